This is an optimization exercise on Yosys and OpenROAD, whose aim is small area and a short achievable clock period, not a production implementation. Where RTL was checked, it was by simulation tests only, not by an equivalence proof against the original. Runs are listed by start time; runs that overlapped did not see each other's results, and the first one shown may already differ from the original design. Not every run is shown, and edits may drop behaviour that the tests do not exercise. Only the layout flow was run in runs 2 to 5; the RTL was not checked for function there. Power figures rest on the tool's default switching activity, not on a simulated workload.

File: flow/constraint.sdc
create_clock -name core_clock -period 7.0 [get_ports {clk}]
set_input_delay 1.4000 -clock core_clock [delete_from_list [all_inputs] [get_ports {clk}]]
set_output_delay 1.4000 -clock core_clock [all_outputs]
set_load 0.01 [all_outputs]
File: flow/run.sh
#!/bin/bash
# synth_recipe.tcl (not shown) runs the flow's synth.tcl, then flattens the netlist and writes it again
# the make line also repeats each setting of config.mk as NAME=value (left out here)
make -C /OpenROAD-flow-scripts/flow DESIGN_CONFIG=/design/flow/config.mk WORK_HOME=/design/flow/orfs CLKGATE_MAP_FILE= SYNTH_SCRIPT=/design/flow/synth_recipe.tcl finish
File: flow/config.mk
export PLATFORM = sky130hd
export DESIGN_NAME = counter
export DESIGN_NICKNAME = counter
export VERILOG_FILES = /design/flow/design.v
export SDC_FILE = /design/flow/constraint.sdc
export NUM_CORES = 4
export LEC_CHECK = 0
export CAP_MARGIN = 40
export CORE_AREA = 6 6 674 674
export DIE_AREA = 0 0 680 680
export PLACE_DENSITY = 0.55
export SLEW_MARGIN = 40
File: flow/design.v
module counter(out,data,load,reset,clk);
parameter n=939;
output[n-1:0] out;
input[n-1:0] data;
input load,clk,reset;
reg[n-1:0] out;
always @(posedge clk or negedge reset)            
      begin
        if(!reset)  	out=0;     
        else  if(!load) out=data;	   
        else	 	out=out+1;	   
     end
endmodule
==> results of run 1 <==
==> power by group <==
group	switching [mW]	leakage, nW	internal (mW)
logic	4.47	24.6	2.22
clock network	3.75	2.58	5.04
registers	1.59	10.4	5.89
==> worst max path at each step <==
stage / start / cells after the start / to
floorplan: out[361] / 10 / out[777]
global placement: out[0] / 10 / out[844]
detailed placement: out[346] / 10 / out[912]
CTS: out[400] / 9 / out[675]
global route: out[400] / 9 / out[668]
finish: out[346] / 10 / out[909]
==> critical path, cell delays in order, from the launching register on <==
cell and delay (ps):
dfrtp_1 660, nand3_1 560, nor4_2 1010, nand4_1 620
buf_4 390, nor2_1 320, nand3_1 520, nor4_2 1030
buf_4 380, xnor2_1 150, a21oi_1 80
==> kinds of logic after synthesis <==
| family | count (synthesis) | synth area share |
|---|---|---|
| and+or+nand+nor | 6275 | 0.459 |
| AOI/OAI and AO/OA | 960 | 0.0687 |
| DFF | 939 | 0.329 |
| xor gates and xnor gates | 908 | 0.111 |
| buffers and inverters | 568 | 0.0307 |
| muxes | 3 | 0.000473 |
| adders and majority gates | 1 | 0.000175 |
==> placed cells by master (no fill, tap or decap), types with 18 or more instances in the layout <==
cell             instances
nor3_2                 111
nand2_1                806
inv_1                  139
and2_1                  77
nand3_1                742
a21oi_1                901
clkbuf_8                30
or3_1                   79
a31oi_1                 26
diode_2                149
nor2b_1                 18
clkbuf_16              156
dfrtp_1                924
buf_4                 1260
and3_1                 189
xor2_1                 184
nor4_1                 544
clkbuf_1                22
buf_12                  21
or4_1                   86
clkinv_2                28
nor3_1                 560
xnor2_1                721
nor2_1                1465
and4_1                 103
nor4_2                 250
nand3_2                 18
or2_2                   26
nor4_4                  46
clkdlybuf4s50_1       1874
nand4_1                930
nor2_2                  73
==> layer usage <==
metal / GRT usage / vias up / share of wire
met5: 0 / - / 0.00060
met3: 0.266 / 2252 / 0.16
met4: 0.335 / 100 / 0.086
met2: 0.600 / 11700 / 0.35
met1: 0.631 / 61700 / 0.40
li1: - / 41900 / -
==> Yosys cell counts (all sizes together), types with 6 or more instances <==
cell type  instances
nand2            809
nand4b            17
or4               90
nand3b            14
and2              81
nor2b             18
or3               79
dfrtp            939
xor2             184
nor3             685
and3             191
nor3b             18
a21oi            901
nand2b            10
inv              139
and4             103
o31a               6
nand3            761
o31ai             11
buf               53
nand4            945
or2               26
o21ai             13
nor4             840
xnor2            724
nor4b             28
nor2            1543
nor4bb             7
clkbuf           374
a31oi             26
==> layout make-up <==
cell class,instances,area share
Antenna cell,149,0.00325
Timing Repair Buffer,3181,0.253
Tap cell,5904,0.0644
Clock buffer,208,0.0384
Clock inverter,63,0.00753
Sequential cell,939,0.205
Inverter,141,0.00462
Multi-Input combinational cell,8147,0.424
==> through the flow <==
step / instances / hold WS (ps) / util
finish: 18700 / 396 / 0.259
global route: 18600 / 417 / 0.258
CTS: 18600 / 540 / 0.257
detailed placement: 18300 / 566 / 0.245
global placement: 18300 / 564 / 0.243
floorplan: 9654 / 579 / -
==> impl_metrics.toml, run 1 <==
[run_status]
status = "finished clean"

[sta]
worst_slew_pin_slew_ps = 1090
fin_ws_ps = 1140
skew_ps = 91.0
fin_crit_ps = 5860
fin_crit_sh = 0.838
slew_viol_final = 0
tns_ps = 0
rsz0062_at_grt = "no"
finalSetupViolCount = 0
hold_viol_final = 0
slew_headroom = 0.271
fmax_mhz = 171

[worst_setup_path]
crit_type = "flop to flop"
cp_max_fo = 9
r2r-start = "out[346]"
critPathLaunchType = "flop"
r2r-end = "out[909]"
cp-end-kind = "flop"
cp.arrival_ps = 6640
rrSetupSlack_ps = 1140
cp.required_ps = 7780
reg2regPathDepth = 10

[place]
placed_cell_area_mm2 = 0.109
place_hpwl_mm = 1030
pre_cts_slack_ps = 1690
place_congestion = 1.15
numPortBuffers = 1880

[cts]
cts_setup_buffers = 0
cts-root-buf = "clkbuf_16"
h-tree-depth = 4
ctsResizeCount = 0
worstSkewPairLatency_ps = 970
hold_buffers = 0
cts_made_buffers = 152
clockBufferDepth = 4
cts_tree = "built"
clock-sinks = 939
cts.clk_slew.worst_paths_ps = 60

[pwr]
finalPower_mw = 23.0
pwr_density_cell_mw_per_mm2 = 200
leakagePower_nw = 37.6
peakVddDrop_mv = 0.185

[synthesis]
synth.distinct_cells = 53
synth_ff_type = "dfrtp_1"
ys_top_cells_by_area = "dfrtp_1 (33%), xnor2_1 (8.9%), nand4_1 (8.2%), nor2_1 (8.1%), nor4_1 (7.0%)"
yosysWarningCount = 1
async_flop_share = 1.00
synth_edf_count = 0
synth_cells = 9654
seq_area_frac_synth = 0.329
mappedNetlistNets = 10600
ys_ff_latch = 939
syn_area_mm2 = 0.0713
post_synth.cell_area_avg_um2 = 7.39
synth_top_cell_by_area = "dfrtp_1"
yosysTopAreaCellShare = 0.329

[route]
via_per_inst = 6.27
ant_nets = 0
routed-via-count = 118000
drt_iter0_markers = 23300
wl_per_cell_um = 63.6
wirelength_mm = 1190
firstDrtPassIters = 9
route.detailed.drc = 0

[layout]
syn2layout_area_growth_pct = 60.8
fillers = 49200
seq_area_mm2 = 0.0235
multi_input_area_mm2 = 0.0486
fin_nets = 13500
drive_gt1_frac = 0.171
stdcell_area_mm2 = 0.115
largest_reg_flops = 939

[floorplan]
coreArea_mm2 = 0.443
die_y_um = 680
row_count = 244
die_area_mm2 = 0.462
die_w_um = 680
initial_core_util = 0.161
ioPinCount = 1881

[global_routing]
grt_usage = 0.487
grt-ovfl-total = 0
antenna_found_initial = 341
grt_start_max_net_pins = 200
grt_pass1_wl_mm = 1420
grt_pass1_vias = 104000

[run]
drv_cap = 0

[min_path]
min_path_type = "input pin to async pin"
==> inputs of run 2 (changes only) <==
==> flow/design.v (replaced) <==
module counter(out,data,load,reset,clk);
parameter n=939;
output[n-1:0] out;
input[n-1:0] data;
input load,clk,reset;
reg[n-1:0] out;
wire[n-1:0] t;    
wire w1 = out[0] & out[1] & out[2] & out[3];
wire w2 = out[4] & out[5] & out[6] & out[7];
wire w3 = out[8] & out[9] & out[10] & out[11];
wire w4 = out[12] & out[13] & out[14] & out[15];
wire w5 = out[16] & out[17] & out[18] & out[19];
wire w6 = out[20] & out[21] & out[22] & out[23];
wire w7 = out[24] & out[25] & out[26] & out[27];
wire w8 = out[28] & out[29] & out[30] & out[31];
wire w9 = out[32] & out[33] & out[34] & out[35];
wire w10 = out[36] & out[37] & out[38] & out[39];
wire w11 = out[40] & out[41] & out[42] & out[43];
wire w12 = out[44] & out[45] & out[46] & out[47];
wire w13 = out[48] & out[49] & out[50] & out[51];
wire w14 = out[52] & out[53] & out[54] & out[55];
wire w15 = out[56] & out[57] & out[58] & out[59];
wire w16 = out[60] & out[61] & out[62] & out[63];
wire w17 = out[64] & out[65] & out[66] & out[67];
wire w18 = out[68] & out[69] & out[70] & out[71];
wire w19 = out[72] & out[73] & out[74] & out[75];
wire w20 = out[76] & out[77] & out[78] & out[79];
wire w21 = out[80] & out[81] & out[82] & out[83];
wire w22 = out[84] & out[85] & out[86] & out[87];
wire w23 = out[88] & out[89] & out[90] & out[91];
wire w24 = out[92] & out[93] & out[94] & out[95];
wire w25 = out[96] & out[97] & out[98] & out[99];
wire w26 = out[100] & out[101] & out[102] & out[103];
wire w27 = out[104] & out[105] & out[106] & out[107];
wire w28 = out[108] & out[109] & out[110] & out[111];
wire w29 = out[112] & out[113] & out[114] & out[115];
wire w30 = out[116] & out[117] & out[118] & out[119];
wire w31 = out[120] & out[121] & out[122] & out[123];
wire w32 = out[124] & out[125] & out[126] & out[127];
wire w33 = out[128] & out[129] & out[130] & out[131];
wire w34 = out[132] & out[133] & out[134] & out[135];
wire w35 = out[136] & out[137] & out[138] & out[139];
wire w36 = out[140] & out[141] & out[142] & out[143];
wire w37 = out[144] & out[145] & out[146] & out[147];
wire w38 = out[148] & out[149] & out[150] & out[151];
wire w39 = out[152] & out[153] & out[154] & out[155];
wire w40 = out[156] & out[157] & out[158] & out[159];
wire w41 = out[160] & out[161] & out[162] & out[163];
wire w42 = out[164] & out[165] & out[166] & out[167];
wire w43 = out[168] & out[169] & out[170] & out[171];
wire w44 = out[172] & out[173] & out[174] & out[175];
wire w45 = out[176] & out[177] & out[178] & out[179];
wire w46 = out[180] & out[181] & out[182] & out[183];
wire w47 = out[184] & out[185] & out[186] & out[187];
wire w48 = out[188] & out[189] & out[190] & out[191];
wire w49 = out[192] & out[193] & out[194] & out[195];
wire w50 = out[196] & out[197] & out[198] & out[199];
wire w51 = out[200] & out[201] & out[202] & out[203];
wire w52 = out[204] & out[205] & out[206] & out[207];
wire w53 = out[208] & out[209] & out[210] & out[211];
wire w54 = out[212] & out[213] & out[214] & out[215];
wire w55 = out[216] & out[217] & out[218] & out[219];
wire w56 = out[220] & out[221] & out[222] & out[223];
wire w57 = out[224] & out[225] & out[226] & out[227];
wire w58 = out[228] & out[229] & out[230] & out[231];
wire w59 = out[232] & out[233] & out[234] & out[235];
wire w60 = out[236] & out[237] & out[238] & out[239];
wire w61 = out[240] & out[241] & out[242] & out[243];
wire w62 = out[244] & out[245] & out[246] & out[247];
wire w63 = out[248] & out[249] & out[250] & out[251];
wire w64 = out[252] & out[253] & out[254] & out[255];
wire w65 = out[256] & out[257] & out[258] & out[259];
wire w66 = out[260] & out[261] & out[262] & out[263];
wire w67 = out[264] & out[265] & out[266] & out[267];
wire w68 = out[268] & out[269] & out[270] & out[271];
wire w69 = out[272] & out[273] & out[274] & out[275];
wire w70 = out[276] & out[277] & out[278] & out[279];
wire w71 = out[280] & out[281] & out[282] & out[283];
wire w72 = out[284] & out[285] & out[286] & out[287];
wire w73 = out[288] & out[289] & out[290] & out[291];
wire w74 = out[292] & out[293] & out[294] & out[295];
wire w75 = out[296] & out[297] & out[298] & out[299];
wire w76 = out[300] & out[301] & out[302] & out[303];
wire w77 = out[304] & out[305] & out[306] & out[307];
wire w78 = out[308] & out[309] & out[310] & out[311];
wire w79 = out[312] & out[313] & out[314] & out[315];
wire w80 = out[316] & out[317] & out[318] & out[319];
wire w81 = out[320] & out[321] & out[322] & out[323];
wire w82 = out[324] & out[325] & out[326] & out[327];
wire w83 = out[328] & out[329] & out[330] & out[331];
wire w84 = out[332] & out[333] & out[334] & out[335];
wire w85 = out[336] & out[337] & out[338] & out[339];
wire w86 = out[340] & out[341] & out[342] & out[343];
wire w87 = out[344] & out[345] & out[346] & out[347];
wire w88 = out[348] & out[349] & out[350] & out[351];
wire w89 = out[352] & out[353] & out[354] & out[355];
wire w90 = out[356] & out[357] & out[358] & out[359];
wire w91 = out[360] & out[361] & out[362] & out[363];
wire w92 = out[364] & out[365] & out[366] & out[367];
wire w93 = out[368] & out[369] & out[370] & out[371];
wire w94 = out[372] & out[373] & out[374] & out[375];
wire w95 = out[376] & out[377] & out[378] & out[379];
wire w96 = out[380] & out[381] & out[382] & out[383];
wire w97 = out[384] & out[385] & out[386] & out[387];
wire w98 = out[388] & out[389] & out[390] & out[391];
wire w99 = out[392] & out[393] & out[394] & out[395];
wire w100 = out[396] & out[397] & out[398] & out[399];
wire w101 = out[400] & out[401] & out[402] & out[403];
wire w102 = out[404] & out[405] & out[406] & out[407];
wire w103 = out[408] & out[409] & out[410] & out[411];
wire w104 = out[412] & out[413] & out[414] & out[415];
wire w105 = out[416] & out[417] & out[418] & out[419];
wire w106 = out[420] & out[421] & out[422] & out[423];
wire w107 = out[424] & out[425] & out[426] & out[427];
wire w108 = out[428] & out[429] & out[430] & out[431];
wire w109 = out[432] & out[433] & out[434] & out[435];
wire w110 = out[436] & out[437] & out[438] & out[439];
wire w111 = out[440] & out[441] & out[442] & out[443];
wire w112 = out[444] & out[445] & out[446] & out[447];
wire w113 = out[448] & out[449] & out[450] & out[451];
wire w114 = out[452] & out[453] & out[454] & out[455];
wire w115 = out[456] & out[457] & out[458] & out[459];
wire w116 = out[460] & out[461] & out[462] & out[463];
wire w117 = out[464] & out[465] & out[466] & out[467];
wire w118 = out[468] & out[469] & out[470] & out[471];
wire w119 = out[472] & out[473] & out[474] & out[475];
wire w120 = out[476] & out[477] & out[478] & out[479];
wire w121 = out[480] & out[481] & out[482] & out[483];
wire w122 = out[484] & out[485] & out[486] & out[487];
wire w123 = out[488] & out[489] & out[490] & out[491];
wire w124 = out[492] & out[493] & out[494] & out[495];
wire w125 = out[496] & out[497] & out[498] & out[499];
wire w126 = out[500] & out[501] & out[502] & out[503];
wire w127 = out[504] & out[505] & out[506] & out[507];
wire w128 = out[508] & out[509] & out[510] & out[511];
wire w129 = out[512] & out[513] & out[514] & out[515];
wire w130 = out[516] & out[517] & out[518] & out[519];
wire w131 = out[520] & out[521] & out[522] & out[523];
wire w132 = out[524] & out[525] & out[526] & out[527];
wire w133 = out[528] & out[529] & out[530] & out[531];
wire w134 = out[532] & out[533] & out[534] & out[535];
wire w135 = out[536] & out[537] & out[538] & out[539];
wire w136 = out[540] & out[541] & out[542] & out[543];
wire w137 = out[544] & out[545] & out[546] & out[547];
wire w138 = out[548] & out[549] & out[550] & out[551];
wire w139 = out[552] & out[553] & out[554] & out[555];
wire w140 = out[556] & out[557] & out[558] & out[559];
wire w141 = out[560] & out[561] & out[562] & out[563];
wire w142 = out[564] & out[565] & out[566] & out[567];
wire w143 = out[568] & out[569] & out[570] & out[571];
wire w144 = out[572] & out[573] & out[574] & out[575];
wire w145 = out[576] & out[577] & out[578] & out[579];
wire w146 = out[580] & out[581] & out[582] & out[583];
wire w147 = out[584] & out[585] & out[586] & out[587];
wire w148 = out[588] & out[589] & out[590] & out[591];
wire w149 = out[592] & out[593] & out[594] & out[595];
wire w150 = out[596] & out[597] & out[598] & out[599];
wire w151 = out[600] & out[601] & out[602] & out[603];
wire w152 = out[604] & out[605] & out[606] & out[607];
wire w153 = out[608] & out[609] & out[610] & out[611];
wire w154 = out[612] & out[613] & out[614] & out[615];
wire w155 = out[616] & out[617] & out[618] & out[619];
wire w156 = out[620] & out[621] & out[622] & out[623];
wire w157 = out[624] & out[625] & out[626] & out[627];
wire w158 = out[628] & out[629] & out[630] & out[631];
wire w159 = out[632] & out[633] & out[634] & out[635];
wire w160 = out[636] & out[637] & out[638] & out[639];
wire w161 = out[640] & out[641] & out[642] & out[643];
wire w162 = out[644] & out[645] & out[646] & out[647];
wire w163 = out[648] & out[649] & out[650] & out[651];
wire w164 = out[652] & out[653] & out[654] & out[655];
wire w165 = out[656] & out[657] & out[658] & out[659];
wire w166 = out[660] & out[661] & out[662] & out[663];
wire w167 = out[664] & out[665] & out[666] & out[667];
wire w168 = out[668] & out[669] & out[670] & out[671];
wire w169 = out[672] & out[673] & out[674] & out[675];
wire w170 = out[676] & out[677] & out[678] & out[679];
wire w171 = out[680] & out[681] & out[682] & out[683];
wire w172 = out[684] & out[685] & out[686] & out[687];
wire w173 = out[688] & out[689] & out[690] & out[691];
wire w174 = out[692] & out[693] & out[694] & out[695];
wire w175 = out[696] & out[697] & out[698] & out[699];
wire w176 = out[700] & out[701] & out[702] & out[703];
wire w177 = out[704] & out[705] & out[706] & out[707];
wire w178 = out[708] & out[709] & out[710] & out[711];
wire w179 = out[712] & out[713] & out[714] & out[715];
wire w180 = out[716] & out[717] & out[718] & out[719];
wire w181 = out[720] & out[721] & out[722] & out[723];
wire w182 = out[724] & out[725] & out[726] & out[727];
wire w183 = out[728] & out[729] & out[730] & out[731];
wire w184 = out[732] & out[733] & out[734] & out[735];
wire w185 = out[736] & out[737] & out[738] & out[739];
wire w186 = out[740] & out[741] & out[742] & out[743];
wire w187 = out[744] & out[745] & out[746] & out[747];
wire w188 = out[748] & out[749] & out[750] & out[751];
wire w189 = out[752] & out[753] & out[754] & out[755];
wire w190 = out[756] & out[757] & out[758] & out[759];
wire w191 = out[760] & out[761] & out[762] & out[763];
wire w192 = out[764] & out[765] & out[766] & out[767];
wire w193 = out[768] & out[769] & out[770] & out[771];
wire w194 = out[772] & out[773] & out[774] & out[775];
wire w195 = out[776] & out[777] & out[778] & out[779];
wire w196 = out[780] & out[781] & out[782] & out[783];
wire w197 = out[784] & out[785] & out[786] & out[787];
wire w198 = out[788] & out[789] & out[790] & out[791];
wire w199 = out[792] & out[793] & out[794] & out[795];
wire w200 = out[796] & out[797] & out[798] & out[799];
wire w201 = out[800] & out[801] & out[802] & out[803];
wire w202 = out[804] & out[805] & out[806] & out[807];
wire w203 = out[808] & out[809] & out[810] & out[811];
wire w204 = out[812] & out[813] & out[814] & out[815];
wire w205 = out[816] & out[817] & out[818] & out[819];
wire w206 = out[820] & out[821] & out[822] & out[823];
wire w207 = out[824] & out[825] & out[826] & out[827];
wire w208 = out[828] & out[829] & out[830] & out[831];
wire w209 = out[832] & out[833] & out[834] & out[835];
wire w210 = out[836] & out[837] & out[838] & out[839];
wire w211 = out[840] & out[841] & out[842] & out[843];
wire w212 = out[844] & out[845] & out[846] & out[847];
wire w213 = out[848] & out[849] & out[850] & out[851];
wire w214 = out[852] & out[853] & out[854] & out[855];
wire w215 = out[856] & out[857] & out[858] & out[859];
wire w216 = out[860] & out[861] & out[862] & out[863];
wire w217 = out[864] & out[865] & out[866] & out[867];
wire w218 = out[868] & out[869] & out[870] & out[871];
wire w219 = out[872] & out[873] & out[874] & out[875];
wire w220 = out[876] & out[877] & out[878] & out[879];
wire w221 = out[880] & out[881] & out[882] & out[883];
wire w222 = out[884] & out[885] & out[886] & out[887];
wire w223 = out[888] & out[889] & out[890] & out[891];
wire w224 = out[892] & out[893] & out[894] & out[895];
wire w225 = out[896] & out[897] & out[898] & out[899];
wire w226 = out[900] & out[901] & out[902] & out[903];
wire w227 = out[904] & out[905] & out[906] & out[907];
wire w228 = out[908] & out[909] & out[910] & out[911];
wire w229 = out[912] & out[913] & out[914] & out[915];
wire w230 = out[916] & out[917] & out[918] & out[919];
wire w231 = out[920] & out[921] & out[922] & out[923];
wire w232 = out[924] & out[925] & out[926] & out[927];
wire w233 = out[928] & out[929] & out[930] & out[931];
wire w234 = out[932] & out[933] & out[934] & out[935];
wire w235 = out[936] & out[937] & out[938];
wire w236 = w1 & w2 & w3 & w4;
wire w237 = w5 & w6 & w7 & w8;
wire w238 = w9 & w10 & w11 & w12;
wire w239 = w13 & w14 & w15 & w16;
wire w240 = w17 & w18 & w19 & w20;
wire w241 = w21 & w22 & w23 & w24;
wire w242 = w25 & w26 & w27 & w28;
wire w243 = w29 & w30 & w31 & w32;
wire w244 = w33 & w34 & w35 & w36;
wire w245 = w37 & w38 & w39 & w40;
wire w246 = w41 & w42 & w43 & w44;
wire w247 = w45 & w46 & w47 & w48;
wire w248 = w49 & w50 & w51 & w52;
wire w249 = w53 & w54 & w55 & w56;
wire w250 = w57 & w58 & w59 & w60;
wire w251 = w61 & w62 & w63 & w64;
wire w252 = w65 & w66 & w67 & w68;
wire w253 = w69 & w70 & w71 & w72;
wire w254 = w73 & w74 & w75 & w76;
wire w255 = w77 & w78 & w79 & w80;
wire w256 = w81 & w82 & w83 & w84;
wire w257 = w85 & w86 & w87 & w88;
wire w258 = w89 & w90 & w91 & w92;
wire w259 = w93 & w94 & w95 & w96;
wire w260 = w97 & w98 & w99 & w100;
wire w261 = w101 & w102 & w103 & w104;
wire w262 = w105 & w106 & w107 & w108;
wire w263 = w109 & w110 & w111 & w112;
wire w264 = w113 & w114 & w115 & w116;
wire w265 = w117 & w118 & w119 & w120;
wire w266 = w121 & w122 & w123 & w124;
wire w267 = w125 & w126 & w127 & w128;
wire w268 = w129 & w130 & w131 & w132;
wire w269 = w133 & w134 & w135 & w136;
wire w270 = w137 & w138 & w139 & w140;
wire w271 = w141 & w142 & w143 & w144;
wire w272 = w145 & w146 & w147 & w148;
wire w273 = w149 & w150 & w151 & w152;
wire w274 = w153 & w154 & w155 & w156;
wire w275 = w157 & w158 & w159 & w160;
wire w276 = w161 & w162 & w163 & w164;
wire w277 = w165 & w166 & w167 & w168;
wire w278 = w169 & w170 & w171 & w172;
wire w279 = w173 & w174 & w175 & w176;
wire w280 = w177 & w178 & w179 & w180;
wire w281 = w181 & w182 & w183 & w184;
wire w282 = w185 & w186 & w187 & w188;
wire w283 = w189 & w190 & w191 & w192;
wire w284 = w193 & w194 & w195 & w196;
wire w285 = w197 & w198 & w199 & w200;
wire w286 = w201 & w202 & w203 & w204;
wire w287 = w205 & w206 & w207 & w208;
wire w288 = w209 & w210 & w211 & w212;
wire w289 = w213 & w214 & w215 & w216;
wire w290 = w217 & w218 & w219 & w220;
wire w291 = w221 & w222 & w223 & w224;
wire w292 = w225 & w226 & w227 & w228;
wire w293 = w229 & w230 & w231 & w232;
wire w294 = w233 & w234 & w235;
wire w295 = w236 & w237 & w238 & w239;
wire w296 = w240 & w241 & w242 & w243;
wire w297 = w244 & w245 & w246 & w247;
wire w298 = w248 & w249 & w250 & w251;
wire w299 = w252 & w253 & w254 & w255;
wire w300 = w256 & w257 & w258 & w259;
wire w301 = w260 & w261 & w262 & w263;
wire w302 = w264 & w265 & w266 & w267;
wire w303 = w268 & w269 & w270 & w271;
wire w304 = w272 & w273 & w274 & w275;
wire w305 = w276 & w277 & w278 & w279;
wire w306 = w280 & w281 & w282 & w283;
wire w307 = w284 & w285 & w286 & w287;
wire w308 = w288 & w289 & w290 & w291;
wire w309 = w292 & w293 & w294;
wire w310 = w295 & w296 & w297 & w298;
wire w311 = w299 & w300 & w301 & w302;
wire w312 = w303 & w304 & w305 & w306;
wire w313 = w307 & w308 & w309;
wire w314 = w310 & w311 & w312 & w313;
wire w315 = w310 & w311;
wire w316 = w310 & w311 & w312;
wire w317 = w295 & w296;
wire w318 = w295 & w296 & w297;
wire w319 = w310 & w299;
wire w320 = w310 & w299 & w300;
wire w321 = w310 & w299 & w300 & w301;
wire w322 = w315 & w303;
wire w323 = w315 & w303 & w304;
wire w324 = w315 & w303 & w304 & w305;
wire w325 = w316 & w307;
wire w326 = w316 & w307 & w308;
wire w327 = w236 & w237;
wire w328 = w236 & w237 & w238;
wire w329 = w295 & w240;
wire w330 = w295 & w240 & w241;
wire w331 = w295 & w240 & w241 & w242;
wire w332 = w317 & w244;
wire w333 = w317 & w244 & w245;
wire w334 = w317 & w244 & w245 & w246;
wire w335 = w318 & w248;
wire w336 = w318 & w248 & w249;
wire w337 = w318 & w248 & w249 & w250;
wire w338 = w310 & w252;
wire w339 = w310 & w252 & w253;
wire w340 = w310 & w252 & w253 & w254;
wire w341 = w319 & w256;
wire w342 = w319 & w256 & w257;
wire w343 = w319 & w256 & w257 & w258;
wire w344 = w320 & w260;
wire w345 = w320 & w260 & w261;
wire w346 = w320 & w260 & w261 & w262;
wire w347 = w321 & w264;
wire w348 = w321 & w264 & w265;
wire w349 = w321 & w264 & w265 & w266;
wire w350 = w315 & w268;
wire w351 = w315 & w268 & w269;
wire w352 = w315 & w268 & w269 & w270;
wire w353 = w322 & w272;
wire w354 = w322 & w272 & w273;
wire w355 = w322 & w272 & w273 & w274;
wire w356 = w323 & w276;
wire w357 = w323 & w276 & w277;
wire w358 = w323 & w276 & w277 & w278;
wire w359 = w324 & w280;
wire w360 = w324 & w280 & w281;
wire w361 = w324 & w280 & w281 & w282;
wire w362 = w316 & w284;
wire w363 = w316 & w284 & w285;
wire w364 = w316 & w284 & w285 & w286;
wire w365 = w325 & w288;
wire w366 = w325 & w288 & w289;
wire w367 = w325 & w288 & w289 & w290;
wire w368 = w326 & w292;
wire w369 = w326 & w292 & w293;
wire w370 = w1 & w2;
wire w371 = w1 & w2 & w3;
wire w372 = w236 & w5;
wire w373 = w236 & w5 & w6;
wire w374 = w236 & w5 & w6 & w7;
wire w375 = w327 & w9;
wire w376 = w327 & w9 & w10;
wire w377 = w327 & w9 & w10 & w11;
wire w378 = w328 & w13;
wire w379 = w328 & w13 & w14;
wire w380 = w328 & w13 & w14 & w15;
wire w381 = w295 & w17;
wire w382 = w295 & w17 & w18;
wire w383 = w295 & w17 & w18 & w19;
wire w384 = w329 & w21;
wire w385 = w329 & w21 & w22;
wire w386 = w329 & w21 & w22 & w23;
wire w387 = w330 & w25;
wire w388 = w330 & w25 & w26;
wire w389 = w330 & w25 & w26 & w27;
wire w390 = w331 & w29;
wire w391 = w331 & w29 & w30;
wire w392 = w331 & w29 & w30 & w31;
wire w393 = w317 & w33;
wire w394 = w317 & w33 & w34;
wire w395 = w317 & w33 & w34 & w35;
wire w396 = w332 & w37;
wire w397 = w332 & w37 & w38;
wire w398 = w332 & w37 & w38 & w39;
wire w399 = w333 & w41;
wire w400 = w333 & w41 & w42;
wire w401 = w333 & w41 & w42 & w43;
wire w402 = w334 & w45;
wire w403 = w334 & w45 & w46;
wire w404 = w334 & w45 & w46 & w47;
wire w405 = w318 & w49;
wire w406 = w318 & w49 & w50;
wire w407 = w318 & w49 & w50 & w51;
wire w408 = w335 & w53;
wire w409 = w335 & w53 & w54;
wire w410 = w335 & w53 & w54 & w55;
wire w411 = w336 & w57;
wire w412 = w336 & w57 & w58;
wire w413 = w336 & w57 & w58 & w59;
wire w414 = w337 & w61;
wire w415 = w337 & w61 & w62;
wire w416 = w337 & w61 & w62 & w63;
wire w417 = w310 & w65;
wire w418 = w310 & w65 & w66;
wire w419 = w310 & w65 & w66 & w67;
wire w420 = w338 & w69;
wire w421 = w338 & w69 & w70;
wire w422 = w338 & w69 & w70 & w71;
wire w423 = w339 & w73;
wire w424 = w339 & w73 & w74;
wire w425 = w339 & w73 & w74 & w75;
wire w426 = w340 & w77;
wire w427 = w340 & w77 & w78;
wire w428 = w340 & w77 & w78 & w79;
wire w429 = w319 & w81;
wire w430 = w319 & w81 & w82;
wire w431 = w319 & w81 & w82 & w83;
wire w432 = w341 & w85;
wire w433 = w341 & w85 & w86;
wire w434 = w341 & w85 & w86 & w87;
wire w435 = w342 & w89;
wire w436 = w342 & w89 & w90;
wire w437 = w342 & w89 & w90 & w91;
wire w438 = w343 & w93;
wire w439 = w343 & w93 & w94;
wire w440 = w343 & w93 & w94 & w95;
wire w441 = w320 & w97;
wire w442 = w320 & w97 & w98;
wire w443 = w320 & w97 & w98 & w99;
wire w444 = w344 & w101;
wire w445 = w344 & w101 & w102;
wire w446 = w344 & w101 & w102 & w103;
wire w447 = w345 & w105;
wire w448 = w345 & w105 & w106;
wire w449 = w345 & w105 & w106 & w107;
wire w450 = w346 & w109;
wire w451 = w346 & w109 & w110;
wire w452 = w346 & w109 & w110 & w111;
wire w453 = w321 & w113;
wire w454 = w321 & w113 & w114;
wire w455 = w321 & w113 & w114 & w115;
wire w456 = w347 & w117;
wire w457 = w347 & w117 & w118;
wire w458 = w347 & w117 & w118 & w119;
wire w459 = w348 & w121;
wire w460 = w348 & w121 & w122;
wire w461 = w348 & w121 & w122 & w123;
wire w462 = w349 & w125;
wire w463 = w349 & w125 & w126;
wire w464 = w349 & w125 & w126 & w127;
wire w465 = w315 & w129;
wire w466 = w315 & w129 & w130;
wire w467 = w315 & w129 & w130 & w131;
wire w468 = w350 & w133;
wire w469 = w350 & w133 & w134;
wire w470 = w350 & w133 & w134 & w135;
wire w471 = w351 & w137;
wire w472 = w351 & w137 & w138;
wire w473 = w351 & w137 & w138 & w139;
wire w474 = w352 & w141;
wire w475 = w352 & w141 & w142;
wire w476 = w352 & w141 & w142 & w143;
wire w477 = w322 & w145;
wire w478 = w322 & w145 & w146;
wire w479 = w322 & w145 & w146 & w147;
wire w480 = w353 & w149;
wire w481 = w353 & w149 & w150;
wire w482 = w353 & w149 & w150 & w151;
wire w483 = w354 & w153;
wire w484 = w354 & w153 & w154;
wire w485 = w354 & w153 & w154 & w155;
wire w486 = w355 & w157;
wire w487 = w355 & w157 & w158;
wire w488 = w355 & w157 & w158 & w159;
wire w489 = w323 & w161;
wire w490 = w323 & w161 & w162;
wire w491 = w323 & w161 & w162 & w163;
wire w492 = w356 & w165;
wire w493 = w356 & w165 & w166;
wire w494 = w356 & w165 & w166 & w167;
wire w495 = w357 & w169;
wire w496 = w357 & w169 & w170;
wire w497 = w357 & w169 & w170 & w171;
wire w498 = w358 & w173;
wire w499 = w358 & w173 & w174;
wire w500 = w358 & w173 & w174 & w175;
wire w501 = w324 & w177;
wire w502 = w324 & w177 & w178;
wire w503 = w324 & w177 & w178 & w179;
wire w504 = w359 & w181;
wire w505 = w359 & w181 & w182;
wire w506 = w359 & w181 & w182 & w183;
wire w507 = w360 & w185;
wire w508 = w360 & w185 & w186;
wire w509 = w360 & w185 & w186 & w187;
wire w510 = w361 & w189;
wire w511 = w361 & w189 & w190;
wire w512 = w361 & w189 & w190 & w191;
wire w513 = w316 & w193;
wire w514 = w316 & w193 & w194;
wire w515 = w316 & w193 & w194 & w195;
wire w516 = w362 & w197;
wire w517 = w362 & w197 & w198;
wire w518 = w362 & w197 & w198 & w199;
wire w519 = w363 & w201;
wire w520 = w363 & w201 & w202;
wire w521 = w363 & w201 & w202 & w203;
wire w522 = w364 & w205;
wire w523 = w364 & w205 & w206;
wire w524 = w364 & w205 & w206 & w207;
wire w525 = w325 & w209;
wire w526 = w325 & w209 & w210;
wire w527 = w325 & w209 & w210 & w211;
wire w528 = w365 & w213;
wire w529 = w365 & w213 & w214;
wire w530 = w365 & w213 & w214 & w215;
wire w531 = w366 & w217;
wire w532 = w366 & w217 & w218;
wire w533 = w366 & w217 & w218 & w219;
wire w534 = w367 & w221;
wire w535 = w367 & w221 & w222;
wire w536 = w367 & w221 & w222 & w223;
wire w537 = w326 & w225;
wire w538 = w326 & w225 & w226;
wire w539 = w326 & w225 & w226 & w227;
wire w540 = w368 & w229;
wire w541 = w368 & w229 & w230;
wire w542 = w368 & w229 & w230 & w231;
wire w543 = w369 & w233;
wire w544 = w369 & w233 & w234;
wire w545 = out[0] & out[1];
wire w546 = out[0] & out[1] & out[2];
wire w547 = w1 & out[4];
wire w548 = w1 & out[4] & out[5];
wire w549 = w1 & out[4] & out[5] & out[6];
wire w550 = w370 & out[8];
wire w551 = w370 & out[8] & out[9];
wire w552 = w370 & out[8] & out[9] & out[10];
wire w553 = w371 & out[12];
wire w554 = w371 & out[12] & out[13];
wire w555 = w371 & out[12] & out[13] & out[14];
wire w556 = w236 & out[16];
wire w557 = w236 & out[16] & out[17];
wire w558 = w236 & out[16] & out[17] & out[18];
wire w559 = w372 & out[20];
wire w560 = w372 & out[20] & out[21];
wire w561 = w372 & out[20] & out[21] & out[22];
wire w562 = w373 & out[24];
wire w563 = w373 & out[24] & out[25];
wire w564 = w373 & out[24] & out[25] & out[26];
wire w565 = w374 & out[28];
wire w566 = w374 & out[28] & out[29];
wire w567 = w374 & out[28] & out[29] & out[30];
wire w568 = w327 & out[32];
wire w569 = w327 & out[32] & out[33];
wire w570 = w327 & out[32] & out[33] & out[34];
wire w571 = w375 & out[36];
wire w572 = w375 & out[36] & out[37];
wire w573 = w375 & out[36] & out[37] & out[38];
wire w574 = w376 & out[40];
wire w575 = w376 & out[40] & out[41];
wire w576 = w376 & out[40] & out[41] & out[42];
wire w577 = w377 & out[44];
wire w578 = w377 & out[44] & out[45];
wire w579 = w377 & out[44] & out[45] & out[46];
wire w580 = w328 & out[48];
wire w581 = w328 & out[48] & out[49];
wire w582 = w328 & out[48] & out[49] & out[50];
wire w583 = w378 & out[52];
wire w584 = w378 & out[52] & out[53];
wire w585 = w378 & out[52] & out[53] & out[54];
wire w586 = w379 & out[56];
wire w587 = w379 & out[56] & out[57];
wire w588 = w379 & out[56] & out[57] & out[58];
wire w589 = w380 & out[60];
wire w590 = w380 & out[60] & out[61];
wire w591 = w380 & out[60] & out[61] & out[62];
wire w592 = w295 & out[64];
wire w593 = w295 & out[64] & out[65];
wire w594 = w295 & out[64] & out[65] & out[66];
wire w595 = w381 & out[68];
wire w596 = w381 & out[68] & out[69];
wire w597 = w381 & out[68] & out[69] & out[70];
wire w598 = w382 & out[72];
wire w599 = w382 & out[72] & out[73];
wire w600 = w382 & out[72] & out[73] & out[74];
wire w601 = w383 & out[76];
wire w602 = w383 & out[76] & out[77];
wire w603 = w383 & out[76] & out[77] & out[78];
wire w604 = w329 & out[80];
wire w605 = w329 & out[80] & out[81];
wire w606 = w329 & out[80] & out[81] & out[82];
wire w607 = w384 & out[84];
wire w608 = w384 & out[84] & out[85];
wire w609 = w384 & out[84] & out[85] & out[86];
wire w610 = w385 & out[88];
wire w611 = w385 & out[88] & out[89];
wire w612 = w385 & out[88] & out[89] & out[90];
wire w613 = w386 & out[92];
wire w614 = w386 & out[92] & out[93];
wire w615 = w386 & out[92] & out[93] & out[94];
wire w616 = w330 & out[96];
wire w617 = w330 & out[96] & out[97];
wire w618 = w330 & out[96] & out[97] & out[98];
wire w619 = w387 & out[100];
wire w620 = w387 & out[100] & out[101];
wire w621 = w387 & out[100] & out[101] & out[102];
wire w622 = w388 & out[104];
wire w623 = w388 & out[104] & out[105];
wire w624 = w388 & out[104] & out[105] & out[106];
wire w625 = w389 & out[108];
wire w626 = w389 & out[108] & out[109];
wire w627 = w389 & out[108] & out[109] & out[110];
wire w628 = w331 & out[112];
wire w629 = w331 & out[112] & out[113];
wire w630 = w331 & out[112] & out[113] & out[114];
wire w631 = w390 & out[116];
wire w632 = w390 & out[116] & out[117];
wire w633 = w390 & out[116] & out[117] & out[118];
wire w634 = w391 & out[120];
wire w635 = w391 & out[120] & out[121];
wire w636 = w391 & out[120] & out[121] & out[122];
wire w637 = w392 & out[124];
wire w638 = w392 & out[124] & out[125];
wire w639 = w392 & out[124] & out[125] & out[126];
wire w640 = w317 & out[128];
wire w641 = w317 & out[128] & out[129];
wire w642 = w317 & out[128] & out[129] & out[130];
wire w643 = w393 & out[132];
wire w644 = w393 & out[132] & out[133];
wire w645 = w393 & out[132] & out[133] & out[134];
wire w646 = w394 & out[136];
wire w647 = w394 & out[136] & out[137];
wire w648 = w394 & out[136] & out[137] & out[138];
wire w649 = w395 & out[140];
wire w650 = w395 & out[140] & out[141];
wire w651 = w395 & out[140] & out[141] & out[142];
wire w652 = w332 & out[144];
wire w653 = w332 & out[144] & out[145];
wire w654 = w332 & out[144] & out[145] & out[146];
wire w655 = w396 & out[148];
wire w656 = w396 & out[148] & out[149];
wire w657 = w396 & out[148] & out[149] & out[150];
wire w658 = w397 & out[152];
wire w659 = w397 & out[152] & out[153];
wire w660 = w397 & out[152] & out[153] & out[154];
wire w661 = w398 & out[156];
wire w662 = w398 & out[156] & out[157];
wire w663 = w398 & out[156] & out[157] & out[158];
wire w664 = w333 & out[160];
wire w665 = w333 & out[160] & out[161];
wire w666 = w333 & out[160] & out[161] & out[162];
wire w667 = w399 & out[164];
wire w668 = w399 & out[164] & out[165];
wire w669 = w399 & out[164] & out[165] & out[166];
wire w670 = w400 & out[168];
wire w671 = w400 & out[168] & out[169];
wire w672 = w400 & out[168] & out[169] & out[170];
wire w673 = w401 & out[172];
wire w674 = w401 & out[172] & out[173];
wire w675 = w401 & out[172] & out[173] & out[174];
wire w676 = w334 & out[176];
wire w677 = w334 & out[176] & out[177];
wire w678 = w334 & out[176] & out[177] & out[178];
wire w679 = w402 & out[180];
wire w680 = w402 & out[180] & out[181];
wire w681 = w402 & out[180] & out[181] & out[182];
wire w682 = w403 & out[184];
wire w683 = w403 & out[184] & out[185];
wire w684 = w403 & out[184] & out[185] & out[186];
wire w685 = w404 & out[188];
wire w686 = w404 & out[188] & out[189];
wire w687 = w404 & out[188] & out[189] & out[190];
wire w688 = w318 & out[192];
wire w689 = w318 & out[192] & out[193];
wire w690 = w318 & out[192] & out[193] & out[194];
wire w691 = w405 & out[196];
wire w692 = w405 & out[196] & out[197];
wire w693 = w405 & out[196] & out[197] & out[198];
wire w694 = w406 & out[200];
wire w695 = w406 & out[200] & out[201];
wire w696 = w406 & out[200] & out[201] & out[202];
wire w697 = w407 & out[204];
wire w698 = w407 & out[204] & out[205];
wire w699 = w407 & out[204] & out[205] & out[206];
wire w700 = w335 & out[208];
wire w701 = w335 & out[208] & out[209];
wire w702 = w335 & out[208] & out[209] & out[210];
wire w703 = w408 & out[212];
wire w704 = w408 & out[212] & out[213];
wire w705 = w408 & out[212] & out[213] & out[214];
wire w706 = w409 & out[216];
wire w707 = w409 & out[216] & out[217];
wire w708 = w409 & out[216] & out[217] & out[218];
wire w709 = w410 & out[220];
wire w710 = w410 & out[220] & out[221];
wire w711 = w410 & out[220] & out[221] & out[222];
wire w712 = w336 & out[224];
wire w713 = w336 & out[224] & out[225];
wire w714 = w336 & out[224] & out[225] & out[226];
wire w715 = w411 & out[228];
wire w716 = w411 & out[228] & out[229];
wire w717 = w411 & out[228] & out[229] & out[230];
wire w718 = w412 & out[232];
wire w719 = w412 & out[232] & out[233];
wire w720 = w412 & out[232] & out[233] & out[234];
wire w721 = w413 & out[236];
wire w722 = w413 & out[236] & out[237];
wire w723 = w413 & out[236] & out[237] & out[238];
wire w724 = w337 & out[240];
wire w725 = w337 & out[240] & out[241];
wire w726 = w337 & out[240] & out[241] & out[242];
wire w727 = w414 & out[244];
wire w728 = w414 & out[244] & out[245];
wire w729 = w414 & out[244] & out[245] & out[246];
wire w730 = w415 & out[248];
wire w731 = w415 & out[248] & out[249];
wire w732 = w415 & out[248] & out[249] & out[250];
wire w733 = w416 & out[252];
wire w734 = w416 & out[252] & out[253];
wire w735 = w416 & out[252] & out[253] & out[254];
wire w736 = w310 & out[256];
wire w737 = w310 & out[256] & out[257];
wire w738 = w310 & out[256] & out[257] & out[258];
wire w739 = w417 & out[260];
wire w740 = w417 & out[260] & out[261];
wire w741 = w417 & out[260] & out[261] & out[262];
wire w742 = w418 & out[264];
wire w743 = w418 & out[264] & out[265];
wire w744 = w418 & out[264] & out[265] & out[266];
wire w745 = w419 & out[268];
wire w746 = w419 & out[268] & out[269];
wire w747 = w419 & out[268] & out[269] & out[270];
wire w748 = w338 & out[272];
wire w749 = w338 & out[272] & out[273];
wire w750 = w338 & out[272] & out[273] & out[274];
wire w751 = w420 & out[276];
wire w752 = w420 & out[276] & out[277];
wire w753 = w420 & out[276] & out[277] & out[278];
wire w754 = w421 & out[280];
wire w755 = w421 & out[280] & out[281];
wire w756 = w421 & out[280] & out[281] & out[282];
wire w757 = w422 & out[284];
wire w758 = w422 & out[284] & out[285];
wire w759 = w422 & out[284] & out[285] & out[286];
wire w760 = w339 & out[288];
wire w761 = w339 & out[288] & out[289];
wire w762 = w339 & out[288] & out[289] & out[290];
wire w763 = w423 & out[292];
wire w764 = w423 & out[292] & out[293];
wire w765 = w423 & out[292] & out[293] & out[294];
wire w766 = w424 & out[296];
wire w767 = w424 & out[296] & out[297];
wire w768 = w424 & out[296] & out[297] & out[298];
wire w769 = w425 & out[300];
wire w770 = w425 & out[300] & out[301];
wire w771 = w425 & out[300] & out[301] & out[302];
wire w772 = w340 & out[304];
wire w773 = w340 & out[304] & out[305];
wire w774 = w340 & out[304] & out[305] & out[306];
wire w775 = w426 & out[308];
wire w776 = w426 & out[308] & out[309];
wire w777 = w426 & out[308] & out[309] & out[310];
wire w778 = w427 & out[312];
wire w779 = w427 & out[312] & out[313];
wire w780 = w427 & out[312] & out[313] & out[314];
wire w781 = w428 & out[316];
wire w782 = w428 & out[316] & out[317];
wire w783 = w428 & out[316] & out[317] & out[318];
wire w784 = w319 & out[320];
wire w785 = w319 & out[320] & out[321];
wire w786 = w319 & out[320] & out[321] & out[322];
wire w787 = w429 & out[324];
wire w788 = w429 & out[324] & out[325];
wire w789 = w429 & out[324] & out[325] & out[326];
wire w790 = w430 & out[328];
wire w791 = w430 & out[328] & out[329];
wire w792 = w430 & out[328] & out[329] & out[330];
wire w793 = w431 & out[332];
wire w794 = w431 & out[332] & out[333];
wire w795 = w431 & out[332] & out[333] & out[334];
wire w796 = w341 & out[336];
wire w797 = w341 & out[336] & out[337];
wire w798 = w341 & out[336] & out[337] & out[338];
wire w799 = w432 & out[340];
wire w800 = w432 & out[340] & out[341];
wire w801 = w432 & out[340] & out[341] & out[342];
wire w802 = w433 & out[344];
wire w803 = w433 & out[344] & out[345];
wire w804 = w433 & out[344] & out[345] & out[346];
wire w805 = w434 & out[348];
wire w806 = w434 & out[348] & out[349];
wire w807 = w434 & out[348] & out[349] & out[350];
wire w808 = w342 & out[352];
wire w809 = w342 & out[352] & out[353];
wire w810 = w342 & out[352] & out[353] & out[354];
wire w811 = w435 & out[356];
wire w812 = w435 & out[356] & out[357];
wire w813 = w435 & out[356] & out[357] & out[358];
wire w814 = w436 & out[360];
wire w815 = w436 & out[360] & out[361];
wire w816 = w436 & out[360] & out[361] & out[362];
wire w817 = w437 & out[364];
wire w818 = w437 & out[364] & out[365];
wire w819 = w437 & out[364] & out[365] & out[366];
wire w820 = w343 & out[368];
wire w821 = w343 & out[368] & out[369];
wire w822 = w343 & out[368] & out[369] & out[370];
wire w823 = w438 & out[372];
wire w824 = w438 & out[372] & out[373];
wire w825 = w438 & out[372] & out[373] & out[374];
wire w826 = w439 & out[376];
wire w827 = w439 & out[376] & out[377];
wire w828 = w439 & out[376] & out[377] & out[378];
wire w829 = w440 & out[380];
wire w830 = w440 & out[380] & out[381];
wire w831 = w440 & out[380] & out[381] & out[382];
wire w832 = w320 & out[384];
wire w833 = w320 & out[384] & out[385];
wire w834 = w320 & out[384] & out[385] & out[386];
wire w835 = w441 & out[388];
wire w836 = w441 & out[388] & out[389];
wire w837 = w441 & out[388] & out[389] & out[390];
wire w838 = w442 & out[392];
wire w839 = w442 & out[392] & out[393];
wire w840 = w442 & out[392] & out[393] & out[394];
wire w841 = w443 & out[396];
wire w842 = w443 & out[396] & out[397];
wire w843 = w443 & out[396] & out[397] & out[398];
wire w844 = w344 & out[400];
wire w845 = w344 & out[400] & out[401];
wire w846 = w344 & out[400] & out[401] & out[402];
wire w847 = w444 & out[404];
wire w848 = w444 & out[404] & out[405];
wire w849 = w444 & out[404] & out[405] & out[406];
wire w850 = w445 & out[408];
wire w851 = w445 & out[408] & out[409];
wire w852 = w445 & out[408] & out[409] & out[410];
wire w853 = w446 & out[412];
wire w854 = w446 & out[412] & out[413];
wire w855 = w446 & out[412] & out[413] & out[414];
wire w856 = w345 & out[416];
wire w857 = w345 & out[416] & out[417];
wire w858 = w345 & out[416] & out[417] & out[418];
wire w859 = w447 & out[420];
wire w860 = w447 & out[420] & out[421];
wire w861 = w447 & out[420] & out[421] & out[422];
wire w862 = w448 & out[424];
wire w863 = w448 & out[424] & out[425];
wire w864 = w448 & out[424] & out[425] & out[426];
wire w865 = w449 & out[428];
wire w866 = w449 & out[428] & out[429];
wire w867 = w449 & out[428] & out[429] & out[430];
wire w868 = w346 & out[432];
wire w869 = w346 & out[432] & out[433];
wire w870 = w346 & out[432] & out[433] & out[434];
wire w871 = w450 & out[436];
wire w872 = w450 & out[436] & out[437];
wire w873 = w450 & out[436] & out[437] & out[438];
wire w874 = w451 & out[440];
wire w875 = w451 & out[440] & out[441];
wire w876 = w451 & out[440] & out[441] & out[442];
wire w877 = w452 & out[444];
wire w878 = w452 & out[444] & out[445];
wire w879 = w452 & out[444] & out[445] & out[446];
wire w880 = w321 & out[448];
wire w881 = w321 & out[448] & out[449];
wire w882 = w321 & out[448] & out[449] & out[450];
wire w883 = w453 & out[452];
wire w884 = w453 & out[452] & out[453];
wire w885 = w453 & out[452] & out[453] & out[454];
wire w886 = w454 & out[456];
wire w887 = w454 & out[456] & out[457];
wire w888 = w454 & out[456] & out[457] & out[458];
wire w889 = w455 & out[460];
wire w890 = w455 & out[460] & out[461];
wire w891 = w455 & out[460] & out[461] & out[462];
wire w892 = w347 & out[464];
wire w893 = w347 & out[464] & out[465];
wire w894 = w347 & out[464] & out[465] & out[466];
wire w895 = w456 & out[468];
wire w896 = w456 & out[468] & out[469];
wire w897 = w456 & out[468] & out[469] & out[470];
wire w898 = w457 & out[472];
wire w899 = w457 & out[472] & out[473];
wire w900 = w457 & out[472] & out[473] & out[474];
wire w901 = w458 & out[476];
wire w902 = w458 & out[476] & out[477];
wire w903 = w458 & out[476] & out[477] & out[478];
wire w904 = w348 & out[480];
wire w905 = w348 & out[480] & out[481];
wire w906 = w348 & out[480] & out[481] & out[482];
wire w907 = w459 & out[484];
wire w908 = w459 & out[484] & out[485];
wire w909 = w459 & out[484] & out[485] & out[486];
wire w910 = w460 & out[488];
wire w911 = w460 & out[488] & out[489];
wire w912 = w460 & out[488] & out[489] & out[490];
wire w913 = w461 & out[492];
wire w914 = w461 & out[492] & out[493];
wire w915 = w461 & out[492] & out[493] & out[494];
wire w916 = w349 & out[496];
wire w917 = w349 & out[496] & out[497];
wire w918 = w349 & out[496] & out[497] & out[498];
wire w919 = w462 & out[500];
wire w920 = w462 & out[500] & out[501];
wire w921 = w462 & out[500] & out[501] & out[502];
wire w922 = w463 & out[504];
wire w923 = w463 & out[504] & out[505];
wire w924 = w463 & out[504] & out[505] & out[506];
wire w925 = w464 & out[508];
wire w926 = w464 & out[508] & out[509];
wire w927 = w464 & out[508] & out[509] & out[510];
wire w928 = w315 & out[512];
wire w929 = w315 & out[512] & out[513];
wire w930 = w315 & out[512] & out[513] & out[514];
wire w931 = w465 & out[516];
wire w932 = w465 & out[516] & out[517];
wire w933 = w465 & out[516] & out[517] & out[518];
wire w934 = w466 & out[520];
wire w935 = w466 & out[520] & out[521];
wire w936 = w466 & out[520] & out[521] & out[522];
wire w937 = w467 & out[524];
wire w938 = w467 & out[524] & out[525];
wire w939 = w467 & out[524] & out[525] & out[526];
wire w940 = w350 & out[528];
wire w941 = w350 & out[528] & out[529];
wire w942 = w350 & out[528] & out[529] & out[530];
wire w943 = w468 & out[532];
wire w944 = w468 & out[532] & out[533];
wire w945 = w468 & out[532] & out[533] & out[534];
wire w946 = w469 & out[536];
wire w947 = w469 & out[536] & out[537];
wire w948 = w469 & out[536] & out[537] & out[538];
wire w949 = w470 & out[540];
wire w950 = w470 & out[540] & out[541];
wire w951 = w470 & out[540] & out[541] & out[542];
wire w952 = w351 & out[544];
wire w953 = w351 & out[544] & out[545];
wire w954 = w351 & out[544] & out[545] & out[546];
wire w955 = w471 & out[548];
wire w956 = w471 & out[548] & out[549];
wire w957 = w471 & out[548] & out[549] & out[550];
wire w958 = w472 & out[552];
wire w959 = w472 & out[552] & out[553];
wire w960 = w472 & out[552] & out[553] & out[554];
wire w961 = w473 & out[556];
wire w962 = w473 & out[556] & out[557];
wire w963 = w473 & out[556] & out[557] & out[558];
wire w964 = w352 & out[560];
wire w965 = w352 & out[560] & out[561];
wire w966 = w352 & out[560] & out[561] & out[562];
wire w967 = w474 & out[564];
wire w968 = w474 & out[564] & out[565];
wire w969 = w474 & out[564] & out[565] & out[566];
wire w970 = w475 & out[568];
wire w971 = w475 & out[568] & out[569];
wire w972 = w475 & out[568] & out[569] & out[570];
wire w973 = w476 & out[572];
wire w974 = w476 & out[572] & out[573];
wire w975 = w476 & out[572] & out[573] & out[574];
wire w976 = w322 & out[576];
wire w977 = w322 & out[576] & out[577];
wire w978 = w322 & out[576] & out[577] & out[578];
wire w979 = w477 & out[580];
wire w980 = w477 & out[580] & out[581];
wire w981 = w477 & out[580] & out[581] & out[582];
wire w982 = w478 & out[584];
wire w983 = w478 & out[584] & out[585];
wire w984 = w478 & out[584] & out[585] & out[586];
wire w985 = w479 & out[588];
wire w986 = w479 & out[588] & out[589];
wire w987 = w479 & out[588] & out[589] & out[590];
wire w988 = w353 & out[592];
wire w989 = w353 & out[592] & out[593];
wire w990 = w353 & out[592] & out[593] & out[594];
wire w991 = w480 & out[596];
wire w992 = w480 & out[596] & out[597];
wire w993 = w480 & out[596] & out[597] & out[598];
wire w994 = w481 & out[600];
wire w995 = w481 & out[600] & out[601];
wire w996 = w481 & out[600] & out[601] & out[602];
wire w997 = w482 & out[604];
wire w998 = w482 & out[604] & out[605];
wire w999 = w482 & out[604] & out[605] & out[606];
wire w1000 = w354 & out[608];
wire w1001 = w354 & out[608] & out[609];
wire w1002 = w354 & out[608] & out[609] & out[610];
wire w1003 = w483 & out[612];
wire w1004 = w483 & out[612] & out[613];
wire w1005 = w483 & out[612] & out[613] & out[614];
wire w1006 = w484 & out[616];
wire w1007 = w484 & out[616] & out[617];
wire w1008 = w484 & out[616] & out[617] & out[618];
wire w1009 = w485 & out[620];
wire w1010 = w485 & out[620] & out[621];
wire w1011 = w485 & out[620] & out[621] & out[622];
wire w1012 = w355 & out[624];
wire w1013 = w355 & out[624] & out[625];
wire w1014 = w355 & out[624] & out[625] & out[626];
wire w1015 = w486 & out[628];
wire w1016 = w486 & out[628] & out[629];
wire w1017 = w486 & out[628] & out[629] & out[630];
wire w1018 = w487 & out[632];
wire w1019 = w487 & out[632] & out[633];
wire w1020 = w487 & out[632] & out[633] & out[634];
wire w1021 = w488 & out[636];
wire w1022 = w488 & out[636] & out[637];
wire w1023 = w488 & out[636] & out[637] & out[638];
wire w1024 = w323 & out[640];
wire w1025 = w323 & out[640] & out[641];
wire w1026 = w323 & out[640] & out[641] & out[642];
wire w1027 = w489 & out[644];
wire w1028 = w489 & out[644] & out[645];
wire w1029 = w489 & out[644] & out[645] & out[646];
wire w1030 = w490 & out[648];
wire w1031 = w490 & out[648] & out[649];
wire w1032 = w490 & out[648] & out[649] & out[650];
wire w1033 = w491 & out[652];
wire w1034 = w491 & out[652] & out[653];
wire w1035 = w491 & out[652] & out[653] & out[654];
wire w1036 = w356 & out[656];
wire w1037 = w356 & out[656] & out[657];
wire w1038 = w356 & out[656] & out[657] & out[658];
wire w1039 = w492 & out[660];
wire w1040 = w492 & out[660] & out[661];
wire w1041 = w492 & out[660] & out[661] & out[662];
wire w1042 = w493 & out[664];
wire w1043 = w493 & out[664] & out[665];
wire w1044 = w493 & out[664] & out[665] & out[666];
wire w1045 = w494 & out[668];
wire w1046 = w494 & out[668] & out[669];
wire w1047 = w494 & out[668] & out[669] & out[670];
wire w1048 = w357 & out[672];
wire w1049 = w357 & out[672] & out[673];
wire w1050 = w357 & out[672] & out[673] & out[674];
wire w1051 = w495 & out[676];
wire w1052 = w495 & out[676] & out[677];
wire w1053 = w495 & out[676] & out[677] & out[678];
wire w1054 = w496 & out[680];
wire w1055 = w496 & out[680] & out[681];
wire w1056 = w496 & out[680] & out[681] & out[682];
wire w1057 = w497 & out[684];
wire w1058 = w497 & out[684] & out[685];
wire w1059 = w497 & out[684] & out[685] & out[686];
wire w1060 = w358 & out[688];
wire w1061 = w358 & out[688] & out[689];
wire w1062 = w358 & out[688] & out[689] & out[690];
wire w1063 = w498 & out[692];
wire w1064 = w498 & out[692] & out[693];
wire w1065 = w498 & out[692] & out[693] & out[694];
wire w1066 = w499 & out[696];
wire w1067 = w499 & out[696] & out[697];
wire w1068 = w499 & out[696] & out[697] & out[698];
wire w1069 = w500 & out[700];
wire w1070 = w500 & out[700] & out[701];
wire w1071 = w500 & out[700] & out[701] & out[702];
wire w1072 = w324 & out[704];
wire w1073 = w324 & out[704] & out[705];
wire w1074 = w324 & out[704] & out[705] & out[706];
wire w1075 = w501 & out[708];
wire w1076 = w501 & out[708] & out[709];
wire w1077 = w501 & out[708] & out[709] & out[710];
wire w1078 = w502 & out[712];
wire w1079 = w502 & out[712] & out[713];
wire w1080 = w502 & out[712] & out[713] & out[714];
wire w1081 = w503 & out[716];
wire w1082 = w503 & out[716] & out[717];
wire w1083 = w503 & out[716] & out[717] & out[718];
wire w1084 = w359 & out[720];
wire w1085 = w359 & out[720] & out[721];
wire w1086 = w359 & out[720] & out[721] & out[722];
wire w1087 = w504 & out[724];
wire w1088 = w504 & out[724] & out[725];
wire w1089 = w504 & out[724] & out[725] & out[726];
wire w1090 = w505 & out[728];
wire w1091 = w505 & out[728] & out[729];
wire w1092 = w505 & out[728] & out[729] & out[730];
wire w1093 = w506 & out[732];
wire w1094 = w506 & out[732] & out[733];
wire w1095 = w506 & out[732] & out[733] & out[734];
wire w1096 = w360 & out[736];
wire w1097 = w360 & out[736] & out[737];
wire w1098 = w360 & out[736] & out[737] & out[738];
wire w1099 = w507 & out[740];
wire w1100 = w507 & out[740] & out[741];
wire w1101 = w507 & out[740] & out[741] & out[742];
wire w1102 = w508 & out[744];
wire w1103 = w508 & out[744] & out[745];
wire w1104 = w508 & out[744] & out[745] & out[746];
wire w1105 = w509 & out[748];
wire w1106 = w509 & out[748] & out[749];
wire w1107 = w509 & out[748] & out[749] & out[750];
wire w1108 = w361 & out[752];
wire w1109 = w361 & out[752] & out[753];
wire w1110 = w361 & out[752] & out[753] & out[754];
wire w1111 = w510 & out[756];
wire w1112 = w510 & out[756] & out[757];
wire w1113 = w510 & out[756] & out[757] & out[758];
wire w1114 = w511 & out[760];
wire w1115 = w511 & out[760] & out[761];
wire w1116 = w511 & out[760] & out[761] & out[762];
wire w1117 = w512 & out[764];
wire w1118 = w512 & out[764] & out[765];
wire w1119 = w512 & out[764] & out[765] & out[766];
wire w1120 = w316 & out[768];
wire w1121 = w316 & out[768] & out[769];
wire w1122 = w316 & out[768] & out[769] & out[770];
wire w1123 = w513 & out[772];
wire w1124 = w513 & out[772] & out[773];
wire w1125 = w513 & out[772] & out[773] & out[774];
wire w1126 = w514 & out[776];
wire w1127 = w514 & out[776] & out[777];
wire w1128 = w514 & out[776] & out[777] & out[778];
wire w1129 = w515 & out[780];
wire w1130 = w515 & out[780] & out[781];
wire w1131 = w515 & out[780] & out[781] & out[782];
wire w1132 = w362 & out[784];
wire w1133 = w362 & out[784] & out[785];
wire w1134 = w362 & out[784] & out[785] & out[786];
wire w1135 = w516 & out[788];
wire w1136 = w516 & out[788] & out[789];
wire w1137 = w516 & out[788] & out[789] & out[790];
wire w1138 = w517 & out[792];
wire w1139 = w517 & out[792] & out[793];
wire w1140 = w517 & out[792] & out[793] & out[794];
wire w1141 = w518 & out[796];
wire w1142 = w518 & out[796] & out[797];
wire w1143 = w518 & out[796] & out[797] & out[798];
wire w1144 = w363 & out[800];
wire w1145 = w363 & out[800] & out[801];
wire w1146 = w363 & out[800] & out[801] & out[802];
wire w1147 = w519 & out[804];
wire w1148 = w519 & out[804] & out[805];
wire w1149 = w519 & out[804] & out[805] & out[806];
wire w1150 = w520 & out[808];
wire w1151 = w520 & out[808] & out[809];
wire w1152 = w520 & out[808] & out[809] & out[810];
wire w1153 = w521 & out[812];
wire w1154 = w521 & out[812] & out[813];
wire w1155 = w521 & out[812] & out[813] & out[814];
wire w1156 = w364 & out[816];
wire w1157 = w364 & out[816] & out[817];
wire w1158 = w364 & out[816] & out[817] & out[818];
wire w1159 = w522 & out[820];
wire w1160 = w522 & out[820] & out[821];
wire w1161 = w522 & out[820] & out[821] & out[822];
wire w1162 = w523 & out[824];
wire w1163 = w523 & out[824] & out[825];
wire w1164 = w523 & out[824] & out[825] & out[826];
wire w1165 = w524 & out[828];
wire w1166 = w524 & out[828] & out[829];
wire w1167 = w524 & out[828] & out[829] & out[830];
wire w1168 = w325 & out[832];
wire w1169 = w325 & out[832] & out[833];
wire w1170 = w325 & out[832] & out[833] & out[834];
wire w1171 = w525 & out[836];
wire w1172 = w525 & out[836] & out[837];
wire w1173 = w525 & out[836] & out[837] & out[838];
wire w1174 = w526 & out[840];
wire w1175 = w526 & out[840] & out[841];
wire w1176 = w526 & out[840] & out[841] & out[842];
wire w1177 = w527 & out[844];
wire w1178 = w527 & out[844] & out[845];
wire w1179 = w527 & out[844] & out[845] & out[846];
wire w1180 = w365 & out[848];
wire w1181 = w365 & out[848] & out[849];
wire w1182 = w365 & out[848] & out[849] & out[850];
wire w1183 = w528 & out[852];
wire w1184 = w528 & out[852] & out[853];
wire w1185 = w528 & out[852] & out[853] & out[854];
wire w1186 = w529 & out[856];
wire w1187 = w529 & out[856] & out[857];
wire w1188 = w529 & out[856] & out[857] & out[858];
wire w1189 = w530 & out[860];
wire w1190 = w530 & out[860] & out[861];
wire w1191 = w530 & out[860] & out[861] & out[862];
wire w1192 = w366 & out[864];
wire w1193 = w366 & out[864] & out[865];
wire w1194 = w366 & out[864] & out[865] & out[866];
wire w1195 = w531 & out[868];
wire w1196 = w531 & out[868] & out[869];
wire w1197 = w531 & out[868] & out[869] & out[870];
wire w1198 = w532 & out[872];
wire w1199 = w532 & out[872] & out[873];
wire w1200 = w532 & out[872] & out[873] & out[874];
wire w1201 = w533 & out[876];
wire w1202 = w533 & out[876] & out[877];
wire w1203 = w533 & out[876] & out[877] & out[878];
wire w1204 = w367 & out[880];
wire w1205 = w367 & out[880] & out[881];
wire w1206 = w367 & out[880] & out[881] & out[882];
wire w1207 = w534 & out[884];
wire w1208 = w534 & out[884] & out[885];
wire w1209 = w534 & out[884] & out[885] & out[886];
wire w1210 = w535 & out[888];
wire w1211 = w535 & out[888] & out[889];
wire w1212 = w535 & out[888] & out[889] & out[890];
wire w1213 = w536 & out[892];
wire w1214 = w536 & out[892] & out[893];
wire w1215 = w536 & out[892] & out[893] & out[894];
wire w1216 = w326 & out[896];
wire w1217 = w326 & out[896] & out[897];
wire w1218 = w326 & out[896] & out[897] & out[898];
wire w1219 = w537 & out[900];
wire w1220 = w537 & out[900] & out[901];
wire w1221 = w537 & out[900] & out[901] & out[902];
wire w1222 = w538 & out[904];
wire w1223 = w538 & out[904] & out[905];
wire w1224 = w538 & out[904] & out[905] & out[906];
wire w1225 = w539 & out[908];
wire w1226 = w539 & out[908] & out[909];
wire w1227 = w539 & out[908] & out[909] & out[910];
wire w1228 = w368 & out[912];
wire w1229 = w368 & out[912] & out[913];
wire w1230 = w368 & out[912] & out[913] & out[914];
wire w1231 = w540 & out[916];
wire w1232 = w540 & out[916] & out[917];
wire w1233 = w540 & out[916] & out[917] & out[918];
wire w1234 = w541 & out[920];
wire w1235 = w541 & out[920] & out[921];
wire w1236 = w541 & out[920] & out[921] & out[922];
wire w1237 = w542 & out[924];
wire w1238 = w542 & out[924] & out[925];
wire w1239 = w542 & out[924] & out[925] & out[926];
wire w1240 = w369 & out[928];
wire w1241 = w369 & out[928] & out[929];
wire w1242 = w369 & out[928] & out[929] & out[930];
wire w1243 = w543 & out[932];
wire w1244 = w543 & out[932] & out[933];
wire w1245 = w543 & out[932] & out[933] & out[934];
wire w1246 = w544 & out[936];
wire w1247 = w544 & out[936] & out[937];
assign t[0] = 1'b1;
assign t[1] = out[0];
assign t[2] = w545;
assign t[3] = w546;
assign t[4] = w1;
assign t[5] = w547;
assign t[6] = w548;
assign t[7] = w549;
assign t[8] = w370;
assign t[9] = w550;
assign t[10] = w551;
assign t[11] = w552;
assign t[12] = w371;
assign t[13] = w553;
assign t[14] = w554;
assign t[15] = w555;
assign t[16] = w236;
assign t[17] = w556;
assign t[18] = w557;
assign t[19] = w558;
assign t[20] = w372;
assign t[21] = w559;
assign t[22] = w560;
assign t[23] = w561;
assign t[24] = w373;
assign t[25] = w562;
assign t[26] = w563;
assign t[27] = w564;
assign t[28] = w374;
assign t[29] = w565;
assign t[30] = w566;
assign t[31] = w567;
assign t[32] = w327;
assign t[33] = w568;
assign t[34] = w569;
assign t[35] = w570;
assign t[36] = w375;
assign t[37] = w571;
assign t[38] = w572;
assign t[39] = w573;
assign t[40] = w376;
assign t[41] = w574;
assign t[42] = w575;
assign t[43] = w576;
assign t[44] = w377;
assign t[45] = w577;
assign t[46] = w578;
assign t[47] = w579;
assign t[48] = w328;
assign t[49] = w580;
assign t[50] = w581;
assign t[51] = w582;
assign t[52] = w378;
assign t[53] = w583;
assign t[54] = w584;
assign t[55] = w585;
assign t[56] = w379;
assign t[57] = w586;
assign t[58] = w587;
assign t[59] = w588;
assign t[60] = w380;
assign t[61] = w589;
assign t[62] = w590;
assign t[63] = w591;
assign t[64] = w295;
assign t[65] = w592;
assign t[66] = w593;
assign t[67] = w594;
assign t[68] = w381;
assign t[69] = w595;
assign t[70] = w596;
assign t[71] = w597;
assign t[72] = w382;
assign t[73] = w598;
assign t[74] = w599;
assign t[75] = w600;
assign t[76] = w383;
assign t[77] = w601;
assign t[78] = w602;
assign t[79] = w603;
assign t[80] = w329;
assign t[81] = w604;
assign t[82] = w605;
assign t[83] = w606;
assign t[84] = w384;
assign t[85] = w607;
assign t[86] = w608;
assign t[87] = w609;
assign t[88] = w385;
assign t[89] = w610;
assign t[90] = w611;
assign t[91] = w612;
assign t[92] = w386;
assign t[93] = w613;
assign t[94] = w614;
assign t[95] = w615;
assign t[96] = w330;
assign t[97] = w616;
assign t[98] = w617;
assign t[99] = w618;
assign t[100] = w387;
assign t[101] = w619;
assign t[102] = w620;
assign t[103] = w621;
assign t[104] = w388;
assign t[105] = w622;
assign t[106] = w623;
assign t[107] = w624;
assign t[108] = w389;
assign t[109] = w625;
assign t[110] = w626;
assign t[111] = w627;
assign t[112] = w331;
assign t[113] = w628;
assign t[114] = w629;
assign t[115] = w630;
assign t[116] = w390;
assign t[117] = w631;
assign t[118] = w632;
assign t[119] = w633;
assign t[120] = w391;
assign t[121] = w634;
assign t[122] = w635;
assign t[123] = w636;
assign t[124] = w392;
assign t[125] = w637;
assign t[126] = w638;
assign t[127] = w639;
assign t[128] = w317;
assign t[129] = w640;
assign t[130] = w641;
assign t[131] = w642;
assign t[132] = w393;
assign t[133] = w643;
assign t[134] = w644;
assign t[135] = w645;
assign t[136] = w394;
assign t[137] = w646;
assign t[138] = w647;
assign t[139] = w648;
assign t[140] = w395;
assign t[141] = w649;
assign t[142] = w650;
assign t[143] = w651;
assign t[144] = w332;
assign t[145] = w652;
assign t[146] = w653;
assign t[147] = w654;
assign t[148] = w396;
assign t[149] = w655;
assign t[150] = w656;
assign t[151] = w657;
assign t[152] = w397;
assign t[153] = w658;
assign t[154] = w659;
assign t[155] = w660;
assign t[156] = w398;
assign t[157] = w661;
assign t[158] = w662;
assign t[159] = w663;
assign t[160] = w333;
assign t[161] = w664;
assign t[162] = w665;
assign t[163] = w666;
assign t[164] = w399;
assign t[165] = w667;
assign t[166] = w668;
assign t[167] = w669;
assign t[168] = w400;
assign t[169] = w670;
assign t[170] = w671;
assign t[171] = w672;
assign t[172] = w401;
assign t[173] = w673;
assign t[174] = w674;
assign t[175] = w675;
assign t[176] = w334;
assign t[177] = w676;
assign t[178] = w677;
assign t[179] = w678;
assign t[180] = w402;
assign t[181] = w679;
assign t[182] = w680;
assign t[183] = w681;
assign t[184] = w403;
assign t[185] = w682;
assign t[186] = w683;
assign t[187] = w684;
assign t[188] = w404;
assign t[189] = w685;
assign t[190] = w686;
assign t[191] = w687;
assign t[192] = w318;
assign t[193] = w688;
assign t[194] = w689;
assign t[195] = w690;
assign t[196] = w405;
assign t[197] = w691;
assign t[198] = w692;
assign t[199] = w693;
assign t[200] = w406;
assign t[201] = w694;
assign t[202] = w695;
assign t[203] = w696;
assign t[204] = w407;
assign t[205] = w697;
assign t[206] = w698;
assign t[207] = w699;
assign t[208] = w335;
assign t[209] = w700;
assign t[210] = w701;
assign t[211] = w702;
assign t[212] = w408;
assign t[213] = w703;
assign t[214] = w704;
assign t[215] = w705;
assign t[216] = w409;
assign t[217] = w706;
assign t[218] = w707;
assign t[219] = w708;
assign t[220] = w410;
assign t[221] = w709;
assign t[222] = w710;
assign t[223] = w711;
assign t[224] = w336;
assign t[225] = w712;
assign t[226] = w713;
assign t[227] = w714;
assign t[228] = w411;
assign t[229] = w715;
assign t[230] = w716;
assign t[231] = w717;
assign t[232] = w412;
assign t[233] = w718;
assign t[234] = w719;
assign t[235] = w720;
assign t[236] = w413;
assign t[237] = w721;
assign t[238] = w722;
assign t[239] = w723;
assign t[240] = w337;
assign t[241] = w724;
assign t[242] = w725;
assign t[243] = w726;
assign t[244] = w414;
assign t[245] = w727;
assign t[246] = w728;
assign t[247] = w729;
assign t[248] = w415;
assign t[249] = w730;
assign t[250] = w731;
assign t[251] = w732;
assign t[252] = w416;
assign t[253] = w733;
assign t[254] = w734;
assign t[255] = w735;
assign t[256] = w310;
assign t[257] = w736;
assign t[258] = w737;
assign t[259] = w738;
assign t[260] = w417;
assign t[261] = w739;
assign t[262] = w740;
assign t[263] = w741;
assign t[264] = w418;
assign t[265] = w742;
assign t[266] = w743;
assign t[267] = w744;
assign t[268] = w419;
assign t[269] = w745;
assign t[270] = w746;
assign t[271] = w747;
assign t[272] = w338;
assign t[273] = w748;
assign t[274] = w749;
assign t[275] = w750;
assign t[276] = w420;
assign t[277] = w751;
assign t[278] = w752;
assign t[279] = w753;
assign t[280] = w421;
assign t[281] = w754;
assign t[282] = w755;
assign t[283] = w756;
assign t[284] = w422;
assign t[285] = w757;
assign t[286] = w758;
assign t[287] = w759;
assign t[288] = w339;
assign t[289] = w760;
assign t[290] = w761;
assign t[291] = w762;
assign t[292] = w423;
assign t[293] = w763;
assign t[294] = w764;
assign t[295] = w765;
assign t[296] = w424;
assign t[297] = w766;
assign t[298] = w767;
assign t[299] = w768;
assign t[300] = w425;
assign t[301] = w769;
assign t[302] = w770;
assign t[303] = w771;
assign t[304] = w340;
assign t[305] = w772;
assign t[306] = w773;
assign t[307] = w774;
assign t[308] = w426;
assign t[309] = w775;
assign t[310] = w776;
assign t[311] = w777;
assign t[312] = w427;
assign t[313] = w778;
assign t[314] = w779;
assign t[315] = w780;
assign t[316] = w428;
assign t[317] = w781;
assign t[318] = w782;
assign t[319] = w783;
assign t[320] = w319;
assign t[321] = w784;
assign t[322] = w785;
assign t[323] = w786;
assign t[324] = w429;
assign t[325] = w787;
assign t[326] = w788;
assign t[327] = w789;
assign t[328] = w430;
assign t[329] = w790;
assign t[330] = w791;
assign t[331] = w792;
assign t[332] = w431;
assign t[333] = w793;
assign t[334] = w794;
assign t[335] = w795;
assign t[336] = w341;
assign t[337] = w796;
assign t[338] = w797;
assign t[339] = w798;
assign t[340] = w432;
assign t[341] = w799;
assign t[342] = w800;
assign t[343] = w801;
assign t[344] = w433;
assign t[345] = w802;
assign t[346] = w803;
assign t[347] = w804;
assign t[348] = w434;
assign t[349] = w805;
assign t[350] = w806;
assign t[351] = w807;
assign t[352] = w342;
assign t[353] = w808;
assign t[354] = w809;
assign t[355] = w810;
assign t[356] = w435;
assign t[357] = w811;
assign t[358] = w812;
assign t[359] = w813;
assign t[360] = w436;
assign t[361] = w814;
assign t[362] = w815;
assign t[363] = w816;
assign t[364] = w437;
assign t[365] = w817;
assign t[366] = w818;
assign t[367] = w819;
assign t[368] = w343;
assign t[369] = w820;
assign t[370] = w821;
assign t[371] = w822;
assign t[372] = w438;
assign t[373] = w823;
assign t[374] = w824;
assign t[375] = w825;
assign t[376] = w439;
assign t[377] = w826;
assign t[378] = w827;
assign t[379] = w828;
assign t[380] = w440;
assign t[381] = w829;
assign t[382] = w830;
assign t[383] = w831;
assign t[384] = w320;
assign t[385] = w832;
assign t[386] = w833;
assign t[387] = w834;
assign t[388] = w441;
assign t[389] = w835;
assign t[390] = w836;
assign t[391] = w837;
assign t[392] = w442;
assign t[393] = w838;
assign t[394] = w839;
assign t[395] = w840;
assign t[396] = w443;
assign t[397] = w841;
assign t[398] = w842;
assign t[399] = w843;
assign t[400] = w344;
assign t[401] = w844;
assign t[402] = w845;
assign t[403] = w846;
assign t[404] = w444;
assign t[405] = w847;
assign t[406] = w848;
assign t[407] = w849;
assign t[408] = w445;
assign t[409] = w850;
assign t[410] = w851;
assign t[411] = w852;
assign t[412] = w446;
assign t[413] = w853;
assign t[414] = w854;
assign t[415] = w855;
assign t[416] = w345;
assign t[417] = w856;
assign t[418] = w857;
assign t[419] = w858;
assign t[420] = w447;
assign t[421] = w859;
assign t[422] = w860;
assign t[423] = w861;
assign t[424] = w448;
assign t[425] = w862;
assign t[426] = w863;
assign t[427] = w864;
assign t[428] = w449;
assign t[429] = w865;
assign t[430] = w866;
assign t[431] = w867;
assign t[432] = w346;
assign t[433] = w868;
assign t[434] = w869;
assign t[435] = w870;
assign t[436] = w450;
assign t[437] = w871;
assign t[438] = w872;
assign t[439] = w873;
assign t[440] = w451;
assign t[441] = w874;
assign t[442] = w875;
assign t[443] = w876;
assign t[444] = w452;
assign t[445] = w877;
assign t[446] = w878;
assign t[447] = w879;
assign t[448] = w321;
assign t[449] = w880;
assign t[450] = w881;
assign t[451] = w882;
assign t[452] = w453;
assign t[453] = w883;
assign t[454] = w884;
assign t[455] = w885;
assign t[456] = w454;
assign t[457] = w886;
assign t[458] = w887;
assign t[459] = w888;
assign t[460] = w455;
assign t[461] = w889;
assign t[462] = w890;
assign t[463] = w891;
assign t[464] = w347;
assign t[465] = w892;
assign t[466] = w893;
assign t[467] = w894;
assign t[468] = w456;
assign t[469] = w895;
assign t[470] = w896;
assign t[471] = w897;
assign t[472] = w457;
assign t[473] = w898;
assign t[474] = w899;
assign t[475] = w900;
assign t[476] = w458;
assign t[477] = w901;
assign t[478] = w902;
assign t[479] = w903;
assign t[480] = w348;
assign t[481] = w904;
assign t[482] = w905;
assign t[483] = w906;
assign t[484] = w459;
assign t[485] = w907;
assign t[486] = w908;
assign t[487] = w909;
assign t[488] = w460;
assign t[489] = w910;
assign t[490] = w911;
assign t[491] = w912;
assign t[492] = w461;
assign t[493] = w913;
assign t[494] = w914;
assign t[495] = w915;
assign t[496] = w349;
assign t[497] = w916;
assign t[498] = w917;
assign t[499] = w918;
assign t[500] = w462;
assign t[501] = w919;
assign t[502] = w920;
assign t[503] = w921;
assign t[504] = w463;
assign t[505] = w922;
assign t[506] = w923;
assign t[507] = w924;
assign t[508] = w464;
assign t[509] = w925;
assign t[510] = w926;
assign t[511] = w927;
assign t[512] = w315;
assign t[513] = w928;
assign t[514] = w929;
assign t[515] = w930;
assign t[516] = w465;
assign t[517] = w931;
assign t[518] = w932;
assign t[519] = w933;
assign t[520] = w466;
assign t[521] = w934;
assign t[522] = w935;
assign t[523] = w936;
assign t[524] = w467;
assign t[525] = w937;
assign t[526] = w938;
assign t[527] = w939;
assign t[528] = w350;
assign t[529] = w940;
assign t[530] = w941;
assign t[531] = w942;
assign t[532] = w468;
assign t[533] = w943;
assign t[534] = w944;
assign t[535] = w945;
assign t[536] = w469;
assign t[537] = w946;
assign t[538] = w947;
assign t[539] = w948;
assign t[540] = w470;
assign t[541] = w949;
assign t[542] = w950;
assign t[543] = w951;
assign t[544] = w351;
assign t[545] = w952;
assign t[546] = w953;
assign t[547] = w954;
assign t[548] = w471;
assign t[549] = w955;
assign t[550] = w956;
assign t[551] = w957;
assign t[552] = w472;
assign t[553] = w958;
assign t[554] = w959;
assign t[555] = w960;
assign t[556] = w473;
assign t[557] = w961;
assign t[558] = w962;
assign t[559] = w963;
assign t[560] = w352;
assign t[561] = w964;
assign t[562] = w965;
assign t[563] = w966;
assign t[564] = w474;
assign t[565] = w967;
assign t[566] = w968;
assign t[567] = w969;
assign t[568] = w475;
assign t[569] = w970;
assign t[570] = w971;
assign t[571] = w972;
assign t[572] = w476;
assign t[573] = w973;
assign t[574] = w974;
assign t[575] = w975;
assign t[576] = w322;
assign t[577] = w976;
assign t[578] = w977;
assign t[579] = w978;
assign t[580] = w477;
assign t[581] = w979;
assign t[582] = w980;
assign t[583] = w981;
assign t[584] = w478;
assign t[585] = w982;
assign t[586] = w983;
assign t[587] = w984;
assign t[588] = w479;
assign t[589] = w985;
assign t[590] = w986;
assign t[591] = w987;
assign t[592] = w353;
assign t[593] = w988;
assign t[594] = w989;
assign t[595] = w990;
assign t[596] = w480;
assign t[597] = w991;
assign t[598] = w992;
assign t[599] = w993;
assign t[600] = w481;
assign t[601] = w994;
assign t[602] = w995;
assign t[603] = w996;
assign t[604] = w482;
assign t[605] = w997;
assign t[606] = w998;
assign t[607] = w999;
assign t[608] = w354;
assign t[609] = w1000;
assign t[610] = w1001;
assign t[611] = w1002;
assign t[612] = w483;
assign t[613] = w1003;
assign t[614] = w1004;
assign t[615] = w1005;
assign t[616] = w484;
assign t[617] = w1006;
assign t[618] = w1007;
assign t[619] = w1008;
assign t[620] = w485;
assign t[621] = w1009;
assign t[622] = w1010;
assign t[623] = w1011;
assign t[624] = w355;
assign t[625] = w1012;
assign t[626] = w1013;
assign t[627] = w1014;
assign t[628] = w486;
assign t[629] = w1015;
assign t[630] = w1016;
assign t[631] = w1017;
assign t[632] = w487;
assign t[633] = w1018;
assign t[634] = w1019;
assign t[635] = w1020;
assign t[636] = w488;
assign t[637] = w1021;
assign t[638] = w1022;
assign t[639] = w1023;
assign t[640] = w323;
assign t[641] = w1024;
assign t[642] = w1025;
assign t[643] = w1026;
assign t[644] = w489;
assign t[645] = w1027;
assign t[646] = w1028;
assign t[647] = w1029;
assign t[648] = w490;
assign t[649] = w1030;
assign t[650] = w1031;
assign t[651] = w1032;
assign t[652] = w491;
assign t[653] = w1033;
assign t[654] = w1034;
assign t[655] = w1035;
assign t[656] = w356;
assign t[657] = w1036;
assign t[658] = w1037;
assign t[659] = w1038;
assign t[660] = w492;
assign t[661] = w1039;
assign t[662] = w1040;
assign t[663] = w1041;
assign t[664] = w493;
assign t[665] = w1042;
assign t[666] = w1043;
assign t[667] = w1044;
assign t[668] = w494;
assign t[669] = w1045;
assign t[670] = w1046;
assign t[671] = w1047;
assign t[672] = w357;
assign t[673] = w1048;
assign t[674] = w1049;
assign t[675] = w1050;
assign t[676] = w495;
assign t[677] = w1051;
assign t[678] = w1052;
assign t[679] = w1053;
assign t[680] = w496;
assign t[681] = w1054;
assign t[682] = w1055;
assign t[683] = w1056;
assign t[684] = w497;
assign t[685] = w1057;
assign t[686] = w1058;
assign t[687] = w1059;
assign t[688] = w358;
assign t[689] = w1060;
assign t[690] = w1061;
assign t[691] = w1062;
assign t[692] = w498;
assign t[693] = w1063;
assign t[694] = w1064;
assign t[695] = w1065;
assign t[696] = w499;
assign t[697] = w1066;
assign t[698] = w1067;
assign t[699] = w1068;
assign t[700] = w500;
assign t[701] = w1069;
assign t[702] = w1070;
assign t[703] = w1071;
assign t[704] = w324;
assign t[705] = w1072;
assign t[706] = w1073;
assign t[707] = w1074;
assign t[708] = w501;
assign t[709] = w1075;
assign t[710] = w1076;
assign t[711] = w1077;
assign t[712] = w502;
assign t[713] = w1078;
assign t[714] = w1079;
assign t[715] = w1080;
assign t[716] = w503;
assign t[717] = w1081;
assign t[718] = w1082;
assign t[719] = w1083;
assign t[720] = w359;
assign t[721] = w1084;
assign t[722] = w1085;
assign t[723] = w1086;
assign t[724] = w504;
assign t[725] = w1087;
assign t[726] = w1088;
assign t[727] = w1089;
assign t[728] = w505;
assign t[729] = w1090;
assign t[730] = w1091;
assign t[731] = w1092;
assign t[732] = w506;
assign t[733] = w1093;
assign t[734] = w1094;
assign t[735] = w1095;
assign t[736] = w360;
assign t[737] = w1096;
assign t[738] = w1097;
assign t[739] = w1098;
assign t[740] = w507;
assign t[741] = w1099;
assign t[742] = w1100;
assign t[743] = w1101;
assign t[744] = w508;
assign t[745] = w1102;
assign t[746] = w1103;
assign t[747] = w1104;
assign t[748] = w509;
assign t[749] = w1105;
assign t[750] = w1106;
assign t[751] = w1107;
assign t[752] = w361;
assign t[753] = w1108;
assign t[754] = w1109;
assign t[755] = w1110;
assign t[756] = w510;
assign t[757] = w1111;
assign t[758] = w1112;
assign t[759] = w1113;
assign t[760] = w511;
assign t[761] = w1114;
assign t[762] = w1115;
assign t[763] = w1116;
assign t[764] = w512;
assign t[765] = w1117;
assign t[766] = w1118;
assign t[767] = w1119;
assign t[768] = w316;
assign t[769] = w1120;
assign t[770] = w1121;
assign t[771] = w1122;
assign t[772] = w513;
assign t[773] = w1123;
assign t[774] = w1124;
assign t[775] = w1125;
assign t[776] = w514;
assign t[777] = w1126;
assign t[778] = w1127;
assign t[779] = w1128;
assign t[780] = w515;
assign t[781] = w1129;
assign t[782] = w1130;
assign t[783] = w1131;
assign t[784] = w362;
assign t[785] = w1132;
assign t[786] = w1133;
assign t[787] = w1134;
assign t[788] = w516;
assign t[789] = w1135;
assign t[790] = w1136;
assign t[791] = w1137;
assign t[792] = w517;
assign t[793] = w1138;
assign t[794] = w1139;
assign t[795] = w1140;
assign t[796] = w518;
assign t[797] = w1141;
assign t[798] = w1142;
assign t[799] = w1143;
assign t[800] = w363;
assign t[801] = w1144;
assign t[802] = w1145;
assign t[803] = w1146;
assign t[804] = w519;
assign t[805] = w1147;
assign t[806] = w1148;
assign t[807] = w1149;
assign t[808] = w520;
assign t[809] = w1150;
assign t[810] = w1151;
assign t[811] = w1152;
assign t[812] = w521;
assign t[813] = w1153;
assign t[814] = w1154;
assign t[815] = w1155;
assign t[816] = w364;
assign t[817] = w1156;
assign t[818] = w1157;
assign t[819] = w1158;
assign t[820] = w522;
assign t[821] = w1159;
assign t[822] = w1160;
assign t[823] = w1161;
assign t[824] = w523;
assign t[825] = w1162;
assign t[826] = w1163;
assign t[827] = w1164;
assign t[828] = w524;
assign t[829] = w1165;
assign t[830] = w1166;
assign t[831] = w1167;
assign t[832] = w325;
assign t[833] = w1168;
assign t[834] = w1169;
assign t[835] = w1170;
assign t[836] = w525;
assign t[837] = w1171;
assign t[838] = w1172;
assign t[839] = w1173;
assign t[840] = w526;
assign t[841] = w1174;
assign t[842] = w1175;
assign t[843] = w1176;
assign t[844] = w527;
assign t[845] = w1177;
assign t[846] = w1178;
assign t[847] = w1179;
assign t[848] = w365;
assign t[849] = w1180;
assign t[850] = w1181;
assign t[851] = w1182;
assign t[852] = w528;
assign t[853] = w1183;
assign t[854] = w1184;
assign t[855] = w1185;
assign t[856] = w529;
assign t[857] = w1186;
assign t[858] = w1187;
assign t[859] = w1188;
assign t[860] = w530;
assign t[861] = w1189;
assign t[862] = w1190;
assign t[863] = w1191;
assign t[864] = w366;
assign t[865] = w1192;
assign t[866] = w1193;
assign t[867] = w1194;
assign t[868] = w531;
assign t[869] = w1195;
assign t[870] = w1196;
assign t[871] = w1197;
assign t[872] = w532;
assign t[873] = w1198;
assign t[874] = w1199;
assign t[875] = w1200;
assign t[876] = w533;
assign t[877] = w1201;
assign t[878] = w1202;
assign t[879] = w1203;
assign t[880] = w367;
assign t[881] = w1204;
assign t[882] = w1205;
assign t[883] = w1206;
assign t[884] = w534;
assign t[885] = w1207;
assign t[886] = w1208;
assign t[887] = w1209;
assign t[888] = w535;
assign t[889] = w1210;
assign t[890] = w1211;
assign t[891] = w1212;
assign t[892] = w536;
assign t[893] = w1213;
assign t[894] = w1214;
assign t[895] = w1215;
assign t[896] = w326;
assign t[897] = w1216;
assign t[898] = w1217;
assign t[899] = w1218;
assign t[900] = w537;
assign t[901] = w1219;
assign t[902] = w1220;
assign t[903] = w1221;
assign t[904] = w538;
assign t[905] = w1222;
assign t[906] = w1223;
assign t[907] = w1224;
assign t[908] = w539;
assign t[909] = w1225;
assign t[910] = w1226;
assign t[911] = w1227;
assign t[912] = w368;
assign t[913] = w1228;
assign t[914] = w1229;
assign t[915] = w1230;
assign t[916] = w540;
assign t[917] = w1231;
assign t[918] = w1232;
assign t[919] = w1233;
assign t[920] = w541;
assign t[921] = w1234;
assign t[922] = w1235;
assign t[923] = w1236;
assign t[924] = w542;
assign t[925] = w1237;
assign t[926] = w1238;
assign t[927] = w1239;
assign t[928] = w369;
assign t[929] = w1240;
assign t[930] = w1241;
assign t[931] = w1242;
assign t[932] = w543;
assign t[933] = w1243;
assign t[934] = w1244;
assign t[935] = w1245;
assign t[936] = w544;
assign t[937] = w1246;
assign t[938] = w1247;
always @(posedge clk or negedge reset)
  if(!reset)     out <= {n{1'b0}};
  else if(!load) out <= data;
  else           out <= out ^ t;
endmodule
==> flow/flow/run.sh (new file) <==
#!/bin/bash
export BUFFER_PORTS_ARGS="-buffer_cell sky130_fd_sc_hd__buf_1"
export PLACE_PINS_ARGS="-min_distance 1 -min_distance_in_tracks"
cp standard.sh standard.sh.txt
bash standard.sh > standard.log 2>&1
==> flow/standard.sh (new file) <==
#!/bin/bash
# synth_recipe.tcl (not shown) runs the flow's synth.tcl, then flattens the netlist and writes it again
# the make line also repeats each setting of config.mk as NAME=value (left out here)
make -C /OpenROAD-flow-scripts/flow DESIGN_CONFIG=/design/flow/config.mk WORK_HOME=/design/flow/orfs CLKGATE_MAP_FILE= SYNTH_SCRIPT=/design/flow/synth_recipe.tcl "${@:-finish}"
--- a/flow/config.mk
+++ b/flow/config.mk
@@ -8,5 +8,5 @@
 export CAP_MARGIN = 40
-export CORE_AREA = 6 6 674 674
-export DIE_AREA = 0 0 680 680
-export PLACE_DENSITY = 0.55
+export CORE_AREA = 4 4 356 356
+export DIE_AREA = 0 0 360 360
+export PLACE_DENSITY = 0.6
 export SLEW_MARGIN = 40
removed: flow/run.sh
==> impl_metrics.toml, run 2 <==
[worst_setup_path]
cp-end-kind = "flop"
critPathLaunchType = "flop"
cp.arrival_ps = 5980
reg2regPathDepth = 12
cp-startpoint = "out[47]"
cp_max_fo = 45
r2r-start = "out[47]"
r2r-end = "out[750]"
cp.required_ps = 7600
rrSetupSlack_ps = 1630
crit_type = "flop to flop"

[sta]
fin_crit_sh = 0.767
tns_ps = 0
worst_slew_pin_slew_ps = 901
slew_headroom = 0.394
skew_ps = 26.7
fmax_mhz = 186
fin_crit_ps = 5370
holdWs_ps = 490
hold_viol_final = 0
finalSetupViolCount = 0
rsz0062_at_grt = "no"
slew_viol_final = 0

[cts]
worstSkewPairLatency_ps = 730
ctsResizeCount = 0
cts_tree = "built"
h-tree-depth = 3
cts-root-buf = "clkbuf_16"
clock-sinks = 939
clockBufferDepth = 3
cts.clk_slew.worst_paths_ps = 60
cts_setup_buffers = 0
hold_buffers = 0
cts_made_buffers = 110

[route]
drt_iter0_markers = 3447
wl_per_cell_um = 30.9
ant_nets = 0
routed-via-count = 42600
via_per_inst = 5.55
route.detailed.drc = 0
firstDrtPassIters = 9
wirelength_mm = 238

[synthesis]
yosysMostFrequentCell = "dfrtp_1"
synth_cells = 3912
yosysWarningCount = 1
synth_edf_count = 0
ys_top_cells_by_area = "dfrtp_1 (48%), ha_1 (18%), mux2_2 (16%), xnor2_1 (4.2%), nand4_1 (2.9%)"
seq_area_frac_synth = 0.478
syn_area_mm2 = 0.0492
synth_ff_type = "dfrtp_1"
ys_ff_latch = 939
async_flop_share = 1.00
post_synth.cell_area_avg_um2 = 12.6
synthTopCellsByCount = "dfrtp_1 (939), ha_1 (704), mux2_2 (704)"
synth_top_cell_by_area = "dfrtp_1"
synth.distinct_cells = 40
mappedNetlistNets = 5558
yosysTopAreaCellShare = 0.478

[floorplan]
ioPinCount = 1881
coreArea_mm2 = 0.122
initial_core_util = 0.402
die_area_mm2 = 0.130
die_w_um = 360
die_y_um = 360
row_count = 128

[global_routing]
grt-ovfl-total = 0
antenna_found_initial = 189
grt_start_max_net_pins = 143
grt_usage = 0.355
grt_pass1_vias = 42500
grt_pass1_wl_mm = 326

[layout]
seq_area_mm2 = 0.0235
drive_gt1_frac = 0.169
multi_input_area_mm2 = 0.0250
fin_util = 0.512
layout.cells.most_common = "buf_1"
final_cell_mix = "buf_1 (1878), dfrtp_1 (939), mux2_2 (704), ha_1 (704), nor2_1 (327)"
syn2layout_area_growth_pct = 27.3
fillers = 11500
fin_nets = 7447
largest_reg_flops = 939

[place]
place_hpwl_mm = 195
place_congestion = 1.09
numPortBuffers = 1880

[pwr]
leakagePower_nw = 26.4
finalPower_mw = 15.1
peakVddDrop_mv = 0.213
pwr_density_cell_mw_per_mm2 = 242

[min_path]
hold_end = "out[0]"
min_path_type = "flop to flop"
worstHoldStart = "out[0]"
whs_path_depth = 1

[run]
drv_cap = 0

[run_status]
status = "finished clean"
-- run 2: through the flow --
| step | cell area, µm² | setup slack (ps) | std cells |
|---|---|---|---|
| floorplan | 49200 | 3210 | 3912 |
| global placement | 58200 | 1870 | 7308 |
| detailed placement | 58300 | 1760 | 7309 |
| CTS | 62100 | 1730 | 7517 |
| global route | 62500 | 1450 | 7635 |
| finish | 62600 | 1630 | 7683 |
-- run 2: how the worst max path moves through the flow --
stage,endpoint
after floorplan,out[906]
after global placement,out[346]
after detailed placement,out[346]
after CTS,out[750]
after global routing,out[750]
final,out[750]
-- run 2: kinds of logic (layout without fill, tap and decap cells) --
logic type	after synthesis	in the layout	synth area share
AO/OA/AOI/OAI	234	234	0.0238
XOR/XNOR	234	234	0.0417
adder cells (fa/ha/maj)	704	704	0.179
buffers and inverters	186	2171	0.0150
flip-flops	939	939	0.478
multiplexers	705	705	0.161
other	0	161	0
AND/OR/NAND/NOR	910	910	0.101
-- run 2: routing by layer --
| metal | part of all wire | up-vias | global-route usage |
|---|---|---|---|
| li1 | - | 18400 | - |
| met1 | 0.34 | 20600 | 0.369 |
| met2 | 0.42 | 2482 | 0.503 |
| met3 | 0.12 | 1110 | 0.193 |
| met4 | 0.11 | 68 | 0.338 |
| met5 | 0.0021 | - | 0.0113 |
-- run 2: where the power goes --
| part | switching (mW) | leakage, nW | total, mW | internal (mW) |
|---|---|---|---|---|
| Clock | 2.45 | 1.89 | 6.03 | 3.58 |
| Combinational | 1.63 | 13.6 | 2.60 | 0.964 |
| Sequential | 0.534 | 10.8 | 6.50 | 5.97 |
-- run 2: layout make-up --
class / instances / share of cell area
multi-input combinational: 2787 / 0.399
tap: 1625 / 0.0325
sequential: 939 / 0.375
timing repair buffer: 1932 / 0.124
inverter: 31 / 0.00186
clock inverter: 32 / 0.00514
antenna: 161 / 0.00643
clock buffer: 176 / 0.0557
-- run 2: worst max-delay path, cell delays in order, from the launching register on --
cell     delay [ps]
dfrtp_1         390
nand4_1         280
nor4_1          870
nand4_1         580
nor4_4          870
nand4_1         220
buf_4           300
buf_4           390
nor4_1          450
ha_1            220
ha_1            150
ha_1            220
mux2_2          260
==> inputs of run 3 (changes only) <==
==> flow/design.v (replaced) <==
module counter(out,data,load,reset,clk);
parameter n=939;
output[n-1:0] out;
input[n-1:0] data;
input load,clk,reset;
reg[n-1:0] out;
wire[n-1:0] nxt;
wire[117:0] gn;    
wire p0_1;
wire p0_2;
wire p0_3;
wire p0_4;
wire p0_5;
wire p0_6;
wire p0_7;
wire p0_8;
wire p0_9;
wire p0_10;
wire p0_11;
wire p0_12;
wire p0_13;
wire p0_14;
wire p0_15;
wire p0_16;
wire p0_17;
wire p0_18;
wire p0_19;
wire p0_20;
wire p0_21;
wire p0_22;
wire p0_23;
wire p0_24;
wire p0_25;
wire p0_26;
wire p0_27;
wire p0_28;
wire p0_29;
wire p0_30;
wire p0_31;
wire p0_32;
wire p0_33;
wire p0_34;
wire p0_35;
wire p0_36;
wire p0_37;
wire p0_38;
wire p0_39;
wire p0_40;
wire p0_41;
wire p0_42;
wire p0_43;
wire p0_44;
wire p0_45;
wire p0_46;
wire p0_47;
wire p0_48;
wire p0_49;
wire p0_50;
wire p0_51;
wire p0_52;
wire p0_53;
wire p0_54;
wire p0_55;
wire p0_56;
wire p0_57;
wire p0_58;
wire p0_59;
wire p0_60;
wire p0_61;
wire p0_62;
wire p0_63;
wire p0_64;
wire p0_65;
wire p0_66;
wire p0_67;
wire p0_68;
wire p0_69;
wire p0_70;
wire p0_71;
wire p0_72;
wire p0_73;
wire p0_74;
wire p0_75;
wire p0_76;
wire p0_77;
wire p0_78;
wire p0_79;
wire p0_80;
wire p0_81;
wire p0_82;
wire p0_83;
wire p0_84;
wire p0_85;
wire p0_86;
wire p0_87;
wire p0_88;
wire p0_89;
wire p0_90;
wire p0_91;
wire p0_92;
wire p0_93;
wire p0_94;
wire p0_95;
wire p0_96;
wire p0_97;
wire p0_98;
wire p0_99;
wire p0_100;
wire p0_101;
wire p0_102;
wire p0_103;
wire p0_104;
wire p0_105;
wire p0_106;
wire p0_107;
wire p0_108;
wire p0_109;
wire p0_110;
wire p0_111;
wire p0_112;
wire p0_113;
wire p0_114;
wire p0_115;
wire p0_116;
wire p0_117;
wire gn_0_n;
wire p1_2;
wire p1_3;
wire p1_4;
wire p1_5;
wire p1_6;
wire p1_7;
wire p1_8;
wire p1_9;
wire p1_10;
wire p1_11;
wire p1_12;
wire p1_13;
wire p1_14;
wire p1_15;
wire p1_16;
wire p1_17;
wire p1_18;
wire p1_19;
wire p1_20;
wire p1_21;
wire p1_22;
wire p1_23;
wire p1_24;
wire p1_25;
wire p1_26;
wire p1_27;
wire p1_28;
wire p1_29;
wire p1_30;
wire p1_31;
wire p1_32;
wire p1_33;
wire p1_34;
wire p1_35;
wire p1_36;
wire p1_37;
wire p1_38;
wire p1_39;
wire p1_40;
wire p1_41;
wire p1_42;
wire p1_43;
wire p1_44;
wire p1_45;
wire p1_46;
wire p1_47;
wire p1_48;
wire p1_49;
wire p1_50;
wire p1_51;
wire p1_52;
wire p1_53;
wire p1_54;
wire p1_55;
wire p1_56;
wire p1_57;
wire p1_58;
wire p1_59;
wire p1_60;
wire p1_61;
wire p1_62;
wire p1_63;
wire p1_64;
wire p1_65;
wire p1_66;
wire p1_67;
wire p1_68;
wire p1_69;
wire p1_70;
wire p1_71;
wire p1_72;
wire p1_73;
wire p1_74;
wire p1_75;
wire p1_76;
wire p1_77;
wire p1_78;
wire p1_79;
wire p1_80;
wire p1_81;
wire p1_82;
wire p1_83;
wire p1_84;
wire p1_85;
wire p1_86;
wire p1_87;
wire p1_88;
wire p1_89;
wire p1_90;
wire p1_91;
wire p1_92;
wire p1_93;
wire p1_94;
wire p1_95;
wire p1_96;
wire p1_97;
wire p1_98;
wire p1_99;
wire p1_100;
wire p1_101;
wire p1_102;
wire p1_103;
wire p1_104;
wire p1_105;
wire p1_106;
wire p1_107;
wire p1_108;
wire p1_109;
wire p1_110;
wire p1_111;
wire p1_112;
wire p1_113;
wire p1_114;
wire p1_115;
wire p1_116;
wire p1_117;
wire p2_4;
wire p0_1_n;
wire p2_5;
wire p2_6;
wire p2_7;
wire p2_8;
wire p2_9;
wire p2_10;
wire p2_11;
wire p2_12;
wire p2_13;
wire p2_14;
wire p2_15;
wire p2_16;
wire p2_17;
wire p2_18;
wire p2_19;
wire p2_20;
wire p2_21;
wire p2_22;
wire p2_23;
wire p2_24;
wire p2_25;
wire p2_26;
wire p2_27;
wire p2_28;
wire p2_29;
wire p2_30;
wire p2_31;
wire p2_32;
wire p2_33;
wire p2_34;
wire p2_35;
wire p2_36;
wire p2_37;
wire p2_38;
wire p2_39;
wire p2_40;
wire p2_41;
wire p2_42;
wire p2_43;
wire p2_44;
wire p2_45;
wire p2_46;
wire p2_47;
wire p2_48;
wire p2_49;
wire p2_50;
wire p2_51;
wire p2_52;
wire p2_53;
wire p2_54;
wire p2_55;
wire p2_56;
wire p2_57;
wire p2_58;
wire p2_59;
wire p2_60;
wire p2_61;
wire p2_62;
wire p2_63;
wire p2_64;
wire p2_65;
wire p2_66;
wire p2_67;
wire p2_68;
wire p2_69;
wire p2_70;
wire p2_71;
wire p2_72;
wire p2_73;
wire p2_74;
wire p2_75;
wire p2_76;
wire p2_77;
wire p2_78;
wire p2_79;
wire p2_80;
wire p2_81;
wire p2_82;
wire p2_83;
wire p2_84;
wire p2_85;
wire p2_86;
wire p2_87;
wire p2_88;
wire p2_89;
wire p2_90;
wire p2_91;
wire p2_92;
wire p2_93;
wire p2_94;
wire p2_95;
wire p2_96;
wire p2_97;
wire p2_98;
wire p2_99;
wire p2_100;
wire p2_101;
wire p2_102;
wire p2_103;
wire p2_104;
wire p2_105;
wire p2_106;
wire p2_107;
wire p2_108;
wire p2_109;
wire p2_110;
wire p2_111;
wire p2_112;
wire p2_113;
wire p2_114;
wire p2_115;
wire p2_116;
wire p2_117;
wire p3_8;
wire p3_9;
wire p1_2_n;
wire p3_10;
wire p1_3_n;
wire p3_11;
wire p3_12;
wire p3_13;
wire p3_14;
wire p3_15;
wire p3_16;
wire p3_17;
wire p3_18;
wire p3_19;
wire p3_20;
wire p3_21;
wire p3_22;
wire p3_23;
wire p3_24;
wire p3_25;
wire p3_26;
wire p3_27;
wire p3_28;
wire p3_29;
wire p3_30;
wire p3_31;
wire p3_32;
wire p3_33;
wire p3_34;
wire p3_35;
wire p3_36;
wire p3_37;
wire p3_38;
wire p3_39;
wire p3_40;
wire p3_41;
wire p3_42;
wire p3_43;
wire p3_44;
wire p3_45;
wire p3_46;
wire p3_47;
wire p3_48;
wire p3_49;
wire p3_50;
wire p3_51;
wire p3_52;
wire p3_53;
wire p3_54;
wire p3_55;
wire p3_56;
wire p3_57;
wire p3_58;
wire p3_59;
wire p3_60;
wire p3_61;
wire p3_62;
wire p3_63;
wire p3_64;
wire p3_65;
wire p3_66;
wire p3_67;
wire p3_68;
wire p3_69;
wire p3_70;
wire p3_71;
wire p3_72;
wire p3_73;
wire p3_74;
wire p3_75;
wire p3_76;
wire p3_77;
wire p3_78;
wire p3_79;
wire p3_80;
wire p3_81;
wire p3_82;
wire p3_83;
wire p3_84;
wire p3_85;
wire p3_86;
wire p3_87;
wire p3_88;
wire p3_89;
wire p3_90;
wire p3_91;
wire p3_92;
wire p3_93;
wire p3_94;
wire p3_95;
wire p3_96;
wire p3_97;
wire p3_98;
wire p3_99;
wire p3_100;
wire p3_101;
wire p3_102;
wire p3_103;
wire p3_104;
wire p3_105;
wire p3_106;
wire p3_107;
wire p3_108;
wire p3_109;
wire p3_110;
wire p3_111;
wire p3_112;
wire p3_113;
wire p3_114;
wire p3_115;
wire p3_116;
wire p3_117;
wire p4_16;
wire p4_17;
wire p4_18;
wire p4_19;
wire p2_4_n;
wire p4_20;
wire p2_5_n;
wire p4_21;
wire p2_6_n;
wire p4_22;
wire p2_7_n;
wire p4_23;
wire p4_24;
wire p4_25;
wire p4_26;
wire p4_27;
wire p4_28;
wire p4_29;
wire p4_30;
wire p4_31;
wire p4_32;
wire p4_33;
wire p4_34;
wire p4_35;
wire p4_36;
wire p4_37;
wire p4_38;
wire p4_39;
wire p4_40;
wire p4_41;
wire p4_42;
wire p4_43;
wire p4_44;
wire p4_45;
wire p4_46;
wire p4_47;
wire p4_48;
wire p4_49;
wire p4_50;
wire p4_51;
wire p4_52;
wire p4_53;
wire p4_54;
wire p4_55;
wire p4_56;
wire p4_57;
wire p4_58;
wire p4_59;
wire p4_60;
wire p4_61;
wire p4_62;
wire p4_63;
wire p4_64;
wire p4_65;
wire p4_66;
wire p4_67;
wire p4_68;
wire p4_69;
wire p4_70;
wire p4_71;
wire p4_72;
wire p4_73;
wire p4_74;
wire p4_75;
wire p4_76;
wire p4_77;
wire p4_78;
wire p4_79;
wire p4_80;
wire p4_81;
wire p4_82;
wire p4_83;
wire p4_84;
wire p4_85;
wire p4_86;
wire p4_87;
wire p4_88;
wire p4_89;
wire p4_90;
wire p4_91;
wire p4_92;
wire p4_93;
wire p4_94;
wire p4_95;
wire p4_96;
wire p4_97;
wire p4_98;
wire p4_99;
wire p4_100;
wire p4_101;
wire p4_102;
wire p4_103;
wire p4_104;
wire p4_105;
wire p4_106;
wire p4_107;
wire p4_108;
wire p4_109;
wire p4_110;
wire p4_111;
wire p4_112;
wire p4_113;
wire p4_114;
wire p4_115;
wire p4_116;
wire p4_117;
wire p5_32;
wire p5_33;
wire p5_34;
wire p5_35;
wire p5_36;
wire p5_37;
wire p5_38;
wire p5_39;
wire p3_8_n;
wire p5_40;
wire p3_9_n;
wire p5_41;
wire p3_10_n;
wire p5_42;
wire p3_11_n;
wire p5_43;
wire p3_12_n;
wire p5_44;
wire p3_13_n;
wire p5_45;
wire p3_14_n;
wire p5_46;
wire p3_15_n;
wire p5_47;
wire p5_48;
wire p5_49;
wire p5_50;
wire p5_51;
wire p5_52;
wire p5_53;
wire p5_54;
wire p5_55;
wire p5_56;
wire p5_57;
wire p5_58;
wire p5_59;
wire p5_60;
wire p5_61;
wire p5_62;
wire p5_63;
wire p5_64;
wire p5_65;
wire p5_66;
wire p5_67;
wire p5_68;
wire p5_69;
wire p5_70;
wire p5_71;
wire p5_72;
wire p5_73;
wire p5_74;
wire p5_75;
wire p5_76;
wire p5_77;
wire p5_78;
wire p5_79;
wire p5_80;
wire p5_81;
wire p5_82;
wire p5_83;
wire p5_84;
wire p5_85;
wire p5_86;
wire p5_87;
wire p5_88;
wire p5_89;
wire p5_90;
wire p5_91;
wire p5_92;
wire p5_93;
wire p5_94;
wire p5_95;
wire p5_96;
wire p5_97;
wire p5_98;
wire p5_99;
wire p5_100;
wire p5_101;
wire p5_102;
wire p5_103;
wire p5_104;
wire p5_105;
wire p5_106;
wire p5_107;
wire p5_108;
wire p5_109;
wire p5_110;
wire p5_111;
wire p5_112;
wire p5_113;
wire p5_114;
wire p5_115;
wire p5_116;
wire p5_117;
wire p6_64;
wire p6_65;
wire p6_66;
wire p6_67;
wire p6_68;
wire p6_69;
wire p6_70;
wire p6_71;
wire p6_72;
wire p6_73;
wire p6_74;
wire p6_75;
wire p6_76;
wire p6_77;
wire p6_78;
wire p6_79;
wire p4_16_n;
wire p6_80;
wire p4_17_n;
wire p6_81;
wire p4_18_n;
wire p6_82;
wire p4_19_n;
wire p6_83;
wire p4_20_n;
wire p6_84;
wire p4_21_n;
wire p6_85;
wire p4_22_n;
wire p6_86;
wire p4_23_n;
wire p6_87;
wire p4_24_n;
wire p6_88;
wire p4_25_n;
wire p6_89;
wire p4_26_n;
wire p6_90;
wire p4_27_n;
wire p6_91;
wire p4_28_n;
wire p6_92;
wire p4_29_n;
wire p6_93;
wire p4_30_n;
wire p6_94;
wire p4_31_n;
wire p6_95;
wire p6_96;
wire p6_97;
wire p6_98;
wire p6_99;
wire p6_100;
wire p6_101;
wire p6_102;
wire p6_103;
wire p6_104;
wire p6_105;
wire p6_106;
wire p6_107;
wire p6_108;
wire p6_109;
wire p6_110;
wire p6_111;
wire p6_112;
wire p6_113;
wire p6_114;
wire p6_115;
wire p6_116;
wire p6_117;
cnt_nor2 up0_1(.a(gn[1]), .b(gn[0]), .y(p0_1));
cnt_nor2 up0_2(.a(gn[2]), .b(gn[1]), .y(p0_2));
cnt_nor2 up0_3(.a(gn[3]), .b(gn[2]), .y(p0_3));
cnt_nor2 up0_4(.a(gn[4]), .b(gn[3]), .y(p0_4));
cnt_nor2 up0_5(.a(gn[5]), .b(gn[4]), .y(p0_5));
cnt_nor2 up0_6(.a(gn[6]), .b(gn[5]), .y(p0_6));
cnt_nor2 up0_7(.a(gn[7]), .b(gn[6]), .y(p0_7));
cnt_nor2 up0_8(.a(gn[8]), .b(gn[7]), .y(p0_8));
cnt_nor2 up0_9(.a(gn[9]), .b(gn[8]), .y(p0_9));
cnt_nor2 up0_10(.a(gn[10]), .b(gn[9]), .y(p0_10));
cnt_nor2 up0_11(.a(gn[11]), .b(gn[10]), .y(p0_11));
cnt_nor2 up0_12(.a(gn[12]), .b(gn[11]), .y(p0_12));
cnt_nor2 up0_13(.a(gn[13]), .b(gn[12]), .y(p0_13));
cnt_nor2 up0_14(.a(gn[14]), .b(gn[13]), .y(p0_14));
cnt_nor2 up0_15(.a(gn[15]), .b(gn[14]), .y(p0_15));
cnt_nor2 up0_16(.a(gn[16]), .b(gn[15]), .y(p0_16));
cnt_nor2 up0_17(.a(gn[17]), .b(gn[16]), .y(p0_17));
cnt_nor2 up0_18(.a(gn[18]), .b(gn[17]), .y(p0_18));
cnt_nor2 up0_19(.a(gn[19]), .b(gn[18]), .y(p0_19));
cnt_nor2 up0_20(.a(gn[20]), .b(gn[19]), .y(p0_20));
cnt_nor2 up0_21(.a(gn[21]), .b(gn[20]), .y(p0_21));
cnt_nor2 up0_22(.a(gn[22]), .b(gn[21]), .y(p0_22));
cnt_nor2 up0_23(.a(gn[23]), .b(gn[22]), .y(p0_23));
cnt_nor2 up0_24(.a(gn[24]), .b(gn[23]), .y(p0_24));
cnt_nor2 up0_25(.a(gn[25]), .b(gn[24]), .y(p0_25));
cnt_nor2 up0_26(.a(gn[26]), .b(gn[25]), .y(p0_26));
cnt_nor2 up0_27(.a(gn[27]), .b(gn[26]), .y(p0_27));
cnt_nor2 up0_28(.a(gn[28]), .b(gn[27]), .y(p0_28));
cnt_nor2 up0_29(.a(gn[29]), .b(gn[28]), .y(p0_29));
cnt_nor2 up0_30(.a(gn[30]), .b(gn[29]), .y(p0_30));
cnt_nor2 up0_31(.a(gn[31]), .b(gn[30]), .y(p0_31));
cnt_nor2 up0_32(.a(gn[32]), .b(gn[31]), .y(p0_32));
cnt_nor2 up0_33(.a(gn[33]), .b(gn[32]), .y(p0_33));
cnt_nor2 up0_34(.a(gn[34]), .b(gn[33]), .y(p0_34));
cnt_nor2 up0_35(.a(gn[35]), .b(gn[34]), .y(p0_35));
cnt_nor2 up0_36(.a(gn[36]), .b(gn[35]), .y(p0_36));
cnt_nor2 up0_37(.a(gn[37]), .b(gn[36]), .y(p0_37));
cnt_nor2 up0_38(.a(gn[38]), .b(gn[37]), .y(p0_38));
cnt_nor2 up0_39(.a(gn[39]), .b(gn[38]), .y(p0_39));
cnt_nor2 up0_40(.a(gn[40]), .b(gn[39]), .y(p0_40));
cnt_nor2 up0_41(.a(gn[41]), .b(gn[40]), .y(p0_41));
cnt_nor2 up0_42(.a(gn[42]), .b(gn[41]), .y(p0_42));
cnt_nor2 up0_43(.a(gn[43]), .b(gn[42]), .y(p0_43));
cnt_nor2 up0_44(.a(gn[44]), .b(gn[43]), .y(p0_44));
cnt_nor2 up0_45(.a(gn[45]), .b(gn[44]), .y(p0_45));
cnt_nor2 up0_46(.a(gn[46]), .b(gn[45]), .y(p0_46));
cnt_nor2 up0_47(.a(gn[47]), .b(gn[46]), .y(p0_47));
cnt_nor2 up0_48(.a(gn[48]), .b(gn[47]), .y(p0_48));
cnt_nor2 up0_49(.a(gn[49]), .b(gn[48]), .y(p0_49));
cnt_nor2 up0_50(.a(gn[50]), .b(gn[49]), .y(p0_50));
cnt_nor2 up0_51(.a(gn[51]), .b(gn[50]), .y(p0_51));
cnt_nor2 up0_52(.a(gn[52]), .b(gn[51]), .y(p0_52));
cnt_nor2 up0_53(.a(gn[53]), .b(gn[52]), .y(p0_53));
cnt_nor2 up0_54(.a(gn[54]), .b(gn[53]), .y(p0_54));
cnt_nor2 up0_55(.a(gn[55]), .b(gn[54]), .y(p0_55));
cnt_nor2 up0_56(.a(gn[56]), .b(gn[55]), .y(p0_56));
cnt_nor2 up0_57(.a(gn[57]), .b(gn[56]), .y(p0_57));
cnt_nor2 up0_58(.a(gn[58]), .b(gn[57]), .y(p0_58));
cnt_nor2 up0_59(.a(gn[59]), .b(gn[58]), .y(p0_59));
cnt_nor2 up0_60(.a(gn[60]), .b(gn[59]), .y(p0_60));
cnt_nor2 up0_61(.a(gn[61]), .b(gn[60]), .y(p0_61));
cnt_nor2 up0_62(.a(gn[62]), .b(gn[61]), .y(p0_62));
cnt_nor2 up0_63(.a(gn[63]), .b(gn[62]), .y(p0_63));
cnt_nor2 up0_64(.a(gn[64]), .b(gn[63]), .y(p0_64));
cnt_nor2 up0_65(.a(gn[65]), .b(gn[64]), .y(p0_65));
cnt_nor2 up0_66(.a(gn[66]), .b(gn[65]), .y(p0_66));
cnt_nor2 up0_67(.a(gn[67]), .b(gn[66]), .y(p0_67));
cnt_nor2 up0_68(.a(gn[68]), .b(gn[67]), .y(p0_68));
cnt_nor2 up0_69(.a(gn[69]), .b(gn[68]), .y(p0_69));
cnt_nor2 up0_70(.a(gn[70]), .b(gn[69]), .y(p0_70));
cnt_nor2 up0_71(.a(gn[71]), .b(gn[70]), .y(p0_71));
cnt_nor2 up0_72(.a(gn[72]), .b(gn[71]), .y(p0_72));
cnt_nor2 up0_73(.a(gn[73]), .b(gn[72]), .y(p0_73));
cnt_nor2 up0_74(.a(gn[74]), .b(gn[73]), .y(p0_74));
cnt_nor2 up0_75(.a(gn[75]), .b(gn[74]), .y(p0_75));
cnt_nor2 up0_76(.a(gn[76]), .b(gn[75]), .y(p0_76));
cnt_nor2 up0_77(.a(gn[77]), .b(gn[76]), .y(p0_77));
cnt_nor2 up0_78(.a(gn[78]), .b(gn[77]), .y(p0_78));
cnt_nor2 up0_79(.a(gn[79]), .b(gn[78]), .y(p0_79));
cnt_nor2 up0_80(.a(gn[80]), .b(gn[79]), .y(p0_80));
cnt_nor2 up0_81(.a(gn[81]), .b(gn[80]), .y(p0_81));
cnt_nor2 up0_82(.a(gn[82]), .b(gn[81]), .y(p0_82));
cnt_nor2 up0_83(.a(gn[83]), .b(gn[82]), .y(p0_83));
cnt_nor2 up0_84(.a(gn[84]), .b(gn[83]), .y(p0_84));
cnt_nor2 up0_85(.a(gn[85]), .b(gn[84]), .y(p0_85));
cnt_nor2 up0_86(.a(gn[86]), .b(gn[85]), .y(p0_86));
cnt_nor2 up0_87(.a(gn[87]), .b(gn[86]), .y(p0_87));
cnt_nor2 up0_88(.a(gn[88]), .b(gn[87]), .y(p0_88));
cnt_nor2 up0_89(.a(gn[89]), .b(gn[88]), .y(p0_89));
cnt_nor2 up0_90(.a(gn[90]), .b(gn[89]), .y(p0_90));
cnt_nor2 up0_91(.a(gn[91]), .b(gn[90]), .y(p0_91));
cnt_nor2 up0_92(.a(gn[92]), .b(gn[91]), .y(p0_92));
cnt_nor2 up0_93(.a(gn[93]), .b(gn[92]), .y(p0_93));
cnt_nor2 up0_94(.a(gn[94]), .b(gn[93]), .y(p0_94));
cnt_nor2 up0_95(.a(gn[95]), .b(gn[94]), .y(p0_95));
cnt_nor2 up0_96(.a(gn[96]), .b(gn[95]), .y(p0_96));
cnt_nor2 up0_97(.a(gn[97]), .b(gn[96]), .y(p0_97));
cnt_nor2 up0_98(.a(gn[98]), .b(gn[97]), .y(p0_98));
cnt_nor2 up0_99(.a(gn[99]), .b(gn[98]), .y(p0_99));
cnt_nor2 up0_100(.a(gn[100]), .b(gn[99]), .y(p0_100));
cnt_nor2 up0_101(.a(gn[101]), .b(gn[100]), .y(p0_101));
cnt_nor2 up0_102(.a(gn[102]), .b(gn[101]), .y(p0_102));
cnt_nor2 up0_103(.a(gn[103]), .b(gn[102]), .y(p0_103));
cnt_nor2 up0_104(.a(gn[104]), .b(gn[103]), .y(p0_104));
cnt_nor2 up0_105(.a(gn[105]), .b(gn[104]), .y(p0_105));
cnt_nor2 up0_106(.a(gn[106]), .b(gn[105]), .y(p0_106));
cnt_nor2 up0_107(.a(gn[107]), .b(gn[106]), .y(p0_107));
cnt_nor2 up0_108(.a(gn[108]), .b(gn[107]), .y(p0_108));
cnt_nor2 up0_109(.a(gn[109]), .b(gn[108]), .y(p0_109));
cnt_nor2 up0_110(.a(gn[110]), .b(gn[109]), .y(p0_110));
cnt_nor2 up0_111(.a(gn[111]), .b(gn[110]), .y(p0_111));
cnt_nor2 up0_112(.a(gn[112]), .b(gn[111]), .y(p0_112));
cnt_nor2 up0_113(.a(gn[113]), .b(gn[112]), .y(p0_113));
cnt_nor2 up0_114(.a(gn[114]), .b(gn[113]), .y(p0_114));
cnt_nor2 up0_115(.a(gn[115]), .b(gn[114]), .y(p0_115));
cnt_nor2 up0_116(.a(gn[116]), .b(gn[115]), .y(p0_116));
cnt_nor2 up0_117(.a(gn[117]), .b(gn[116]), .y(p0_117));
cnt_inv ugn_0_n(.a(gn[0]), .y(gn_0_n));
cnt_nand2 up1_2(.a(p0_2), .b(gn_0_n), .y(p1_2));
cnt_nand2 up1_3(.a(p0_3), .b(p0_1), .y(p1_3));
cnt_nand2 up1_4(.a(p0_4), .b(p0_2), .y(p1_4));
cnt_nand2 up1_5(.a(p0_5), .b(p0_3), .y(p1_5));
cnt_nand2 up1_6(.a(p0_6), .b(p0_4), .y(p1_6));
cnt_nand2 up1_7(.a(p0_7), .b(p0_5), .y(p1_7));
cnt_nand2 up1_8(.a(p0_8), .b(p0_6), .y(p1_8));
cnt_nand2 up1_9(.a(p0_9), .b(p0_7), .y(p1_9));
cnt_nand2 up1_10(.a(p0_10), .b(p0_8), .y(p1_10));
cnt_nand2 up1_11(.a(p0_11), .b(p0_9), .y(p1_11));
cnt_nand2 up1_12(.a(p0_12), .b(p0_10), .y(p1_12));
cnt_nand2 up1_13(.a(p0_13), .b(p0_11), .y(p1_13));
cnt_nand2 up1_14(.a(p0_14), .b(p0_12), .y(p1_14));
cnt_nand2 up1_15(.a(p0_15), .b(p0_13), .y(p1_15));
cnt_nand2 up1_16(.a(p0_16), .b(p0_14), .y(p1_16));
cnt_nand2 up1_17(.a(p0_17), .b(p0_15), .y(p1_17));
cnt_nand2 up1_18(.a(p0_18), .b(p0_16), .y(p1_18));
cnt_nand2 up1_19(.a(p0_19), .b(p0_17), .y(p1_19));
cnt_nand2 up1_20(.a(p0_20), .b(p0_18), .y(p1_20));
cnt_nand2 up1_21(.a(p0_21), .b(p0_19), .y(p1_21));
cnt_nand2 up1_22(.a(p0_22), .b(p0_20), .y(p1_22));
cnt_nand2 up1_23(.a(p0_23), .b(p0_21), .y(p1_23));
cnt_nand2 up1_24(.a(p0_24), .b(p0_22), .y(p1_24));
cnt_nand2 up1_25(.a(p0_25), .b(p0_23), .y(p1_25));
cnt_nand2 up1_26(.a(p0_26), .b(p0_24), .y(p1_26));
cnt_nand2 up1_27(.a(p0_27), .b(p0_25), .y(p1_27));
cnt_nand2 up1_28(.a(p0_28), .b(p0_26), .y(p1_28));
cnt_nand2 up1_29(.a(p0_29), .b(p0_27), .y(p1_29));
cnt_nand2 up1_30(.a(p0_30), .b(p0_28), .y(p1_30));
cnt_nand2 up1_31(.a(p0_31), .b(p0_29), .y(p1_31));
cnt_nand2 up1_32(.a(p0_32), .b(p0_30), .y(p1_32));
cnt_nand2 up1_33(.a(p0_33), .b(p0_31), .y(p1_33));
cnt_nand2 up1_34(.a(p0_34), .b(p0_32), .y(p1_34));
cnt_nand2 up1_35(.a(p0_35), .b(p0_33), .y(p1_35));
cnt_nand2 up1_36(.a(p0_36), .b(p0_34), .y(p1_36));
cnt_nand2 up1_37(.a(p0_37), .b(p0_35), .y(p1_37));
cnt_nand2 up1_38(.a(p0_38), .b(p0_36), .y(p1_38));
cnt_nand2 up1_39(.a(p0_39), .b(p0_37), .y(p1_39));
cnt_nand2 up1_40(.a(p0_40), .b(p0_38), .y(p1_40));
cnt_nand2 up1_41(.a(p0_41), .b(p0_39), .y(p1_41));
cnt_nand2 up1_42(.a(p0_42), .b(p0_40), .y(p1_42));
cnt_nand2 up1_43(.a(p0_43), .b(p0_41), .y(p1_43));
cnt_nand2 up1_44(.a(p0_44), .b(p0_42), .y(p1_44));
cnt_nand2 up1_45(.a(p0_45), .b(p0_43), .y(p1_45));
cnt_nand2 up1_46(.a(p0_46), .b(p0_44), .y(p1_46));
cnt_nand2 up1_47(.a(p0_47), .b(p0_45), .y(p1_47));
cnt_nand2 up1_48(.a(p0_48), .b(p0_46), .y(p1_48));
cnt_nand2 up1_49(.a(p0_49), .b(p0_47), .y(p1_49));
cnt_nand2 up1_50(.a(p0_50), .b(p0_48), .y(p1_50));
cnt_nand2 up1_51(.a(p0_51), .b(p0_49), .y(p1_51));
cnt_nand2 up1_52(.a(p0_52), .b(p0_50), .y(p1_52));
cnt_nand2 up1_53(.a(p0_53), .b(p0_51), .y(p1_53));
cnt_nand2 up1_54(.a(p0_54), .b(p0_52), .y(p1_54));
cnt_nand2 up1_55(.a(p0_55), .b(p0_53), .y(p1_55));
cnt_nand2 up1_56(.a(p0_56), .b(p0_54), .y(p1_56));
cnt_nand2 up1_57(.a(p0_57), .b(p0_55), .y(p1_57));
cnt_nand2 up1_58(.a(p0_58), .b(p0_56), .y(p1_58));
cnt_nand2 up1_59(.a(p0_59), .b(p0_57), .y(p1_59));
cnt_nand2 up1_60(.a(p0_60), .b(p0_58), .y(p1_60));
cnt_nand2 up1_61(.a(p0_61), .b(p0_59), .y(p1_61));
cnt_nand2 up1_62(.a(p0_62), .b(p0_60), .y(p1_62));
cnt_nand2 up1_63(.a(p0_63), .b(p0_61), .y(p1_63));
cnt_nand2 up1_64(.a(p0_64), .b(p0_62), .y(p1_64));
cnt_nand2 up1_65(.a(p0_65), .b(p0_63), .y(p1_65));
cnt_nand2 up1_66(.a(p0_66), .b(p0_64), .y(p1_66));
cnt_nand2 up1_67(.a(p0_67), .b(p0_65), .y(p1_67));
cnt_nand2 up1_68(.a(p0_68), .b(p0_66), .y(p1_68));
cnt_nand2 up1_69(.a(p0_69), .b(p0_67), .y(p1_69));
cnt_nand2 up1_70(.a(p0_70), .b(p0_68), .y(p1_70));
cnt_nand2 up1_71(.a(p0_71), .b(p0_69), .y(p1_71));
cnt_nand2 up1_72(.a(p0_72), .b(p0_70), .y(p1_72));
cnt_nand2 up1_73(.a(p0_73), .b(p0_71), .y(p1_73));
cnt_nand2 up1_74(.a(p0_74), .b(p0_72), .y(p1_74));
cnt_nand2 up1_75(.a(p0_75), .b(p0_73), .y(p1_75));
cnt_nand2 up1_76(.a(p0_76), .b(p0_74), .y(p1_76));
cnt_nand2 up1_77(.a(p0_77), .b(p0_75), .y(p1_77));
cnt_nand2 up1_78(.a(p0_78), .b(p0_76), .y(p1_78));
cnt_nand2 up1_79(.a(p0_79), .b(p0_77), .y(p1_79));
cnt_nand2 up1_80(.a(p0_80), .b(p0_78), .y(p1_80));
cnt_nand2 up1_81(.a(p0_81), .b(p0_79), .y(p1_81));
cnt_nand2 up1_82(.a(p0_82), .b(p0_80), .y(p1_82));
cnt_nand2 up1_83(.a(p0_83), .b(p0_81), .y(p1_83));
cnt_nand2 up1_84(.a(p0_84), .b(p0_82), .y(p1_84));
cnt_nand2 up1_85(.a(p0_85), .b(p0_83), .y(p1_85));
cnt_nand2 up1_86(.a(p0_86), .b(p0_84), .y(p1_86));
cnt_nand2 up1_87(.a(p0_87), .b(p0_85), .y(p1_87));
cnt_nand2 up1_88(.a(p0_88), .b(p0_86), .y(p1_88));
cnt_nand2 up1_89(.a(p0_89), .b(p0_87), .y(p1_89));
cnt_nand2 up1_90(.a(p0_90), .b(p0_88), .y(p1_90));
cnt_nand2 up1_91(.a(p0_91), .b(p0_89), .y(p1_91));
cnt_nand2 up1_92(.a(p0_92), .b(p0_90), .y(p1_92));
cnt_nand2 up1_93(.a(p0_93), .b(p0_91), .y(p1_93));
cnt_nand2 up1_94(.a(p0_94), .b(p0_92), .y(p1_94));
cnt_nand2 up1_95(.a(p0_95), .b(p0_93), .y(p1_95));
cnt_nand2 up1_96(.a(p0_96), .b(p0_94), .y(p1_96));
cnt_nand2 up1_97(.a(p0_97), .b(p0_95), .y(p1_97));
cnt_nand2 up1_98(.a(p0_98), .b(p0_96), .y(p1_98));
cnt_nand2 up1_99(.a(p0_99), .b(p0_97), .y(p1_99));
cnt_nand2 up1_100(.a(p0_100), .b(p0_98), .y(p1_100));
cnt_nand2 up1_101(.a(p0_101), .b(p0_99), .y(p1_101));
cnt_nand2 up1_102(.a(p0_102), .b(p0_100), .y(p1_102));
cnt_nand2 up1_103(.a(p0_103), .b(p0_101), .y(p1_103));
cnt_nand2 up1_104(.a(p0_104), .b(p0_102), .y(p1_104));
cnt_nand2 up1_105(.a(p0_105), .b(p0_103), .y(p1_105));
cnt_nand2 up1_106(.a(p0_106), .b(p0_104), .y(p1_106));
cnt_nand2 up1_107(.a(p0_107), .b(p0_105), .y(p1_107));
cnt_nand2 up1_108(.a(p0_108), .b(p0_106), .y(p1_108));
cnt_nand2 up1_109(.a(p0_109), .b(p0_107), .y(p1_109));
cnt_nand2 up1_110(.a(p0_110), .b(p0_108), .y(p1_110));
cnt_nand2 up1_111(.a(p0_111), .b(p0_109), .y(p1_111));
cnt_nand2 up1_112(.a(p0_112), .b(p0_110), .y(p1_112));
cnt_nand2 up1_113(.a(p0_113), .b(p0_111), .y(p1_113));
cnt_nand2 up1_114(.a(p0_114), .b(p0_112), .y(p1_114));
cnt_nand2 up1_115(.a(p0_115), .b(p0_113), .y(p1_115));
cnt_nand2 up1_116(.a(p0_116), .b(p0_114), .y(p1_116));
cnt_nand2 up1_117(.a(p0_117), .b(p0_115), .y(p1_117));
cnt_nor2 up2_4(.a(p1_4), .b(gn[0]), .y(p2_4));
cnt_inv up0_1_n(.a(p0_1), .y(p0_1_n));
cnt_nor2 up2_5(.a(p1_5), .b(p0_1_n), .y(p2_5));
cnt_nor2 up2_6(.a(p1_6), .b(p1_2), .y(p2_6));
cnt_nor2 up2_7(.a(p1_7), .b(p1_3), .y(p2_7));
cnt_nor2 up2_8(.a(p1_8), .b(p1_4), .y(p2_8));
cnt_nor2 up2_9(.a(p1_9), .b(p1_5), .y(p2_9));
cnt_nor2 up2_10(.a(p1_10), .b(p1_6), .y(p2_10));
cnt_nor2 up2_11(.a(p1_11), .b(p1_7), .y(p2_11));
cnt_nor2 up2_12(.a(p1_12), .b(p1_8), .y(p2_12));
cnt_nor2 up2_13(.a(p1_13), .b(p1_9), .y(p2_13));
cnt_nor2 up2_14(.a(p1_14), .b(p1_10), .y(p2_14));
cnt_nor2 up2_15(.a(p1_15), .b(p1_11), .y(p2_15));
cnt_nor2 up2_16(.a(p1_16), .b(p1_12), .y(p2_16));
cnt_nor2 up2_17(.a(p1_17), .b(p1_13), .y(p2_17));
cnt_nor2 up2_18(.a(p1_18), .b(p1_14), .y(p2_18));
cnt_nor2 up2_19(.a(p1_19), .b(p1_15), .y(p2_19));
cnt_nor2 up2_20(.a(p1_20), .b(p1_16), .y(p2_20));
cnt_nor2 up2_21(.a(p1_21), .b(p1_17), .y(p2_21));
cnt_nor2 up2_22(.a(p1_22), .b(p1_18), .y(p2_22));
cnt_nor2 up2_23(.a(p1_23), .b(p1_19), .y(p2_23));
cnt_nor2 up2_24(.a(p1_24), .b(p1_20), .y(p2_24));
cnt_nor2 up2_25(.a(p1_25), .b(p1_21), .y(p2_25));
cnt_nor2 up2_26(.a(p1_26), .b(p1_22), .y(p2_26));
cnt_nor2 up2_27(.a(p1_27), .b(p1_23), .y(p2_27));
cnt_nor2 up2_28(.a(p1_28), .b(p1_24), .y(p2_28));
cnt_nor2 up2_29(.a(p1_29), .b(p1_25), .y(p2_29));
cnt_nor2 up2_30(.a(p1_30), .b(p1_26), .y(p2_30));
cnt_nor2 up2_31(.a(p1_31), .b(p1_27), .y(p2_31));
cnt_nor2 up2_32(.a(p1_32), .b(p1_28), .y(p2_32));
cnt_nor2 up2_33(.a(p1_33), .b(p1_29), .y(p2_33));
cnt_nor2 up2_34(.a(p1_34), .b(p1_30), .y(p2_34));
cnt_nor2 up2_35(.a(p1_35), .b(p1_31), .y(p2_35));
cnt_nor2 up2_36(.a(p1_36), .b(p1_32), .y(p2_36));
cnt_nor2 up2_37(.a(p1_37), .b(p1_33), .y(p2_37));
cnt_nor2 up2_38(.a(p1_38), .b(p1_34), .y(p2_38));
cnt_nor2 up2_39(.a(p1_39), .b(p1_35), .y(p2_39));
cnt_nor2 up2_40(.a(p1_40), .b(p1_36), .y(p2_40));
cnt_nor2 up2_41(.a(p1_41), .b(p1_37), .y(p2_41));
cnt_nor2 up2_42(.a(p1_42), .b(p1_38), .y(p2_42));
cnt_nor2 up2_43(.a(p1_43), .b(p1_39), .y(p2_43));
cnt_nor2 up2_44(.a(p1_44), .b(p1_40), .y(p2_44));
cnt_nor2 up2_45(.a(p1_45), .b(p1_41), .y(p2_45));
cnt_nor2 up2_46(.a(p1_46), .b(p1_42), .y(p2_46));
cnt_nor2 up2_47(.a(p1_47), .b(p1_43), .y(p2_47));
cnt_nor2 up2_48(.a(p1_48), .b(p1_44), .y(p2_48));
cnt_nor2 up2_49(.a(p1_49), .b(p1_45), .y(p2_49));
cnt_nor2 up2_50(.a(p1_50), .b(p1_46), .y(p2_50));
cnt_nor2 up2_51(.a(p1_51), .b(p1_47), .y(p2_51));
cnt_nor2 up2_52(.a(p1_52), .b(p1_48), .y(p2_52));
cnt_nor2 up2_53(.a(p1_53), .b(p1_49), .y(p2_53));
cnt_nor2 up2_54(.a(p1_54), .b(p1_50), .y(p2_54));
cnt_nor2 up2_55(.a(p1_55), .b(p1_51), .y(p2_55));
cnt_nor2 up2_56(.a(p1_56), .b(p1_52), .y(p2_56));
cnt_nor2 up2_57(.a(p1_57), .b(p1_53), .y(p2_57));
cnt_nor2 up2_58(.a(p1_58), .b(p1_54), .y(p2_58));
cnt_nor2 up2_59(.a(p1_59), .b(p1_55), .y(p2_59));
cnt_nor2 up2_60(.a(p1_60), .b(p1_56), .y(p2_60));
cnt_nor2 up2_61(.a(p1_61), .b(p1_57), .y(p2_61));
cnt_nor2 up2_62(.a(p1_62), .b(p1_58), .y(p2_62));
cnt_nor2 up2_63(.a(p1_63), .b(p1_59), .y(p2_63));
cnt_nor2 up2_64(.a(p1_64), .b(p1_60), .y(p2_64));
cnt_nor2 up2_65(.a(p1_65), .b(p1_61), .y(p2_65));
cnt_nor2 up2_66(.a(p1_66), .b(p1_62), .y(p2_66));
cnt_nor2 up2_67(.a(p1_67), .b(p1_63), .y(p2_67));
cnt_nor2 up2_68(.a(p1_68), .b(p1_64), .y(p2_68));
cnt_nor2 up2_69(.a(p1_69), .b(p1_65), .y(p2_69));
cnt_nor2 up2_70(.a(p1_70), .b(p1_66), .y(p2_70));
cnt_nor2 up2_71(.a(p1_71), .b(p1_67), .y(p2_71));
cnt_nor2 up2_72(.a(p1_72), .b(p1_68), .y(p2_72));
cnt_nor2 up2_73(.a(p1_73), .b(p1_69), .y(p2_73));
cnt_nor2 up2_74(.a(p1_74), .b(p1_70), .y(p2_74));
cnt_nor2 up2_75(.a(p1_75), .b(p1_71), .y(p2_75));
cnt_nor2 up2_76(.a(p1_76), .b(p1_72), .y(p2_76));
cnt_nor2 up2_77(.a(p1_77), .b(p1_73), .y(p2_77));
cnt_nor2 up2_78(.a(p1_78), .b(p1_74), .y(p2_78));
cnt_nor2 up2_79(.a(p1_79), .b(p1_75), .y(p2_79));
cnt_nor2 up2_80(.a(p1_80), .b(p1_76), .y(p2_80));
cnt_nor2 up2_81(.a(p1_81), .b(p1_77), .y(p2_81));
cnt_nor2 up2_82(.a(p1_82), .b(p1_78), .y(p2_82));
cnt_nor2 up2_83(.a(p1_83), .b(p1_79), .y(p2_83));
cnt_nor2 up2_84(.a(p1_84), .b(p1_80), .y(p2_84));
cnt_nor2 up2_85(.a(p1_85), .b(p1_81), .y(p2_85));
cnt_nor2 up2_86(.a(p1_86), .b(p1_82), .y(p2_86));
cnt_nor2 up2_87(.a(p1_87), .b(p1_83), .y(p2_87));
cnt_nor2 up2_88(.a(p1_88), .b(p1_84), .y(p2_88));
cnt_nor2 up2_89(.a(p1_89), .b(p1_85), .y(p2_89));
cnt_nor2 up2_90(.a(p1_90), .b(p1_86), .y(p2_90));
cnt_nor2 up2_91(.a(p1_91), .b(p1_87), .y(p2_91));
cnt_nor2 up2_92(.a(p1_92), .b(p1_88), .y(p2_92));
cnt_nor2 up2_93(.a(p1_93), .b(p1_89), .y(p2_93));
cnt_nor2 up2_94(.a(p1_94), .b(p1_90), .y(p2_94));
cnt_nor2 up2_95(.a(p1_95), .b(p1_91), .y(p2_95));
cnt_nor2 up2_96(.a(p1_96), .b(p1_92), .y(p2_96));
cnt_nor2 up2_97(.a(p1_97), .b(p1_93), .y(p2_97));
cnt_nor2 up2_98(.a(p1_98), .b(p1_94), .y(p2_98));
cnt_nor2 up2_99(.a(p1_99), .b(p1_95), .y(p2_99));
cnt_nor2 up2_100(.a(p1_100), .b(p1_96), .y(p2_100));
cnt_nor2 up2_101(.a(p1_101), .b(p1_97), .y(p2_101));
cnt_nor2 up2_102(.a(p1_102), .b(p1_98), .y(p2_102));
cnt_nor2 up2_103(.a(p1_103), .b(p1_99), .y(p2_103));
cnt_nor2 up2_104(.a(p1_104), .b(p1_100), .y(p2_104));
cnt_nor2 up2_105(.a(p1_105), .b(p1_101), .y(p2_105));
cnt_nor2 up2_106(.a(p1_106), .b(p1_102), .y(p2_106));
cnt_nor2 up2_107(.a(p1_107), .b(p1_103), .y(p2_107));
cnt_nor2 up2_108(.a(p1_108), .b(p1_104), .y(p2_108));
cnt_nor2 up2_109(.a(p1_109), .b(p1_105), .y(p2_109));
cnt_nor2 up2_110(.a(p1_110), .b(p1_106), .y(p2_110));
cnt_nor2 up2_111(.a(p1_111), .b(p1_107), .y(p2_111));
cnt_nor2 up2_112(.a(p1_112), .b(p1_108), .y(p2_112));
cnt_nor2 up2_113(.a(p1_113), .b(p1_109), .y(p2_113));
cnt_nor2 up2_114(.a(p1_114), .b(p1_110), .y(p2_114));
cnt_nor2 up2_115(.a(p1_115), .b(p1_111), .y(p2_115));
cnt_nor2 up2_116(.a(p1_116), .b(p1_112), .y(p2_116));
cnt_nor2 up2_117(.a(p1_117), .b(p1_113), .y(p2_117));
cnt_nand2 up3_8(.a(p2_8), .b(gn_0_n), .y(p3_8));
cnt_nand2 up3_9(.a(p2_9), .b(p0_1), .y(p3_9));
cnt_inv up1_2_n(.a(p1_2), .y(p1_2_n));
cnt_nand2 up3_10(.a(p2_10), .b(p1_2_n), .y(p3_10));
cnt_inv up1_3_n(.a(p1_3), .y(p1_3_n));
cnt_nand2 up3_11(.a(p2_11), .b(p1_3_n), .y(p3_11));
cnt_nand2 up3_12(.a(p2_12), .b(p2_4), .y(p3_12));
cnt_nand2 up3_13(.a(p2_13), .b(p2_5), .y(p3_13));
cnt_nand2 up3_14(.a(p2_14), .b(p2_6), .y(p3_14));
cnt_nand2 up3_15(.a(p2_15), .b(p2_7), .y(p3_15));
cnt_nand2 up3_16(.a(p2_16), .b(p2_8), .y(p3_16));
cnt_nand2 up3_17(.a(p2_17), .b(p2_9), .y(p3_17));
cnt_nand2 up3_18(.a(p2_18), .b(p2_10), .y(p3_18));
cnt_nand2 up3_19(.a(p2_19), .b(p2_11), .y(p3_19));
cnt_nand2 up3_20(.a(p2_20), .b(p2_12), .y(p3_20));
cnt_nand2 up3_21(.a(p2_21), .b(p2_13), .y(p3_21));
cnt_nand2 up3_22(.a(p2_22), .b(p2_14), .y(p3_22));
cnt_nand2 up3_23(.a(p2_23), .b(p2_15), .y(p3_23));
cnt_nand2 up3_24(.a(p2_24), .b(p2_16), .y(p3_24));
cnt_nand2 up3_25(.a(p2_25), .b(p2_17), .y(p3_25));
cnt_nand2 up3_26(.a(p2_26), .b(p2_18), .y(p3_26));
cnt_nand2 up3_27(.a(p2_27), .b(p2_19), .y(p3_27));
cnt_nand2 up3_28(.a(p2_28), .b(p2_20), .y(p3_28));
cnt_nand2 up3_29(.a(p2_29), .b(p2_21), .y(p3_29));
cnt_nand2 up3_30(.a(p2_30), .b(p2_22), .y(p3_30));
cnt_nand2 up3_31(.a(p2_31), .b(p2_23), .y(p3_31));
cnt_nand2 up3_32(.a(p2_32), .b(p2_24), .y(p3_32));
cnt_nand2 up3_33(.a(p2_33), .b(p2_25), .y(p3_33));
cnt_nand2 up3_34(.a(p2_34), .b(p2_26), .y(p3_34));
cnt_nand2 up3_35(.a(p2_35), .b(p2_27), .y(p3_35));
cnt_nand2 up3_36(.a(p2_36), .b(p2_28), .y(p3_36));
cnt_nand2 up3_37(.a(p2_37), .b(p2_29), .y(p3_37));
cnt_nand2 up3_38(.a(p2_38), .b(p2_30), .y(p3_38));
cnt_nand2 up3_39(.a(p2_39), .b(p2_31), .y(p3_39));
cnt_nand2 up3_40(.a(p2_40), .b(p2_32), .y(p3_40));
cnt_nand2 up3_41(.a(p2_41), .b(p2_33), .y(p3_41));
cnt_nand2 up3_42(.a(p2_42), .b(p2_34), .y(p3_42));
cnt_nand2 up3_43(.a(p2_43), .b(p2_35), .y(p3_43));
cnt_nand2 up3_44(.a(p2_44), .b(p2_36), .y(p3_44));
cnt_nand2 up3_45(.a(p2_45), .b(p2_37), .y(p3_45));
cnt_nand2 up3_46(.a(p2_46), .b(p2_38), .y(p3_46));
cnt_nand2 up3_47(.a(p2_47), .b(p2_39), .y(p3_47));
cnt_nand2 up3_48(.a(p2_48), .b(p2_40), .y(p3_48));
cnt_nand2 up3_49(.a(p2_49), .b(p2_41), .y(p3_49));
cnt_nand2 up3_50(.a(p2_50), .b(p2_42), .y(p3_50));
cnt_nand2 up3_51(.a(p2_51), .b(p2_43), .y(p3_51));
cnt_nand2 up3_52(.a(p2_52), .b(p2_44), .y(p3_52));
cnt_nand2 up3_53(.a(p2_53), .b(p2_45), .y(p3_53));
cnt_nand2 up3_54(.a(p2_54), .b(p2_46), .y(p3_54));
cnt_nand2 up3_55(.a(p2_55), .b(p2_47), .y(p3_55));
cnt_nand2 up3_56(.a(p2_56), .b(p2_48), .y(p3_56));
cnt_nand2 up3_57(.a(p2_57), .b(p2_49), .y(p3_57));
cnt_nand2 up3_58(.a(p2_58), .b(p2_50), .y(p3_58));
cnt_nand2 up3_59(.a(p2_59), .b(p2_51), .y(p3_59));
cnt_nand2 up3_60(.a(p2_60), .b(p2_52), .y(p3_60));
cnt_nand2 up3_61(.a(p2_61), .b(p2_53), .y(p3_61));
cnt_nand2 up3_62(.a(p2_62), .b(p2_54), .y(p3_62));
cnt_nand2 up3_63(.a(p2_63), .b(p2_55), .y(p3_63));
cnt_nand2 up3_64(.a(p2_64), .b(p2_56), .y(p3_64));
cnt_nand2 up3_65(.a(p2_65), .b(p2_57), .y(p3_65));
cnt_nand2 up3_66(.a(p2_66), .b(p2_58), .y(p3_66));
cnt_nand2 up3_67(.a(p2_67), .b(p2_59), .y(p3_67));
cnt_nand2 up3_68(.a(p2_68), .b(p2_60), .y(p3_68));
cnt_nand2 up3_69(.a(p2_69), .b(p2_61), .y(p3_69));
cnt_nand2 up3_70(.a(p2_70), .b(p2_62), .y(p3_70));
cnt_nand2 up3_71(.a(p2_71), .b(p2_63), .y(p3_71));
cnt_nand2 up3_72(.a(p2_72), .b(p2_64), .y(p3_72));
cnt_nand2 up3_73(.a(p2_73), .b(p2_65), .y(p3_73));
cnt_nand2 up3_74(.a(p2_74), .b(p2_66), .y(p3_74));
cnt_nand2 up3_75(.a(p2_75), .b(p2_67), .y(p3_75));
cnt_nand2 up3_76(.a(p2_76), .b(p2_68), .y(p3_76));
cnt_nand2 up3_77(.a(p2_77), .b(p2_69), .y(p3_77));
cnt_nand2 up3_78(.a(p2_78), .b(p2_70), .y(p3_78));
cnt_nand2 up3_79(.a(p2_79), .b(p2_71), .y(p3_79));
cnt_nand2 up3_80(.a(p2_80), .b(p2_72), .y(p3_80));
cnt_nand2 up3_81(.a(p2_81), .b(p2_73), .y(p3_81));
cnt_nand2 up3_82(.a(p2_82), .b(p2_74), .y(p3_82));
cnt_nand2 up3_83(.a(p2_83), .b(p2_75), .y(p3_83));
cnt_nand2 up3_84(.a(p2_84), .b(p2_76), .y(p3_84));
cnt_nand2 up3_85(.a(p2_85), .b(p2_77), .y(p3_85));
cnt_nand2 up3_86(.a(p2_86), .b(p2_78), .y(p3_86));
cnt_nand2 up3_87(.a(p2_87), .b(p2_79), .y(p3_87));
cnt_nand2 up3_88(.a(p2_88), .b(p2_80), .y(p3_88));
cnt_nand2 up3_89(.a(p2_89), .b(p2_81), .y(p3_89));
cnt_nand2 up3_90(.a(p2_90), .b(p2_82), .y(p3_90));
cnt_nand2 up3_91(.a(p2_91), .b(p2_83), .y(p3_91));
cnt_nand2 up3_92(.a(p2_92), .b(p2_84), .y(p3_92));
cnt_nand2 up3_93(.a(p2_93), .b(p2_85), .y(p3_93));
cnt_nand2 up3_94(.a(p2_94), .b(p2_86), .y(p3_94));
cnt_nand2 up3_95(.a(p2_95), .b(p2_87), .y(p3_95));
cnt_nand2 up3_96(.a(p2_96), .b(p2_88), .y(p3_96));
cnt_nand2 up3_97(.a(p2_97), .b(p2_89), .y(p3_97));
cnt_nand2 up3_98(.a(p2_98), .b(p2_90), .y(p3_98));
cnt_nand2 up3_99(.a(p2_99), .b(p2_91), .y(p3_99));
cnt_nand2 up3_100(.a(p2_100), .b(p2_92), .y(p3_100));
cnt_nand2 up3_101(.a(p2_101), .b(p2_93), .y(p3_101));
cnt_nand2 up3_102(.a(p2_102), .b(p2_94), .y(p3_102));
cnt_nand2 up3_103(.a(p2_103), .b(p2_95), .y(p3_103));
cnt_nand2 up3_104(.a(p2_104), .b(p2_96), .y(p3_104));
cnt_nand2 up3_105(.a(p2_105), .b(p2_97), .y(p3_105));
cnt_nand2 up3_106(.a(p2_106), .b(p2_98), .y(p3_106));
cnt_nand2 up3_107(.a(p2_107), .b(p2_99), .y(p3_107));
cnt_nand2 up3_108(.a(p2_108), .b(p2_100), .y(p3_108));
cnt_nand2 up3_109(.a(p2_109), .b(p2_101), .y(p3_109));
cnt_nand2 up3_110(.a(p2_110), .b(p2_102), .y(p3_110));
cnt_nand2 up3_111(.a(p2_111), .b(p2_103), .y(p3_111));
cnt_nand2 up3_112(.a(p2_112), .b(p2_104), .y(p3_112));
cnt_nand2 up3_113(.a(p2_113), .b(p2_105), .y(p3_113));
cnt_nand2 up3_114(.a(p2_114), .b(p2_106), .y(p3_114));
cnt_nand2 up3_115(.a(p2_115), .b(p2_107), .y(p3_115));
cnt_nand2 up3_116(.a(p2_116), .b(p2_108), .y(p3_116));
cnt_nand2 up3_117(.a(p2_117), .b(p2_109), .y(p3_117));
cnt_nor2 up4_16(.a(p3_16), .b(gn[0]), .y(p4_16));
cnt_nor2 up4_17(.a(p3_17), .b(p0_1_n), .y(p4_17));
cnt_nor2 up4_18(.a(p3_18), .b(p1_2), .y(p4_18));
cnt_nor2 up4_19(.a(p3_19), .b(p1_3), .y(p4_19));
cnt_inv up2_4_n(.a(p2_4), .y(p2_4_n));
cnt_nor2 up4_20(.a(p3_20), .b(p2_4_n), .y(p4_20));
cnt_inv up2_5_n(.a(p2_5), .y(p2_5_n));
cnt_nor2 up4_21(.a(p3_21), .b(p2_5_n), .y(p4_21));
cnt_inv up2_6_n(.a(p2_6), .y(p2_6_n));
cnt_nor2 up4_22(.a(p3_22), .b(p2_6_n), .y(p4_22));
cnt_inv up2_7_n(.a(p2_7), .y(p2_7_n));
cnt_nor2 up4_23(.a(p3_23), .b(p2_7_n), .y(p4_23));
cnt_nor2 up4_24(.a(p3_24), .b(p3_8), .y(p4_24));
cnt_nor2 up4_25(.a(p3_25), .b(p3_9), .y(p4_25));
cnt_nor2 up4_26(.a(p3_26), .b(p3_10), .y(p4_26));
cnt_nor2 up4_27(.a(p3_27), .b(p3_11), .y(p4_27));
cnt_nor2 up4_28(.a(p3_28), .b(p3_12), .y(p4_28));
cnt_nor2 up4_29(.a(p3_29), .b(p3_13), .y(p4_29));
cnt_nor2 up4_30(.a(p3_30), .b(p3_14), .y(p4_30));
cnt_nor2 up4_31(.a(p3_31), .b(p3_15), .y(p4_31));
cnt_nor2 up4_32(.a(p3_32), .b(p3_16), .y(p4_32));
cnt_nor2 up4_33(.a(p3_33), .b(p3_17), .y(p4_33));
cnt_nor2 up4_34(.a(p3_34), .b(p3_18), .y(p4_34));
cnt_nor2 up4_35(.a(p3_35), .b(p3_19), .y(p4_35));
cnt_nor2 up4_36(.a(p3_36), .b(p3_20), .y(p4_36));
cnt_nor2 up4_37(.a(p3_37), .b(p3_21), .y(p4_37));
cnt_nor2 up4_38(.a(p3_38), .b(p3_22), .y(p4_38));
cnt_nor2 up4_39(.a(p3_39), .b(p3_23), .y(p4_39));
cnt_nor2 up4_40(.a(p3_40), .b(p3_24), .y(p4_40));
cnt_nor2 up4_41(.a(p3_41), .b(p3_25), .y(p4_41));
cnt_nor2 up4_42(.a(p3_42), .b(p3_26), .y(p4_42));
cnt_nor2 up4_43(.a(p3_43), .b(p3_27), .y(p4_43));
cnt_nor2 up4_44(.a(p3_44), .b(p3_28), .y(p4_44));
cnt_nor2 up4_45(.a(p3_45), .b(p3_29), .y(p4_45));
cnt_nor2 up4_46(.a(p3_46), .b(p3_30), .y(p4_46));
cnt_nor2 up4_47(.a(p3_47), .b(p3_31), .y(p4_47));
cnt_nor2 up4_48(.a(p3_48), .b(p3_32), .y(p4_48));
cnt_nor2 up4_49(.a(p3_49), .b(p3_33), .y(p4_49));
cnt_nor2 up4_50(.a(p3_50), .b(p3_34), .y(p4_50));
cnt_nor2 up4_51(.a(p3_51), .b(p3_35), .y(p4_51));
cnt_nor2 up4_52(.a(p3_52), .b(p3_36), .y(p4_52));
cnt_nor2 up4_53(.a(p3_53), .b(p3_37), .y(p4_53));
cnt_nor2 up4_54(.a(p3_54), .b(p3_38), .y(p4_54));
cnt_nor2 up4_55(.a(p3_55), .b(p3_39), .y(p4_55));
cnt_nor2 up4_56(.a(p3_56), .b(p3_40), .y(p4_56));
cnt_nor2 up4_57(.a(p3_57), .b(p3_41), .y(p4_57));
cnt_nor2 up4_58(.a(p3_58), .b(p3_42), .y(p4_58));
cnt_nor2 up4_59(.a(p3_59), .b(p3_43), .y(p4_59));
cnt_nor2 up4_60(.a(p3_60), .b(p3_44), .y(p4_60));
cnt_nor2 up4_61(.a(p3_61), .b(p3_45), .y(p4_61));
cnt_nor2 up4_62(.a(p3_62), .b(p3_46), .y(p4_62));
cnt_nor2 up4_63(.a(p3_63), .b(p3_47), .y(p4_63));
cnt_nor2 up4_64(.a(p3_64), .b(p3_48), .y(p4_64));
cnt_nor2 up4_65(.a(p3_65), .b(p3_49), .y(p4_65));
cnt_nor2 up4_66(.a(p3_66), .b(p3_50), .y(p4_66));
cnt_nor2 up4_67(.a(p3_67), .b(p3_51), .y(p4_67));
cnt_nor2 up4_68(.a(p3_68), .b(p3_52), .y(p4_68));
cnt_nor2 up4_69(.a(p3_69), .b(p3_53), .y(p4_69));
cnt_nor2 up4_70(.a(p3_70), .b(p3_54), .y(p4_70));
cnt_nor2 up4_71(.a(p3_71), .b(p3_55), .y(p4_71));
cnt_nor2 up4_72(.a(p3_72), .b(p3_56), .y(p4_72));
cnt_nor2 up4_73(.a(p3_73), .b(p3_57), .y(p4_73));
cnt_nor2 up4_74(.a(p3_74), .b(p3_58), .y(p4_74));
cnt_nor2 up4_75(.a(p3_75), .b(p3_59), .y(p4_75));
cnt_nor2 up4_76(.a(p3_76), .b(p3_60), .y(p4_76));
cnt_nor2 up4_77(.a(p3_77), .b(p3_61), .y(p4_77));
cnt_nor2 up4_78(.a(p3_78), .b(p3_62), .y(p4_78));
cnt_nor2 up4_79(.a(p3_79), .b(p3_63), .y(p4_79));
cnt_nor2 up4_80(.a(p3_80), .b(p3_64), .y(p4_80));
cnt_nor2 up4_81(.a(p3_81), .b(p3_65), .y(p4_81));
cnt_nor2 up4_82(.a(p3_82), .b(p3_66), .y(p4_82));
cnt_nor2 up4_83(.a(p3_83), .b(p3_67), .y(p4_83));
cnt_nor2 up4_84(.a(p3_84), .b(p3_68), .y(p4_84));
cnt_nor2 up4_85(.a(p3_85), .b(p3_69), .y(p4_85));
cnt_nor2 up4_86(.a(p3_86), .b(p3_70), .y(p4_86));
cnt_nor2 up4_87(.a(p3_87), .b(p3_71), .y(p4_87));
cnt_nor2 up4_88(.a(p3_88), .b(p3_72), .y(p4_88));
cnt_nor2 up4_89(.a(p3_89), .b(p3_73), .y(p4_89));
cnt_nor2 up4_90(.a(p3_90), .b(p3_74), .y(p4_90));
cnt_nor2 up4_91(.a(p3_91), .b(p3_75), .y(p4_91));
cnt_nor2 up4_92(.a(p3_92), .b(p3_76), .y(p4_92));
cnt_nor2 up4_93(.a(p3_93), .b(p3_77), .y(p4_93));
cnt_nor2 up4_94(.a(p3_94), .b(p3_78), .y(p4_94));
cnt_nor2 up4_95(.a(p3_95), .b(p3_79), .y(p4_95));
cnt_nor2 up4_96(.a(p3_96), .b(p3_80), .y(p4_96));
cnt_nor2 up4_97(.a(p3_97), .b(p3_81), .y(p4_97));
cnt_nor2 up4_98(.a(p3_98), .b(p3_82), .y(p4_98));
cnt_nor2 up4_99(.a(p3_99), .b(p3_83), .y(p4_99));
cnt_nor2 up4_100(.a(p3_100), .b(p3_84), .y(p4_100));
cnt_nor2 up4_101(.a(p3_101), .b(p3_85), .y(p4_101));
cnt_nor2 up4_102(.a(p3_102), .b(p3_86), .y(p4_102));
cnt_nor2 up4_103(.a(p3_103), .b(p3_87), .y(p4_103));
cnt_nor2 up4_104(.a(p3_104), .b(p3_88), .y(p4_104));
cnt_nor2 up4_105(.a(p3_105), .b(p3_89), .y(p4_105));
cnt_nor2 up4_106(.a(p3_106), .b(p3_90), .y(p4_106));
cnt_nor2 up4_107(.a(p3_107), .b(p3_91), .y(p4_107));
cnt_nor2 up4_108(.a(p3_108), .b(p3_92), .y(p4_108));
cnt_nor2 up4_109(.a(p3_109), .b(p3_93), .y(p4_109));
cnt_nor2 up4_110(.a(p3_110), .b(p3_94), .y(p4_110));
cnt_nor2 up4_111(.a(p3_111), .b(p3_95), .y(p4_111));
cnt_nor2 up4_112(.a(p3_112), .b(p3_96), .y(p4_112));
cnt_nor2 up4_113(.a(p3_113), .b(p3_97), .y(p4_113));
cnt_nor2 up4_114(.a(p3_114), .b(p3_98), .y(p4_114));
cnt_nor2 up4_115(.a(p3_115), .b(p3_99), .y(p4_115));
cnt_nor2 up4_116(.a(p3_116), .b(p3_100), .y(p4_116));
cnt_nor2 up4_117(.a(p3_117), .b(p3_101), .y(p4_117));
cnt_nand2 up5_32(.a(p4_32), .b(gn_0_n), .y(p5_32));
cnt_nand2 up5_33(.a(p4_33), .b(p0_1), .y(p5_33));
cnt_nand2 up5_34(.a(p4_34), .b(p1_2_n), .y(p5_34));
cnt_nand2 up5_35(.a(p4_35), .b(p1_3_n), .y(p5_35));
cnt_nand2 up5_36(.a(p4_36), .b(p2_4), .y(p5_36));
cnt_nand2 up5_37(.a(p4_37), .b(p2_5), .y(p5_37));
cnt_nand2 up5_38(.a(p4_38), .b(p2_6), .y(p5_38));
cnt_nand2 up5_39(.a(p4_39), .b(p2_7), .y(p5_39));
cnt_inv up3_8_n(.a(p3_8), .y(p3_8_n));
cnt_nand2 up5_40(.a(p4_40), .b(p3_8_n), .y(p5_40));
cnt_inv up3_9_n(.a(p3_9), .y(p3_9_n));
cnt_nand2 up5_41(.a(p4_41), .b(p3_9_n), .y(p5_41));
cnt_inv up3_10_n(.a(p3_10), .y(p3_10_n));
cnt_nand2 up5_42(.a(p4_42), .b(p3_10_n), .y(p5_42));
cnt_inv up3_11_n(.a(p3_11), .y(p3_11_n));
cnt_nand2 up5_43(.a(p4_43), .b(p3_11_n), .y(p5_43));
cnt_inv up3_12_n(.a(p3_12), .y(p3_12_n));
cnt_nand2 up5_44(.a(p4_44), .b(p3_12_n), .y(p5_44));
cnt_inv up3_13_n(.a(p3_13), .y(p3_13_n));
cnt_nand2 up5_45(.a(p4_45), .b(p3_13_n), .y(p5_45));
cnt_inv up3_14_n(.a(p3_14), .y(p3_14_n));
cnt_nand2 up5_46(.a(p4_46), .b(p3_14_n), .y(p5_46));
cnt_inv up3_15_n(.a(p3_15), .y(p3_15_n));
cnt_nand2 up5_47(.a(p4_47), .b(p3_15_n), .y(p5_47));
cnt_nand2 up5_48(.a(p4_48), .b(p4_16), .y(p5_48));
cnt_nand2 up5_49(.a(p4_49), .b(p4_17), .y(p5_49));
cnt_nand2 up5_50(.a(p4_50), .b(p4_18), .y(p5_50));
cnt_nand2 up5_51(.a(p4_51), .b(p4_19), .y(p5_51));
cnt_nand2 up5_52(.a(p4_52), .b(p4_20), .y(p5_52));
cnt_nand2 up5_53(.a(p4_53), .b(p4_21), .y(p5_53));
cnt_nand2 up5_54(.a(p4_54), .b(p4_22), .y(p5_54));
cnt_nand2 up5_55(.a(p4_55), .b(p4_23), .y(p5_55));
cnt_nand2 up5_56(.a(p4_56), .b(p4_24), .y(p5_56));
cnt_nand2 up5_57(.a(p4_57), .b(p4_25), .y(p5_57));
cnt_nand2 up5_58(.a(p4_58), .b(p4_26), .y(p5_58));
cnt_nand2 up5_59(.a(p4_59), .b(p4_27), .y(p5_59));
cnt_nand2 up5_60(.a(p4_60), .b(p4_28), .y(p5_60));
cnt_nand2 up5_61(.a(p4_61), .b(p4_29), .y(p5_61));
cnt_nand2 up5_62(.a(p4_62), .b(p4_30), .y(p5_62));
cnt_nand2 up5_63(.a(p4_63), .b(p4_31), .y(p5_63));
cnt_nand2 up5_64(.a(p4_64), .b(p4_32), .y(p5_64));
cnt_nand2 up5_65(.a(p4_65), .b(p4_33), .y(p5_65));
cnt_nand2 up5_66(.a(p4_66), .b(p4_34), .y(p5_66));
cnt_nand2 up5_67(.a(p4_67), .b(p4_35), .y(p5_67));
cnt_nand2 up5_68(.a(p4_68), .b(p4_36), .y(p5_68));
cnt_nand2 up5_69(.a(p4_69), .b(p4_37), .y(p5_69));
cnt_nand2 up5_70(.a(p4_70), .b(p4_38), .y(p5_70));
cnt_nand2 up5_71(.a(p4_71), .b(p4_39), .y(p5_71));
cnt_nand2 up5_72(.a(p4_72), .b(p4_40), .y(p5_72));
cnt_nand2 up5_73(.a(p4_73), .b(p4_41), .y(p5_73));
cnt_nand2 up5_74(.a(p4_74), .b(p4_42), .y(p5_74));
cnt_nand2 up5_75(.a(p4_75), .b(p4_43), .y(p5_75));
cnt_nand2 up5_76(.a(p4_76), .b(p4_44), .y(p5_76));
cnt_nand2 up5_77(.a(p4_77), .b(p4_45), .y(p5_77));
cnt_nand2 up5_78(.a(p4_78), .b(p4_46), .y(p5_78));
cnt_nand2 up5_79(.a(p4_79), .b(p4_47), .y(p5_79));
cnt_nand2 up5_80(.a(p4_80), .b(p4_48), .y(p5_80));
cnt_nand2 up5_81(.a(p4_81), .b(p4_49), .y(p5_81));
cnt_nand2 up5_82(.a(p4_82), .b(p4_50), .y(p5_82));
cnt_nand2 up5_83(.a(p4_83), .b(p4_51), .y(p5_83));
cnt_nand2 up5_84(.a(p4_84), .b(p4_52), .y(p5_84));
cnt_nand2 up5_85(.a(p4_85), .b(p4_53), .y(p5_85));
cnt_nand2 up5_86(.a(p4_86), .b(p4_54), .y(p5_86));
cnt_nand2 up5_87(.a(p4_87), .b(p4_55), .y(p5_87));
cnt_nand2 up5_88(.a(p4_88), .b(p4_56), .y(p5_88));
cnt_nand2 up5_89(.a(p4_89), .b(p4_57), .y(p5_89));
cnt_nand2 up5_90(.a(p4_90), .b(p4_58), .y(p5_90));
cnt_nand2 up5_91(.a(p4_91), .b(p4_59), .y(p5_91));
cnt_nand2 up5_92(.a(p4_92), .b(p4_60), .y(p5_92));
cnt_nand2 up5_93(.a(p4_93), .b(p4_61), .y(p5_93));
cnt_nand2 up5_94(.a(p4_94), .b(p4_62), .y(p5_94));
cnt_nand2 up5_95(.a(p4_95), .b(p4_63), .y(p5_95));
cnt_nand2 up5_96(.a(p4_96), .b(p4_64), .y(p5_96));
cnt_nand2 up5_97(.a(p4_97), .b(p4_65), .y(p5_97));
cnt_nand2 up5_98(.a(p4_98), .b(p4_66), .y(p5_98));
cnt_nand2 up5_99(.a(p4_99), .b(p4_67), .y(p5_99));
cnt_nand2 up5_100(.a(p4_100), .b(p4_68), .y(p5_100));
cnt_nand2 up5_101(.a(p4_101), .b(p4_69), .y(p5_101));
cnt_nand2 up5_102(.a(p4_102), .b(p4_70), .y(p5_102));
cnt_nand2 up5_103(.a(p4_103), .b(p4_71), .y(p5_103));
cnt_nand2 up5_104(.a(p4_104), .b(p4_72), .y(p5_104));
cnt_nand2 up5_105(.a(p4_105), .b(p4_73), .y(p5_105));
cnt_nand2 up5_106(.a(p4_106), .b(p4_74), .y(p5_106));
cnt_nand2 up5_107(.a(p4_107), .b(p4_75), .y(p5_107));
cnt_nand2 up5_108(.a(p4_108), .b(p4_76), .y(p5_108));
cnt_nand2 up5_109(.a(p4_109), .b(p4_77), .y(p5_109));
cnt_nand2 up5_110(.a(p4_110), .b(p4_78), .y(p5_110));
cnt_nand2 up5_111(.a(p4_111), .b(p4_79), .y(p5_111));
cnt_nand2 up5_112(.a(p4_112), .b(p4_80), .y(p5_112));
cnt_nand2 up5_113(.a(p4_113), .b(p4_81), .y(p5_113));
cnt_nand2 up5_114(.a(p4_114), .b(p4_82), .y(p5_114));
cnt_nand2 up5_115(.a(p4_115), .b(p4_83), .y(p5_115));
cnt_nand2 up5_116(.a(p4_116), .b(p4_84), .y(p5_116));
cnt_nand2 up5_117(.a(p4_117), .b(p4_85), .y(p5_117));
cnt_nor2 up6_64(.a(p5_64), .b(gn[0]), .y(p6_64));
cnt_nor2 up6_65(.a(p5_65), .b(p0_1_n), .y(p6_65));
cnt_nor2 up6_66(.a(p5_66), .b(p1_2), .y(p6_66));
cnt_nor2 up6_67(.a(p5_67), .b(p1_3), .y(p6_67));
cnt_nor2 up6_68(.a(p5_68), .b(p2_4_n), .y(p6_68));
cnt_nor2 up6_69(.a(p5_69), .b(p2_5_n), .y(p6_69));
cnt_nor2 up6_70(.a(p5_70), .b(p2_6_n), .y(p6_70));
cnt_nor2 up6_71(.a(p5_71), .b(p2_7_n), .y(p6_71));
cnt_nor2 up6_72(.a(p5_72), .b(p3_8), .y(p6_72));
cnt_nor2 up6_73(.a(p5_73), .b(p3_9), .y(p6_73));
cnt_nor2 up6_74(.a(p5_74), .b(p3_10), .y(p6_74));
cnt_nor2 up6_75(.a(p5_75), .b(p3_11), .y(p6_75));
cnt_nor2 up6_76(.a(p5_76), .b(p3_12), .y(p6_76));
cnt_nor2 up6_77(.a(p5_77), .b(p3_13), .y(p6_77));
cnt_nor2 up6_78(.a(p5_78), .b(p3_14), .y(p6_78));
cnt_nor2 up6_79(.a(p5_79), .b(p3_15), .y(p6_79));
cnt_inv up4_16_n(.a(p4_16), .y(p4_16_n));
cnt_nor2 up6_80(.a(p5_80), .b(p4_16_n), .y(p6_80));
cnt_inv up4_17_n(.a(p4_17), .y(p4_17_n));
cnt_nor2 up6_81(.a(p5_81), .b(p4_17_n), .y(p6_81));
cnt_inv up4_18_n(.a(p4_18), .y(p4_18_n));
cnt_nor2 up6_82(.a(p5_82), .b(p4_18_n), .y(p6_82));
cnt_inv up4_19_n(.a(p4_19), .y(p4_19_n));
cnt_nor2 up6_83(.a(p5_83), .b(p4_19_n), .y(p6_83));
cnt_inv up4_20_n(.a(p4_20), .y(p4_20_n));
cnt_nor2 up6_84(.a(p5_84), .b(p4_20_n), .y(p6_84));
cnt_inv up4_21_n(.a(p4_21), .y(p4_21_n));
cnt_nor2 up6_85(.a(p5_85), .b(p4_21_n), .y(p6_85));
cnt_inv up4_22_n(.a(p4_22), .y(p4_22_n));
cnt_nor2 up6_86(.a(p5_86), .b(p4_22_n), .y(p6_86));
cnt_inv up4_23_n(.a(p4_23), .y(p4_23_n));
cnt_nor2 up6_87(.a(p5_87), .b(p4_23_n), .y(p6_87));
cnt_inv up4_24_n(.a(p4_24), .y(p4_24_n));
cnt_nor2 up6_88(.a(p5_88), .b(p4_24_n), .y(p6_88));
cnt_inv up4_25_n(.a(p4_25), .y(p4_25_n));
cnt_nor2 up6_89(.a(p5_89), .b(p4_25_n), .y(p6_89));
cnt_inv up4_26_n(.a(p4_26), .y(p4_26_n));
cnt_nor2 up6_90(.a(p5_90), .b(p4_26_n), .y(p6_90));
cnt_inv up4_27_n(.a(p4_27), .y(p4_27_n));
cnt_nor2 up6_91(.a(p5_91), .b(p4_27_n), .y(p6_91));
cnt_inv up4_28_n(.a(p4_28), .y(p4_28_n));
cnt_nor2 up6_92(.a(p5_92), .b(p4_28_n), .y(p6_92));
cnt_inv up4_29_n(.a(p4_29), .y(p4_29_n));
cnt_nor2 up6_93(.a(p5_93), .b(p4_29_n), .y(p6_93));
cnt_inv up4_30_n(.a(p4_30), .y(p4_30_n));
cnt_nor2 up6_94(.a(p5_94), .b(p4_30_n), .y(p6_94));
cnt_inv up4_31_n(.a(p4_31), .y(p4_31_n));
cnt_nor2 up6_95(.a(p5_95), .b(p4_31_n), .y(p6_95));
cnt_nor2 up6_96(.a(p5_96), .b(p5_32), .y(p6_96));
cnt_nor2 up6_97(.a(p5_97), .b(p5_33), .y(p6_97));
cnt_nor2 up6_98(.a(p5_98), .b(p5_34), .y(p6_98));
cnt_nor2 up6_99(.a(p5_99), .b(p5_35), .y(p6_99));
cnt_nor2 up6_100(.a(p5_100), .b(p5_36), .y(p6_100));
cnt_nor2 up6_101(.a(p5_101), .b(p5_37), .y(p6_101));
cnt_nor2 up6_102(.a(p5_102), .b(p5_38), .y(p6_102));
cnt_nor2 up6_103(.a(p5_103), .b(p5_39), .y(p6_103));
cnt_nor2 up6_104(.a(p5_104), .b(p5_40), .y(p6_104));
cnt_nor2 up6_105(.a(p5_105), .b(p5_41), .y(p6_105));
cnt_nor2 up6_106(.a(p5_106), .b(p5_42), .y(p6_106));
cnt_nor2 up6_107(.a(p5_107), .b(p5_43), .y(p6_107));
cnt_nor2 up6_108(.a(p5_108), .b(p5_44), .y(p6_108));
cnt_nor2 up6_109(.a(p5_109), .b(p5_45), .y(p6_109));
cnt_nor2 up6_110(.a(p5_110), .b(p5_46), .y(p6_110));
cnt_nor2 up6_111(.a(p5_111), .b(p5_47), .y(p6_111));
cnt_nor2 up6_112(.a(p5_112), .b(p5_48), .y(p6_112));
cnt_nor2 up6_113(.a(p5_113), .b(p5_49), .y(p6_113));
cnt_nor2 up6_114(.a(p5_114), .b(p5_50), .y(p6_114));
cnt_nor2 up6_115(.a(p5_115), .b(p5_51), .y(p6_115));
cnt_nor2 up6_116(.a(p5_116), .b(p5_52), .y(p6_116));
cnt_nor2 up6_117(.a(p5_117), .b(p5_53), .y(p6_117));
cnt_grp #(.K(8), .CP(2)) g0(.q(out[7:0]), .d(data[7:0]), .cx(1'b1), .load(load), .nxt(nxt[7:0]), .gn(gn[0]));
cnt_grp #(.K(8), .CP(0)) g1(.q(out[15:8]), .d(data[15:8]), .cx(gn[0]), .load(load), .nxt(nxt[15:8]), .gn(gn[1]));
cnt_grp #(.K(8), .CP(1)) g2(.q(out[23:16]), .d(data[23:16]), .cx(p0_1), .load(load), .nxt(nxt[23:16]), .gn(gn[2]));
cnt_grp #(.K(8), .CP(0)) g3(.q(out[31:24]), .d(data[31:24]), .cx(p1_2), .load(load), .nxt(nxt[31:24]), .gn(gn[3]));
cnt_grp #(.K(8), .CP(0)) g4(.q(out[39:32]), .d(data[39:32]), .cx(p1_3), .load(load), .nxt(nxt[39:32]), .gn(gn[4]));
cnt_grp #(.K(8), .CP(1)) g5(.q(out[47:40]), .d(data[47:40]), .cx(p2_4), .load(load), .nxt(nxt[47:40]), .gn(gn[5]));
cnt_grp #(.K(8), .CP(1)) g6(.q(out[55:48]), .d(data[55:48]), .cx(p2_5), .load(load), .nxt(nxt[55:48]), .gn(gn[6]));
cnt_grp #(.K(8), .CP(1)) g7(.q(out[63:56]), .d(data[63:56]), .cx(p2_6), .load(load), .nxt(nxt[63:56]), .gn(gn[7]));
cnt_grp #(.K(8), .CP(1)) g8(.q(out[71:64]), .d(data[71:64]), .cx(p2_7), .load(load), .nxt(nxt[71:64]), .gn(gn[8]));
cnt_grp #(.K(8), .CP(0)) g9(.q(out[79:72]), .d(data[79:72]), .cx(p3_8), .load(load), .nxt(nxt[79:72]), .gn(gn[9]));
cnt_grp #(.K(8), .CP(0)) g10(.q(out[87:80]), .d(data[87:80]), .cx(p3_9), .load(load), .nxt(nxt[87:80]), .gn(gn[10]));
cnt_grp #(.K(8), .CP(0)) g11(.q(out[95:88]), .d(data[95:88]), .cx(p3_10), .load(load), .nxt(nxt[95:88]), .gn(gn[11]));
cnt_grp #(.K(8), .CP(0)) g12(.q(out[103:96]), .d(data[103:96]), .cx(p3_11), .load(load), .nxt(nxt[103:96]), .gn(gn[12]));
cnt_grp #(.K(8), .CP(0)) g13(.q(out[111:104]), .d(data[111:104]), .cx(p3_12), .load(load), .nxt(nxt[111:104]), .gn(gn[13]));
cnt_grp #(.K(8), .CP(0)) g14(.q(out[119:112]), .d(data[119:112]), .cx(p3_13), .load(load), .nxt(nxt[119:112]), .gn(gn[14]));
cnt_grp #(.K(8), .CP(0)) g15(.q(out[127:120]), .d(data[127:120]), .cx(p3_14), .load(load), .nxt(nxt[127:120]), .gn(gn[15]));
cnt_grp #(.K(8), .CP(0)) g16(.q(out[135:128]), .d(data[135:128]), .cx(p3_15), .load(load), .nxt(nxt[135:128]), .gn(gn[16]));
cnt_grp #(.K(8), .CP(1)) g17(.q(out[143:136]), .d(data[143:136]), .cx(p4_16), .load(load), .nxt(nxt[143:136]), .gn(gn[17]));
cnt_grp #(.K(8), .CP(1)) g18(.q(out[151:144]), .d(data[151:144]), .cx(p4_17), .load(load), .nxt(nxt[151:144]), .gn(gn[18]));
cnt_grp #(.K(8), .CP(1)) g19(.q(out[159:152]), .d(data[159:152]), .cx(p4_18), .load(load), .nxt(nxt[159:152]), .gn(gn[19]));
cnt_grp #(.K(8), .CP(1)) g20(.q(out[167:160]), .d(data[167:160]), .cx(p4_19), .load(load), .nxt(nxt[167:160]), .gn(gn[20]));
cnt_grp #(.K(8), .CP(1)) g21(.q(out[175:168]), .d(data[175:168]), .cx(p4_20), .load(load), .nxt(nxt[175:168]), .gn(gn[21]));
cnt_grp #(.K(8), .CP(1)) g22(.q(out[183:176]), .d(data[183:176]), .cx(p4_21), .load(load), .nxt(nxt[183:176]), .gn(gn[22]));
cnt_grp #(.K(8), .CP(1)) g23(.q(out[191:184]), .d(data[191:184]), .cx(p4_22), .load(load), .nxt(nxt[191:184]), .gn(gn[23]));
cnt_grp #(.K(8), .CP(1)) g24(.q(out[199:192]), .d(data[199:192]), .cx(p4_23), .load(load), .nxt(nxt[199:192]), .gn(gn[24]));
cnt_grp #(.K(8), .CP(1)) g25(.q(out[207:200]), .d(data[207:200]), .cx(p4_24), .load(load), .nxt(nxt[207:200]), .gn(gn[25]));
cnt_grp #(.K(8), .CP(1)) g26(.q(out[215:208]), .d(data[215:208]), .cx(p4_25), .load(load), .nxt(nxt[215:208]), .gn(gn[26]));
cnt_grp #(.K(8), .CP(1)) g27(.q(out[223:216]), .d(data[223:216]), .cx(p4_26), .load(load), .nxt(nxt[223:216]), .gn(gn[27]));
cnt_grp #(.K(8), .CP(1)) g28(.q(out[231:224]), .d(data[231:224]), .cx(p4_27), .load(load), .nxt(nxt[231:224]), .gn(gn[28]));
cnt_grp #(.K(8), .CP(1)) g29(.q(out[239:232]), .d(data[239:232]), .cx(p4_28), .load(load), .nxt(nxt[239:232]), .gn(gn[29]));
cnt_grp #(.K(8), .CP(1)) g30(.q(out[247:240]), .d(data[247:240]), .cx(p4_29), .load(load), .nxt(nxt[247:240]), .gn(gn[30]));
cnt_grp #(.K(8), .CP(1)) g31(.q(out[255:248]), .d(data[255:248]), .cx(p4_30), .load(load), .nxt(nxt[255:248]), .gn(gn[31]));
cnt_grp #(.K(8), .CP(1)) g32(.q(out[263:256]), .d(data[263:256]), .cx(p4_31), .load(load), .nxt(nxt[263:256]), .gn(gn[32]));
cnt_grp #(.K(8), .CP(0)) g33(.q(out[271:264]), .d(data[271:264]), .cx(p5_32), .load(load), .nxt(nxt[271:264]), .gn(gn[33]));
cnt_grp #(.K(8), .CP(0)) g34(.q(out[279:272]), .d(data[279:272]), .cx(p5_33), .load(load), .nxt(nxt[279:272]), .gn(gn[34]));
cnt_grp #(.K(8), .CP(0)) g35(.q(out[287:280]), .d(data[287:280]), .cx(p5_34), .load(load), .nxt(nxt[287:280]), .gn(gn[35]));
cnt_grp #(.K(8), .CP(0)) g36(.q(out[295:288]), .d(data[295:288]), .cx(p5_35), .load(load), .nxt(nxt[295:288]), .gn(gn[36]));
cnt_grp #(.K(8), .CP(0)) g37(.q(out[303:296]), .d(data[303:296]), .cx(p5_36), .load(load), .nxt(nxt[303:296]), .gn(gn[37]));
cnt_grp #(.K(8), .CP(0)) g38(.q(out[311:304]), .d(data[311:304]), .cx(p5_37), .load(load), .nxt(nxt[311:304]), .gn(gn[38]));
cnt_grp #(.K(8), .CP(0)) g39(.q(out[319:312]), .d(data[319:312]), .cx(p5_38), .load(load), .nxt(nxt[319:312]), .gn(gn[39]));
cnt_grp #(.K(8), .CP(0)) g40(.q(out[327:320]), .d(data[327:320]), .cx(p5_39), .load(load), .nxt(nxt[327:320]), .gn(gn[40]));
cnt_grp #(.K(8), .CP(0)) g41(.q(out[335:328]), .d(data[335:328]), .cx(p5_40), .load(load), .nxt(nxt[335:328]), .gn(gn[41]));
cnt_grp #(.K(8), .CP(0)) g42(.q(out[343:336]), .d(data[343:336]), .cx(p5_41), .load(load), .nxt(nxt[343:336]), .gn(gn[42]));
cnt_grp #(.K(8), .CP(0)) g43(.q(out[351:344]), .d(data[351:344]), .cx(p5_42), .load(load), .nxt(nxt[351:344]), .gn(gn[43]));
cnt_grp #(.K(8), .CP(0)) g44(.q(out[359:352]), .d(data[359:352]), .cx(p5_43), .load(load), .nxt(nxt[359:352]), .gn(gn[44]));
cnt_grp #(.K(8), .CP(0)) g45(.q(out[367:360]), .d(data[367:360]), .cx(p5_44), .load(load), .nxt(nxt[367:360]), .gn(gn[45]));
cnt_grp #(.K(8), .CP(0)) g46(.q(out[375:368]), .d(data[375:368]), .cx(p5_45), .load(load), .nxt(nxt[375:368]), .gn(gn[46]));
cnt_grp #(.K(8), .CP(0)) g47(.q(out[383:376]), .d(data[383:376]), .cx(p5_46), .load(load), .nxt(nxt[383:376]), .gn(gn[47]));
cnt_grp #(.K(8), .CP(0)) g48(.q(out[391:384]), .d(data[391:384]), .cx(p5_47), .load(load), .nxt(nxt[391:384]), .gn(gn[48]));
cnt_grp #(.K(8), .CP(0)) g49(.q(out[399:392]), .d(data[399:392]), .cx(p5_48), .load(load), .nxt(nxt[399:392]), .gn(gn[49]));
cnt_grp #(.K(8), .CP(0)) g50(.q(out[407:400]), .d(data[407:400]), .cx(p5_49), .load(load), .nxt(nxt[407:400]), .gn(gn[50]));
cnt_grp #(.K(8), .CP(0)) g51(.q(out[415:408]), .d(data[415:408]), .cx(p5_50), .load(load), .nxt(nxt[415:408]), .gn(gn[51]));
cnt_grp #(.K(8), .CP(0)) g52(.q(out[423:416]), .d(data[423:416]), .cx(p5_51), .load(load), .nxt(nxt[423:416]), .gn(gn[52]));
cnt_grp #(.K(8), .CP(0)) g53(.q(out[431:424]), .d(data[431:424]), .cx(p5_52), .load(load), .nxt(nxt[431:424]), .gn(gn[53]));
cnt_grp #(.K(8), .CP(0)) g54(.q(out[439:432]), .d(data[439:432]), .cx(p5_53), .load(load), .nxt(nxt[439:432]), .gn(gn[54]));
cnt_grp #(.K(8), .CP(0)) g55(.q(out[447:440]), .d(data[447:440]), .cx(p5_54), .load(load), .nxt(nxt[447:440]), .gn(gn[55]));
cnt_grp #(.K(8), .CP(0)) g56(.q(out[455:448]), .d(data[455:448]), .cx(p5_55), .load(load), .nxt(nxt[455:448]), .gn(gn[56]));
cnt_grp #(.K(8), .CP(0)) g57(.q(out[463:456]), .d(data[463:456]), .cx(p5_56), .load(load), .nxt(nxt[463:456]), .gn(gn[57]));
cnt_grp #(.K(8), .CP(0)) g58(.q(out[471:464]), .d(data[471:464]), .cx(p5_57), .load(load), .nxt(nxt[471:464]), .gn(gn[58]));
cnt_grp #(.K(8), .CP(0)) g59(.q(out[479:472]), .d(data[479:472]), .cx(p5_58), .load(load), .nxt(nxt[479:472]), .gn(gn[59]));
cnt_grp #(.K(8), .CP(0)) g60(.q(out[487:480]), .d(data[487:480]), .cx(p5_59), .load(load), .nxt(nxt[487:480]), .gn(gn[60]));
cnt_grp #(.K(8), .CP(0)) g61(.q(out[495:488]), .d(data[495:488]), .cx(p5_60), .load(load), .nxt(nxt[495:488]), .gn(gn[61]));
cnt_grp #(.K(8), .CP(0)) g62(.q(out[503:496]), .d(data[503:496]), .cx(p5_61), .load(load), .nxt(nxt[503:496]), .gn(gn[62]));
cnt_grp #(.K(8), .CP(0)) g63(.q(out[511:504]), .d(data[511:504]), .cx(p5_62), .load(load), .nxt(nxt[511:504]), .gn(gn[63]));
cnt_grp #(.K(8), .CP(0)) g64(.q(out[519:512]), .d(data[519:512]), .cx(p5_63), .load(load), .nxt(nxt[519:512]), .gn(gn[64]));
cnt_grp #(.K(8), .CP(1)) g65(.q(out[527:520]), .d(data[527:520]), .cx(p6_64), .load(load), .nxt(nxt[527:520]), .gn(gn[65]));
cnt_grp #(.K(8), .CP(1)) g66(.q(out[535:528]), .d(data[535:528]), .cx(p6_65), .load(load), .nxt(nxt[535:528]), .gn(gn[66]));
cnt_grp #(.K(8), .CP(1)) g67(.q(out[543:536]), .d(data[543:536]), .cx(p6_66), .load(load), .nxt(nxt[543:536]), .gn(gn[67]));
cnt_grp #(.K(8), .CP(1)) g68(.q(out[551:544]), .d(data[551:544]), .cx(p6_67), .load(load), .nxt(nxt[551:544]), .gn(gn[68]));
cnt_grp #(.K(8), .CP(1)) g69(.q(out[559:552]), .d(data[559:552]), .cx(p6_68), .load(load), .nxt(nxt[559:552]), .gn(gn[69]));
cnt_grp #(.K(8), .CP(1)) g70(.q(out[567:560]), .d(data[567:560]), .cx(p6_69), .load(load), .nxt(nxt[567:560]), .gn(gn[70]));
cnt_grp #(.K(8), .CP(1)) g71(.q(out[575:568]), .d(data[575:568]), .cx(p6_70), .load(load), .nxt(nxt[575:568]), .gn(gn[71]));
cnt_grp #(.K(8), .CP(1)) g72(.q(out[583:576]), .d(data[583:576]), .cx(p6_71), .load(load), .nxt(nxt[583:576]), .gn(gn[72]));
cnt_grp #(.K(8), .CP(1)) g73(.q(out[591:584]), .d(data[591:584]), .cx(p6_72), .load(load), .nxt(nxt[591:584]), .gn(gn[73]));
cnt_grp #(.K(8), .CP(1)) g74(.q(out[599:592]), .d(data[599:592]), .cx(p6_73), .load(load), .nxt(nxt[599:592]), .gn(gn[74]));
cnt_grp #(.K(8), .CP(1)) g75(.q(out[607:600]), .d(data[607:600]), .cx(p6_74), .load(load), .nxt(nxt[607:600]), .gn(gn[75]));
cnt_grp #(.K(8), .CP(1)) g76(.q(out[615:608]), .d(data[615:608]), .cx(p6_75), .load(load), .nxt(nxt[615:608]), .gn(gn[76]));
cnt_grp #(.K(8), .CP(1)) g77(.q(out[623:616]), .d(data[623:616]), .cx(p6_76), .load(load), .nxt(nxt[623:616]), .gn(gn[77]));
cnt_grp #(.K(8), .CP(1)) g78(.q(out[631:624]), .d(data[631:624]), .cx(p6_77), .load(load), .nxt(nxt[631:624]), .gn(gn[78]));
cnt_grp #(.K(8), .CP(1)) g79(.q(out[639:632]), .d(data[639:632]), .cx(p6_78), .load(load), .nxt(nxt[639:632]), .gn(gn[79]));
cnt_grp #(.K(8), .CP(1)) g80(.q(out[647:640]), .d(data[647:640]), .cx(p6_79), .load(load), .nxt(nxt[647:640]), .gn(gn[80]));
cnt_grp #(.K(8), .CP(1)) g81(.q(out[655:648]), .d(data[655:648]), .cx(p6_80), .load(load), .nxt(nxt[655:648]), .gn(gn[81]));
cnt_grp #(.K(8), .CP(1)) g82(.q(out[663:656]), .d(data[663:656]), .cx(p6_81), .load(load), .nxt(nxt[663:656]), .gn(gn[82]));
cnt_grp #(.K(8), .CP(1)) g83(.q(out[671:664]), .d(data[671:664]), .cx(p6_82), .load(load), .nxt(nxt[671:664]), .gn(gn[83]));
cnt_grp #(.K(8), .CP(1)) g84(.q(out[679:672]), .d(data[679:672]), .cx(p6_83), .load(load), .nxt(nxt[679:672]), .gn(gn[84]));
cnt_grp #(.K(8), .CP(1)) g85(.q(out[687:680]), .d(data[687:680]), .cx(p6_84), .load(load), .nxt(nxt[687:680]), .gn(gn[85]));
cnt_grp #(.K(8), .CP(1)) g86(.q(out[695:688]), .d(data[695:688]), .cx(p6_85), .load(load), .nxt(nxt[695:688]), .gn(gn[86]));
cnt_grp #(.K(8), .CP(1)) g87(.q(out[703:696]), .d(data[703:696]), .cx(p6_86), .load(load), .nxt(nxt[703:696]), .gn(gn[87]));
cnt_grp #(.K(8), .CP(1)) g88(.q(out[711:704]), .d(data[711:704]), .cx(p6_87), .load(load), .nxt(nxt[711:704]), .gn(gn[88]));
cnt_grp #(.K(8), .CP(1)) g89(.q(out[719:712]), .d(data[719:712]), .cx(p6_88), .load(load), .nxt(nxt[719:712]), .gn(gn[89]));
cnt_grp #(.K(8), .CP(1)) g90(.q(out[727:720]), .d(data[727:720]), .cx(p6_89), .load(load), .nxt(nxt[727:720]), .gn(gn[90]));
cnt_grp #(.K(8), .CP(1)) g91(.q(out[735:728]), .d(data[735:728]), .cx(p6_90), .load(load), .nxt(nxt[735:728]), .gn(gn[91]));
cnt_grp #(.K(8), .CP(1)) g92(.q(out[743:736]), .d(data[743:736]), .cx(p6_91), .load(load), .nxt(nxt[743:736]), .gn(gn[92]));
cnt_grp #(.K(8), .CP(1)) g93(.q(out[751:744]), .d(data[751:744]), .cx(p6_92), .load(load), .nxt(nxt[751:744]), .gn(gn[93]));
cnt_grp #(.K(8), .CP(1)) g94(.q(out[759:752]), .d(data[759:752]), .cx(p6_93), .load(load), .nxt(nxt[759:752]), .gn(gn[94]));
cnt_grp #(.K(8), .CP(1)) g95(.q(out[767:760]), .d(data[767:760]), .cx(p6_94), .load(load), .nxt(nxt[767:760]), .gn(gn[95]));
cnt_grp #(.K(8), .CP(1)) g96(.q(out[775:768]), .d(data[775:768]), .cx(p6_95), .load(load), .nxt(nxt[775:768]), .gn(gn[96]));
cnt_grp #(.K(8), .CP(1)) g97(.q(out[783:776]), .d(data[783:776]), .cx(p6_96), .load(load), .nxt(nxt[783:776]), .gn(gn[97]));
cnt_grp #(.K(8), .CP(1)) g98(.q(out[791:784]), .d(data[791:784]), .cx(p6_97), .load(load), .nxt(nxt[791:784]), .gn(gn[98]));
cnt_grp #(.K(8), .CP(1)) g99(.q(out[799:792]), .d(data[799:792]), .cx(p6_98), .load(load), .nxt(nxt[799:792]), .gn(gn[99]));
cnt_grp #(.K(8), .CP(1)) g100(.q(out[807:800]), .d(data[807:800]), .cx(p6_99), .load(load), .nxt(nxt[807:800]), .gn(gn[100]));
cnt_grp #(.K(8), .CP(1)) g101(.q(out[815:808]), .d(data[815:808]), .cx(p6_100), .load(load), .nxt(nxt[815:808]), .gn(gn[101]));
cnt_grp #(.K(8), .CP(1)) g102(.q(out[823:816]), .d(data[823:816]), .cx(p6_101), .load(load), .nxt(nxt[823:816]), .gn(gn[102]));
cnt_grp #(.K(8), .CP(1)) g103(.q(out[831:824]), .d(data[831:824]), .cx(p6_102), .load(load), .nxt(nxt[831:824]), .gn(gn[103]));
cnt_grp #(.K(8), .CP(1)) g104(.q(out[839:832]), .d(data[839:832]), .cx(p6_103), .load(load), .nxt(nxt[839:832]), .gn(gn[104]));
cnt_grp #(.K(8), .CP(1)) g105(.q(out[847:840]), .d(data[847:840]), .cx(p6_104), .load(load), .nxt(nxt[847:840]), .gn(gn[105]));
cnt_grp #(.K(8), .CP(1)) g106(.q(out[855:848]), .d(data[855:848]), .cx(p6_105), .load(load), .nxt(nxt[855:848]), .gn(gn[106]));
cnt_grp #(.K(8), .CP(1)) g107(.q(out[863:856]), .d(data[863:856]), .cx(p6_106), .load(load), .nxt(nxt[863:856]), .gn(gn[107]));
cnt_grp #(.K(8), .CP(1)) g108(.q(out[871:864]), .d(data[871:864]), .cx(p6_107), .load(load), .nxt(nxt[871:864]), .gn(gn[108]));
cnt_grp #(.K(8), .CP(1)) g109(.q(out[879:872]), .d(data[879:872]), .cx(p6_108), .load(load), .nxt(nxt[879:872]), .gn(gn[109]));
cnt_grp #(.K(8), .CP(1)) g110(.q(out[887:880]), .d(data[887:880]), .cx(p6_109), .load(load), .nxt(nxt[887:880]), .gn(gn[110]));
cnt_grp #(.K(8), .CP(1)) g111(.q(out[895:888]), .d(data[895:888]), .cx(p6_110), .load(load), .nxt(nxt[895:888]), .gn(gn[111]));
cnt_grp #(.K(8), .CP(1)) g112(.q(out[903:896]), .d(data[903:896]), .cx(p6_111), .load(load), .nxt(nxt[903:896]), .gn(gn[112]));
cnt_grp #(.K(8), .CP(1)) g113(.q(out[911:904]), .d(data[911:904]), .cx(p6_112), .load(load), .nxt(nxt[911:904]), .gn(gn[113]));
cnt_grp #(.K(8), .CP(1)) g114(.q(out[919:912]), .d(data[919:912]), .cx(p6_113), .load(load), .nxt(nxt[919:912]), .gn(gn[114]));
cnt_grp #(.K(8), .CP(1)) g115(.q(out[927:920]), .d(data[927:920]), .cx(p6_114), .load(load), .nxt(nxt[927:920]), .gn(gn[115]));
cnt_grp #(.K(8), .CP(1)) g116(.q(out[935:928]), .d(data[935:928]), .cx(p6_115), .load(load), .nxt(nxt[935:928]), .gn(gn[116]));
cnt_grp #(.K(3), .CP(1)) g117(.q(out[938:936]), .d(data[938:936]), .cx(p6_116), .load(load), .nxt(nxt[938:936]), .gn(gn[117]));
always @(posedge clk or negedge reset)
  if(!reset) out <= {n{1'b0}};
  else       out <= nxt;
endmodule
module cnt_grp #(parameter K=4, parameter CP=1) (input [K-1:0] q, input [K-1:0] d, input cx, input load, output [K-1:0] nxt, output gn);
wire c = (CP == 2) ? 1'b1 : (CP == 1) ? cx : ~cx;
wire [K-1:0] t;
assign t[0] = c;
genvar i;
generate for (i=1; i<K; i=i+1) begin: b
  assign t[i] = c & (&q[i-1:0]);
end endgenerate
assign nxt = load ? (q ^ t) : d;
assign gn = ~&q;
endmodule
module cnt_nor2(input a, input b, output y);
assign y = ~(a | b);
endmodule
module cnt_nand2(input a, input b, output y);
assign y = ~(a & b);
endmodule
module cnt_inv(input a, output y);
assign y = ~a;
endmodule
module cnt_andn(input a, input bn, output y);
assign y = a & ~bn;
endmodule
--- a/flow/config.mk
+++ b/flow/config.mk
@@ -8,5 +8,8 @@
 export CAP_MARGIN = 40
-export CORE_AREA = 4 4 356 356
-export DIE_AREA = 0 0 360 360
+export CORE_AREA = 4 4 336 336
+export DIE_AREA = 0 0 340 340
 export PLACE_DENSITY = 0.6
+export SETUP_SLACK_MARGIN = 4.5
 export SLEW_MARGIN = 40
+export SYNTH_HIERARCHICAL = 1
+export SYNTH_MINIMUM_KEEP_SIZE = 0
==> impl_metrics.toml, run 3 <==
[run_status]
failing_step = "5_1_grt"
status = "did not finish"
stop_error = "[ERROR GRT-0116] Global routing finished with congestion. Check the congestion regions in the DRC Viewer."

[global_routing]
grt-ovfl-total = 78
grt_usage = 0.594
grt_start_max_net_pins = 217
grt_pass1_wl_mm = 503
grt_pass1_vias = 71400

[cts]
cts_made_buffers = 109
clockBufferDepth = 3
clock-sinks = 939
hold_buffers = 0
h-tree-depth = 3
cts-root-buf = "clkbuf_16"

[synthesis]
mappedNetlistNets = 6913
post_synth.cell_area_avg_um2 = 9.08
yosysWarningCount = 7
synth_cells = 5852
syn_area_mm2 = 0.0531

[place]
place_congestion = 1.06
place_hpwl_mm = 210
place_inst = 9132
placed_cell_area_mm2 = 0.0628
numPortBuffers = 1880

[floorplan]
row_count = 121
die_y_um = 340
die_w_um = 340
ioPinCount = 1881
initial_core_util = 0.487
run 3: how the worst max path moves through the flow:
stage	startpoint	to	slack (ps)	cells past startpoint
floorplan	out[0]	out[502]	4190	12
global placement	out[11]	out[910]	3310	14
detailed placement	out[0]	out[647]	3300	11
CTS	out[0]	out[711]	4010	15
run 3: metrics by stage:
| step | setup WS (ps) | util |
|---|---|---|
| 2_1_floorplan | 4190 | - |
| 3_3_place_gp | 3310 | 0.575 |
| 3_5_place_dp | 3300 | 0.575 |
| 4_1_cts | 4010 | 0.830 |
run 3: repair_timing:
action                                  in CTS
endpoints found under the setup margin    1829
endpoints found under the hold margin        0
setup buffers                             1452
gates cloned                                49
pin swaps                                  814
resized for setup                         4024
run 3: power groups by stage:
stage / Sequential (mW) / Clock (mW) / Combinational, mW
4_1_cts: 6.54 / 6.01 / 4.50
3_5_place_dp: 6.77 / 0 / 2.50
3_3_place_gp: 6.73 / 0 / 2.47
2_1_floorplan: 6.87 / 0 / 0.939
run 3: metal layers:
layer / track usage / overflow
met5: 0.105 / 0
met4: 0.506 / 36
met3: 0.377 / 2
met2: 0.805 / 38
met1: 0.633 / 2
==> inputs of run 4 (changes only) <==
==> flow/design.v (replaced) <==
module counter(out,data,load,reset,clk);
parameter n=939;
output[n-1:0] out;
input[n-1:0] data;
input load,clk,reset;
reg[n-1:0] out;
wire[n-1:0] nxt;
wire[234:0] gn;    
wire[234:0] c;     
cnt_pre pre(.gn(gn), .c(c));
genvar g;
generate for (g=0; g<235; g=g+1) begin: grp
  if (g*4+4 <= n)
    cnt_grp #(.K(4)) u(.q(out[g*4+4-1:g*4]), .d(data[g*4+4-1:g*4]), .c(c[g]), .load(load), .nxt(nxt[g*4+4-1:g*4]), .gn(gn[g]));
  else
    cnt_grp #(.K(n-g*4)) u(.q(out[n-1:g*4]), .d(data[n-1:g*4]), .c(c[g]), .load(load), .nxt(nxt[n-1:g*4]), .gn(gn[g]));
end endgenerate
always @(posedge clk or negedge reset)
  if(!reset) out <= {n{1'b0}};
  else       out <= nxt;
endmodule
module cnt_grp #(parameter K=4) (input [K-1:0] q, input [K-1:0] d, input c, input load, output [K-1:0] nxt, output gn);
wire [K-1:0] t;
assign t[0] = c;
genvar i;
generate for (i=1; i<K; i=i+1) begin: b
  assign t[i] = c & (&q[i-1:0]);
end endgenerate
assign nxt = load ? (q ^ t) : d;
assign gn = ~&q;
endmodule
module cnt_pre(input [234:0] gn, output [234:0] c);
assign c[0] = 1'b1;
genvar g;
generate for (g=1; g<235; g=g+1) begin: p
  assign c[g] = ~|gn[g-1:0];
end endgenerate
endmodule
==> impl_metrics.toml, run 4 <==
[run_status]
status = "did not finish"
failing_step = "5_1_grt"
stop_error = "[ERROR GRT-0116] Global routing finished with congestion. Check the congestion regions in the DRC Viewer."

[cts]
cts-root-buf = "clkbuf_16"
clock-sinks = 939
clockBufferDepth = 3
cts_made_buffers = 112
hold_buffers = 0
h-tree-depth = 3

[place]
numPortBuffers = 1880
place_hpwl_mm = 185
place_congestion = 1.07
pre_cts_slack_ps = 1870

[global_routing]
grt-ovfl-total = 4
grt_usage = 0.442
grt_pass1_wl_mm = 369
grt_pass1_vias = 52700
grt_start_max_net_pins = 213

[synthesis]
synth_cells = 4623
yosysWarningCount = 7
post_synth.cell_area_avg_um2 = 10.3
mappedNetlistNets = 5800
syn_area_mm2 = 0.0477

[floorplan]
row_count = 121
die_w_um = 340
ioPinCount = 1881
die_y_um = 340
initial_core_util = 0.437
run 4: worst max-delay path by stage:
stage                          end  slack (ps)  cells past startpoint
after floorplan           out[924]        3140                     11
after CTS                 out[936]        3090                     12
after global placement    out[828]        1860                     12
after detailed placement  out[932]        1870                     10
run 4: repair_timing:
| action | in CTS |
|---|---|
| buffers inserted | 449 |
| hold endpoints to repair | 0 |
| resized for setup | 2017 |
| pin swaps | 512 |
| gates cloned | 4 |
| setup endpoints to repair | 1840 |
run 4: through the flow:
step | cells | hold slack [ps] | cell area (µm²)
floorplan | 4623 | 615 | 49900
global placement | 8004 | 583 | 59100
detailed placement | 8005 | 589 | 59100
CTS | 8658 | 600 | 71800
run 4: per-layer routing:
layer,overflow,GRT usage
met5,0,0.0321
met4,1,0.386
met3,0,0.255
met2,3,0.630
met1,0,0.460
run 4: power groups by stage:
stage | clock network [mW] | registers [mW] | logic (mW)
after floorplan | 0 | 6.81 | 0.820
after global placement | 0 | 6.67 | 2.43
after detailed placement | 0 | 6.70 | 2.45
after CTS | 5.79 | 6.62 | 3.01
==> inputs of run 5 (changes only) <==
==> flow/design.v: back to that of run 3 <==
--- a/flow/config.mk
+++ b/flow/config.mk
@@ -7,3 +7,3 @@
 export LEC_CHECK = 0
-export CAP_MARGIN = 40
+export CAP_MARGIN = 20
 export CORE_AREA = 4 4 336 336
@@ -11,4 +11,4 @@
 export PLACE_DENSITY = 0.6
-export SETUP_SLACK_MARGIN = 4.5
-export SLEW_MARGIN = 40
+export SETUP_SLACK_MARGIN = 4.0
+export SLEW_MARGIN = 20
 export SYNTH_HIERARCHICAL = 1
==> impl_metrics.toml, run 5 <==
[cts]
clockBufferDepth = 3
cts_made_buffers = 109
cts_tree = "built"
h-tree-depth = 3
clock-sinks = 939
worstSkewPairLatency_ps = 720
cts-root-buf = "clkbuf_16"
hold_buffers = 0
cts.clk_slew.worst_paths_ps = 60

[sta]
slew_headroom = 0.305
fmax_mhz = 316
finalSetupViolCount = 0
slew_viol_final = 0
tns_ps = 0
fin_crit_ps = 3170
hold_viol_final = 0
worst_slew_pin_slew_ps = 1040
rsz0062_at_grt = "yes"
skew_ps = 23.7
fin_crit_sh = 0.453

[place]
numPortBuffers = 1880
place_inst = 9135
place_hpwl_mm = 210
place_congestion = 1.03

[floorplan]
die_y_um = 340
initial_core_util = 0.487
row_count = 121
die_w_um = 340
die_area_mm2 = 0.116
coreArea_mm2 = 0.109
ioPinCount = 1881

[route]
route.detailed.drc = 0
firstDrtPassIters = 9
drt_iter0_markers = 6244
ant_nets = 0
via_per_inst = 6.10
wirelength_mm = 282
wl_per_cell_um = 28.5
routed-via-count = 60500

[synthesis]
syn_area_mm2 = 0.0531
post_synth.cell_area_avg_um2 = 9.08
mappedNetlistNets = 6913
yosysWarningCount = 7
synth_cells = 5852

[layout]
final_cell_mix = "buf_1 (1843), nor2_1 (829), dfrtp_1 (696)"
seq_area_mm2 = 0.0238
instances_no_fill = 9908
multi_input_area_mm2 = 0.0318
syn2layout_area_growth_pct = 38.0
drive_gt1_frac = 0.220
largest_reg_flops = 939
fillers = 9434
layout.cells.most_common = "buf_1"
fin_nets = 9255

[worst_setup_path]
cp.required_ps = 7630
cp-end-kind = "flop"
critPathLaunchType = "flop"
crit_type = "flop to flop"
rrSetupSlack_ps = 3830
cp.arrival_ps = 3800
cp_max_fo = 5

[global_routing]
grt_usage = 0.463
grt-ovfl-total = 0
grt_pass1_vias = 53800
antenna_found_initial = 191
grt_start_max_net_pins = 207
grt_pass1_wl_mm = 388

[pwr]
leakagePower_nw = 26.2
pwr_density_cell_mw_per_mm2 = 216
peakVddDrop_mv = 0.196

[run]
drv_cap = 0

[min_path]
min_path_type = "flop to flop"

[run_status]
status = "finished clean"
## run 5: worst max-delay path: stages, from the launching register on
cell and delay [ps]:
dfrtp_1 360, ha_2 200, nand2_2 60, or3_4 450
nor2_4 220, buf_6 140, inv_4 30, nor2_4 170
buf_6 150, buf_6 90, buf_6 100, nand2_8 60
buf_12 140, nand3b_1 220, buf_6 170, or3_1 320
a31oi_1 180
## run 5: power breakdown
group	switching, mW	leakage, nW	internal (mW)
logic	1.80	13.9	1.01
clock network	2.50	1.90	3.75
registers	0.797	10.4	5.95
total	5.10	26.2	10.7
## run 5: per-layer routing
metal / wire length (µm) / GRT usage / vias up
li1: - / - / 26200
met1: 93900 / 0.507 / 29000
met2: 119000 / 0.648 / 3709
met3: 37000 / 0.246 / 1424
met4: 31900 / 0.406 / 114
met5: 983 / 0.0238 / -
## run 5: area by class of cell
class,count,area share
multi-input cells,4675,0.433
well taps,1476,0.0252
diodes,146,0.00498
clock buffers,159,0.0436
clock inverters,44,0.00903
inverters,150,0.00862
flip-flops and latches,939,0.325
repair buffers,2319,0.151
## run 5: timing repair
item	CTS	global route
setup endpoints to repair	767	590
setup buffers	165	230
cloned	7	22
pin swaps	90	275
gates resized for setup	374	782
## run 5: path summary, 6_finish.rpt
path	from	depth (start not counted)	end
hold / removal	out[38]	2	out[38]
max in group asynchronous	reset	3	out[579]
min in group asynchronous	reset	1	out[13]
setup reg to reg	out[0]	16	out[308]
setup / recovery	out[0]	16	out[308]
hold reg to reg	out[38]	2	out[38]
## run 5: stage by stage
step                hold WS (ps)  cell area (µm²)   util  setup slack, ps  total power, mW
floorplan                    543            53200      -             4030             7.80
global placement             499            62200  0.570             2660             9.19
detailed placement           520            62200  0.570             2560             9.25
CTS                          580            68600  0.628             3940             15.5
global route                 616            73100  0.670             3770             16.3
finish                       592            73300  0.672             3830             15.8
## Run 6: large edit since run 5, in outline
flow/design.v: 1615 -> 2274 lines; modules unchanged: 5
  counter: edited, 1592 -> 2251 lines, shown in part
==> module counter, changes in run 6, first 141 of 2356 lines <==
@@ -7,3 +7,120 @@
 wire[n-1:0] nxt;
-wire[117:0] gn;    
+wire[234:0] gn;    
+wire bf0;
+wire bf1;
+wire bf2;
+wire bf3;
+wire bf4;
+wire bf5;
+wire bf6;
+wire bf7;
+wire bf8;
+wire bf9;
+wire bf10;
+wire bf11;
+wire bf12;
+wire bf13;
+wire bf14;
+wire bf15;
+wire bf16;
+wire bf17;
+wire bf18;
+wire bf19;
+wire bf20;
+wire bf21;
+wire bf22;
+wire bf23;
+wire bf24;
+wire bf25;
+wire bf26;
+wire bf27;
+wire bf28;
+wire bf29;
+wire bf30;
+wire bf31;
+wire bf32;
+wire bf33;
+wire bf34;
+wire bf35;
+wire bf36;
+wire bf37;
+wire bf38;
+wire bf39;
+wire bf40;
+wire bf41;
+wire bf42;
+wire bf43;
+wire bf44;
+wire bf45;
+wire bf46;
+wire bf47;
+wire bf48;
+wire bf49;
+wire bf50;
+wire bf51;
+wire bf52;
+wire bf53;
+wire bf54;
+wire bf55;
+wire bf56;
+wire bf57;
+wire bf58;
+wire bf59;
+wire bf60;
+wire bf61;
+wire bf62;
+wire bf63;
+wire bf64;
+wire bf65;
+wire bf66;
+wire bf67;
+wire bf68;
+wire bf69;
+wire bf70;
+wire bf71;
+wire bf72;
+wire bf73;
+wire bf74;
+wire bf75;
+wire bf76;
+wire bf77;
+wire bf78;
+wire bf79;
+wire bf80;
+wire bf81;
+wire bf82;
+wire bf83;
+wire bf84;
+wire bf85;
+wire bf86;
+wire bf87;
+wire bf88;
+wire bf89;
+wire bf90;
+wire bf91;
+wire bf92;
+wire bf93;
+wire bf94;
+wire bf95;
+wire bf96;
+wire bf97;
+wire bf98;
+wire bf99;
+wire bf100;
+wire bf101;
+wire bf102;
+wire bf103;
+wire bf104;
+wire bf105;
+wire bf106;
+wire bf107;
+wire bf108;
+wire bf109;
+wire bf110;
+wire bf111;
+wire bf112;
+wire bf113;
+wire bf114;
+wire bf115;
+wire bf116;
 wire p0_1;
@@ -124,4 +241,5 @@
 wire p0_116;
+wire bf116_n;
 wire p0_117;
-wire gn_0_n;
+wire bf0_n;
 wire p1_2;
@@ -241,2 +359,3 @@
 wire p1_116;
+wire p0_115_n;
 wire p1_117;
@@ -356,2 +475,3 @@
 wire p2_116;
+wire p1_113_n;
 wire p2_117;
@@ -468,2 +588,3 @@
 wire p3_116;
+wire p2_109_n;
 wire p3_117;
--- a/flow/config.mk
+++ b/flow/config.mk
@@ -9,5 +9,7 @@
 export CORE_AREA = 4 4 336 336
+export CTS_BUF_LIST = sky130_fd_sc_hd__clkbuf_4 sky130_fd_sc_hd__clkbuf_8
+export CTS_CLUSTER_SIZE = 20
 export DIE_AREA = 0 0 340 340
 export PLACE_DENSITY = 0.6
-export SETUP_SLACK_MARGIN = 4.0
+export SETUP_SLACK_MARGIN = 4.3
 export SLEW_MARGIN = 20
==> impl_metrics.toml, run 6 <==
[run_status]
status = "did not finish"
failing_step = "5_1_grt"
stop_error = "[ERROR GRT-0116] Global routing finished with congestion. Check the congestion regions in the DRC Viewer."

[place]
placed_cell_area_mm2 = 0.0593
place_hpwl_mm = 217
place_inst = 8674
numPortBuffers = 1880
place_congestion = 1.07

[cts]
cts-root-buf = "clkbuf_8"
cts_made_buffers = 173
clock-sinks = 939
hold_buffers = 0
clockBufferDepth = 3
h-tree-depth = 4

[global_routing]
grt_pass1_vias = 61100
grt_start_max_net_pins = 199
grt-ovfl-total = 9
grt_pass1_wl_mm = 429
grt_usage = 0.520

[synthesis]
yosysWarningCount = 7
syn_area_mm2 = 0.0499
post_synth.cell_area_avg_um2 = 9.44
mappedNetlistNets = 6462
synth_cells = 5284

[floorplan]
die_w_um = 340
ioPinCount = 1881
die_y_um = 340
row_count = 121
initial_core_util = 0.457
==> run 6: how the worst min path moves through the flow <==
stage                       from      to  depth (start not counted)
after global placement    out[0]  out[0]                          1
after floorplan           out[0]  out[0]                          1
after CTS                 out[0]  out[0]                          1
after detailed placement  out[0]  out[0]                          1
==> run 6: power groups by stage <==
stage                     logic [mW]  clock network [mW]  registers (mW)
after floorplan                0.764                   0            6.80
after global placement          2.42                   0            6.64
after detailed placement        2.42                   0            6.67
after CTS                       4.22                5.65            6.35
==> run 6: metrics by stage <==
| step | util | worst slack, ps |
|---|---|---|
| 4_1_cts | 0.731 | 4050 |
| 3_5_place_dp | 0.543 | 3070 |
| 3_3_place_gp | 0.543 | 3130 |
| 2_1_floorplan | - | 4250 |
==> run 6: what timing repair did <==
item | CTS
setup buffers | 1127
gates cloned | 0
gates resized for setup | 3009
pin swaps | 158
setup endpoints to repair | 1770
==> run 6: metal layers <==
| layer | GRT overflow | global-route usage |
|---|---|---|
| met2 | 3 | 0.733 |
| met5 | 0 | 0.0813 |
| met1 | 0 | 0.545 |
| met4 | 6 | 0.453 |
| met3 | 0 | 0.304 |
==> inputs of run 7 (changes only) <==
==> flow/config.mk (replaced) <==
export PLATFORM = sky130hd
export DESIGN_NAME = counter
export DESIGN_NICKNAME = counter
export VERILOG_FILES = /design/flow/design.v
export SDC_FILE = /design/flow/constraint.sdc
export NUM_CORES = 4
export LEC_CHECK = 0
export CAP_MARGIN = 20
export CORE_AREA = 4 4 296 296
export DIE_AREA = 0 0 300 300
export PLACE_DENSITY = 0.75
export SETUP_SLACK_MARGIN = 4.0
export SLEW_MARGIN = 20
export SYNTH_HIERARCHICAL = 1
export SYNTH_MINIMUM_KEEP_SIZE = 0
==> impl_metrics.toml, run 7 <==
[run_status]
status = "did not finish"
failing_step = "5_1_grt"
stop_error = "[ERROR GRT-0116] Global routing finished with congestion. Check the congestion regions in the DRC Viewer."

[floorplan]
row_count = 106
die_y_um = 300
initial_core_util = 0.593
ioPinCount = 1881
die_w_um = 300

[place]
place_inst = 8323
numPortBuffers = 1880
place_hpwl_mm = 210
place_congestion = 1.19
pre_cts_slack_ps = 2600

[synthesis]
syn_area_mm2 = 0.0499
post_synth.cell_area_avg_um2 = 9.44
synth_cells = 5284
yosysWarningCount = 7
mappedNetlistNets = 6462

[cts]
cts-root-buf = "clkbuf_16"
clock-sinks = 939
cts_made_buffers = 101
clockBufferDepth = 3
h-tree-depth = 3

[global_routing]
grt_pass1_vias = 53500
grt_usage = 0.599
grt_start_max_net_pins = 230
grt-ovfl-total = 4
grt_pass1_wl_mm = 384
## run 7: worst max path at each step
stage | endpoint | slack (ps) | startpoint | cells after the start
floorplan | out[892] | 4020 | out[0] | 13
CTS | out[884] | 3940 | out[0] | 13
detailed placement | out[892] | 2600 | out[0] | 13
global placement | out[892] | 2770 | out[0] | 13
## run 7: what timing repair did
action                                  in CTS
endpoints found under the setup margin     751
hold buffers                                 0
hold endpoints to repair                     0
resized for setup                          254
setup buffers                               30
pin swaps                                   30
## run 7: power by group through the flow
stage                     Combinational, mW  Sequential [mW]  Clock (mW)
after floorplan                       0.763             6.80           0
after global placement                 2.41             6.63           0
after detailed placement               2.44             6.67           0
after CTS                              2.48             6.58        5.53
## run 7: metal layers
| metal | global-route usage | overflow |
|---|---|---|
| met1 | 0.620 | 0 |
| met2 | 0.816 | 3 |
| met4 | 0.576 | 1 |
| met3 | 0.370 | 0 |
| met5 | 0.0536 | 0 |
## run 7: per-stage QoR
step | util | area (µm²)
after CTS | 0.751 | 63200
after global placement | 0.699 | 58700
after detailed placement | 0.699 | 58700
after floorplan | - | 49900
==> inputs of run 8 (changes only) <==
--- a/flow/config.mk
+++ b/flow/config.mk
@@ -8,5 +8,5 @@
 export CAP_MARGIN = 20
-export CORE_AREA = 4 4 296 296
-export DIE_AREA = 0 0 300 300
-export PLACE_DENSITY = 0.75
+export CORE_AREA = 4 4 556 176
+export DIE_AREA = 0 0 560 180
+export PLACE_DENSITY = 0.7
 export SETUP_SLACK_MARGIN = 4.0
==> impl_metrics.toml, run 8 <==
[pwr]
leakagePower_nw = 25.1
p_int_mw = 9.37
power.net_switching_mw = 4.52
pwr-share-seq = 0.477
power.share.clock = 0.345
peakVddDrop_mv = 0.167
pwr_density_cell_mw_per_mm2 = 209
switching_share = 0.325
p_comb_frac = 0.178

[global_routing]
grt_pass1_vias = 50800
grt_start_max_net_pins = 212
grt_usage = 0.460
antenna_found_initial = 113
grt-ovfl-total = 0
grt_pass1_wl_mm = 343

[layout]
syn2layout_area_growth_pct = 33.2
fin_nets = 8647
drive_gt1_frac = 0.159
instances_no_fill = 8883
final_cell_mix = "buf_1 (1878), nor2_1 (873), dfrtp_1 (872)"
layout.cells.most_common = "buf_1"
largest_reg_flops = 939

[route]
firstDrtPassIters = 10
wirelength_mm = 245
drt_iter0_markers = 6420
routed-via-count = 54600
route.detailed.drc = 0
via_per_inst = 6.15
ant_nets = 0
wl_per_cell_um = 27.5

[cts]
h-tree-depth = 3
cts_made_buffers = 78
cts.clk_slew.worst_paths_ps = 80
cts-root-buf = "clkbuf_16"
clock-sinks = 939
clockBufferDepth = 3
cts_tree = "built"
worstSkewPairLatency_ps = 680
hold_buffers = 0

[run_status]
status = "finished clean"

[synthesis]
post_synth.cell_area_avg_um2 = 9.44
synth_cells = 5284
yosysWarningCount = 7
mappedNetlistNets = 6462
syn_area_mm2 = 0.0499

[min_path]
hold_end = "out[0]"
min_path_type = "flop to flop"
worstHoldStart = "out[0]"
whs_path_depth = 2

[floorplan]
ioPinCount = 1881
die_w_um = 560
row_count = 62
coreArea_mm2 = 0.0930
die_area_mm2 = 0.101
die_y_um = 180
initial_core_util = 0.536

[worst_setup_path]
cp.arrival_ps = 3710
r2r-start = "out[432]"
path_cells = "nand4_1, nor2_4, buf_12, buf_12, nand2_2, nor2_4, nand2_2, nor2_4, nand2_4, nor2_4, nand2_4, nor2_4, ha_1, mux2_2"
path_common_cell = "nor2_4"
crit_type = "flop to flop"
critPathLaunchType = "flop"
cp_max_fo = 5
max_stage_delay_ps = 410
crit_path_top_delay_cell = "dfrtp_1"
rrSetupSlack_ps = 3840
reg2regPathDepth = 14
cp.required_ps = 7550
r2r-end = "out[676]"
cp-end-kind = "flop"

[sta]
fin_crit_ps = 3160
fmax_mhz = 317
tns_ps = 0
finalSetupViolCount = 0
skew_ps = 35.6
slew_headroom = 0.241
hold_viol_final = 0
slew_viol_final = 0
worst_slew_pin_slew_ps = 1140
holdWs_ps = 573
fin_crit_sh = 0.451
rsz0062_at_grt = "yes"

[place]
place_inst = 8456
place_hpwl_mm = 194
place_congestion = 1.20
numPortBuffers = 1880

[run]
drv_cap = 0
-- run 8: per-layer routing --
| metal | track usage | share of wire | vias to the layer above |
|---|---|---|---|
| met2 | 0.614 | 0.41 | 3783 |
| met5 | 0.0352 | 0.0030 | - |
| met3 | 0.240 | 0.14 | 1357 |
| li1 | - | - | 22900 |
| met1 | 0.553 | 0.36 | 26600 |
| met4 | 0.355 | 0.093 | 40 |
-- run 8: repair_timing --
action / CTS / global route
resized for setup: 439 / 437
buffers inserted: 61 / 120
pin swaps: 62 / 150
setup endpoints to repair: 825 / 530
cloned: 0 / 0
-- run 8: through the flow --
step / worst slack (ps) / total power, mW / area, µm² / utilization
3_5_place_dp: 2270 / 8.96 / 59000 / 0.634
5_1_grt: 3880 / 14.4 / 66400 / 0.714
3_3_place_gp: 2490 / 8.87 / 59000 / 0.634
4_1_cts: 3930 / 13.7 / 63800 / 0.686
2_1_floorplan: 4020 / 7.57 / 49900 / -
6_report: 3840 / 13.9 / 66400 / 0.714
-- run 8: power by group through the flow --
stage                     registers [mW]  logic, mW  clock network (mW)
after global placement              6.63       2.25                   0
after floorplan                     6.80      0.763                   0
final                               6.62       2.48                4.79
after detailed placement            6.68       2.28                   0
after global routing                6.69       2.62                5.05
after CTS                           6.58       2.33                4.78
-- run 8: how the worst max path moves through the flow --
stage	cells past startpoint	from	to	slack, ps
floorplan	13	out[0]	out[892]	4020
global placement	13	out[0]	out[500]	2490
detailed placement	13	out[0]	out[508]	2270
CTS	12	out[496]	out[540]	3930
global route	13	out[0]	out[860]	3880
finish	14	out[432]	out[676]	3840
-- run 8: cell type report --
| class | instances | area, µm² |
|---|---|---|
| multi-input cells | 4205 | 28500 |
| inverters | 140 | 536 |
| diodes | 104 | 260 |
| well taps | 1248 | 1560 |
| fillers | 7573 | 26600 |
| flip-flops and latches | 939 | 23600 |
| clock buffers | 107 | 2200 |
| clock inverters | 35 | 419 |
| repair buffers | 2105 | 9370 |
-- run 8: critical path, delay by kind of cell (launching register included) --
family,cells,cell delay (ps)
simple gates,10,1820
flops,1,410
buf+inv,2,270
mux,1,260
fa+ha+maj,1,230
==> inputs of run 9 (changes only) <==
--- a/flow/config.mk
+++ b/flow/config.mk
@@ -11,3 +11,3 @@
 export PLACE_DENSITY = 0.7
-export SETUP_SLACK_MARGIN = 4.0
+export SETUP_SLACK_MARGIN = 4.2
 export SLEW_MARGIN = 20
==> impl_metrics.toml, run 9 <==
[run_status]
status = "finished clean"

[layout]
fillers = 6755
largest_reg_flops = 939
multi_input_area_mm2 = 0.0297
final_cell_mix = "buf_1 (1733), dfrtp_1 (863), nor2_1 (814)"
drive_gt1_frac = 0.235
layout.cells.most_common = "buf_1"
fin_nets = 8971
seq_area_mm2 = 0.0236
syn2layout_area_growth_pct = 41.7

[cts]
cts-root-buf = "clkbuf_16"
cts.clk_slew.worst_paths_ps = 80
clockBufferDepth = 3
h-tree-depth = 3
cts_made_buffers = 79
worstSkewPairLatency_ps = 680
hold_buffers = 0
clock-sinks = 939
cts_tree = "built"

[sta]
rsz0062_at_grt = "yes"
fin_crit_ps = 3080
slew_headroom = 0.193
fmax_mhz = 324
finalSetupViolCount = 0
slew_viol_final = 0
fin_crit_sh = 0.441
skew_ps = 32.6
tns_ps = 0
hold_viol_final = 0
worst_slew_pin_slew_ps = 1210

[synthesis]
mappedNetlistNets = 6462
syn_area_mm2 = 0.0499
synth_cells = 5284
yosysWarningCount = 7
post_synth.cell_area_avg_um2 = 9.44

[route]
via_per_inst = 6.18
ant_nets = 0
routed-via-count = 56800
wirelength_mm = 257
firstDrtPassIters = 7
wl_per_cell_um = 27.9
route.detailed.drc = 0
drt_iter0_markers = 7137

[worst_setup_path]
cp.arrival_ps = 3640
critPathLaunchType = "flop"
cp-end-kind = "flop"
max_stage_delay_ps = 420
cp_max_fo = 6
crit_type = "flop to flop"
r2r-end = "out[772]"
crit_buf_inv = 3
r2r-start = "out[10]"
crit_path_top_delay_cell = "dfrtp_1"
path_cells = "nand4_1, nor2_4, buf_4, nand2_8, nor2_4, nand2_4, nor2_4, buf_4, nand2_4, inv_1, nand2_2, nor2_2, ha_1, mux2_2"
cp.required_ps = 7560
path_common_cell = "nor2_4"
reg2regPathDepth = 14
cpLargestDelayFamily = "simple AND/OR/NAND/NOR gates"
rrSetupSlack_ps = 3920

[global_routing]
grt_usage = 0.480
grt_pass1_vias = 53200
grt_pass1_wl_mm = 359
grt_start_max_net_pins = 210
antenna_found_initial = 108
grt-ovfl-total = 0

[pwr]
switching_share = 0.325
power.net_switching_mw = 4.70
p_int_mw = 9.77
pwr_density_cell_mw_per_mm2 = 205
peakVddDrop_mv = 0.175
power.share.clock = 0.349
pwr-share-seq = 0.454
p_comb_frac = 0.197
finalPower_mw = 14.5
leakagePower_nw = 27.8

[run]
drv_cap = 0

[floorplan]
coreArea_mm2 = 0.0930
die_w_um = 560
ioPinCount = 1881
initial_core_util = 0.536
die_area_mm2 = 0.101
row_count = 62
die_y_um = 180

[min_path]
worstHoldStart = "out[937]"
min_path_type = "flop to flop"
whs_path_depth = 2
hold_end = "out[937]"

[place]
numPortBuffers = 1880
place_hpwl_mm = 196
place_congestion = 1.16
-- run 9: how the worst max path moves through the flow --
stage                          end  startpoint  slack (ps)  cells past startpoint
after CTS                 out[932]     out[51]        4120                     14
after global placement    out[676]    out[433]        2430                     12
final                     out[772]     out[10]        3920                     14
after detailed placement  out[492]      out[0]        2490                     11
after global routing      out[107]     out[16]        3870                     19
after floorplan           out[900]      out[0]        4190                     13
-- run 9: final cells by class --
| cell class | count | share of cell area |
|---|---|---|
| timing repair buffer | 2428 | 0.173 |
| multi-input combinational | 4205 | 0.420 |
| antenna | 95 | 0.00336 |
| clock buffer | 101 | 0.0314 |
| inverter | 140 | 0.00772 |
| sequential | 939 | 0.334 |
| clock inverter | 44 | 0.00818 |
| tap | 1248 | 0.0221 |
-- run 9: routing by layer --
| layer | share of wire | up-vias | GRT usage |
|---|---|---|---|
| li1 | - | 23500 | - |
| met1 | 0.36 | 27500 | 0.567 |
| met2 | 0.40 | 4198 | 0.643 |
| met3 | 0.15 | 1514 | 0.272 |
| met4 | 0.091 | 62 | 0.351 |
| met5 | 0.0031 | - | 0.0523 |
-- run 9: worst register-to-register path, cell delays in order, from the launching register on --
cell     delay (ps)
dfrtp_1         420
nand4_1         240
nor2_4          180
buf_4           160
nand2_8          80
nor2_4          250
nand2_4         170
nor2_4          340
buf_4           190
nand2_4          80
inv_1            70
nand2_2         130
nor2_2          170
ha_1            240
mux2_2          260
-- run 9: timing repair --
item	in CTS	in global routing
buffers inserted	267	238
resized for setup	780	603
pin swaps	168	239
endpoints found under the setup margin	932	816
-- run 9: power groups by stage --
| stage | combinational [mW] | sequential, mW | clock [mW] |
|---|---|---|---|
| 6_report | 2.85 | 6.57 | 5.06 |
| 5_1_grt | 3.00 | 6.63 | 5.30 |
| 4_1_cts | 2.53 | 6.54 | 5.03 |
| 3_5_place_dp | 2.29 | 6.68 | 0 |
| 3_3_place_gp | 2.25 | 6.62 | 0 |
| 2_1_floorplan | 0.764 | 6.80 | 0 |
-- run 9: per-stage QoR --
stage / setup slack (ps) / instances / hold WS (ps) / util / cell area (µm²)
after detailed placement: 2490 / 8455 / 497 / 0.634 / 59000
after global placement: 2430 / 8455 / 480 / 0.634 / 59000
final: 3920 / 9200 / 624 / 0.760 / 70700
after CTS: 4120 / 8867 / 616 / 0.716 / 66600
after floorplan: 4190 / 5284 / 519 / - / 49900
after global routing: 3870 / 9178 / 639 / 0.759 / 70600
==> inputs of run 10 (changes only) <==
--- a/flow/config.mk
+++ b/flow/config.mk
@@ -11,3 +11,3 @@
 export PLACE_DENSITY = 0.7
-export SETUP_SLACK_MARGIN = 4.2
+export SETUP_SLACK_MARGIN = 3.8
 export SLEW_MARGIN = 20
==> impl_metrics.toml, run 10 <==
[run_status]
status = "finished clean"

[worst_setup_path]
cpLargestDelayFamily = "simple AND/OR/NAND/NOR gates"
path_common_cell = "nor2_4"
crit_path_top_delay_cell = "dfrtp_1"
critPathLaunchType = "flop"
cp.required_ps = 7540
cp.arrival_ps = 3880
path_cells = "nand4_1, nor2_4, nand2_1, nor2_1, nand2_1, nor2_4, nand2_4, nor2_4, buf_4, inv_1, nor2_1, ha_1, mux2_2"
cp_max_fo = 6
cp-end-kind = "flop"
crit_buf_inv = 2
crit_type = "flop to flop"
max_stage_delay_ps = 430

[route]
route.detailed.drc = 0
wirelength_mm = 241
routed-via-count = 53800
ant_nets = 0
firstDrtPassIters = 9
wl_per_cell_um = 27.6
via_per_inst = 6.15
drt_iter0_markers = 6174

[sta]
rsz0062_at_grt = "yes"
fin_crit_ps = 3340
slew_viol_final = 0
finalSetupViolCount = 0
slew_headroom = 0.239
tns_ps = 0
hold_viol_final = 0
skew_ps = 26.0
worst_slew_pin_slew_ps = 1140
holdWs_ps = 507
fin_crit_sh = 0.477
fmax_mhz = 299

[pwr]
power.net_switching_mw = 4.45
leakagePower_nw = 23.9
peakVddDrop_mv = 0.158
pwr_density_cell_mw_per_mm2 = 212
pwr-share-seq = 0.486
power.share.clock = 0.338
p_int_mw = 9.16
switching_share = 0.327
p_comb_frac = 0.176

[global_routing]
grt_pass1_wl_mm = 341
grt_pass1_vias = 50300
grt_util_met1 = 0.559
met3_usage = 0.230
antenna_found_initial = 100
busiest_layer = "met2"
grt_start_max_net_pins = 212
grt-ovfl-total = 0
grt_usage = 0.455
use_met2 = 0.612

[synthesis]
syn_area_mm2 = 0.0499
post_synth.cell_area_avg_um2 = 9.44
synth_cells = 5284
mappedNetlistNets = 6462
yosysWarningCount = 7

[cts]
worstSkewPairLatency_ps = 670
h-tree-depth = 3
cts_made_buffers = 76
cts_tree = "built"
cts.clk_slew.worst_paths_ps = 80
clock-sinks = 939
cts-root-buf = "clkbuf_16"
clockBufferDepth = 3
hold_buffers = 0

[floorplan]
die_y_um = 180
row_count = 62
initial_core_util = 0.536
die_w_um = 560
ioPinCount = 1881
coreArea_mm2 = 0.0930
die_area_mm2 = 0.101

[layout]
largest_reg_flops = 939
drive_gt1_frac = 0.110
fillers = 7730
fin_util = 0.690
seq_area_mm2 = 0.0235
syn2layout_area_growth_pct = 28.6
instances_no_fill = 8751
final_cell_mix = "buf_1 (1878), nor2_1 (995), dfrtp_1 (933)"
multi_input_area_mm2 = 0.0274
fin_nets = 8532
layout.cells.most_common = "buf_1"

[place]
place_hpwl_mm = 194
place_inst = 8452
numPortBuffers = 1880
place_congestion = 1.16

[min_path]
min_path_type = "flop to flop"

[run]
drv_cap = 0
-- run 10: cell count changes in the layout (fill, tap and decap cells not counted), moves of 34 or more --
cell | previous run | this run
dfrtp_1 | 863 | 933
buf_2 | 49 | 0
buf_6 | 35 | 1
buf_4 | 467 | 70
nand2_2 | 146 | 68
nor2_1 | 814 | 995
nand2_4 | 85 | 19
clkbuf_2 | 83 | 0
buf_1 | 1733 | 1878
nand2_1 | 145 | 296
dfrtp_2 | 76 | 6
nor2_4 | 288 | 128
-- run 10: what timing repair did --
item | 4_1_cts | 5_1_grt
setup endpoints to repair | 828 | 443
setup buffers | 32 | 40
pin swaps | 23 | 56
gates resized for setup | 261 | 231
hold endpoints to repair | 0 | 0
-- run 10: worst paths after layout --
kind                            endpoint  depth (start not counted)     start  slack, ps
worst max-delay path            out[396]                         13  out[128]       3660
worst min-delay path              out[0]                          1    out[0]        510
worst max register to register  out[396]                         13  out[128]       3660
worst min register to register    out[0]                          1    out[0]        510
max in group asynchronous       out[891]                          3     reset       4690
min in group asynchronous       out[542]                          1     reset        780
-- run 10: power by group through the flow --
stage	registers, mW	clock network, mW	logic, mW
after global placement	6.63	0	2.24
after detailed placement	6.68	0	2.28
final	6.61	4.61	2.39
after CTS	6.58	4.60	2.31
after floorplan	6.80	0	0.763
after global routing	6.69	4.84	2.54
-- run 10: routing by layer --
| metal | part of all wire | vias up |
|---|---|---|
| met5 | 0.0041 | - |
| met4 | 0.088 | 44 |
| met3 | 0.13 | 1254 |
| met2 | 0.40 | 3687 |
| met1 | 0.37 | 26200 |
| li1 | - | 22600 |
-- run 10: per-stage QoR --
stage               cell area (µm²)  worst slack, ps  power, mW
finish                        64200             3660       13.6
global route                  64100             3680       14.1
CTS                           62700             3740       13.5
detailed placement            59000             2130       8.96
global placement              59000             2380       8.87
floorplan                     49900             3820       7.57
-- run 10: area by class of cell --
type / count / share of cell area
multi-input cells: 4205 / 0.428
flip-flops and latches: 939 / 0.366
repair buffers: 1992 / 0.131
clock buffers: 103 / 0.0336
well taps: 1248 / 0.0243
inverters: 140 / 0.00825
clock inverters: 31 / 0.00503
diodes: 93 / 0.00363
==> inputs of run 11 (changes only) <==
--- a/flow/config.mk
+++ b/flow/config.mk
@@ -9,5 +9,7 @@
 export CORE_AREA = 4 4 556 176
+export CTS_CLUSTER_DIAMETER = 60
+export CTS_CLUSTER_SIZE = 20
 export DIE_AREA = 0 0 560 180
 export PLACE_DENSITY = 0.7
-export SETUP_SLACK_MARGIN = 3.8
+export SETUP_SLACK_MARGIN = 4.0
 export SLEW_MARGIN = 20
@@ -15 +17,2 @@
 export SYNTH_MINIMUM_KEEP_SIZE = 0
+export TNS_END_PERCENT = 10
==> impl_metrics.toml, run 11 <==
[run_status]
status = "finished clean"

[global_routing]
grt_start_max_net_pins = 212
grt_usage = 0.454
grt_pass1_vias = 50400
grt_pass1_wl_mm = 340
antenna_found_initial = 112
grt-ovfl-total = 0

[place]
place_hpwl_mm = 194
place_congestion = 1.20
numPortBuffers = 1880

[cts]
cts-root-buf = "clkbuf_16"
clock-sinks = 939
worstSkewPairLatency_ps = 690
cts_made_buffers = 52
h-tree-depth = 2
clockBufferDepth = 3
cts_tree = "built"
cts.clk_slew.worst_paths_ps = 90

[sta]
fin_crit_sh = 0.446
skew_ps = 35.3
worst_slew_pin_slew_ps = 1200
finalSetupViolCount = 0
hold_viol_final = 0
tns_ps = 0
slew_viol_final = 0
slew_headroom = 0.198
fmax_mhz = 320
rsz0062_at_grt = "yes"
fin_crit_ps = 3120

[floorplan]
die_w_um = 560
coreArea_mm2 = 0.0930
die_y_um = 180
initial_core_util = 0.536
die_area_mm2 = 0.101
ioPinCount = 1881
row_count = 62

[synthesis]
synth_cells = 5284
post_synth.cell_area_avg_um2 = 9.44
mappedNetlistNets = 6462
yosysWarningCount = 7
syn_area_mm2 = 0.0499

[route]
wirelength_mm = 241
route.detailed.drc = 0
ant_nets = 0
wl_per_cell_um = 27.4
via_per_inst = 6.12
firstDrtPassIters = 10
drt_iter0_markers = 5800
routed-via-count = 53900

[layout]
final_cell_mix = "buf_1 (1878), nor2_1 (907), dfrtp_1 (865)"
syn2layout_area_growth_pct = 29.7
drive_gt1_frac = 0.144
layout.cells.most_common = "buf_1"
largest_reg_flops = 939
fin_util = 0.696
fin_nets = 8616
fillers = 7851

[worst_setup_path]
cp.required_ps = 7570
cp-startpoint = "out[745]"
r2r-end = "out[780]"
crit_end = "out[780]"
cp.arrival_ps = 3690
rrSetupSlack_ps = 3880
critPathLaunchType = "flop"
cp_max_fo = 5
r2r-start = "out[745]"
cp-end-kind = "flop"
reg2regPathDepth = 12
crit_type = "flop to flop"

[pwr]
peakVddDrop_mv = 0.180
leakagePower_nw = 24.2
pwr_density_cell_mw_per_mm2 = 192

[min_path]
min_path_type = "flop to flop"

[run]
drv_cap = 0
-- run 11: how the worst min path moves through the flow --
stage,to,start,slack [ps],depth (start not counted)
after global routing,out[0],out[0],580,2
after floorplan,out[0],out[0],520,1
after detailed placement,out[0],out[0],490,1
after CTS,out[0],out[0],500,1
final,out[0],out[0],570,2
after global placement,out[0],out[0],470,1
-- run 11: power by group --
group          switching (mW)  total, mW  internal, mW
clock network            1.96       3.31          1.35
logic                    1.56       2.49         0.928
registers               0.682       6.61          5.93
-- run 11: area by class of cell --
| class | instances | area, µm² | share of cell area |
|---|---|---|---|
| Inverter | 140 | 533 | 0.00824 |
| Sequential cell | 939 | 23600 | 0.365 |
| Timing Repair Buffer | 2100 | 9290 | 0.143 |
| Clock buffer | 54 | 1330 | 0.0206 |
| Multi-Input combinational cell | 4205 | 28100 | 0.435 |
| Tap cell | 1248 | 1560 | 0.0241 |
| Antenna cell | 108 | 270 | 0.00418 |
-- run 11: per-stage QoR --
stage / setup slack [ps] / total power [mW] / hold slack (ps) / area, µm² / instances
6_report: 3880 / 12.4 / 574 / 64700 / 8794
5_1_grt: 3850 / 12.8 / 584 / 64700 / 8784
4_1_cts: 3930 / 12.2 / 502 / 62200 / 8564
3_5_place_dp: 2270 / 8.96 / 488 / 59000 / 8456
3_3_place_gp: 2490 / 8.87 / 468 / 59000 / 8456
2_1_floorplan: 4020 / 7.57 / 519 / 49900 / 5284
-- run 11: layer usage --
metal / global-route usage / vias up / share of wire
met5: 0.0583 / - / 0.0045
met3: 0.234 / 1257 / 0.14
met4: 0.355 / 38 / 0.092
li1: - / 22700 / -
met1: 0.547 / 26300 / 0.36
met2: 0.604 / 3571 / 0.40
-- run 11: critical path, stage by stage (launching register included) --
cell     delay [ps]
dfrtp_1         450
nand4_1         190
nor2_2          250
nand2_1         270
nor2_2          270
nand2_1         120
nor2_2          260
nand2_1         180
nor2_2          200
nand2_4         150
nor2_2          160
ha_1            240
mux2_2          250
-- run 11: repair_timing --
| item | in CTS | in global routing |
|---|---|---|
| endpoints found under the setup margin | 822 | 555 |
| resized for setup | 388 | 389 |
| pin swaps | 47 | 125 |
| setup buffers | 54 | 122 |
| hold buffers | 0 | 0 |
==> inputs of run 12 (changes only) <==
--- a/flow/config.mk
+++ b/flow/config.mk
@@ -7,3 +7,3 @@
 export LEC_CHECK = 0
-export CAP_MARGIN = 20
+export CAP_MARGIN = 10
 export CORE_AREA = 4 4 556 176
@@ -14,5 +14,4 @@
 export SETUP_SLACK_MARGIN = 4.0
-export SLEW_MARGIN = 20
+export SLEW_MARGIN = 10
 export SYNTH_HIERARCHICAL = 1
 export SYNTH_MINIMUM_KEEP_SIZE = 0
-export TNS_END_PERCENT = 10
==> impl_metrics.toml, run 12 <==
[run_status]
status = "finished clean"

[pwr]
pwr_density_cell_mw_per_mm2 = 191
leakagePower_nw = 24.3
peakVddDrop_mv = 0.180

[place]
place_congestion = 1.20
numPortBuffers = 1880
pre_cts_slack_ps = 2270
place_hpwl_mm = 194

[global_routing]
grt_usage = 0.454
grt_start_max_net_pins = 212
grt_pass1_vias = 50400
grt_pass1_wl_mm = 340
antenna_found_initial = 111
grt-ovfl-total = 0

[cts]
cts_made_buffers = 52
h-tree-depth = 2
cts-root-buf = "clkbuf_16"
cts.clk_slew.worst_paths_ps = 100
clockBufferDepth = 3
clock-sinks = 939
cts_tree = "built"
hold_buffers = 0
worstSkewPairLatency_ps = 700

[route]
route.detailed.drc = 0
wl_per_cell_um = 27.5
routed-via-count = 53900
wirelength_mm = 242
drt_iter0_markers = 6071
firstDrtPassIters = 7
ant_nets = 0
via_per_inst = 6.13

[run]
drv_cap = 0

[floorplan]
die_area_mm2 = 0.101
ioPinCount = 1881
coreArea_mm2 = 0.0930
initial_core_util = 0.536
die_y_um = 180
die_w_um = 560
row_count = 62

[synthesis]
post_synth.cell_area_avg_um2 = 9.44
yosysWarningCount = 7
mappedNetlistNets = 6462
synth_cells = 5284
syn_area_mm2 = 0.0499

[sta]
rsz0062_at_grt = "yes"
worst_slew_pin_slew_ps = 1220
fmax_mhz = 324
hold_viol_final = 0
tns_ps = 0
slew_headroom = 0.185
fin_crit_ps = 3090
skew_ps = 39.8
fin_ws_ps = 3910
finalSetupViolCount = 0
slew_viol_final = 0
fin_crit_sh = 0.441

[min_path]
min_path_type = "flop to flop"

[worst_setup_path]
cp.required_ps = 7560
cp.arrival_ps = 3650
cp-end-kind = "flop"
cp_max_fo = 5
crit_type = "flop to flop"
critPathLaunchType = "flop"

[layout]
fin_nets = 8623
layout.cells.most_common = "buf_1"
final_cell_mix = "buf_1 (1878), nor2_1 (890), dfrtp_1 (870)"
drive_gt1_frac = 0.148
largest_reg_flops = 939
syn2layout_area_growth_pct = 30.3
-- run 12: timing repair --
item                                    in CTS  in global routing
pin swaps                                   56                138
endpoints found under the setup margin     822                498
resized for setup                          440                390
buffers inserted                            66                117
-- run 12: cell type report --
| cell class | count | area [µm²] |
|---|---|---|
| inverters | 140 | 533 |
| multi-input cells | 4205 | 28400 |
| diodes | 101 | 253 |
| well taps | 1248 | 1560 |
| repair buffers | 2107 | 9370 |
| clock buffers | 54 | 1330 |
| fillers | 7811 | 28000 |
| flip-flops and latches | 939 | 23600 |
-- run 12: power by group --
part           internal [mW]  switching [mW]
registers               5.93           0.684
clock network           1.35            1.97
logic                  0.930            1.56
total                   8.21            4.21
-- run 12: per-layer routing --
layer | global-route usage | share of wire | up-vias
met5 | 0.0606 | 0.0056 | -
met4 | 0.350 | 0.092 | 56
met3 | 0.228 | 0.13 | 1281
met2 | 0.606 | 0.41 | 3559
met1 | 0.550 | 0.37 | 26300
li1 | - | - | 22700
-- run 12: stage by stage --
stage / hold WS (ps) / util / instances / area, µm² / total power [mW]
6_report: 624 / 0.699 / 8794 / 65000 / 12.4
3_5_place_dp: 488 / 0.634 / 8456 / 59000 / 8.96
3_3_place_gp: 468 / 0.634 / 8456 / 59000 / 8.87
5_1_grt: 636 / 0.698 / 8781 / 65000 / 12.9
2_1_floorplan: 519 / - / 5284 / 49900 / 7.57
4_1_cts: 502 / 0.672 / 8576 / 62500 / 12.2
-- run 12: path summary, 6_finish.rpt --
path	from	cells past startpoint	end	slack, ps
worst max-delay path	out[717]	12	out[788]	3910
worst min-delay path	out[249]	2	out[249]	620
worst max register to register	out[717]	12	out[788]	3910
worst min register to register	out[249]	2	out[249]	620
max in group asynchronous	reset	3	out[84]	4340
min in group asynchronous	reset	1	out[0]	820
-- run 12: critical path, stage by stage (launching register included) --
cell	delay, ps
dfrtp_1	440
nand4_1	130
nor2_1	330
nand2_1	290
nor2_1	220
nand2_1	100
nor2_1	200
nand2_2	190
nor2_1	210
nand2_4	150
nor2_2	190
ha_1	250
mux2_2	260
==> inputs of run 13 (changes only) <==
--- a/flow/config.mk
+++ b/flow/config.mk
@@ -7,3 +7,3 @@
 export LEC_CHECK = 0
-export CAP_MARGIN = 10
+export CAP_MARGIN = 20
 export CORE_AREA = 4 4 556 176
@@ -12,5 +12,5 @@
 export DIE_AREA = 0 0 560 180
-export PLACE_DENSITY = 0.7
+export PLACE_DENSITY = 0.6
 export SETUP_SLACK_MARGIN = 4.0
-export SLEW_MARGIN = 10
+export SLEW_MARGIN = 20
 export SYNTH_HIERARCHICAL = 1
==> impl_metrics.toml, run 13 <==
[layout]
largest_reg_flops = 939
final_cell_mix = "buf_1 (1875), nor2_1 (899), dfrtp_1 (886)"
multi_input_area_mm2 = 0.0283
layout.cells.most_common = "buf_1"
seq_area_mm2 = 0.0236
fin_nets = 8608
drive_gt1_frac = 0.142
fillers = 7854
syn2layout_area_growth_pct = 30.0

[global_routing]
grt_pass1_vias = 49000
met3_usage = 0.172
grt_pass1_wl_mm = 311
grt_start_max_net_pins = 178
antenna_found_initial = 123
use_met2 = 0.593
busiest_layer = "met2"
grt_util_met1 = 0.482
grt-ovfl-total = 0
grt_usage = 0.413

[floorplan]
die_y_um = 180
die_w_um = 560
row_count = 62
ioPinCount = 1881
coreArea_mm2 = 0.0930
initial_core_util = 0.536
die_area_mm2 = 0.101

[sta]
rsz0062_at_grt = "yes"
finalSetupViolCount = 0
tns_ps = 0
fmax_mhz = 323
fin_crit_sh = 0.443
hold_viol_final = 0
slew_headroom = 0.286
skew_ps = 23.0
worst_slew_pin_slew_ps = 1070
fin_crit_ps = 3100
slew_viol_final = 0

[worst_setup_path]
cp.arrival_ps = 3660
cp.required_ps = 7560
rrSetupSlack_ps = 3900
reg2regPathDepth = 13
crit_type = "flop to flop"
cp_max_fo = 4
crit_end = "out[660]"
cp-end-kind = "flop"
r2r-start = "out[425]"
critPathLaunchType = "flop"
cp-startpoint = "out[425]"
r2r-end = "out[660]"

[route]
ant_nets = 0
drt_iter0_markers = 4939
firstDrtPassIters = 6
route.detailed.drc = 0
wirelength_mm = 221
routed-via-count = 52000
via_per_inst = 5.92
wl_per_cell_um = 25.1

[cts]
cts.clk_slew.worst_paths_ps = 100
h-tree-depth = 2
cts-root-buf = "clkbuf_16"
clockBufferDepth = 3
hold_buffers = 0
worstSkewPairLatency_ps = 670
clock-sinks = 939
cts_tree = "built"
cts_made_buffers = 52

[place]
place_congestion = 1.05
numPortBuffers = 1880
place_hpwl_mm = 173

[pwr]
pwr_density_cell_mw_per_mm2 = 189
finalPower_mw = 12.2
leakagePower_nw = 24.2
peakVddDrop_mv = 0.183

[synthesis]
syn_area_mm2 = 0.0499
synth_cells = 5284
yosysWarningCount = 7
mappedNetlistNets = 6462
post_synth.cell_area_avg_um2 = 9.44

[min_path]
min_path_type = "flop to flop"

[run]
drv_cap = 0

[run_status]
status = "finished clean"
run 13: power by group:
part	internal [mW]	total [mW]	leakage, nW	switching (mW)
combinational	0.911	2.39	13.0	1.48
clock	1.35	3.25	0.655	1.91
sequential	5.93	6.59	10.5	0.662
run 13: worst min-delay path by stage:
stage | from | endpoint | cells after the start
finish | out[0] | out[0] | 1
global route | out[0] | out[0] | 1
CTS | out[0] | out[0] | 1
detailed placement | out[0] | out[0] | 1
global placement | out[0] | out[0] | 1
floorplan | out[0] | out[0] | 1
run 13: area by class of cell:
class,count,area share
diodes,112,0.00432
clock buffers,54,0.0205
inverters,140,0.00816
multi-input cells,4205,0.437
flip-flops and latches,939,0.363
well taps,1248,0.0241
repair buffers,2092,0.143
run 13: worst max-delay path: stages (launching register included):
cell,delay (ps)
dfrtp_1,410
nand4_1,230
nor2_4,180
buf_12,150
nand2_1,140
nor2_4,170
nand2_2,160
nor2_4,270
nand2_4,160
nor2_4,220
nand2_1,180
nor2_2,180
ha_1,240
mux2_2,260
run 13: metrics by stage:
step,instance area (µm²),hold WS (ps),setup slack [ps],util,std cells
finish,64900,539,3900,0.697,8790
global route,64800,578,3880,0.697,8779
CTS,62300,504,3960,0.670,8572
detailed placement,58900,481,2210,0.633,8451
global placement,58900,472,2360,0.633,8451
floorplan,49900,519,4020,-,5284
run 13: repair_timing:
item | CTS | global route
buffers inserted | 67 | 106
endpoints found under the setup margin | 832 | 570
resized for setup | 394 | 404
hold endpoints to repair | 0 | 0
pin swaps | 53 | 129
run 13: per-layer routing:
layer,vias to the layer above,part of all wire
met4,44,0.097
met2,2933,0.43
met5,-,0.0022
met3,1085,0.11
li1,22800,-
met1,25200,0.36
==> inputs of run 14 (changes only) <==
--- a/flow/config.mk
+++ b/flow/config.mk
@@ -12,3 +12,3 @@
 export DIE_AREA = 0 0 560 180
-export PLACE_DENSITY = 0.6
+export PLACE_DENSITY = 0.7
 export SETUP_SLACK_MARGIN = 4.0
==> impl_metrics.toml, run 14 <==
[worst_setup_path]
cp-end-kind = "flop"
crit_path_top_delay_cell = "dfrtp_1"
crit_type = "flop to flop"
rrSetupSlack_ps = 3910
cp.arrival_ps = 3650
cp_max_fo = 5
path_cells = "nand4_1, nor2_1, nand2_1, nor2_1, nand2_1, nor2_1, nand2_2, nor2_1, nand2_4, nor2_2, ha_1, mux2_2"
cp-startpoint = "out[717]"
path_common_cell = "nor2_1"
r2r-start = "out[717]"
r2r-end = "out[788]"
reg2regPathDepth = 12
max_stage_delay_ps = 440
critPathLaunchType = "flop"
cp.required_ps = 7560

[route]
wirelength_mm = 242
ant_nets = 0
routed-via-count = 53900
via_per_inst = 6.13
drt_iter0_markers = 6071
route.detailed.drc = 0
wl_per_cell_um = 27.5
firstDrtPassIters = 7

[floorplan]
coreArea_mm2 = 0.0930
initial_core_util = 0.536
ioPinCount = 1881
die_y_um = 180
row_count = 62
die_w_um = 560
die_area_mm2 = 0.101

[global_routing]
grt-ovfl-total = 0
grt_pass1_vias = 50400
grt_pass1_wl_mm = 340
grt_usage = 0.454
antenna_found_initial = 111
grt_start_max_net_pins = 212

[run_status]
status = "finished clean"

[layout]
largest_reg_flops = 939
fillers = 7811
fin_util = 0.699
fin_nets = 8623
drive_gt1_frac = 0.148
final_cell_mix = "buf_1 (1878), nor2_1 (890), dfrtp_1 (870)"
syn2layout_area_growth_pct = 30.3
layout.cells.most_common = "buf_1"

[sta]
tns_ps = 0
finalSetupViolCount = 0
rsz0062_at_grt = "yes"
slew_headroom = 0.185
hold_viol_final = 0
fmax_mhz = 324
slew_viol_final = 0
skew_ps = 39.8
fin_crit_sh = 0.441
worst_slew_pin_slew_ps = 1220
fin_crit_ps = 3090

[pwr]
finalPower_mw = 12.4
pwr-share-seq = 0.532
leakagePower_nw = 24.3
pwr_density_cell_mw_per_mm2 = 191
peakVddDrop_mv = 0.180
power.share.clock = 0.267
p_int_mw = 8.21
switching_share = 0.339
power.net_switching_mw = 4.21
p_comb_frac = 0.201

[min_path]
whs_path_depth = 2
min_path_type = "flop to flop"
hold_end = "out[249]"
worstHoldStart = "out[249]"

[synthesis]
post_synth.cell_area_avg_um2 = 9.44
syn_area_mm2 = 0.0499
synth_cells = 5284
yosysWarningCount = 7
mappedNetlistNets = 6462

[run]
drv_cap = 0

[cts]
cts_tree = "built"
clock-sinks = 939
clockBufferDepth = 3
hold_buffers = 0
h-tree-depth = 2
cts_made_buffers = 52
cts-root-buf = "clkbuf_16"
cts.clk_slew.worst_paths_ps = 100
worstSkewPairLatency_ps = 700

[place]
place_hpwl_mm = 194
place_congestion = 1.20
numPortBuffers = 1880
[run 14: cell types whose count changed in the layout (fill, tap and decap cells not counted), sizes merged]
cell,change
diode,-11
buf,+17
clkinvlp,+1
clkbuf,-2
inv,-1
[run 14: worst max-delay path by stage]
stage | endpoint | cells after the start
after floorplan | out[892] | 13
after global placement | out[500] | 13
final | out[788] | 12
after detailed placement | out[508] | 13
after global routing | out[820] | 12
after CTS | out[676] | 13
[run 14: layer usage]
metal	vias to the layer above	track usage	part of all wire
li1	22700	-	-
met1	26300	0.550	0.37
met2	3559	0.606	0.41
met3	1281	0.228	0.13
met4	56	0.350	0.092
met5	-	0.0606	0.0056
[run 14: repair_timing]
item,CTS,global route
hold endpoints to repair,0,0
setup buffers,66,117
setup endpoints to repair,822,498
pin swaps,56,138
gates cloned,0,0
gates resized for setup,440,390
[run 14: stage by stage]
| stage | setup WS (ps) | area, µm² | instances | hold WS (ps) |
|---|---|---|---|---|
| 6_report | 3910 | 65000 | 8794 | 624 |
| 5_1_grt | 3880 | 65000 | 8781 | 636 |
| 4_1_cts | 3940 | 62500 | 8576 | 502 |
| 3_5_place_dp | 2270 | 59000 | 8456 | 488 |
| 3_3_place_gp | 2490 | 59000 | 8456 | 468 |
| 2_1_floorplan | 4020 | 49900 | 5284 | 519 |
[run 14: power by group through the flow]
stage	Clock, mW	Combinational (mW)	Sequential [mW]
after CTS	3.30	2.34	6.58
after global placement	0	2.25	6.63
after global routing	3.54	2.63	6.69
final	3.31	2.49	6.61
after detailed placement	0	2.28	6.68
after floorplan	0	0.763	6.80
[run 14: worst max-delay path: cells and delay by family (launching register included)]
| family | cells | cell delay [ps] |
|---|---|---|
| mux | 1 | 260 |
| flops | 1 | 440 |
| fa+ha+maj | 1 | 250 |
| simple gates | 10 | 2010 |
[run 14: cell type report]
type / instances / area (µm²) / share of cell area
diodes: 101 / 253 / 0.00389
repair buffers: 2107 / 9370 / 0.144
well taps: 1248 / 1560 / 0.0240
clock buffers: 54 / 1330 / 0.0205
inverters: 140 / 533 / 0.00820
multi-input cells: 4205 / 28400 / 0.436
flip-flops and latches: 939 / 23600 / 0.363
==> inputs of run 15 (changes only) <==
--- a/flow/config.mk
+++ b/flow/config.mk
@@ -10,5 +10,5 @@
 export CTS_CLUSTER_DIAMETER = 60
-export CTS_CLUSTER_SIZE = 20
+export CTS_CLUSTER_SIZE = 24
 export DIE_AREA = 0 0 560 180
-export PLACE_DENSITY = 0.7
+export PLACE_DENSITY = 0.6
 export SETUP_SLACK_MARGIN = 4.0
==> impl_metrics.toml, run 15 <==
[route]
ant_nets = 0
via_per_inst = 5.91
drt_iter0_markers = 5058
route.detailed.drc = 0
wirelength_mm = 221
wl_per_cell_um = 25.1
firstDrtPassIters = 6
routed-via-count = 52100

[synthesis]
synth_cells = 5284
post_synth.cell_area_avg_um2 = 9.44
yosysWarningCount = 7
mappedNetlistNets = 6462
syn_area_mm2 = 0.0499

[cts]
cts-root-buf = "clkbuf_16"
cts_tree = "built"
clockBufferDepth = 3
cts.clk_slew.worst_paths_ps = 100
cts_made_buffers = 45
h-tree-depth = 2
clock-sinks = 939
worstSkewPairLatency_ps = 660

[sta]
fmax_mhz = 322
skew_ps = 22.6
rsz0062_at_grt = "yes"
slew_headroom = 0.283
tns_ps = 0
worst_slew_pin_slew_ps = 1070
fin_ws_ps = 3900
fin_crit_ps = 3100
finalSetupViolCount = 0
slew_viol_final = 0
fin_crit_sh = 0.443
holdWs_ps = 617
hold_viol_final = 0

[layout]
largest_reg_flops = 939
fin_nets = 8625
final_cell_mix = "buf_1 (1875), nor2_1 (896), dfrtp_1 (886)"
fillers = 7849
drive_gt1_frac = 0.143
syn2layout_area_growth_pct = 30.0
seq_area_mm2 = 0.0236
layout.cells.most_common = "buf_1"
multi_input_area_mm2 = 0.0283

[worst_setup_path]
cp.required_ps = 7550
cp-end-kind = "flop"
crit_path_top_delay_cell = "dfrtp_1"
cp.arrival_ps = 3650
critPathLaunchType = "flop"
path_cells = "nand4_1, nor2_4, buf_4, nand2_1, nor2_1, nand2_1, nor2_2, nand2_1, nor2_4, nand2_2, nor2_2, ha_1, mux2_2"
crit_buf_inv = 1
path_common_cell = "nand2_1"
cp_max_fo = 4
rrSetupSlack_ps = 3900
max_stage_delay_ps = 400
cpLargestDelayFamily = "simple AND/OR/NAND/NOR gates"
crit_type = "flop to flop"

[place]
numPortBuffers = 1880
pre_cts_slack_ps = 2210
place_congestion = 1.05
place_hpwl_mm = 173

[global_routing]
grt_pass1_wl_mm = 312
grt-ovfl-total = 0
antenna_found_initial = 127
grt_start_max_net_pins = 178
grt_usage = 0.413
grt_pass1_vias = 49000

[pwr]
leakagePower_nw = 24.2
power.net_switching_mw = 4.02
peakVddDrop_mv = 0.142
switching_share = 0.333
p_comb_frac = 0.199
p_int_mw = 8.05
pwr-share-seq = 0.545
pwr_density_cell_mw_per_mm2 = 186
power.share.clock = 0.255

[run]
drv_cap = 0

[run_status]
status = "finished clean"

[floorplan]
die_area_mm2 = 0.101
die_y_um = 180
die_w_um = 560
coreArea_mm2 = 0.0930
initial_core_util = 0.536
row_count = 62
ioPinCount = 1881

[min_path]
min_path_type = "flop to flop"
## run 15: changes by cell type in the layout (fill, tap and decap cells not counted), sizes merged
cell / previous run / this run
bufinv: 0 / 1
clkinvlp: 2 / 3
buf: 2105 / 2112
clkbuf: 56 / 49
diode: 101 / 117
inv: 138 / 140
## run 15: path summary, 6_finish.rpt
check	from	end	depth (start not counted)
max	out[147]	out[908]	13
max in group asynchronous	reset	out[113]	3
min	out[249]	out[249]	2
min in group asynchronous	reset	out[581]	1
max reg2reg	out[147]	out[908]	13
min reg2reg	out[249]	out[249]	2
## run 15: tightest hold or removal path: cells and delay by family (launching register included)
| family | cells | cell delay, ps |
|---|---|---|
| flops | 1 | 410 |
| xor+xnor | 1 | 120 |
| compound gates | 1 | 60 |
## run 15: final cells by class
class                   instances  share of cell area
well taps                    1248              0.0241
clock inverters                 4            0.000830
multi-input cells            4205               0.436
flip-flops and latches        939               0.364
inverters                     140             0.00816
clock buffers                  45              0.0174
diodes                        117             0.00452
repair buffers               2116               0.145
## run 15: power by group through the flow
| stage | registers, mW | clock network, mW | logic (mW) |
|---|---|---|---|
| floorplan | 6.80 | 0 | 0.763 |
| global placement | 6.62 | 0 | 2.17 |
| detailed placement | 6.66 | 0 | 2.21 |
| CTS | 6.56 | 3.11 | 2.27 |
| global route | 6.67 | 3.33 | 2.57 |
| finish | 6.59 | 3.08 | 2.41 |
## run 15: per-stage QoR
step                      power (mW)  utilization  instances  area, µm²
final                           12.1        0.697       8814      64800
after detailed placement        8.88        0.633       8451      58900
after global routing            12.6        0.697       8801      64800
after global placement          8.79        0.633       8451      58900
after floorplan                 7.57            -       5284      49900
after CTS                       11.9        0.670       8582      62300
## run 15: repair_timing
action,4_1_cts,5_1_grt
endpoints found under the setup margin,833,557
pin swaps,62,127
buffers inserted,82,115
gates resized for setup,401,387
hold buffers,0,0
## run 15: metal layers
layer | vias up | share of wire | GRT usage
met4 | 38 | 0.093 | 0.345
li1 | 22700 | - | -
met1 | 25300 | 0.36 | 0.482
met5 | - | 0.0022 | 0
met3 | 1048 | 0.11 | 0.171
met2 | 2901 | 0.43 | 0.594
==> inputs of run 16 (changes only) <==
--- a/flow/config.mk
+++ b/flow/config.mk
@@ -10,5 +10,5 @@
 export CTS_CLUSTER_DIAMETER = 60
-export CTS_CLUSTER_SIZE = 24
+export CTS_CLUSTER_SIZE = 20
 export DIE_AREA = 0 0 560 180
-export PLACE_DENSITY = 0.6
+export PLACE_DENSITY = 0.45
 export SETUP_SLACK_MARGIN = 4.0
==> impl_metrics.toml, run 16 <==
[layout]
largest_reg_flops = 939
syn2layout_area_growth_pct = 29.5
seq_area_mm2 = 0.0236
drive_gt1_frac = 0.135
layout.cells.most_common = "buf_1"
multi_input_area_mm2 = 0.0281
fillers = 7769
final_cell_mix = "buf_1 (1877), nor2_1 (926), dfrtp_1 (878)"
fin_nets = 8595

[place]
place_congestion = 1.03
numPortBuffers = 1880
pre_cts_slack_ps = 2230
place_hpwl_mm = 172

[worst_setup_path]
cp-end-kind = "flop"
r2r-end = "out[936]"
rrSetupSlack_ps = 3950
cp_max_fo = 5
cp.required_ps = 7560
critPathLaunchType = "flop"
cp.arrival_ps = 3610
r2r-start = "out[777]"
reg2regPathDepth = 12
crit_type = "flop to flop"

[cts]
clock-sinks = 939
worstSkewPairLatency_ps = 680
hold_buffers = 0
cts_tree = "built"
h-tree-depth = 2
cts-root-buf = "clkbuf_16"
cts.clk_slew.worst_paths_ps = 90
clockBufferDepth = 3
cts_made_buffers = 52

[floorplan]
row_count = 62
die_w_um = 560
die_area_mm2 = 0.101
die_y_um = 180
ioPinCount = 1881
coreArea_mm2 = 0.0930
initial_core_util = 0.536

[route]
wirelength_mm = 216
firstDrtPassIters = 6
via_per_inst = 5.84
route.detailed.drc = 0
drt_iter0_markers = 4680
routed-via-count = 51300
wl_per_cell_um = 24.6
ant_nets = 0

[synthesis]
yosysWarningCount = 7
syn_area_mm2 = 0.0499
post_synth.cell_area_avg_um2 = 9.44
synth_cells = 5284
mappedNetlistNets = 6462

[sta]
fin_ws_ps = 3950
skew_ps = 39.5
rsz0062_at_grt = "yes"
tns_ps = 0
slew_viol_final = 0
holdWs_ps = 616
worst_slew_pin_slew_ps = 1190
finalSetupViolCount = 0
slew_headroom = 0.206
fin_crit_ps = 3050
hold_viol_final = 0
fmax_mhz = 327
fin_crit_sh = 0.436

[pwr]
peakVddDrop_mv = 0.170
pwr-share-seq = 0.539
p_comb_frac = 0.194
power.share.clock = 0.266
leakagePower_nw = 23.9
pwr_density_cell_mw_per_mm2 = 189
power.net_switching_mw = 4.03
finalPower_mw = 12.2
p_int_mw = 8.19
switching_share = 0.330

[min_path]
hold_end = "out[938]"
min_path_type = "flop to flop"
whs_path_depth = 2
worstHoldStart = "out[938]"

[global_routing]
grt_usage = 0.405
antenna_found_initial = 136
grt_pass1_vias = 48900
grt_pass1_wl_mm = 307
grt_start_max_net_pins = 224
grt-ovfl-total = 0

[run]
drv_cap = 0

[run_status]
status = "finished clean"
[run 16: worst max-delay path by stage]
stage	slack, ps	end	cells past startpoint	startpoint
floorplan	4020	out[892]	13	out[0]
global placement	2320	out[508]	13	out[0]
detailed placement	2230	out[508]	13	out[0]
CTS	3960	out[492]	12	out[129]
global route	3890	out[308]	13	out[176]
finish	3950	out[936]	12	out[777]
[run 16: power by group through the flow]
stage                     Combinational [mW]  Sequential [mW]  Clock (mW)
after floorplan                        0.763             6.80           0
after global routing                    2.54             6.67        3.51
after global placement                  2.17             6.62           0
after CTS                               2.26             6.56        3.28
after detailed placement                2.21             6.66           0
final                                   2.37             6.59        3.26
[run 16: layout make-up]
class                           instances  share of cell area
Antenna cell                          130             0.00504
Clock buffer                           54              0.0206
Inverter                              140             0.00829
Multi-Input combinational cell       4205               0.435
Sequential cell                       939               0.365
Tap cell                             1248              0.0242
Timing Repair Buffer                 2079               0.142
[run 16: worst max-delay path, stage by stage (launching register included)]
cell,delay (ps)
dfrtp_1,440
nand4_1,260
nor2_4,300
nand2_1,140
nor2_1,270
nand2_1,130
nor2_2,210
nand2_1,210
nor2_4,260
nand2_1,160
inv_1,90
ha_1,220
mux2_2,260
[run 16: routing by layer]
layer,global-route usage,wire (µm)
met4,0.342,20900
met5,0,353
met2,0.594,94500
met3,0.156,23600
met1,0.471,76900
[run 16: repair_timing]
item / in CTS / in global routing
setup buffers: 56 / 101
resized for setup: 394 / 342
endpoints found under the setup margin: 833 / 509
pin swaps: 55 / 139
gates cloned: 0 / 0
hold endpoints to repair: 0 / 0
[run 16: stage by stage]
stage	cell area, µm²	instances	utilization
2_1_floorplan	49900	5284	-
3_3_place_gp	59000	8453	0.634
3_5_place_dp	59000	8453	0.634
4_1_cts	62300	8563	0.669
5_1_grt	64600	8786	0.694
6_report	64600	8795	0.694
==> inputs of run 17 (changes only) <==
--- a/flow/config.mk
+++ b/flow/config.mk
@@ -12,3 +12,3 @@
 export DIE_AREA = 0 0 560 180
-export PLACE_DENSITY = 0.45
+export PLACE_DENSITY = 0.4
 export SETUP_SLACK_MARGIN = 4.0
==> impl_metrics.toml, run 17 <==
[run_status]
status = "finished clean"

[pwr]
peakVddDrop_mv = 0.170
leakagePower_nw = 23.9
finalPower_mw = 12.2
pwr_density_cell_mw_per_mm2 = 189

[route]
routed-via-count = 51300
wl_per_cell_um = 24.6
route.detailed.drc = 0
ant_nets = 0
wirelength_mm = 216
firstDrtPassIters = 6
via_per_inst = 5.84
drt_iter0_markers = 4680

[sta]
worst_slew_pin_slew_ps = 1190
skew_ps = 39.5
tns_ps = 0
holdWs_ps = 616
slew_headroom = 0.206
fin_ws_ps = 3950
fmax_mhz = 327
hold_viol_final = 0
fin_crit_ps = 3050
rsz0062_at_grt = "yes"
fin_crit_sh = 0.436
finalSetupViolCount = 0
slew_viol_final = 0

[cts]
hold_buffers = 0
h-tree-depth = 2
cts.clk_slew.worst_paths_ps = 90
cts_tree = "built"
clock-sinks = 939
worstSkewPairLatency_ps = 680
cts_made_buffers = 52
cts-root-buf = "clkbuf_16"
clockBufferDepth = 3

[layout]
final_cell_mix = "buf_1 (1877), nor2_1 (926), dfrtp_1 (878)"
syn2layout_area_growth_pct = 29.5
layout.cells.most_common = "buf_1"
drive_gt1_frac = 0.135
largest_reg_flops = 939
fin_nets = 8595
instances_no_fill = 8795
fillers = 7769

[floorplan]
die_area_mm2 = 0.101
ioPinCount = 1881
initial_core_util = 0.536
coreArea_mm2 = 0.0930
die_w_um = 560
die_y_um = 180
row_count = 62

[worst_setup_path]
reg2regPathDepth = 12
cp-startpoint = "out[777]"
cp_max_fo = 5
max_stage_delay_ps = 440
cpLargestDelayFamily = "simple AND/OR/NAND/NOR gates"
critPathLaunchType = "flop"
crit_type = "flop to flop"
path_common_cell = "nand2_1"
crit_buf_inv = 1
critical_path_depth = 12
r2r-end = "out[936]"
path_cells = "nand4_1, nor2_4, nand2_1, nor2_1, nand2_1, nor2_2, nand2_1, nor2_4, nand2_1, inv_1, ha_1, mux2_2"
cp-end-kind = "flop"
crit_path_top_delay_cell = "dfrtp_1"
cp.arrival_ps = 3610
cp.required_ps = 7560
r2r-start = "out[777]"
rrSetupSlack_ps = 3950
crit_end = "out[936]"

[min_path]
min_path_type = "flop to flop"

[synthesis]
mappedNetlistNets = 6462
yosysWarningCount = 7
post_synth.cell_area_avg_um2 = 9.44
synth_cells = 5284
syn_area_mm2 = 0.0499

[place]
place_inst = 8453
numPortBuffers = 1880
pre_cts_slack_ps = 2230
place_congestion = 1.03
place_hpwl_mm = 172

[global_routing]
grt_pass1_vias = 48900
grt_pass1_wl_mm = 307
grt_start_max_net_pins = 224
antenna_found_initial = 136
grt-ovfl-total = 0
grt_usage = 0.405

[run]
drv_cap = 0
## run 17: final cells by class
type                       instances  area (µm²)  share of cell area
inverter                         140         536             0.00829
sequential                       939       23600               0.365
timing repair buffer            2079        9150               0.142
tap                             1248        1560              0.0242
antenna                          130         325             0.00504
clock buffer                      54        1330              0.0206
multi-input combinational       4205       28100               0.435
## run 17: worst min-delay path by stage
stage	start	depth (start not counted)	end
6_report	out[938]	2	out[938]
5_1_grt	out[545]	2	out[545]
4_1_cts	out[0]	1	out[0]
3_5_place_dp	out[0]	1	out[0]
3_3_place_gp	out[0]	1	out[0]
2_1_floorplan	out[0]	1	out[0]
## run 17: routing by layer
metal / up-vias / routed length [µm] / global-route usage / share of wire
met5: - / 353 / 0 / 0.0016
met4: 26 / 20900 / 0.342 / 0.097
met2: 2741 / 94500 / 0.594 / 0.44
met1: 24900 / 76900 / 0.471 / 0.36
met3: 1032 / 23600 / 0.156 / 0.11
li1: 22700 / - / - / -
## run 17: timing repair
action	4_1_cts	5_1_grt
gates resized for setup	394	342
buffers inserted	56	101
setup endpoints to repair	833	509
pin swaps	55	139
## run 17: where the power goes
part           switching, mW  total (mW)  internal (mW)
logic                   1.46        2.37          0.911
clock network           1.91        3.26           1.35
registers              0.663        6.59           5.93
## run 17: stage by stage
stage          area, µm²  utilization
3_3_place_gp       59000        0.634
3_5_place_dp       59000        0.634
2_1_floorplan      49900            -
6_report           64600        0.694
4_1_cts            62300        0.669
5_1_grt            64600        0.694
## run 17: worst register-to-register path: cells and delay by family (launching register included)
kind	cells	cell delay, ps
adder cells (fa/ha/maj)	1	220
buffers and inverters	1	90
flip-flops	1	440
multiplexers	1	260
AND/OR/NAND/NOR	9	1950
==> inputs of run 18 (changes only) <==
--- a/flow/config.mk
+++ b/flow/config.mk
@@ -12,3 +12,3 @@
 export DIE_AREA = 0 0 560 180
-export PLACE_DENSITY = 0.4
+export PLACE_DENSITY = 0.5
 export SETUP_SLACK_MARGIN = 4.0
==> impl_metrics.toml, run 18 <==
[run_status]
status = "finished clean"

[worst_setup_path]
critPathLaunchType = "flop"
max_stage_delay_ps = 440
crit_path_top_delay_cell = "dfrtp_1"
cp-end-kind = "flop"
reg2regPathDepth = 12
r2r-start = "out[777]"
cp.arrival_ps = 3610
rrSetupSlack_ps = 3950
path_cells = "nand4_1, nor2_4, nand2_1, nor2_1, nand2_1, nor2_2, nand2_1, nor2_4, nand2_1, inv_1, ha_1, mux2_2"
cp_max_fo = 5
cp.required_ps = 7560
path_common_cell = "nand2_1"
r2r-end = "out[936]"
crit_type = "flop to flop"

[global_routing]
grt-ovfl-total = 0
grt_pass1_wl_mm = 307
busiest_layer = "met2"
grt_usage = 0.405
grt_pass1_vias = 48900
antenna_found_initial = 136
grt_start_max_net_pins = 224
use_met2 = 0.594
met3_usage = 0.156
grt_util_met1 = 0.471

[synthesis]
post_synth.cell_area_avg_um2 = 9.44
synth_cells = 5284
yosysWarningCount = 7
mappedNetlistNets = 6462
syn_area_mm2 = 0.0499

[pwr]
pwr_density_cell_mw_per_mm2 = 189
leakagePower_nw = 23.9
peakVddDrop_mv = 0.170

[cts]
clock-sinks = 939
clockBufferDepth = 3
cts.clk_slew.worst_paths_ps = 90
cts_made_buffers = 52
hold_buffers = 0
h-tree-depth = 2
worstSkewPairLatency_ps = 680
cts-root-buf = "clkbuf_16"
cts_tree = "built"

[sta]
hold_viol_final = 0
tns_ps = 0
fin_crit_sh = 0.436
skew_ps = 39.5
slew_viol_final = 0
fin_crit_ps = 3050
worst_slew_pin_slew_ps = 1190
rsz0062_at_grt = "yes"
finalSetupViolCount = 0
fmax_mhz = 327
slew_headroom = 0.206

[run]
drv_cap = 0

[floorplan]
die_area_mm2 = 0.101
coreArea_mm2 = 0.0930
ioPinCount = 1881
die_w_um = 560
row_count = 62
initial_core_util = 0.536
die_y_um = 180

[layout]
fin_nets = 8595
fin_util = 0.694
fillers = 7769
syn2layout_area_growth_pct = 29.5
drive_gt1_frac = 0.135
largest_reg_flops = 939
final_cell_mix = "buf_1 (1877), nor2_1 (926), dfrtp_1 (878)"
layout.cells.most_common = "buf_1"
stdcell_area_mm2 = 0.0646

[min_path]
min_path_type = "flop to flop"
hold_end = "out[938]"
whs_path_depth = 2
worstHoldStart = "out[938]"

[place]
place_hpwl_mm = 172
placed_cell_area_mm2 = 0.0590
numPortBuffers = 1880
place_congestion = 1.03

[route]
ant_nets = 0
via_per_inst = 5.84
route.detailed.drc = 0
routed-via-count = 51300
firstDrtPassIters = 6
drt_iter0_markers = 4680
wirelength_mm = 216
wl_per_cell_um = 24.6
[run 18: cell type report]
| type | instances | area [µm²] | area share |
|---|---|---|---|
| Clock buffer | 54 | 1330 | 0.0206 |
| Antenna cell | 130 | 325 | 0.00504 |
| Multi-Input combinational cell | 4205 | 28100 | 0.435 |
| Timing Repair Buffer | 2079 | 9150 | 0.142 |
| Inverter | 140 | 536 | 0.00829 |
| Sequential cell | 939 | 23600 | 0.365 |
| Tap cell | 1248 | 1560 | 0.0242 |
[run 18: critical path: cells and delay by family (launching register included)]
family | cells | cell delay, ps
flops | 1 | 440
fa+ha+maj | 1 | 220
simple gates | 9 | 1940
buf+inv | 1 | 90
mux | 1 | 260
[run 18: timing repair]
action / in CTS / in global routing
gates resized for setup: 394 / 342
buffers inserted: 56 / 101
pin swaps: 55 / 139
setup endpoints to repair: 833 / 509
[run 18: worst max path at each step]
stage	from	depth (start not counted)	end
floorplan	out[0]	13	out[892]
global placement	out[0]	13	out[508]
detailed placement	out[0]	13	out[508]
CTS	out[129]	12	out[492]
global route	out[176]	13	out[308]
finish	out[777]	12	out[936]
[run 18: per-stage QoR]
| step | setup WS, ps | hold WS, ps | power [mW] | instances |
|---|---|---|---|---|
| 6_report | 3950 | 616 | 12.2 | 8795 |
| 5_1_grt | 3890 | 653 | 12.7 | 8786 |
| 4_1_cts | 3960 | 516 | 12.1 | 8563 |
| 3_5_place_dp | 2230 | 503 | 8.88 | 8453 |
| 3_3_place_gp | 2320 | 479 | 8.79 | 8453 |
| 2_1_floorplan | 4020 | 519 | 7.57 | 5284 |
[run 18: power by group]
| part | switching [mW] | internal (mW) |
|---|---|---|
| registers | 0.663 | 5.93 |
| logic | 1.46 | 0.911 |
| clock network | 1.91 | 1.35 |
| total | 4.03 | 8.19 |
[run 18: routing by layer]
| metal | routed length, µm | vias up |
|---|---|---|
| met1 | 76900 | 24900 |
| li1 | - | 22700 |
| met5 | 353 | - |
| met2 | 94500 | 2741 |
| met3 | 23600 | 1032 |
| met4 | 20900 | 26 |
==> inputs of run 19 (changes only) <==
--- a/flow/config.mk
+++ b/flow/config.mk
@@ -8,6 +8,6 @@
 export CAP_MARGIN = 20
-export CORE_AREA = 4 4 556 176
+export CORE_AREA = 4 4 596 186
 export CTS_CLUSTER_DIAMETER = 60
 export CTS_CLUSTER_SIZE = 20
-export DIE_AREA = 0 0 560 180
+export DIE_AREA = 0 0 600 190
 export PLACE_DENSITY = 0.5
==> impl_metrics.toml, run 19 <==
[cts]
cts.clk_slew.worst_paths_ps = 100
hold_buffers = 0
cts_tree = "built"
cts_made_buffers = 52
clock-sinks = 939
worstSkewPairLatency_ps = 680
cts-root-buf = "clkbuf_16"
h-tree-depth = 2
clockBufferDepth = 3

[pwr]
pwr-share-seq = 0.536
peakVddDrop_mv = 0.193
finalPower_mw = 12.3
leakagePower_nw = 24.3
p_int_mw = 8.21
pwr_density_cell_mw_per_mm2 = 187
p_comb_frac = 0.196
power.share.clock = 0.268
switching_share = 0.331
power.net_switching_mw = 4.06

[sta]
tns_ps = 0
hold_viol_final = 0
fmax_mhz = 322
slew_headroom = 0.303
rsz0062_at_grt = "yes"
fin_crit_sh = 0.443
fin_crit_ps = 3100
slew_viol_final = 0
holdWs_ps = 562
skew_ps = 32.2
finalSetupViolCount = 0
fin_ws_ps = 3900
worst_slew_pin_slew_ps = 1050

[run]
drv_cap = 0

[synthesis]
synth_cells = 5284
yosysWarningCount = 7
post_synth.cell_area_avg_um2 = 9.44
syn_area_mm2 = 0.0499
mappedNetlistNets = 6462

[route]
drt_iter0_markers = 4079
via_per_inst = 5.62
wl_per_cell_um = 24.6
ant_nets = 0
firstDrtPassIters = 5
route.detailed.drc = 0
wirelength_mm = 222
routed-via-count = 50800

[worst_setup_path]
r2r-start = "out[1]"
path_common_cell = "nor2_4"
crit_buf_inv = 4
cp.arrival_ps = 3650
max_stage_delay_ps = 360
cp-startpoint = "out[1]"
cp_max_fo = 4
path_cells = "ha_2, nand3_4, nor2_4, buf_6, clkinvlp_4, nor2_4, inv_4, nor2_4, inv_2, nor2_4, nand2_4, nor2_4, ha_2, mux2_2"
cp.required_ps = 7550
crit_type = "flop to flop"
critPathLaunchType = "flop"
cpLargestDelayFamily = "simple AND/OR/NAND/NOR gates"
cp-end-kind = "flop"
crit_path_top_delay_cell = "dfrtp_1"

[place]
place_hpwl_mm = 177
place_inst = 8633
placed_cell_area_mm2 = 0.0592
pre_cts_slack_ps = 1980
numPortBuffers = 1880
place_congestion = 1.04

[min_path]
min_path_type = "flop to flop"
worstHoldStart = "out[0]"

[floorplan]
ioPinCount = 1881
die_area_mm2 = 0.114
initial_core_util = 0.470
die_w_um = 600
row_count = 66
die_y_um = 190
coreArea_mm2 = 0.106

[global_routing]
antenna_found_initial = 144
grt_pass1_vias = 47900
grt_usage = 0.364
grt_pass1_wl_mm = 306
grt_start_max_net_pins = 182
grt-ovfl-total = 0

[layout]
instances_no_fill = 9036
final_cell_mix = "buf_1 (1878), nor2_1 (895), dfrtp_1 (879)"
fin_nets = 8650
syn2layout_area_growth_pct = 31.5
drive_gt1_frac = 0.150
stdcell_area_mm2 = 0.0656
layout.cells.most_common = "buf_1"
fin_util = 0.618
largest_reg_flops = 939

[run_status]
status = "finished clean"
## run 19: cell types whose count changed in the layout (fill, tap and decap cells not counted), sizes merged
cell	delta
buf	+56
clkbuf	-1
clkinvlp	+1
diode	+6
inv	-1
## run 19: power by group through the flow
stage	clock, mW	sequential (mW)	combinational [mW]
after floorplan	0	6.80	0.763
after global placement	0	6.63	2.19
after detailed placement	0	6.66	2.23
after CTS	3.35	6.56	2.28
after global routing	3.56	6.66	2.58
final	3.29	6.58	2.40
## run 19: path summary, 6_finish.rpt
path / to / slack (ps) / cells past startpoint
setup / recovery: out[860] / 3900 / 14
hold / removal: out[0] / 560 / 2
setup reg to reg: out[860] / 3900 / 14
hold reg to reg: out[0] / 560 / 2
max in group asynchronous: out[396] / 4600 / 3
min in group asynchronous: out[639] / 760 / 1
## run 19: metal layers
| layer | share of wire | track usage | up-vias |
|---|---|---|---|
| li1 | - | - | 22800 |
| met1 | 0.37 | 0.427 | 24800 |
| met2 | 0.45 | 0.543 | 2256 |
| met3 | 0.090 | 0.116 | 904 |
| met4 | 0.095 | 0.320 | 14 |
| met5 | 0.00046 | 0 | - |
## run 19: timing repair
action,CTS,global route
setup endpoints to repair,863,528
resized for setup,444,380
pin swaps,77,147
buffers inserted,75,138
## run 19: area by class of cell
class | instances | area (µm²)
Timing Repair Buffer | 2134 | 9640
Sequential cell | 939 | 23600
Inverter | 140 | 547
Fill cell | 9717 | 40600
Multi-Input combinational cell | 4205 | 28400
Tap cell | 1428 | 1790
Clock buffer | 54 | 1330
Antenna cell | 136 | 340
## run 19: worst min-delay path, stage by stage (launching register included)
cell and delay, ps:
dfrtp_1 360, buf_4 110, mux2i_1 60
==> inputs of run 20 (changes only) <==
--- a/flow/config.mk
+++ b/flow/config.mk
@@ -8,8 +8,8 @@
 export CAP_MARGIN = 20
-export CORE_AREA = 4 4 596 186
+export CORE_AREA = 4 4 556 176
 export CTS_CLUSTER_DIAMETER = 60
 export CTS_CLUSTER_SIZE = 20
-export DIE_AREA = 0 0 600 190
+export DIE_AREA = 0 0 560 180
 export PLACE_DENSITY = 0.5
-export SETUP_SLACK_MARGIN = 4.0
+export SETUP_SLACK_MARGIN = 4.1
 export SLEW_MARGIN = 20
==> impl_metrics.toml, run 20 <==
[run_status]
status = "finished clean"

[place]
place_hpwl_mm = 173
place_congestion = 1.05
numPortBuffers = 1880
placed_cell_area_mm2 = 0.0590

[pwr]
peakVddDrop_mv = 0.175
finalPower_mw = 12.4
leakagePower_nw = 25.1
pwr_density_cell_mw_per_mm2 = 185

[worst_setup_path]
cp.required_ps = 7560
cp_max_fo = 3
cp.arrival_ps = 3620
critPathLaunchType = "flop"
cp-end-kind = "flop"
crit_type = "flop to flop"

[cts]
clockBufferDepth = 3
clock-sinks = 939
hold_buffers = 0
worstSkewPairLatency_ps = 680
cts_tree = "built"
cts-root-buf = "clkbuf_16"
cts_made_buffers = 52
h-tree-depth = 2
cts.clk_slew.worst_paths_ps = 100

[route]
wirelength_mm = 223
via_per_inst = 5.91
ant_nets = 0
drt_iter0_markers = 4864
wl_per_cell_um = 25.0
firstDrtPassIters = 6
route.detailed.drc = 0
routed-via-count = 52600

[sta]
fin_crit_sh = 0.436
slew_viol_final = 0
fin_crit_ps = 3050
worst_slew_pin_slew_ps = 1130
finalSetupViolCount = 0
tns_ps = 0
rsz0062_at_grt = "yes"
fmax_mhz = 328
hold_viol_final = 0
skew_ps = 24.0
slew_headroom = 0.248

[layout]
syn2layout_area_growth_pct = 34.1
drive_gt1_frac = 0.177
fin_nets = 8741
layout.cells.most_common = "buf_1"
stdcell_area_mm2 = 0.0669
final_cell_mix = "buf_1 (1872), dfrtp_1 (872), nor2_1 (840)"
largest_reg_flops = 939

[floorplan]
die_area_mm2 = 0.101
ioPinCount = 1881
die_w_um = 560
coreArea_mm2 = 0.0930
initial_core_util = 0.536
row_count = 62
die_y_um = 180

[synthesis]
yosysWarningCount = 7
synth_cells = 5284
syn_area_mm2 = 0.0499
post_synth.cell_area_avg_um2 = 9.44
mappedNetlistNets = 6462

[global_routing]
grt_start_max_net_pins = 224
grt_pass1_wl_mm = 311
grt_usage = 0.411
grt-ovfl-total = 0
grt_pass1_vias = 49700
antenna_found_initial = 114

[min_path]
min_path_type = "flop to flop"

[run]
drv_cap = 0
-- run 20: cell count changes in the layout (fill, tap and decap cells not counted), sizes merged --
cell,delta
buf,+86
clkbuf,+5
clkinvlp,+1
diode,-34
inv,-1
-- run 20: power by group --
group	leakage, nW	internal [mW]	switching [mW]
sequential	10.5	5.93	0.651
combinational	14.0	0.981	1.52
clock	0.655	1.35	1.93
total	25.1	8.26	4.10
-- run 20: path summary, 6_finish.rpt --
kind / start / slack, ps / endpoint / cells past startpoint
setup / recovery: out[275] / 3950 / out[600] / 13
hold / removal: out[0] / 580 / out[0] / 2
setup reg to reg: out[275] / 3950 / out[600] / 13
hold reg to reg: out[0] / 580 / out[0] / 2
max in group asynchronous: reset / 4520 / out[393] / 3
min in group asynchronous: reset / 770 / out[4] / 1
-- run 20: cell type report --
class	instances	area (µm²)
clock buffers	54	1330
flip-flops and latches	939	23600
inverters	140	553
diodes	102	255
multi-input cells	4205	29200
repair buffers	2225	10400
fillers	7569	26100
well taps	1248	1560
-- run 20: timing repair --
item | CTS | global route
setup endpoints to repair | 867 | 593
pin swaps | 89 | 218
resized for setup | 527 | 531
setup buffers | 97 | 206
-- run 20: routing by layer --
metal  share of wire  wire [µm]  global-route usage  up-vias
met5          0.0010        230             0.00370        -
li1                -          -                   -    23000
met4           0.094      20900               0.330       32
met1            0.35      78300               0.483    25700
met3            0.11      24200               0.148     1060
met2            0.44      98900               0.611     2863
-- run 20: critical path: stages, from the launching register on --
cell and delay [ps]:
dfrtp_1 390, nand4_1 270, nor2_4 310, nand2_1 140
nor2_2 210, nand2_2 140, nor2_4 220, nand2_1 190
nor2_4 230, nand2_8 100, buf_4 160, inv_1 50
ha_2 250, mux2_2 260
-- run 20: per-stage QoR --
stage / hold WS (ps) / utilization / setup slack (ps) / cells
2_1_floorplan: 519 / - / 4090 / 5284
3_3_place_gp: 473 / 0.634 / 2370 / 8454
3_5_place_dp: 512 / 0.634 / 2220 / 8454
4_1_cts: 577 / 0.678 / 4040 / 8605
5_1_grt: 603 / 0.719 / 3910 / 8907
6_report: 581 / 0.719 / 3950 / 8913
==> inputs of run 21 (changes only) <==
--- a/flow/config.mk
+++ b/flow/config.mk
@@ -13,3 +13,3 @@
 export PLACE_DENSITY = 0.5
-export SETUP_SLACK_MARGIN = 4.1
+export SETUP_SLACK_MARGIN = 3.9
 export SLEW_MARGIN = 20
==> impl_metrics.toml, run 21 <==
[synthesis]
synth_cells = 5284
yosysWarningCount = 7
syn_area_mm2 = 0.0499
mappedNetlistNets = 6462
post_synth.cell_area_avg_um2 = 9.44

[global_routing]
grt_usage = 0.406
grt_pass1_vias = 48700
antenna_found_initial = 133
grt-ovfl-total = 0
grt_start_max_net_pins = 226
grt_pass1_wl_mm = 307

[sta]
slew_headroom = 0.300
hold_viol_final = 0
fin_ws_ps = 3850
fin_crit_ps = 3150
fmax_mhz = 318
slew_viol_final = 0
tns_ps = 0
rsz0062_at_grt = "yes"
fin_crit_sh = 0.449
worst_slew_pin_slew_ps = 1050
finalSetupViolCount = 0
skew_ps = 24.3

[min_path]
hold_end = "out[0]"
whs_path_depth = 2
min_path_type = "flop to flop"
worstHoldStart = "out[0]"

[run]
drv_cap = 0

[pwr]
leakagePower_nw = 23.5
peakVddDrop_mv = 0.175
pwr_density_cell_mw_per_mm2 = 191

[cts]
clock-sinks = 939
cts-root-buf = "clkbuf_16"
worstSkewPairLatency_ps = 680
cts_tree = "built"
clockBufferDepth = 3
cts_made_buffers = 52
hold_buffers = 0
cts.clk_slew.worst_paths_ps = 100
h-tree-depth = 2

[floorplan]
row_count = 62
ioPinCount = 1881
die_w_um = 560
die_area_mm2 = 0.101
die_y_um = 180
coreArea_mm2 = 0.0930
initial_core_util = 0.536

[layout]
multi_input_area_mm2 = 0.0276
drive_gt1_frac = 0.109
largest_reg_flops = 939
fillers = 8018
instances_no_fill = 8725
fin_nets = 8538
syn2layout_area_growth_pct = 27.1
layout.cells.most_common = "buf_1"
seq_area_mm2 = 0.0235
final_cell_mix = "buf_1 (1878), nor2_1 (976), dfrtp_1 (929)"
fin_util = 0.681

[route]
drt_iter0_markers = 4955
firstDrtPassIters = 6
route.detailed.drc = 0
wl_per_cell_um = 24.7
via_per_inst = 5.86
ant_nets = 0
routed-via-count = 51100
wirelength_mm = 216

[run_status]
status = "finished clean"

[worst_setup_path]
reg2regPathDepth = 12
r2r-end = "out[724]"
rrSetupSlack_ps = 3850
cp-end-kind = "flop"
crit_type = "flop to flop"
r2r-start = "out[341]"
cp_max_fo = 5
cp.required_ps = 7560
critPathLaunchType = "flop"
cp.arrival_ps = 3710

[place]
numPortBuffers = 1880
pre_cts_slack_ps = 2040
place_congestion = 1.06
place_inst = 8445
place_hpwl_mm = 170
==> run 21: report_power, final <==
| part | leakage [nW] | internal (mW) | switching (mW) |
|---|---|---|---|
| Sequential | 10.6 | 5.92 | 0.663 |
| Combinational | 12.3 | 0.881 | 1.44 |
| Clock | 0.655 | 1.35 | 1.88 |
| Total | 23.5 | 8.15 | 3.99 |
==> run 21: worst max-delay path by stage <==
stage	startpoint	end	slack (ps)	cells after the start
detailed placement	out[0]	out[900]	2040	13
CTS	out[169]	out[900]	3830	12
floorplan	out[0]	out[900]	3940	13
global route	out[233]	out[900]	3830	12
global placement	out[0]	out[900]	2280	13
finish	out[341]	out[724]	3850	12
==> run 21: per-stage QoR <==
step | hold WS [ps] | power, mW | area [µm²]
final | 580 | 12.1 | 63400
after global routing | 596 | 12.7 | 63400
after CTS | 514 | 12.1 | 61700
after detailed placement | 502 | 8.87 | 58900
after global placement | 470 | 8.78 | 58900
after floorplan | 519 | 7.57 | 49900
==> run 21: cell type report <==
cell class                 instances  share of cell area
sequential                       939               0.371
inverter                         140             0.00841
tap                             1248              0.0246
timing repair buffer            2022               0.135
multi-input combinational       4205               0.436
antenna                          117             0.00462
clock buffer                      54              0.0210
==> run 21: routing by layer <==
| metal | vias to the layer above | routed length, µm | global-route usage |
|---|---|---|---|
| li1 | 22600 | - | - |
| met1 | 24800 | 76500 | 0.469 |
| met2 | 2672 | 93700 | 0.591 |
| met3 | 1067 | 23500 | 0.161 |
| met4 | 38 | 21400 | 0.347 |
| met5 | - | 591 | 0 |
==> run 21: critical path: stages, from the launching register on <==
cell     delay [ps]
dfrtp_1         440
nand4_1         210
nor2_4          210
nand2_1         160
nor2_4          220
nand2_1         230
nor2_4          260
nand2_1         250
nor2_1          170
nand2_1         170
nor2_2          190
ha_1            250
mux2_2          270
==> run 21: timing repair <==
item	4_1_cts	5_1_grt
setup buffers	43	66
pin swaps	41	83
cloned	0	0
setup endpoints to repair	824	442
gates resized for setup	299	241
endpoints found under the hold margin	0	0
==> inputs of run 22 (changes only) <==
--- a/flow/config.mk
+++ b/flow/config.mk
@@ -8,8 +8,8 @@
 export CAP_MARGIN = 20
-export CORE_AREA = 4 4 556 176
+export CORE_AREA = 4 4 526 176
 export CTS_CLUSTER_DIAMETER = 60
 export CTS_CLUSTER_SIZE = 20
-export DIE_AREA = 0 0 560 180
+export DIE_AREA = 0 0 530 180
 export PLACE_DENSITY = 0.5
-export SETUP_SLACK_MARGIN = 3.9
+export SETUP_SLACK_MARGIN = 4.0
 export SLEW_MARGIN = 20
==> impl_metrics.toml, run 22 <==
[floorplan]
die_area_mm2 = 0.0954
die_y_um = 180
die_w_um = 530
initial_core_util = 0.567
row_count = 62
coreArea_mm2 = 0.0880
ioPinCount = 1881

[cts]
clockBufferDepth = 3
cts_tree = "built"
worstSkewPairLatency_ps = 660
h-tree-depth = 2
cts-root-buf = "clkbuf_16"
cts_made_buffers = 52
cts.clk_slew.worst_paths_ps = 90
clock-sinks = 939
hold_buffers = 0

[min_path]
hold_end = "out[0]"
worstHoldStart = "out[0]"
min_path_type = "flop to flop"
whs_path_depth = 2

[global_routing]
grt-ovfl-total = 0
grt_pass1_wl_mm = 306
antenna_found_initial = 126
grt_usage = 0.430
grt_pass1_vias = 49100
grt_start_max_net_pins = 223

[pwr]
leakagePower_nw = 23.7
pwr_density_cell_mw_per_mm2 = 191
peakVddDrop_mv = 0.203
finalPower_mw = 12.2

[run_status]
status = "finished clean"

[sta]
hold_viol_final = 0
finalSetupViolCount = 0
fin_crit_sh = 0.442
worst_slew_pin_slew_ps = 1000
tns_ps = 0
skew_ps = 19.8
fmax_mhz = 323
fin_crit_ps = 3090
rsz0062_at_grt = "yes"
slew_headroom = 0.330
slew_viol_final = 0

[synthesis]
synth_cells = 5284
mappedNetlistNets = 6462
syn_area_mm2 = 0.0499
yosysWarningCount = 7
post_synth.cell_area_avg_um2 = 9.44

[route]
firstDrtPassIters = 6
routed-via-count = 51500
wl_per_cell_um = 24.8
ant_nets = 0
route.detailed.drc = 0
via_per_inst = 5.93
wirelength_mm = 215
drt_iter0_markers = 4766

[layout]
drive_gt1_frac = 0.121
fillers = 7118
largest_reg_flops = 939
layout.cells.most_common = "buf_1"
syn2layout_area_growth_pct = 27.7
multi_input_area_mm2 = 0.0278
final_cell_mix = "buf_1 (1877), nor2_1 (940), dfrtp_1 (918)"
fin_nets = 8559
seq_area_mm2 = 0.0235
fin_util = 0.724

[worst_setup_path]
r2r-end = "out[548]"
cp.arrival_ps = 3630
critPathLaunchType = "flop"
r2r-start = "out[297]"
crit_buf_inv = 1
max_stage_delay_ps = 430
cpLargestDelayFamily = "simple AND/OR/NAND/NOR gates"
cp_max_fo = 4
crit_path_top_delay_cell = "dfrtp_1"
cp-end-kind = "flop"
rrSetupSlack_ps = 3910
path_cells = "nand4_1, nor2_4, buf_12, nand2_1, nor2_2, nand2_2, nor2_4, nand2_2, nor2_4, nand2_2, nor2_2, ha_1, mux2_2"
crit_type = "flop to flop"
reg2regPathDepth = 13
cp.required_ps = 7540

[run]
drv_cap = 0

[place]
place_congestion = 1.07
numPortBuffers = 1880
place_hpwl_mm = 168
run 22: routing by layer:
| metal | up-vias | routed length [µm] | global-route usage |
|---|---|---|---|
| li1 | 22600 | - | - |
| met1 | 24800 | 74600 | 0.492 |
| met2 | 2919 | 94200 | 0.625 |
| met3 | 1154 | 22600 | 0.159 |
| met4 | 28 | 23400 | 0.395 |
| met5 | - | 477 | 0.0104 |
run 22: tightest hold or removal path: stages, from the launching register on:
cell and delay, ps:
dfrtp_1 360, buf_4 120, mux2i_1 60
run 22: area by class of cell:
class                           instances  area share
Antenna cell                          124     0.00487
Tap cell                             1184      0.0233
Clock buffer                           54      0.0209
Sequential cell                       939       0.369
Inverter                              140     0.00841
Timing Repair Buffer                 2043       0.136
Multi-Input combinational cell       4205       0.437
run 22: power breakdown:
part           switching (mW)  internal, mW
combinational            1.47         0.896
sequential              0.658          5.92
clock                    1.90          1.35
total                    4.02          8.17
run 22: timing repair:
item                                    4_1_cts  5_1_grt
pin swaps                                    46       96
gates resized for setup                     373      262
endpoints found under the setup margin      831      526
buffers inserted                             50       75
cloned                                        0        0
run 22: metrics by stage:
step	hold slack [ps]	area [µm²]	setup WS (ps)	std cells
floorplan	519	49900	4020	5284
global placement	474	58900	2410	8386
detailed placement	491	58900	2310	8386
CTS	505	61900	3930	8490
global route	598	63700	3820	8676
finish	573	63700	3910	8689
run 22: worst max path at each step:
stage	slack [ps]	start	cells past startpoint	end
3_3_place_gp	2410	out[0]	14	out[508]
4_1_cts	3930	out[0]	14	out[492]
2_1_floorplan	4020	out[0]	13	out[892]
3_5_place_dp	2310	out[0]	13	out[900]
6_report	3910	out[297]	13	out[548]
5_1_grt	3820	out[297]	13	out[388]

## static timing again, ports no longer ideal
How much do the figures lean on ideal ports? The routed layouts below were timed once more, with nothing changed but the port constraints.
Step 1 sets driving cells, clkbuf_16 on the clock port and buf_2 on the other inputs (assumed; they add their load-dependent delay and slew).
Step 2 adds t to the input delays and takes it off the output delays; t is the mean of the earliest and latest rising clock arrival at the registers after step 1. Input paths then give back, and output paths get back, about the clock's delay inside the block.
Three values: ideal ports, drivers, drivers and shift; two values: the first two.
run	shift t [ns]	setup WS [ns]	hold slack, ns	worst setup path after step 2	pins driven straight from the clock port
run 1	1.010	1.137 / 1.137 / 1.137	0.396 / 0.375 / 0.573	register to register	1
run 2	0.787	1.628 / 1.628 / 1.628	0.490 / 0.490 / 0.490	register to register	1
run 5	0.792	3.832 / 3.832 / 3.510	0.592 / 0.592 / 0.592	input to register	1
run 8	0.750	3.840 / 3.840 / 3.346	0.573 / 0.573 / 0.573	input to register	1
run 9	0.758	3.916 / 3.916 / 3.681	0.624 / 0.624 / 0.624	input to register	1
run 10	0.747	3.659 / 3.659 / 3.284	0.507 / 0.507 / 0.507	input to register	1
run 11	0.764	3.876 / 3.876 / 3.261	0.574 / 0.574 / 0.574	input to register	1
run 12	0.766	3.914 / 3.914 / 3.219	0.624 / 0.624 / 0.624	input to register	1
run 13	0.756	3.901 / 3.901 / 3.418	0.539 / 0.539 / 0.539	input to register	1
run 14	0.766	3.914 / 3.914 / 3.219	0.624 / 0.624 / 0.624	input to register	1
run 15	0.738	3.899 / 3.899 / 3.417	0.617 / 0.617 / 0.617	input to register	1
run 16	0.755	3.946 / 3.946 / 3.328	0.616 / 0.616 / 0.616	input to register	1
run 17	0.755	3.946 / 3.946 / 3.328	0.616 / 0.616 / 0.616	input to register	1
run 18	0.755	3.946 / 3.946 / 3.328	0.616 / 0.616 / 0.616	input to register	1
run 19	0.752	3.898 / 3.898 / 3.362	0.562 / 0.562 / 0.562	input to register	1
run 20	0.761	3.947 / 3.947 / 3.449	0.581 / 0.581 / 0.581	input to register	1
run 21	0.758	3.854 / 3.854 / 3.284	0.580 / 0.580 / 0.580	input to register	1
run 22	0.738	3.908 / 3.908 / 3.468	0.573 / 0.573 / 0.573	input to register	1
After both steps setup and hold are still met in every run listed.
